Source: an optimization exercise on an open RTL-to-GDS flow (aim: a short achievable clock period and few clock cycles). Production flows keep margins and buffers that such runs may drop. In this exercise RTL edits were held to simulation tests only and were not proved equivalent to the original. The runs stand in the order in which they began. Some may have run side by side, so a run need not build on the results above it, and the first need not be the original design. Not every run is shown, and edits may drop behaviour that the tests do not exercise. The clock port is modelled as an ideal driver; clocking choices that lean on that would not hold on a real chip.

## config.mk

```make
export PLATFORM = sky130hd
export DESIGN_NAME = cpu
export DESIGN_NICKNAME = cpu
export VERILOG_FILES = /design/flow/design.v
export SDC_FILE = /design/flow/constraint.sdc
export NUM_CORES = 4
export LEC_CHECK = 0
export CAP_MARGIN = 20
export CORE_MARGIN = 2
export CORE_UTILIZATION = 40
export SLEW_MARGIN = 20
```

## constraint.sdc

```tcl
create_clock -name core_clock -period 6.5 [get_ports {clk}]
set_input_delay 1.3000 -clock core_clock [delete_from_list [all_inputs] [get_ports {clk}]]
set_output_delay 1.3000 -clock core_clock [all_outputs]
set_load 0.01 [all_outputs]
```

## design.v

```verilog
localparam ac_none       = 3'd0;
localparam ac_and_md     = 3'd1;
localparam ac_add_md     = 3'd2;
localparam ac_zero       = 3'd3;
localparam ac_uc         = 3'd4;
localparam ac_iot        = 3'd5;
localparam pc_none       = 3'd0;
localparam pc_data       = 3'd1;
localparam pc_ma         = 3'd2;
localparam pc_ma1        = 3'd3;
localparam pc_incr       = 3'd4;
localparam skip_none     = 2'd0;
localparam skip_md_clear = 2'd1;
localparam skip_uc       = 2'd2;
localparam skip_iot      = 2'd3;
localparam addr_none     = 2'd0;
localparam addr_ma       = 2'd1;
localparam addr_pc       = 2'd2;
localparam addr_ea       = 2'd3;
localparam data_none     = 3'd0;
localparam data_ac       = 3'd1;
localparam data_md       = 3'd2;
localparam data_pc       = 3'd3;
localparam data_pc1      = 3'd4;
localparam iot_none      = 1'd0;
localparam iot_en        = 1'd1;
localparam ir_none       = 1'd0;
localparam ir_data       = 1'd1;
localparam ma_none       = 2'd0;
localparam ma_data       = 2'd1;
localparam ma_ea         = 2'd2;
localparam md_none       = 2'd0;
localparam md_data       = 2'd1;
localparam md_data1      = 2'd2;
module state(
    clk,
    nrst,
    run,
    hlt,
    opcode,
    indirect,
    sel_ac,
    sel_pc,
    sel_skip,
    sel_addr,
    sel_data,
    sel_iot,
    sel_ir,
    sel_ma,
    sel_md,
    mem_read,
    mem_write,
    mem_valid,
    halted
);
localparam ac_none       = 3'd0;
localparam ac_and_md     = 3'd1;
localparam ac_add_md     = 3'd2;
localparam ac_zero       = 3'd3;
localparam ac_uc         = 3'd4;
localparam ac_iot        = 3'd5;
localparam pc_none       = 3'd0;
localparam pc_data       = 3'd1;
localparam pc_ma         = 3'd2;
localparam pc_ma1        = 3'd3;
localparam pc_incr       = 3'd4;
localparam skip_none     = 2'd0;
localparam skip_md_clear = 2'd1;
localparam skip_uc       = 2'd2;
localparam skip_iot      = 2'd3;
localparam addr_none     = 2'd0;
localparam addr_ma       = 2'd1;
localparam addr_pc       = 2'd2;
localparam addr_ea       = 2'd3;
localparam data_none     = 3'd0;
localparam data_ac       = 3'd1;
localparam data_md       = 3'd2;
localparam data_pc       = 3'd3;
localparam data_pc1      = 3'd4;
localparam iot_none      = 1'd0;
localparam iot_en        = 1'd1;
localparam ir_none       = 1'd0;
localparam ir_data       = 1'd1;
localparam ma_none       = 2'd0;
localparam ma_data       = 2'd1;
localparam ma_ea         = 2'd2;
localparam md_none       = 2'd0;
localparam md_data       = 2'd1;
localparam md_data1      = 2'd2;
    input clk;
    input nrst;
    input run;
    input hlt;
    input [2:0] opcode;
    input indirect;
    output reg [2:0] sel_ac;
    output reg [2:0] sel_pc;
    output reg [1:0] sel_skip;
    output reg [1:0] sel_addr;
    output reg [2:0] sel_data;
    output reg [0:0] sel_iot;
    output reg [0:0] sel_ir;
    output reg [1:0] sel_ma;
    output reg [1:0] sel_md;
    output reg mem_read;
    output reg mem_write;
    input mem_valid;
    output reg halted;
    localparam integer Shalt = 3'd0;
    localparam integer SreadInstr = 3'd1;
    localparam integer SdecodeInstr = 3'd2;
    localparam integer SreadIndirect = 3'd3;
    localparam integer SexecInstr = 3'd4;
    localparam integer SexecInstr2 = 3'd5;
    reg [3:0] current_state;
    reg [3:0] next_state;
    wire [11:0] ac = 12'b0;
    wire [11:0] ir = 12'b0;
    wire [11:0] ea = 12'b0;
    wire [11:0] pc = 12'b0;
    localparam integer OpcodeAnd = 3'b000;
    localparam integer OpcodeTad = 3'b001;
    localparam integer OpcodeIsz = 3'b010;
    localparam integer OpcodeDca = 3'b011;
    localparam integer OpcodeJms = 3'b100;
    localparam integer OpcodeJmp = 3'b101;
    localparam integer OpcodeIot = 3'b110;
    localparam integer OpcodeOpr = 3'b111;
    always @(posedge clk)
    begin
        if(!nrst)
            current_state <= SreadInstr;
        else
            current_state <= next_state;
    end
    always @*
    begin
        halted <= 1'b0;
        mem_read <= 1'b0;
        mem_write <= 1'b0;
        sel_ac <= ac_none;
        sel_pc <= pc_none;
        sel_skip <= skip_none;
        sel_addr <= addr_none;
        sel_data <= data_none;
        sel_iot <= iot_none;
        sel_ir <= ir_none;
        sel_ma <= ma_none;
        sel_md <= md_none;
        next_state <= current_state;
        case(current_state)
            Shalt: begin
                halted <= 1'b1;
                if(run)
                    next_state <= SreadInstr;
            end
            SreadInstr: begin
                sel_addr <= addr_pc;
                sel_ir <= ir_data;
                mem_read <= 1'b1;
                if(mem_valid)
                    next_state <= SdecodeInstr;
            end
            SdecodeInstr: begin
                if(opcode == OpcodeOpr)
                    next_state <= SexecInstr;
                else if(opcode == OpcodeIot)
                    next_state <= SexecInstr;
                else if(indirect)
                    next_state <= SreadIndirect;
                else begin
                    sel_ma <= ma_ea;
                    next_state <= SexecInstr;
                end
            end
            SreadIndirect: begin
                sel_addr <= addr_ea;
                sel_ma <= ma_data;
                mem_read <= 1'b1;
                if(mem_valid)
                    next_state <= SexecInstr;
            end
            SexecInstr: begin
                case(opcode)
                    OpcodeAnd: begin
                        sel_addr <= addr_ma;
                        sel_md <= md_data;
                        mem_read <= 1'b1;
                        if(mem_valid)
                                next_state <= SexecInstr2;
                    end
                    OpcodeTad: begin
                        sel_addr <= addr_ma;
                        sel_md <= md_data;
                        mem_read <= 1'b1;
                        if(mem_valid)
                                next_state <= SexecInstr2;
                    end
                    OpcodeIsz: begin
                        sel_addr <= addr_ma;
                        sel_md <= md_data1;
                        mem_read <= 1'b1;
                        if(mem_valid)
                                next_state <= SexecInstr2;
                    end
                    OpcodeDca: begin
                        sel_addr <= addr_ma;
                        sel_data <= data_ac;
                        mem_write <= 1'b1;
                        if(mem_valid)
                                next_state <= SexecInstr2;
                    end
                    OpcodeJms: begin
                        sel_addr <= addr_ma;
                        sel_data <= data_pc1;
                        mem_write <= 1'b1;
                        if(mem_valid)
                                next_state <= SexecInstr2;
                    end
                    OpcodeJmp: begin
                        sel_pc <= pc_ma;
                        next_state <= SreadInstr;
                    end
                    OpcodeIot: begin
                        sel_ac <= ac_iot;
                        sel_pc <= pc_incr;
                        sel_skip <= skip_iot;
                        sel_iot <= iot_en;
                        next_state <= SreadInstr;
                    end
                    OpcodeOpr: begin
                        sel_ac <= ac_uc;
                        sel_pc <= pc_incr;
                        sel_skip <= skip_uc;
                        if(hlt)
                            next_state <= Shalt;
                        else
                            next_state <= SreadInstr;
                    end
                    default: begin
                        next_state <= Shalt;
                    end
                endcase
            end
            SexecInstr2: begin
                sel_pc <= pc_incr;
                next_state <= SreadInstr;
                case(opcode)
                    OpcodeAnd:
                        sel_ac <= ac_and_md;
                    OpcodeTad:
                        sel_ac <= ac_add_md;
                    OpcodeIsz: begin
                        sel_pc <= pc_none;
                        next_state <= current_state;
                        sel_addr <= addr_ma;
                        sel_data <= data_md;
                        mem_write <= 1'b1;
                        if(mem_valid) begin
                            sel_pc <= pc_incr;
                            sel_skip <= skip_md_clear;
                            next_state <= SreadInstr;
                        end
                    end
                    OpcodeDca:
                        sel_ac <= ac_zero;
                    OpcodeJms:
                        sel_pc <= pc_ma1;
                    default: ;
                endcase
            end
            default:
                next_state <= Shalt;
        endcase
    end
endmodule
module cpu(
    input clk,
    input nrst,
    output halt,
    output bit1_cp2,
    output bit2_cp3,
    output [2:0] io_address,
    output [7:0] dataout,
    input skip_flag,
    input clearacc,
    input [7:0] datain,
    output reg [11:0] address,
    output reg [11:0] write_data,
    output write_enable,
    output mem_load,
    input [11:0] read_data,
    input mem_ready
);
localparam ac_none       = 3'd0;
localparam ac_and_md     = 3'd1;
localparam ac_add_md     = 3'd2;
localparam ac_zero       = 3'd3;
localparam ac_uc         = 3'd4;
localparam ac_iot        = 3'd5;
localparam pc_none       = 3'd0;
localparam pc_data       = 3'd1;
localparam pc_ma         = 3'd2;
localparam pc_ma1        = 3'd3;
localparam pc_incr       = 3'd4;
localparam skip_none     = 2'd0;
localparam skip_md_clear = 2'd1;
localparam skip_uc       = 2'd2;
localparam skip_iot      = 2'd3;
localparam addr_none     = 2'd0;
localparam addr_ma       = 2'd1;
localparam addr_pc       = 2'd2;
localparam addr_ea       = 2'd3;
localparam data_none     = 3'd0;
localparam data_ac       = 3'd1;
localparam data_md       = 3'd2;
localparam data_pc       = 3'd3;
localparam data_pc1      = 3'd4;
localparam iot_none      = 1'd0;
localparam iot_en        = 1'd1;
localparam ir_none       = 1'd0;
localparam ir_data       = 1'd1;
localparam ma_none       = 2'd0;
localparam ma_data       = 2'd1;
localparam ma_ea         = 2'd2;
localparam md_none       = 2'd0;
localparam md_data       = 2'd1;
localparam md_data1      = 2'd2;
reg [12:0] link_ac;
wire [11:0] ac;
wire link;
reg [11:0] ir;
reg [11:0] ma;
reg [11:0] md;
reg [11:0] ea;
reg [11:0] pc;
reg skip;
localparam integer ZBit = 7;
localparam integer IBit = 8;
localparam integer UcGroup1Bit = 8;
localparam integer UcGroup2Bit = 0;
localparam integer Group1 = 2'd0;
localparam integer Group2 = 2'd1;
localparam integer Group3 = 2'd2;
wire [1:0] uc_group;
localparam integer ClaBit = 7;
localparam integer CllBit = 6;
localparam integer CmaBit = 5;
localparam integer CmlBit = 4;
localparam integer RarBit = 3;
localparam integer RalBit = 2;
localparam integer BswBit = 1;
localparam integer IacBit = 0;
localparam integer SmaBit = 6;
localparam integer SzaBit = 5;
localparam integer SnlBit = 4;
localparam integer AndBit = 3;
localparam integer OsrBit = 2;
localparam integer HltBit = 1;
localparam integer MqaBit = 6;
localparam integer ScaBit = 5;
localparam integer MqlBit = 4;
wire en_cla;
wire en_cll;
wire en_cma;
wire en_cml;
reg en_rar;
reg en_ral;
reg en_rtr;
reg en_rtl;
reg en_bsw;
wire en_iac;
wire en_sma;
wire en_sza;
wire en_snl;
wire en_and;
wire [12:0] uc1_stage1;
wire [12:0] uc1_stage2;
wire [12:0] uc1_stage3;
wire [12:0] uc1_stage4;
wire [12:0] uc2_stage1;
wire uc2_skip;
reg [12:0] uc_link_ac;
reg uc_skip;
wire [2:0] sel_ac;
wire [2:0] sel_pc;
wire [1:0] sel_skip;
wire [1:0] sel_addr;
wire [2:0] sel_data;
wire [0:0] sel_iot;
wire [0:0] sel_ir;
wire [1:0] sel_ma;
wire [1:0] sel_md;
wire md_clear;
wire iot_skip2;
wire [2:0] iot_bits;
wire mem_read, mem_write;
    state inst_state(
        .clk(clk),
        .nrst(nrst),
        .run(1'b0),
        .hlt(ir[UcGroup1Bit] & ~ir[UcGroup2Bit] & ir[HltBit]),
        .opcode(ir[11:9]),
        .indirect(ir[IBit]),
        .sel_ac(sel_ac),
        .sel_pc(sel_pc),
        .sel_skip(sel_skip),
        .sel_addr(sel_addr),
        .sel_data(sel_data),
        .sel_iot(sel_iot),
        .sel_ir(sel_ir),
        .sel_ma(sel_ma),
        .sel_md(sel_md),
        .mem_read(mem_read),
        .mem_write(mem_write),
        .mem_valid(mem_ready),
        .halted(halt)
    );
    always @* case(sel_addr)
        addr_ea:  address = ea;
        addr_ma:  address = ma;
        addr_pc:  address = pc;
        default:  address = ea;
    endcase
    always @* case(sel_data)
        data_ac:  write_data = ac;
        data_md:  write_data = md;
        data_pc1:  write_data = pc+1;
        default:  write_data = ea;
    endcase
    reg [11:7] page;
    always @*
    begin
        if(ir[ZBit] == 1'b1)
            page = pc[11:7];
        else
            page = 5'b0;
        ea <= {page, ir[6:0]};
    end
    always @(posedge clk)
    begin
        if(!nrst)
            pc <= 12'd0;
        else if(sel_pc == pc_data)
            pc <= read_data;
        else if(sel_pc == pc_ma)
            pc <= ma;
        else if(sel_pc == pc_ma1)
            pc <= ma + 1;
        else if(sel_pc == pc_incr) begin
            if(skip == 1'b1)
                pc <= pc + 12'd2;
            else
                pc <= pc + 12'd1;
        end
    end
    always @(posedge clk)
    begin
        if(!nrst)
            link_ac <= 13'd0;
        else if(sel_ac == ac_and_md)
            link_ac <= link_ac & {1'b1, md};
        else if(sel_ac == ac_add_md)
            link_ac <= link_ac + {1'b0, md};
        else if(sel_ac == ac_zero)
            link_ac <= {link, 12'b000000000000};
        else if(sel_ac == ac_uc)
            link_ac <= uc_link_ac;
        else if(sel_ac == ac_iot) begin
            if(clearacc)
                link_ac <= {link, 4'b0000, datain};
            else
                link_ac <= {link, ac | {4'b0000, datain}};
        end
    end
    always @(posedge clk)
    begin
        if(!nrst)
            ir <= 12'd0;
        else if(sel_ir == ir_data)
            ir <= read_data;
    end
    always @(posedge clk)
    begin
        if(!nrst)
            ma <= 12'd0;
        else if(sel_ma == ma_data)
            ma <= read_data;
        else if(sel_ma == ma_ea)
            ma <= ea;
    end
    always @(posedge clk)
    begin
        if(!nrst)
            md <= 12'd0;
        else if(sel_md == md_data)
            md <= read_data;
        else if(sel_md == md_data1)
            md <= read_data + 1;
    end
    assign md_clear = (md == 12'b0) ? 1'b1 : 1'b0;
    assign iot_skip2 = (skip_flag && ir[0] == 1'b1) ? 1'b1 : 1'b0;
    always @* case(sel_skip)
        skip_md_clear:  skip = md_clear;
        skip_uc:        skip = uc_skip;
        skip_iot:       skip = iot_skip2;
        default:        skip = 1'b0;
    endcase
    assign uc_group = (ir[UcGroup1Bit] == 1'b0) ? Group1 :
                      (ir[UcGroup2Bit] == 1'b0) ? Group2 :
                      Group3;
    assign en_cla = ir[ClaBit];
    assign en_cll = ir[CllBit];
    assign en_cma = ir[CmaBit];
    assign en_cml = ir[CmlBit];
    assign en_iac = ir[IacBit];
    assign en_sma = ir[SmaBit];
    assign en_sza = ir[SzaBit];
    assign en_snl = ir[SnlBit];
    assign en_and = ir[AndBit];
    always @(ir[RarBit:BswBit])
    begin
        en_rar <= 1'b0;
        en_rtr <= 1'b0;
        en_ral <= 1'b0;
        en_rtl <= 1'b0;
        en_bsw <= 1'b0;
        case(ir[RarBit:BswBit])
            3'b100: en_rar <= 1'b1;
            3'b101: en_rtr <= 1'b1;
            3'b010: en_ral <= 1'b1;
            3'b011: en_rtl <= 1'b1;
            3'b001: en_bsw <= 1'b1;
            default: ;
        endcase
    end
    assign uc1_stage1[11:0] = en_cla ? 12'b0 : ac;
    assign uc1_stage1[12]   = en_cll ?  1'b0 : link;
    assign uc1_stage2[11:0] = en_cma ? ~uc1_stage1[11:0] : uc1_stage1[11:0];
    assign uc1_stage2[12]   = en_cml ? ~uc1_stage1[12]   : uc1_stage1[12];
    assign uc1_stage3 = en_iac ? uc1_stage2 + 1 : uc1_stage2;
    assign uc1_stage4 = en_ral ? {uc1_stage3[11:00], uc1_stage3[12:12]} :
                        en_rtl ? {uc1_stage3[10:00], uc1_stage3[12:11]} :
                        en_rar ? {uc1_stage3[00:00], uc1_stage3[12:01]} :
                        en_rtr ? {uc1_stage3[01:00], uc1_stage3[12:02]} :
                        en_bsw ? {uc1_stage3[12]   , uc1_stage3[5:0], uc1_stage3[11:6]} :
                        uc1_stage3;
    assign uc2_stage1[11:0] = en_cla ? 12'b0 : ac;
    assign uc2_stage1[12] = link;
    assign uc2_skip = ((en_sma && ac[11] == 1'b1) ||
                       (en_sza && ac == 12'b0) ||
                       (en_snl && link)) ^
                      en_and ? 1'b1 : 1'b0;
    always @(uc_group, uc1_stage4, uc2_stage1, uc2_skip, link_ac)
    begin
        case(uc_group)
            Group1: begin
                uc_link_ac <= uc1_stage4;
                uc_skip <= 1'b0;
            end
            Group2: begin
                uc_link_ac <= uc2_stage1;
                uc_skip <= uc2_skip;
            end
            Group3: begin
                uc_link_ac <= link_ac;
                uc_skip <= 1'b0;
            end
            default: begin
                uc_link_ac <= link_ac;
                uc_skip <= 1'b0;
            end
        endcase
    end
    assign ac = link_ac[11:0];
    assign link = link_ac[12];
    assign dataout = ac[7:0];
    assign io_address = (sel_iot == iot_en) ? ir[8:6] : 6'b000000;
    assign iot_bits = ir[2:0];
    assign bit1_cp2 = iot_bits[1];
    assign bit2_cp3 = iot_bits[2];
    assign mem_load = mem_write | mem_read;
    assign write_enable = mem_write;
endmodule
```

## run.sh

```bash
#!/bin/bash
# synth_recipe.tcl (not shown) runs the flow's synth.tcl, then flattens the netlist and writes it again
# the make line also repeats each setting of config.mk as NAME=value (left out here)
make -C /OpenROAD-flow-scripts/flow DESIGN_CONFIG=/design/flow/config.mk WORK_HOME=/design/flow/orfs CLKGATE_MAP_FILE= SYNTH_SCRIPT=/design/flow/synth_recipe.tcl finish
```

==> flow_metrics.tcl, run 1 <==
set metrics [dict create \
    status "complete, no violations" \
    vias_per_cell 6.54 \
    synthFlopType "dfxtp_1" \
    drive_above_1_share_pct 4.33 \
    yosysWarnings 2 \
    max_clock_freq_ghz 0.189 \
    drtPass1Iterations 5 \
    finalCritPeriodShare_pct 81.3 \
    yosysUniqueCellTypes 81 \
    r2r_cells 12 \
    coreArea_sq_mm 0.0166 \
    path_class "reg -> out" \
    synth_edf_count 0 \
    grt_max_degree 47 \
    antenna_found_initial 0 \
    num_rows 47 \
    synth_cells 992 \
    num_vias 7935 \
    post-dp-hpwl_mm 19.9 \
    period_minus_slack_ps 5290 \
    path_buf_inv 2 \
    cap_violations 0 \
    drcViolationCount 0 \
    hold_path.class "reg -> reg" \
    grt_pass1_wl_mm 42.3 \
    die_y_um 135 \
    wl_mm 27.5 \
    place_ws_ps 1690 \
    grt.overflow.total 0 \
    endpoint "write_data[9]" \
    holdWs_ps 526 \
    dieArea_sq_mm 0.0181 \
    grt_usage_pct 30.2 \
    ctsHtreeMaxLevel 3 \
    rrSetupSlack_ps 2620 \
    cts_setup_buffers 0 \
    io_pins 65 \
    hold_viol 0 \
    cp.arrival_ps 3990 \
    slew_viol_final 0 \
    cp_top_family "simple AND/OR/NAND/NOR gates" \
    area_delta_synth_final_pct 13.6 \
    n_antenna_cell 0 \
    cp_slowest_cell "dfxtp_1" \
    reg2reg_from "ir[7]$_SDFFE_PN0N_" \
    wl_per_cell_um 22.7 \
    synth-seq-cells 64 \
    cts_buffers 9 \
    gp_congestion 0.963 \
    worstPathRequired_ps 5200 \
    syn-cell-area_sq_mm 0.00682 \
    avgSynthCellArea_sq_um 6.87 \
    cpPeakStageDelay_ps 730 \
    cp-startpoint "inst_state.current_state[1]$_SDFFE_PN0P_" \
    cts.sinks 64 \
    timing.rr.end "link_ac[4]$_SDFFE_PN0P_" \
    cts_resized 0 \
    startpoint_type "register" \
    fin_tns_setup_ps 0 \
    synthArstFlopShare_pct 0 \
    fin_ws_ps 1220 \
    cts_tree "done" \
    crit_cells 10 \
    nNetsFinal 1035 \
    worstPathMaxFanout 21 \
    fill_cells 1735 \
    portBuffers 64 \
    crit_chain "nand2b_1, or3_1, nor3_2, nor3_1, inv_1, nor2_1, o21ai_0, o21ai_0, a221o_1, clkdlybuf4s50_1" \
    cp_common_cell "o21ai_0" \
    grt_pass1_vias 7167 \
    die_x_um 135 \
    ctsHoldBuffers 0 \
    drtIter0Drc 1105 \
    clockRootBuffer "clkbuf_16" \
    synth_seq_area_share_pct 18.8 \
    rsz0062_at_grt "false" \
    relSlewSlack_pct 35.0 \
    cts.clk_slew.worst_paths_ps 60 \
    setup_viol_count_final 0 \
    tightest_slew_ps 974 \
    start_util_pct 41.0 \
    antenna_left 0 \
    crit_path_end_kind "output pin" \
    clock_skew_ps 8.53 \
    clk_latency_ps 350 \
    clk_path_buf_depth 2 \
]
[state kept, by name, indices dropped and copies added (netlist names)]
| register | cells |
|---|---|
| link_ac | 13 |
| pc | 12 |
| md | 12 |
| ma | 12 |
| inst_state.current_state | 3 |
| ir | 12 |
[through the flow]
| step | instances | util (%) | instance area (sq um) |
|---|---|---|---|
| floorplan | 992 | - | 6820 |
| CTS | 1213 | 46.5 | 7740 |
| finish | 1213 | 46.5 | 7740 |
| global placement | 1197 | 44.6 | 7430 |
| detailed placement | 1197 | 44.7 | 7430 |
| global route | 1213 | 46.5 | 7740 |
[worst reg2reg max path, delay by kind of cell (launching register included)]
| family | cells | cell delay, ps |
|---|---|---|
| compound gates | 5 | 1280 |
| xor+xnor | 1 | 330 |
| fa+ha+maj | 1 | 230 |
| buf+inv | 1 | 80 |
| flops | 1 | 810 |
| mux | 1 | 450 |
| simple gates | 3 | 540 |
[worst min path at each step]
stage                                  start                  endpoint  slack, ps  cells after the start
floorplan           link_ac[12]$_SDFFE_PN0P_  link_ac[12]$_SDFFE_PN0P_        460                      1
CTS                 link_ac[12]$_SDFFE_PN0P_  link_ac[12]$_SDFFE_PN0P_        520                      1
global route        link_ac[12]$_SDFFE_PN0P_  link_ac[12]$_SDFFE_PN0P_        560                      1
detailed placement  link_ac[12]$_SDFFE_PN0P_  link_ac[12]$_SDFFE_PN0P_        510                      1
global placement    link_ac[12]$_SDFFE_PN0P_  link_ac[12]$_SDFFE_PN0P_        510                      1
finish              link_ac[12]$_SDFFE_PN0P_  link_ac[12]$_SDFFE_PN0P_        530                      1
[cell usage in the layout (no fill, tap or decap), types with 14 or more instances in the layout]
cell type	count
xor2_1	19
and3_1	14
dfxtp_1	64
a221oi_1	17
o21ai_0	76
nor2_1	109
nand2_1	94
a21oi_1	120
mux2i_1	16
nor3_1	26
nor2b_1	19
nand3_1	21
xnor2_1	29
ha_1	21
inv_1	21
clkdlybuf4s50_1	64
[kinds of logic (layout without fill, tap and decap cells)]
kind of cell,after synthesis,in the layout,synth area share [%]
compound gates,365,365,34.9
simple gates,361,361,25.9
buf+inv,112,113,6.94
flops,64,64,18.8
xor+xnor,48,48,6.17
fa+ha+maj,22,22,4.15
mux,20,20,3.17
[layout make-up]
type	count	area, sq um	area share [%]
Tap cell	220	275	3.56
Clock buffer	9	225	2.91
Inverter	23	86.3	1.12
Multi-Input combinational cell	816	5080	65.6
Timing Repair Buffer	74	716	9.24
Clock inverter	7	77.6	1.00
Sequential cell	64	1280	16.5
[per-layer routing]
metal,GRT usage (%),part of all wire [%],up-vias
met5,0,0,-
met4,10.6,3.4,0
met3,5.71,8.6,54
met2,45.8,44,405
met1,42.6,44,3795
li1,-,-,3681
[synthesized netlist by cell type, types with 5 or more instances]
master     number  area share (%)
a21oi_1       120             8.8
nor2_1        109             6.0
nand2_1        94             5.2
o21ai_0        76             5.6
clkbuf_1       65             3.6
dfxtp_1        64              19
xnor2_1        29             3.7
nor3_1         27             2.0
ha_1           21             3.9
inv_1          21             1.2
nand3_1        21             1.5
nor2b_1        19             1.7
xor2_1         19             2.4
a221oi_1       17             2.2
mux2i_1        16             2.3
and3_1         14             1.3
a211oi_1       13             1.4
nand2b_1       13             1.2
buf_2          12            0.88
o211ai_1       12             1.3
a22oi_1        11             1.2
a31oi_1        11             1.0
nor4_1         11             1.0
a22o_1         10             1.3
o221ai_1       10             1.3
a311oi_1        9             1.2
and2_1          9            0.83
nand4_1         9            0.83
buf_4           8            0.88
o21a_1          7            0.77
o22ai_1         7            0.64
or3_1           7            0.64
a222oi_1        6            0.88
a211o_1         5            0.64
o2111ai_1       5            0.64
o311ai_0        5            0.64
Testbench counts, summed over its fixed seeds: cycles 261,968.
Power of run 1 is not shown: the default activity estimate is doubtful for this run.
==> inputs of run 2 (changes only) <==
==> design.v (replaced) <==
module cpu(
    input clk,
    input nrst,
    output halt,
    output bit1_cp2,
    output bit2_cp3,
    output [2:0] io_address,
    output [7:0] dataout,
    input skip_flag,
    input clearacc,
    input [7:0] datain,
    output [11:0] address,
    output [11:0] write_data,
    output write_enable,
    output mem_load,
    input [11:0] read_data,
    input mem_ready
);
localparam S_FETCH = 3'd0;   
localparam S_PTR   = 3'd1;   
localparam S_OPRD  = 3'd2;   
localparam S_WRITE = 3'd3;   
localparam S_IOTF  = 3'd4;   
localparam S_HALT  = 3'd5;
localparam P_NONE = 2'd0;
localparam P_AND  = 2'd1;
localparam P_TAD  = 2'd2;
localparam P_OPR1 = 2'd3;
reg [2:0] st;
reg [1:0] pend;
reg [11:0] pc;
reg [11:0] ir;
reg [11:0] ac;
reg l;
reg [11:0] md;
reg sk;
reg [11:0] addr_r;
reg [11:0] wd_r;
reg we_r;
reg ml_r;
reg halt_r;
reg [2:0] io_r;
reg [7:0] dout_r;
reg b1_r, b2_r;
assign address = addr_r;
assign write_data = wd_r;
assign write_enable = we_r;
assign mem_load = ml_r;
assign halt = halt_r;
assign io_address = io_r;
assign dataout = dout_r;
assign bit1_cp2 = b1_r;
assign bit2_cp3 = b2_r;
reg [12:0] g1_s1, g1_s3, g1_out;
always @* begin
    g1_s1[11:0] = ir[7] ? 12'd0 : ac;
    g1_s1[12]   = ir[6] ? 1'b0 : l;
    if (ir[5]) g1_s1[11:0] = ~g1_s1[11:0];
    if (ir[4]) g1_s1[12] = ~g1_s1[12];
    g1_s3 = ir[0] ? g1_s1 + 13'd1 : g1_s1;
    case (ir[3:1])
        3'b100: g1_out = {g1_s3[0], g1_s3[12:1]};
        3'b101: g1_out = {g1_s3[1:0], g1_s3[12:2]};
        3'b010: g1_out = {g1_s3[11:0], g1_s3[12]};
        3'b011: g1_out = {g1_s3[10:0], g1_s3[12:11]};
        3'b001: g1_out = {g1_s3[12], g1_s3[5:0], g1_s3[11:6]};
        default: g1_out = g1_s3;
    endcase
end
reg [12:0] lac_cur;
always @* case (pend)
    P_AND:  lac_cur = {l, ac & md};
    P_TAD:  lac_cur = {l, ac} + {1'b0, md};
    P_OPR1: lac_cur = g1_out;
    default: lac_cur = {l, ac};
endcase
wire iotc = (st == S_IOTF);
wire [11:0] ac_iot = clearacc ? {4'b0000, datain} : (ac | {4'b0000, datain});
wire [12:0] lac_v = iotc ? {l, ac_iot} : lac_cur;
wire [11:0] ac_v = lac_v[11:0];
wire l_v = lac_v[12];
wire [11:0] pc1 = pc + 12'd1;
wire [11:0] pc2 = pc + 12'd2;
wire squash = iotc & ir[0] & skip_flag;
wire [11:0] I = read_data;
wire [2:0] op = I[11:9];
wire [11:0] ea = {I[7] ? pc[11:7] : 5'b00000, I[6:0]};
wire g2skip = ((I[6] & ac_v[11]) | (I[5] & (ac_v == 12'd0)) | (I[4] & l_v)) ^ I[3];
wire opr2 = (op == 3'd7) & I[8] & ~I[0];
always @(posedge clk) begin
    if (!nrst) begin
        st <= S_FETCH;
        pend <= P_NONE;
        pc <= 12'd0;
        ir <= 12'd0;
        ac <= 12'd0;
        l <= 1'b0;
        md <= 12'd0;
        sk <= 1'b0;
        addr_r <= 12'd0;
        wd_r <= 12'd0;
        we_r <= 1'b0;
        ml_r <= 1'b1;
        halt_r <= 1'b0;
        io_r <= 3'd0;
        dout_r <= 8'd0;
        b1_r <= 1'b0;
        b2_r <= 1'b0;
    end else begin
        {l, ac} <= lac_v;
        pend <= P_NONE;
        io_r <= 3'd0;
        case (st)
        S_FETCH, S_IOTF: begin
            if (squash || !mem_ready) begin
                st <= S_FETCH;
                if (squash) begin
                    addr_r <= pc1;
                    pc <= pc1;
                end
            end else begin
                ir <= I;
                case (op)
                3'd0, 3'd1, 3'd2: begin
                    addr_r <= ea;
                    st <= I[8] ? S_PTR : S_OPRD;
                end
                3'd3: begin
                    addr_r <= ea;
                    if (I[8])
                        st <= S_PTR;
                    else begin
                        st <= S_WRITE;
                        we_r <= 1'b1;
                        wd_r <= ac_v;
                        ac <= 12'd0;
                    end
                end
                3'd4: begin
                    addr_r <= ea;
                    if (I[8])
                        st <= S_PTR;
                    else begin
                        st <= S_WRITE;
                        we_r <= 1'b1;
                        wd_r <= pc1;
                    end
                end
                3'd5: begin
                    addr_r <= ea;
                    if (I[8])
                        st <= S_PTR;
                    else begin
                        st <= S_FETCH;
                        pc <= ea;
                    end
                end
                3'd6: begin
                    addr_r <= pc1;
                    pc <= pc1;
                    if (I[8:6] != 3'd0) begin
                        st <= S_IOTF;
                        io_r <= I[8:6];
                        b1_r <= I[1];
                        b2_r <= I[2];
                        dout_r <= ac_v[7:0];
                    end else
                        st <= S_FETCH;
                end
                default: begin
                    st <= S_FETCH;
                    if (!I[8]) begin
                        pend <= P_OPR1;
                        addr_r <= pc1;
                        pc <= pc1;
                    end else if (!I[0]) begin
                        addr_r <= g2skip ? pc2 : pc1;
                        pc <= g2skip ? pc2 : pc1;
                        if (I[7]) ac <= 12'd0;
                        if (I[1]) begin
                            st <= S_HALT;
                            halt_r <= 1'b1;
                            ml_r <= 1'b0;
                        end
                    end else begin
                        addr_r <= pc1;
                        pc <= pc1;
                    end
                end
                endcase
            end
        end
        S_PTR: if (mem_ready) begin
            addr_r <= read_data;
            case (ir[11:9])
            3'd3: begin
                st <= S_WRITE;
                we_r <= 1'b1;
                wd_r <= ac_v;
                ac <= 12'd0;
            end
            3'd4: begin
                st <= S_WRITE;
                we_r <= 1'b1;
                wd_r <= pc1;
            end
            3'd5: begin
                st <= S_FETCH;
                pc <= read_data;
            end
            default: st <= S_OPRD;
            endcase
        end
        S_OPRD: if (mem_ready) begin
            if (ir[10]) begin
                st <= S_WRITE;
                we_r <= 1'b1;
                wd_r <= read_data + 12'd1;
                sk <= &read_data;
            end else begin
                st <= S_FETCH;
                pend <= ir[9] ? P_TAD : P_AND;
                md <= read_data;
                addr_r <= pc1;
                pc <= pc1;
            end
        end
        S_WRITE: if (mem_ready) begin
            st <= S_FETCH;
            we_r <= 1'b0;
            if (ir[11]) begin
                addr_r <= addr_r + 12'd1;
                pc <= addr_r + 12'd1;
            end else if (ir[10:9] == 2'b10 && sk) begin
                addr_r <= pc2;
                pc <= pc2;
            end else begin
                addr_r <= pc1;
                pc <= pc1;
            end
        end
        default: begin
            ml_r <= 1'b0;
        end
        endcase
    end
end
endmodule
==> run 2 against run 1 <==
Area after synthesis is 33% higher. Non-clock buffer count is 12 higher. Via count is 29% higher. Largest cell class unchanged.
==> flow_metrics.tcl, run 2 <==
set metrics [dict create \
    synthArstFlopShare_pct 0 \
    num_rows 55 \
    clockRootBuffer "clkbuf_16" \
    cp.arrival_ps 5640 \
    num_vias 10300 \
    yosysTopAreaCell "dfxtp_1" \
    grt_max_degree 68 \
    vias_per_cell 6.50 \
    grt_usage_pct 31.0 \
    startpoint_type "register" \
    max_clock_freq_ghz 0.185 \
    fill_cells 2281 \
    die_y_um 154 \
    cts.clk_slew.worst_paths_ps 80 \
    post-dp-hpwl_mm 27.5 \
    cts.sinks 94 \
    area_delta_synth_final_pct 11.9 \
    wl_mm 37.8 \
    synthFlopType "dfxtp_1" \
    ctsHoldBuffers 0 \
    min_to "b1_r$_SDFFE_PN0P_" \
    clk_path_buf_depth 2 \
    timing.rr.end "pc[3]$_SDFFE_PN0P_" \
    crit_path_end_kind "register" \
    grt_pass1_wl_mm 57.2 \
    ctsHtreeMaxLevel 3 \
    synth_area_leaders "dfxtp_1 21%, nand2_1 6.8%, nor2_1 6.2%, a21oi_1 5.6%, xnor2_1 4.5%" \
    hold_depth 2 \
    drtIter0Drc 1239 \
    slew_viol_final 0 \
    start_util_pct 40.3 \
    hold_path_startpoint "b1_r$_SDFFE_PN0P_" \
    synth_cells 1281 \
    clk_latency_ps 370 \
    worstPathRequired_ps 6740 \
    antenna_found_initial 0 \
    path_class "reg -> reg" \
    final_common_cell "nand2_1" \
    r2r_cells 16 \
    grt.overflow.total 0 \
    worstPathMaxFanout 18 \
    yosysUniqueCellTypes 99 \
    grt_pass1_vias 9445 \
    cts_resized 0 \
    cap_violations 0 \
    synth_edf_count 0 \
    cts_setup_buffers 0 \
    yosys-top-cells-count "165 x nand2_1, 150 x nor2_1, 102 x a21oi_1, 94 x dfxtp_1, 79 x clkbuf_1" \
    yosysWarnings 1 \
    synth_top_area_share_pct 20.8 \
    mostFrequentLayoutCells "165 x nand2_1, 150 x nor2_1, 102 x a21oi_1" \
    setup_viol_count_final 0 \
    drcViolationCount 0 \
    antenna_left 0 \
    portBuffers 64 \
    fin_tns_setup_ps 0 \
    cts_buffers 9 \
    avgSynthCellArea_sq_um 7.06 \
    tightest_slew_ps 1060 \
    cts_tree "done" \
    hold_viol 0 \
    rrSetupSlack_ps 1100 \
    n_antenna_cell 0 \
    finalCritPeriodShare_pct 83.1 \
    gp_congestion 1.01 \
    die_x_um 154 \
    synth_seq_area_share_pct 20.8 \
    drive_above_1_share_pct 7.04 \
    status "complete, no violations" \
    relSlewSlack_pct 29.4 \
    wl_per_cell_um 23.9 \
    period_minus_slack_ps 5400 \
    dieArea_sq_mm 0.0238 \
    clock_skew_ps 14.7 \
    io_pins 65 \
    coreArea_sq_mm 0.0224 \
    yosysMostFrequentCell "nand2_1" \
    drtPass1Iterations 6 \
    reg2reg_from "ir[5]$_SDFFE_PN0P_" \
    syn-cell-area_sq_mm 0.00904 \
    hold_path.class "reg -> reg" \
    nNetsFinal 1332 \
    rsz0062_at_grt "false" \
    synth-seq-cells 94 \
]
[run 2: changes by cell type in the layout (fill, tap and decap cells not counted), moves of 10 or more]
cell      previous run  this run
nand2_1             94       165
nor2_1             109       150
dfxtp_1             64        94
a211oi_1            13        29
xnor2_1             29        46
o211ai_1            12        23
a21o_1               1        11
a21oi_1            120       102
a21boi_0             4        35
nand3_1             21        43
buf_4               10        22
[run 2: per-layer routing]
| metal | wire length, um | track usage (%) | vias up |
|---|---|---|---|
| li1 | - | - | 4700 |
| met1 | 15000 | 39.4 | 4801 |
| met2 | 17400 | 51.2 | 605 |
| met3 | 3290 | 4.51 | 150 |
| met4 | 2100 | 16.5 | 0 |
| met5 | 0 | 0 | - |
[run 2: how the worst max path moves through the flow]
stage / end / slack [ps] / startpoint
floorplan: pc[3]$_SDFFE_PN0P_ / 2300 / ir[5]$_SDFFE_PN0P_
global placement: pc[3]$_SDFFE_PN0P_ / 1360 / ir[5]$_SDFFE_PN0P_
detailed placement: pc[3]$_SDFFE_PN0P_ / 1190 / ir[5]$_SDFFE_PN0P_
CTS: pc[3]$_SDFFE_PN0P_ / 1170 / ir[5]$_SDFFE_PN0P_
global route: pc[3]$_SDFFE_PN0P_ / 730 / ir[5]$_SDFFE_PN0P_
finish: pc[3]$_SDFFE_PN0P_ / 1100 / ir[5]$_SDFFE_PN0P_
[run 2: kinds of logic after synthesis]
| group | after synthesis | share of synthesized area, % |
|---|---|---|
| simple gates | 512 | 27.1 |
| mux | 19 | 2.19 |
| fa+ha+maj | 19 | 2.71 |
| compound gates | 446 | 34.6 |
| xor+xnor | 72 | 7.28 |
| buf+inv | 119 | 5.30 |
| flops | 94 | 20.8 |
[run 2: final cells by class]
cell class	instances	area (sq um)	area share, %
clock inverter	6	46.3	0.457
tap	285	357	3.52
multi-input combinational	1068	6690	66.1
sequential	94	1880	18.6
timing repair buffer	86	801	7.91
clock buffer	10	239	2.36
inverter	29	109	1.08
[run 2: metrics by stage]
step	utilization (%)	hold WS [ps]	worst slack (ps)	std cells	area, sq um
3_3_place_gp	43.8	450	1360	1562	9840
6_report	45.1	460	1100	1578	10100
5_1_grt	45.1	493	726	1578	10100
4_1_cts	45.1	462	1170	1578	10100
3_5_place_dp	43.8	451	1190	1562	9840
2_1_floorplan	-	444	2300	1281	9040
[run 2: worst max-delay path, cell delays in order, from the launching register on]
cell,delay (ps)
dfxtp_1,680
clkinv_1,410
xnor2_1,250
ha_1,210
and2_1,220
a32oi_1,140
xnor2_1,620
o22ai_1,170
a211o_1,310
a21oi_2,250
nor4b_4,290
nand4_4,190
o311ai_4,390
nand3_2,370
mux2_2,390
a221oi_1,260
a21boi_0,120
Testbench counts for the RTL of run 2, summed over its fixed seeds: cycles 131,574.
Power of run 2 is not shown: the default activity estimate is doubtful for this run.
==> inputs of run 3 (changes only) <==
--- a/design.v
+++ b/design.v
@@ -85,8 +85,36 @@
 wire [11:0] I = read_data;
 wire [2:0] op = I[11:9];
 wire [11:0] ea = {I[7] ? pc[11:7] : 5'b00000, I[6:0]};
-wire g2skip = ((I[6] & ac_v[11]) | (I[5] & (ac_v == 12'd0)) | (I[4] & l_v)) ^ I[3];
+wire [11:0] tad_x = ac ^ md;
+wire [11:0] tad_o = ac | md;
+wire tad_z = &(tad_x ~^ {tad_o[10:0], 1'b0});
+reg f_n, f_z, f_l;
+always @* begin
+    if (iotc) begin
+        f_n = ~clearacc & ac[11];
+        f_z = ~(|datain) & (clearacc | ~(|ac));
+        f_l = l;
+    end else case (pend)
+        P_AND: begin
+            f_n = ac[11] & md[11];
+            f_z = ~(|(ac & md));
+            f_l = l;
+        end
+        P_TAD: begin
+            f_n = lac_cur[11];
+            f_z = tad_z;
+            f_l = lac_cur[12];
+        end
+        default: begin
+            f_n = ac[11];
+            f_z = ~(|ac);
+            f_l = l;
+        end
+    endcase
+end
+wire g2skip = ((I[6] & f_n) | (I[5] & f_z) | (I[4] & f_l)) ^ I[3];
 wire opr2 = (op == 3'd7) & I[8] & ~I[0];
+wire opr_stall = (pend == P_OPR1) & opr2 & (I[6] | I[5] | I[4]);
 always @(posedge clk) begin
     if (!nrst) begin
         st <= S_FETCH;
@@ -112,7 +140,7 @@
         io_r <= 3'd0;
         case (st)
         S_FETCH, S_IOTF: begin
-            if (squash || !mem_ready) begin
+            if (squash || !mem_ready || opr_stall) begin
                 st <= S_FETCH;
                 if (squash) begin
                     addr_r <= pc1;
--- a/config.mk
+++ b/config.mk
@@ -8,4 +8,6 @@
 export CAP_MARGIN = 20
 export CORE_MARGIN = 2
 export CORE_UTILIZATION = 40
+export SETUP_SLACK_MARGIN = 4.0
 export SLEW_MARGIN = 20
+export TNS_END_PERCENT = 100
==> run 3 against run 2 <==
Still clean on timing, DRC and antenna. Non-clock buffer count is 138 higher. Hold slack hardly changed. Via count is 12% higher. Final area is 29% higher. Count of clock-buffer cells in the layout is 1 lower. Area after synthesis is 2.4% higher. Register-to-register slack better by 1700 ps. Flip-flop and latch count stayed put. Global-route usage is 4.0 points higher. Critical path depth is 1 higher. Fmax is 45% higher. Final cell count is 11% higher.
==> flow_metrics.tcl, run 3 <==
set metrics [dict create \
    antenna_left 0 \
    synth_area_leaders "dfxtp_1 20%, nand2_1 7.3%, xnor2_1 5.9%, o21ai_0 5.7%, nor2_1 5.1%" \
    clk_path_buf_depth 2 \
    synth_seq_area_share_pct 20.3 \
    reg2reg_from "ir[7]$_SDFFE_PN0P_" \
    slew_viol_final 0 \
    path_class "reg -> reg" \
    yosys-top-cells-count "181 x nand2_1, 125 x nor2_1, 105 x o21ai_0, 94 x dfxtp_1, 88 x clkbuf_1" \
    crit_path_end_kind "register" \
    wl_mm 43.3 \
    drtPass1Iterations 8 \
    synth_edf_count 0 \
    drcViolationCount 0 \
    grt_max_degree 64 \
    synthArstFlopShare_pct 0 \
    grt_pass1_vias 10700 \
    nNetsFinal 1515 \
    start_util_pct 40.8 \
    clk_latency_ps 380 \
    coreArea_sq_mm 0.0227 \
    drtIter0Drc 1556 \
    hold_depth 1 \
    finalCritPeriodShare_pct 57.4 \
    worstPathMaxFanout 6 \
    clock_skew_ps 25.9 \
    ctsHtreeMaxLevel 3 \
    hold_path_startpoint "halt_r$_SDFFE_PN0P_" \
    num_rows 55 \
    avgSynthCellArea_sq_um 7.03 \
    clockRootBuffer "clkbuf_16" \
    cts.clk_slew.worst_paths_ps 90 \
    yosysWarnings 1 \
    ctsHoldBuffers 0 \
    period_minus_slack_ps 3730 \
    synthFlopType "dfxtp_1" \
    cp-startpoint "ir[7]$_SDFFE_PN0P_" \
    startpoint_type "register" \
    final_common_cell "nand2_1" \
    r2r_cells 17 \
    drive_above_1_share_pct 28.1 \
    area_delta_synth_final_pct 40.5 \
    io_pins 65 \
    yosysUniqueCellTypes 87 \
    max_clock_freq_ghz 0.268 \
    cts_buffers 9 \
    setup_viol_count_final 0 \
    yosysTopAreaCell "dfxtp_1" \
    hold_path.class "reg -> reg" \
    dp.cells 1592 \
    post-dp-hpwl_mm 28.3 \
    portBuffers 64 \
    antenna_found_initial 3 \
    worstPathRequired_ps 6810 \
    grt_usage_pct 35.1 \
    gp_congestion 0.960 \
    die_y_um 156 \
    stdcell_count 1749 \
    relSlewSlack_pct 30.6 \
    num_vias 11500 \
    synth-seq-cells 94 \
    synth_cells 1318 \
    rsz0062_at_grt "true" \
    cap_violations 0 \
    yosysMostFrequentCell "nand2_1" \
    hold_viol 0 \
    grt_pass1_wl_mm 65.3 \
    fin_tns_setup_ps 0 \
    tightest_slew_ps 1030 \
    mostFrequentLayoutCells "169 x nand2_1, 109 x buf_4, 106 x nor2_1" \
    cts.sinks 94 \
    cts_tree "done" \
    die_x_um 156 \
    dieArea_sq_mm 0.0244 \
    vias_per_cell 6.59 \
    grt.overflow.total 0 \
    syn-cell-area_sq_mm 0.00926 \
    status "complete, no violations" \
    synth_top_area_share_pct 20.3 \
    wl_per_cell_um 24.7 \
    cp.arrival_ps 4040 \
    fill_cells 2067 \
]
-- run 3: cell count changes after synthesis, moves of 15 or more --
cell and change:
nor2_1 -25, o21ai_0 +33, inv_1 +20, a211oi_1 -22, nand2_1 +16, ha_1 +15
xnor2_1 +16, a21oi_1 -29
-- run 3: cell families (layout without fill, tap and decap cells) --
group | count (synthesis) | count (layout) | synth area share, %
AOI/OAI and AO/OA | 436 | 438 | 32.5
xor gates and xnor gates | 83 | 83 | 8.08
adders and majority gates | 34 | 34 | 4.67
buffers and inverters | 147 | 286 | 6.32
DFF | 94 | 94 | 20.3
muxes | 27 | 27 | 3.03
other | 0 | 3 | 0
and+or+nand+nor | 497 | 499 | 25.1
-- run 3: what timing repair did --
action / in CTS / in global routing
setup buffers: 111 / 20
cloned: 7 / 0
endpoints found under the setup margin: 134 / 83
pin swaps: 89 / 71
resized for setup: 302 / 80
-- run 3: routing by layer --
| layer | part of all wire [%] | vias up | global-route usage [%] |
|---|---|---|---|
| met5 | 0 | - | 0 |
| met4 | 4.2 | 0 | 14.5 |
| met3 | 13 | 146 | 11.2 |
| met2 | 42 | 804 | 50.7 |
| met1 | 41 | 5473 | 47.9 |
| li1 | - | 5100 | - |
-- run 3: stage by stage --
stage                     setup slack [ps]  utilization (%)  hold slack, ps  instance area (sq um)
after floorplan                       3200                -             435                   9610
after global placement                1760             45.3             452                  10300
after detailed placement              1620             45.3             453                  10300
after CTS                             2820             54.8             466                  12400
after global routing                  2680             57.3             492                  13000
final                                 2770             57.3             460                  13000
-- run 3: path summary, 6_finish.rpt --
check / to / slack, ps
setup / recovery: addr_r[6]$_SDFFE_PN0P_ / 2770
hold / removal: halt_r$_SDFFE_PN0P_ / 460
setup reg to reg: addr_r[6]$_SDFFE_PN0P_ / 2770
hold reg to reg: halt_r$_SDFFE_PN0P_ / 460
-- run 3: cell type report --
cell class	instances	area, sq um	share of cell area, %
Tap cell	285	357	2.74
Clock buffer	9	225	1.73
Multi-Input combinational cell	1081	8120	62.4
Antenna cell	3	7.51	0.0577
Timing Repair Buffer	224	2110	16.2
Clock inverter	7	75.1	0.577
Sequential cell	94	1940	14.9
Inverter	46	184	1.41
-- run 3: critical path, cell delays in order (launching register included) --
cell	delay (ps)
dfxtp_4	390
nor2b_4	180
xnor2_4	90
ha_4	180
and3_4	190
a2bb2oi_4	260
buf_12	150
o21ai_4	70
a21oi_4	280
nor4_4	70
o41ai_4	320
a41oi_2	280
o211a_4	360
buf_12	130
buf_6	100
or2_4	300
mux2i_1	130
o21ai_1	170
Testbench counts for the RTL of run 3, summed over its fixed seeds: cycles 132,595.
Power of run 3 is not shown: the default activity estimate is doubtful for this run.
==> inputs of run 4 (changes only) <==
==> design.v (replaced) <==
module cpu(
    input clk,
    input nrst,
    output halt,
    output bit1_cp2,
    output bit2_cp3,
    output [2:0] io_address,
    output [7:0] dataout,
    input skip_flag,
    input clearacc,
    input [7:0] datain,
    output [11:0] address,
    output [11:0] write_data,
    output write_enable,
    output mem_load,
    input [11:0] read_data,
    input mem_ready
);
localparam S_FETCH = 3'd0;   
localparam S_PTR   = 3'd1;   
localparam S_OPRD  = 3'd2;   
localparam S_WRITE = 3'd3;   
localparam S_IOTF  = 3'd4;   
localparam S_HALT  = 3'd5;
localparam P_NONE = 3'd0;
localparam P_AND  = 3'd1;
localparam P_TAD  = 3'd2;
localparam P_OPR1 = 3'd3;
localparam P_OPR2 = 3'd4;
localparam P_CLR  = 3'd5;
reg [2:0] st;
reg [2:0] pend;
reg [11:0] pc;
reg [11:0] ir;
reg [11:0] ac;
reg l;
reg [11:0] md;
reg sk;
reg [11:0] addr_r;
reg [11:0] wd_r;
reg we_r;
reg ml_r;
reg halt_r;
reg [2:0] io_r;
reg [7:0] dout_r;
reg b1_r, b2_r;
assign address = addr_r;
assign write_data = wd_r;
assign write_enable = we_r;
assign mem_load = ml_r;
assign halt = halt_r;
assign io_address = io_r;
assign dataout = dout_r;
assign bit1_cp2 = b1_r;
assign bit2_cp3 = b2_r;
reg [12:0] g1_s1, g1_s3, g1_out;
always @* begin
    g1_s1[11:0] = ir[7] ? 12'd0 : ac;
    g1_s1[12]   = ir[6] ? 1'b0 : l;
    if (ir[5]) g1_s1[11:0] = ~g1_s1[11:0];
    if (ir[4]) g1_s1[12] = ~g1_s1[12];
    g1_s3 = ir[0] ? g1_s1 + 13'd1 : g1_s1;
    case (ir[3:1])
        3'b100: g1_out = {g1_s3[0], g1_s3[12:1]};
        3'b101: g1_out = {g1_s3[1:0], g1_s3[12:2]};
        3'b010: g1_out = {g1_s3[11:0], g1_s3[12]};
        3'b011: g1_out = {g1_s3[10:0], g1_s3[12:11]};
        3'b001: g1_out = {g1_s3[12], g1_s3[5:0], g1_s3[11:6]};
        default: g1_out = g1_s3;
    endcase
end
reg [12:0] lac_cur;
always @* case (pend)
    P_AND:  lac_cur = {l, ac & md};
    P_TAD:  lac_cur = {l, ac} + {1'b0, md};
    P_OPR1: lac_cur = g1_out;
    P_OPR2: lac_cur = {l, ir[7] ? 12'd0 : ac};
    P_CLR:  lac_cur = {l, 12'd0};
    default: lac_cur = {l, ac};
endcase
wire iotc = (st == S_IOTF);
wire fetchc = (st == S_FETCH) | iotc;
wire [11:0] ac_iot = clearacc ? {4'b0000, datain} : (ac | {4'b0000, datain});
wire [12:0] lac_v = iotc ? {l, ac_iot} : lac_cur;
wire [11:0] ac_v = lac_v[11:0];
wire [11:0] pc1 = pc + 12'd1;
wire g2skip = ((ir[6] & ac[11]) | (ir[5] & ~(|ac)) | (ir[4] & l)) ^ ir[3];
wire squash = (iotc & ir[0] & skip_flag) | ((pend == P_OPR2) & g2skip);
wire [11:0] I = read_data;
wire [2:0] op = I[11:9];
wire [11:0] ea = {I[7] ? pc[11:7] : 5'b00000, I[6:0]};
wire take = fetchc & mem_ready & ~squash;
always @(posedge clk) begin
    if (!nrst) begin
        l <= 1'b0;
        ac <= 12'd0;
    end else
        {l, ac} <= lac_v;
end
always @(posedge clk) begin
    if (!nrst)
        ir <= 12'd0;
    else if (take)
        ir <= I;
end
always @(posedge clk)
    if (st == S_OPRD) begin
        md <= read_data;
        sk <= &read_data;
    end
always @(posedge clk) begin
    case (st)
    S_FETCH, S_IOTF: wd_r <= I[11] ? pc1 : ac_v;
    S_PTR:           wd_r <= ir[11] ? pc1 : ac_v;
    S_OPRD:          wd_r <= read_data + 12'd1;
    default: ;
    endcase
end
always @(posedge clk) begin
    if (fetchc) begin
        dout_r <= ac_v[7:0];
        b1_r <= I[1];
        b2_r <= I[2];
    end
end
always @(posedge clk) begin
    if (!nrst)
        io_r <= 3'd0;
    else if (take && op == 3'd6)
        io_r <= I[8:6];
    else
        io_r <= 3'd0;
end
always @(posedge clk) begin
    if (!nrst) begin
        addr_r <= 12'd0;
        pc <= 12'd0;
    end else case (st)
    S_FETCH, S_IOTF: begin
        if (squash) begin
            addr_r <= pc1;
            pc <= pc1;
        end else if (mem_ready) begin
            addr_r <= (I[11] & I[10]) ? pc1 : ea;
            if (I[11] & I[10])
                pc <= pc1;
            else if (op == 3'd5 && !I[8])
                pc <= ea;
        end
    end
    S_PTR: if (mem_ready) begin
        addr_r <= read_data;
        if (ir[11:9] == 3'd5)
            pc <= read_data;
    end
    S_OPRD: if (mem_ready && !ir[10]) begin
        addr_r <= pc1;
        pc <= pc1;
    end
    S_WRITE: if (mem_ready) begin
        if (ir[11]) begin
            addr_r <= addr_r + 12'd1;
            pc <= addr_r + 12'd1;
        end else if (ir[10:9] == 2'b10 && sk) begin
            addr_r <= pc + 12'd2;
            pc <= pc + 12'd2;
        end else begin
            addr_r <= pc1;
            pc <= pc1;
        end
    end
    default: ;
    endcase
end
always @(posedge clk) begin
    if (!nrst) begin
        st <= S_FETCH;
        pend <= P_NONE;
        we_r <= 1'b0;
        ml_r <= 1'b1;
        halt_r <= 1'b0;
    end else begin
        pend <= P_NONE;
        case (st)
        S_FETCH, S_IOTF: begin
            if (!take)
                st <= S_FETCH;
            else case (op)
            3'd0, 3'd1, 3'd2:
                st <= I[8] ? S_PTR : S_OPRD;
            3'd3: begin
                if (I[8])
                    st <= S_PTR;
                else begin
                    st <= S_WRITE;
                    we_r <= 1'b1;
                    pend <= P_CLR;
                end
            end
            3'd4: begin
                if (I[8])
                    st <= S_PTR;
                else begin
                    st <= S_WRITE;
                    we_r <= 1'b1;
                end
            end
            3'd5:
                st <= I[8] ? S_PTR : S_FETCH;
            3'd6:
                st <= (I[8:6] != 3'd0) ? S_IOTF : S_FETCH;
            default: begin
                st <= S_FETCH;
                if (!I[8])
                    pend <= P_OPR1;
                else if (!I[0]) begin
                    pend <= P_OPR2;
                    if (I[1]) begin
                        st <= S_HALT;
                        halt_r <= 1'b1;
                        ml_r <= 1'b0;
                    end
                end
            end
            endcase
        end
        S_PTR: if (mem_ready) begin
            case (ir[11:9])
            3'd3: begin
                st <= S_WRITE;
                we_r <= 1'b1;
                pend <= P_CLR;
            end
            3'd4: begin
                st <= S_WRITE;
                we_r <= 1'b1;
            end
            3'd5: st <= S_FETCH;
            default: st <= S_OPRD;
            endcase
        end
        S_OPRD: if (mem_ready) begin
            if (ir[10]) begin
                st <= S_WRITE;
                we_r <= 1'b1;
            end else begin
                st <= S_FETCH;
                pend <= ir[9] ? P_TAD : P_AND;
            end
        end
        S_WRITE: if (mem_ready) begin
            st <= S_FETCH;
            we_r <= 1'b0;
        end
        default: ml_r <= 1'b0;
        endcase
    end
end
endmodule
==> run 4 against run 3 <==
Clock skew fell by 17 ps. Non-clock buffer count fell by 75. Synthesized cell count fell by 23%. Hold slack improved by 9.4 ps. Utilization fell by 2.1 points. Die area fell by 14%. Global-route usage fell by 7.3 points. Setup slack improved by 640 ps. Largest cell class unchanged. Final area fell by 18%.
==> flow_metrics.tcl, run 4 <==
set metrics [dict create \
    yosys-top-cells-count "117 x nor2_1, 100 x nand2_1, 82 x a21oi_1, 60 x dfxtp_1, 58 x o21ai_0" \
    nNetsFinal 1151 \
    num_rows 51 \
    fill_cells 1824 \
    yosysMostFrequentCell "nor2_1" \
    clk_path_buf_depth 2 \
    n_antenna_cell 0 \
    die_x_um 144 \
    synth_top_family_by_area "compound AO/OA/AOI/OAI gates" \
    area_delta_synth_final_pct 35.6 \
    drtIter0Drc 768 \
    yosysUniqueCellTypes 89 \
    clockRootBuffer "clkbuf_16" \
    hold_path.class "reg -> reg" \
    crit_path_end_kind "register" \
    start_util_pct 40.7 \
    wl_mm 29.6 \
    synth-simple-area-share_pct 24.1 \
    synth_mux_area_share_pct 3.58 \
    dieArea_sq_mm 0.0209 \
    status "complete, no violations" \
    cts.sinks 95 \
    syn-cell-area_sq_mm 0.00789 \
    grt_pass1_vias 7972 \
    finalCritPeriodShare_pct 47.6 \
    cts_tree "done" \
    yosysWarnings 1 \
    wl_per_cell_um 21.5 \
    final_common_cell "nor2_1" \
    synth_top_area_share_pct 15.2 \
    io_pins 65 \
    synth_seq_area_share_pct 28.5 \
    hold_depth 2 \
    synth-seq-cells 95 \
    grt_usage_pct 27.8 \
    hold_viol 0 \
    avgSynthCellArea_sq_um 7.76 \
    drcViolationCount 0 \
    setup_viol_count_final 0 \
    ctsHoldBuffers 0 \
    fin_tns_setup_ps 0 \
    ctsHtreeMaxLevel 3 \
    portBuffers 64 \
    worstPathMaxFanout 5 \
    synth_compound_area_share_pct 28.1 \
    grt_pass1_wl_mm 44.5 \
    path_class "reg -> reg" \
    antenna_left 0 \
    r2r_cells 14 \
    synthFlopType "dfxtp_1" \
    period_minus_slack_ps 3090 \
    relSlewSlack_pct 33.0 \
    synth_area_leaders "dfxtp_1 15%, edfxtp_1 13%, nor2_1 5.6%, a21oi_1 5.2%, nand2_1 4.8%" \
    die_y_um 144 \
    coreArea_sq_mm 0.0194 \
    startpoint_type "register" \
    post-dp-hpwl_mm 19.6 \
    cts_buffers 9 \
    drtPass1Iterations 6 \
    yosysTopAreaCell "dfxtp_1" \
    rsz0062_at_grt "true" \
    cap_violations 0 \
    worstPathRequired_ps 6610 \
    multiInputGateArea_sq_mm 0.00626 \
    synthAdderAreaFrac_pct 3.27 \
    synth_cells 1017 \
    gp_congestion 0.924 \
    clk_latency_ps 360 \
    cp.arrival_ps 3200 \
    synth-xor-area-share_pct 7.09 \
    grt_max_degree 40 \
    max_clock_freq_ghz 0.323 \
    clock_skew_ps 8.68 \
    drive_above_1_share_pct 25.7 \
    synthArstFlopShare_pct 0 \
    regArea_sq_mm 0.00228 \
    num_vias 8516 \
    mostFrequentLayoutCells "107 x nor2_1, 91 x nand2_1, 62 x a21oi_1" \
    cts.clk_slew.worst_paths_ps 60 \
    antenna_found_initial 0 \
    slew_viol_final 0 \
    synth_edf_count 35 \
    tightest_slew_ps 1000 \
    grt.overflow.total 0 \
    vias_per_cell 6.19 \
]
run 4: cell count changes in the layout (fill, tap and decap cells not counted), moves of 16 or more:
| cell | previous run | this run |
|---|---|---|
| o21ai_0 | 73 | 40 |
| o211ai_1 | 31 | 15 |
| edfxtp_1 | 0 | 35 |
| nand2_1 | 169 | 91 |
| dfxtp_1 | 69 | 45 |
| inv_1 | 42 | 23 |
| xnor2_1 | 55 | 32 |
| buf_4 | 109 | 52 |
run 4: final timing paths:
check / endpoint / slack, ps / start
worst max register to register: wd_r[3]$_DFFE_PP_ / 3410 / ir[7]$_SDFFE_PN0P_
worst min register to register: ml_r$_SDFFE_PN1P_ / 470 / ml_r$_SDFFE_PN1P_
worst min-delay path: ml_r$_SDFFE_PN1P_ / 470 / ml_r$_SDFFE_PN1P_
worst max-delay path: wd_r[3]$_DFFE_PP_ / 3410 / ir[7]$_SDFFE_PN0P_
run 4: final cells by class:
type	count	area share, %
clock buffer	10	2.14
multi-input combinational	826	58.5
timing repair buffer	149	13.2
clock inverter	6	0.889
tap	265	3.10
sequential	95	21.3
inverter	25	0.924
run 4: cells by family (layout without fill, tap and decap cells):
group / after synthesis / in the layout
simple gates: 388 / 391
xor+xnor: 63 / 63
fa+ha+maj: 20 / 20
flops: 95 / 95
buf+inv: 99 / 190
mux: 28 / 28
compound gates: 324 / 324
run 4: per-layer routing:
layer | up-vias | share of wire, % | GRT usage [%]
met5 | - | 0 | 0
met4 | 0 | 5.8 | 16.0
met3 | 112 | 6.0 | 2.75
met2 | 395 | 48 | 47.0
met1 | 4074 | 41 | 34.5
li1 | 3935 | - | -
run 4: worst max-delay path: stages (launching register included):
cell	delay [ps]
dfxtp_4	390
nor2b_4	160
xnor2_4	70
ha_2	190
and3_4	190
a32oi_4	370
buf_6	160
buf_6	100
xnor2_4	150
buf_4	160
a22oi_2	40
o32ai_2	100
a221o_1	260
a31oi_4	130
a221o_1	360
run 4: stage by stage:
stage	std cells	instance area [sq um]	hold WS (ps)	utilization (%)	setup WS (ps)
global placement	1290	8860	456	45.7	2610
CTS	1351	10000	468	51.7	3430
detailed placement	1290	8860	453	45.7	2570
finish	1376	10700	470	55.2	3410
global route	1376	10700	481	55.2	3310
floorplan	1017	8140	480	-	3560
run 4: repair_timing:
action | in CTS | in global routing
buffers inserted | 42 | 22
pin swaps | 43 | 53
gates cloned | 3 | 3
setup endpoints to repair | 132 | 91
gates resized for setup | 182 | 110
Testbench counts for the RTL of run 4, summed over its fixed seeds: cycles 135,783.
Power of run 4 is not shown: the default activity estimate is doubtful for this run.
==> inputs of run 5 (changes only) <==
==> design.v (replaced) <==
module cpu(
    input clk,
    input nrst,
    output halt,
    output bit1_cp2,
    output bit2_cp3,
    output [2:0] io_address,
    output [7:0] dataout,
    input skip_flag,
    input clearacc,
    input [7:0] datain,
    output [11:0] address,
    output [11:0] write_data,
    output write_enable,
    output mem_load,
    input [11:0] read_data,
    input mem_ready
);
reg s_fetch;    
reg s_ptr;      
reg s_oprd;     
reg s_write;    
reg s_iotf;     
reg s_halt;
reg p_none;
reg p_and;
reg p_tad;
reg p_g1;       
reg p_clr;      
reg p_g2;       
reg [11:0] pc;
reg [11:0] ir;
reg [11:0] ac;
reg l;
reg [11:0] md;
reg sk;
reg r_rar, r_rtr, r_ral, r_rtl, r_bsw, r_none;
reg [11:0] addr_r;
reg [11:0] wd_r;
reg we_r;
reg ml_r;
reg [2:0] io_r;
assign address = addr_r;
assign write_data = wd_r;
assign write_enable = we_r;
assign mem_load = ml_r;
assign halt = s_halt;
assign io_address = io_r;
assign dataout = ac[7:0];
assign bit1_cp2 = ir[1];
assign bit2_cp3 = ir[2];
wire cla = ir[7], cll = ir[6], cma = ir[5], cml = ir[4], iac = ir[0];
wire [11:0] s1 = (ac & {12{~cla}}) ^ {12{cma}};
wire s1l = (l & ~cll) ^ cml;
wire [12:0] c;
assign c[0] = iac;
genvar gi;
generate
    for (gi = 1; gi <= 12; gi = gi + 1) begin : g_carry
        assign c[gi] = iac & (cla ? cma : (cma ? ~(|ac[gi-1:0]) : &ac[gi-1:0]));
    end
endgenerate
wire [12:0] s3 = {s1l, s1} ^ c;
wire [12:0] g1 = ({13{r_none}} & s3)
               | ({13{r_rar}} & {s3[0], s3[12:1]})
               | ({13{r_rtr}} & {s3[1:0], s3[12:2]})
               | ({13{r_ral}} & {s3[11:0], s3[12]})
               | ({13{r_rtl}} & {s3[10:0], s3[12:11]})
               | ({13{r_bsw}} & {s3[12], s3[5:0], s3[11:6]});
wire [12:0] tad_sum = {l, ac} + {1'b0, md};
wire [11:0] ac_iot = clearacc ? {4'b0000, datain} : (ac | {4'b0000, datain});
wire [12:0] lac_v = ({13{p_none}} & {l, ac})
                  | ({13{p_and}} & {l, ac & md})
                  | ({13{p_tad}} & tad_sum)
                  | ({13{p_g1}} & g1)
                  | ({13{p_clr}} & {l, 12'd0})
                  | ({13{s_iotf}} & {l, ac_iot});
wire [11:0] ac_v = lac_v[11:0];
wire [11:0] pc1 = pc + 12'd1;
wire g2skip = ((ir[6] & ac[11]) | (ir[5] & ~(|ac)) | (ir[4] & l)) ^ ir[3];
wire squash = (s_iotf & ir[0] & skip_flag) | (p_g2 & g2skip);
wire fetchc = s_fetch | s_iotf;
wire [11:0] I = read_data;
wire [2:0] op = I[11:9];
wire [11:0] ea = {I[7] ? pc[11:7] : 5'b00000, I[6:0]};
wire take = fetchc & mem_ready & ~squash;
always @(posedge clk) begin
    if (!nrst) begin
        l <= 1'b0;
        ac <= 12'd0;
    end else
        {l, ac} <= lac_v;
end
always @(posedge clk) begin
    if (!nrst)
        ir <= 12'd0;
    else if (take)
        ir <= I;
end
always @(posedge clk) begin
    if (!nrst) begin
        r_rar <= 1'b0;
        r_rtr <= 1'b0;
        r_ral <= 1'b0;
        r_rtl <= 1'b0;
        r_bsw <= 1'b0;
        r_none <= 1'b1;
    end else if (take) begin
        r_rar <= (I[3:1] == 3'b100);
        r_rtr <= (I[3:1] == 3'b101);
        r_ral <= (I[3:1] == 3'b010);
        r_rtl <= (I[3:1] == 3'b011);
        r_bsw <= (I[3:1] == 3'b001);
        r_none <= (I[3:1] == 3'b000) | (I[3:1] == 3'b110) | (I[3:1] == 3'b111);
    end
end
always @(posedge clk)
    if (s_oprd) begin
        md <= read_data;
        sk <= &read_data;
    end
always @(posedge clk) begin
    if (fetchc)
        wd_r <= I[11] ? pc1 : ac_v;
    else if (s_ptr)
        wd_r <= ir[11] ? pc1 : ac_v;
    else if (s_oprd)
        wd_r <= read_data + 12'd1;
end
always @(posedge clk) begin
    if (!nrst)
        io_r <= 3'd0;
    else if (take && op == 3'd6)
        io_r <= I[8:6];
    else
        io_r <= 3'd0;
end
always @(posedge clk) begin
    if (!nrst) begin
        addr_r <= 12'd0;
        pc <= 12'd0;
    end else if (fetchc) begin
        if (squash) begin
            addr_r <= pc1;
            pc <= pc1;
        end else if (mem_ready) begin
            addr_r <= (I[11] & I[10]) ? pc1 : ea;
            if (I[11] & I[10])
                pc <= pc1;
            else if (op == 3'd5 && !I[8])
                pc <= ea;
        end
    end else if (s_ptr) begin
        if (mem_ready) begin
            addr_r <= read_data;
            if (ir[11:9] == 3'd5)
                pc <= read_data;
        end
    end else if (s_oprd) begin
        if (mem_ready && !ir[10]) begin
            addr_r <= pc1;
            pc <= pc1;
        end
    end else if (s_write) begin
        if (mem_ready) begin
            if (ir[11]) begin
                addr_r <= addr_r + 12'd1;
                pc <= addr_r + 12'd1;
            end else if (ir[10:9] == 2'b10 && sk) begin
                addr_r <= pc + 12'd2;
                pc <= pc + 12'd2;
            end else begin
                addr_r <= pc1;
                pc <= pc1;
            end
        end
    end
end
reg n_fetch, n_ptr, n_oprd, n_write, n_iotf, n_halt;
reg n_and, n_tad, n_g1, n_clr, n_g2;
always @* begin
    n_fetch = 1'b0; n_ptr = 1'b0; n_oprd = 1'b0; n_write = 1'b0; n_iotf = 1'b0; n_halt = 1'b0;
    n_and = 1'b0; n_tad = 1'b0; n_g1 = 1'b0; n_clr = 1'b0; n_g2 = 1'b0;
    if (fetchc) begin
        if (!take)
            n_fetch = 1'b1;
        else case (op)
        3'd0, 3'd1, 3'd2: begin
            n_ptr = I[8];
            n_oprd = ~I[8];
        end
        3'd3: begin
            n_ptr = I[8];
            n_write = ~I[8];
            n_clr = ~I[8];
        end
        3'd4: begin
            n_ptr = I[8];
            n_write = ~I[8];
        end
        3'd5: begin
            n_ptr = I[8];
            n_fetch = ~I[8];
        end
        3'd6: begin
            n_iotf = (I[8:6] != 3'd0);
            n_fetch = (I[8:6] == 3'd0);
        end
        default: begin
            if (!I[8]) begin
                n_fetch = 1'b1;
                n_g1 = 1'b1;
            end else if (!I[0]) begin
                n_g2 = 1'b1;
                n_clr = I[7];
                n_halt = I[1];
                n_fetch = ~I[1];
            end else
                n_fetch = 1'b1;
        end
        endcase
    end else if (s_ptr) begin
        if (!mem_ready)
            n_ptr = 1'b1;
        else case (ir[11:9])
        3'd3: begin
            n_write = 1'b1;
            n_clr = 1'b1;
        end
        3'd4: n_write = 1'b1;
        3'd5: n_fetch = 1'b1;
        default: n_oprd = 1'b1;
        endcase
    end else if (s_oprd) begin
        if (!mem_ready)
            n_oprd = 1'b1;
        else if (ir[10])
            n_write = 1'b1;    
        else begin
            n_fetch = 1'b1;
            n_tad = ir[9];
            n_and = ~ir[9];
        end
    end else if (s_write) begin
        n_write = ~mem_ready;
        n_fetch = mem_ready;
    end else
        n_halt = 1'b1;
end
always @(posedge clk) begin
    if (!nrst) begin
        s_fetch <= 1'b1;
        s_ptr <= 1'b0;
        s_oprd <= 1'b0;
        s_write <= 1'b0;
        s_iotf <= 1'b0;
        s_halt <= 1'b0;
        p_none <= 1'b1;
        p_and <= 1'b0;
        p_tad <= 1'b0;
        p_g1 <= 1'b0;
        p_clr <= 1'b0;
        p_g2 <= 1'b0;
        we_r <= 1'b0;
        ml_r <= 1'b1;
    end else begin
        s_fetch <= n_fetch;
        s_ptr <= n_ptr;
        s_oprd <= n_oprd;
        s_write <= n_write;
        s_iotf <= n_iotf;
        s_halt <= n_halt;
        p_and <= n_and;
        p_tad <= n_tad;
        p_g1 <= n_g1;
        p_clr <= n_clr;
        p_g2 <= n_g2;
        p_none <= ~(n_and | n_tad | n_g1 | n_clr | n_iotf);
        we_r <= n_write;
        ml_r <= ~n_halt;
    end
end
endmodule
==> run 5 against run 4 <==
Clock skew is 2.8 ps higher. Setup slack improved by 310 ps. Sequential share of layout area up 0.11 points. Largest cell class unchanged. Highest routed layer unchanged.
==> flow_metrics.tcl, run 5 <==
set metrics [dict create \
    wl_per_cell_um 22.0 \
    cts_tree "done" \
    post-dp-hpwl_mm 19.2 \
    status "complete, no violations" \
    syn-cell-area_sq_mm 0.00771 \
    synth_edf_count 25 \
    path_class "reg -> reg" \
    cts.clk_slew.worst_paths_ps 70 \
    yosysWarnings 1 \
    drtIter0Drc 1074 \
    vias_per_cell 6.26 \
    crit_chain "buf_12, nand3b_1, o31ai_4, buf_4, o21ai_4, mux2i_4, a222oi_1, nand4_1, a21oi_1, a211oi_1" \
    synthFlopType "dfxtp_1" \
    synthAdderAreaFrac_pct 3.02 \
    clockRootBuffer "clkbuf_16" \
    ctsHtreeMaxLevel 3 \
    antenna_found_initial 0 \
    portBuffers 64 \
    cts.sinks 95 \
    cap_violations 0 \
    clk_latency_ps 360 \
    regArea_sq_mm 0.00222 \
    final_common_cell "nand2_1" \
    grt_max_degree 44 \
    synth_area_leaders "dfxtp_1 18%, edfxtp_1 9.7%, nand2_1 6.0%, a21oi_1 4.2%, nor2_1 4.1%" \
    cp_slowest_cell "a222oi_1" \
    synth-simple-area-share_pct 24.9 \
    wl_mm 29.7 \
    nNetsFinal 1127 \
    synthArstFlopShare_pct 0 \
    die_y_um 143 \
    avgSynthCellArea_sq_um 7.69 \
    synth-xor-area-share_pct 6.02 \
    dieArea_sq_mm 0.0204 \
    fin_tns_setup_ps 0 \
    drive_above_1_share_pct 28.5 \
    num_vias 8449 \
    crit_path_end_kind "register" \
    synth_seq_area_share_pct 27.9 \
    rsz0062_at_grt "true" \
    yosysMostFrequentCell "nand2_1" \
    gp_congestion 0.963 \
    grt_usage_pct 29.3 \
    period_minus_slack_ps 2780 \
    max_clock_freq_ghz 0.359 \
    r2r_cells 10 \
    clock_skew_ps 11.5 \
    hold_viol 0 \
    drcViolationCount 0 \
    synth_mux_area_share_pct 3.20 \
    synth-seq-cells 95 \
    mostFrequentLayoutCells "117 x nand2_1, 76 x buf_4, 73 x nor2_1" \
    drtPass1Iterations 12 \
    cts_buffers 9 \
    fill_cells 1784 \
    cp.arrival_ps 2870 \
    die_x_um 143 \
    coreArea_sq_mm 0.0188 \
    worstPathMaxFanout 5 \
    num_rows 50 \
    finalCritPeriodShare_pct 42.8 \
    grt_pass1_vias 7997 \
    slew_viol_final 0 \
    multiInputGateArea_sq_mm 0.00584 \
    hold_path.class "reg -> reg" \
    hold_depth 2 \
    grt_pass1_wl_mm 46.2 \
    cpPeakStageDelay_ps 410 \
    area_delta_synth_final_pct 34.3 \
    synth_cells 1002 \
    start_util_pct 40.9 \
    io_pins 65 \
    yosysUniqueCellTypes 84 \
    synth_top_area_share_pct 18.2 \
    synth_compound_area_share_pct 28.2 \
    startpoint_type "register" \
    antenna_left 0 \
    n_antenna_cell 0 \
    clk_path_buf_depth 2 \
    grt.overflow.total 0 \
    worstPathRequired_ps 6590 \
    tightest_slew_ps 1080 \
    relSlewSlack_pct 28.0 \
    setup_viol_count_final 0 \
    yosysTopAreaCell "dfxtp_1" \
    synth_top_family_by_area "compound AO/OA/AOI/OAI gates" \
    ctsHoldBuffers 0 \
    yosys-top-cells-count "124 x nand2_1, 84 x nor2_1, 71 x clkbuf_1, 70 x dfxtp_1, 64 x a21oi_1" \
]
run 5: changes by cell type in the layout (fill, tap and decap cells not counted), sizes merged, moves of 10 or more:
cell    before  now
nor2       117   84
buf         85  108
nand2      102  124
a21oi       82   65
o22ai       26    9
a222oi       2   17
xnor2       39   26
nand2b      20    9
and2        22   12
dfxtp       60   70
edfxtp      35   25
mux2i       26   16
run 5: worst paths after layout:
kind,slack (ps),startpoint,endpoint
max,3720,ir[5]$_SDFFE_PN0N_,wd_r[7]$_DFFE_PP_
min reg2reg,470,ir[2]$_SDFFE_PN0N_,ir[2]$_SDFFE_PN0N_
max reg2reg,3720,ir[5]$_SDFFE_PN0N_,wd_r[7]$_DFFE_PP_
min,470,ir[2]$_SDFFE_PN0N_,ir[2]$_SDFFE_PN0N_
run 5: layout make-up:
cell class | count | area share (%)
Sequential cell | 95 | 21.4
Tap cell | 260 | 3.14
Multi-Input combinational cell | 787 | 56.4
Clock buffer | 9 | 2.18
Inverter | 26 | 1.11
Timing Repair Buffer | 165 | 15.2
Clock inverter | 7 | 0.544
run 5: cell families after synthesis:
kind of cell | count (synthesis)
adder cells (fa/ha/maj) | 18
XOR/XNOR | 53
flip-flops | 95
AND/OR/NAND/NOR | 385
buffers and inverters | 121
AO/OA/AOI/OAI | 307
multiplexers | 23
run 5: what timing repair did:
action,in CTS,in global routing
setup buffers,73,14
pin swaps,80,47
gates cloned,5,0
gates resized for setup,282,63
setup endpoints to repair,130,77
run 5: worst max-delay path, delay by kind of cell, from the launching register on:
kind	cells	cell delay (ps)
AND/OR/NAND/NOR	2	530
multiplexers	1	210
AO/OA/AOI/OAI	5	1050
flip-flops	1	390
buffers and inverters	2	320
run 5: routing by layer:
| layer | wire [um] | share of wire, % | up-vias | GRT usage (%) |
|---|---|---|---|---|
| met1 | 12200 | 41 | 4011 | 38.5 |
| met3 | 2240 | 7.5 | 106 | 4.06 |
| li1 | - | - | 3904 | - |
| met2 | 13900 | 47 | 428 | 47.6 |
| met5 | 0 | 0 | - | 0 |
| met4 | 1390 | 4.7 | 0 | 13.9 |
run 5: through the flow:
step,setup slack [ps],instances,util (%),area (sq um),hold slack [ps]
after CTS,3780,1335,53.1,9990,467
after global routing,3670,1349,55.0,10400,484
after detailed placement,2640,1241,44.7,8410,454
after global placement,2670,1241,44.7,8410,452
final,3720,1349,55.0,10400,466
after floorplan,3790,1002,-,7830,444
Testbench counts for the RTL of run 5, summed over its fixed seeds: cycles 135,783.
Power of run 5 is not shown: the default activity estimate is doubtful for this run.
==> inputs of run 6 (changes only) <==
==> flow/run.sh (new file) <==
#!/bin/bash
# Layout: the standard synthesis and layout, with the resizer free to swap
# cells across footprints (the platform's default ties each cell to its own
# footprint, which keeps slow port buffers and small gates on critical paths).
set -euo pipefail
bash standard.sh synth > synth.log 2>&1
bash standard.sh MATCH_CELL_FOOTPRINT=0 finish > layout.log 2>&1
==> standard.sh (new file) <==
#!/bin/bash
# synth_recipe.tcl (not shown) runs the flow's synth.tcl, then flattens the netlist and writes it again
# the make line also repeats each setting of config.mk as NAME=value (left out here)
make -C /OpenROAD-flow-scripts/flow DESIGN_CONFIG=/design/flow/config.mk WORK_HOME=/design/flow/orfs CLKGATE_MAP_FILE= SYNTH_SCRIPT=/design/flow/synth_recipe.tcl "${@:-finish}"
removed: run.sh
==> run 6 against run 5 <==
Area after synthesis is the same. Flip-flop and latch count unchanged. Setup slack got worse by 31 ps.
==> flow_metrics.tcl, run 6 <==
set metrics [dict create \
    status "complete, no violations" \
    hold_path.class "reg -> reg" \
    tightest_slew_ps 734 \
    timing.rr.end "wd_r[2]$_DFFE_PP_" \
    min_to "ir[2]$_SDFFE_PN0N_" \
    num_rows 50 \
    synth_area_leaders "dfxtp_1 18%, edfxtp_1 9.7%, nand2_1 6.0%, a21oi_1 4.2%, nor2_1 4.1%" \
    vias_per_cell 6.40 \
    relSlewSlack_pct 51.0 \
    gp_congestion 0.987 \
    nNetsFinal 1140 \
    yosysUniqueCellTypes 84 \
    grt_usage_pct 28.3 \
    synth_seq_area_share_pct 27.9 \
    start_util_pct 40.9 \
    clk_latency_ps 360 \
    crit_path_end_kind "register" \
    antenna_left 0 \
    r2r_cells 9 \
    cts.clk_slew.worst_paths_ps 70 \
    worstPathRequired_ps 6600 \
    drtIter0Drc 1051 \
    post-dp-hpwl_mm 19.3 \
    yosysTopAreaCell "dfxtp_1" \
    synth_top_area_share_pct 18.2 \
    drcViolationCount 0 \
    syn-cell-area_sq_mm 0.00771 \
    antenna_found_initial 0 \
    drtPass1Iterations 7 \
    place_ws_ps 2660 \
    yosys-top-cells-count "124 x nand2_1, 84 x nor2_1, 71 x clkbuf_1, 70 x dfxtp_1, 64 x a21oi_1" \
    coreArea_sq_mm 0.0188 \
    cts_buffers 9 \
    clk_path_buf_depth 2 \
    grt_pass1_vias 7803 \
    period_minus_slack_ps 2810 \
    clockRootBuffer "clkbuf_16" \
    max_clock_freq_ghz 0.355 \
    reg2reg_from "ac[2]$_SDFF_PN0_" \
    fin_ws_ps 3690 \
    n_antenna_cell 0 \
    io_pins 65 \
    setup_viol_count_final 0 \
    synthArstFlopShare_pct 0 \
    avgSynthCellArea_sq_um 7.69 \
    rrSetupSlack_ps 3690 \
    stdcell_count 1362 \
    grt.overflow.total 0 \
    grt_pass1_wl_mm 44.9 \
    hold_viol 0 \
    finalCritPeriodShare_pct 43.3 \
    area_delta_synth_final_pct 40.0 \
    hold_path_startpoint "ir[2]$_SDFFE_PN0N_" \
    cap_violations 0 \
    fin_area_sq_mm 0.0108 \
    slew_viol_final 0 \
    clock_skew_ps 11.5 \
    ctsHtreeMaxLevel 3 \
    grt_max_degree 51 \
    portBuffers 64 \
    cp.arrival_ps 2910 \
    path_class "reg -> reg" \
    rsz0062_at_grt "true" \
    dieArea_sq_mm 0.0204 \
    worstPathMaxFanout 4 \
    startpoint_type "register" \
    mostFrequentLayoutCells "118 x nand2_1, 80 x buf_4, 70 x nor2_1" \
    num_vias 8714 \
    wl_mm 30.3 \
    hold_depth 2 \
    final_common_cell "nand2_1" \
    fin_tns_setup_ps 0 \
    die_y_um 143 \
    synth-seq-cells 95 \
    synth_cells 1002 \
    yosysWarnings 1 \
    synth_edf_count 25 \
    place_area_sq_mm 0.00840 \
    dp.cells 1241 \
    die_x_um 143 \
    drive_above_1_share_pct 30.5 \
    cts_tree "done" \
    yosysMostFrequentCell "nand2_1" \
    cts.sinks 95 \
    synthFlopType "dfxtp_1" \
    wl_per_cell_um 22.2 \
]
run 6: cell counts after synthesis:
Identical to the previous run, type by type.
run 6: kinds of logic after synthesis:
family	after synthesis	share of synthesized area, %
AOI/OAI and AO/OA	307	28.2
xor gates and xnor gates	53	6.02
adders and majority gates	18	3.02
buffers and inverters	121	6.79
DFF	95	27.9
muxes	23	3.20
and+or+nand+nor	385	24.9
run 6: layout make-up:
cell class	count	area, sq um
Fill cell	1690	8040
Multi-Input combinational cell	789	6000
Clock buffer	9	225
Tap cell	260	325
Sequential cell	95	2220
Inverter	26	111
Clock inverter	7	83.8
Timing Repair Buffer	176	1830
run 6: critical path, stage by stage, from the launching register on:
cell	delay [ps]
dfxtp_4	400
clkbuf_16	150
and4_1	220
o32ai_2	90
a311oi_2	350
o22ai_2	170
a211o_1	360
o32ai_4	400
nor3b_2	90
o31a_1	320
run 6: per-layer routing:
layer | GRT usage (%) | vias up | share of wire [%]
met1 | 37.0 | 4143 | 41
li1 | - | 3943 | -
met5 | 0 | - | 0
met3 | 5.80 | 106 | 8.6
met4 | 12.9 | 0 | 4.5
met2 | 45.1 | 522 | 46
run 6: what timing repair did:
action	4_1_cts	5_1_grt
resized for setup	256	84
cloned	6	3
buffers inserted	68	28
pin swaps	75	63
endpoints found under the setup margin	133	78
hold buffers	0	0
run 6: stage by stage:
| step | utilization (%) | hold WS (ps) |
|---|---|---|
| floorplan | - | 444 |
| global placement | 44.6 | 452 |
| detailed placement | 44.6 | 452 |
| CTS | 53.8 | 460 |
| global route | 57.3 | 471 |
| finish | 57.3 | 457 |
run 6: worst max-delay path by stage:
stage                         endpoint              from  cells after the start
floorplan            wd_r[2]$_DFFE_PP_         datain[2]                      5
global placement    pc[2]$_SDFFE_PN0P_         mem_ready                      6
detailed placement  pc[2]$_SDFFE_PN0P_         mem_ready                      6
CTS                 wd_r[10]$_DFFE_PP_  ac[1]$_SDFF_PN0_                      8
global route         wd_r[9]$_DFFE_PP_  ac[1]$_SDFF_PN0_                     10
finish               wd_r[2]$_DFFE_PP_  ac[2]$_SDFF_PN0_                      9
Power of run 6 is not shown: the default activity estimate is doubtful for this run.
==> inputs of run 7 (changes only) <==
--- a/design.v
+++ b/design.v
@@ -25,23 +25,21 @@
 reg p_none;
 reg p_and;
 reg p_tad;
-reg p_g1;       
 reg p_clr;      
-reg p_g2;       
 reg [11:0] pc;
 reg [11:0] ir;
 reg [11:0] ac;
 reg l;
 reg [11:0] md;
 reg sk;
-reg r_rar, r_rtr, r_ral, r_rtl, r_bsw, r_none;
 reg [11:0] addr_r;
 reg [11:0] wd_r;
+reg w_ac;
 reg we_r;
 reg ml_r;
 reg [2:0] io_r;
 assign address = addr_r;
-assign write_data = wd_r;
+assign write_data = w_ac ? ac : wd_r;
 assign write_enable = we_r;
 assign mem_load = ml_r;
 assign halt = s_halt;
@@ -50,6 +48,7 @@
 assign bit1_cp2 = ir[1];
 assign bit2_cp3 = ir[2];
 wire cla = ir[7], cll = ir[6], cma = ir[5], cml = ir[4], iac = ir[0];
+reg m_inc, m_neg, m_one;
 wire [11:0] s1 = (ac & {12{~cla}}) ^ {12{cma}};
 wire s1l = (l & ~cll) ^ cml;
 wire [12:0] c;
@@ -57,28 +56,31 @@
 genvar gi;
 generate
     for (gi = 1; gi <= 12; gi = gi + 1) begin : g_carry
-        assign c[gi] = iac & (cla ? cma : (cma ? ~(|ac[gi-1:0]) : &ac[gi-1:0]));
+        assign c[gi] = (m_inc & (&ac[gi-1:0])) | (m_neg & ~(|ac[gi-1:0])) | m_one;
     end
 endgenerate
 wire [12:0] s3 = {s1l, s1} ^ c;
-wire [12:0] g1 = ({13{r_none}} & s3)
-               | ({13{r_rar}} & {s3[0], s3[12:1]})
-               | ({13{r_rtr}} & {s3[1:0], s3[12:2]})
-               | ({13{r_ral}} & {s3[11:0], s3[12]})
-               | ({13{r_rtl}} & {s3[10:0], s3[12:11]})
-               | ({13{r_bsw}} & {s3[12], s3[5:0], s3[11:6]});
+reg q_none, q_rar, q_rtr, q_ral, q_rtl, q_bsw;
+wire [12:0] g1 = ({13{q_none}} & s3)
+               | ({13{q_rar}} & {s3[0], s3[12:1]})
+               | ({13{q_rtr}} & {s3[1:0], s3[12:2]})
+               | ({13{q_ral}} & {s3[11:0], s3[12]})
+               | ({13{q_rtl}} & {s3[10:0], s3[12:11]})
+               | ({13{q_bsw}} & {s3[12], s3[5:0], s3[11:6]});
 wire [12:0] tad_sum = {l, ac} + {1'b0, md};
 wire [11:0] ac_iot = clearacc ? {4'b0000, datain} : (ac | {4'b0000, datain});
 wire [12:0] lac_v = ({13{p_none}} & {l, ac})
                   | ({13{p_and}} & {l, ac & md})
                   | ({13{p_tad}} & tad_sum)
-                  | ({13{p_g1}} & g1)
+                  | g1
                   | ({13{p_clr}} & {l, 12'd0})
                   | ({13{s_iotf}} & {l, ac_iot});
 wire [11:0] ac_v = lac_v[11:0];
 wire [11:0] pc1 = pc + 12'd1;
-wire g2skip = ((ir[6] & ac[11]) | (ir[5] & ~(|ac)) | (ir[4] & l)) ^ ir[3];
-wire squash = (s_iotf & ir[0] & skip_flag) | (p_g2 & g2skip);
+reg t_sma, t_sza, t_snl, t_inv;
+reg t_iot;
+wire g2skip = ((t_sma & ac[11]) | (t_sza & ~(|ac)) | (t_snl & l)) ^ t_inv;
+wire squash = (t_iot & skip_flag) | g2skip;
 wire fetchc = s_fetch | s_iotf;
 wire [11:0] I = read_data;
 wire [2:0] op = I[11:9];
@@ -99,19 +101,25 @@
 end
 always @(posedge clk) begin
     if (!nrst) begin
-        r_rar <= 1'b0;
-        r_rtr <= 1'b0;
-        r_ral <= 1'b0;
-        r_rtl <= 1'b0;
-        r_bsw <= 1'b0;
-        r_none <= 1'b1;
-    end else if (take) begin
-        r_rar <= (I[3:1] == 3'b100);
-        r_rtr <= (I[3:1] == 3'b101);
-        r_ral <= (I[3:1] == 3'b010);
-        r_rtl <= (I[3:1] == 3'b011);
-        r_bsw <= (I[3:1] == 3'b001);
-        r_none <= (I[3:1] == 3'b000) | (I[3:1] == 3'b110) | (I[3:1] == 3'b111);
+        q_none <= 1'b0;
+        q_rar <= 1'b0;
+        q_rtr <= 1'b0;
+        q_ral <= 1'b0;
+        q_rtl <= 1'b0;
+        q_bsw <= 1'b0;
+        m_inc <= 1'b0;
+        m_neg <= 1'b0;
+        m_one <= 1'b0;
+    end else begin
+        q_none <= n_g1 & ((I[3:1] == 3'b000) | (I[3:1] == 3'b110) | (I[3:1] == 3'b111));
+        q_rar <= n_g1 & (I[3:1] == 3'b100);
+        q_rtr <= n_g1 & (I[3:1] == 3'b101);
+        q_ral <= n_g1 & (I[3:1] == 3'b010);
+        q_rtl <= n_g1 & (I[3:1] == 3'b011);
+        q_bsw <= n_g1 & (I[3:1] == 3'b001);
+        m_inc <= I[0] & ~I[7] & ~I[5];
+        m_neg <= I[0] & ~I[7] & I[5];
+        m_one <= I[0] & I[7] & I[5];
     end
 end
 always @(posedge clk)
@@ -120,10 +128,8 @@
         sk <= &read_data;
     end
 always @(posedge clk) begin
-    if (fetchc)
-        wd_r <= I[11] ? pc1 : ac_v;
-    else if (s_ptr)
-        wd_r <= ir[11] ? pc1 : ac_v;
+    if (fetchc | s_ptr)
+        wd_r <= pc1;
     else if (s_oprd)
         wd_r <= read_data + 12'd1;
 end
@@ -177,10 +183,10 @@
     end
 end
 reg n_fetch, n_ptr, n_oprd, n_write, n_iotf, n_halt;
-reg n_and, n_tad, n_g1, n_clr, n_g2;
+reg n_and, n_tad, n_g1, n_clr, n_g2, n_dca;
 always @* begin
     n_fetch = 1'b0; n_ptr = 1'b0; n_oprd = 1'b0; n_write = 1'b0; n_iotf = 1'b0; n_halt = 1'b0;
-    n_and = 1'b0; n_tad = 1'b0; n_g1 = 1'b0; n_clr = 1'b0; n_g2 = 1'b0;
+    n_and = 1'b0; n_tad = 1'b0; n_g1 = 1'b0; n_clr = 1'b0; n_g2 = 1'b0; n_dca = 1'b0;
     if (fetchc) begin
         if (!take)
             n_fetch = 1'b1;
@@ -192,7 +198,7 @@
         3'd3: begin
             n_ptr = I[8];
             n_write = ~I[8];
-            n_clr = ~I[8];
+            n_dca = ~I[8];
         end
         3'd4: begin
             n_ptr = I[8];
@@ -225,7 +231,7 @@
         else case (ir[11:9])
         3'd3: begin
             n_write = 1'b1;
-            n_clr = 1'b1;
+            n_dca = 1'b1;
         end
         3'd4: n_write = 1'b1;
         3'd5: n_fetch = 1'b1;
@@ -243,6 +249,8 @@
         end
     end else if (s_write) begin
         n_write = ~mem_ready;
+        n_dca = ~mem_ready & w_ac;
+        n_clr = mem_ready & w_ac;
         n_fetch = mem_ready;
     end else
         n_halt = 1'b1;
@@ -258,10 +266,14 @@
         p_none <= 1'b1;
         p_and <= 1'b0;
         p_tad <= 1'b0;
-        p_g1 <= 1'b0;
         p_clr <= 1'b0;
-        p_g2 <= 1'b0;
+        t_sma <= 1'b0;
+        t_sza <= 1'b0;
+        t_snl <= 1'b0;
+        t_inv <= 1'b0;
+        t_iot <= 1'b0;
         we_r <= 1'b0;
+        w_ac <= 1'b0;
         ml_r <= 1'b1;
     end else begin
         s_fetch <= n_fetch;
@@ -272,11 +284,15 @@
         s_halt <= n_halt;
         p_and <= n_and;
         p_tad <= n_tad;
-        p_g1 <= n_g1;
         p_clr <= n_clr;
-        p_g2 <= n_g2;
+        t_sma <= n_g2 & I[6];
+        t_sza <= n_g2 & I[5];
+        t_snl <= n_g2 & I[4];
+        t_inv <= n_g2 & I[3];
+        t_iot <= n_iotf & I[0];
         p_none <= ~(n_and | n_tad | n_g1 | n_clr | n_iotf);
         we_r <= n_write;
+        w_ac <= n_dca;
         ml_r <= ~n_halt;
     end
 end
==> run.sh (new file) <==
#!/bin/bash
# synth_recipe.tcl (not shown) runs the flow's synth.tcl, then flattens the netlist and writes it again
# the make line also repeats each setting of config.mk as NAME=value (left out here)
make -C /OpenROAD-flow-scripts/flow DESIGN_CONFIG=/design/flow/config.mk WORK_HOME=/design/flow/orfs CLKGATE_MAP_FILE= SYNTH_SCRIPT=/design/flow/synth_recipe.tcl finish
removed: flow/run.sh
removed: standard.sh
==> run 7 against run 6 <==
Still clean. Non-clock buffer count shrank 60. Routed wire length shrank 17%. Register-to-register slack gained 280 ps. Synthesized cell count shrank 18%. Via count shrank 19%. Final area shrank 20%. Critical path depth shrank 6. Flip-flop and latch count grew 6. Utilization shrank 5.2 points. Largest cell class unchanged. Highest routed layer unchanged.
==> flow_metrics.tcl, run 7 <==
set metrics [dict create \
    antenna_left 0 \
    synth_cells 823 \
    wl_per_cell_um 22.8 \
    area_delta_synth_final_pct 27.1 \
    relSlewSlack_pct 46.5 \
    rsz0062_at_grt "true" \
    cts.clk_slew.worst_paths_ps 80 \
    post-dp-hpwl_mm 17.2 \
    synthArstFlopShare_pct 0 \
    fin_tns_setup_ps 0 \
    grt_max_degree 39 \
    synth-seq-cells 101 \
    clockRootBuffer "clkbuf_16" \
    cp.arrival_ps 1330 \
    grt_pass1_vias 6703 \
    grt_usage_pct 28.0 \
    grt.overflow.total 0 \
    drtIter0Drc 752 \
    drcViolationCount 0 \
    final_common_cell "nand2_1" \
    portBuffers 64 \
    period_minus_slack_ps 2630 \
    clock_skew_ps 10.2 \
    ctsHtreeMaxLevel 3 \
    drive_above_1_share_pct 22.6 \
    n_antenna_cell 0 \
    cap_violations 0 \
    grt_pass1_wl_mm 38.9 \
    die_x_um 135 \
    syn-cell-area_sq_mm 0.00683 \
    synth_edf_count 25 \
    nNetsFinal 927 \
    hold_viol 0 \
    yosysTopAreaCell "dfxtp_1" \
    cts_buffers 9 \
    yosysWarnings 1 \
    crit_path_end_kind "output pin" \
    rrSetupSlack_ps 3970 \
    cts_tree "done" \
    yosysUniqueCellTypes 72 \
    dieArea_sq_mm 0.0181 \
    clk_latency_ps 360 \
    avgSynthCellArea_sq_um 8.30 \
    finalCritPeriodShare_pct 40.5 \
    tightest_slew_ps 801 \
    cts.sinks 101 \
    drtPass1Iterations 6 \
    worstPathRequired_ps 5200 \
    worstPathMaxFanout 7 \
    max_clock_freq_ghz 0.380 \
    coreArea_sq_mm 0.0166 \
    startpoint_type "register" \
    antenna_found_initial 0 \
    status "complete, no violations" \
    synth_seq_area_share_pct 33.3 \
    num_vias 7024 \
    synth_top_area_share_pct 22.3 \
    clk_path_buf_depth 2 \
    slew_viol_final 0 \
    gp_congestion 0.923 \
    start_util_pct 41.0 \
    path_class "reg -> out" \
    hold_path.class "reg -> reg" \
    vias_per_cell 6.33 \
    synth_area_leaders "dfxtp_1 22%, edfxtp_1 11%, xnor2_1 6.4%, nand2_1 4.2%, a21oi_1 4.1%" \
    num_rows 47 \
    synthFlopType "dfxtp_1" \
    die_y_um 135 \
    wl_mm 25.3 \
    setup_viol_count_final 0 \
    io_pins 65 \
    yosys-top-cells-count "76 x dfxtp_1, 76 x nand2_1, 60 x nor2_1, 56 x a21oi_1" \
    mostFrequentLayoutCells "73 x nand2_1, 56 x nor2_1, 54 x dfxtp_1" \
    fill_cells 1572 \
]
## run 7: cell types whose count changed in the layout (fill, tap and decap cells not counted), sizes merged, moves of 7 or more
cell	change
a221oi	+7
xnor2	+24
nor2	-24
nand2	-49
buf	-41
xor2	-10
a21oi	-9
o21ai	-20
clkbuf	-8
inv	-8
dlygate4sd2	+31
dlymetal6s2s	-47
nand3	+7
## run 7: logic make-up (layout without fill, tap and decap cells)
group / count (synthesis) / after routing / synth area share (%)
AO/OA/AOI/OAI: 235 / 237 / 23.8
XOR/XNOR: 67 / 67 / 8.59
adder cells (fa/ha/maj): 18 / 18 / 3.41
buffers and inverters: 87 / 151 / 5.37
flip-flops: 101 / 101 / 33.3
multiplexers: 26 / 26 / 4.05
AND/OR/NAND/NOR: 289 / 289 / 21.5
## run 7: final cells by class
class / count / area, sq um / share of cell area (%)
clock buffers: 10 / 250 / 2.88
clock inverters: 6 / 52.6 / 0.606
inverters: 19 / 76.3 / 0.880
multi-input cells: 637 / 4630 / 53.4
flip-flops and latches: 101 / 2330 / 26.8
well taps: 220 / 275 / 3.17
repair buffers: 116 / 1060 / 12.3
## run 7: worst paths after layout
path	endpoint	from	cells after the start
min reg2reg	ir[2]$_SDFFE_PN0P_	ir[2]$_SDFFE_PN0P_	2
max reg2reg	ac[10]$_SDFF_PN0_	ac[0]$_SDFF_PN0_	8
min	ir[2]$_SDFFE_PN0P_	ir[2]$_SDFFE_PN0P_	2
max	write_data[10]	w_ac$_SDFF_PN0_	3
## run 7: layer usage
metal | wire (um) | GRT usage (%) | share of wire (%) | up-vias
met5 | 0 | 0 | 0 | -
met4 | 924 | 12.3 | 3.7 | 0
met3 | 2400 | 6.16 | 9.5 | 66
met2 | 11600 | 43.4 | 46 | 401
met1 | 10400 | 37.5 | 41 | 3369
li1 | - | - | - | 3188
## run 7: repair_timing
action                                  in CTS  in global routing
hold endpoints to repair                     0                  0
pin swaps                                   17                 25
gates cloned                                 3                  0
endpoints found under the setup margin     123                 61
hold buffers                                 0                  0
resized for setup                          229                 62
setup buffers                               34                 10
## run 7: metrics by stage
stage	hold WS (ps)	utilization, %	std cells	setup WS, ps	instance area [sq um]
floorplan	458	-	823	3890	6950
global placement	485	45.5	1046	2710	7580
detailed placement	496	45.5	1046	2610	7580
CTS	509	50.3	1099	3820	8360
global route	549	52.1	1109	3850	8680
finish	499	52.1	1109	3870	8680
## run 7: critical path, stage by stage, from the launching register on
cell and delay (ps):
dfxtp_4 380, buf_12 140, mux2_4 320, buf_6 120
Testbench counts for the RTL of run 7, summed over its fixed seeds: cycles 135,783.
Power of run 7 is not shown: the default activity estimate is doubtful for this run.
==> inputs of run 8 (changes only) <==
==> flow/run.sh (new file) <==
#!/bin/bash
# Layout: the standard synthesis and layout, with two resizer settings
# changed: ports get a plain buf_6 instead of the smallest buffer (a slow
# delay cell in this library), and the resizer may swap cells across
# footprints (the platform's default ties each cell to its own footprint).
set -euo pipefail
bash standard.sh synth > synth.log 2>&1
bash standard.sh MATCH_CELL_FOOTPRINT=0 "BUFFER_PORTS_ARGS=-buffer_cell sky130_fd_sc_hd__buf_6" finish > layout.log 2>&1
==> standard.sh (new file) <==
#!/bin/bash
# synth_recipe.tcl (not shown) runs the flow's synth.tcl, then flattens the netlist and writes it again
# the make line also repeats each setting of config.mk as NAME=value (left out here)
make -C /OpenROAD-flow-scripts/flow DESIGN_CONFIG=/design/flow/config.mk WORK_HOME=/design/flow/orfs CLKGATE_MAP_FILE= SYNTH_SCRIPT=/design/flow/synth_recipe.tcl "${@:-finish}"
removed: run.sh
==> run 8 against run 7 <==
Highest routed layer unchanged. Non-clock buffer count is 22 lower. Area after synthesis stayed put. Routed wire length is 1.5% lower. Critical endpoint unchanged. Fmax is 0.33% lower.
==> flow_metrics.tcl, run 8 <==
set metrics [dict create \
    synth_top_area_share_pct 22.3 \
    cap_violations 0 \
    area_delta_synth_final_pct 25.5 \
    finalCritPeriodShare_pct 40.6 \
    wl_mm 24.9 \
    cts.sinks 101 \
    drcViolationCount 0 \
    antenna_found_initial 0 \
    hold_viol 0 \
    drtPass1Iterations 8 \
    rsz0062_at_grt "true" \
    io_pins 65 \
    coreArea_sq_mm 0.0166 \
    startpoint_type "register" \
    r2r_cells 7 \
    cts_tree "done" \
    slew_viol_final 0 \
    fill_cells 1546 \
    setup_viol_count_final 0 \
    synth_cells 823 \
    mostFrequentLayoutCells "71 x nand2_1, 67 x dfxtp_1, 62 x buf_6" \
    yosys-top-cells-count "76 x dfxtp_1, 76 x nand2_1, 60 x nor2_1, 56 x a21oi_1" \
    max_clock_freq_ghz 0.379 \
    cts.clk_slew.worst_paths_ps 80 \
    gp_congestion 0.922 \
    clk_latency_ps 370 \
    synthFlopType "dfxtp_1" \
    yosysWarnings 1 \
    multiInputGateArea_sq_mm 0.00461 \
    ctsHoldBuffers 0 \
    cts_buffers 9 \
    yosysTopAreaCell "dfxtp_1" \
    clk_path_buf_depth 2 \
    num_vias 6897 \
    portBuffers 64 \
    n_antenna_cell 0 \
    grt.overflow.total 0 \
    synth-seq-cells 101 \
    clock_skew_ps 15.6 \
    tightest_slew_ps 818 \
    dieArea_sq_mm 0.0181 \
    worstPathRequired_ps 5200 \
    avgSynthCellArea_sq_um 8.30 \
    fin_area_sq_mm 0.00857 \
    cp-startpoint "w_ac$_SDFF_PN0_" \
    ctsHtreeMaxLevel 3 \
    rrSetupSlack_ps 4010 \
    grt_pass1_vias 6393 \
    path_class "reg -> out" \
    die_y_um 135 \
    relSlewSlack_pct 45.1 \
    final_common_cell "nand2_1" \
    die_x_um 135 \
    place_area_sq_mm 0.00764 \
    start_util_pct 41.0 \
    reg2reg_from "s_iotf$_SDFF_PN0_" \
    status "complete, no violations" \
    synth_seq_area_share_pct 33.3 \
    regArea_sq_mm 0.00229 \
    worstPathMaxFanout 7 \
    synth_area_leaders "dfxtp_1 22%, edfxtp_1 11%, xnor2_1 6.4%, nand2_1 4.2%, a21oi_1 4.1%" \
    vias_per_cell 6.34 \
    endpoint "write_data[10]" \
    synth_edf_count 25 \
    num_rows 47 \
    grt_pass1_wl_mm 36.9 \
    clockRootBuffer "clkbuf_16" \
    grt_usage_pct 26.4 \
    timing.rr.end "s_halt$_SDFF_PN0_" \
    fin_util_pct 51.5 \
    wl_per_cell_um 22.9 \
    post-dp-hpwl_mm 16.9 \
    period_minus_slack_ps 2640 \
    nNetsFinal 906 \
    syn-cell-area_sq_mm 0.00683 \
    holdWs_ps 513 \
    hold_path.class "reg -> reg" \
    fin_tns_setup_ps 0 \
    drive_above_1_share_pct 22.9 \
    drtIter0Drc 823 \
    synthArstFlopShare_pct 0 \
    yosysUniqueCellTypes 72 \
    grt_max_degree 40 \
    cp.arrival_ps 1340 \
    crit_path_end_kind "output pin" \
    antenna_left 0 \
]
-- run 8: cell families after synthesis --
group	synth area share [%]
flip-flops	33.3
AO/OA/AOI/OAI	23.8
buffers and inverters	5.37
AND/OR/NAND/NOR	21.5
XOR/XNOR	8.59
adder cells (fa/ha/maj)	3.41
multiplexers	4.05
-- run 8: area by class of cell --
type | count | share of cell area, %
inverters | 19 | 0.992
flip-flops and latches | 101 | 26.8
repair buffers | 94 | 11.7
clock buffers | 10 | 2.79
well taps | 220 | 3.21
multi-input cells | 637 | 53.7
clock inverters | 6 | 0.730
repair inverters | 1 | 0.0584
-- run 8: layer usage --
layer  vias up  track usage [%]  share of wire [%]  routed length, um
li1       3148                -                  -                  -
met1      3290             35.1                 42              10500
met2       412             41.7                 47              11600
met3        47             6.49                8.6               2130
met4         0             9.53                2.5                618
met5         -                0                  0                  0
-- run 8: worst min-delay path by stage --
stage                             from                 end  cells past startpoint
floorplan           ir[9]$_SDFFE_PN0P_    p_and$_SDFF_PN0_                      1
finish              ir[6]$_SDFFE_PN0P_  ir[6]$_SDFFE_PN0P_                      2
detailed placement  ir[6]$_SDFFE_PN0P_  ir[6]$_SDFFE_PN0P_                      2
global placement    ir[6]$_SDFFE_PN0P_  ir[6]$_SDFFE_PN0P_                      2
global route        ir[6]$_SDFFE_PN0P_  ir[6]$_SDFFE_PN0P_                      2
CTS                 ir[6]$_SDFFE_PN0P_  ir[6]$_SDFFE_PN0P_                      2
-- run 8: repair_timing --
action | in CTS | in global routing
setup buffers | 10 | 15
pin swaps | 5 | 23
endpoints found under the hold margin | 0 | 0
gates cloned | 2 | 2
gates resized for setup | 28 | 58
setup endpoints to repair | 84 | 49
-- run 8: metrics by stage --
step	instances	setup WS, ps
6_report	1088	3860
5_1_grt	1088	3840
4_1_cts	1071	3810
3_5_place_dp	1043	2850
3_3_place_gp	1043	2990
2_1_floorplan	823	3920
-- run 8: worst max-delay path, cell delays in order (launching register included) --
cell	delay, ps
dfxtp_4	380
buf_12	140
mux2_4	320
buf_6	120
Power of run 8 is not shown: the default activity estimate is doubtful for this run.
==> inputs of run 9 (changes only) <==
==> run.sh (new file) <==
#!/bin/bash
# synth_recipe.tcl (not shown) runs the flow's synth.tcl, then flattens the netlist and writes it again
# the make line also repeats each setting of config.mk as NAME=value (left out here)
make -C /OpenROAD-flow-scripts/flow DESIGN_CONFIG=/design/flow/config.mk WORK_HOME=/design/flow/orfs CLKGATE_MAP_FILE= SYNTH_SCRIPT=/design/flow/synth_recipe.tcl finish
--- a/config.mk
+++ b/config.mk
@@ -5,9 +5,9 @@
 export SDC_FILE = /design/flow/constraint.sdc
 export NUM_CORES = 4
 export LEC_CHECK = 0
-export CAP_MARGIN = 20
+export CAP_MARGIN = 60
 export CORE_MARGIN = 2
 export CORE_UTILIZATION = 40
 export SETUP_SLACK_MARGIN = 4.0
-export SLEW_MARGIN = 20
+export SLEW_MARGIN = 60
 export TNS_END_PERCENT = 100
removed: flow/run.sh
removed: standard.sh
==> run 9 against run 8 <==
Register-to-register slack better by 20 ps. Highest routed layer unchanged. Flip-flop and latch count stayed put. First-iteration DRC count is 5.3% lower. Hold slack worse by 7.5 ps. Via count is 1.4% higher.
==> flow_metrics.tcl, run 9 <==
set metrics [dict create \
    wl_per_cell_um 22.7 \
    grt_pass1_vias 6529 \
    drtIter0Drc 779 \
    cap_violations 0 \
    cts.sinks 101 \
    tightest_slew_ps 635 \
    relSlewSlack_pct 57.6 \
    startpoint_type "register" \
    hold_depth 2 \
    status "complete, no violations" \
    nNetsFinal 930 \
    area_delta_synth_final_pct 29.1 \
    path_class "reg -> out" \
    synthFlopType "dfxtp_1" \
    synth_top_area_share_pct 22.3 \
    clk_latency_ps 360 \
    grt.overflow.total 0 \
    grt_pass1_wl_mm 38.4 \
    die_x_um 135 \
    io_pins 65 \
    fill_cells 1585 \
    num_rows 47 \
    ctsHtreeMaxLevel 3 \
    synthArstFlopShare_pct 0 \
    yosysWarnings 1 \
    wl_mm 25.3 \
    cpPeakStageDelay_ps 370 \
    endpoint "write_data[0]" \
    synth-seq-cells 101 \
    slew_viol_final 0 \
    drive_above_1_share_pct 24.9 \
    timing.rr.end "t_iot$_SDFF_PN0_" \
    gp_congestion 0.923 \
    yosysUniqueCellTypes 72 \
    rsz0062_at_grt "true" \
    hold_path.class "reg -> reg" \
    synth_seq_area_share_pct 33.3 \
    antenna_left 0 \
    clk_path_buf_depth 2 \
    clockRootBuffer "clkbuf_16" \
    cp_slowest_cell "dfxtp_4" \
    crit_cells 4 \
    dieArea_sq_mm 0.0181 \
    yosysTopAreaCell "dfxtp_1" \
    max_clock_freq_ghz 0.370 \
    worstPathMaxFanout 7 \
    hold_path_startpoint "ir[2]$_SDFFE_PN0P_" \
    finalCritPeriodShare_pct 41.6 \
    hold_viol 0 \
    drcViolationCount 0 \
    post-dp-hpwl_mm 17.4 \
    cp-startpoint "w_ac$_SDFF_PN0_" \
    r2r_cells 9 \
    portBuffers 64 \
    cp.arrival_ps 1400 \
    vias_per_cell 6.29 \
    coreArea_sq_mm 0.0166 \
    yosys-top-cells-count "76 x dfxtp_1, 76 x nand2_1, 60 x nor2_1, 56 x a21oi_1" \
    grt_max_degree 39 \
    clock_skew_ps 9.07 \
    n_antenna_cell 0 \
    drtPass1Iterations 6 \
    syn-cell-area_sq_mm 0.00683 \
    final_common_cell "nand2_1" \
    grt_usage_pct 27.6 \
    synth_area_leaders "dfxtp_1 22%, edfxtp_1 11%, xnor2_1 6.4%, nand2_1 4.2%, a21oi_1 4.1%" \
    synth_cells 823 \
    synth_edf_count 25 \
    cp_top_family "buffers and inverters" \
    crit_chain "buf_12, buf_6, mux2_4, buf_6" \
    rrSetupSlack_ps 4030 \
    setup_viol_count_final 0 \
    reg2reg_from "ac[6]$_SDFF_PN0_" \
    worstPathRequired_ps 5200 \
    cts_tree "done" \
    mostFrequentLayoutCells "70 x nand2_1, 56 x nor2_1, 51 x dfxtp_1" \
    num_vias 6995 \
    crit_path_end_kind "output pin" \
    start_util_pct 41.0 \
    die_y_um 135 \
    avgSynthCellArea_sq_um 8.30 \
    cp_common_cell "buf_6" \
    path_buf_inv 3 \
    antenna_found_initial 0 \
    cts_buffers 9 \
    period_minus_slack_ps 2700 \
    fin_tns_setup_ps 0 \
    cts.clk_slew.worst_paths_ps 80 \
]
[run 9: cell type report]
| type | count | area (sq um) | share of cell area [%] |
|---|---|---|---|
| clock buffers | 9 | 225 | 2.56 |
| clock inverters | 7 | 61.3 | 0.696 |
| inverters | 19 | 76.3 | 0.866 |
| multi-input cells | 636 | 4760 | 54.0 |
| flip-flops and latches | 101 | 2330 | 26.4 |
| well taps | 220 | 275 | 3.12 |
| repair buffers | 120 | 1090 | 12.4 |
[run 9: worst min path at each step]
stage / to
2_1_floorplan: p_and$_SDFF_PN0_
3_3_place_gp: ir[6]$_SDFFE_PN0P_
3_5_place_dp: ir[1]$_SDFFE_PN0P_
4_1_cts: ir[1]$_SDFFE_PN0P_
5_1_grt: ir[2]$_SDFFE_PN0P_
6_report: ir[2]$_SDFFE_PN0P_
[run 9: kinds of logic (layout without fill, tap and decap cells)]
| group | count (synthesis) | in the layout | share of synthesized area (%) |
|---|---|---|---|
| AND/OR/NAND/NOR | 289 | 289 | 21.5 |
| XOR/XNOR | 67 | 67 | 8.59 |
| AO/OA/AOI/OAI | 235 | 236 | 23.8 |
| buffers and inverters | 87 | 155 | 5.37 |
| multiplexers | 26 | 26 | 4.05 |
| flip-flops | 101 | 101 | 33.3 |
| adder cells (fa/ha/maj) | 18 | 18 | 3.41 |
[run 9: per-stage QoR]
stage	std cells	setup WS, ps	cell area, sq um	hold WS, ps	utilization [%]
finish	1112	3800	8810	505	53.0
global route	1112	3760	8810	536	53.0
CTS	1097	3770	8370	509	50.3
detailed placement	1048	2660	7660	495	46.0
global placement	1046	2710	7580	485	45.5
floorplan	823	3890	6950	458	-
[run 9: timing repair]
item | 4_1_cts | 5_1_grt
gates resized for setup | 227 | 69
hold buffers | 0 | 0
pin swaps | 17 | 21
endpoints found under the setup margin | 123 | 62
setup buffers | 31 | 14
cloned | 2 | 0
[run 9: tightest hold or removal path: cells and delay by family, from the launching register on]
family | cells | cell delay, ps
mux | 1 | 70
simple gates | 1 | 80
flops | 1 | 330
[run 9: routing by layer]
| metal | GRT usage (%) | share of wire, % | up-vias |
|---|---|---|---|
| met4 | 8.13 | 2.8 | 0 |
| met1 | 38.9 | 44 | 3403 |
| met3 | 4.02 | 7.1 | 52 |
| li1 | - | - | 3197 |
| met2 | 43.9 | 46 | 343 |
| met5 | 0 | 0 | - |
Power of run 9 is not shown: the default activity estimate is doubtful for this run.
==> inputs of run 10 (changes only) <==
--- a/design.v
+++ b/design.v
@@ -39,7 +39,7 @@
 reg ml_r;
 reg [2:0] io_r;
 assign address = addr_r;
-assign write_data = w_ac ? ac : wd_r;
+assign write_data = ({12{w_ac}} & ac) | wd_r;
 assign write_enable = we_r;
 assign mem_load = ml_r;
 assign halt = s_halt;
@@ -128,8 +128,10 @@
         sk <= &read_data;
     end
 always @(posedge clk) begin
-    if (fetchc | s_ptr)
-        wd_r <= pc1;
+    if (fetchc)
+        wd_r <= I[11] ? pc1 : 12'd0;
+    else if (s_ptr)
+        wd_r <= ir[11] ? pc1 : 12'd0;
     else if (s_oprd)
         wd_r <= read_data + 12'd1;
 end
==> flow/run.sh (new file) <==
#!/bin/bash
# Layout: the standard synthesis and layout, with two resizer settings
# changed: ports get a plain buf_6 instead of the smallest buffer (a slow
# delay cell in this library), and the resizer may swap cells across
# footprints (the platform's default ties each cell to its own footprint).
set -euo pipefail
bash standard.sh synth > synth.log 2>&1
bash standard.sh MATCH_CELL_FOOTPRINT=0 "BUFFER_PORTS_ARGS=-buffer_cell sky130_fd_sc_hd__buf_6" finish > layout.log 2>&1
==> standard.sh (new file) <==
#!/bin/bash
# synth_recipe.tcl (not shown) runs the flow's synth.tcl, then flattens the netlist and writes it again
# the make line also repeats each setting of config.mk as NAME=value (left out here)
make -C /OpenROAD-flow-scripts/flow DESIGN_CONFIG=/design/flow/config.mk WORK_HOME=/design/flow/orfs CLKGATE_MAP_FILE= SYNTH_SCRIPT=/design/flow/synth_recipe.tcl "${@:-finish}"
--- a/config.mk
+++ b/config.mk
@@ -5,9 +5,9 @@
 export SDC_FILE = /design/flow/constraint.sdc
 export NUM_CORES = 4
 export LEC_CHECK = 0
-export CAP_MARGIN = 60
+export CAP_MARGIN = 20
 export CORE_MARGIN = 2
 export CORE_UTILIZATION = 40
 export SETUP_SLACK_MARGIN = 4.0
-export SLEW_MARGIN = 60
+export SLEW_MARGIN = 20
 export TNS_END_PERCENT = 100
removed: run.sh
==> run 10 against run 9 <==
Still clean on timing, DRC and antenna. Non-clock buffer count fell by 47. Sequential share of layout area rose by 2.1 points. Count of clock-buffer cells in the layout rose by 1. First-iteration DRC count rose by 3.1%. Die area barely moved. Fmax rose by 8.4%. Final area fell by 8.5%. Global-route usage fell by 1.6 points. Synthesized cell count rose by 0.49%. Hold slack got worse by 8.1 ps. Routed wire length fell by 7.0%. Setup slack improved by 210 ps. Largest cell class unchanged. Highest routed layer unchanged.
==> flow_metrics.tcl, run 10 <==
set metrics [dict create \
    status "complete, no violations" \
    worstPathMaxFanout 9 \
    timing.rr.end "addr_r[6]$_SDFFE_PN0P_" \
    n_antenna_cell 0 \
    post-dp-hpwl_mm 16.8 \
    clk_path_buf_depth 2 \
    num_vias 6641 \
    drtPass1Iterations 5 \
    tightest_slew_ps 819 \
    die_x_um 135 \
    yosysUniqueCellTypes 75 \
    portBuffers 64 \
    rrSetupSlack_ps 4020 \
    crit_path_end_kind "output pin" \
    start_util_pct 41.0 \
    clockRootBuffer "clkbuf_16" \
    hold_viol 0 \
    area_delta_synth_final_pct 18.1 \
    cp.arrival_ps 1190 \
    grt.overflow.total 0 \
    fin_util_pct 48.5 \
    yosysWarnings 1 \
    hold_path_startpoint "ir[6]$_SDFFE_PN0P_" \
    finalCritPeriodShare_pct 38.4 \
    drcViolationCount 0 \
    path_class "reg -> out" \
    min_to "ir[6]$_SDFFE_PN0P_" \
    yosysTopAreaCell "dfxtp_1" \
    synthArstFlopShare_pct 0 \
    die_y_um 135 \
    slew_viol_final 0 \
    io_pins 65 \
    cts_buffers 9 \
    wl_mm 23.5 \
    gp_congestion 0.951 \
    rsz0062_at_grt "true" \
    fin_area_sq_mm 0.00807 \
    ctsHoldBuffers 0 \
    r2r_cells 7 \
    relSlewSlack_pct 45.0 \
    cap_violations 0 \
    syn-cell-area_sq_mm 0.00683 \
    antenna_left 0 \
    nNetsFinal 885 \
    wl_per_cell_um 22.0 \
    fin_tns_setup_ps 0 \
    synth_area_leaders "dfxtp_1 22%, edfxtp_1 11%, xnor2_1 6.2%, nand2_1 4.5%, o21ai_0 3.6%" \
    grt_max_degree 36 \
    worstPathRequired_ps 5200 \
    grt_pass1_vias 6263 \
    synth-seq-cells 101 \
    grt_usage_pct 26.0 \
    antenna_found_initial 0 \
    num_rows 47 \
    fill_cells 1630 \
    final_common_cell "nand2_1" \
    period_minus_slack_ps 2490 \
    grt_pass1_wl_mm 36.2 \
    mostFrequentLayoutCells "80 x nand2_1, 65 x buf_6, 61 x dfxtp_1" \
    coreArea_sq_mm 0.0166 \
    cts_tree "done" \
    place_area_sq_mm 0.00752 \
    clk_latency_ps 360 \
    ctsHtreeMaxLevel 3 \
    synth_cells 827 \
    reg2reg_from "ac[7]$_SDFF_PN0_" \
    hold_depth 2 \
    cts.clk_slew.worst_paths_ps 70 \
    setup_viol_count_final 0 \
    drtIter0Drc 803 \
    multiInputGateArea_sq_mm 0.00432 \
    vias_per_cell 6.22 \
    clock_skew_ps 8.98 \
    synth_top_area_share_pct 22.3 \
    yosysMostFrequentCell "nand2_1" \
    yosys-top-cells-count "82 x nand2_1, 76 x dfxtp_1, 60 x nor2_1, 51 x clkbuf_1, 49 x o21ai_0" \
    synthFlopType "dfxtp_1" \
    regArea_sq_mm 0.00230 \
    startpoint_type "register" \
    max_clock_freq_ghz 0.401 \
    synth_edf_count 25 \
    synth_seq_area_share_pct 33.3 \
    cts.sinks 101 \
    avgSynthCellArea_sq_um 8.26 \
    hold_path.class "reg -> reg" \
    dieArea_sq_mm 0.0181 \
    drive_above_1_share_pct 18.4 \
]
run 10: cell count changes in the layout (fill, tap and decap cells not counted), moves of 11 or more:
cell and change:
buf_4 -38, buf_6 +46, dlygate4sd2_1 -30, mux2_4 -12
nand3_1 -13, o21ai_0 +11, o22ai_1 +11
run 10: critical path, stage by stage (launching register included):
cell and delay, ps:
dfxtp_4 370, buf_4 170, a21o_1 180, buf_6 120
run 10: cell families after synthesis:
group	synth area share, %
adder cells (fa/ha/maj)	3.41
AND/OR/NAND/NOR	20.4
buffers and inverters	6.25
XOR/XNOR	8.72
multiplexers	2.53
flip-flops	33.3
AO/OA/AOI/OAI	25.4
run 10: routing by layer:
layer	share of wire [%]	GRT usage (%)
met5	0	0
met4	3.3	11.2
met3	6.0	3.15
met2	49	44.0
met1	42	33.4
run 10: metrics by stage:
step	cells	hold slack, ps	worst slack, ps
after CTS	1062	501	3940
after global routing	1067	545	3950
after floorplan	827	451	3990
final	1067	497	4010
after global placement	1044	469	3410
after detailed placement	1044	484	3270
run 10: area by class of cell:
type	instances	area share, %
clock inverter	6	0.760
clock buffer	10	2.84
timing repair buffer	73	9.78
multi-input combinational	633	53.5
inverter	24	1.16
sequential	101	28.5
tap	220	3.41
run 10: repair_timing:
| item | 4_1_cts | 5_1_grt |
|---|---|---|
| pin swaps | 1 | 6 |
| resized for setup | 32 | 28 |
| setup buffers | 1 | 5 |
| setup endpoints to repair | 66 | 44 |
| gates cloned | 1 | 0 |
run 10: worst max-delay path by stage:
| stage | endpoint | from | slack [ps] |
|---|---|---|---|
| 6_report | write_data[0] | ac[0]$_SDFF_PN0_ | 4010 |
| 3_5_place_dp | pc[5]$_SDFFE_PN0P_ | mem_ready | 3270 |
| 4_1_cts | ac[6]$_SDFF_PN0_ | clearacc | 3940 |
| 3_3_place_gp | pc[2]$_SDFFE_PN0P_ | mem_ready | 3410 |
| 5_1_grt | addr_r[2]$_SDFFE_PN0P_ | ac[7]$_SDFF_PN0_ | 3950 |
| 2_1_floorplan | wd_r[11]$_DFFE_PP_ | read_data[5] | 3990 |
Testbench counts for the RTL of run 10, summed over its fixed seeds: cycles 135,783.
Power of run 10 is not shown: the default activity estimate is doubtful for this run.
==> inputs of run 11 (changes only) <==
--- a/design.v
+++ b/design.v
@@ -77,6 +77,7 @@
                   | ({13{s_iotf}} & {l, ac_iot});
 wire [11:0] ac_v = lac_v[11:0];
 wire [11:0] pc1 = pc + 12'd1;
+wire [11:0] a1 = addr_r + 12'd1;
 reg t_sma, t_sza, t_snl, t_inv;
 reg t_iot;
 wire g2skip = ((t_sma & ac[11]) | (t_sza & ~(|ac)) | (t_snl & l)) ^ t_inv;
@@ -84,7 +85,7 @@
 wire fetchc = s_fetch | s_iotf;
 wire [11:0] I = read_data;
 wire [2:0] op = I[11:9];
-wire [11:0] ea = {I[7] ? pc[11:7] : 5'b00000, I[6:0]};
+wire [11:0] ea = {I[7] ? addr_r[11:7] : 5'b00000, I[6:0]};
 wire take = fetchc & mem_ready & ~squash;
 always @(posedge clk) begin
     if (!nrst) begin
@@ -129,7 +130,7 @@
     end
 always @(posedge clk) begin
     if (fetchc)
-        wd_r <= I[11] ? pc1 : 12'd0;
+        wd_r <= I[11] ? a1 : 12'd0;
     else if (s_ptr)
         wd_r <= ir[11] ? pc1 : 12'd0;
     else if (s_oprd)
@@ -144,43 +145,33 @@
         io_r <= 3'd0;
 end
 always @(posedge clk) begin
+    if (!nrst)
+        pc <= 12'd0;
+    else if (fetchc)
+        pc <= addr_r;
+end
+always @(posedge clk) begin
     if (!nrst) begin
         addr_r <= 12'd0;
-        pc <= 12'd0;
     end else if (fetchc) begin
-        if (squash) begin
+        if (squash)
+            addr_r <= a1;
+        else if (mem_ready)
+            addr_r <= (I[11] & I[10]) ? a1 : ea;
+    end else if (s_ptr) begin
+        if (mem_ready)
+            addr_r <= read_data;
+    end else if (s_oprd) begin
+        if (mem_ready && !ir[10])
             addr_r <= pc1;
-            pc <= pc1;
-        end else if (mem_ready) begin
-            addr_r <= (I[11] & I[10]) ? pc1 : ea;
-            if (I[11] & I[10])
-                pc <= pc1;
-            else if (op == 3'd5 && !I[8])
-                pc <= ea;
-        end
-    end else if (s_ptr) begin
-        if (mem_ready) begin
-            addr_r <= read_data;
-            if (ir[11:9] == 3'd5)
-                pc <= read_data;
-        end
-    end else if (s_oprd) begin
-        if (mem_ready && !ir[10]) begin
-            addr_r <= pc1;
-            pc <= pc1;
-        end
     end else if (s_write) begin
         if (mem_ready) begin
-            if (ir[11]) begin
-                addr_r <= addr_r + 12'd1;
-                pc <= addr_r + 12'd1;
-            end else if (ir[10:9] == 2'b10 && sk) begin
-                addr_r <= pc + 12'd2;
-                pc <= pc + 12'd2;
-            end else begin
+            if (ir[11])
+                addr_r <= a1;                 
+            else if (ir[10:9] == 2'b10 && sk)
+                addr_r <= pc + 12'd2;         
+            else
                 addr_r <= pc1;
-                pc <= pc1;
-            end
         end
     end
 end
==> run 11 against run 10 <==
Fmax is 3.8% lower. First-iteration DRC count is 0.12% lower. Global-route usage is 0.26 points lower. Critical path depth is 5 higher. Critical endpoint is now addr_r[5]$_SDFFE_PN0P_.
==> flow_metrics.tcl, run 11 <==
set metrics [dict create \
    status "complete, no violations" \
    drtPass1Iterations 7 \
    fin_tns_setup_ps 0 \
    grt_max_degree 46 \
    synthFlopType "dfxtp_1" \
    synth_cells 869 \
    worstPathMaxFanout 3 \
    ctsHtreeMaxLevel 3 \
    synthArstFlopShare_pct 0 \
    synth_top_area_share_pct 21.8 \
    drtIter0Drc 802 \
    grt_pass1_wl_mm 36.5 \
    die_x_um 136 \
    antenna_found_initial 0 \
    endpoint "addr_r[5]$_SDFFE_PN0P_" \
    area_delta_synth_final_pct 22.2 \
    ctsHoldBuffers 0 \
    grtUsageMet2_pct 40.4 \
    relSlewSlack_pct 54.2 \
    timing.rr.end "addr_r[5]$_SDFFE_PN0P_" \
    num_rows 48 \
    yosysUniqueCellTypes 79 \
    r2r_cells 8 \
    worstPathRequired_ps 6750 \
    syn-cell-area_sq_mm 0.00699 \
    startpoint_type "primary input" \
    hold_viol 0 \
    mostFrequentLayoutCells "107 x nand2_1, 62 x dfxtp_1, 60 x buf_6" \
    cts_buffers 9 \
    avgSynthCellArea_sq_um 8.05 \
    cp-startpoint "skip_flag" \
    vias_per_cell 6.13 \
    nNetsFinal 946 \
    rrSetupSlack_ps 3910 \
    cts.sinks 101 \
    wl_per_cell_um 20.9 \
    path_class "in -> reg" \
    antenna_left 0 \
    drcViolationCount 0 \
    coreArea_sq_mm 0.0172 \
    dieArea_sq_mm 0.0186 \
    num_vias 6940 \
    rsz0062_at_grt "true" \
    place_area_sq_mm 0.00773 \
    yosysMostFrequentCell "nand2_1" \
    fill_cells 1701 \
    wl_mm 23.7 \
    grt_pass1_vias 6283 \
    crit_path_end_kind "register" \
    clock_skew_ps 5.42 \
    drive_above_1_share_pct 20.4 \
    period_minus_slack_ps 2590 \
    synth_edf_count 25 \
    cp.arrival_ps 2840 \
    tightest_slew_ps 682 \
    use_met3_pct 5.63 \
    finalCritPeriodShare_pct 39.9 \
    synth_seq_area_share_pct 32.5 \
    slew_viol_final 0 \
    yosysWarnings 1 \
    clk_path_buf_depth 2 \
    hold_path.class "reg -> reg" \
    start_util_pct 40.7 \
    final_common_cell "nand2_1" \
    post-dp-hpwl_mm 16.6 \
    synth_area_leaders "dfxtp_1 22%, edfxtp_1 11%, nand2_1 5.9%, xnor2_1 5.8%, nor2_1 3.3%" \
    cts_tree "done" \
    die_y_um 136 \
    clockRootBuffer "clkbuf_16" \
    synth-seq-cells 101 \
    clk_latency_ps 350 \
    gp_congestion 0.917 \
    max_clock_freq_ghz 0.386 \
    io_pins 65 \
    reg2reg_from "ac[1]$_SDFF_PN0_" \
    grt_usage_pct 25.7 \
    fin_area_sq_mm 0.00855 \
    grtUsageMet1_pct 34.7 \
    setup_viol_count_final 0 \
    yosys-top-cells-count "110 x nand2_1, 76 x dfxtp_1, 61 x nor2_1, 57 x clkbuf_1, 46 x xnor2_1" \
    cts.clk_slew.worst_paths_ps 70 \
    portBuffers 64 \
    grt.overflow.total 0 \
    busiest_layer "met2" \
    cap_violations 0 \
    n_antenna_cell 0 \
    yosysTopAreaCell "dfxtp_1" \
]
[run 11: cell types whose count changed after synthesis, sizes merged, moves of 5 or more]
cell	delta
nand3	+20
nand2	+27
nand2b	-7
clkbuf	+6
o22ai	-9
nor3	-11
mux2i	-10
o21ai	-8
a221oi	-6
o31ai	+5
a22oi	+9
[run 11: worst min-delay path by stage]
stage                     slack, ps          startpoint                  to  cells after the start
final                           470  ir[0]$_SDFFE_PN0P_  ir[0]$_SDFFE_PN0P_                      2
after global routing            490  ir[6]$_SDFFE_PN0P_  ir[6]$_SDFFE_PN0P_                      2
after CTS                       470  ir[0]$_SDFFE_PN0P_  ir[0]$_SDFFE_PN0P_                      2
after detailed placement        460  ir[0]$_SDFFE_PN0P_  ir[0]$_SDFFE_PN0P_                      2
after global placement          450  ir[6]$_SDFFE_PN0P_  ir[6]$_SDFFE_PN0P_                      2
after floorplan                 430  ir[9]$_SDFFE_PN0P_    p_and$_SDFF_PN0_                      1
[run 11: worst max-delay path, stage by stage]
cell,delay [ps]
buf_6,90
nand2_4,60
o21ai_2,60
or4_4,420
and3_4,210
or3_1,340
o211a_1,120
o221a_1,240
[run 11: stage by stage]
| step | hold WS [ps] | util (%) | instances | setup WS, ps |
|---|---|---|---|---|
| 2_1_floorplan | 434 | - | 869 | 3460 |
| 3_3_place_gp | 448 | 45.0 | 1087 | 3370 |
| 3_5_place_dp | 462 | 45.0 | 1087 | 3340 |
| 4_1_cts | 471 | 48.3 | 1121 | 3840 |
| 5_1_grt | 489 | 49.8 | 1133 | 3870 |
| 6_report | 472 | 49.8 | 1133 | 3910 |
[run 11: per-layer routing]
layer  up-vias  wire length, um
met1      3292            10200
met3        60             1950
li1       3277                -
met5         -                0
met4         0              824
met2       311            10700
[run 11: cell families after synthesis]
logic type | Yosys count | synth area share (%)
AO/OA/AOI/OAI | 247 | 24.7
XOR/XNOR | 68 | 8.52
adder cells (fa/ha/maj) | 18 | 3.33
buffers and inverters | 99 | 6.15
flip-flops | 101 | 32.5
multiplexers | 7 | 1.04
AND/OR/NAND/NOR | 329 | 23.7
[run 11: area by class of cell]
type | count | area (sq um) | area share, %
multi-input cells | 669 | 4540 | 53.1
inverters | 24 | 104 | 1.22
well taps | 225 | 282 | 3.29
flip-flops and latches | 101 | 2300 | 27.0
clock inverters | 5 | 37.5 | 0.439
clock buffers | 11 | 233 | 2.72
repair buffers | 98 | 1050 | 12.3
[run 11: what timing repair did]
item / in CTS / in global routing
gates resized for setup: 44 / 38
cloned: 0 / 0
pin swaps: 10 / 10
setup buffers: 18 / 12
endpoints found under the setup margin: 69 / 35
Testbench counts for the RTL of run 11, summed over its fixed seeds: cycles 135,783.
Power of run 11 is not shown: the default activity estimate is doubtful for this run.
==> inputs of run 12 (changes only) <==
==> flow/run.sh (replaced) <==
#!/bin/bash
# Layout: the standard synthesis and layout, with resizer settings
# changed: ports get a plain buf_6 instead of the smallest buffer (a slow
# delay cell in this library), the resizer may swap cells across footprints,
# and after CTS the resizer runs once more (flow/post_cts.tcl).
set -euo pipefail
bash standard.sh synth > synth.log 2>&1
bash standard.sh MATCH_CELL_FOOTPRINT=0 "BUFFER_PORTS_ARGS=-buffer_cell sky130_fd_sc_hd__buf_6" \
    "POST_CTS_TCL=$PWD/flow/post_cts.tcl" finish > layout.log 2>&1
==> flow/post_cts.tcl (new file) <==
# Extra setup repair after CTS: the resizer again, with more passes and a
# tighter aim than the step's own run, then legal placement again.
puts "post_cts: extra setup repair"
estimate_parasitics -placement
repair_timing -setup -setup_margin 4.4 -repair_tns 100 -max_passes 5000 -verbose
detailed_placement
check_placement -verbose
estimate_parasitics -placement
report_worst_slack -max
==> run 12 against run 11 <==
Highest routed layer unchanged. Count of clock-buffer cells in the layout is the same. Synthesized cell count unchanged. Fmax shrank 0.22%. Critical endpoint unchanged. Via count is 4.3% higher. Register-to-register slack better by 50 ps.
==> flow_metrics.tcl, run 12 <==
set metrics [dict create \
    cts_tree "done" \
    start_util_pct 40.7 \
    cp-startpoint "skip_flag" \
    n_antenna_cell 0 \
    hold_path_startpoint "ir[1]$_SDFFE_PN0P_" \
    synth_cells 869 \
    drtIter0Drc 811 \
    gp_congestion 0.917 \
    clk_latency_ps 350 \
    yosysMostFrequentCell "nand2_1" \
    area_delta_synth_final_pct 32.9 \
    hold_depth 2 \
    worstPathRequired_ps 6750 \
    die_y_um 136 \
    path_class "in -> reg" \
    crit_chain "buf_6, nand2_4, o21ai_2, or4_4, and3_4, or3_1, o211a_1, o221a_1" \
    yosys-top-cells-count "110 x nand2_1, 76 x dfxtp_1, 61 x nor2_1, 57 x clkbuf_1, 46 x xnor2_1" \
    cts.clk_slew.worst_paths_ps 70 \
    grt_pass1_wl_mm 39.0 \
    vias_per_cell 6.18 \
    hold_path.class "reg -> reg" \
    io_pins 65 \
    num_rows 48 \
    rsz0062_at_grt "true" \
    hold_viol 0 \
    synth-seq-cells 101 \
    syn-cell-area_sq_mm 0.00699 \
    grt_pass1_vias 6696 \
    relSlewSlack_pct 49.9 \
    grt_usage_pct 27.6 \
    coreArea_sq_mm 0.0172 \
    crit_path_end_kind "register" \
    use_met3_pct 5.85 \
    startpoint_type "primary input" \
    yosysWarnings 1 \
    cap_violations 0 \
    period_minus_slack_ps 2600 \
    drive_above_1_share_pct 30.5 \
    reg2reg_from "ac[0]$_SDFF_PN0_" \
    dieArea_sq_mm 0.0186 \
    r2r_cells 9 \
    clock_skew_ps 5.89 \
    drcViolationCount 0 \
    stdcell_count 1170 \
    slew_viol_final 0 \
    wl_per_cell_um 21.8 \
    cp_slowest_cell "or4_4" \
    antenna_found_initial 0 \
    worstPathMaxFanout 2 \
    die_x_um 136 \
    synthFlopType "dfxtp_1" \
    post-dp-hpwl_mm 16.6 \
    path_buf_inv 1 \
    yosysTopAreaCell "dfxtp_1" \
    avgSynthCellArea_sq_um 8.05 \
    busiest_layer "met2" \
    crit_cells 8 \
    portBuffers 64 \
    grt.overflow.total 0 \
    status "complete, no violations" \
    dp.cells 1087 \
    cts.sinks 101 \
    final_common_cell "nand2_1" \
    mostFrequentLayoutCells "102 x nand2_1, 73 x buf_6, 57 x nor2_1" \
    max_clock_freq_ghz 0.385 \
    wl_mm 25.5 \
    yosysUniqueCellTypes 79 \
    synthArstFlopShare_pct 0 \
    synth_top_area_share_pct 21.8 \
    synth_seq_area_share_pct 32.5 \
    fin_tns_setup_ps 0 \
    synth_area_leaders "dfxtp_1 22%, edfxtp_1 11%, nand2_1 5.9%, xnor2_1 5.8%, nor2_1 3.3%" \
    finalCritPeriodShare_pct 40.0 \
    setup_viol_count_final 0 \
    tightest_slew_ps 751 \
    grt_max_degree 46 \
    grtUsageMet1_pct 36.0 \
    fill_cells 1593 \
    antenna_left 0 \
    drtPass1Iterations 9 \
    nNetsFinal 983 \
    num_vias 7236 \
    cp.arrival_ps 2850 \
    grtUsageMet2_pct 44.3 \
    cpPeakStageDelay_ps 430 \
    cp_top_family "simple AND/OR/NAND/NOR gates" \
    synth_edf_count 25 \
]
[run 12: cell counts after synthesis]
No cell type changed its count.
[run 12: tightest hold or removal path: stages, from the launching register on]
cell	delay (ps)
dfxtp_2	320
nand2_1	50
a21oi_1	50
[run 12: final cells by class]
cell class	instances	area, sq um	share of cell area, %
timing repair buffer	133	1390	14.9
multi-input combinational	671	4910	52.8
inverter	24	109	1.17
tap	225	282	3.03
clock inverter	5	37.5	0.404
sequential	101	2340	25.1
clock buffer	11	233	2.50
[run 12: routing by layer]
layer	part of all wire (%)	vias to the layer above
met1	43	3453
met3	7.0	67
li1	-	3346
met2	47	370
met4	3.7	0
met5	0	-
[run 12: stage by stage]
stage / cell area [sq um] / worst slack [ps] / hold WS (ps) / utilization (%)
floorplan: 7050 / 3460 / 434 / -
global placement: 7730 / 3370 / 448 / 45.0
detailed placement: 7730 / 3340 / 462 / 45.0
global route: 9290 / 3880 / 489 / 54.1
finish: 9290 / 3900 / 463 / 54.1
[run 12: path summary, 6_finish.rpt]
check / to / slack (ps)
min: ir[1]$_SDFFE_PN0P_ / 460
max: addr_r[5]$_SDFFE_PN0P_ / 3900
min reg2reg: ir[1]$_SDFFE_PN0P_ / 460
max reg2reg: addr_r[5]$_SDFFE_PN0P_ / 3960
[run 12: cells by family (layout without fill, tap and decap cells)]
kind of cell	count (synthesis)	count (layout)	share of synthesized area, %
DFF	101	101	32.5
AOI/OAI and AO/OA	247	248	24.7
adders and majority gates	18	18	3.33
and+or+nand+nor	329	330	23.7
xor gates and xnor gates	68	68	8.52
buffers and inverters	99	173	6.15
muxes	7	7	1.04
Power of run 12 is not shown: the default activity estimate is doubtful for this run.
==> inputs of run 13 (changes only) <==
--- a/design.v
+++ b/design.v
@@ -68,32 +68,27 @@
                | ({13{q_rtl}} & {s3[10:0], s3[12:11]})
                | ({13{q_bsw}} & {s3[12], s3[5:0], s3[11:6]});
 wire [12:0] tad_sum = {l, ac} + {1'b0, md};
-wire [11:0] ac_iot = clearacc ? {4'b0000, datain} : (ac | {4'b0000, datain});
-wire [12:0] lac_v = ({13{p_none}} & {l, ac})
-                  | ({13{p_and}} & {l, ac & md})
-                  | ({13{p_tad}} & tad_sum)
-                  | g1
-                  | ({13{p_clr}} & {l, 12'd0})
-                  | ({13{s_iotf}} & {l, ac_iot});
+wire [12:0] lac_v;
+acc_next u_acc_next(
+    .l(l), .ac(ac), .md(md), .tad_sum(tad_sum), .g1(g1),
+    .p_none(p_none), .p_and(p_and), .p_tad(p_tad), .p_clr(p_clr), .iotc(s_iotf),
+    .datain(datain), .clearacc(clearacc), .nrst(nrst), .lac_v(lac_v));
 wire [11:0] ac_v = lac_v[11:0];
 wire [11:0] pc1 = pc + 12'd1;
 wire [11:0] a1 = addr_r + 12'd1;
 reg t_sma, t_sza, t_snl, t_inv;
 reg t_iot;
-wire g2skip = ((t_sma & ac[11]) | (t_sza & ~(|ac)) | (t_snl & l)) ^ t_inv;
-wire squash = (t_iot & skip_flag) | g2skip;
+wire squash;
+skip_test u_skip_test(
+    .ac(ac), .l(l), .t_sma(t_sma), .t_sza(t_sza), .t_snl(t_snl), .t_inv(t_inv),
+    .t_iot(t_iot), .skip_flag(skip_flag), .squash(squash));
 wire fetchc = s_fetch | s_iotf;
 wire [11:0] I = read_data;
 wire [2:0] op = I[11:9];
 wire [11:0] ea = {I[7] ? addr_r[11:7] : 5'b00000, I[6:0]};
 wire take = fetchc & mem_ready & ~squash;
-always @(posedge clk) begin
-    if (!nrst) begin
-        l <= 1'b0;
-        ac <= 12'd0;
-    end else
-        {l, ac} <= lac_v;
-end
+always @(posedge clk)
+    {l, ac} <= lac_v;
 always @(posedge clk) begin
     if (!nrst)
         ir <= 12'd0;
@@ -150,31 +145,14 @@
     else if (fetchc)
         pc <= addr_r;
 end
-always @(posedge clk) begin
-    if (!nrst) begin
-        addr_r <= 12'd0;
-    end else if (fetchc) begin
-        if (squash)
-            addr_r <= a1;
-        else if (mem_ready)
-            addr_r <= (I[11] & I[10]) ? a1 : ea;
-    end else if (s_ptr) begin
-        if (mem_ready)
-            addr_r <= read_data;
-    end else if (s_oprd) begin
-        if (mem_ready && !ir[10])
-            addr_r <= pc1;
-    end else if (s_write) begin
-        if (mem_ready) begin
-            if (ir[11])
-                addr_r <= a1;                 
-            else if (ir[10:9] == 2'b10 && sk)
-                addr_r <= pc + 12'd2;         
-            else
-                addr_r <= pc1;
-        end
-    end
-end
+wire [11:0] wsrc = ir[11] ? a1 : (ir[10:9] == 2'b10 && sk) ? pc + 12'd2 : pc1;
+wire [11:0] addr_d;
+addr_next u_addr_next(
+    .rd(read_data), .mem_ready(mem_ready), .squash(squash),
+    .fetchc(fetchc), .s_ptr(s_ptr), .s_oprd_on(s_oprd & ~ir[10]), .s_write(s_write),
+    .addr_r(addr_r), .a1(a1), .pc1(pc1), .wsrc(wsrc), .nrst(nrst), .addr_d(addr_d));
+always @(posedge clk)
+    addr_r <= addr_d;
 reg n_fetch, n_ptr, n_oprd, n_write, n_iotf, n_halt;
 reg n_and, n_tad, n_g1, n_clr, n_g2, n_dca;
 always @* begin
@@ -290,3 +268,67 @@
     end
 end
 endmodule
+module skip_test(
+    input [11:0] ac,
+    input l,
+    input t_sma, t_sza, t_snl, t_inv, t_iot,
+    input skip_flag,
+    output squash
+);
+    wire g2skip = ((t_sma & ac[11]) | (t_sza & ~(|ac)) | (t_snl & l)) ^ t_inv;
+    assign squash = (t_iot & skip_flag) | g2skip;
+endmodule
+module acc_next(
+    input l,
+    input [11:0] ac,
+    input [11:0] md,
+    input [12:0] tad_sum,
+    input [12:0] g1,
+    input p_none, p_and, p_tad, p_clr, iotc,
+    input [7:0] datain,
+    input clearacc,
+    input nrst,
+    output [12:0] lac_v
+);
+    wire [11:0] ac_iot = clearacc ? {4'b0000, datain} : (ac | {4'b0000, datain});
+    assign lac_v = {13{nrst}} & (({13{p_none}} & {l, ac})
+                 | ({13{p_and}} & {l, ac & md})
+                 | ({13{p_tad}} & tad_sum)
+                 | g1
+                 | ({13{p_clr}} & {l, 12'd0})
+                 | ({13{iotc}} & {l, ac_iot}));
+endmodule
+module addr_next(
+    input [11:0] rd,
+    input mem_ready,
+    input squash,
+    input fetchc, s_ptr, s_oprd_on, s_write,
+    input [11:0] addr_r,
+    input [11:0] a1,
+    input [11:0] pc1,
+    input [11:0] wsrc,
+    input nrst,
+    output reg [11:0] addr_d
+);
+    wire [11:0] ea = {rd[7] ? addr_r[11:7] : 5'b00000, rd[6:0]};
+    always @* begin
+        addr_d = addr_r;
+        if (fetchc) begin
+            if (squash)
+                addr_d = a1;
+            else if (mem_ready)
+                addr_d = (rd[11] & rd[10]) ? a1 : ea;
+        end else if (s_ptr) begin
+            if (mem_ready)
+                addr_d = rd;
+        end else if (s_oprd_on) begin
+            if (mem_ready)
+                addr_d = pc1;
+        end else if (s_write) begin
+            if (mem_ready)
+                addr_d = wsrc;
+        end
+        if (!nrst)
+            addr_d = 12'd0;
+    end
+endmodule
==> flow/run.sh (replaced) <==
#!/bin/bash
# Layout: the standard synthesis and layout, with two resizer settings
# changed: ports get a plain buf_6 instead of the smallest buffer (a slow
# delay cell in this library), and the resizer may swap cells across
# footprints (the platform's default ties each cell to its own footprint).
set -euo pipefail
bash standard.sh synth > synth.log 2>&1
bash standard.sh MATCH_CELL_FOOTPRINT=0 "BUFFER_PORTS_ARGS=-buffer_cell sky130_fd_sc_hd__buf_6" finish > layout.log 2>&1
--- a/config.mk
+++ b/config.mk
@@ -10,4 +10,6 @@
 export CORE_UTILIZATION = 40
 export SETUP_SLACK_MARGIN = 4.0
 export SLEW_MARGIN = 20
+export SYNTH_HIERARCHICAL = 1
+export SYNTH_MINIMUM_KEEP_SIZE = 0
 export TNS_END_PERCENT = 100
removed: flow/post_cts.tcl
==> run 13 against run 12 <==
Global-route usage is 2.3 points lower. Sequential share of layout area hardly changed. Synthesized cell count is 4.6% higher. Die area is 3.2% higher. Final cell count is 2.8% higher. Final area is 1.3% lower. Setup slack better by 45 ps. Utilization is 2.7 points lower. Flip-flop and latch count stayed put. Register-to-register slack better by 20 ps. Fmax is 1.8% higher. Critical path type unchanged. Critical endpoint is now p_none$_SDFF_PN1_.
==> flow_metrics.tcl, run 13 <==
set metrics [dict create \
    status "complete, no violations" \
    nNetsFinal 1012 \
    synth_compound_area_share_pct 24.3 \
    synth-xor-area-share_pct 9.09 \
    hold_depth 2 \
    portBuffers 64 \
    wl_mm 25.7 \
    synth_seq_area_share_pct 31.4 \
    clk_path_buf_depth 2 \
    ctsHoldBuffers 0 \
    hold_path.class "reg -> reg" \
    antenna_left 0 \
    grt_max_degree 46 \
    clk_latency_ps 360 \
    fin_tns_setup_ps 0 \
    grt_pass1_wl_mm 38.6 \
    synthArstFlopShare_pct 0 \
    fill_cells 1709 \
    cts.clk_slew.worst_paths_ps 70 \
    io_pins 65 \
    use_met3_pct 5.20 \
    drtIter0Drc 962 \
    worstPathRequired_ps 6750 \
    hold_path_startpoint "ir[6]$_SDFFE_PN0P_" \
    cpPeakStageDelay_ps 250 \
    synth_edf_count 25 \
    dieArea_sq_mm 0.0192 \
    syn-cell-area_sq_mm 0.00723 \
    drive_above_1_share_pct 23.7 \
    synthAdderAreaFrac_pct 3.22 \
    mostFrequentLayoutCells "117 x nand2_1, 69 x a21oi_1, 67 x buf_6" \
    crit_chain "buf_8, nand2_4, nand2_4, a21oi_4, a31oi_4, buf_6, nor3b_4, nand3_4, nor4_4, nand2_1, o21a_1" \
    gp_congestion 0.933 \
    setup_viol_count_final 0 \
    synthFlopType "dfxtp_1" \
    grt.overflow.total 0 \
    tightest_slew_ps 755 \
    ctsHtreeMaxLevel 3 \
    grtUsageMet2_pct 41.2 \
    worstPathMaxFanout 7 \
    synth_top_family_by_area "simple AND/OR/NAND/NOR gates" \
    max_clock_freq_ghz 0.392 \
    grt_usage_pct 25.2 \
    hold_viol 0 \
    cap_violations 0 \
    cp_common_cell "nand2_4" \
    finalCritPeriodShare_pct 39.3 \
    n_antenna_cell 0 \
    coreArea_sq_mm 0.0178 \
    synth-simple-area-share_pct 24.4 \
    synth_top_area_share_pct 21.0 \
    rrSetupSlack_ps 3980 \
    drcViolationCount 0 \
    final_common_cell "nand2_1" \
    synth_mux_area_share_pct 1.47 \
    yosysUniqueCellTypes 72 \
    min_to "ir[6]$_SDFFE_PN0P_" \
    cts.sinks 101 \
    grtUsageMet1_pct 32.9 \
    die_y_um 138 \
    rsz0062_at_grt "true" \
    num_vias 7435 \
    area_delta_synth_final_pct 26.9 \
    antenna_found_initial 0 \
    r2r_cells 9 \
    startpoint_type "primary input" \
    clockRootBuffer "clkbuf_16" \
    avgSynthCellArea_sq_um 7.95 \
    yosysTopAreaCell "dfxtp_1" \
    wl_per_cell_um 21.4 \
    die_x_um 138 \
    cp_slowest_cell "nor3b_4" \
    reg2reg_from "ac[0]$_DFF_P_" \
    yosys-top-cells-count "119 x nand2_1, 76 x dfxtp_1, 74 x a21oi_1, 53 x xnor2_1, 48 x nor2_1" \
    drtPass1Iterations 6 \
    synth-seq-cells 101 \
    path_class "in -> reg" \
    clock_skew_ps 11.1 \
    slew_viol_final 0 \
    timing.rr.end "ac[8]$_DFF_P_" \
    yosysMostFrequentCell "nand2_1" \
    post-dp-hpwl_mm 16.9 \
    crit_path_end_kind "register" \
    synth_cells 909 \
    cts_buffers 9 \
    relSlewSlack_pct 49.6 \
    start_util_pct 40.5 \
    cts_tree "done" \
    yosysWarnings 8 \
    busiest_layer "met2" \
    num_rows 49 \
    synth_area_leaders "dfxtp_1 21%, edfxtp_1 10%, xnor2_1 6.4%, nand2_1 6.2%, a21oi_1 5.1%" \
    period_minus_slack_ps 2550 \
    cp.arrival_ps 2800 \
    vias_per_cell 6.18 \
    grt_pass1_vias 6644 \
]
==> run 13: cell count changes after synthesis, moves of 6 or more <==
| cell | delta |
|---|---|
| a21oi_1 | +31 |
| a22oi_1 | -9 |
| a41oi_1 | -6 |
| buf_2 | +12 |
| clkbuf_1 | -19 |
| nand2_1 | +9 |
| nand2b_1 | +18 |
| nand3b_1 | +7 |
| nor2_1 | -13 |
| o22ai_1 | +12 |
| o311ai_1 | +6 |
| xnor2_1 | +7 |
==> run 13: critical path, delay by kind of cell <==
family / cells / cell delay, ps
simple gates: 6 / 880
compound gates: 3 / 320
buf+inv: 2 / 290
==> run 13: cells by family (layout without fill, tap and decap cells) <==
group | after synthesis | after routing
xor+xnor | 75 | 75
flops | 101 | 101
buf+inv | 92 | 156
fa+ha+maj | 18 | 18
compound gates | 263 | 263
simple gates | 350 | 351
mux | 10 | 10
==> run 13: how the worst max path moves through the flow <==
stage	slack (ps)	end	cells past startpoint	startpoint
2_1_floorplan	3950	addr_r[0]$_DFF_P_	9	skip_flag
3_3_place_gp	3030	p_none$_SDFF_PN1_	11	skip_flag
3_5_place_dp	2970	p_none$_SDFF_PN1_	11	skip_flag
4_1_cts	3960	p_none$_SDFF_PN1_	11	skip_flag
5_1_grt	3850	ac[10]$_DFF_P_	8	ac[5]$_DFF_P_
6_report	3950	p_none$_SDFF_PN1_	11	skip_flag
==> run 13: timing repair <==
action	4_1_cts	5_1_grt
buffers inserted	7	42
gates resized for setup	37	74
cloned	3	0
endpoints found under the setup margin	73	58
pin swaps	12	47
==> run 13: final cells by class <==
class                      instances  area, sq um  share of cell area [%]
multi-input combinational        717         5000                    54.5
clock buffer                       9          225                    2.45
clock inverter                     7         56.3                   0.614
sequential                       101         2310                    25.2
timing repair buffer             120         1220                    13.3
inverter                          20         75.1                   0.818
tap                              229          287                    3.12
==> run 13: through the flow <==
step           setup slack, ps  hold slack [ps]  util, %  instance area [sq um]  std cells
2_1_floorplan             3950              431        -                   7370        909
3_3_place_gp              3030              444     44.9                   8020       1134
3_5_place_dp              2970              444     44.9                   8020       1134
4_1_cts                   3960              454     47.7                   8510       1160
5_1_grt                   3850              488     51.4                   9180       1203
6_report                  3950              458     51.4                   9180       1203
==> run 13: per-module statistics from Yosys (local to each module, per instance) <==
module | copies in the design | cell area (sq um) | cells inside
addr_next | 1 | 835 | 133
skip_test | 1 | 73.8 | 11
acc_next | 1 | 379 | 60
cpu | 1 | 5940 | 705
==> run 13: routing by layer <==
layer	wire length [um]	part of all wire, %	vias up
met5	0	0	-
met4	871	3.4	0
met3	1970	7.7	69
met2	12300	48	390
met1	10600	41	3514
li1	-	-	3462
Testbench counts for the RTL of run 13, summed over its fixed seeds: cycles 135,783.
Power of run 13 is not shown: the default activity estimate is doubtful for this run.
==> inputs of run 14 (changes only) <==
--- a/design.v
+++ b/design.v
@@ -47,30 +47,17 @@
 assign dataout = ac[7:0];
 assign bit1_cp2 = ir[1];
 assign bit2_cp3 = ir[2];
-wire cla = ir[7], cll = ir[6], cma = ir[5], cml = ir[4], iac = ir[0];
 reg m_inc, m_neg, m_one;
-wire [11:0] s1 = (ac & {12{~cla}}) ^ {12{cma}};
-wire s1l = (l & ~cll) ^ cml;
-wire [12:0] c;
-assign c[0] = iac;
-genvar gi;
-generate
-    for (gi = 1; gi <= 12; gi = gi + 1) begin : g_carry
-        assign c[gi] = (m_inc & (&ac[gi-1:0])) | (m_neg & ~(|ac[gi-1:0])) | m_one;
-    end
-endgenerate
-wire [12:0] s3 = {s1l, s1} ^ c;
+wire [12:0] s3;
+opr1_value u_opr1_value(
+    .ac(ac), .l(l), .cla(ir[7]), .cll(ir[6]), .cma(ir[5]), .cml(ir[4]), .iac(ir[0]),
+    .m_inc(m_inc), .m_neg(m_neg), .m_one(m_one), .s3(s3));
 reg q_none, q_rar, q_rtr, q_ral, q_rtl, q_bsw;
-wire [12:0] g1 = ({13{q_none}} & s3)
-               | ({13{q_rar}} & {s3[0], s3[12:1]})
-               | ({13{q_rtr}} & {s3[1:0], s3[12:2]})
-               | ({13{q_ral}} & {s3[11:0], s3[12]})
-               | ({13{q_rtl}} & {s3[10:0], s3[12:11]})
-               | ({13{q_bsw}} & {s3[12], s3[5:0], s3[11:6]});
 wire [12:0] tad_sum = {l, ac} + {1'b0, md};
 wire [12:0] lac_v;
 acc_next u_acc_next(
-    .l(l), .ac(ac), .md(md), .tad_sum(tad_sum), .g1(g1),
+    .l(l), .ac(ac), .md(md), .tad_sum(tad_sum), .s3(s3),
+    .q_none(q_none), .q_rar(q_rar), .q_rtr(q_rtr), .q_ral(q_ral), .q_rtl(q_rtl), .q_bsw(q_bsw),
     .p_none(p_none), .p_and(p_and), .p_tad(p_tad), .p_clr(p_clr), .iotc(s_iotf),
     .datain(datain), .clearacc(clearacc), .nrst(nrst), .lac_v(lac_v));
 wire [11:0] ac_v = lac_v[11:0];
@@ -283,20 +270,45 @@
     input [11:0] ac,
     input [11:0] md,
     input [12:0] tad_sum,
-    input [12:0] g1,
+    input [12:0] s3,
+    input q_none, q_rar, q_rtr, q_ral, q_rtl, q_bsw,
     input p_none, p_and, p_tad, p_clr, iotc,
     input [7:0] datain,
     input clearacc,
     input nrst,
     output [12:0] lac_v
 );
-    wire [11:0] ac_iot = clearacc ? {4'b0000, datain} : (ac | {4'b0000, datain});
-    assign lac_v = {13{nrst}} & (({13{p_none}} & {l, ac})
-                 | ({13{p_and}} & {l, ac & md})
+    wire [11:0] keep = {12{p_none}} | ({12{p_and}} & md) | {12{iotc & ~clearacc}};
+    wire lkeep = p_none | p_and | p_clr | iotc;
+    assign lac_v = {13{nrst}} & (
+                   {lkeep & l, keep & ac}
                  | ({13{p_tad}} & tad_sum)
-                 | g1
-                 | ({13{p_clr}} & {l, 12'd0})
-                 | ({13{iotc}} & {l, ac_iot}));
+                 | {5'd0, {8{iotc}} & datain}
+                 | ({13{q_none}} & s3)
+                 | ({13{q_rar}} & {s3[0], s3[12:1]})
+                 | ({13{q_rtr}} & {s3[1:0], s3[12:2]})
+                 | ({13{q_ral}} & {s3[11:0], s3[12]})
+                 | ({13{q_rtl}} & {s3[10:0], s3[12:11]})
+                 | ({13{q_bsw}} & {s3[12], s3[5:0], s3[11:6]}));
+endmodule
+module opr1_value(
+    input [11:0] ac,
+    input l,
+    input cla, cll, cma, cml, iac,
+    input m_inc, m_neg, m_one,
+    output [12:0] s3
+);
+    wire [11:0] s1 = (ac & {12{~cla}}) ^ {12{cma}};
+    wire s1l = (l & ~cll) ^ cml;
+    wire [12:0] c;
+    assign c[0] = iac;
+    genvar gi;
+    generate
+        for (gi = 1; gi <= 12; gi = gi + 1) begin : g_carry
+            assign c[gi] = (m_inc & (&ac[gi-1:0])) | (m_neg & ~(|ac[gi-1:0])) | m_one;
+        end
+    endgenerate
+    assign s3 = {s1l, s1} ^ c;
 endmodule
 module addr_next(
     input [11:0] rd,
==> run 14 against run 13 <==
Utilization shrank 3.7 points. Flip-flop and latch count is the same. Hold slack lost 5.9 ps. Critical path depth shrank 2. Clock skew grew 5.1 ps. Final area shrank 3.6%. Critical endpoint is now addr_r[1]$_DFF_P_. Synthesized cell count shrank 1.7%. Still clean on timing, DRC and antenna. Global-route usage shrank 0.15 points. Critical path type unchanged.
==> flow_metrics.tcl, run 14 <==
set metrics [dict create \
    status "complete, no violations" \
    yosys-top-cells-count "94 x nand2_1, 78 x a21oi_1, 76 x dfxtp_1, 54 x xnor2_1, 43 x nor2_1" \
    n_antenna_cell 0 \
    slew_viol_final 0 \
    hold_path_startpoint "ir[6]$_SDFFE_PN0P_" \
    worstPathMaxFanout 10 \
    rsz0062_at_grt "true" \
    relSlewSlack_pct 48.9 \
    path_buf_inv 2 \
    grt_pass1_vias 6758 \
    fin_tns_setup_ps 0 \
    yosysWarnings 8 \
    clock_skew_ps 16.2 \
    synthArstFlopShare_pct 0 \
    clockRootBuffer "clkbuf_16" \
    fin_util_pct 47.8 \
    path_class "in -> reg" \
    drtPass1Iterations 7 \
    setup_viol_count_final 0 \
    cts_buffers 9 \
    die_x_um 141 \
    antenna_found_initial 0 \
    portBuffers 64 \
    area_delta_synth_final_pct 18.2 \
    wl_per_cell_um 21.5 \
    reg2reg_from "ac[2]$_DFF_P_" \
    cpPeakStageDelay_ps 370 \
    wl_mm 24.9 \
    clk_latency_ps 370 \
    grt_pass1_wl_mm 39.0 \
    dieArea_sq_mm 0.0198 \
    io_pins 65 \
    synthFlopType "dfxtp_1" \
    cap_violations 0 \
    startpoint_type "primary input" \
    cts.clk_slew.worst_paths_ps 80 \
    drive_above_1_share_pct 20.1 \
    max_clock_freq_ghz 0.400 \
    hold_path.class "reg -> reg" \
    period_minus_slack_ps 2500 \
    stdcell_count 1156 \
    hold_depth 2 \
    r2r_cells 7 \
    yosysUniqueCellTypes 83 \
    avgSynthCellArea_sq_um 8.37 \
    synth_area_leaders "dfxtp_1 20%, edfxtp_1 10%, xnor2_1 6.3%, a21oi_1 5.2%, nand2_1 4.7%" \
    ctsHoldBuffers 0 \
    timing.rr.end "ac[7]$_DFF_P_" \
    crit_cells 9 \
    tightest_slew_ps 767 \
    finalCritPeriodShare_pct 38.5 \
    nNetsFinal 960 \
    drtIter0Drc 712 \
    antenna_left 0 \
    dp.cells 1126 \
    holdWs_ps 452 \
    gp_congestion 0.860 \
    crit_chain "buf_8, nand2_1, nand2_2, a21oi_4, buf_12, a31oi_4, o311ai_2, a21oi_1, or3_1" \
    yosysTopAreaCell "dfxtp_1" \
    grt.overflow.total 0 \
    synth_cells 894 \
    cts.sinks 101 \
    cp_top_family "compound AO/OA/AOI/OAI gates" \
    fill_cells 1819 \
    drcViolationCount 0 \
    syn-cell-area_sq_mm 0.00748 \
    cp.arrival_ps 2760 \
    rrSetupSlack_ps 4030 \
    synth_top_area_share_pct 20.3 \
    mostFrequentLayoutCells "92 x nand2_1, 74 x a21oi_1, 63 x buf_6" \
    ctsHtreeMaxLevel 3 \
    synth_edf_count 25 \
    vias_per_cell 6.19 \
    coreArea_sq_mm 0.0185 \
    grt_max_degree 43 \
    post-dp-hpwl_mm 17.2 \
    die_y_um 141 \
    worstPathRequired_ps 6750 \
    yosysMostFrequentCell "nand2_1" \
    cts_tree "done" \
    crit_path_end_kind "register" \
    hold_viol 0 \
    grt_usage_pct 25.1 \
    synth-seq-cells 101 \
    num_vias 7157 \
    synth_seq_area_share_pct 30.4 \
    clk_path_buf_depth 2 \
    final_common_cell "nand2_1" \
    start_util_pct 40.4 \
    cp_slowest_cell "o311ai_2" \
    num_rows 50 \
    min_to "ir[6]$_SDFFE_PN0P_" \
]
run 14: worst register-to-register path, stage by stage (launching register included):
cell      delay, ps
dfxtp_2         400
or4b_4          650
o31ai_1         310
a21oi_1         120
xnor2_2         230
a22o_1          270
a221oi_1        230
a31oi_1         120
run 14: cell type report:
class / instances / area (sq um) / share of cell area [%]
Clock buffer: 9 / 225 / 2.55
Clock inverter: 7 / 75.1 / 0.849
Inverter: 25 / 96.3 / 1.09
Multi-Input combinational cell: 699 / 4980 / 56.3
Sequential cell: 101 / 2310 / 26.1
Tap cell: 234 / 293 / 3.31
Timing Repair Buffer: 81 / 865 / 9.77
run 14: worst max path at each step:
stage	startpoint	to	slack [ps]
finish	skip_flag	addr_r[1]$_DFF_P_	4000
global route	ac[2]$_DFF_P_	ac[7]$_DFF_P_	3930
CTS	ac[0]$_DFF_P_	ac[8]$_DFF_P_	4000
detailed placement	skip_flag	t_iot$_SDFF_PN0_	2650
global placement	skip_flag	t_iot$_SDFF_PN0_	2680
floorplan	skip_flag	addr_r[0]$_DFF_P_	3980
run 14: per-layer routing:
metal	wire, um	GRT usage (%)
met5	0	0
met4	703	10.5
met3	1760	3.80
met2	11500	40.3
met1	10900	33.7
run 14: cells by family after synthesis:
family | share of synthesized area (%)
mux | 1.69
compound gates | 25.7
xor+xnor | 9.01
flops | 30.4
fa+ha+maj | 3.11
buf+inv | 7.56
simple gates | 22.6
run 14: repair_timing:
| action | CTS | global route |
|---|---|---|
| pin swaps | 4 | 10 |
| endpoints found under the setup margin | 78 | 47 |
| gates cloned | 1 | 0 |
| setup buffers | 10 | 3 |
| gates resized for setup | 38 | 34 |
run 14: through the flow:
step	worst slack, ps	area [sq um]
finish	4000	8850
global placement	2680	8130
floorplan	3980	7570
detailed placement	2650	8130
CTS	4000	8640
global route	3930	8850
run 14: Yosys stat by module, one instance, submodules excluded:
module / cells / times used / flops+latches
addr_next: 133 / 1 / 0
skip_test: 11 / 1 / 0
acc_next: 99 / 1 / 0
cpu: 565 / 1 / 101
opr1_value: 86 / 1 / 0
Testbench counts for the RTL of run 14, summed over its fixed seeds: cycles 135,783.
Power of run 14 is not shown: the default activity estimate is doubtful for this run.
==> inputs of run 15 (changes only) <==
==> design.v (replaced) <==
module cpu(
    input clk,
    input nrst,
    output halt,
    output bit1_cp2,
    output bit2_cp3,
    output [2:0] io_address,
    output [7:0] dataout,
    input skip_flag,
    input clearacc,
    input [7:0] datain,
    output [11:0] address,
    output [11:0] write_data,
    output write_enable,
    output mem_load,
    input [11:0] read_data,
    input mem_ready
);
reg s_fetch;    
reg s_ptr;      
reg s_oprd;     
reg s_write;    
reg s_iotf;     
reg s_halt;
reg p_none;
reg p_and;
reg p_tad;
reg p_clr;      
reg [11:0] pc;
reg [11:0] ir;
reg [11:0] ac;
reg l;
reg [11:0] md;
reg sk;
reg [11:0] addr_r;
reg [11:0] wd_r;
reg w_ac;
reg we_r;
reg ml_r;
reg [2:0] io_r;
assign address = addr_r;
assign write_data = ({12{w_ac}} & ac) | wd_r;
assign write_enable = we_r;
assign mem_load = ml_r;
assign halt = s_halt;
assign io_address = io_r;
assign dataout = ac[7:0];
assign bit1_cp2 = ir[1];
assign bit2_cp3 = ir[2];
reg m_inc, m_neg, m_one;
wire [12:0] s3;
opr1_value u_opr1_value(
    .ac(ac), .l(l), .cla(ir[7]), .cll(ir[6]), .cma(ir[5]), .cml(ir[4]), .iac(ir[0]),
    .m_inc(m_inc), .m_neg(m_neg), .m_one(m_one), .s3(s3));
reg q_none, q_rar, q_rtr, q_ral, q_rtl, q_bsw;
wire [12:0] tad_sum = {l, ac} + {1'b0, md};
wire [12:0] lac_v;
acc_next u_acc_next(
    .l(l), .ac(ac), .md(md), .tad_sum(tad_sum), .s3(s3),
    .q_none(q_none), .q_rar(q_rar), .q_rtr(q_rtr), .q_ral(q_ral), .q_rtl(q_rtl), .q_bsw(q_bsw),
    .p_none(p_none), .p_and(p_and), .p_tad(p_tad), .p_clr(p_clr), .iotc(s_iotf),
    .datain(datain), .clearacc(clearacc), .nrst(nrst), .lac_v(lac_v));
wire [11:0] ac_v = lac_v[11:0];
wire [11:0] pc1 = pc + 12'd1;
wire [11:0] a1 = addr_r + 12'd1;
reg t_sma, t_sza, t_snl, t_inv;
reg t_iot;
wire g2skip;
skip_test u_skip_test(
    .ac(ac), .l(l), .t_sma(t_sma), .t_sza(t_sza), .t_snl(t_snl), .t_inv(t_inv),
    .g2skip(g2skip));
wire fetchc = s_fetch | s_iotf;
wire [11:0] I = read_data;
wire [2:0] op = I[11:9];
wire [11:0] ea = {I[7] ? addr_r[11:7] : 5'b00000, I[6:0]};
always @(posedge clk)
    {l, ac} <= lac_v;
wire [11:0] ir_d;
take_pick #(.W(12), .R(12'd0)) u_ir_pick(
    .fetchc(fetchc), .mem_ready(mem_ready), .t_iot(t_iot), .skip_flag(skip_flag),
    .g2skip(g2skip), .nrst(nrst), .a(I), .b(ir), .y(ir_d));
always @(posedge clk)
    ir <= ir_d;
always @(posedge clk) begin
    m_inc <= I[0] & ~I[7] & ~I[5];
    m_neg <= I[0] & ~I[7] & I[5];
    m_one <= I[0] & I[7] & I[5];
end
always @(posedge clk)
    if (s_oprd) begin
        md <= read_data;
        sk <= &read_data;
    end
always @(posedge clk) begin
    if (fetchc)
        wd_r <= I[11] ? a1 : 12'd0;
    else if (s_ptr)
        wd_r <= ir[11] ? pc1 : 12'd0;
    else if (s_oprd)
        wd_r <= read_data + 12'd1;
end
always @(posedge clk) begin
    if (!nrst)
        pc <= 12'd0;
    else if (fetchc)
        pc <= addr_r;
end
wire [11:0] wsrc = ir[11] ? a1 : (ir[10:9] == 2'b10 && sk) ? pc + 12'd2 : pc1;
wire [11:0] addr_d;
addr_next u_addr_next(
    .rd(read_data), .mem_ready(mem_ready),
    .t_iot(t_iot), .skip_flag(skip_flag), .g2skip(g2skip),
    .fetchc(fetchc), .s_ptr(s_ptr), .s_oprd_on(s_oprd & ~ir[10]), .s_write(s_write),
    .addr_r(addr_r), .a1(a1), .pc1(pc1), .wsrc(wsrc), .nrst(nrst), .addr_d(addr_d));
always @(posedge clk)
    addr_r <= addr_d;
localparam CW = 27;
wire [CW-1:0] c_q = {s_fetch, s_ptr, s_oprd, s_write, s_iotf, s_halt,
                     p_none, p_and, p_tad, p_clr,
                     q_none, q_rar, q_rtr, q_ral, q_rtl, q_bsw,
                     t_sma, t_sza, t_snl, t_inv, t_iot,
                     we_r, w_ac, ml_r, io_r};
localparam [CW-1:0] C_RESET = {6'b100000, 4'b1000, 6'd0, 5'd0, 3'b001, 3'd0};
reg [CW-1:0] d_take;
always @* begin : dec_take
    reg f, pt, po, w, io, h, a_, t_, g1, cl, g2, dca;
    f = 1'b0; pt = 1'b0; po = 1'b0; w = 1'b0; io = 1'b0; h = 1'b0;
    a_ = 1'b0; t_ = 1'b0; g1 = 1'b0; cl = 1'b0; g2 = 1'b0; dca = 1'b0;
    case (op)
    3'd0, 3'd1, 3'd2: begin
        pt = I[8];
        po = ~I[8];
    end
    3'd3: begin
        pt = I[8];
        w = ~I[8];
        dca = ~I[8];
    end
    3'd4: begin
        pt = I[8];
        w = ~I[8];
    end
    3'd5: begin
        pt = I[8];
        f = ~I[8];
    end
    3'd6: begin
        io = (I[8:6] != 3'd0);
        f = (I[8:6] == 3'd0);
    end
    default: begin
        if (!I[8]) begin
            f = 1'b1;
            g1 = 1'b1;
        end else if (!I[0]) begin
            g2 = 1'b1;
            cl = I[7];
            h = I[1];
            f = ~I[1];
        end else
            f = 1'b1;
    end
    endcase
    d_take = {f, pt, po, w, io, h,
              ~(g1 | cl | io), 1'b0, 1'b0, cl,
              g1 & ((I[3:1] == 3'b000) | (I[3:1] == 3'b110) | (I[3:1] == 3'b111)),
              g1 & (I[3:1] == 3'b100), g1 & (I[3:1] == 3'b101),
              g1 & (I[3:1] == 3'b010), g1 & (I[3:1] == 3'b011), g1 & (I[3:1] == 3'b001),
              g2 & I[6], g2 & I[5], g2 & I[4], g2 & I[3], io & I[0],
              w, dca, ~h, (op == 3'd6) ? I[8:6] : 3'd0};
end
reg [CW-1:0] d_else;
always @* begin : dec_else
    reg f, pt, po, w, h, a_, t_, cl, dca;
    f = 1'b0; pt = 1'b0; po = 1'b0; w = 1'b0; h = 1'b0;
    a_ = 1'b0; t_ = 1'b0; cl = 1'b0; dca = 1'b0;
    if (fetchc)
        f = 1'b1;                
    else if (s_ptr) begin
        if (!mem_ready)
            pt = 1'b1;
        else case (ir[11:9])
        3'd3: begin
            w = 1'b1;
            dca = 1'b1;
        end
        3'd4: w = 1'b1;
        3'd5: f = 1'b1;
        default: po = 1'b1;
        endcase
    end else if (s_oprd) begin
        if (!mem_ready)
            po = 1'b1;
        else if (ir[10])
            w = 1'b1;            
        else begin
            f = 1'b1;
            t_ = ir[9];
            a_ = ~ir[9];
        end
    end else if (s_write) begin
        w = ~mem_ready;
        dca = ~mem_ready & w_ac;
        cl = mem_ready & w_ac;
        f = mem_ready;
    end else
        h = 1'b1;
    d_else = {f, pt, po, w, 1'b0, h,
              ~(a_ | t_ | cl), a_, t_, cl,
              6'd0,
              5'd0,
              w, dca, ~h, 3'd0};
end
wire [CW-1:0] c_d;
take_pick #(.W(CW), .R(C_RESET)) u_c_pick(
    .fetchc(fetchc), .mem_ready(mem_ready), .t_iot(t_iot), .skip_flag(skip_flag),
    .g2skip(g2skip), .nrst(nrst), .a(d_take), .b(d_else), .y(c_d));
always @(posedge clk)
    {s_fetch, s_ptr, s_oprd, s_write, s_iotf, s_halt,
     p_none, p_and, p_tad, p_clr,
     q_none, q_rar, q_rtr, q_ral, q_rtl, q_bsw,
     t_sma, t_sza, t_snl, t_inv, t_iot,
     we_r, w_ac, ml_r, io_r} <= c_d;
endmodule
module skip_test(
    input [11:0] ac,
    input l,
    input t_sma, t_sza, t_snl, t_inv,
    output g2skip
);
    assign g2skip = ((t_sma & ac[11]) | (t_sza & ~(|ac)) | (t_snl & l)) ^ t_inv;
endmodule
module acc_next(
    input l,
    input [11:0] ac,
    input [11:0] md,
    input [12:0] tad_sum,
    input [12:0] s3,
    input q_none, q_rar, q_rtr, q_ral, q_rtl, q_bsw,
    input p_none, p_and, p_tad, p_clr, iotc,
    input [7:0] datain,
    input clearacc,
    input nrst,
    output [12:0] lac_v
);
    wire [11:0] keep = {12{p_none}} | ({12{p_and}} & md) | {12{iotc & ~clearacc}};
    wire lkeep = p_none | p_and | p_clr | iotc;
    assign lac_v = {13{nrst}} & (
                   {lkeep & l, keep & ac}
                 | ({13{p_tad}} & tad_sum)
                 | {5'd0, {8{iotc}} & datain}
                 | ({13{q_none}} & s3)
                 | ({13{q_rar}} & {s3[0], s3[12:1]})
                 | ({13{q_rtr}} & {s3[1:0], s3[12:2]})
                 | ({13{q_ral}} & {s3[11:0], s3[12]})
                 | ({13{q_rtl}} & {s3[10:0], s3[12:11]})
                 | ({13{q_bsw}} & {s3[12], s3[5:0], s3[11:6]}));
endmodule
module opr1_value(
    input [11:0] ac,
    input l,
    input cla, cll, cma, cml, iac,
    input m_inc, m_neg, m_one,
    output [12:0] s3
);
    wire [11:0] s1 = (ac & {12{~cla}}) ^ {12{cma}};
    wire s1l = (l & ~cll) ^ cml;
    wire [12:0] c;
    assign c[0] = iac;
    genvar gi;
    generate
        for (gi = 1; gi <= 12; gi = gi + 1) begin : g_carry
            assign c[gi] = (m_inc & (&ac[gi-1:0])) | (m_neg & ~(|ac[gi-1:0])) | m_one;
        end
    endgenerate
    assign s3 = {s1l, s1} ^ c;
endmodule
module addr_next(
    input [11:0] rd,
    input mem_ready,
    input t_iot, skip_flag, g2skip,
    input fetchc, s_ptr, s_oprd_on, s_write,
    input [11:0] addr_r,
    input [11:0] a1,
    input [11:0] pc1,
    input [11:0] wsrc,
    input nrst,
    output reg [11:0] addr_d
);
    wire [11:0] ea = {rd[7] ? addr_r[11:7] : 5'b00000, rd[6:0]};
    wire squash = (t_iot & skip_flag) | g2skip;
    always @* begin
        addr_d = addr_r;
        if (fetchc) begin
            if (squash)
                addr_d = a1;
            else if (mem_ready)
                addr_d = (rd[11] & rd[10]) ? a1 : ea;
        end else if (s_ptr) begin
            if (mem_ready)
                addr_d = rd;
        end else if (s_oprd_on) begin
            if (mem_ready)
                addr_d = pc1;
        end else if (s_write) begin
            if (mem_ready)
                addr_d = wsrc;
        end
        if (!nrst)
            addr_d = 12'd0;
    end
endmodule
module take_pick #(
    parameter W = 1,
    parameter [W-1:0] R = 0
) (
    input fetchc, mem_ready, t_iot, skip_flag, g2skip, nrst,
    input [W-1:0] a,
    input [W-1:0] b,
    output [W-1:0] y
);
    wire take = fetchc & mem_ready & ~(t_iot & skip_flag) & ~g2skip;
    assign y = !nrst ? R : (take ? a : b);
endmodule
==> run 15 against run 14 <==
Global-route usage fell by 1.6 points. Fmax rose by 0.56%. Final cell count rose by 13%. Sequential share of layout area fell by 1.7 points. First-iteration DRC count fell by 1.7%. Clock skew fell by 1.8 ps. Non-clock buffer count rose by 1. Count of clock-buffer cells in the layout rose by 1. Final area rose by 8.4%. Area after synthesis rose by 9.8%. Synthesized cell count rose by 11%. Hold slack improved by 31 ps.
==> flow_metrics.tcl, run 15 <==
set metrics [dict create \
    status "complete, no violations" \
    nNetsFinal 1073 \
    regArea_sq_mm 0.00234 \
    max_clock_freq_ghz 0.402 \
    n_antenna_cell 0 \
    period_minus_slack_ps 2490 \
    clockRootBuffer "clkbuf_16" \
    cts_buffers 9 \
    hold_path_startpoint "ir[2]$_DFF_P_" \
    num_vias 7622 \
    avgSynthCellArea_sq_um 8.26 \
    cp_slowest_cell "dfxtp_4" \
    cpPeakStageDelay_ps 460 \
    drtPass1Iterations 7 \
    rrSetupSlack_ps 4040 \
    portBuffers 64 \
    path_class "reg -> out" \
    coreArea_sq_mm 0.0202 \
    r2r_cells 10 \
    worstPathMaxFanout 13 \
    drcViolationCount 0 \
    synth_cells 995 \
    fin_tns_setup_ps 0 \
    antenna_found_initial 0 \
    yosysWarnings 8 \
    slew_viol_final 0 \
    fill_cells 1983 \
    crit_path_end_kind "output pin" \
    cts.sinks 102 \
    wl_mm 25.7 \
    grt_pass1_wl_mm 40.5 \
    num_rows 52 \
    drtIter0Drc 700 \
    cap_violations 0 \
    die_y_um 147 \
    die_x_um 147 \
    final_common_cell "nand2_1" \
    clk_latency_ps 370 \
    multiInputGateArea_sq_mm 0.00562 \
    grt.overflow.total 0 \
    cp.arrival_ps 1190 \
    hold_depth 2 \
    relSlewSlack_pct 28.8 \
    startpoint_type "register" \
    tightest_slew_ps 1070 \
    grt_usage_pct 23.5 \
    crit_chain "a21o_1, buf_6" \
    clk_path_buf_depth 2 \
    syn-cell-area_sq_mm 0.00822 \
    gp_congestion 0.901 \
    io_pins 65 \
    drive_above_1_share_pct 18.4 \
    clock_skew_ps 14.4 \
    grt_max_degree 92 \
    dieArea_sq_mm 0.0217 \
    hold_path.class "reg -> reg" \
    area_delta_synth_final_pct 16.7 \
    grt_pass1_vias 7165 \
    antenna_left 0 \
    setup_viol_count_final 0 \
    start_util_pct 40.8 \
    vias_per_cell 5.84 \
    worstPathRequired_ps 5200 \
    min_to "ir[2]$_DFF_P_" \
    hold_viol 0 \
    rsz0062_at_grt "true" \
    reg2reg_from "ac[0]$_DFF_P_" \
    ctsHtreeMaxLevel 3 \
    path_buf_inv 1 \
    cts_tree "done" \
    wl_per_cell_um 19.7 \
    post-dp-hpwl_mm 18.3 \
    holdWs_ps 483 \
    fin_util_pct 47.5 \
    timing.rr.end "ac[10]$_DFF_P_" \
    mostFrequentLayoutCells "149 x nand2_1, 65 x buf_6, 56 x dfxtp_1" \
    finalCritPeriodShare_pct 38.3 \
    cp_top_family "flip-flops" \
    cts.clk_slew.worst_paths_ps 70 \
]
run 15: final cells by class:
type,instances,area share [%]
clock buffer,10,2.49
clock inverter,6,0.561
inverter,31,1.21
multi-input combinational,804,58.6
sequential,102,24.4
tap,270,3.52
timing repair buffer,82,9.17
run 15: how the worst max path moves through the flow:
stage             startpoint        endpoint  slack, ps  cells after the start
3_3_place_gp       mem_ready   q_rtl$_DFF_P_       3560                      5
3_5_place_dp       mem_ready    we_r$_DFF_P_       3530                      5
5_1_grt        ac[0]$_DFF_P_  ac[10]$_DFF_P_       3960                     10
2_1_floorplan  ac[0]$_DFF_P_  ac[10]$_DFF_P_       4020                     10
4_1_cts        ac[4]$_DFF_P_  ac[11]$_DFF_P_       4000                      9
6_report        w_ac$_DFF_P_  write_data[11]       4010                      2
run 15: worst reg2reg max path: stages, from the launching register on:
cell	delay [ps]
dfxtp_4	400
ha_1	180
inv_1	50
fa_1	400
nand2b_4	160
a21oi_2	170
o311a_4	250
nor4_1	50
a311o_1	350
a221oi_2	220
a31oi_1	100
run 15: timing repair:
action,in CTS,in global routing
hold buffers,0,0
endpoints found under the setup margin,88,54
gates resized for setup,32,47
pin swaps,3,15
gates cloned,0,1
buffers inserted,6,8
run 15: stage by stage:
stage                     setup WS [ps]  area (sq um)  instances
final                              4010          9590       1305
after global routing               3960          9590       1305
after CTS                          4000          9320       1296
after detailed placement           3530          8860       1274
after global placement             3560          8860       1274
after floorplan                    4020          8280       1011
run 15: routing by layer:
| metal | GRT usage [%] | routed length (um) | vias to the layer above |
|---|---|---|---|
| met5 | 0 | 0 | - |
| met4 | 8.89 | 939 | 0 |
| met3 | 3.73 | 1340 | 52 |
| met2 | 37.3 | 11900 | 281 |
| met1 | 32.1 | 11500 | 3615 |
| li1 | - | - | 3674 |
Testbench counts for the RTL of run 15, summed over its fixed seeds: cycles 135,783.
Power of run 15 is not shown: the default activity estimate is doubtful for this run.
==> inputs of run 16 (changes only) <==
--- a/design.v
+++ b/design.v
@@ -30,7 +30,7 @@
 reg [11:0] ir;
 reg [11:0] ac;
 reg l;
-reg [11:0] md;
+reg [11:0] md_g, md_p;
 reg sk;
 reg [11:0] addr_r;
 reg [11:0] wd_r;
@@ -53,10 +53,11 @@
     .ac(ac), .l(l), .cla(ir[7]), .cll(ir[6]), .cma(ir[5]), .cml(ir[4]), .iac(ir[0]),
     .m_inc(m_inc), .m_neg(m_neg), .m_one(m_one), .s3(s3));
 reg q_none, q_rar, q_rtr, q_ral, q_rtl, q_bsw;
-wire [12:0] tad_sum = {l, ac} + {1'b0, md};
+wire [12:0] tad_sum;
+tad_add u_tad_add(.g(md_g), .p(md_p), .l(l), .sum(tad_sum));
 wire [12:0] lac_v;
 acc_next u_acc_next(
-    .l(l), .ac(ac), .md(md), .tad_sum(tad_sum), .s3(s3),
+    .l(l), .ac(ac), .md_g(md_g), .tad_sum(tad_sum), .s3(s3),
     .q_none(q_none), .q_rar(q_rar), .q_rtr(q_rtr), .q_ral(q_ral), .q_rtl(q_rtl), .q_bsw(q_bsw),
     .p_none(p_none), .p_and(p_and), .p_tad(p_tad), .p_clr(p_clr), .iotc(s_iotf),
     .datain(datain), .clearacc(clearacc), .nrst(nrst), .lac_v(lac_v));
@@ -88,17 +89,16 @@
 end
 always @(posedge clk)
     if (s_oprd) begin
-        md <= read_data;
+        md_g <= ac & read_data;
+        md_p <= ac ^ read_data;
         sk <= &read_data;
     end
-always @(posedge clk) begin
-    if (fetchc)
-        wd_r <= I[11] ? a1 : 12'd0;
-    else if (s_ptr)
-        wd_r <= ir[11] ? pc1 : 12'd0;
-    else if (s_oprd)
-        wd_r <= read_data + 12'd1;
-end
+wire [11:0] wd_d;
+wd_next u_wd_next(
+    .rd(read_data), .a1(a1), .pc1(pc1), .ir11(ir[11]),
+    .fetchc(fetchc), .s_ptr(s_ptr), .s_oprd(s_oprd), .wd_r(wd_r), .wd_d(wd_d));
+always @(posedge clk)
+    wd_r <= wd_d;
 always @(posedge clk) begin
     if (!nrst)
         pc <= 12'd0;
@@ -121,54 +121,8 @@
                      t_sma, t_sza, t_snl, t_inv, t_iot,
                      we_r, w_ac, ml_r, io_r};
 localparam [CW-1:0] C_RESET = {6'b100000, 4'b1000, 6'd0, 5'd0, 3'b001, 3'd0};
-reg [CW-1:0] d_take;
-always @* begin : dec_take
-    reg f, pt, po, w, io, h, a_, t_, g1, cl, g2, dca;
-    f = 1'b0; pt = 1'b0; po = 1'b0; w = 1'b0; io = 1'b0; h = 1'b0;
-    a_ = 1'b0; t_ = 1'b0; g1 = 1'b0; cl = 1'b0; g2 = 1'b0; dca = 1'b0;
-    case (op)
-    3'd0, 3'd1, 3'd2: begin
-        pt = I[8];
-        po = ~I[8];
-    end
-    3'd3: begin
-        pt = I[8];
-        w = ~I[8];
-        dca = ~I[8];
-    end
-    3'd4: begin
-        pt = I[8];
-        w = ~I[8];
-    end
-    3'd5: begin
-        pt = I[8];
-        f = ~I[8];
-    end
-    3'd6: begin
-        io = (I[8:6] != 3'd0);
-        f = (I[8:6] == 3'd0);
-    end
-    default: begin
-        if (!I[8]) begin
-            f = 1'b1;
-            g1 = 1'b1;
-        end else if (!I[0]) begin
-            g2 = 1'b1;
-            cl = I[7];
-            h = I[1];
-            f = ~I[1];
-        end else
-            f = 1'b1;
-    end
-    endcase
-    d_take = {f, pt, po, w, io, h,
-              ~(g1 | cl | io), 1'b0, 1'b0, cl,
-              g1 & ((I[3:1] == 3'b000) | (I[3:1] == 3'b110) | (I[3:1] == 3'b111)),
-              g1 & (I[3:1] == 3'b100), g1 & (I[3:1] == 3'b101),
-              g1 & (I[3:1] == 3'b010), g1 & (I[3:1] == 3'b011), g1 & (I[3:1] == 3'b001),
-              g2 & I[6], g2 & I[5], g2 & I[4], g2 & I[3], io & I[0],
-              w, dca, ~h, (op == 3'd6) ? I[8:6] : 3'd0};
-end
+wire [CW-1:0] d_take;
+ctl_decode #(.CW(CW)) u_ctl_decode(.I(I), .d_take(d_take));
 reg [CW-1:0] d_else;
 always @* begin : dec_else
     reg f, pt, po, w, h, a_, t_, cl, dca;
@@ -233,7 +187,7 @@
 module acc_next(
     input l,
     input [11:0] ac,
-    input [11:0] md,
+    input [11:0] md_g,
     input [12:0] tad_sum,
     input [12:0] s3,
     input q_none, q_rar, q_rtr, q_ral, q_rtl, q_bsw,
@@ -243,10 +197,11 @@
     input nrst,
     output [12:0] lac_v
 );
-    wire [11:0] keep = {12{p_none}} | ({12{p_and}} & md) | {12{iotc & ~clearacc}};
+    wire [11:0] keep = {12{p_none}} | {12{iotc & ~clearacc}};
     wire lkeep = p_none | p_and | p_clr | iotc;
     assign lac_v = {13{nrst}} & (
                    {lkeep & l, keep & ac}
+                 | {1'b0, {12{p_and}} & md_g}
                  | ({13{p_tad}} & tad_sum)
                  | {5'd0, {8{iotc}} & datain}
                  | ({13{q_none}} & s3)
@@ -322,3 +277,124 @@
     wire take = fetchc & mem_ready & ~(t_iot & skip_flag) & ~g2skip;
     assign y = !nrst ? R : (take ? a : b);
 endmodule
+module tad_add(
+    input [11:0] g,
+    input [11:0] p,
+    input l,
+    output [12:0] sum
+);
+    wire [11:0] g1, p1, g2, p2, g4, p4, g8;
+    genvar i;
+    generate
+        for (i = 0; i < 12; i = i + 1) begin : k1
+            if (i >= 1) begin : a
+                assign g1[i] = g[i] | (p[i] & g[i-1]);
+                assign p1[i] = p[i] & p[i-1];
+            end else begin : b
+                assign g1[i] = g[i];
+                assign p1[i] = p[i];
+            end
+        end
+        for (i = 0; i < 12; i = i + 1) begin : k2
+            if (i >= 2) begin : a
+                assign g2[i] = g1[i] | (p1[i] & g1[i-2]);
+                assign p2[i] = p1[i] & p1[i-2];
+            end else begin : b
+                assign g2[i] = g1[i];
+                assign p2[i] = p1[i];
+            end
+        end
+        for (i = 0; i < 12; i = i + 1) begin : k4
+            if (i >= 4) begin : a
+                assign g4[i] = g2[i] | (p2[i] & g2[i-4]);
+                assign p4[i] = p2[i] & p2[i-4];
+            end else begin : b
+                assign g4[i] = g2[i];
+                assign p4[i] = p2[i];
+            end
+        end
+        for (i = 0; i < 12; i = i + 1) begin : k8
+            if (i >= 8) begin : a
+                assign g8[i] = g4[i] | (p4[i] & g4[i-8]);
+            end else begin : b
+                assign g8[i] = g4[i];
+            end
+        end
+    endgenerate
+    assign sum = {l ^ g8[11], p ^ {g8[10:0], 1'b0}};
+endmodule
+module ctl_decode #(parameter CW = 27) (
+    input [11:0] I,
+    output reg [CW-1:0] d_take
+);
+wire [2:0] op = I[11:9];
+always @* begin : dec_take
+    reg f, pt, po, w, io, h, a_, t_, g1, cl, g2, dca;
+    f = 1'b0; pt = 1'b0; po = 1'b0; w = 1'b0; io = 1'b0; h = 1'b0;
+    a_ = 1'b0; t_ = 1'b0; g1 = 1'b0; cl = 1'b0; g2 = 1'b0; dca = 1'b0;
+    case (op)
+    3'd0, 3'd1, 3'd2: begin
+        pt = I[8];
+        po = ~I[8];
+    end
+    3'd3: begin
+        pt = I[8];
+        w = ~I[8];
+        dca = ~I[8];
+    end
+    3'd4: begin
+        pt = I[8];
+        w = ~I[8];
+    end
+    3'd5: begin
+        pt = I[8];
+        f = ~I[8];
+    end
+    3'd6: begin
+        io = (I[8:6] != 3'd0);
+        f = (I[8:6] == 3'd0);
+    end
+    default: begin
+        if (!I[8]) begin
+            f = 1'b1;
+            g1 = 1'b1;
+        end else if (!I[0]) begin
+            g2 = 1'b1;
+            cl = I[7];
+            h = I[1];
+            f = ~I[1];
+        end else
+            f = 1'b1;
+    end
+    endcase
+    d_take = {f, pt, po, w, io, h,
+              ~(g1 | cl | io), 1'b0, 1'b0, cl,
+              g1 & ((I[3:1] == 3'b000) | (I[3:1] == 3'b110) | (I[3:1] == 3'b111)),
+              g1 & (I[3:1] == 3'b100), g1 & (I[3:1] == 3'b101),
+              g1 & (I[3:1] == 3'b010), g1 & (I[3:1] == 3'b011), g1 & (I[3:1] == 3'b001),
+              g2 & I[6], g2 & I[5], g2 & I[4], g2 & I[3], io & I[0],
+              w, dca, ~h, (op == 3'd6) ? I[8:6] : 3'd0};
+end
+endmodule
+module wd_next(
+    input [11:0] rd,
+    input [11:0] a1,
+    input [11:0] pc1,
+    input ir11,
+    input fetchc, s_ptr, s_oprd,
+    input [11:0] wd_r,
+    output [11:0] wd_d
+);
+    wire [11:0] inc;
+    inc12 u_inc12(.x(rd), .y(inc));
+    assign wd_d = fetchc ? (rd[11] ? a1 : 12'd0)
+                : s_ptr ? (ir11 ? pc1 : 12'd0)
+                : s_oprd ? inc
+                : wd_r;
+endmodule
+module inc12(
+    input [11:0] x,
+    output [11:0] y
+);
+    assign y = x + 12'd1;
+endmodule
==> run 16 against run 15 <==
Setup slack got worse by 16 ps. Final area increased by 7.9%. Via count increased by 6.4%. Flip-flop and latch count increased by 12. Clock skew decreased by 6.6 ps. Area after synthesis increased by 7.4%. Utilization about the same. Highest routed layer unchanged. Critical endpoint is now write_data[1]. Global-route usage increased by 0.16 points. Critical path depth unchanged. Hold slack got worse by 12 ps. Final cell count increased by 5.4%.
==> flow_metrics.tcl, run 16 <==
set metrics [dict create \
    startpoint_type "register" \
    setup_viol_count_final 0 \
    avgSynthCellArea_sq_um 8.44 \
    cp.arrival_ps 1200 \
    grt_usage_pct 23.6 \
    portBuffers 64 \
    hold_viol 0 \
    cts_buffers 17 \
    worstPathMaxFanout 13 \
    path_class "reg -> out" \
    n_antenna_cell 0 \
    cts_tree "done" \
    cap_violations 0 \
    num_rows 54 \
    slew_viol_final 0 \
    stdcell_count 1375 \
    tightest_slew_ps 837 \
    die_x_um 153 \
    clk_latency_ps 420 \
    dieArea_sq_mm 0.0233 \
    coreArea_sq_mm 0.0218 \
    vias_per_cell 5.90 \
    drtIter0Drc 676 \
    worstPathRequired_ps 5200 \
    grt.overflow.total 0 \
    fin_area_sq_mm 0.0103 \
    hold_path.class "reg -> reg" \
    area_delta_synth_final_pct 17.2 \
    holdWs_ps 471 \
    drtPass1Iterations 7 \
    wl_per_cell_um 20.2 \
    place_area_sq_mm 0.00941 \
    antenna_left 0 \
    start_util_pct 40.6 \
    ctsHtreeMaxLevel 4 \
    dp.cells 1327 \
    nNetsFinal 1124 \
    grt_pass1_wl_mm 43.9 \
    yosysWarnings 9 \
    drive_above_1_share_pct 19.6 \
    num_vias 8106 \
    io_pins 65 \
    clock_skew_ps 7.72 \
    final_common_cell "nand2_1" \
    die_y_um 153 \
    clockRootBuffer "clkbuf_16" \
    synth_cells 1046 \
    cts.sinks 114 \
    gp_congestion 0.887 \
    drcViolationCount 0 \
    grt_pass1_vias 7637 \
    antenna_found_initial 0 \
    clk_path_buf_depth 2 \
    wl_mm 27.7 \
    syn-cell-area_sq_mm 0.00883 \
    grt_max_degree 92 \
    post-dp-hpwl_mm 18.9 \
    status "complete, no violations" \
    period_minus_slack_ps 2500 \
    rsz0062_at_grt "true" \
    max_clock_freq_ghz 0.400 \
    mostFrequentLayoutCells "146 x nand2_1, 65 x dfxtp_1, 63 x buf_6" \
    finalCritPeriodShare_pct 38.5 \
    fin_tns_setup_ps 0 \
    cts.clk_slew.worst_paths_ps 60 \
    relSlewSlack_pct 43.8 \
    crit_path_end_kind "output pin" \
]
## run 16: per-stage QoR
stage	worst slack (ps)	utilization, %
global route	3870	47.6
global placement	3380	43.2
finish	4000	47.6
CTS	4000	46.9
floorplan	4080	-
detailed placement	3360	43.2
## run 16: timing repair
action                     4_1_cts  5_1_grt
buffers inserted                 9        6
resized for setup               37       24
pin swaps                        3        8
setup endpoints to repair       93       57
hold buffers                     0        0
hold endpoints to repair         0        0
cloned                           0        1
## run 16: layout make-up
cell class | count | area, sq um
flip-flops and latches | 114 | 2590
multi-input cells | 831 | 5770
well taps | 280 | 350
repair buffers | 83 | 878
fillers | 2117 | 11400
clock buffers | 18 | 429
inverters | 35 | 134
clock inverters | 14 | 188
## run 16: layer usage
metal  vias to the layer above  part of all wire [%]  GRT usage [%]
met3                        44                   6.6           5.06
met4                         0                   2.3           6.70
met1                      3850                    45           32.0
met5                         -                     0              0
met2                       296                    46           38.1
li1                       3916                     -              -
## run 16: worst max-delay path, stage by stage (launching register included)
cell and delay [ps]:
dfxtp_4 450, a21o_1 210, buf_6 120
## run 16: worst paths after layout
check	from	slack, ps	end	depth (start not counted)
setup / recovery	w_ac$_DFF_P_	4000	write_data[1]	2
hold / removal	ir[6]$_DFF_P_	470	ir[6]$_DFF_P_	2
setup reg to reg	ac[1]$_DFF_P_	4060	ac[0]$_DFF_P_	7
hold reg to reg	ir[6]$_DFF_P_	470	ir[6]$_DFF_P_	2
Testbench counts for the RTL of run 16, summed over its fixed seeds: cycles 135,783.
Power of run 16 is not shown: the default activity estimate is doubtful for this run.
==> inputs of run 17 (changes only) <==
--- a/design.v
+++ b/design.v
@@ -38,13 +38,13 @@
 reg we_r;
 reg ml_r;
 reg [2:0] io_r;
-assign address = addr_r;
-assign write_data = ({12{w_ac}} & ac) | wd_r;
+assign address = addr_o;
+assign write_data = ({12{w_ac}} & acw) | wd_r;
 assign write_enable = we_r;
 assign mem_load = ml_r;
 assign halt = s_halt;
 assign io_address = io_r;
-assign dataout = ac[7:0];
+assign dataout = acw[7:0];
 assign bit1_cp2 = ir[1];
 assign bit2_cp3 = ir[2];
 reg m_inc, m_neg, m_one;
@@ -62,6 +62,15 @@
     .p_none(p_none), .p_and(p_and), .p_tad(p_tad), .p_clr(p_clr), .iotc(s_iotf),
     .datain(datain), .clearacc(clearacc), .nrst(nrst), .lac_v(lac_v));
 wire [11:0] ac_v = lac_v[11:0];
+wire [12:0] lac_w;
+acc_next u_acc_copy(
+    .l(l), .ac(ac), .md_g(md_g), .tad_sum(tad_sum), .s3(s3),
+    .q_none(q_none), .q_rar(q_rar), .q_rtr(q_rtr), .q_ral(q_ral), .q_rtl(q_rtl), .q_bsw(q_bsw),
+    .p_none(p_none), .p_and(p_and), .p_tad(p_tad), .p_clr(p_clr), .iotc(s_iotf),
+    .datain(datain), .clearacc(clearacc), .nrst(nrst), .lac_v(lac_w));
+reg [11:0] acw;
+always @(posedge clk)
+    acw <= lac_w[11:0];
 wire [11:0] pc1 = pc + 12'd1;
 wire [11:0] a1 = addr_r + 12'd1;
 reg t_sma, t_sza, t_snl, t_inv;
@@ -112,8 +121,17 @@
     .t_iot(t_iot), .skip_flag(skip_flag), .g2skip(g2skip),
     .fetchc(fetchc), .s_ptr(s_ptr), .s_oprd_on(s_oprd & ~ir[10]), .s_write(s_write),
     .addr_r(addr_r), .a1(a1), .pc1(pc1), .wsrc(wsrc), .nrst(nrst), .addr_d(addr_d));
-always @(posedge clk)
+wire [11:0] addr_dc;
+addr_next u_addr_copy(
+    .rd(read_data), .mem_ready(mem_ready),
+    .t_iot(t_iot), .skip_flag(skip_flag), .g2skip(g2skip),
+    .fetchc(fetchc), .s_ptr(s_ptr), .s_oprd_on(s_oprd & ~ir[10]), .s_write(s_write),
+    .addr_r(addr_r), .a1(a1), .pc1(pc1), .wsrc(wsrc), .nrst(nrst), .addr_d(addr_dc));
+reg [11:0] addr_o;
+always @(posedge clk) begin
     addr_r <= addr_d;
+    addr_o <= addr_dc;
+end
 localparam CW = 27;
 wire [CW-1:0] c_q = {s_fetch, s_ptr, s_oprd, s_write, s_iotf, s_halt,
                      p_none, p_and, p_tad, p_clr,
@@ -166,9 +184,18 @@
               w, dca, ~h, 3'd0};
 end
 wire [CW-1:0] c_d;
-take_pick #(.W(CW), .R(C_RESET)) u_c_pick(
+take_pick #(.W(6), .R(C_RESET[26:21])) u_c_pick0(
+    .fetchc(fetchc), .mem_ready(mem_ready), .t_iot(t_iot), .skip_flag(skip_flag),
+    .g2skip(g2skip), .nrst(nrst), .a(d_take[26:21]), .b(d_else[26:21]), .y(c_d[26:21]));
+take_pick #(.W(10), .R(C_RESET[20:11])) u_c_pick1(
+    .fetchc(fetchc), .mem_ready(mem_ready), .t_iot(t_iot), .skip_flag(skip_flag),
+    .g2skip(g2skip), .nrst(nrst), .a(d_take[20:11]), .b(d_else[20:11]), .y(c_d[20:11]));
+take_pick #(.W(5), .R(C_RESET[10:6])) u_c_pick2(
+    .fetchc(fetchc), .mem_ready(mem_ready), .t_iot(t_iot), .skip_flag(skip_flag),
+    .g2skip(g2skip), .nrst(nrst), .a(d_take[10:6]), .b(d_else[10:6]), .y(c_d[10:6]));
+take_pick #(.W(6), .R(C_RESET[5:0])) u_c_pick3(
     .fetchc(fetchc), .mem_ready(mem_ready), .t_iot(t_iot), .skip_flag(skip_flag),
-    .g2skip(g2skip), .nrst(nrst), .a(d_take), .b(d_else), .y(c_d));
+    .g2skip(g2skip), .nrst(nrst), .a(d_take[5:0]), .b(d_else[5:0]), .y(c_d[5:0]));
 always @(posedge clk)
     {s_fetch, s_ptr, s_oprd, s_write, s_iotf, s_halt,
      p_none, p_and, p_tad, p_clr,
==> run 17 against run 16 <==
Still clean. Utilization rose by 1.0 points. Hold slack got worse by 8.8 ps. Critical path depth rose by 8. Setup slack got worse by 24 ps. Non-clock buffer count rose by 30. Critical path type is now reg -> reg. Critical endpoint is now ac[9]$_DFF_P_. Largest cell class unchanged. Highest routed layer unchanged.
==> flow_metrics.tcl, run 17 <==
set metrics [dict create \
    setup_viol_count_final 0 \
    syn-cell-area_sq_mm 0.0109 \
    timing.rr.end "ac[9]$_DFF_P_" \
    status "complete, no violations" \
    drtPass1Iterations 9 \
    finalCritPeriodShare_pct 38.9 \
    fin_area_sq_mm 0.0131 \
    worstPathRequired_ps 6790 \
    crit_chain "or4b_4, buf_8, o31ai_1, a21oi_1, xnor2_1, buf_4, buf_4, a22o_1, a221oi_1, a31oi_1" \
    grt.overflow.total 0 \
    final_common_cell "nand2_1" \
    reg2reg_from "ac[1]$_DFF_P_" \
    fin_tns_setup_ps 0 \
    clock_skew_ps 14.1 \
    cp-startpoint "ac[1]$_DFF_P_" \
    start_util_pct 40.7 \
    relSlewSlack_pct 23.5 \
    path_class "reg -> reg" \
    rsz0062_at_grt "true" \
    crit_path_end_kind "register" \
    place_area_sq_mm 0.0115 \
    num_rows 60 \
    max_clock_freq_ghz 0.396 \
    dieArea_sq_mm 0.0287 \
    mostFrequentLayoutCells "157 x nand2_1, 85 x dfxtp_1, 65 x buf_6" \
    cts.clk_slew.worst_paths_ps 70 \
    wl_mm 40.2 \
    startpoint_type "register" \
    cp_common_cell "buf_4" \
    slew_viol_final 0 \
    die_x_um 169 \
    endpoint "ac[9]$_DFF_P_" \
    cts_tree "done" \
    tightest_slew_ps 1150 \
    period_minus_slack_ps 2530 \
    nNetsFinal 1392 \
    cp_top_family "compound AO/OA/AOI/OAI gates" \
    gp_congestion 0.941 \
    grt_pass1_wl_mm 60.7 \
    post-dp-hpwl_mm 25.6 \
    area_delta_synth_final_pct 19.5 \
    n_antenna_cell 0 \
    cap_violations 0 \
    crit_cells 10 \
    die_y_um 169 \
    cp.arrival_ps 2810 \
    clk_path_buf_depth 2 \
    synth_cells 1307 \
    drtIter0Drc 2080 \
    drcViolationCount 0 \
    vias_per_cell 6.49 \
    hold_viol 0 \
    hold_path.class "reg -> reg" \
    cts.sinks 138 \
    cts_buffers 17 \
    worstPathMaxFanout 9 \
    rrSetupSlack_ps 3970 \
    clk_latency_ps 430 \
    path_buf_inv 3 \
    r2r_cells 10 \
    ctsHtreeMaxLevel 4 \
    cpPeakStageDelay_ps 560 \
    yosysWarnings 9 \
    io_pins 65 \
    antenna_left 0 \
    grt_usage_pct 27.4 \
    cp_slowest_cell "or4b_4" \
    num_vias 11100 \
    drive_above_1_share_pct 22.4 \
    antenna_found_initial 0 \
    grt_pass1_vias 9890 \
    grt_max_degree 98 \
    avgSynthCellArea_sq_um 8.36 \
    portBuffers 64 \
    clockRootBuffer "clkbuf_16" \
    coreArea_sq_mm 0.0269 \
    wl_per_cell_um 23.6 \
]
-- run 17: cell count changes in the layout (fill, tap and decap cells not counted), moves of 9 or more --
cell	change
a22oi_1	+25
buf_4	+24
dfxtp_1	+20
o21ai_0	+18
nor2_1	+16
a22o_1	+14
nand2_1	+11
a31oi_1	+9
-- run 17: worst reg2reg max path, cell delays in order (launching register included) --
cell and delay [ps]:
dfxtp_4 370, or4b_4 560, buf_8 160, o31ai_1 220, a21oi_1 90, xnor2_1 170, buf_4 150, buf_4 160
a22o_1 180, a221oi_1 210, a31oi_1 110
-- run 17: area by class of cell --
class | count | area, sq um
Fill cell | 2624 | 13800
Multi-Input combinational cell | 1040 | 7670
Sequential cell | 138 | 3080
Timing Repair Buffer | 113 | 1140
Clock buffer | 22 | 517
Tap cell | 341 | 427
Inverter | 40 | 154
Clock inverter | 10 | 75.1
-- run 17: routing by layer --
layer  share of wire, %  GRT usage [%]  routed length (um)
met1                 43           38.6               17300
met3                 10           6.13                4100
met4                4.0           11.3                1610
met2                 43           40.6               17200
met5                  0              0                   0
-- run 17: how the worst min path moves through the flow --
stage | startpoint | endpoint | slack (ps) | cells after the start
4_1_cts | ir[6]$_DFF_P_ | ir[6]$_DFF_P_ | 460 | 2
3_3_place_gp | ir[6]$_DFF_P_ | ir[6]$_DFF_P_ | 450 | 2
6_report | ir[6]$_DFF_P_ | ir[6]$_DFF_P_ | 460 | 2
5_1_grt | pc[10]$_SDFFE_PN0N_ | pc[10]$_SDFFE_PN0N_ | 490 | 2
2_1_floorplan | ir[10]$_DFF_P_ | ir[10]$_DFF_P_ | 430 | 2
3_5_place_dp | ir[6]$_DFF_P_ | ir[6]$_DFF_P_ | 450 | 2
-- run 17: repair_timing --
action	CTS	global route
buffers inserted	11	25
gates cloned	3	2
setup endpoints to repair	122	66
gates resized for setup	74	67
pin swaps	13	25
hold buffers	0	0
-- run 17: metrics by stage --
step	util, %	hold slack, ps	std cells	setup WS (ps)
final	48.6	462	1704	3970
after global routing	48.6	488	1704	3890
after CTS	46.6	463	1677	3940
after detailed placement	42.8	453	1631	2930
after global placement	42.8	454	1631	3050
after floorplan	-	431	1322	4020
Testbench counts for the RTL of run 17, summed over its fixed seeds: cycles 135,783.
Power of run 17 is not shown: the default activity estimate is doubtful for this run.
==> inputs of run 18 (changes only) <==
==> design.v: back to that of run 16 <==
--- a/config.mk
+++ b/config.mk
@@ -8,7 +8,7 @@
 export CAP_MARGIN = 20
 export CORE_MARGIN = 2
 export CORE_UTILIZATION = 40
-export SETUP_SLACK_MARGIN = 4.0
+export SETUP_SLACK_MARGIN = 4.4
 export SLEW_MARGIN = 20
 export SYNTH_HIERARCHICAL = 1
 export SYNTH_MINIMUM_KEEP_SIZE = 0
==> run 18 against run 17 <==
Still clean on timing, DRC and antenna. Routed wire length shrank 24%. Setup slack gained 28 ps. First-iteration DRC count shrank 61%. Die area shrank 19%. Final cell count shrank 15%. Flip-flop and latch count shrank 24. Area after synthesis shrank 19%. Non-clock buffer count grew 34. Hold slack gained 4.7 ps. Synthesized cell count shrank 20%. Fmax grew 1.1%.
==> flow_metrics.tcl, run 18 <==
set metrics [dict create \
    status "complete, no violations" \
    max_clock_freq_ghz 0.400 \
    grt.overflow.total 0 \
    startpoint_type "register" \
    post-dp-hpwl_mm 18.9 \
    fin_tns_setup_ps 0 \
    setup_viol_count_final 0 \
    slew_viol_final 0 \
    mostFrequentLayoutCells "144 x nand2_1, 80 x buf_6, 56 x buf_4" \
    grt_usage_pct 25.3 \
    cp_slowest_cell "dfxtp_4" \
    portBuffers 64 \
    cp_top_family "flip-flops" \
    fill_cells 1963 \
    drtPass1Iterations 9 \
    cp.arrival_ps 1200 \
    cts_tree "done" \
    antenna_found_initial 0 \
    wl_per_cell_um 21.1 \
    drive_above_1_share_pct 31.4 \
    io_pins 65 \
    clk_path_buf_depth 2 \
    period_minus_slack_ps 2500 \
    grt_pass1_vias 8150 \
    cts_buffers 17 \
    synth_cells 1046 \
    tightest_slew_ps 864 \
    rsz0062_at_grt "true" \
    finalCritPeriodShare_pct 38.4 \
    grt_max_degree 92 \
    wl_mm 30.3 \
    path_class "reg -> out" \
    num_vias 8522 \
    cap_violations 0 \
    cts.sinks 114 \
    avgSynthCellArea_sq_um 8.44 \
    start_util_pct 40.6 \
    dieArea_sq_mm 0.0233 \
    path_buf_inv 1 \
    clk_latency_ps 430 \
    crit_chain "a21o_1, buf_6" \
    cpPeakStageDelay_ps 450 \
    vias_per_cell 5.92 \
    antenna_left 0 \
    nNetsFinal 1189 \
    gp_congestion 0.869 \
    hold_viol 0 \
    yosysWarnings 9 \
    die_x_um 153 \
    worstPathMaxFanout 13 \
    drtIter0Drc 801 \
    final_common_cell "nand2_1" \
    drcViolationCount 0 \
    die_y_um 153 \
    n_antenna_cell 0 \
    grt_pass1_wl_mm 46.6 \
    worstPathRequired_ps 5200 \
    ctsHtreeMaxLevel 4 \
    syn-cell-area_sq_mm 0.00883 \
    cts.clk_slew.worst_paths_ps 60 \
    crit_path_end_kind "output pin" \
    num_rows 54 \
    area_delta_synth_final_pct 31.2 \
    clockRootBuffer "clkbuf_16" \
    relSlewSlack_pct 42.0 \
    coreArea_sq_mm 0.0218 \
    clock_skew_ps 12.2 \
    hold_path.class "reg -> reg" \
]
## run 18: path summary, 6_finish.rpt
check | from | to | slack [ps] | depth (start not counted)
setup / recovery | w_ac$_DFF_P_ | write_data[3] | 4000 | 2
hold / removal | ir[6]$_DFF_P_ | ir[6]$_DFF_P_ | 470 | 2
setup reg to reg | ac[0]$_DFF_P_ | ac[9]$_DFF_P_ | 4030 | 8
hold reg to reg | ir[6]$_DFF_P_ | ir[6]$_DFF_P_ | 470 | 2
## run 18: worst register-to-register path, stage by stage, from the launching register on
cell	delay (ps)
dfxtp_4	410
buf_4	160
nand4_1	340
nor3_2	400
a21oi_2	150
xnor2_4	220
a22o_1	270
a221oi_2	230
a31oi_1	130
## run 18: through the flow
stage | hold slack [ps] | util (%) | area, sq um | instances | setup slack [ps]
2_1_floorplan | 437 | - | 9110 | 1061 | 4270
3_3_place_gp | 448 | 44.1 | 9590 | 1327 | 3330
3_5_place_dp | 462 | 44.1 | 9590 | 1327 | 3260
4_1_cts | 470 | 51.7 | 11300 | 1428 | 4000
5_1_grt | 498 | 53.2 | 11600 | 1440 | 3960
6_report | 467 | 53.2 | 11600 | 1440 | 4000
## run 18: final cells by class
type / count / area [sq um] / area share (%)
clock buffers: 22 / 497 / 4.29
clock inverters: 10 / 95.1 / 0.821
inverters: 35 / 134 / 1.16
multi-input cells: 832 / 6310 / 54.5
flip-flops and latches: 114 / 2660 / 22.9
well taps: 280 / 350 / 3.03
repair buffers: 147 / 1540 / 13.3
## run 18: metal layers
metal	routed length, um	GRT usage, %
met5	0	0
met3	2230	4.84
met1	12800	33.5
met4	968	9.22
met2	14400	41.4
## run 18: what timing repair did
action                                  4_1_cts  5_1_grt
hold buffers                                  0        0
pin swaps                                    57       42
buffers inserted                             65       12
gates cloned                                  4        0
endpoints found under the setup margin      126      103
resized for setup                           140       49
Testbench counts for the RTL of run 18, summed over its fixed seeds: cycles 135,783.
Power of run 18 is not shown: the default activity estimate is doubtful for this run.
==> inputs of run 19 (changes only) <==
--- a/design.v
+++ b/design.v
@@ -38,8 +38,8 @@
 reg we_r;
 reg ml_r;
 reg [2:0] io_r;
-assign address = addr_r;
-assign write_data = ({12{w_ac}} & ac) | wd_r;
+assign address = addr_o;
+assign write_data = ({{4{w_ac3}}, {4{w_ac2}}, {4{w_ac1}}} & ac) | wd_r;
 assign write_enable = we_r;
 assign mem_load = ml_r;
 assign halt = s_halt;
@@ -63,7 +63,8 @@
     .datain(datain), .clearacc(clearacc), .nrst(nrst), .lac_v(lac_v));
 wire [11:0] ac_v = lac_v[11:0];
 wire [11:0] pc1 = pc + 12'd1;
-wire [11:0] a1 = addr_r + 12'd1;
+wire [11:0] a1;
+inc12 u_inc_a1(.x(addr_r), .y(a1));
 reg t_sma, t_sza, t_snl, t_inv;
 reg t_iot;
 wire g2skip;
@@ -112,8 +113,17 @@
     .t_iot(t_iot), .skip_flag(skip_flag), .g2skip(g2skip),
     .fetchc(fetchc), .s_ptr(s_ptr), .s_oprd_on(s_oprd & ~ir[10]), .s_write(s_write),
     .addr_r(addr_r), .a1(a1), .pc1(pc1), .wsrc(wsrc), .nrst(nrst), .addr_d(addr_d));
-always @(posedge clk)
+wire [11:0] addr_dc;
+addr_next u_addr_copy(
+    .rd(read_data), .mem_ready(mem_ready),
+    .t_iot(t_iot), .skip_flag(skip_flag), .g2skip(g2skip),
+    .fetchc(fetchc), .s_ptr(s_ptr), .s_oprd_on(s_oprd & ~ir[10]), .s_write(s_write),
+    .addr_r(addr_r), .a1(a1), .pc1(pc1), .wsrc(wsrc), .nrst(nrst), .addr_d(addr_dc));
+reg [11:0] addr_o;
+always @(posedge clk) begin
     addr_r <= addr_d;
+    addr_o <= addr_dc;
+end
 localparam CW = 27;
 wire [CW-1:0] c_q = {s_fetch, s_ptr, s_oprd, s_write, s_iotf, s_halt,
                      p_none, p_and, p_tad, p_clr,
@@ -166,9 +176,31 @@
               w, dca, ~h, 3'd0};
 end
 wire [CW-1:0] c_d;
-take_pick #(.W(CW), .R(C_RESET)) u_c_pick(
+take_pick #(.W(6), .R(C_RESET[26:21])) u_c_pick0(
+    .fetchc(fetchc), .mem_ready(mem_ready), .t_iot(t_iot), .skip_flag(skip_flag),
+    .g2skip(g2skip), .nrst(nrst), .a(d_take[26:21]), .b(d_else[26:21]), .y(c_d[26:21]));
+take_pick #(.W(10), .R(C_RESET[20:11])) u_c_pick1(
     .fetchc(fetchc), .mem_ready(mem_ready), .t_iot(t_iot), .skip_flag(skip_flag),
-    .g2skip(g2skip), .nrst(nrst), .a(d_take), .b(d_else), .y(c_d));
+    .g2skip(g2skip), .nrst(nrst), .a(d_take[20:11]), .b(d_else[20:11]), .y(c_d[20:11]));
+take_pick #(.W(5), .R(C_RESET[10:6])) u_c_pick2(
+    .fetchc(fetchc), .mem_ready(mem_ready), .t_iot(t_iot), .skip_flag(skip_flag),
+    .g2skip(g2skip), .nrst(nrst), .a(d_take[10:6]), .b(d_else[10:6]), .y(c_d[10:6]));
+take_pick #(.W(6), .R(C_RESET[5:0])) u_c_pick3(
+    .fetchc(fetchc), .mem_ready(mem_ready), .t_iot(t_iot), .skip_flag(skip_flag),
+    .g2skip(g2skip), .nrst(nrst), .a(d_take[5:0]), .b(d_else[5:0]), .y(c_d[5:0]));
+wire [2:0] w_ac_d;
+take_pick #(.W(1), .R(1'b0)) u_wac_pick1(
+    .fetchc(fetchc), .mem_ready(mem_ready), .t_iot(t_iot), .skip_flag(skip_flag),
+    .g2skip(g2skip), .nrst(nrst), .a(d_take[4]), .b(d_else[4]), .y(w_ac_d[0]));
+take_pick #(.W(1), .R(1'b0)) u_wac_pick2(
+    .fetchc(fetchc), .mem_ready(mem_ready), .t_iot(t_iot), .skip_flag(skip_flag),
+    .g2skip(g2skip), .nrst(nrst), .a(d_take[4]), .b(d_else[4]), .y(w_ac_d[1]));
+take_pick #(.W(1), .R(1'b0)) u_wac_pick3(
+    .fetchc(fetchc), .mem_ready(mem_ready), .t_iot(t_iot), .skip_flag(skip_flag),
+    .g2skip(g2skip), .nrst(nrst), .a(d_take[4]), .b(d_else[4]), .y(w_ac_d[2]));
+reg w_ac1, w_ac2, w_ac3;
+always @(posedge clk)
+    {w_ac3, w_ac2, w_ac1} <= w_ac_d;
 always @(posedge clk)
     {s_fetch, s_ptr, s_oprd, s_write, s_iotf, s_halt,
      p_none, p_and, p_tad, p_clr,
--- a/config.mk
+++ b/config.mk
@@ -8,7 +8,7 @@
 export CAP_MARGIN = 20
 export CORE_MARGIN = 2
 export CORE_UTILIZATION = 40
-export SETUP_SLACK_MARGIN = 4.4
+export SETUP_SLACK_MARGIN = 4.0
 export SLEW_MARGIN = 20
 export SYNTH_HIERARCHICAL = 1
 export SYNTH_MINIMUM_KEEP_SIZE = 0
==> run 19 against run 18 <==
Final cell count rose by 12%. Fmax decreased by 1.4%. Synthesized cell count increased by 17%. Critical path depth increased by 5. Hold slack got worse by 1.3 ps. Area after synthesis grew 15%. Setup slack worse by 35 ps. First-iteration DRC count grew 67%. Count of clock-buffer cells in the layout shrank 5. Critical path type is now reg -> reg. Sequential share of layout area rose by 1.3 points. Routed wire length grew 11%.
==> flow_metrics.tcl, run 19 <==
set metrics [dict create \
    status "complete, no violations" \
    setup_viol_count_final 0 \
    met3_length_mm 2.52 \
    wl_per_cell_um 21.0 \
    relSlewSlack_pct 35.7 \
    vias_per_cell 6.10 \
    post-dp-hpwl_mm 23.0 \
    drtPass1Iterations 10 \
    avgSynthCellArea_sq_um 8.31 \
    startpoint_type "register" \
    hold_path_startpoint "ir[6]$_DFF_P_" \
    fin_area_sq_mm 0.0119 \
    min_to "ir[6]$_DFF_P_" \
    yosysWarnings 9 \
    tightest_slew_ps 963 \
    grt_pass1_vias 9054 \
    dieArea_sq_mm 0.0266 \
    ctsHoldBuffers 0 \
    drive_above_1_share_pct 20.9 \
    antenna_left 0 \
    clk_path_buf_depth 2 \
    antenna_found_initial 0 \
    grt_usage_pct 25.3 \
    reg2reg_from "ac[2]$_DFF_P_" \
    die_y_um 163 \
    grt_max_degree 103 \
    clk_latency_ps 430 \
    hold_depth 2 \
    finalCritPeriodShare_pct 39.0 \
    num_vias 9828 \
    synth_cells 1220 \
    cts_tree "done" \
    hold_viol 0 \
    die_x_um 163 \
    rsz0062_at_grt "true" \
    syn-cell-area_sq_mm 0.0101 \
    cp.arrival_ps 2880 \
    start_util_pct 40.5 \
    fin_tns_setup_ps 0 \
    clockRootBuffer "clkbuf_16" \
    wl_met2_mm 15.7 \
    grt_pass1_wl_mm 52.6 \
    wl_mm 33.8 \
    crit_path_end_kind "register" \
    max_clock_freq_ghz 0.395 \
    nNetsFinal 1309 \
    hold_path.class "reg -> reg" \
    timing.rr.end "ac[8]$_DFF_P_" \
    period_minus_slack_ps 2530 \
    cts.clk_slew.worst_paths_ps 70 \
    wl_met1_mm 14.6 \
    grt.overflow.total 0 \
    cp-startpoint "ac[2]$_DFF_P_" \
    place_area_sq_mm 0.0108 \
    rrSetupSlack_ps 3970 \
    cts_buffers 17 \
    gp_congestion 0.911 \
    n_antenna_cell 0 \
    coreArea_sq_mm 0.0250 \
    area_delta_synth_final_pct 17.8 \
    clock_skew_ps 9.79 \
    cts.sinks 129 \
    drtIter0Drc 1334 \
    worstPathRequired_ps 6850 \
    slew_viol_final 0 \
    fill_cells 2441 \
    final_common_cell "nand2_1" \
    path_class "reg -> reg" \
    top_layer "met4" \
    cap_violations 0 \
    r2r_cells 7 \
    drcViolationCount 0 \
    portBuffers 64 \
    mostFrequentLayoutCells "173 x nand2_1, 76 x dfxtp_1, 70 x nor2_1" \
    worstPathMaxFanout 9 \
    num_rows 58 \
    ctsHtreeMaxLevel 4 \
    io_pins 65 \
]
==> run 19: how the worst max path moves through the flow <==
stage | to | cells past startpoint | slack (ps)
3_5_place_dp | q_rar$_DFF_P_ | 4 | 3290
2_1_floorplan | addr_o[5]$_DFF_P_ | 9 | 4090
5_1_grt | addr_r[10]$_DFF_P_ | 9 | 3940
3_3_place_gp | q_none$_DFF_P_ | 4 | 3330
4_1_cts | addr_r[9]$_DFF_P_ | 9 | 4000
6_report | ac[8]$_DFF_P_ | 7 | 3970
==> run 19: what timing repair did <==
action / 4_1_cts / 5_1_grt
hold endpoints to repair: 0 / 0
endpoints found under the setup margin: 98 / 53
setup buffers: 11 / 21
resized for setup: 54 / 36
pin swaps: 4 / 11
gates cloned: 0 / 1
==> run 19: layer usage <==
layer	vias up	global-route usage, %
li1	4591	-
met1	4739	34.6
met4	0	8.89
met5	-	0
met3	77	4.52
met2	421	40.1
==> run 19: final cells by class <==
| cell class | count | area (sq um) | area share (%) |
|---|---|---|---|
| clock buffers | 17 | 425 | 3.56 |
| clock inverters | 15 | 135 | 1.13 |
| inverters | 37 | 143 | 1.19 |
| multi-input cells | 980 | 6880 | 57.6 |
| flip-flops and latches | 129 | 2900 | 24.3 |
| well taps | 330 | 413 | 3.46 |
| repair buffers | 102 | 1050 | 8.77 |
==> run 19: through the flow <==
stage	setup WS [ps]	instances	utilization [%]	hold WS (ps)
finish	3970	1610	47.7	466
global route	3940	1610	47.7	480
CTS	4000	1588	46.4	464
detailed placement	3290	1545	43.0	455
global placement	3330	1545	43.0	448
floorplan	4090	1235	-	431
==> run 19: worst max-delay path, stage by stage, from the launching register on <==
cell	delay, ps
dfxtp_4	400
or4b_4	610
nor4_4	290
nor3_1	110
xnor2_2	490
a22o_1	280
a221oi_1	70
a31oi_1	200
Testbench counts for the RTL of run 19, summed over its fixed seeds: cycles 135,783.
Power of run 19 is not shown: the default activity estimate is doubtful for this run.
==> inputs of run 20 (changes only) <==
--- a/design.v
+++ b/design.v
@@ -38,8 +38,8 @@
 reg we_r;
 reg ml_r;
 reg [2:0] io_r;
-assign address = addr_o;
-assign write_data = ({{4{w_ac3}}, {4{w_ac2}}, {4{w_ac1}}} & ac) | wd_r;
+assign address = addr_r;
+assign write_data = ({12{w_ac}} & ac) | wd_r;
 assign write_enable = we_r;
 assign mem_load = ml_r;
 assign halt = s_halt;
@@ -47,12 +47,22 @@
 assign dataout = ac[7:0];
 assign bit1_cp2 = ir[1];
 assign bit2_cp3 = ir[2];
-reg m_inc, m_neg, m_one;
+reg [11:0] inc_r, neg_r;
+reg a1s_r, a0s_r;
+always @(posedge clk) begin
+    inc_r <= p_clr ? 12'd1 : ac + 12'd1;
+    neg_r <= p_clr ? 12'd0 : 12'd0 - ac;
+    a1s_r <= ~p_clr & (&ac);
+    a0s_r <= p_clr | ~(|ac);
+end
+wire pend_ok = p_none | p_clr;
 wire [12:0] s3;
 opr1_value u_opr1_value(
     .ac(ac), .l(l), .cla(ir[7]), .cll(ir[6]), .cma(ir[5]), .cml(ir[4]), .iac(ir[0]),
-    .m_inc(m_inc), .m_neg(m_neg), .m_one(m_one), .s3(s3));
+    .inc_r(inc_r), .neg_r(neg_r), .a1s_r(a1s_r), .a0s_r(a0s_r), .s3(s3));
 reg q_none, q_rar, q_rtr, q_ral, q_rtl, q_bsw;
+reg qs_none, qs_rar, qs_rtr, qs_ral, qs_rtl, qs_bsw;
+reg g1w;
 wire [12:0] tad_sum;
 tad_add u_tad_add(.g(md_g), .p(md_p), .l(l), .sum(tad_sum));
 wire [12:0] lac_v;
@@ -63,8 +73,7 @@
     .datain(datain), .clearacc(clearacc), .nrst(nrst), .lac_v(lac_v));
 wire [11:0] ac_v = lac_v[11:0];
 wire [11:0] pc1 = pc + 12'd1;
-wire [11:0] a1;
-inc12 u_inc_a1(.x(addr_r), .y(a1));
+wire [11:0] a1 = addr_r + 12'd1;
 reg t_sma, t_sza, t_snl, t_inv;
 reg t_iot;
 wire g2skip;
@@ -80,14 +89,9 @@
 wire [11:0] ir_d;
 take_pick #(.W(12), .R(12'd0)) u_ir_pick(
     .fetchc(fetchc), .mem_ready(mem_ready), .t_iot(t_iot), .skip_flag(skip_flag),
-    .g2skip(g2skip), .nrst(nrst), .a(I), .b(ir), .y(ir_d));
+    .g2skip(g2skip), .g1w(g1w), .nrst(nrst), .a(I), .b(ir), .y(ir_d));
 always @(posedge clk)
     ir <= ir_d;
-always @(posedge clk) begin
-    m_inc <= I[0] & ~I[7] & ~I[5];
-    m_neg <= I[0] & ~I[7] & I[5];
-    m_one <= I[0] & I[7] & I[5];
-end
 always @(posedge clk)
     if (s_oprd) begin
         md_g <= ac & read_data;
@@ -110,29 +114,15 @@
 wire [11:0] addr_d;
 addr_next u_addr_next(
     .rd(read_data), .mem_ready(mem_ready),
-    .t_iot(t_iot), .skip_flag(skip_flag), .g2skip(g2skip),
+    .t_iot(t_iot), .skip_flag(skip_flag), .g2skip(g2skip), .g1w(g1w),
     .fetchc(fetchc), .s_ptr(s_ptr), .s_oprd_on(s_oprd & ~ir[10]), .s_write(s_write),
     .addr_r(addr_r), .a1(a1), .pc1(pc1), .wsrc(wsrc), .nrst(nrst), .addr_d(addr_d));
-wire [11:0] addr_dc;
-addr_next u_addr_copy(
-    .rd(read_data), .mem_ready(mem_ready),
-    .t_iot(t_iot), .skip_flag(skip_flag), .g2skip(g2skip),
-    .fetchc(fetchc), .s_ptr(s_ptr), .s_oprd_on(s_oprd & ~ir[10]), .s_write(s_write),
-    .addr_r(addr_r), .a1(a1), .pc1(pc1), .wsrc(wsrc), .nrst(nrst), .addr_d(addr_dc));
-reg [11:0] addr_o;
-always @(posedge clk) begin
+always @(posedge clk)
     addr_r <= addr_d;
-    addr_o <= addr_dc;
-end
-localparam CW = 27;
-wire [CW-1:0] c_q = {s_fetch, s_ptr, s_oprd, s_write, s_iotf, s_halt,
-                     p_none, p_and, p_tad, p_clr,
-                     q_none, q_rar, q_rtr, q_ral, q_rtl, q_bsw,
-                     t_sma, t_sza, t_snl, t_inv, t_iot,
-                     we_r, w_ac, ml_r, io_r};
-localparam [CW-1:0] C_RESET = {6'b100000, 4'b1000, 6'd0, 5'd0, 3'b001, 3'd0};
+localparam CW = 34;
+localparam [CW-1:0] C_RESET = {6'b100000, 4'b1000, 6'd0, 5'd0, 3'b001, 3'd0, 7'd0};
 wire [CW-1:0] d_take;
-ctl_decode #(.CW(CW)) u_ctl_decode(.I(I), .d_take(d_take));
+ctl_decode #(.CW(CW)) u_ctl_decode(.I(I), .pend_ok(pend_ok), .d_take(d_take));
 reg [CW-1:0] d_else;
 always @* begin : dec_else
     reg f, pt, po, w, h, a_, t_, cl, dca;
@@ -170,43 +160,23 @@
     end else
         h = 1'b1;
     d_else = {f, pt, po, w, 1'b0, h,
-              ~(a_ | t_ | cl), a_, t_, cl,
-              6'd0,
+              ~(a_ | t_ | cl | g1w), a_, t_, cl,
+              {6{g1w}} & {qs_none, qs_rar, qs_rtr, qs_ral, qs_rtl, qs_bsw},
               5'd0,
-              w, dca, ~h, 3'd0};
+              w, dca, ~h, 3'd0,
+              7'd0};
 end
 wire [CW-1:0] c_d;
-take_pick #(.W(6), .R(C_RESET[26:21])) u_c_pick0(
-    .fetchc(fetchc), .mem_ready(mem_ready), .t_iot(t_iot), .skip_flag(skip_flag),
-    .g2skip(g2skip), .nrst(nrst), .a(d_take[26:21]), .b(d_else[26:21]), .y(c_d[26:21]));
-take_pick #(.W(10), .R(C_RESET[20:11])) u_c_pick1(
+take_pick #(.W(CW), .R(C_RESET)) u_c_pick(
     .fetchc(fetchc), .mem_ready(mem_ready), .t_iot(t_iot), .skip_flag(skip_flag),
-    .g2skip(g2skip), .nrst(nrst), .a(d_take[20:11]), .b(d_else[20:11]), .y(c_d[20:11]));
-take_pick #(.W(5), .R(C_RESET[10:6])) u_c_pick2(
-    .fetchc(fetchc), .mem_ready(mem_ready), .t_iot(t_iot), .skip_flag(skip_flag),
-    .g2skip(g2skip), .nrst(nrst), .a(d_take[10:6]), .b(d_else[10:6]), .y(c_d[10:6]));
-take_pick #(.W(6), .R(C_RESET[5:0])) u_c_pick3(
-    .fetchc(fetchc), .mem_ready(mem_ready), .t_iot(t_iot), .skip_flag(skip_flag),
-    .g2skip(g2skip), .nrst(nrst), .a(d_take[5:0]), .b(d_else[5:0]), .y(c_d[5:0]));
-wire [2:0] w_ac_d;
-take_pick #(.W(1), .R(1'b0)) u_wac_pick1(
-    .fetchc(fetchc), .mem_ready(mem_ready), .t_iot(t_iot), .skip_flag(skip_flag),
-    .g2skip(g2skip), .nrst(nrst), .a(d_take[4]), .b(d_else[4]), .y(w_ac_d[0]));
-take_pick #(.W(1), .R(1'b0)) u_wac_pick2(
-    .fetchc(fetchc), .mem_ready(mem_ready), .t_iot(t_iot), .skip_flag(skip_flag),
-    .g2skip(g2skip), .nrst(nrst), .a(d_take[4]), .b(d_else[4]), .y(w_ac_d[1]));
-take_pick #(.W(1), .R(1'b0)) u_wac_pick3(
-    .fetchc(fetchc), .mem_ready(mem_ready), .t_iot(t_iot), .skip_flag(skip_flag),
-    .g2skip(g2skip), .nrst(nrst), .a(d_take[4]), .b(d_else[4]), .y(w_ac_d[2]));
-reg w_ac1, w_ac2, w_ac3;
-always @(posedge clk)
-    {w_ac3, w_ac2, w_ac1} <= w_ac_d;
+    .g2skip(g2skip), .g1w(g1w), .nrst(nrst), .a(d_take), .b(d_else), .y(c_d));
 always @(posedge clk)
     {s_fetch, s_ptr, s_oprd, s_write, s_iotf, s_halt,
      p_none, p_and, p_tad, p_clr,
      q_none, q_rar, q_rtr, q_ral, q_rtl, q_bsw,
      t_sma, t_sza, t_snl, t_inv, t_iot,
-     we_r, w_ac, ml_r, io_r} <= c_d;
+     we_r, w_ac, ml_r, io_r,
+     qs_none, qs_rar, qs_rtr, qs_ral, qs_rtl, qs_bsw, g1w} <= c_d;
 endmodule
 module skip_test(
     input [11:0] ac,
@@ -247,25 +217,20 @@
     input [11:0] ac,
     input l,
     input cla, cll, cma, cml, iac,
-    input m_inc, m_neg, m_one,
+    input [11:0] inc_r,
+    input [11:0] neg_r,
+    input a1s_r, a0s_r,
     output [12:0] s3
 );
-    wire [11:0] s1 = (ac & {12{~cla}}) ^ {12{cma}};
-    wire s1l = (l & ~cll) ^ cml;
-    wire [12:0] c;
-    assign c[0] = iac;
-    genvar gi;
-    generate
-        for (gi = 1; gi <= 12; gi = gi + 1) begin : g_carry
-            assign c[gi] = (m_inc & (&ac[gi-1:0])) | (m_neg & ~(|ac[gi-1:0])) | m_one;
-        end
-    endgenerate
-    assign s3 = {s1l, s1} ^ c;
+    wire cout = iac & ((~cla & ~cma & a1s_r) | (~cla & cma & a0s_r) | (cla & cma));
+    assign s3[11:0] = cla ? ((cma & ~iac) ? 12'o7777 : {11'd0, ~cma & iac})
+                          : (iac ? (cma ? neg_r : inc_r) : (ac ^ {12{cma}}));
+    assign s3[12] = ((l & ~cll) ^ cml) ^ cout;
 endmodule
 module addr_next(
     input [11:0] rd,
     input mem_ready,
-    input t_iot, skip_flag, g2skip,
+    input t_iot, skip_flag, g2skip, g1w,
     input fetchc, s_ptr, s_oprd_on, s_write,
     input [11:0] addr_r,
     input [11:0] a1,
@@ -281,7 +246,7 @@
         if (fetchc) begin
             if (squash)
                 addr_d = a1;
-            else if (mem_ready)
+            else if (mem_ready & ~g1w)
                 addr_d = (rd[11] & rd[10]) ? a1 : ea;
         end else if (s_ptr) begin
             if (mem_ready)
@@ -301,12 +266,12 @@
     parameter W = 1,
     parameter [W-1:0] R = 0
 ) (
-    input fetchc, mem_ready, t_iot, skip_flag, g2skip, nrst,
+    input fetchc, mem_ready, t_iot, skip_flag, g2skip, g1w, nrst,
     input [W-1:0] a,
     input [W-1:0] b,
     output [W-1:0] y
 );
-    wire take = fetchc & mem_ready & ~(t_iot & skip_flag) & ~g2skip;
+    wire take = fetchc & mem_ready & ~(t_iot & skip_flag) & ~g2skip & ~g1w;
     assign y = !nrst ? R : (take ? a : b);
 endmodule
 module tad_add(
@@ -355,13 +320,15 @@
     endgenerate
     assign sum = {l ^ g8[11], p ^ {g8[10:0], 1'b0}};
 endmodule
-module ctl_decode #(parameter CW = 27) (
+module ctl_decode #(parameter CW = 34) (
     input [11:0] I,
+    input pend_ok,
     output reg [CW-1:0] d_take
 );
 wire [2:0] op = I[11:9];
 always @* begin : dec_take
-    reg f, pt, po, w, io, h, a_, t_, g1, cl, g2, dca;
+    reg f, pt, po, w, io, h, a_, t_, g1, cl, g2, dca, slow;
+    reg [5:0] rot;
     f = 1'b0; pt = 1'b0; po = 1'b0; w = 1'b0; io = 1'b0; h = 1'b0;
     a_ = 1'b0; t_ = 1'b0; g1 = 1'b0; cl = 1'b0; g2 = 1'b0; dca = 1'b0;
     case (op)
@@ -399,13 +366,16 @@
             f = 1'b1;
     end
     endcase
+    rot = {(I[3:1] == 3'b000) | (I[3:1] == 3'b110) | (I[3:1] == 3'b111),
+           I[3:1] == 3'b100, I[3:1] == 3'b101,
+           I[3:1] == 3'b010, I[3:1] == 3'b011, I[3:1] == 3'b001};
+    slow = g1 & I[0] & ~pend_ok;
     d_take = {f, pt, po, w, io, h,
-              ~(g1 | cl | io), 1'b0, 1'b0, cl,
-              g1 & ((I[3:1] == 3'b000) | (I[3:1] == 3'b110) | (I[3:1] == 3'b111)),
-              g1 & (I[3:1] == 3'b100), g1 & (I[3:1] == 3'b101),
-              g1 & (I[3:1] == 3'b010), g1 & (I[3:1] == 3'b011), g1 & (I[3:1] == 3'b001),
+              ~((g1 & ~slow) | cl | io), 1'b0, 1'b0, cl,
+              {6{g1 & ~slow}} & rot,
               g2 & I[6], g2 & I[5], g2 & I[4], g2 & I[3], io & I[0],
-              w, dca, ~h, (op == 3'd6) ? I[8:6] : 3'd0};
+              w, dca, ~h, (op == 3'd6) ? I[8:6] : 3'd0,
+              {6{slow}} & rot, slow};
 end
 endmodule
 module wd_next(
==> run 20 against run 19 <==
Still clean on timing, DRC and antenna. Die area rose by 0.32%. First-iteration DRC count fell by 31%. Critical path depth fell by 4. Sequential share of layout area rose by 2.8 points. Clock skew fell by 0.77 ps. Flip-flop and latch count rose by 14. Non-clock buffer count fell by 1. Critical path type is now reg -> out. Highest routed layer unchanged.
==> flow_metrics.tcl, run 20 <==
set metrics [dict create \
    status "complete, no violations" \
    portBuffers 64 \
    top_layer "met4" \
    cp.arrival_ps 1200 \
    coreArea_sq_mm 0.0250 \
    grt.overflow.total 0 \
    fin_ws_ps 4000 \
    drtIter0Drc 925 \
    place_ws_ps 3390 \
    fill_cells 2436 \
    hold_path.class "reg -> reg" \
    dieArea_sq_mm 0.0267 \
    clk_path_buf_depth 2 \
    start_util_pct 40.6 \
    clk_latency_ps 430 \
    relSlewSlack_pct 27.6 \
    area_delta_synth_final_pct 15.6 \
    crit_cells 3 \
    wl_met1_mm 13.8 \
    wl_met2_mm 15.2 \
    cap_violations 0 \
    rsz0062_at_grt "true" \
    grt_pass1_wl_mm 49.9 \
    grt_pass1_vias 8678 \
    crit_path_end_kind "output pin" \
    yosysWarnings 9 \
    gp_congestion 0.870 \
    drcViolationCount 0 \
    synth_cells 1187 \
    crit_chain "buf_12, a21o_1, buf_6" \
    cts_tree "done" \
    cp_slowest_cell "dfxtp_4" \
    path_buf_inv 2 \
    startpoint_type "register" \
    setup_viol_count_final 0 \
    die_y_um 163 \
    final_common_cell "nand2_1" \
    drtPass1Iterations 6 \
    vias_per_cell 5.92 \
    clock_skew_ps 9.02 \
    period_minus_slack_ps 2500 \
    wl_per_cell_um 20.5 \
    ctsHtreeMaxLevel 4 \
    max_clock_freq_ghz 0.400 \
    fin_tns_setup_ps 0 \
    antenna_found_initial 0 \
    antenna_left 0 \
    grt_max_degree 104 \
    grt_usage_pct 24.2 \
    r2r_cells 8 \
    nNetsFinal 1265 \
    syn-cell-area_sq_mm 0.0102 \
    cp_top_family "flip-flops" \
    num_vias 9249 \
    tightest_slew_ps 1080 \
    drive_above_1_share_pct 18.7 \
    cts.clk_slew.worst_paths_ps 60 \
    hold_depth 2 \
    mostFrequentLayoutCells "181 x nand2_1, 94 x dfxtp_1, 93 x mux2i_1" \
    die_x_um 163 \
    worstPathMaxFanout 3 \
    post-dp-hpwl_mm 21.2 \
    avgSynthCellArea_sq_um 8.56 \
    multiInputGateArea_sq_mm 0.00633 \
    regArea_sq_mm 0.00318 \
    met3_length_mm 2.10 \
    ctsHoldBuffers 0 \
    rrSetupSlack_ps 4100 \
    cts_buffers 17 \
    cts.sinks 143 \
    slew_viol_final 0 \
    cpPeakStageDelay_ps 350 \
    finalCritPeriodShare_pct 38.4 \
    wl_mm 32.1 \
    n_antenna_cell 0 \
    path_class "reg -> out" \
    worstPathRequired_ps 5200 \
    clockRootBuffer "clkbuf_16" \
    io_pins 65 \
    hold_viol 0 \
    num_rows 58 \
]
run 20: changes by cell type in the layout (fill, tap and decap cells not counted), moves of 10 or more:
cell      delta
mux2i_1     +29
a32o_1      -14
nand3_1     -16
dfxtp_1     +18
a211oi_1    -13
o22ai_1     +13
o21ai_0     -29
xnor2_2     -10
nor2_1      -13
run 20: worst paths after layout:
kind | from | endpoint
worst min register to register | ir[6]$_DFF_P_ | ir[6]$_DFF_P_
worst max register to register | addr_r[4]$_DFF_P_ | addr_r[6]$_DFF_P_
worst max-delay path | ac[6]$_DFF_P_ | write_data[6]
worst min-delay path | ir[6]$_DFF_P_ | ir[6]$_DFF_P_
run 20: metal layers:
| metal | vias up | global-route usage [%] |
|---|---|---|
| li1 | 4375 | - |
| met1 | 4419 | 31.7 |
| met2 | 391 | 39.8 |
| met3 | 64 | 3.81 |
| met4 | 0 | 9.65 |
| met5 | - | 0 |
run 20: repair_timing:
item	4_1_cts	5_1_grt
setup endpoints to repair	88	63
gates resized for setup	45	20
gates cloned	2	1
setup buffers	15	6
hold endpoints to repair	0	0
pin swaps	4	2
run 20: worst reg2reg max path, delay by kind of cell (launching register included):
family | cells | cell delay (ps)
and+or+nand+nor | 3 | 620
buffers and inverters | 1 | 200
AOI/OAI and AO/OA | 4 | 890
DFF | 1 | 570
run 20: layout make-up:
| type | instances | share of cell area, % |
|---|---|---|
| Clock inverter | 12 | 1.12 |
| Timing Repair inverter | 1 | 0.0426 |
| Clock buffer | 20 | 3.98 |
| Inverter | 40 | 1.31 |
| Multi-Input combinational cell | 916 | 53.9 |
| Tap cell | 330 | 3.51 |
| Sequential cell | 143 | 27.0 |
| Timing Repair Buffer | 101 | 9.12 |
run 20: per-stage QoR:
step / utilization (%) / cell area (sq um) / cells / hold slack (ps)
floorplan: - / 10200 / 1203 / 431
global placement: 43.1 / 10800 / 1507 / 460
detailed placement: 43.1 / 10800 / 1507 / 464
CTS: 46.5 / 11600 / 1556 / 474
global route: 46.9 / 11800 / 1563 / 497
finish: 46.9 / 11800 / 1563 / 474
Testbench counts for the RTL of run 20, summed over its fixed seeds: cycles 137,261.
Power of run 20 is not shown: the default activity estimate is doubtful for this run.
==> inputs of run 21 (changes only) <==
--- a/design.v
+++ b/design.v
@@ -38,13 +38,13 @@
 reg we_r;
 reg ml_r;
 reg [2:0] io_r;
-assign address = addr_r;
-assign write_data = ({12{w_ac}} & ac) | wd_r;
+assign address = addr_o;
+assign write_data = ({{4{w_ac3}}, {4{w_ac2}}, {4{w_ac1}}} & acw) | wd_r;
 assign write_enable = we_r;
 assign mem_load = ml_r;
 assign halt = s_halt;
 assign io_address = io_r;
-assign dataout = ac[7:0];
+assign dataout = acw[7:0];
 assign bit1_cp2 = ir[1];
 assign bit2_cp3 = ir[2];
 reg [11:0] inc_r, neg_r;
@@ -70,7 +70,11 @@
     .l(l), .ac(ac), .md_g(md_g), .tad_sum(tad_sum), .s3(s3),
     .q_none(q_none), .q_rar(q_rar), .q_rtr(q_rtr), .q_ral(q_ral), .q_rtl(q_rtl), .q_bsw(q_bsw),
     .p_none(p_none), .p_and(p_and), .p_tad(p_tad), .p_clr(p_clr), .iotc(s_iotf),
-    .datain(datain), .clearacc(clearacc), .nrst(nrst), .lac_v(lac_v));
+    .datain(datain), .clearacc(clearacc), .nrst(nrst), .lac_v(lac_v), .lac_w(lac_w));
+wire [11:0] lac_w;
+reg [11:0] acw;
+always @(posedge clk)
+    acw <= lac_w;
 wire [11:0] ac_v = lac_v[11:0];
 wire [11:0] pc1 = pc + 12'd1;
 wire [11:0] a1 = addr_r + 12'd1;
@@ -117,8 +121,17 @@
     .t_iot(t_iot), .skip_flag(skip_flag), .g2skip(g2skip), .g1w(g1w),
     .fetchc(fetchc), .s_ptr(s_ptr), .s_oprd_on(s_oprd & ~ir[10]), .s_write(s_write),
     .addr_r(addr_r), .a1(a1), .pc1(pc1), .wsrc(wsrc), .nrst(nrst), .addr_d(addr_d));
-always @(posedge clk)
+wire [11:0] addr_dc;
+addr_next u_addr_copy(
+    .rd(read_data), .mem_ready(mem_ready),
+    .t_iot(t_iot), .skip_flag(skip_flag), .g2skip(g2skip), .g1w(g1w),
+    .fetchc(fetchc), .s_ptr(s_ptr), .s_oprd_on(s_oprd & ~ir[10]), .s_write(s_write),
+    .addr_r(addr_r), .a1(a1), .pc1(pc1), .wsrc(wsrc), .nrst(nrst), .addr_d(addr_dc));
+reg [11:0] addr_o;
+always @(posedge clk) begin
     addr_r <= addr_d;
+    addr_o <= addr_dc;
+end
 localparam CW = 34;
 localparam [CW-1:0] C_RESET = {6'b100000, 4'b1000, 6'd0, 5'd0, 3'b001, 3'd0, 7'd0};
 wire [CW-1:0] d_take;
@@ -170,6 +183,19 @@
 take_pick #(.W(CW), .R(C_RESET)) u_c_pick(
     .fetchc(fetchc), .mem_ready(mem_ready), .t_iot(t_iot), .skip_flag(skip_flag),
     .g2skip(g2skip), .g1w(g1w), .nrst(nrst), .a(d_take), .b(d_else), .y(c_d));
+wire [2:0] w_ac_d;
+take_pick #(.W(1), .R(1'b0)) u_wac_pick1(
+    .fetchc(fetchc), .mem_ready(mem_ready), .t_iot(t_iot), .skip_flag(skip_flag),
+    .g2skip(g2skip), .g1w(g1w), .nrst(nrst), .a(d_take[11]), .b(d_else[11]), .y(w_ac_d[0]));
+take_pick #(.W(1), .R(1'b0)) u_wac_pick2(
+    .fetchc(fetchc), .mem_ready(mem_ready), .t_iot(t_iot), .skip_flag(skip_flag),
+    .g2skip(g2skip), .g1w(g1w), .nrst(nrst), .a(d_take[11]), .b(d_else[11]), .y(w_ac_d[1]));
+take_pick #(.W(1), .R(1'b0)) u_wac_pick3(
+    .fetchc(fetchc), .mem_ready(mem_ready), .t_iot(t_iot), .skip_flag(skip_flag),
+    .g2skip(g2skip), .g1w(g1w), .nrst(nrst), .a(d_take[11]), .b(d_else[11]), .y(w_ac_d[2]));
+reg w_ac1, w_ac2, w_ac3;
+always @(posedge clk)
+    {w_ac3, w_ac2, w_ac1} <= w_ac_d;
 always @(posedge clk)
     {s_fetch, s_ptr, s_oprd, s_write, s_iotf, s_halt,
      p_none, p_and, p_tad, p_clr,
@@ -197,12 +223,15 @@
     input [7:0] datain,
     input clearacc,
     input nrst,
-    output [12:0] lac_v
+    output [12:0] lac_v,
+    output [11:0] lac_w
 );
     wire [11:0] keep = {12{p_none}} | {12{iotc & ~clearacc}};
     wire lkeep = p_none | p_and | p_clr | iotc;
-    assign lac_v = {13{nrst}} & (
-                   {lkeep & l, keep & ac}
+    wire [12:0] v;
+    assign lac_v = {13{nrst}} & v;
+    assign lac_w = v[11:0];
+    assign v =     {lkeep & l, keep & ac}
                  | {1'b0, {12{p_and}} & md_g}
                  | ({13{p_tad}} & tad_sum)
                  | {5'd0, {8{iotc}} & datain}
@@ -211,7 +240,7 @@
                  | ({13{q_rtr}} & {s3[1:0], s3[12:2]})
                  | ({13{q_ral}} & {s3[11:0], s3[12]})
                  | ({13{q_rtl}} & {s3[10:0], s3[12:11]})
-                 | ({13{q_bsw}} & {s3[12], s3[5:0], s3[11:6]}));
+                 | ({13{q_bsw}} & {s3[12], s3[5:0], s3[11:6]});
 endmodule
 module opr1_value(
     input [11:0] ac,
==> run 21 against run 20 <==
Clock skew increased by 4.6 ps. Hold slack worse by 4.3 ps. Final area grew 13%. First-iteration DRC count is 18% higher. Critical path depth decreased by 1. Global-route usage fell by 0.62 points. Fmax increased by 2.4%. Non-clock buffer count shrank 2. Largest cell class unchanged.
==> flow_metrics.tcl, run 21 <==
set metrics [dict create \
    nNetsFinal 1410 \
    cts.sinks 170 \
    setup_viol_count_final 0 \
    r2r_cells 9 \
    drtPass1Iterations 6 \
    post-dp-hpwl_mm 24.6 \
    top_layer "met4" \
    cts_buffers 17 \
    grt_max_degree 116 \
    path_class "reg -> out" \
    crit_path_end_kind "output pin" \
    syn-cell-area_sq_mm 0.0116 \
    fin_tns_setup_ps 0 \
    yosysWarnings 9 \
    avgSynthCellArea_sq_um 8.64 \
    period_minus_slack_ps 2440 \
    clock_skew_ps 13.6 \
    slew_viol_final 0 \
    clk_latency_ps 440 \
    clk_path_buf_depth 2 \
    crit_chain "a21o_1, buf_6" \
    antenna_left 0 \
    startpoint_type "register" \
    wl_mm 36.4 \
    drive_above_1_share_pct 18.7 \
    timing.rr.end "addr_r[11]$_DFF_P_" \
    hold_path.class "reg -> reg" \
    cpPeakStageDelay_ps 380 \
    clockRootBuffer "clkbuf_16" \
    gp_congestion 0.882 \
    fin_util_pct 46.6 \
    wl_met1_mm 16.3 \
    antenna_found_initial 0 \
    cap_violations 0 \
    fin_ws_ps 4060 \
    cp.arrival_ps 1140 \
    min_to "ir[6]$_DFF_P_" \
    portBuffers 64 \
    cp_slowest_cell "dfxtp_2" \
    die_x_um 174 \
    rrSetupSlack_ps 4070 \
    drcViolationCount 0 \
    coreArea_sq_mm 0.0286 \
    grt_pass1_vias 9499 \
    final_common_cell "nand2_1" \
    hold_viol 0 \
    cts.clk_slew.worst_paths_ps 70 \
    hold_depth 2 \
    relSlewSlack_pct 25.8 \
    max_clock_freq_ghz 0.410 \
    hold_path_startpoint "ir[6]$_DFF_P_" \
    start_util_pct 40.4 \
    wl_met2_mm 16.9 \
    io_pins 65 \
    grt_usage_pct 23.6 \
    num_vias 10300 \
    grt_pass1_wl_mm 56.4 \
    num_rows 62 \
    n_antenna_cell 0 \
    finalCritPeriodShare_pct 37.5 \
    met3_length_mm 2.43 \
    ctsHtreeMaxLevel 4 \
    tightest_slew_ps 1110 \
    vias_per_cell 5.86 \
    cts_tree "done" \
    grt.overflow.total 0 \
    reg2reg_from "ac[6]$_DFF_P_" \
    die_y_um 174 \
    drtIter0Drc 1093 \
    wl_per_cell_um 20.7 \
    worstPathMaxFanout 4 \
    status "complete, no violations" \
    synth_cells 1339 \
    area_delta_synth_final_pct 15.1 \
    place_ws_ps 2920 \
    rsz0062_at_grt "true" \
    dieArea_sq_mm 0.0303 \
    worstPathRequired_ps 5200 \
    mostFrequentLayoutCells "220 x nand2_1, 118 x mux2i_1, 115 x dfxtp_1" \
]
==> run 21: cell count changes in the layout (fill, tap and decap cells not counted), sizes merged, moves of 6 or more <==
cell	delta
mux2i	+26
nand2	+42
a22oi	+16
mux2	+9
o22ai	+12
dfxtp	+27
nor2b	+7
nand3	+6
==> run 21: repair_timing <==
action / 4_1_cts / 5_1_grt
resized for setup: 30 / 56
setup buffers: 11 / 10
gates cloned: 1 / 1
setup endpoints to repair: 95 / 106
hold buffers: 0 / 0
hold endpoints to repair: 0 / 0
pin swaps: 5 / 9
==> run 21: routing by layer <==
metal / vias to the layer above / GRT usage, %
li1: 4918 / -
met1: 4945 / 32.5
met2: 405 / 37.8
met3: 52 / 3.50
met4: 0 / 7.88
met5: - / 0
==> run 21: final cells by class <==
class                   count  area [sq um]
flip-flops and latches    170          3710
clock inverters            11           101
repair buffers             99          1100
fillers                  2698         15300
multi-input cells        1039          7330
well taps                 384           480
inverters                  38           143
clock buffers              21           470
==> run 21: worst max path at each step <==
| stage | start | cells after the start | slack [ps] | end |
|---|---|---|---|---|
| floorplan | s_oprd$_DFF_P_ | 6 | 4010 | addr_o[1]$_DFF_P_ |
| global route | addr_r[0]$_DFF_P_ | 9 | 3970 | addr_o[10]$_DFF_P_ |
| finish | w_ac3$_DFF_P_ | 2 | 4060 | write_data[8] |
| global placement | s_oprd$_DFF_P_ | 5 | 2930 | addr_o[7]$_DFF_P_ |
| detailed placement | mem_ready | 5 | 2920 | q_rar$_DFF_P_ |
| CTS | ac[4]$_DFF_P_ | 9 | 3990 | q_rar$_DFF_P_ |
==> run 21: critical path, delay by kind of cell (launching register included) <==
| family | cells | cell delay (ps) |
|---|---|---|
| DFF | 1 | 380 |
| AOI/OAI and AO/OA | 1 | 210 |
| buffers and inverters | 1 | 120 |
==> run 21: metrics by stage <==
| step | instances | hold slack (ps) | cell area [sq um] |
|---|---|---|---|
| 6_report | 1762 | 469 | 13300 |
| 5_1_grt | 1762 | 500 | 13300 |
| 4_1_cts | 1751 | 472 | 13100 |
| 3_5_place_dp | 1707 | 462 | 12300 |
| 3_3_place_gp | 1706 | 452 | 12300 |
| 2_1_floorplan | 1355 | 431 | 11600 |
Testbench counts for the RTL of run 21, summed over its fixed seeds: cycles 137,261.
Power of run 21 is not shown: the default activity estimate is doubtful for this run.
==> inputs of run 22 (changes only) <==
--- a/design.v
+++ b/design.v
@@ -80,9 +80,18 @@
 wire [11:0] a1 = addr_r + 12'd1;
 reg t_sma, t_sza, t_snl, t_inv;
 reg t_iot;
+reg zf;
+wire zf_d;
+zero_next u_zero_next(
+    .ac(ac), .md_g(md_g), .md_p(md_p), .s3(s3),
+    .q_none(q_none), .q_rar(q_rar), .q_rtr(q_rtr), .q_ral(q_ral), .q_rtl(q_rtl), .q_bsw(q_bsw),
+    .p_none(p_none), .p_and(p_and), .p_tad(p_tad), .p_clr(p_clr), .iotc(s_iotf),
+    .datain(datain), .clearacc(clearacc), .nrst(nrst), .zf_d(zf_d));
+always @(posedge clk)
+    zf <= zf_d;
 wire g2skip;
 skip_test u_skip_test(
-    .ac(ac), .l(l), .t_sma(t_sma), .t_sza(t_sza), .t_snl(t_snl), .t_inv(t_inv),
+    .ac11(ac[11]), .zf(zf), .l(l), .t_sma(t_sma), .t_sza(t_sza), .t_snl(t_snl), .t_inv(t_inv),
     .g2skip(g2skip));
 wire fetchc = s_fetch | s_iotf;
 wire [11:0] I = read_data;
@@ -205,12 +214,13 @@
      qs_none, qs_rar, qs_rtr, qs_ral, qs_rtl, qs_bsw, g1w} <= c_d;
 endmodule
 module skip_test(
-    input [11:0] ac,
+    input ac11,
+    input zf,
     input l,
     input t_sma, t_sza, t_snl, t_inv,
     output g2skip
 );
-    assign g2skip = ((t_sma & ac[11]) | (t_sza & ~(|ac)) | (t_snl & l)) ^ t_inv;
+    assign g2skip = ((t_sma & ac11) | (t_sza & zf) | (t_snl & l)) ^ t_inv;
 endmodule
 module acc_next(
     input l,
@@ -429,3 +439,28 @@
 );
     assign y = x + 12'd1;
 endmodule
+module zero_next(
+    input [11:0] ac,
+    input [11:0] md_g,
+    input [11:0] md_p,
+    input [12:0] s3,
+    input q_none, q_rar, q_rtr, q_ral, q_rtl, q_bsw,
+    input p_none, p_and, p_tad, p_clr, iotc,
+    input [7:0] datain,
+    input clearacc,
+    input nrst,
+    output zf_d
+);
+    wire z_ac = ~(|ac);
+    wire z_and = ~(|md_g);
+    wire [11:0] o = md_g | md_p;
+    wire z_tad = &(md_p ~^ {o[10:0], 1'b0});
+    wire z_iot = ~(|datain) & (clearacc | z_ac);
+    wire z_g1 = ((q_none | q_bsw) & ~(|s3[11:0]))
+              | (q_rar & ~(|s3[12:1]))
+              | (q_rtr & ~(|{s3[12:2], s3[0]}))
+              | (q_ral & ~(|{s3[12], s3[10:0]}))
+              | (q_rtl & ~(|{s3[12:11], s3[9:0]}));
+    assign zf_d = ~nrst | (p_none & z_ac) | p_clr | (p_and & z_and) | (p_tad & z_tad)
+                | (iotc & z_iot) | z_g1;
+endmodule
==> run 22 against run 21 <==
Die area is 2.5% higher. Highest routed layer unchanged. Critical path type unchanged. Via count is 5.0% higher. Count of clock-buffer cells in the layout is 3 lower. Largest cell class unchanged. Still clean on timing, DRC and antenna. Utilization is 0.51 points lower.
==> flow_metrics.tcl, run 22 <==
set metrics [dict create \
    final_common_cell "nand2_1" \
    portBuffers 64 \
    yosysWarnings 9 \
    rrSetupSlack_ps 4060 \
    post-dp-hpwl_mm 25.8 \
    grt_pass1_wl_mm 58.1 \
    max_clock_freq_ghz 0.405 \
    drive_above_1_share_pct 16.6 \
    dieArea_sq_mm 0.0311 \
    grt_usage_pct 24.0 \
    cts.clk_slew.worst_paths_ps 80 \
    gp_congestion 0.952 \
    min_to "ir[4]$_DFF_P_" \
    clock_skew_ps 11.6 \
    rsz0062_at_grt "true" \
    io_pins 65 \
    num_vias 10800 \
    timing.rr.end "l$_DFF_P_" \
    hold_path.class "reg -> reg" \
    antenna_found_initial 0 \
    fin_tns_setup_ps 0 \
    avgSynthCellArea_sq_um 8.58 \
    status "complete, no violations" \
    vias_per_cell 6.00 \
    place_ws_ps 3220 \
    setup_viol_count_final 0 \
    startpoint_type "register" \
    die_x_um 176 \
    fin_util_pct 46.1 \
    die_y_um 176 \
    wl_per_cell_um 20.8 \
    ctsHtreeMaxLevel 4 \
    drtIter0Drc 1352 \
    hold_viol 0 \
    path_class "reg -> out" \
    worstPathMaxFanout 4 \
    grt_max_degree 117 \
    fin_ws_ps 4030 \
    syn-cell-area_sq_mm 0.0119 \
    area_delta_synth_final_pct 14.1 \
    start_util_pct 40.4 \
    clk_path_buf_depth 2 \
    reg2reg_from "md_g[0]$_DFFE_PP_" \
    worstPathRequired_ps 5200 \
    wl_mm 37.6 \
    fin_area_sq_mm 0.0135 \
    cts_buffers 17 \
    tightest_slew_ps 1060 \
    finalCritPeriodShare_pct 38.0 \
    clockRootBuffer "clkbuf_16" \
    cts_tree "done" \
    n_antenna_cell 0 \
    grt_pass1_vias 10100 \
    hold_depth 2 \
    clk_latency_ps 440 \
    relSlewSlack_pct 28.4 \
    cap_violations 0 \
    grt.overflow.total 0 \
    period_minus_slack_ps 2470 \
    mostFrequentLayoutCells "221 x nand2_1, 123 x dfxtp_1, 121 x mux2i_1" \
    slew_viol_final 0 \
    place_area_sq_mm 0.0126 \
    antenna_left 0 \
    cp.arrival_ps 1170 \
    nNetsFinal 1447 \
    num_rows 63 \
    crit_path_end_kind "output pin" \
    drcViolationCount 0 \
    r2r_cells 7 \
    cts.sinks 171 \
    synth_cells 1383 \
    hold_path_startpoint "ir[4]$_DFF_P_" \
    drtPass1Iterations 10 \
    coreArea_sq_mm 0.0294 \
]
-- run 22: layout make-up --
cell class | count | area [sq um]
flip-flops and latches | 171 | 3710
repair buffers | 89 | 977
well taps | 390 | 488
clock inverters | 14 | 178
clock buffers | 18 | 450
fillers | 2819 | 15900
inverters | 42 | 158
multi-input cells | 1081 | 7570
-- run 22: what timing repair did --
action / 4_1_cts / 5_1_grt
buffers inserted: 4 / 7
gates resized for setup: 21 / 46
hold buffers: 0 / 0
setup endpoints to repair: 96 / 87
pin swaps: 3 / 6
endpoints found under the hold margin: 0 / 0
-- run 22: routing by layer --
| metal | up-vias | global-route usage (%) | wire length, um |
|---|---|---|---|
| met2 | 475 | 39.2 | 17600 |
| met4 | 0 | 7.64 | 1050 |
| met1 | 5188 | 32.1 | 16100 |
| met3 | 75 | 4.37 | 2870 |
| met5 | - | 0 | 0 |
| li1 | 5101 | - | - |
-- run 22: stage by stage --
step / std cells / hold slack [ps]
2_1_floorplan: 1399 / 439
3_3_place_gp: 1762 / 449
3_5_place_dp: 1762 / 460
4_1_cts: 1798 / 494
5_1_grt: 1805 / 515
6_report: 1805 / 497
-- run 22: worst max-delay path, stage by stage (launching register included) --
cell,delay [ps]
dfxtp_2,340
a21o_1,240
buf_6,140
-- run 22: worst max-delay path by stage --
| stage | cells after the start | from | end |
|---|---|---|---|
| 4_1_cts | 9 | ir[0]$_DFF_P_ | zf$_DFF_P_ |
| 2_1_floorplan | 6 | s_oprd$_DFF_P_ | addr_o[1]$_DFF_P_ |
| 3_3_place_gp | 4 | mem_ready | ir[0]$_DFF_P_ |
| 5_1_grt | 9 | ir[0]$_DFF_P_ | zf$_DFF_P_ |
| 6_report | 2 | w_ac3$_DFF_P_ | write_data[8] |
| 3_5_place_dp | 4 | mem_ready | ir[0]$_DFF_P_ |
Testbench counts for the RTL of run 22, summed over its fixed seeds: cycles 137,261.
Power of run 22 is not shown: the default activity estimate is doubtful for this run.
==> inputs of run 23 (changes only) <==
--- a/design.v
+++ b/design.v
@@ -93,7 +93,7 @@
 skip_test u_skip_test(
     .ac11(ac[11]), .zf(zf), .l(l), .t_sma(t_sma), .t_sza(t_sza), .t_snl(t_snl), .t_inv(t_inv),
     .g2skip(g2skip));
-wire fetchc = s_fetch | s_iotf;
+reg fetchc;
 wire [11:0] I = read_data;
 wire [2:0] op = I[11:9];
 wire [11:0] ea = {I[7] ? addr_r[11:7] : 5'b00000, I[6:0]};
@@ -141,8 +141,8 @@
     addr_r <= addr_d;
     addr_o <= addr_dc;
 end
-localparam CW = 34;
-localparam [CW-1:0] C_RESET = {6'b100000, 4'b1000, 6'd0, 5'd0, 3'b001, 3'd0, 7'd0};
+localparam CW = 35;
+localparam [CW-1:0] C_RESET = {6'b100000, 4'b1000, 6'd0, 5'd0, 3'b001, 3'd0, 7'd0, 1'b1};
 wire [CW-1:0] d_take;
 ctl_decode #(.CW(CW)) u_ctl_decode(.I(I), .pend_ok(pend_ok), .d_take(d_take));
 reg [CW-1:0] d_else;
@@ -186,7 +186,7 @@
               {6{g1w}} & {qs_none, qs_rar, qs_rtr, qs_ral, qs_rtl, qs_bsw},
               5'd0,
               w, dca, ~h, 3'd0,
-              7'd0};
+              7'd0, f};
 end
 wire [CW-1:0] c_d;
 take_pick #(.W(CW), .R(C_RESET)) u_c_pick(
@@ -195,13 +195,13 @@
 wire [2:0] w_ac_d;
 take_pick #(.W(1), .R(1'b0)) u_wac_pick1(
     .fetchc(fetchc), .mem_ready(mem_ready), .t_iot(t_iot), .skip_flag(skip_flag),
-    .g2skip(g2skip), .g1w(g1w), .nrst(nrst), .a(d_take[11]), .b(d_else[11]), .y(w_ac_d[0]));
+    .g2skip(g2skip), .g1w(g1w), .nrst(nrst), .a(d_take[12]), .b(d_else[12]), .y(w_ac_d[0]));
 take_pick #(.W(1), .R(1'b0)) u_wac_pick2(
     .fetchc(fetchc), .mem_ready(mem_ready), .t_iot(t_iot), .skip_flag(skip_flag),
-    .g2skip(g2skip), .g1w(g1w), .nrst(nrst), .a(d_take[11]), .b(d_else[11]), .y(w_ac_d[1]));
+    .g2skip(g2skip), .g1w(g1w), .nrst(nrst), .a(d_take[12]), .b(d_else[12]), .y(w_ac_d[1]));
 take_pick #(.W(1), .R(1'b0)) u_wac_pick3(
     .fetchc(fetchc), .mem_ready(mem_ready), .t_iot(t_iot), .skip_flag(skip_flag),
-    .g2skip(g2skip), .g1w(g1w), .nrst(nrst), .a(d_take[11]), .b(d_else[11]), .y(w_ac_d[2]));
+    .g2skip(g2skip), .g1w(g1w), .nrst(nrst), .a(d_take[12]), .b(d_else[12]), .y(w_ac_d[2]));
 reg w_ac1, w_ac2, w_ac3;
 always @(posedge clk)
     {w_ac3, w_ac2, w_ac1} <= w_ac_d;
@@ -211,7 +211,7 @@
      q_none, q_rar, q_rtr, q_ral, q_rtl, q_bsw,
      t_sma, t_sza, t_snl, t_inv, t_iot,
      we_r, w_ac, ml_r, io_r,
-     qs_none, qs_rar, qs_rtr, qs_ral, qs_rtl, qs_bsw, g1w} <= c_d;
+     qs_none, qs_rar, qs_rtr, qs_ral, qs_rtl, qs_bsw, g1w, fetchc} <= c_d;
 endmodule
 module skip_test(
     input ac11,
@@ -359,7 +359,7 @@
     endgenerate
     assign sum = {l ^ g8[11], p ^ {g8[10:0], 1'b0}};
 endmodule
-module ctl_decode #(parameter CW = 34) (
+module ctl_decode #(parameter CW = 35) (
     input [11:0] I,
     input pend_ok,
     output reg [CW-1:0] d_take
@@ -414,7 +414,7 @@
               {6{g1 & ~slow}} & rot,
               g2 & I[6], g2 & I[5], g2 & I[4], g2 & I[3], io & I[0],
               w, dca, ~h, (op == 3'd6) ? I[8:6] : 3'd0,
-              {6{slow}} & rot, slow};
+              {6{slow}} & rot, slow, f | io};
 end
 endmodule
 module wd_next(
==> run 23 against run 22 <==
Still clean on timing, DRC and antenna. Utilization is 0.29 points lower. Clock skew up 3.0 ps. Final cell count is 0.22% lower. Final area about the same. Synthesized cell count down 0.29%. Setup slack improved by 25 ps. Critical path depth is 5 higher. Area after synthesis up 0.63%. Count of clock-buffer cells in the layout fell by 1. Fmax rose by 1.0%. Flip-flop and latch count is the same.
==> flow_metrics.tcl, run 23 <==
set metrics [dict create \
    dieArea_sq_mm 0.0313 \
    hold_path.class "reg -> reg" \
    rsz0062_at_grt "true" \
    post-dp-hpwl_mm 26.0 \
    die_y_um 177 \
    finalCritPeriodShare_pct 37.6 \
    worstPathRequired_ps 6880 \
    fin_tns_setup_ps 0 \
    nNetsFinal 1443 \
    cp_common_cell "nor4_1" \
    grt.overflow.total 0 \
    wl_per_cell_um 21.5 \
    path_buf_inv 0 \
    clk_path_buf_depth 2 \
    cp_top_family "compound AO/OA/AOI/OAI gates" \
    cts.clk_slew.worst_paths_ps 80 \
    grt_pass1_wl_mm 60.0 \
    yosysWarnings 9 \
    place_area_sq_mm 0.0126 \
    grt_pass1_vias 10200 \
    period_minus_slack_ps 2450 \
    drtPass1Iterations 8 \
    drtIter0Drc 1323 \
    cp_slowest_cell "dfxtp_1" \
    path_class "reg -> reg" \
    die_x_um 177 \
    relSlewSlack_pct 26.4 \
    cp.arrival_ps 2820 \
    cpPeakStageDelay_ps 770 \
    crit_path_end_kind "register" \
    mostFrequentLayoutCells "196 x nand2_1, 132 x mux2i_1, 123 x dfxtp_1" \
    syn-cell-area_sq_mm 0.0119 \
    status "complete, no violations" \
    drcViolationCount 0 \
    num_vias 10900 \
    ctsHtreeMaxLevel 4 \
    grt_max_degree 117 \
    cts.sinks 171 \
    final_common_cell "nand2_1" \
    num_rows 63 \
    synth_cells 1379 \
    portBuffers 64 \
    startpoint_type "register" \
    start_util_pct 40.4 \
    hold_viol 0 \
    wl_mm 38.8 \
    crit_chain "o21ai_0, a221o_2, nor4_1, nand2_1, a2111oi_2, nor4_1, o21ai_1" \
    antenna_found_initial 0 \
    clockRootBuffer "clkbuf_16" \
    area_delta_synth_final_pct 13.3 \
    avgSynthCellArea_sq_um 8.66 \
    vias_per_cell 6.04 \
    grt_usage_pct 24.7 \
    antenna_left 0 \
    cap_violations 0 \
    cts_tree "done" \
    fin_area_sq_mm 0.0135 \
    io_pins 65 \
    clk_latency_ps 450 \
    setup_viol_count_final 0 \
    drive_above_1_share_pct 17.6 \
    n_antenna_cell 0 \
    tightest_slew_ps 1100 \
    cts_buffers 17 \
    gp_congestion 0.894 \
    max_clock_freq_ghz 0.409 \
    worstPathMaxFanout 13 \
    coreArea_sq_mm 0.0296 \
    clock_skew_ps 14.6 \
    slew_viol_final 0 \
]
-- run 23: cell types whose count changed in the layout (fill, tap and decap cells not counted), moves of 7 or more --
cell / before / now
nand2_1: 221 / 196
a21boi_0: 12 / 0
mux2i_1: 121 / 132
nor2b_1: 19 / 28
clkinvlp_4: 0 / 7
nor3_1: 39 / 46
-- run 23: layout make-up --
class	count	area, sq um
Timing Repair Buffer	93	998
Timing Repair inverter	1	5.00
Fill cell	2909	16000
Tap cell	390	488
Sequential cell	171	3710
Clock inverter	15	128
Inverter	43	173
Clock buffer	17	425
Multi-Input combinational cell	1071	7600
-- run 23: repair_timing --
item                                    4_1_cts  5_1_grt
endpoints found under the setup margin       96       82
buffers inserted                              7       14
hold buffers                                  0        0
pin swaps                                     4       11
gates resized for setup                      34       43
hold endpoints to repair                      0        0
cloned                                        1        0
-- run 23: worst register-to-register path: stages, from the launching register on --
cell	delay, ps
dfxtp_1	770
o21ai_0	160
a221o_2	480
nor4_1	300
nand2_1	120
a2111oi_2	360
nor4_1	100
o21ai_1	100
-- run 23: layer usage --
| layer | vias to the layer above | track usage, % | wire length (um) |
|---|---|---|---|
| met5 | - | 0 | 0 |
| met4 | 0 | 10.6 | 1530 |
| met3 | 109 | 4.75 | 2940 |
| met2 | 520 | 38.4 | 17500 |
| met1 | 5171 | 33.4 | 16800 |
| li1 | 5085 | - | - |
-- run 23: stage by stage --
step	hold slack (ps)	cells	utilization [%]	setup WS (ps)
after floorplan	435	1395	-	4070
after global placement	449	1747	42.5	3220
after detailed placement	461	1747	42.5	3130
after CTS	473	1787	45.0	3850
after global routing	493	1801	45.8	3900
final	472	1801	45.8	4050
-- run 23: final timing paths --
| kind | start | endpoint | slack [ps] | cells past startpoint |
|---|---|---|---|---|
| worst max register to register | ac[6]$_DFF_P_ | zf$_DFF_P_ | 4050 | 7 |
| worst max-delay path | ac[6]$_DFF_P_ | zf$_DFF_P_ | 4050 | 7 |
| worst min-delay path | ir[6]$_DFF_P_ | ir[6]$_DFF_P_ | 470 | 2 |
| worst min register to register | ir[6]$_DFF_P_ | ir[6]$_DFF_P_ | 470 | 2 |
Testbench counts for the RTL of run 23, summed over its fixed seeds: cycles 137,261.
Power of run 23 is not shown: the default activity estimate is doubtful for this run.
==> inputs of run 24 (changes only) <==
--- a/design.v
+++ b/design.v
@@ -39,7 +39,7 @@
 reg ml_r;
 reg [2:0] io_r;
 assign address = addr_o;
-assign write_data = ({{4{w_ac3}}, {4{w_ac2}}, {4{w_ac1}}} & acw) | wd_r;
+assign write_data = acd | wd_r;
 assign write_enable = we_r;
 assign mem_load = ml_r;
 assign halt = s_halt;
@@ -192,19 +192,9 @@
 take_pick #(.W(CW), .R(C_RESET)) u_c_pick(
     .fetchc(fetchc), .mem_ready(mem_ready), .t_iot(t_iot), .skip_flag(skip_flag),
     .g2skip(g2skip), .g1w(g1w), .nrst(nrst), .a(d_take), .b(d_else), .y(c_d));
-wire [2:0] w_ac_d;
-take_pick #(.W(1), .R(1'b0)) u_wac_pick1(
-    .fetchc(fetchc), .mem_ready(mem_ready), .t_iot(t_iot), .skip_flag(skip_flag),
-    .g2skip(g2skip), .g1w(g1w), .nrst(nrst), .a(d_take[12]), .b(d_else[12]), .y(w_ac_d[0]));
-take_pick #(.W(1), .R(1'b0)) u_wac_pick2(
-    .fetchc(fetchc), .mem_ready(mem_ready), .t_iot(t_iot), .skip_flag(skip_flag),
-    .g2skip(g2skip), .g1w(g1w), .nrst(nrst), .a(d_take[12]), .b(d_else[12]), .y(w_ac_d[1]));
-take_pick #(.W(1), .R(1'b0)) u_wac_pick3(
-    .fetchc(fetchc), .mem_ready(mem_ready), .t_iot(t_iot), .skip_flag(skip_flag),
-    .g2skip(g2skip), .g1w(g1w), .nrst(nrst), .a(d_take[12]), .b(d_else[12]), .y(w_ac_d[2]));
-reg w_ac1, w_ac2, w_ac3;
+reg [11:0] acd;
 always @(posedge clk)
-    {w_ac3, w_ac2, w_ac1} <= w_ac_d;
+    acd <= {12{c_d[12]}} & lac_w;    
 always @(posedge clk)
     {s_fetch, s_ptr, s_oprd, s_write, s_iotf, s_halt,
      p_none, p_and, p_tad, p_clr,
==> run 24 against run 23 <==
Area after synthesis shrank 0.21%. Sequential share of layout area rose by 0.52 points. Clock skew decreased by 3.9 ps. Die area is 0.20% lower. Count of clock-buffer cells in the layout up 1. Highest routed layer unchanged.
==> flow_metrics.tcl, run 24 <==
set metrics [dict create \
    status "complete, no violations" \
    cp_slowest_cell "dfxtp_1" \
    drive_above_1_share_pct 18.3 \
    dieArea_sq_mm 0.0312 \
    coreArea_sq_mm 0.0295 \
    wl_met1_mm 16.1 \
    vias_per_cell 5.95 \
    worstPathRequired_ps 6880 \
    wl_mm 37.6 \
    hold_viol 0 \
    finalCritPeriodShare_pct 38.3 \
    clockRootBuffer "clkbuf_16" \
    post-dp-hpwl_mm 25.1 \
    rrSetupSlack_ps 4010 \
    hold_path_startpoint "ir[1]$_DFF_P_" \
    drcViolationCount 0 \
    place_ws_ps 3210 \
    final_common_cell "nand2_1" \
    crit_chain "o21ai_0, a221o_2, nor4_2, nand2_1, a2111oi_4, nor4_1, o21ai_1" \
    fin_ws_ps 4010 \
    fin_tns_setup_ps 0 \
    r2r_cells 7 \
    portBuffers 64 \
    cp_top_family "compound AO/OA/AOI/OAI gates" \
    ctsHtreeMaxLevel 4 \
    startpoint_type "register" \
    grt_pass1_wl_mm 58.2 \
    min_to "ir[1]$_DFF_P_" \
    relSlewSlack_pct 22.0 \
    cts_buffers 17 \
    grt_max_degree 111 \
    mostFrequentLayoutCells "186 x nand2_1, 128 x mux2i_1, 124 x dfxtp_1" \
    hold_path.class "reg -> reg" \
    slew_viol_final 0 \
    cpPeakStageDelay_ps 700 \
    drtPass1Iterations 9 \
    cp-startpoint "ac[5]$_DFF_P_" \
    cts.sinks 176 \
    reg2reg_from "ac[5]$_DFF_P_" \
    grt_usage_pct 23.8 \
    period_minus_slack_ps 2490 \
    setup_viol_count_final 0 \
    cap_violations 0 \
    crit_path_end_kind "register" \
    area_delta_synth_final_pct 14.8 \
    die_y_um 177 \
    cts_tree "done" \
    synth_cells 1367 \
    wl_met2_mm 17.2 \
    nNetsFinal 1437 \
    timing.rr.end "zf$_DFF_P_" \
    start_util_pct 40.4 \
    path_buf_inv 0 \
    n_antenna_cell 0 \
    num_rows 63 \
    path_class "reg -> reg" \
    hold_depth 2 \
    worstPathMaxFanout 12 \
    num_vias 10700 \
    clock_skew_ps 10.7 \
    syn-cell-area_sq_mm 0.0119 \
    top_layer "met4" \
    grt.overflow.total 0 \
    grt_pass1_vias 10100 \
    clk_path_buf_depth 2 \
    io_pins 65 \
    yosysWarnings 9 \
    antenna_found_initial 0 \
    tightest_slew_ps 1160 \
    met3_length_mm 2.80 \
    max_clock_freq_ghz 0.402 \
    drtIter0Drc 1330 \
    clk_latency_ps 440 \
    antenna_left 0 \
    avgSynthCellArea_sq_um 8.72 \
    cp.arrival_ps 2870 \
    cts.clk_slew.worst_paths_ps 80 \
    gp_congestion 0.908 \
    wl_per_cell_um 20.9 \
    rsz0062_at_grt "true" \
    die_x_um 177 \
]
[run 24: cell types whose count changed in the layout (fill, tap and decap cells not counted), sizes merged, moves of 4 or more]
cell,before,now
and2,28,41
clkinvlp,8,1
nand2,198,189
or3,10,6
or2,6,18
nor3,48,44
dfxtp,146,151
a21o,16,3
[run 24: layout make-up]
class | count | area, sq um
clock buffers | 18 | 439
clock inverters | 14 | 136
fillers | 2860 | 15800
inverters | 40 | 150
multi-input cells | 1065 | 7580
flip-flops and latches | 176 | 3820
well taps | 390 | 488
repair buffers | 92 | 1060
[run 24: worst register-to-register path: stages (launching register included)]
cell and delay, ps:
dfxtp_1 700, o21ai_0 210, a221o_2 490, nor4_2 320, nand2_1 160, a2111oi_4 360
nor4_1 110, o21ai_1 80
[run 24: worst max path at each step]
stage,end,cells after the start
detailed placement,addr_o[7]$_DFF_P_,4
floorplan,acd[0]$_DFF_P_,6
CTS,addr_o[7]$_DFF_P_,4
finish,zf$_DFF_P_,7
global placement,acd[2]$_DFF_P_,7
global route,zf$_DFF_P_,9
[run 24: per-layer routing]
layer	GRT usage [%]	vias up
met5	0	-
met4	9.19	0
met3	5.48	87
met2	37.8	483
met1	31.3	5080
li1	-	5039
[run 24: metrics by stage]
stage          utilization (%)  area, sq um  std cells  hold WS [ps]
2_1_floorplan                -        12000       1383           439
3_3_place_gp              42.8        12600       1744           451
3_5_place_dp              42.8        12600       1744           464
4_1_cts                   45.6        13400       1785           491
5_1_grt                   46.4        13700       1795           500
6_report                  46.4        13700       1795           487
[run 24: timing repair]
action	CTS	global route
cloned	0	1
pin swaps	8	12
endpoints found under the hold margin	0	0
hold buffers	0	0
setup buffers	9	9
resized for setup	46	43
setup endpoints to repair	99	71
Testbench counts for the RTL of run 24, summed over its fixed seeds: cycles 137,261.
Power of run 24 is not shown: the default activity estimate is doubtful for this run.
==> inputs of run 25 (changes only) <==
--- a/design.v
+++ b/design.v
@@ -31,6 +31,7 @@
 reg [11:0] ac;
 reg l;
 reg [11:0] md_g, md_p;
+reg [11:0] md_g2, md_p2;
 reg sk;
 reg [11:0] addr_r;
 reg [11:0] wd_r;
@@ -64,7 +65,9 @@
 reg qs_none, qs_rar, qs_rtr, qs_ral, qs_rtl, qs_bsw;
 reg g1w;
 wire [12:0] tad_sum;
-tad_add u_tad_add(.g(md_g), .p(md_p), .l(l), .sum(tad_sum));
+wire [11:0] tp_g2, tp_p2;
+tad_pre u_tad_pre(.a(ac), .b(read_data), .g2(tp_g2), .p2(tp_p2));
+tad_add u_tad_add(.g2(md_g2), .p2(md_p2), .p(md_p), .l(l), .sum(tad_sum));
 wire [12:0] lac_v;
 acc_next u_acc_next(
     .l(l), .ac(ac), .md_g(md_g), .tad_sum(tad_sum), .s3(s3),
@@ -76,8 +79,10 @@
 always @(posedge clk)
     acw <= lac_w;
 wire [11:0] ac_v = lac_v[11:0];
-wire [11:0] pc1 = pc + 12'd1;
-wire [11:0] a1 = addr_r + 12'd1;
+reg [11:0] a1_r, pc1_r, pc2_r, pc3_r;
+wire [11:0] a1 = a1_r;
+wire [11:0] a2 = a1_r + 12'd1;
+wire [11:0] pc1 = pc1_r;
 reg t_sma, t_sza, t_snl, t_inv;
 reg t_iot;
 reg zf;
@@ -109,6 +114,8 @@
     if (s_oprd) begin
         md_g <= ac & read_data;
         md_p <= ac ^ read_data;
+        md_g2 <= tp_g2;
+        md_p2 <= tp_p2;
         sk <= &read_data;
     end
 wire [11:0] wd_d;
@@ -123,7 +130,19 @@
     else if (fetchc)
         pc <= addr_r;
 end
-wire [11:0] wsrc = ir[11] ? a1 : (ir[10:9] == 2'b10 && sk) ? pc + 12'd2 : pc1;
+always @(posedge clk) begin
+    if (!nrst) begin
+        pc1_r <= 12'd1;
+        pc2_r <= 12'd2;
+        pc3_r <= 12'd3;
+    end else if (fetchc) begin
+        pc1_r <= a1_r;
+        pc2_r <= a2;
+        pc3_r <= a1_r + 12'd2;
+    end
+end
+wire [11:0] wsrc = ir[11] ? a1 : (ir[10:9] == 2'b10 && sk) ? pc2_r : pc1;
+wire [11:0] wsrc1 = ir[11] ? a2 : (ir[10:9] == 2'b10 && sk) ? pc3_r : pc2_r;
 wire [11:0] addr_d;
 addr_next u_addr_next(
     .rd(read_data), .mem_ready(mem_ready),
@@ -137,6 +156,15 @@
     .fetchc(fetchc), .s_ptr(s_ptr), .s_oprd_on(s_oprd & ~ir[10]), .s_write(s_write),
     .addr_r(addr_r), .a1(a1), .pc1(pc1), .wsrc(wsrc), .nrst(nrst), .addr_d(addr_dc));
 reg [11:0] addr_o;
+wire [11:0] a1_d;
+addr_next1 u_addr_next1(
+    .rd(read_data), .mem_ready(mem_ready),
+    .t_iot(t_iot), .skip_flag(skip_flag), .g2skip(g2skip), .g1w(g1w),
+    .fetchc(fetchc), .s_ptr(s_ptr), .s_oprd_on(s_oprd & ~ir[10]), .s_write(s_write),
+    .addr_hi(addr_r[11:7]), .a1(a1), .a2(a2), .pc2(pc2_r), .wsrc1(wsrc1), .nrst(nrst),
+    .a1_d(a1_d));
+always @(posedge clk)
+    a1_r <= a1_d;
 always @(posedge clk) begin
     addr_r <= addr_d;
     addr_o <= addr_dc;
@@ -303,46 +331,60 @@
     wire take = fetchc & mem_ready & ~(t_iot & skip_flag) & ~g2skip & ~g1w;
     assign y = !nrst ? R : (take ? a : b);
 endmodule
-module tad_add(
-    input [11:0] g,
-    input [11:0] p,
-    input l,
-    output [12:0] sum
+module tad_pre(
+    input [11:0] a,
+    input [11:0] b,
+    output [11:0] g2,
+    output [11:0] p2
 );
-    wire [11:0] g1, p1, g2, p2, g4, p4, g8;
+    wire [11:0] g = a & b;
+    wire [11:0] p = a ^ b;
+    wire [11:0] g1, p1;
     genvar i;
     generate
         for (i = 0; i < 12; i = i + 1) begin : k1
-            if (i >= 1) begin : a
+            if (i >= 1) begin : a1
                 assign g1[i] = g[i] | (p[i] & g[i-1]);
                 assign p1[i] = p[i] & p[i-1];
-            end else begin : b
+            end else begin : b1
                 assign g1[i] = g[i];
                 assign p1[i] = p[i];
             end
         end
         for (i = 0; i < 12; i = i + 1) begin : k2
-            if (i >= 2) begin : a
+            if (i >= 2) begin : a2
                 assign g2[i] = g1[i] | (p1[i] & g1[i-2]);
                 assign p2[i] = p1[i] & p1[i-2];
-            end else begin : b
+            end else begin : b2
                 assign g2[i] = g1[i];
                 assign p2[i] = p1[i];
             end
         end
+    endgenerate
+endmodule
+module tad_add(
+    input [11:0] g2,
+    input [11:0] p2,
+    input [11:0] p,
+    input l,
+    output [12:0] sum
+);
+    wire [11:0] g4, p4, g8;
+    genvar i;
+    generate
         for (i = 0; i < 12; i = i + 1) begin : k4
-            if (i >= 4) begin : a
+            if (i >= 4) begin : a4
                 assign g4[i] = g2[i] | (p2[i] & g2[i-4]);
                 assign p4[i] = p2[i] & p2[i-4];
-            end else begin : b
+            end else begin : b4
                 assign g4[i] = g2[i];
                 assign p4[i] = p2[i];
             end
         end
         for (i = 0; i < 12; i = i + 1) begin : k8
-            if (i >= 8) begin : a
+            if (i >= 8) begin : a8
                 assign g8[i] = g4[i] | (p4[i] & g4[i-8]);
-            end else begin : b
+            end else begin : b8
                 assign g8[i] = g4[i];
             end
         end
@@ -454,3 +496,40 @@
     assign zf_d = ~nrst | (p_none & z_ac) | p_clr | (p_and & z_and) | (p_tad & z_tad)
                 | (iotc & z_iot) | z_g1;
 endmodule
+module addr_next1(
+    input [11:0] rd,
+    input mem_ready,
+    input t_iot, skip_flag, g2skip, g1w,
+    input fetchc, s_ptr, s_oprd_on, s_write,
+    input [11:7] addr_hi,
+    input [11:0] a1,
+    input [11:0] a2,
+    input [11:0] pc2,
+    input [11:0] wsrc1,
+    input nrst,
+    output reg [11:0] a1_d
+);
+    wire [11:0] ea1 = {rd[7] ? addr_hi : 5'b00000, rd[6:0]} + 12'd1;
+    wire [11:0] rd1 = rd + 12'd1;
+    wire squash = (t_iot & skip_flag) | g2skip;
+    always @* begin
+        a1_d = a1;
+        if (fetchc) begin
+            if (squash)
+                a1_d = a2;
+            else if (mem_ready & ~g1w)
+                a1_d = (rd[11] & rd[10]) ? a2 : ea1;
+        end else if (s_ptr) begin
+            if (mem_ready)
+                a1_d = rd1;
+        end else if (s_oprd_on) begin
+            if (mem_ready)
+                a1_d = pc2;
+        end else if (s_write) begin
+            if (mem_ready)
+                a1_d = wsrc1;
+        end
+        if (!nrst)
+            a1_d = 12'd1;
+    end
+endmodule
==> run 25 against run 24 <==
First-iteration DRC count is 31% higher. Flip-flop and latch count increased by 55. Non-clock buffer count grew 18. Still clean. Final cell count increased by 24%. Setup slack got worse by 54 ps. Fmax fell by 2.1%. Critical path depth fell by 5. Count of clock-buffer cells in the layout increased by 11. Sequential share of layout area is 2.0 points higher. Via count is 27% higher.
==> flow_metrics.tcl, run 25 <==
set metrics [dict create \
    nNetsFinal 1785 \
    reg2reg_from "a1_r[1]$_DFF_P_" \
    wl_per_cell_um 23.2 \
    syn-cell-area_sq_mm 0.0148 \
    antenna_found_initial 1 \
    cts_tree "done" \
    status "complete, no violations" \
    path_class "reg -> out" \
    grt_max_degree 100 \
    cts_buffers 27 \
    hold_viol 0 \
    vias_per_cell 6.13 \
    io_pins 65 \
    cp-startpoint "wd_r[8]$_DFF_P_" \
    final_common_cell "nand2_1" \
    cp_top_family "flip-flops" \
    cp_slowest_cell "dfxtp_2" \
    drcViolationCount 0 \
    coreArea_sq_mm 0.0365 \
    die_y_um 196 \
    dieArea_sq_mm 0.0385 \
    relSlewSlack_pct 20.5 \
    worstPathRequired_ps 5200 \
    die_x_um 196 \
    slew_viol_final 0 \
    ctsHtreeMaxLevel 1 \
    setup_viol_count_final 0 \
    avgSynthCellArea_sq_um 8.69 \
    grt_pass1_wl_mm 77.2 \
    grt.overflow.total 0 \
    area_delta_synth_final_pct 16.2 \
    n_antenna_cell 0 \
    post-dp-hpwl_mm 31.6 \
    stdcell_count 2218 \
    yosysWarnings 10 \
    crit_chain "or2_4, buf_6" \
    cp.arrival_ps 1240 \
    rsz0062_at_grt "true" \
    tightest_slew_ps 1180 \
    num_rows 70 \
    clk_path_buf_depth 3 \
    start_util_pct 40.5 \
    path_buf_inv 1 \
    drive_above_1_share_pct 17.7 \
    grt_usage_pct 25.8 \
    gp_congestion 0.977 \
    crit_path_end_kind "output pin" \
    drtPass1Iterations 8 \
    clock_skew_ps 21.9 \
    grt_pass1_vias 12700 \
    startpoint_type "register" \
    portBuffers 64 \
    cts.sinks 231 \
    wl_mm 51.5 \
    antenna_left 0 \
    worstPathMaxFanout 2 \
    period_minus_slack_ps 2540 \
    clk_latency_ps 570 \
    hold_path_startpoint "pc3_r[3]$_SDFFE_PN0P_" \
    dp.cells 2133 \
    clockRootBuffer "clkbuf_16" \
    finalCritPeriodShare_pct 39.1 \
    num_vias 13600 \
    cts.clk_slew.worst_paths_ps 60 \
    hold_path.class "reg -> reg" \
    cpPeakStageDelay_ps 340 \
    synth_cells 1702 \
    fin_tns_setup_ps 0 \
    cap_violations 0 \
    mostFrequentLayoutCells "231 x nand2_1, 148 x dfxtp_1, 143 x mux2i_1" \
    drtIter0Drc 1738 \
    max_clock_freq_ghz 0.393 \
]
[run 25: metal layers]
metal,wire length (um),up-vias,GRT usage (%)
li1,-,6287,-
met5,11,-,0
met3,4620,102,4.66
met1,22700,6529,36.3
met2,22700,673,40.1
met4,1410,2,7.91
[run 25: path summary, 6_finish.rpt]
path,depth (start not counted),slack (ps),endpoint
worst max-delay path,2,3960,write_data[8]
worst min-delay path,2,480,pc3_r[3]$_SDFFE_PN0P_
worst max register to register,9,4010,a1_r[8]$_DFF_P_
worst min register to register,2,480,pc3_r[3]$_SDFFE_PN0P_
[run 25: stage by stage]
stage	utilization, %	cell area (sq um)	hold WS (ps)	setup WS, ps
final	47.0	17200	480	3960
after global routing	47.0	17200	499	3910
after CTS	46.3	16900	476	3940
after detailed placement	42.5	15500	464	2680
after global placement	42.5	15500	455	2750
after floorplan	-	14900	431	4010
[run 25: timing repair]
item | CTS | global route
hold buffers | 0 | 0
resized for setup | 78 | 26
pin swaps | 19 | 10
cloned | 3 | 1
buffers inserted | 17 | 14
setup endpoints to repair | 111 | 65
[run 25: area by class of cell]
cell class | instances | area (sq um)
clock inverter | 21 | 200
inverter | 51 | 195
sequential | 231 | 5140
clock buffer | 29 | 693
fill | 3406 | 19300
timing repair buffer | 110 | 1300
tap | 468 | 586
multi-input combinational | 1308 | 9050
[run 25: tightest hold or removal path, stage by stage (launching register included)]
cell,delay [ps]
dfxtp_1,310
nor2_1,80
a211oi_1,50
Testbench counts for the RTL of run 25, summed over its fixed seeds: cycles 137,261.
Power of run 25 is not shown: the default activity estimate is doubtful for this run.
==> inputs of run 26 (changes only) <==
--- a/design.v
+++ b/design.v
@@ -110,14 +110,15 @@
     .g2skip(g2skip), .g1w(g1w), .nrst(nrst), .a(I), .b(ir), .y(ir_d));
 always @(posedge clk)
     ir <= ir_d;
+always @(posedge clk) begin
+    md_g <= ac & read_data;
+    md_p <= ac ^ read_data;
+    md_g2 <= tp_g2;
+    md_p2 <= tp_p2;
+end
 always @(posedge clk)
-    if (s_oprd) begin
-        md_g <= ac & read_data;
-        md_p <= ac ^ read_data;
-        md_g2 <= tp_g2;
-        md_p2 <= tp_p2;
+    if (s_oprd)
         sk <= &read_data;
-    end
 wire [11:0] wd_d;
 wd_next u_wd_next(
     .rd(read_data), .a1(a1), .pc1(pc1), .ir11(ir[11]),
--- a/config.mk
+++ b/config.mk
@@ -8,7 +8,7 @@
 export CAP_MARGIN = 20
 export CORE_MARGIN = 2
 export CORE_UTILIZATION = 40
-export SETUP_SLACK_MARGIN = 4.0
+export SETUP_SLACK_MARGIN = 4.4
 export SLEW_MARGIN = 20
 export SYNTH_HIERARCHICAL = 1
 export SYNTH_MINIMUM_KEEP_SIZE = 0
==> run 26 against run 25 <==
Global-route usage increased by 1.1 points. Sequential share of layout area shrank 3.9 points. Count of clock-buffer cells in the layout grew 7. Flip-flop and latch count is the same. Area after synthesis fell by 3.1%. Die area fell by 3.1%. Register-to-register slack gained 20 ps. Clock skew grew 6.3 ps. Via count is 1.6% higher. Utilization increased by 4.7 points. Critical endpoint is now write_data[11]. Largest cell class unchanged.
==> flow_metrics.tcl, run 26 <==
set metrics [dict create \
    status "complete, no violations" \
    rsz0062_at_grt "true" \
    wl_mm 51.2 \
    final_common_cell "nand2_1" \
    fin_area_sq_mm 0.0183 \
    relSlewSlack_pct 37.1 \
    die_x_um 193 \
    period_minus_slack_ps 2580 \
    portBuffers 64 \
    tightest_slew_ps 944 \
    hold_path.class "reg -> reg" \
    drcViolationCount 0 \
    setup_viol_count_final 0 \
    grt_pass1_vias 13000 \
    drtIter0Drc 1661 \
    grt.overflow.total 0 \
    syn-cell-area_sq_mm 0.0143 \
    antenna_found_initial 0 \
    max_clock_freq_ghz 0.388 \
    num_rows 69 \
    clock_skew_ps 28.1 \
    ctsHtreeMaxLevel 1 \
    clk_path_buf_depth 3 \
    gp_congestion 0.938 \
    cts_tree "done" \
    fin_util_pct 51.7 \
    worstPathRequired_ps 5200 \
    cts_buffers 28 \
    slew_viol_final 0 \
    place_area_sq_mm 0.0152 \
    num_vias 13800 \
    grt_usage_pct 26.9 \
    cp.arrival_ps 1280 \
    startpoint_type "register" \
    hold_viol 0 \
    worstPathMaxFanout 2 \
    vias_per_cell 6.06 \
    cap_violations 0 \
    post-dp-hpwl_mm 30.5 \
    antenna_left 0 \
    clockRootBuffer "clkbuf_16" \
    multiInputGateArea_sq_mm 0.00956 \
    synth_cells 1696 \
    coreArea_sq_mm 0.0354 \
    yosysWarnings 10 \
    wl_per_cell_um 22.5 \
    ctsHoldBuffers 0 \
    die_y_um 193 \
    drtPass1Iterations 6 \
    grt_max_degree 123 \
    finalCritPeriodShare_pct 39.6 \
    path_class "reg -> out" \
    n_antenna_cell 0 \
    clk_latency_ps 580 \
    cts.sinks 231 \
    fill_cells 3233 \
    start_util_pct 40.4 \
    io_pins 65 \
    crit_path_end_kind "output pin" \
    grt_pass1_wl_mm 78.0 \
    nNetsFinal 1853 \
    fin_tns_setup_ps 0 \
    area_delta_synth_final_pct 27.9 \
    mostFrequentLayoutCells "221 x nand2_1, 160 x dfxtp_1, 131 x mux2i_1" \
    drive_above_1_share_pct 27.5 \
    avgSynthCellArea_sq_um 8.44 \
    cts.clk_slew.worst_paths_ps 60 \
    regArea_sq_mm 0.00476 \
    dieArea_sq_mm 0.0373 \
]
==> run 26: per-stage QoR <==
stage	worst slack, ps	hold slack [ps]	instances
global route	3910	496	2278
floorplan	4010	439	1712
finish	3920	473	2278
global placement	2720	452	2119
CTS	3910	478	2253
detailed placement	2680	468	2119
==> run 26: metal layers <==
metal  routed length, um  global-route usage [%]
met1               23000                    38.9
met4                1510                    8.57
met3                4560                    4.24
met2               22200                    40.9
met5                   0                       0
==> run 26: path summary, 6_finish.rpt <==
kind / from / to / slack, ps / cells past startpoint
worst max-delay path: wd_r[11]$_DFF_P_ / write_data[11] / 3920 / 2
worst min-delay path: ir[6]$_DFF_P_ / ir[6]$_DFF_P_ / 470 / 2
worst max register to register: ir[0]$_DFF_P_ / acd[9]$_DFF_P_ / 4030 / 10
worst min register to register: ir[6]$_DFF_P_ / ir[6]$_DFF_P_ / 470 / 2
==> run 26: timing repair <==
item | in CTS | in global routing
buffers inserted | 73 | 24
gates cloned | 11 | 1
pin swaps | 79 | 42
setup endpoints to repair | 196 | 168
resized for setup | 222 | 66
==> run 26: layout make-up <==
cell class              instances  share of cell area (%)
flip-flops and latches        231                    26.0
clock buffers                  36                    4.43
well taps                     461                    3.15
clock inverters                14                    1.20
repair inverters                1                  0.0410
multi-input cells            1304                    52.2
inverters                      49                    1.06
repair buffers                182                    11.9
==> run 26: critical path, cell delays in order, from the launching register on <==
cell and delay [ps]:
dfxtp_1 310, or2_4 270, buf_6 130
Testbench counts for the RTL of run 26, summed over its fixed seeds: cycles 137,261.
Power of run 26 is not shown: the default activity estimate is doubtful for this run.
==> inputs of run 27 (changes only) <==
==> design.v: back to that of run 21 <==
==> run 27 against run 26 <==
Flip-flop and latch count fell by 61. Global-route usage down 0.87 points. Setup slack better by 160 ps. Routed wire length decreased by 22%. Register-to-register slack gained 70 ps. Final cell count fell by 20%. Fmax grew 6.8%. Sequential share of layout area increased by 0.15 points. First-iteration DRC count shrank 19%. Critical path depth unchanged.
==> flow_metrics.tcl, run 27 <==
set metrics [dict create \
    hold_path_startpoint "ir[2]$_DFF_P_" \
    relSlewSlack_pct 29.9 \
    syn-cell-area_sq_mm 0.0116 \
    io_pins 65 \
    die_x_um 174 \
    stdcell_count 1816 \
    worstPathMaxFanout 4 \
    num_rows 62 \
    gp_congestion 0.888 \
    clock_skew_ps 16.9 \
    path_class "reg -> out" \
    wl_per_cell_um 21.9 \
    n_antenna_cell 0 \
    drcViolationCount 0 \
    worstPathRequired_ps 5200 \
    rsz0062_at_grt "true" \
    grt_pass1_vias 10400 \
    place_area_sq_mm 0.0123 \
    fin_tns_setup_ps 0 \
    cts_buffers 17 \
    setup_viol_count_final 0 \
    drive_above_1_share_pct 27.1 \
    tightest_slew_ps 1050 \
    num_vias 10900 \
    grt_max_degree 116 \
    synth_cells 1339 \
    cts.clk_slew.worst_paths_ps 70 \
    crit_path_end_kind "output pin" \
    post-dp-hpwl_mm 25.4 \
    grt_pass1_wl_mm 61.4 \
    clk_path_buf_depth 2 \
    hold_path.class "reg -> reg" \
    r2r_cells 10 \
    endpoint "write_data[9]" \
    cts.sinks 170 \
    yosysWarnings 9 \
    drtIter0Drc 1350 \
    area_delta_synth_final_pct 24.6 \
    nNetsFinal 1464 \
    slew_viol_final 0 \
    startpoint_type "register" \
    start_util_pct 40.4 \
    cp-startpoint "w_ac3$_DFF_P_" \
    status "complete, no violations" \
    timing.rr.end "addr_r[4]$_DFF_P_" \
    grt_usage_pct 26.1 \
    grt.overflow.total 0 \
    final_common_cell "nand2_1" \
    portBuffers 64 \
    clockRootBuffer "clkbuf_16" \
    dp.cells 1707 \
    mostFrequentLayoutCells "218 x nand2_1, 112 x mux2i_1, 85 x dfxtp_1" \
    avgSynthCellArea_sq_um 8.64 \
    ctsHtreeMaxLevel 4 \
    fin_area_sq_mm 0.0144 \
    antenna_left 0 \
    cts_tree "done" \
    finalCritPeriodShare_pct 37.1 \
    dieArea_sq_mm 0.0303 \
    vias_per_cell 5.99 \
    antenna_found_initial 0 \
    max_clock_freq_ghz 0.414 \
    die_y_um 174 \
    cp.arrival_ps 1110 \
    reg2reg_from "ac[4]$_DFF_P_" \
    coreArea_sq_mm 0.0286 \
    cap_violations 0 \
    wl_mm 39.8 \
    hold_viol 0 \
    rrSetupSlack_ps 4100 \
    clk_latency_ps 440 \
    period_minus_slack_ps 2410 \
    fill_cells 2591 \
    drtPass1Iterations 7 \
]
==> run 27: per-layer routing <==
layer  vias up  share of wire (%)  track usage [%]
met5         -                  0                0
met4         0                4.3             11.4
met3       114                8.0             5.01
met2       510                 46             41.1
met1      5210                 42             34.8
li1       5035                  -                -
==> run 27: worst min path at each step <==
stage	endpoint	slack [ps]	cells past startpoint
final	ir[2]$_DFF_P_	470	2
after global routing	ir[2]$_DFF_P_	480	2
after CTS	ir[2]$_DFF_P_	470	2
after detailed placement	ir[4]$_DFF_P_	470	2
after global placement	ir[4]$_DFF_P_	470	2
after floorplan	ir[10]$_DFF_P_	430	2
==> run 27: final cells by class <==
type | instances | area [sq um] | share of cell area, %
multi-input cells | 1040 | 7640 | 53.0
flip-flops and latches | 170 | 3770 | 26.2
repair buffers | 152 | 1750 | 12.2
well taps | 384 | 480 | 3.33
clock buffers | 19 | 433 | 3.00
clock inverters | 13 | 180 | 1.25
inverters | 38 | 155 | 1.08
==> run 27: through the flow <==
step           hold WS (ps)  utilization [%]  setup WS (ps)
6_report                473             50.4           4090
5_1_grt                 481             50.4           4010
4_1_cts                 474             49.4           4060
3_5_place_dp            470             43.1           2880
3_3_place_gp            467             43.1           2990
2_1_floorplan           431                -           4030
==> run 27: worst max-delay path: stages (launching register included) <==
cell	delay [ps]
dfxtp_2	340
a21o_1	210
buf_6	140
==> run 27: repair_timing <==
item / in CTS / in global routing
setup endpoints to repair: 160 / 132
hold buffers: 0 / 0
pin swaps: 37 / 28
resized for setup: 160 / 45
buffers inserted: 50 / 15
cloned: 12 / 0
Testbench counts for the RTL of run 27, summed over its fixed seeds: cycles 137,261.
Power of run 27 is not shown: the default activity estimate is doubtful for this run.
==> inputs of run 28 (changes only) <==
--- a/design.v
+++ b/design.v
@@ -80,9 +80,18 @@
 wire [11:0] a1 = addr_r + 12'd1;
 reg t_sma, t_sza, t_snl, t_inv;
 reg t_iot;
+reg zf;
+wire zf_d;
+zero_next u_zero_next(
+    .ac(ac), .md_g(md_g), .md_p(md_p), .s3(s3),
+    .q_none(q_none), .q_rar(q_rar), .q_rtr(q_rtr), .q_ral(q_ral), .q_rtl(q_rtl), .q_bsw(q_bsw),
+    .p_none(p_none), .p_and(p_and), .p_tad(p_tad), .p_clr(p_clr), .iotc(s_iotf),
+    .datain(datain), .clearacc(clearacc), .nrst(nrst), .zf_d(zf_d));
+always @(posedge clk)
+    zf <= zf_d;
 wire g2skip;
 skip_test u_skip_test(
-    .ac(ac), .l(l), .t_sma(t_sma), .t_sza(t_sza), .t_snl(t_snl), .t_inv(t_inv),
+    .ac11(ac[11]), .zf(zf), .l(l), .t_sma(t_sma), .t_sza(t_sza), .t_snl(t_snl), .t_inv(t_inv),
     .g2skip(g2skip));
 wire fetchc = s_fetch | s_iotf;
 wire [11:0] I = read_data;
@@ -205,12 +214,13 @@
      qs_none, qs_rar, qs_rtr, qs_ral, qs_rtl, qs_bsw, g1w} <= c_d;
 endmodule
 module skip_test(
-    input [11:0] ac,
+    input ac11,
+    input zf,
     input l,
     input t_sma, t_sza, t_snl, t_inv,
     output g2skip
 );
-    assign g2skip = ((t_sma & ac[11]) | (t_sza & ~(|ac)) | (t_snl & l)) ^ t_inv;
+    assign g2skip = ((t_sma & ac11) | (t_sza & zf) | (t_snl & l)) ^ t_inv;
 endmodule
 module acc_next(
     input l,
@@ -429,3 +439,28 @@
 );
     assign y = x + 12'd1;
 endmodule
+module zero_next(
+    input [11:0] ac,
+    input [11:0] md_g,
+    input [11:0] md_p,
+    input [12:0] s3,
+    input q_none, q_rar, q_rtr, q_ral, q_rtl, q_bsw,
+    input p_none, p_and, p_tad, p_clr, iotc,
+    input [7:0] datain,
+    input clearacc,
+    input nrst,
+    output zf_d
+);
+    wire z_ac = ~(|ac);
+    wire z_and = ~(|md_g);
+    wire [11:0] o = md_g | md_p;
+    wire z_tad = &(md_p ~^ {o[10:0], 1'b0});
+    wire z_iot = ~(|datain) & (clearacc | z_ac);
+    wire z_g1 = ((q_none | q_bsw) & ~(|s3[11:0]))
+              | (q_rar & ~(|s3[12:1]))
+              | (q_rtr & ~(|{s3[12:2], s3[0]}))
+              | (q_ral & ~(|{s3[12], s3[10:0]}))
+              | (q_rtl & ~(|{s3[12:11], s3[9:0]}));
+    assign zf_d = ~nrst | (p_none & z_ac) | p_clr | (p_and & z_and) | (p_tad & z_tad)
+                | (iotc & z_iot) | z_g1;
+endmodule
==> run 28 against run 27 <==
Largest cell class unchanged. Global-route usage grew 0.52 points. Highest routed layer unchanged. Area after synthesis grew 2.5%. Final cell count grew 4.5%. Critical path depth is the same. Synthesized cell count grew 3.3%. Via count grew 5.4%. Non-clock buffer count grew 29. Fmax shrank 1.4%. Die area grew 2.5%. Sequential share of layout area shrank 0.86 points. Count of clock-buffer cells in the layout is the same. Register-to-register slack gained 30 ps.
==> flow_metrics.tcl, run 28 <==
set metrics [dict create \
    status "complete, no violations" \
    min_to "ir[6]$_DFF_P_" \
    timing.rr.end "zf$_DFF_P_" \
    clockRootBuffer "clkbuf_16" \
    nNetsFinal 1540 \
    setup_viol_count_final 0 \
    cp.arrival_ps 1150 \
    cts_tree "done" \
    start_util_pct 40.4 \
    die_x_um 176 \
    cts.sinks 171 \
    hold_viol 0 \
    drcViolationCount 0 \
    portBuffers 64 \
    num_rows 63 \
    cts.clk_slew.worst_paths_ps 80 \
    max_clock_freq_ghz 0.408 \
    antenna_found_initial 0 \
    io_pins 65 \
    num_vias 11500 \
    clk_path_buf_depth 2 \
    area_delta_synth_final_pct 27.6 \
    fin_area_sq_mm 0.0151 \
    wl_mm 41.9 \
    worstPathRequired_ps 5200 \
    fin_tns_setup_ps 0 \
    n_antenna_cell 0 \
    finalCritPeriodShare_pct 37.7 \
    crit_path_end_kind "output pin" \
    ctsHoldBuffers 0 \
    grt.overflow.total 0 \
    cp_slowest_cell "dfxtp_2" \
    tightest_slew_ps 1140 \
    stdcell_count 1898 \
    cp_top_family "flip-flops" \
    post-dp-hpwl_mm 25.7 \
    drtIter0Drc 1653 \
    rrSetupSlack_ps 4130 \
    place_area_sq_mm 0.0126 \
    hold_path.class "reg -> reg" \
    coreArea_sq_mm 0.0294 \
    syn-cell-area_sq_mm 0.0119 \
    path_class "reg -> out" \
    drive_above_1_share_pct 30.0 \
    worstPathMaxFanout 2 \
    path_buf_inv 1 \
    clk_latency_ps 450 \
    wl_per_cell_um 22.1 \
    grt_max_degree 117 \
    grt_usage_pct 26.6 \
    drtPass1Iterations 8 \
    cpPeakStageDelay_ps 340 \
    vias_per_cell 6.04 \
    die_y_um 176 \
    antenna_left 0 \
    rsz0062_at_grt "true" \
    crit_chain "a21o_1, buf_6" \
    hold_path_startpoint "ir[6]$_DFF_P_" \
    gp_congestion 0.887 \
    synth_cells 1383 \
    grt_pass1_wl_mm 63.9 \
    reg2reg_from "ir[0]$_DFF_P_" \
    relSlewSlack_pct 23.8 \
    final_common_cell "nand2_1" \
    avgSynthCellArea_sq_um 8.58 \
    r2r_cells 9 \
    startpoint_type "register" \
    mostFrequentLayoutCells "214 x nand2_1, 120 x mux2i_1, 86 x buf_4" \
    grt_pass1_vias 10800 \
    slew_viol_final 0 \
    clock_skew_ps 13.2 \
    dp.cells 1756 \
    ctsHtreeMaxLevel 4 \
    period_minus_slack_ps 2450 \
    yosysWarnings 9 \
    dieArea_sq_mm 0.0311 \
    cap_violations 0 \
    hold_depth 2 \
    cts_buffers 17 \
]
[run 28: cell types whose count changed in the layout (fill, tap and decap cells not counted), moves of 5 or more]
cell / change
nor2_1: +9
a221oi_1: -16
nor4_1: +7
mux2i_2: -5
dfxtp_4: +11
mux2_4: +6
dfxtp_1: -8
buf_6: -5
a221oi_2: +16
buf_4: +31
mux2i_1: +8
mux2_2: -8
[run 28: worst register-to-register path, delay by kind of cell (launching register included)]
kind / cells / cell delay, ps
mux: 1 / 180
simple gates: 3 / 410
buf+inv: 1 / 180
compound gates: 4 / 1080
flops: 1 / 430
[run 28: final cells by class]
class	instances	area, sq um
inverter	42	175
clock buffer	19	443
timing repair buffer	181	2000
fill	2653	14300
clock inverter	13	129
sequential	171	3830
multi-input combinational	1082	8080
tap	390	488
[run 28: worst max-delay path by stage]
stage                               start                 end  slack [ps]  cells after the start
after floorplan                 mem_ready   addr_r[0]$_DFF_P_        4080                      6
after global placement     s_oprd$_DFF_P_  addr_o[10]$_DFF_P_        3000                      5
after detailed placement             nrst  addr_o[11]$_DFF_P_        3240                      4
after CTS                   w_ac3$_DFF_P_       write_data[9]        4030                      2
after global routing        ir[0]$_DFF_P_          zf$_DFF_P_        4020                      8
final                     wd_r[8]$_DFF_P_       write_data[8]        4050                      2
[run 28: metrics by stage]
step | utilization, % | hold WS, ps | setup WS [ps]
2_1_floorplan | - | 439 | 4080
5_1_grt | 51.5 | 501 | 4020
4_1_cts | 49.4 | 470 | 4030
6_report | 51.5 | 467 | 4050
3_5_place_dp | 43.0 | 460 | 3240
3_3_place_gp | 42.9 | 451 | 3000
[run 28: repair_timing]
| action | 4_1_cts | 5_1_grt |
|---|---|---|
| buffers inserted | 59 | 41 |
| gates resized for setup | 197 | 65 |
| cloned | 9 | 1 |
| setup endpoints to repair | 153 | 140 |
| pin swaps | 56 | 58 |
[run 28: routing by layer]
layer / wire, um / track usage, %
met4: 1530 / 10.9
met3: 3340 / 4.74
met1: 17200 / 34.7
met2: 19800 / 43.4
met5: 0 / 0
Testbench counts for the RTL of run 28, summed over its fixed seeds: cycles 137,261.
Power of run 28 is not shown: the default activity estimate is doubtful for this run.
==> inputs of run 29 (changes only) <==
==> design.v: back to that of run 23 <==
==> run 29 against run 28 <==
Final area is 0.32% higher. Critical endpoint is now write_data[0]. Critical path type unchanged. Hold slack better by 5.6 ps. Flip-flop and latch count stayed put. Still clean on timing, DRC and antenna.
==> flow_metrics.tcl, run 29 <==
set metrics [dict create \
    status "complete, no violations" \
    grt_pass1_vias 10800 \
    num_rows 63 \
    cap_violations 0 \
    startpoint_type "register" \
    nNetsFinal 1519 \
    relSlewSlack_pct 51.0 \
    dp.cells 1746 \
    regArea_sq_mm 0.00380 \
    reg2reg_from "ir[0]$_DFF_P_" \
    rsz0062_at_grt "true" \
    dieArea_sq_mm 0.0313 \
    drcViolationCount 0 \
    ctsHtreeMaxLevel 4 \
    endpoint "write_data[0]" \
    avgSynthCellArea_sq_um 8.66 \
    slew_viol_final 0 \
    fill_cells 2770 \
    period_minus_slack_ps 2450 \
    synth_cells 1379 \
    post-dp-hpwl_mm 25.9 \
    clk_path_buf_depth 2 \
    cts.clk_slew.worst_paths_ps 70 \
    use_met3_pct 5.48 \
    wl_per_cell_um 22.8 \
    area_delta_synth_final_pct 27.2 \
    gp_congestion 0.912 \
    cts.sinks 171 \
    drive_above_1_share_pct 30.6 \
    clock_skew_ps 9.30 \
    crit_chain "a21o_1, buf_6" \
    clockRootBuffer "clkbuf_16" \
    clk_latency_ps 450 \
    final_common_cell "nand2_1" \
    drtIter0Drc 1337 \
    worstPathMaxFanout 2 \
    crit_cells 2 \
    cp.arrival_ps 1150 \
    crit_path_end_kind "output pin" \
    io_pins 65 \
    finalCritPeriodShare_pct 37.7 \
    syn-cell-area_sq_mm 0.0119 \
    yosysWarnings 9 \
    ctsHoldBuffers 0 \
    hold_path.class "reg -> reg" \
    rrSetupSlack_ps 4170 \
    cpPeakStageDelay_ps 360 \
    grt_pass1_wl_mm 64.2 \
    cts_tree "done" \
    hold_viol 0 \
    drtPass1Iterations 7 \
    fin_tns_setup_ps 0 \
    multiInputGateArea_sq_mm 0.00824 \
    grtUsageMet2_pct 41.4 \
    timing.rr.end "zf$_DFF_P_" \
    worstPathRequired_ps 5200 \
    antenna_left 0 \
    grt_max_degree 117 \
    cp_top_family "flip-flops" \
    n_antenna_cell 0 \
    setup_viol_count_final 0 \
    wl_mm 42.8 \
    die_x_um 177 \
    antenna_found_initial 0 \
    r2r_cells 9 \
    cp_slowest_cell "dfxtp_2" \
    path_buf_inv 1 \
    cp-startpoint "acw[0]$_DFF_P_" \
    busiest_layer "met2" \
    cts_buffers 17 \
    vias_per_cell 6.21 \
    tightest_slew_ps 734 \
    grtUsageMet1_pct 36.2 \
    path_class "reg -> out" \
    mostFrequentLayoutCells "189 x nand2_1, 128 x mux2i_1, 83 x dfxtp_1" \
    grt_usage_pct 26.8 \
    grt.overflow.total 0 \
    max_clock_freq_ghz 0.408 \
    start_util_pct 40.4 \
    coreArea_sq_mm 0.0296 \
    num_vias 11700 \
    die_y_um 177 \
    portBuffers 64 \
    stdcell_count 1877 \
]
==> run 29: layout make-up <==
cell class,instances,share of cell area [%]
well taps,390,3.21
repair buffers,168,12.7
clock inverters,14,0.741
flip-flops and latches,171,25.0
multi-input cells,1072,54.3
repair inverters,1,0.0494
inverters,43,1.15
clock buffers,18,2.83
==> run 29: timing repair <==
action,4_1_cts,5_1_grt
resized for setup,188,92
cloned,9,4
buffers inserted,65,21
endpoints found under the setup margin,140,148
pin swaps,51,72
hold endpoints to repair,0,0
==> run 29: through the flow <==
step	setup WS (ps)	instance area (sq um)	hold slack, ps	utilization (%)
2_1_floorplan	4080	12100	435	-
3_3_place_gp	3350	12600	449	42.8
3_5_place_dp	3290	12600	458	42.8
4_1_cts	4030	14500	476	49.0
5_1_grt	4030	15200	495	51.4
6_report	4050	15200	473	51.4
==> run 29: routing by layer <==
metal / vias up / wire length, um / share of wire, %
met5: - / 0 / 0
met4: 0 / 1750 / 4.1
met3: 149 / 3650 / 8.5
met2: 601 / 19100 / 45
met1: 5660 / 18300 / 43
li1: 5254 / - / -
==> run 29: worst min path at each step <==
| stage | endpoint | slack, ps | startpoint | cells after the start |
|---|---|---|---|---|
| final | ir[6]$_DFF_P_ | 470 | ir[6]$_DFF_P_ | 2 |
| after global routing | ir[2]$_DFF_P_ | 500 | ir[2]$_DFF_P_ | 2 |
| after CTS | ir[6]$_DFF_P_ | 480 | ir[6]$_DFF_P_ | 2 |
| after floorplan | ir[10]$_DFF_P_ | 440 | ir[10]$_DFF_P_ | 2 |
| after global placement | ir[6]$_DFF_P_ | 450 | ir[6]$_DFF_P_ | 2 |
| after detailed placement | ir[6]$_DFF_P_ | 460 | ir[6]$_DFF_P_ | 2 |
==> run 29: worst register-to-register path, stage by stage, from the launching register on <==
cell and delay, ps:
dfxtp_4 460, inv_4 60, ha_4 190, buf_6 140, a221o_2 440, nor4_2 260
nand2_1 140, a2111oi_4 360, nor4_1 100, o21ai_1 100
Testbench counts for the RTL of run 29, summed over its fixed seeds: cycles 137,261.
Power of run 29 is not shown: the default activity estimate is doubtful for this run.
==> inputs of run 30 (changes only) <==
--- a/design.v
+++ b/design.v
@@ -39,7 +39,7 @@
 reg ml_r;
 reg [2:0] io_r;
 assign address = addr_o;
-assign write_data = ({{4{w_ac3}}, {4{w_ac2}}, {4{w_ac1}}} & acw) | wd_r;
+assign write_data = wdo;
 assign write_enable = we_r;
 assign mem_load = ml_r;
 assign halt = s_halt;
@@ -66,11 +66,18 @@
 wire [12:0] tad_sum;
 tad_add u_tad_add(.g(md_g), .p(md_p), .l(l), .sum(tad_sum));
 wire [12:0] lac_v;
+wire [11:0] wd_d;      
+wire w_ac_n;           
+wire [11:0] wdo_d;
 acc_next u_acc_next(
     .l(l), .ac(ac), .md_g(md_g), .tad_sum(tad_sum), .s3(s3),
     .q_none(q_none), .q_rar(q_rar), .q_rtr(q_rtr), .q_ral(q_ral), .q_rtl(q_rtl), .q_bsw(q_bsw),
     .p_none(p_none), .p_and(p_and), .p_tad(p_tad), .p_clr(p_clr), .iotc(s_iotf),
-    .datain(datain), .clearacc(clearacc), .nrst(nrst), .lac_v(lac_v), .lac_w(lac_w));
+    .datain(datain), .clearacc(clearacc), .nrst(nrst),
+    .sel_dca(w_ac_n), .wd_d(wd_d), .lac_v(lac_v), .lac_w(lac_w), .wdo_d(wdo_d));
+reg [11:0] wdo;
+always @(posedge clk)
+    wdo <= wdo_d;
 wire [11:0] lac_w;
 reg [11:0] acw;
 always @(posedge clk)
@@ -93,7 +100,7 @@
 skip_test u_skip_test(
     .ac11(ac[11]), .zf(zf), .l(l), .t_sma(t_sma), .t_sza(t_sza), .t_snl(t_snl), .t_inv(t_inv),
     .g2skip(g2skip));
-reg fetchc;
+wire fetchc = s_fetch | s_iotf;
 wire [11:0] I = read_data;
 wire [2:0] op = I[11:9];
 wire [11:0] ea = {I[7] ? addr_r[11:7] : 5'b00000, I[6:0]};
@@ -111,7 +118,6 @@
         md_p <= ac ^ read_data;
         sk <= &read_data;
     end
-wire [11:0] wd_d;
 wd_next u_wd_next(
     .rd(read_data), .a1(a1), .pc1(pc1), .ir11(ir[11]),
     .fetchc(fetchc), .s_ptr(s_ptr), .s_oprd(s_oprd), .wd_r(wd_r), .wd_d(wd_d));
@@ -141,8 +147,8 @@
     addr_r <= addr_d;
     addr_o <= addr_dc;
 end
-localparam CW = 35;
-localparam [CW-1:0] C_RESET = {6'b100000, 4'b1000, 6'd0, 5'd0, 3'b001, 3'd0, 7'd0, 1'b1};
+localparam CW = 34;
+localparam [CW-1:0] C_RESET = {6'b100000, 4'b1000, 6'd0, 5'd0, 3'b001, 3'd0, 7'd0};
 wire [CW-1:0] d_take;
 ctl_decode #(.CW(CW)) u_ctl_decode(.I(I), .pend_ok(pend_ok), .d_take(d_take));
 reg [CW-1:0] d_else;
@@ -186,32 +192,22 @@
               {6{g1w}} & {qs_none, qs_rar, qs_rtr, qs_ral, qs_rtl, qs_bsw},
               5'd0,
               w, dca, ~h, 3'd0,
-              7'd0, f};
+              7'd0};
 end
 wire [CW-1:0] c_d;
 take_pick #(.W(CW), .R(C_RESET)) u_c_pick(
     .fetchc(fetchc), .mem_ready(mem_ready), .t_iot(t_iot), .skip_flag(skip_flag),
     .g2skip(g2skip), .g1w(g1w), .nrst(nrst), .a(d_take), .b(d_else), .y(c_d));
-wire [2:0] w_ac_d;
-take_pick #(.W(1), .R(1'b0)) u_wac_pick1(
-    .fetchc(fetchc), .mem_ready(mem_ready), .t_iot(t_iot), .skip_flag(skip_flag),
-    .g2skip(g2skip), .g1w(g1w), .nrst(nrst), .a(d_take[12]), .b(d_else[12]), .y(w_ac_d[0]));
-take_pick #(.W(1), .R(1'b0)) u_wac_pick2(
+take_pick #(.W(1), .R(1'b0)) u_wac_pick(
     .fetchc(fetchc), .mem_ready(mem_ready), .t_iot(t_iot), .skip_flag(skip_flag),
-    .g2skip(g2skip), .g1w(g1w), .nrst(nrst), .a(d_take[12]), .b(d_else[12]), .y(w_ac_d[1]));
-take_pick #(.W(1), .R(1'b0)) u_wac_pick3(
-    .fetchc(fetchc), .mem_ready(mem_ready), .t_iot(t_iot), .skip_flag(skip_flag),
-    .g2skip(g2skip), .g1w(g1w), .nrst(nrst), .a(d_take[12]), .b(d_else[12]), .y(w_ac_d[2]));
-reg w_ac1, w_ac2, w_ac3;
-always @(posedge clk)
-    {w_ac3, w_ac2, w_ac1} <= w_ac_d;
+    .g2skip(g2skip), .g1w(g1w), .nrst(nrst), .a(d_take[11]), .b(d_else[11]), .y(w_ac_n));
 always @(posedge clk)
     {s_fetch, s_ptr, s_oprd, s_write, s_iotf, s_halt,
      p_none, p_and, p_tad, p_clr,
      q_none, q_rar, q_rtr, q_ral, q_rtl, q_bsw,
      t_sma, t_sza, t_snl, t_inv, t_iot,
      we_r, w_ac, ml_r, io_r,
-     qs_none, qs_rar, qs_rtr, qs_ral, qs_rtl, qs_bsw, g1w, fetchc} <= c_d;
+     qs_none, qs_rar, qs_rtr, qs_ral, qs_rtl, qs_bsw, g1w} <= c_d;
 endmodule
 module skip_test(
     input ac11,
@@ -234,13 +230,17 @@
     input clearacc,
     input nrst,
     output [12:0] lac_v,
-    output [11:0] lac_w
+    input sel_dca,
+    input [11:0] wd_d,
+    output [11:0] lac_w,
+    output [11:0] wdo_d
 );
     wire [11:0] keep = {12{p_none}} | {12{iotc & ~clearacc}};
     wire lkeep = p_none | p_and | p_clr | iotc;
     wire [12:0] v;
     assign lac_v = {13{nrst}} & v;
     assign lac_w = v[11:0];
+    assign wdo_d = sel_dca ? v[11:0] : wd_d;
     assign v =     {lkeep & l, keep & ac}
                  | {1'b0, {12{p_and}} & md_g}
                  | ({13{p_tad}} & tad_sum)
@@ -359,7 +359,7 @@
     endgenerate
     assign sum = {l ^ g8[11], p ^ {g8[10:0], 1'b0}};
 endmodule
-module ctl_decode #(parameter CW = 35) (
+module ctl_decode #(parameter CW = 34) (
     input [11:0] I,
     input pend_ok,
     output reg [CW-1:0] d_take
@@ -414,7 +414,7 @@
               {6{g1 & ~slow}} & rot,
               g2 & I[6], g2 & I[5], g2 & I[4], g2 & I[3], io & I[0],
               w, dca, ~h, (op == 3'd6) ? I[8:6] : 3'd0,
-              {6{slow}} & rot, slow, f | io};
+              {6{slow}} & rot, slow};
 end
 endmodule
 module wd_next(
==> run 30 against run 29 <==
Flip-flop and latch count grew 5. Area after synthesis grew 1.4%. Die area grew 1.4%. Routed wire length grew 3.1%. Count of clock-buffer cells in the layout grew 2. Final area grew 2.5%. Critical path depth grew 6. First-iteration DRC count grew 5.4%. Setup slack gained 130 ps. Fmax grew 5.8%. Clock skew grew 6.0 ps.
==> flow_metrics.tcl, run 30 <==
set metrics [dict create \
    met3_length_mm 3.03 \
    drive_above_1_share_pct 32.5 \
    n_antenna_cell 0 \
    vias_per_cell 6.15 \
    final_common_cell "nand2_1" \
    regArea_sq_mm 0.00390 \
    cts_buffers 17 \
    wl_per_cell_um 23.3 \
    path_class "in -> reg" \
    rsz0062_at_grt "true" \
    multiInputGateArea_sq_mm 0.00835 \
    stdcell_count 1891 \
    grt_max_degree 109 \
    ctsHoldBuffers 0 \
    dp.cells 1757 \
    grt_usage_pct 27.7 \
    drtIter0Drc 1409 \
    startpoint_type "primary input" \
    mostFrequentLayoutCells "195 x nand2_1, 112 x mux2i_1, 83 x dfxtp_1" \
    cp.arrival_ps 2680 \
    clk_path_buf_depth 2 \
    grt_pass1_wl_mm 66.6 \
    max_clock_freq_ghz 0.431 \
    die_x_um 178 \
    grt_pass1_vias 10800 \
    start_util_pct 40.7 \
    fin_tns_setup_ps 0 \
    fill_cells 2706 \
    num_vias 11600 \
    hold_path.class "reg -> reg" \
    antenna_found_initial 0 \
    cap_violations 0 \
    dieArea_sq_mm 0.0317 \
    portBuffers 64 \
    clk_latency_ps 460 \
    area_delta_synth_final_pct 28.6 \
    wl_met1_mm 18.5 \
    ctsHtreeMaxLevel 4 \
    die_y_um 178 \
    post-dp-hpwl_mm 27.4 \
    cts_tree "done" \
    status "complete, no violations" \
    wl_met2_mm 20.5 \
    top_layer "met4" \
    relSlewSlack_pct 37.0 \
    num_rows 63 \
    crit_path_end_kind "register" \
    worstPathRequired_ps 6860 \
    grt.overflow.total 0 \
    drtPass1Iterations 7 \
    syn-cell-area_sq_mm 0.0121 \
    setup_viol_count_final 0 \
    yosysWarnings 9 \
    period_minus_slack_ps 2320 \
    nNetsFinal 1533 \
    clockRootBuffer "clkbuf_16" \
    tightest_slew_ps 944 \
    antenna_left 0 \
    hold_viol 0 \
    io_pins 65 \
    avgSynthCellArea_sq_um 8.78 \
    wl_mm 44.1 \
    cts.sinks 176 \
    drcViolationCount 0 \
    finalCritPeriodShare_pct 35.7 \
    worstPathMaxFanout 12 \
    coreArea_sq_mm 0.0297 \
    synth_cells 1379 \
    gp_congestion 0.966 \
    cts.clk_slew.worst_paths_ps 80 \
    slew_viol_final 0 \
    clock_skew_ps 15.3 \
]
run 30: cell count changes in the layout (fill, tap and decap cells not counted), moves of 8 or more:
| cell | before | now |
|---|---|---|
| a21o_1 | 16 | 4 |
| buf_6 | 78 | 70 |
| buf_4 | 63 | 74 |
| mux2i_1 | 128 | 112 |
| a21boi_0 | 0 | 14 |
| a22oi_2 | 12 | 2 |
| xnor2_1 | 28 | 36 |
| nor2b_1 | 27 | 17 |
| nor3_1 | 37 | 29 |
| o21ai_2 | 3 | 13 |
| dfxtp_2 | 43 | 51 |
run 30: path summary, 6_finish.rpt:
kind                startpoint        endpoint  slack [ps]  depth (start not counted)
min reg2reg      ir[6]$_DFF_P_   ir[6]$_DFF_P_         470                          2
min              ir[6]$_DFF_P_   ir[6]$_DFF_P_         470                          2
max reg2reg  md_g[0]$_DFFE_PP_       l$_DFF_P_        4230                          7
max                  mem_ready  wdo[3]$_DFF_P_        4180                          8
run 30: critical path: stages:
cell       delay, ps
buf_16           120
nand2_2           70
a2111oi_4        340
buf_6            190
mux2i_4          250
buf_12           160
nor2_1            50
a41oi_1          190
run 30: layout make-up:
class,instances,area share [%]
Multi-Input combinational cell,1076,53.6
Sequential cell,176,25.1
Timing Repair Buffer,174,12.9
Clock buffer,20,3.14
Tap cell,390,3.13
Inverter,43,1.11
Clock inverter,12,0.989
run 30: through the flow:
stage	util (%)	hold WS [ps]	setup slack (ps)	area (sq um)
after detailed placement	43.3	462	3000	12900
after CTS	50.4	474	4180	15000
after global routing	52.4	499	4060	15600
final	52.4	473	4180	15600
after floorplan	-	439	4000	12300
after global placement	43.3	450	3070	12900
run 30: metal layers:
metal,vias up,GRT usage [%]
li1,5313,-
met1,5607,35.1
met2,573,44.8
met3,141,5.33
met4,0,14.3
met5,-,0
run 30: timing repair:
item	in CTS	in global routing
setup endpoints to repair	166	141
pin swaps	51	48
setup buffers	62	27
gates cloned	9	4
gates resized for setup	221	68
Testbench counts for the RTL of run 30, summed over its fixed seeds: cycles 137,261.
Power of run 30 is not shown: the default activity estimate is doubtful for this run.
==> inputs of run 31 (changes only) <==
--- a/config.mk
+++ b/config.mk
@@ -8,7 +8,7 @@
 export CAP_MARGIN = 20
 export CORE_MARGIN = 2
 export CORE_UTILIZATION = 40
-export SETUP_SLACK_MARGIN = 4.4
+export SETUP_SLACK_MARGIN = 4.8
 export SLEW_MARGIN = 20
 export SYNTH_HIERARCHICAL = 1
 export SYNTH_MINIMUM_KEEP_SIZE = 0
==> run 31 against run 30 <==
Setup slack got worse by 120 ps. Die area unchanged. Highest routed layer unchanged. Largest cell class unchanged. Non-clock buffer count is 23 higher. Sequential share of layout area fell by 0.98 points. Critical path depth unchanged. Critical path type is now reg -> reg.
==> flow_metrics.tcl, run 31 <==
set metrics [dict create \
    cts.sinks 176 \
    coreArea_sq_mm 0.0297 \
    finalCritPeriodShare_pct 37.5 \
    cts_buffers 17 \
    path_class "reg -> reg" \
    top_layer "met4" \
    grt_pass1_wl_mm 66.0 \
    antenna_left 0 \
    wl_mm 43.2 \
    die_y_um 178 \
    max_clock_freq_ghz 0.410 \
    io_pins 65 \
    wl_met2_mm 19.3 \
    yosysWarnings 9 \
    status "complete, no violations" \
    cts.clk_slew.worst_paths_ps 70 \
    drive_above_1_share_pct 34.8 \
    clk_path_buf_depth 2 \
    post-dp-hpwl_mm 26.2 \
    drcViolationCount 0 \
    met3_length_mm 3.37 \
    grt.overflow.total 0 \
    cap_violations 0 \
    wl_per_cell_um 22.6 \
    regArea_sq_mm 0.00389 \
    startpoint_type "register" \
    clk_latency_ps 440 \
    setup_viol_count_final 0 \
    portBuffers 64 \
    start_util_pct 40.7 \
    n_antenna_cell 0 \
    cp.arrival_ps 2710 \
    tightest_slew_ps 941 \
    wl_met1_mm 19.1 \
    drtPass1Iterations 6 \
    relSlewSlack_pct 37.2 \
    hold_path.class "reg -> reg" \
    crit_path_end_kind "register" \
    num_vias 11500 \
    dieArea_sq_mm 0.0317 \
    ctsHtreeMaxLevel 4 \
    worstPathMaxFanout 16 \
    gp_congestion 0.940 \
    mostFrequentLayoutCells "201 x nand2_1, 116 x mux2i_1, 82 x dfxtp_1" \
    holdWs_ps 477 \
    multiInputGateArea_sq_mm 0.00861 \
    fin_tns_setup_ps 0 \
    clock_skew_ps 13.5 \
    area_delta_synth_final_pct 33.5 \
    drtIter0Drc 1277 \
    fin_util_pct 54.4 \
    ctsHoldBuffers 0 \
    worstPathRequired_ps 6770 \
    period_minus_slack_ps 2440 \
    num_rows 63 \
    nNetsFinal 1556 \
    grt_usage_pct 27.1 \
    final_common_cell "nand2_1" \
    cts_tree "done" \
    clockRootBuffer "clkbuf_16" \
    die_x_um 178 \
    vias_per_cell 6.03 \
    grt_max_degree 73 \
    syn-cell-area_sq_mm 0.0121 \
    rsz0062_at_grt "true" \
    synth_cells 1379 \
    slew_viol_final 0 \
    hold_viol 0 \
    antenna_found_initial 0 \
    avgSynthCellArea_sq_um 8.78 \
    fill_cells 2612 \
    grt_pass1_vias 11000 \
]
-- run 31: cell types whose count changed in the layout (fill, tap and decap cells not counted), sizes merged --
cell,before,now
bufinv,1,0
clkinvlp,1,3
buf,166,186
clkbuf,28,29
inv,46,47
-- run 31: routing by layer --
metal | vias up | global-route usage [%]
li1 | 5356 | -
met1 | 5576 | 37.1
met2 | 512 | 42.6
met3 | 88 | 4.97
met4 | 0 | 10.0
met5 | - | 0
-- run 31: final cells by class --
type                    instances  share of cell area (%)
flip-flops and latches        176                    24.1
well taps                     390                    3.02
clock buffers                  18                    2.65
inverters                      43                    1.09
multi-input cells            1076                    53.3
repair buffers                197                    15.0
clock inverters                14                   0.898
-- run 31: worst max-delay path, cell delays in order (launching register included) --
cell	delay [ps]
dfxtp_2	360
buf_8	170
nor3b_1	200
o21ai_1	140
xnor2_2	520
o22ai_1	160
nor3b_2	170
nor4_1	340
o21ai_1	220
-- run 31: stage by stage --
step	instances	instance area, sq um	worst slack [ps]
floorplan	1395	12500	4000
global placement	1761	13100	3050
detailed placement	1761	13100	2980
CTS	1890	15700	4120
global route	1914	16200	4020
finish	1914	16200	4060
-- run 31: worst paths after layout --
kind              cells after the start  slack [ps]       endpoint          start
setup / recovery                      8        4060     zf$_DFF_P_  ir[5]$_DFF_P_
hold / removal                        2         480  ir[6]$_DFF_P_  ir[6]$_DFF_P_
hold reg to reg                       2         480  ir[6]$_DFF_P_  ir[6]$_DFF_P_
setup reg to reg                      8        4060     zf$_DFF_P_  ir[5]$_DFF_P_
-- run 31: repair_timing --
action | in CTS | in global routing
cloned | 13 | 2
resized for setup | 283 | 48
pin swaps | 71 | 38
setup buffers | 84 | 22
endpoints found under the setup margin | 177 | 177
Power of run 31 is not shown: the default activity estimate is doubtful for this run.
==> inputs of run 32 (changes only) <==
--- a/design.v
+++ b/design.v
@@ -198,9 +198,9 @@
 take_pick #(.W(CW), .R(C_RESET)) u_c_pick(
     .fetchc(fetchc), .mem_ready(mem_ready), .t_iot(t_iot), .skip_flag(skip_flag),
     .g2skip(g2skip), .g1w(g1w), .nrst(nrst), .a(d_take), .b(d_else), .y(c_d));
-take_pick #(.W(1), .R(1'b0)) u_wac_pick(
-    .fetchc(fetchc), .mem_ready(mem_ready), .t_iot(t_iot), .skip_flag(skip_flag),
-    .g2skip(g2skip), .g1w(g1w), .nrst(nrst), .a(d_take[11]), .b(d_else[11]), .y(w_ac_n));
+assign w_ac_n = fetchc ? (read_data[11:8] == 4'b0110)
+              : s_ptr ? (ir[11:9] == 3'd3)
+              : w_ac;
 always @(posedge clk)
     {s_fetch, s_ptr, s_oprd, s_write, s_iotf, s_halt,
      p_none, p_and, p_tad, p_clr,
--- a/config.mk
+++ b/config.mk
@@ -8,7 +8,7 @@
 export CAP_MARGIN = 20
 export CORE_MARGIN = 2
 export CORE_UTILIZATION = 40
-export SETUP_SLACK_MARGIN = 4.8
+export SETUP_SLACK_MARGIN = 4.4
 export SLEW_MARGIN = 20
 export SYNTH_HIERARCHICAL = 1
 export SYNTH_MINIMUM_KEEP_SIZE = 0
==> run 32 against run 31 <==
Fmax increased by 3.0%. Die area increased by 0.28%. Hold slack got worse by 3.3 ps. Count of clock-buffer cells in the layout unchanged. Critical path depth increased by 1. Non-clock buffer count decreased by 4. Register-to-register slack improved by 70 ps. Final area decreased by 2.0%. Final cell count decreased by 0.10%. Routed wire length increased by 4.4%. First-iteration DRC count increased by 19%.
==> flow_metrics.tcl, run 32 <==
set metrics [dict create \
    status "complete, no violations" \
    crit_chain "inv_4, ha_4, buf_6, a221o_2, nor4_4, nand2_1, a2111oi_4, nor4_2, o21ai_2" \
    ctsHtreeMaxLevel 4 \
    path_class "reg -> reg" \
    antenna_left 0 \
    wl_per_cell_um 23.6 \
    n_antenna_cell 0 \
    drtPass1Iterations 6 \
    place_area_sq_mm 0.0129 \
    ctsHoldBuffers 0 \
    num_vias 11900 \
    relSlewSlack_pct 34.2 \
    grt_pass1_wl_mm 67.5 \
    multiInputGateArea_sq_mm 0.00844 \
    rrSetupSlack_ps 4130 \
    startpoint_type "register" \
    post-dp-hpwl_mm 27.0 \
    cp_slowest_cell "dfxtp_4" \
    hold_viol 0 \
    num_rows 63 \
    drcViolationCount 0 \
    worstPathRequired_ps 6850 \
    vias_per_cell 6.21 \
    clockRootBuffer "clkbuf_16" \
    fin_area_sq_mm 0.0158 \
    die_y_um 178 \
    start_util_pct 40.8 \
    cts.sinks 176 \
    clock_skew_ps 13.2 \
    drive_above_1_share_pct 34.2 \
    finalCritPeriodShare_pct 36.4 \
    setup_viol_count_final 0 \
    syn-cell-area_sq_mm 0.0121 \
    cpPeakStageDelay_ps 460 \
    synth_cells 1380 \
    hold_path.class "reg -> reg" \
    gp_congestion 0.910 \
    cts_tree "done" \
    wl_mm 45.1 \
    slew_viol_final 0 \
    grt_pass1_vias 11000 \
    yosysWarnings 9 \
    period_minus_slack_ps 2370 \
    cp.arrival_ps 2720 \
    clk_path_buf_depth 2 \
    mostFrequentLayoutCells "201 x nand2_1, 111 x mux2i_1, 91 x buf_4" \
    worstPathMaxFanout 8 \
    coreArea_sq_mm 0.0298 \
    cts_buffers 17 \
    clk_latency_ps 450 \
    grt_usage_pct 28.2 \
    grt.overflow.total 0 \
    rsz0062_at_grt "true" \
    hold_depth 2 \
    cts.clk_slew.worst_paths_ps 70 \
    cap_violations 0 \
    die_x_um 178 \
    portBuffers 64 \
    regArea_sq_mm 0.00392 \
    fill_cells 2631 \
    tightest_slew_ps 985 \
    final_common_cell "nand2_1" \
    dieArea_sq_mm 0.0318 \
    crit_path_end_kind "register" \
    grt_max_degree 107 \
    io_pins 65 \
    max_clock_freq_ghz 0.422 \
    antenna_found_initial 1 \
    drtIter0Drc 1521 \
    avgSynthCellArea_sq_um 8.80 \
    nNetsFinal 1554 \
    r2r_cells 9 \
    area_delta_synth_final_pct 30.4 \
    fin_tns_setup_ps 0 \
]
run 32: path summary, 6_finish.rpt:
check                                   start            end
worst max-delay path            ir[0]$_DFF_P_     zf$_DFF_P_
worst min-delay path            ir[1]$_DFF_P_  ir[1]$_DFF_P_
worst max register to register  ir[0]$_DFF_P_     zf$_DFF_P_
worst min register to register  ir[1]$_DFF_P_  ir[1]$_DFF_P_
run 32: cell type report:
class / count / share of cell area, %
Sequential cell: 176 / 24.7
Clock inverter: 14 / 1.21
Timing Repair Buffer: 193 / 13.9
Tap cell: 390 / 3.08
Inverter: 43 / 1.10
Multi-Input combinational cell: 1078 / 53.3
Clock buffer: 18 / 2.71
run 32: what timing repair did:
item                       in CTS  in global routing
setup endpoints to repair     166                142
resized for setup             231                 65
pin swaps                      63                 38
buffers inserted               91                 17
cloned                         12                  2
run 32: metrics by stage:
step           util [%]  hold WS, ps  std cells  setup slack [ps]
6_report           53.1          474       1912              4130
2_1_floorplan         -          435       1396              4080
4_1_cts            51.5          472       1893              4200
5_1_grt            53.1          492       1912              4040
3_3_place_gp       43.4          449       1758              3090
3_5_place_dp       43.4          461       1758              2870
run 32: layer usage:
layer	up-vias	track usage [%]	routed length, um
met5	-	0.160	16
met4	2	11.9	2050
met3	147	5.99	4460
met2	671	44.0	20000
met1	5708	37.7	18600
li1	5344	-	-
run 32: worst max-delay path, delay by kind of cell (launching register included):
family                     cells  cell delay [ps]
and+or+nand+nor                3              470
adders and majority gates      1              200
AOI/OAI and AO/OA              3              940
buffers and inverters          2              200
DFF                            1              460
Testbench counts for the RTL of run 32, summed over its fixed seeds: cycles 137,261.
Power of run 32 is not shown: the default activity estimate is doubtful for this run.
==> inputs of run 33 (changes only) <==
--- a/design.v
+++ b/design.v
@@ -31,6 +31,7 @@
 reg [11:0] ac;
 reg l;
 reg [11:0] md_g, md_p;
+reg [11:0] md_g2, md_p2;
 reg sk;
 reg [11:0] addr_r;
 reg [11:0] wd_r;
@@ -64,7 +65,9 @@
 reg qs_none, qs_rar, qs_rtr, qs_ral, qs_rtl, qs_bsw;
 reg g1w;
 wire [12:0] tad_sum;
-tad_add u_tad_add(.g(md_g), .p(md_p), .l(l), .sum(tad_sum));
+wire [11:0] tp_g2, tp_p2;
+tad_pre u_tad_pre(.a(ac), .b(read_data), .g2(tp_g2), .p2(tp_p2));
+tad_add u_tad_add(.g2(md_g2), .p2(md_p2), .p(md_p), .l(l), .sum(tad_sum));
 wire [12:0] lac_v;
 wire [11:0] wd_d;      
 wire w_ac_n;           
@@ -112,12 +115,15 @@
     .g2skip(g2skip), .g1w(g1w), .nrst(nrst), .a(I), .b(ir), .y(ir_d));
 always @(posedge clk)
     ir <= ir_d;
+always @(posedge clk) begin
+    md_g <= ac & read_data;
+    md_p <= ac ^ read_data;
+    md_g2 <= tp_g2;
+    md_p2 <= tp_p2;
+end
 always @(posedge clk)
-    if (s_oprd) begin
-        md_g <= ac & read_data;
-        md_p <= ac ^ read_data;
+    if (s_oprd)
         sk <= &read_data;
-    end
 wd_next u_wd_next(
     .rd(read_data), .a1(a1), .pc1(pc1), .ir11(ir[11]),
     .fetchc(fetchc), .s_ptr(s_ptr), .s_oprd(s_oprd), .wd_r(wd_r), .wd_d(wd_d));
@@ -313,46 +319,60 @@
     wire take = fetchc & mem_ready & ~(t_iot & skip_flag) & ~g2skip & ~g1w;
     assign y = !nrst ? R : (take ? a : b);
 endmodule
-module tad_add(
-    input [11:0] g,
-    input [11:0] p,
-    input l,
-    output [12:0] sum
+module tad_pre(
+    input [11:0] a,
+    input [11:0] b,
+    output [11:0] g2,
+    output [11:0] p2
 );
-    wire [11:0] g1, p1, g2, p2, g4, p4, g8;
+    wire [11:0] g = a & b;
+    wire [11:0] p = a ^ b;
+    wire [11:0] g1, p1;
     genvar i;
     generate
         for (i = 0; i < 12; i = i + 1) begin : k1
-            if (i >= 1) begin : a
+            if (i >= 1) begin : a1
                 assign g1[i] = g[i] | (p[i] & g[i-1]);
                 assign p1[i] = p[i] & p[i-1];
-            end else begin : b
+            end else begin : b1
                 assign g1[i] = g[i];
                 assign p1[i] = p[i];
             end
         end
         for (i = 0; i < 12; i = i + 1) begin : k2
-            if (i >= 2) begin : a
+            if (i >= 2) begin : a2
                 assign g2[i] = g1[i] | (p1[i] & g1[i-2]);
                 assign p2[i] = p1[i] & p1[i-2];
-            end else begin : b
+            end else begin : b2
                 assign g2[i] = g1[i];
                 assign p2[i] = p1[i];
             end
         end
+    endgenerate
+endmodule
+module tad_add(
+    input [11:0] g2,
+    input [11:0] p2,
+    input [11:0] p,
+    input l,
+    output [12:0] sum
+);
+    wire [11:0] g4, p4, g8;
+    genvar i;
+    generate
         for (i = 0; i < 12; i = i + 1) begin : k4
-            if (i >= 4) begin : a
+            if (i >= 4) begin : a4
                 assign g4[i] = g2[i] | (p2[i] & g2[i-4]);
                 assign p4[i] = p2[i] & p2[i-4];
-            end else begin : b
+            end else begin : b4
                 assign g4[i] = g2[i];
                 assign p4[i] = p2[i];
             end
         end
         for (i = 0; i < 12; i = i + 1) begin : k8
-            if (i >= 8) begin : a
+            if (i >= 8) begin : a8
                 assign g8[i] = g4[i] | (p4[i] & g4[i-8]);
-            end else begin : b
+            end else begin : b8
                 assign g8[i] = g4[i];
             end
         end
==> run 33 against run 32 <==
Still clean on timing, DRC and antenna. Critical path depth fell by 1. Global-route usage fell by 0.78 points. Clock skew rose by 3.7 ps. Via count fell by 2.2%. Hold slack got worse by 1.2 ps. Non-clock buffer count fell by 17. Synthesized cell count rose by 0.94%. Die area rose by 0.82%. First-iteration DRC count fell by 17%. Sequential share of layout area rose by 1.3 points. Routed wire length fell by 2.5%. Utilization fell by 1.8 points.
==> flow_metrics.tcl, run 33 <==
set metrics [dict create \
    status "complete, no violations" \
    wl_per_cell_um 22.9 \
    max_clock_freq_ghz 0.417 \
    path_class "reg -> reg" \
    post-dp-hpwl_mm 26.8 \
    vias_per_cell 6.06 \
    grt_pass1_wl_mm 66.5 \
    relSlewSlack_pct 24.3 \
    antenna_left 0 \
    yosysWarnings 9 \
    worstPathMaxFanout 28 \
    setup_viol_count_final 0 \
    final_common_cell "nand2_1" \
    drtPass1Iterations 6 \
    r2r_cells 8 \
    met3_length_mm 3.76 \
    endpoint "zf$_DFF_P_" \
    die_y_um 179 \
    crit_path_end_kind "register" \
    crit_chain "buf_6, nor2b_4, a221o_2, and2b_4, o21ai_2, a2111oi_4, nor4_2, o21ai_2" \
    multiInputGateArea_sq_mm 0.00827 \
    wl_mm 43.9 \
    fin_tns_setup_ps 0 \
    io_pins 65 \
    die_x_um 179 \
    num_vias 11600 \
    ctsHtreeMaxLevel 4 \
    worstPathRequired_ps 6810 \
    grt_pass1_vias 11000 \
    cp_common_cell "o21ai_2" \
    finalCritPeriodShare_pct 36.9 \
    mostFrequentLayoutCells "204 x nand2_1, 122 x dfxtp_1, 115 x mux2i_1" \
    drive_above_1_share_pct 31.0 \
    coreArea_sq_mm 0.0303 \
    n_antenna_cell 0 \
    grt_max_degree 107 \
    nNetsFinal 1562 \
    portBuffers 64 \
    cp.arrival_ps 2710 \
    area_delta_synth_final_pct 27.3 \
    rrSetupSlack_ps 4100 \
    antenna_found_initial 0 \
    rsz0062_at_grt "true" \
    clockRootBuffer "clkbuf_16" \
    hold_path.class "reg -> reg" \
    path_buf_inv 1 \
    cts.sinks 196 \
    clock_skew_ps 16.9 \
    dieArea_sq_mm 0.0320 \
    clk_path_buf_depth 2 \
    drtIter0Drc 1267 \
    wl_met2_mm 20.4 \
    slew_viol_final 0 \
    cp-startpoint "ir[7]$_DFF_P_" \
    cp_top_family "simple AND/OR/NAND/NOR gates" \
    crit_cells 8 \
    start_util_pct 40.3 \
    cap_violations 0 \
    startpoint_type "register" \
    tightest_slew_ps 1130 \
    cts_buffers 17 \
    cts_tree "done" \
    cp_slowest_cell "a221o_2" \
    grt.overflow.total 0 \
    avgSynthCellArea_sq_um 8.79 \
    syn-cell-area_sq_mm 0.0122 \
    gp_congestion 0.901 \
    regArea_sq_mm 0.00406 \
    grt_usage_pct 27.4 \
    cpPeakStageDelay_ps 400 \
    wl_met1_mm 18.0 \
    num_rows 64 \
    clk_latency_ps 450 \
    fill_cells 2779 \
    reg2reg_from "ir[7]$_DFF_P_" \
    timing.rr.end "zf$_DFF_P_" \
    drcViolationCount 0 \
    hold_viol 0 \
    synth_cells 1393 \
    period_minus_slack_ps 2400 \
    top_layer "met4" \
    cts.clk_slew.worst_paths_ps 80 \
]
## run 33: worst reg2reg max path, stage by stage (launching register included)
cell,delay [ps]
dfxtp_1,320
buf_6,180
nor2b_4,380
a221o_2,400
and2b_4,230
o21ai_2,170
a2111oi_4,90
nor4_2,360
o21ai_2,140
## run 33: final cells by class
type | count | share of cell area [%]
repair inverters | 1 | 0.0321
clock inverters | 15 | 1.13
repair buffers | 176 | 12.7
inverters | 43 | 1.12
flip-flops and latches | 196 | 26.0
well taps | 396 | 3.18
clock buffers | 17 | 2.73
multi-input cells | 1071 | 53.1
## run 33: what timing repair did
action                                  4_1_cts  5_1_grt
endpoints found under the setup margin      154      144
hold buffers                                  0        0
gates cloned                                 10        1
pin swaps                                    45       28
setup buffers                                72       16
gates resized for setup                     213       63
## run 33: through the flow
stage | hold slack (ps) | setup slack [ps] | std cells | utilization, % | area, sq um
5_1_grt | 503 | 4140 | 1915 | 51.4 | 15600
2_1_floorplan | 439 | 4080 | 1409 | - | 12500
4_1_cts | 476 | 4180 | 1898 | 50.0 | 15200
3_3_place_gp | 454 | 3060 | 1784 | 43.1 | 13100
3_5_place_dp | 464 | 3190 | 1784 | 43.1 | 13100
6_report | 473 | 4100 | 1915 | 51.4 | 15600
## run 33: worst min-delay path by stage
stage | start | end | slack [ps] | cells past startpoint
2_1_floorplan | ir[6]$_DFF_P_ | ir[6]$_DFF_P_ | 440 | 2
3_3_place_gp | ir[6]$_DFF_P_ | ir[6]$_DFF_P_ | 450 | 2
3_5_place_dp | ir[6]$_DFF_P_ | ir[6]$_DFF_P_ | 460 | 2
4_1_cts | ir[6]$_DFF_P_ | ir[6]$_DFF_P_ | 480 | 2
5_1_grt | ir[1]$_DFF_P_ | ir[1]$_DFF_P_ | 500 | 2
6_report | ir[6]$_DFF_P_ | ir[6]$_DFF_P_ | 470 | 2
## run 33: layer usage
layer | vias to the layer above | GRT usage [%]
met3 | 129 | 6.06
met4 | 0 | 11.7
li1 | 5312 | -
met5 | - | 0
met1 | 5548 | 34.7
met2 | 622 | 44.9
Testbench counts for the RTL of run 33, summed over its fixed seeds: cycles 137,261.
Power of run 33 is not shown: the default activity estimate is doubtful for this run.

separate check: timing with driven ports:
The flow's constraints put no driver on any port. The routed layouts listed below were extracted and timed again, unchanged, in two steps.
Step 1: set_driving_cell puts a clkbuf_16 on clk and a buf_2 on each other input, an assumption about the parent block.
Step 2, shift: input delay + t, output delay - t, t = (earliest + latest rising clock arrival at the registers) / 2. This alone moves slack from input paths to output paths.
a / b / c = ideal / step 1 / step 2; a / b = the first two.
run | t (ns) | setup slack, ns | worst setup path after step 2 | latest minus earliest clock arrival (ns)
run 1 | 0.390 | 1.215 / 1.172 / 1.561 | register to output | 0.009 / 0.009
run 2 | 0.405 | 1.098 / 1.098 / 1.098 | register to register | 0.015 / 0.015
run 3 | 0.418 | 2.769 / 2.769 / 2.458 | input to register | 0.026 / 0.026
run 4 | 0.402 | 3.406 / 3.406 / 3.244 | input to register | 0.009 / 0.009
run 5 | 0.403 | 3.717 / 3.717 / 3.399 | input to register | 0.012 / 0.011
run 6 | 0.397 | 3.686 / 3.686 / 3.378 | input to register | 0.012 / 0.011
run 7 | 0.401 | 3.868 / 3.821 / 3.610 | input to register | 0.010 / 0.010
run 8 | 0.402 | 3.859 / 3.815 / 3.532 | input to register | 0.015 / 0.015
run 9 | 0.399 | 3.797 / 3.752 / 3.613 | input to register | 0.009 / 0.010
run 10 | 0.398 | 4.007 / 3.964 / 3.637 | input to register | 0.009 / 0.010
run 11 | 0.399 | 3.907 / 3.911 / 3.514 | input to register | 0.006 / 0.006
run 12 | 0.399 | 3.901 / 3.903 / 3.504 | input to register | 0.006 / 0.007
run 13 | 0.398 | 3.947 / 3.951 / 3.554 | input to register | 0.012 / 0.011
run 14 | 0.402 | 3.999 / 3.972 / 3.601 | input to register | 0.017 / 0.017
run 15 | 0.406 | 4.013 / 3.967 / 3.710 | input to register | 0.015 / 0.014
run 16 | 0.462 | 3.997 / 3.951 / 3.744 | input to register | 0.008 / 0.008
run 17 | 0.477 | 3.974 / 3.949 / 3.643 | input to register | 0.014 / 0.015
run 18 | 0.470 | 4.001 / 3.954 / 3.857 | input to register | 0.012 / 0.012
run 19 | 0.478 | 3.966 / 3.952 / 3.643 | input to register | 0.010 / 0.010
run 20 | 0.473 | 4.001 / 3.956 / 3.657 | input to register | 0.010 / 0.010
run 21 | 0.481 | 4.060 / 4.009 / 3.597 | input to register | 0.016 / 0.017
run 22 | 0.489 | 4.030 / 3.979 / 3.652 | input to register | 0.012 / 0.011
run 23 | 0.491 | 4.055 / 4.023 / 3.674 | input to register | 0.015 / 0.015
run 24 | 0.487 | 4.010 / 3.988 / 3.564 | input to register | 0.011 / 0.011
run 25 | 0.611 | 3.956 / 3.885 / 3.274 | input to register | 0.023 / 0.022
run 26 | 0.615 | 3.923 / 3.875 / 3.416 | input to register | 0.028 / 0.028
run 27 | 0.478 | 4.086 / 4.034 / 3.660 | input to register | 0.017 / 0.017
run 28 | 0.489 | 4.052 / 4.001 / 3.682 | input to register | 0.013 / 0.014
run 29 | 0.500 | 4.047 / 3.992 / 3.643 | input to register | 0.012 / 0.012
run 30 | 0.509 | 4.181 / 4.006 / 3.497 | input to register | 0.018 / 0.018
run 31 | 0.479 | 4.060 / 3.912 / 3.433 | input to register | 0.014 / 0.014
run 32 | 0.496 | 4.131 / 4.131 / 3.656 | input to register | 0.014 / 0.013
run 33 | 0.493 | 4.104 / 4.104 / 3.647 | input to register | 0.018 / 0.017
After both steps every run listed still meets setup and hold. For run 30, which loses most, drivers alone change the setup slack by -0.175 ns; drivers and shift together by -0.684 ns.
